Source: an optimization exercise on an open RTL-to-GDS flow (aim: a short achievable clock period and few clock cycles). Production flows keep margins and buffers that such runs may drop. Only simulation tests tie the RTL to the original design; equivalence was not proved. Runs are listed by start time; runs that overlapped did not see each other's results, and the first one shown may already differ from the original design. The series may have gaps, and a smaller design here may also do less where the tests do not look. Power is estimated from default activity; no workload was simulated.

==> flow/design.v <==
`timescale 1ns / 1ps
module xmega_alu # (
		parameter  [10 - 1:0]CORE_TYPE = 10'b0111111111
		)(
	input [15:0]inst,
	input [4:0]rs1a,
	input [15:0]rs1,
	input [4:0]rs2a,
	input [15:0]rs2,
	input [4:0]rda,
	output reg [15:0]rd,
	input [7:0]sreg_in,
	output reg[7:0]sreg_out
);
reg [7:0]TMP;
(* use_dsp48 = "yes" *)
wire [15:0]mul_result_int = rs1 * rs2;
wire flag_h_adc_sub_cp = |{(~rs1[3] & rs2[3]), (rs2[3] & rd[3]), (rd[3] & ~rs1[3])};
wire flag_h_subi_sbci_cpi = |{(~rs1[3] & inst[3]), (inst[3] & rd[3]), (rd[3] & ~rs1[3])};
wire flag_v_add_adc = (&{rs1[7], rs2[7], ~rd[7]}) | (&{~rs1[7], ~rs2[7], rd[7]});
wire flag_v_sub_sbc = (&{rs1[7], ~rs2[7], ~rd[7]}) | (&{~rs1[7], rs2[7], rd[7]});
wire flag_v_subi_sbci_cpi = (&{rs1[7], ~inst[11], ~rd[7]}) | (&{~rs1[1], inst[11], rd[7]});
wire in_addr_1_and_2_equal = rs1a == rs2a;
wire RD_8_IS_ZERO = ~(|rd[7:0]);
wire RD_16_IS_ZERO = ~(|rd);
wire FLAG_S_NEG_INC_DEC_ADD_ADC = rd[7] ^ sreg_out[3];
wire FLAG_S_SUB_SBC_CP_CPC = rd[7] ^ flag_v_sub_sbc;
wire FLAG_S_SUBI_SBCI_CPI = rd[7] ^ flag_v_subi_sbci_cpi;
wire FLAG_S_ADIW_SBIW = rd[15] ^ sreg_out[0];
wire FLAG_S_ADD_ADC = rd[7] ^ flag_v_add_adc;
wire [8:0]RESULT_SUBI_SBCI_CPI = rs1[7:0] - {inst[11:8], inst[3:0]};
wire [8:0]RESULT_ADD_ADC = rs1[7:0] + rs2[7:0];
wire [8:0]RESULT_SUB_SBC = rs1[7:0] - rs2[7:0];
always @ *
begin
	sreg_out = sreg_in;
	rd = 16'h0000;
	casex({CORE_TYPE, inst})
	{10'bxxxx1xxxxx, 	16'b00000001xxxxxxxx},
	{10'bxxxxxxxxx1, 		16'b001011xxxxxxxxxx}: 
	begin
		rd = rs2;
	end
	{10'bxxxx1xxxxx, 	16'b100111xxxxxxxxxx}:
	begin
		rd = mul_result_int;
		sreg_out[0] = rd[15];
		sreg_out[1] = RD_16_IS_ZERO;
	end
	{10'bxxxx1xxxxx, 	16'b00000010xxxxxxxx}:
	begin
		case({rs1[7], rs2[7]})
		2'b00: rd = {mul_result_int[15:8], mul_result_int[7:0]}; 
		2'b10, 2'b01: rd = {~mul_result_int[15:8], mul_result_int[7:0]}; 
		default: rd = {1'b0, 7'h00 - mul_result_int[14:8], mul_result_int[7:0]}; 
		endcase
		sreg_out[0] = rd[15];
		sreg_out[1] = RD_16_IS_ZERO;
	end
	{10'bxxxx1xxxxx, 	16'b000000110xxx0xxx}:
	begin
		rd = {(rs1[7] ? ~mul_result_int[15:8] : mul_result_int[15:8]), mul_result_int[7:0]};
		sreg_out[0] = rd[15];
		sreg_out[1] = RD_16_IS_ZERO;
	end
	{10'bxxxx1xxxxx, 	16'b000000110xxx1xxx}:
	begin
		rd = {mul_result_int[14:0], 1'b0};
		sreg_out[0] = rd[15];
		sreg_out[1] = RD_16_IS_ZERO;
	end
	{10'bxxxx1xxxxx, 	16'b000000111xxx0xxx}:
	begin
		case({rs1[7], rs2[7]})
		2'b00: rd = {mul_result_int[14:8], mul_result_int[7:0], 1'b0}; 
		2'b10, 2'b01: rd = {~mul_result_int[14:8], mul_result_int[7:0], 1'b0}; 
		default: rd = {7'h00 - mul_result_int[14:8], mul_result_int[7:0], 1'b0}; 
		endcase
		sreg_out[0] = rd[15];
		sreg_out[1] = RD_16_IS_ZERO;
	end
	{10'bxxxx1xxxxx, 	16'b000000111xxx1xxx}:
	begin
		rd = {(rs1[7] ? ~mul_result_int[14:8] : mul_result_int[14:8]), mul_result_int[7:0], 1'b0};
		sreg_out[0] = rd[15];
		sreg_out[1] = RD_16_IS_ZERO;
	end
	{10'bxxxxxxxxx1, 		16'b000110xxxxxxxxxx}: 
	begin
		{sreg_out[0], rd[7:0]} = RESULT_SUB_SBC;
		sreg_out[5] = flag_h_adc_sub_cp;
		sreg_out[3] = flag_v_sub_sbc;
		sreg_out[2] = rd[7];
		sreg_out[4] = FLAG_S_SUB_SBC_CP_CPC;
		sreg_out[1] = RD_8_IS_ZERO;
	end
	{10'bxxxxxxxxx1, 		16'b000010xxxxxxxxxx}: 
	begin
		{sreg_out[0], rd[7:0]} = RESULT_SUB_SBC - sreg_in[0];
		sreg_out[5] = flag_h_adc_sub_cp;
		sreg_out[3] = flag_v_sub_sbc;
		sreg_out[2] = rd[7];
		sreg_out[4] = FLAG_S_SUB_SBC_CP_CPC;
		sreg_out[1] = &{~rd[7:0], sreg_in[1]};
	end
	{10'bxxxxxxxxx1, 		16'b000011xxxxxxxxxx}:
	begin
		{sreg_out[0], rd[7:0]} = RESULT_ADD_ADC;
		sreg_out[2] = rd[7];
		sreg_out[1] = RD_8_IS_ZERO;
		if(in_addr_1_and_2_equal)
		begin  
			sreg_out[5] = rs1[3];
			sreg_out[3] = rd[7] ^ sreg_out[0];
			sreg_out[4] = FLAG_S_NEG_INC_DEC_ADD_ADC;
		end
		else
		begin  
			sreg_out[5] = |{(rs1[3] & rs2[3]), (rs2[3] & ~rd[3]), (~rd[3] & rs1[3])};
			sreg_out[3] = flag_v_add_adc;
			sreg_out[4] = FLAG_S_ADD_ADC;
		end
	end
	{10'bxxxxxxxxx1, 		16'b000111xxxxxxxxxx}: 
	begin
		{sreg_out[0], rd[7:0]} = RESULT_ADD_ADC + sreg_in[0];
		sreg_out[2] = rd[7];
		sreg_out[1] = RD_8_IS_ZERO;
		if(in_addr_1_and_2_equal)
		begin  
			sreg_out[5] = rs1[3];
			sreg_out[3] = rd[7] ^ sreg_out[0];
			sreg_out[4] = FLAG_S_NEG_INC_DEC_ADD_ADC;
		end
		else
		begin  
			sreg_out[5] = |{(rs1[3] & rs2[3]), (rs2[3] & rd[3]), (~rd[3] & ~rs1[3])};
			sreg_out[3] = flag_v_add_adc;
			sreg_out[4] = FLAG_S_ADD_ADC;
		end
	end
	{10'bxxxxxxxxx1, 		16'b001000xxxxxxxxxx}:
	begin
		rd[7:0] = rs1[7:0] & rs2[7:0];
		sreg_out[3] = 1'b0;
		sreg_out[2] = rd[7];
		sreg_out[4] = rd[7];
		sreg_out[1] = RD_8_IS_ZERO;
	end
	{10'bxxxxxxxxx1, 		16'b001001xxxxxxxxxx}:
	begin
		rd[7:0] = rs1[7:0] ^ rs2[7:0];
		sreg_out[3] = 1'b0;
		sreg_out[2] = rd[7];
		sreg_out[4] = rd[7];
		sreg_out[1] = RD_8_IS_ZERO;
	end
	{10'bxxxxxxxxx1, 		16'b001010xxxxxxxxxx}:
	begin
		rd[7:0] = rs1[7:0] | rs2[7:0];
		sreg_out[3] = 1'b0;
		sreg_out[2] = rd[7];
		sreg_out[4] = rd[7];
		sreg_out[1] = RD_8_IS_ZERO;
	end
	{10'bxxxxxxxx1x, 		16'b0101xxxxxxxxxxxx}:
	begin
		{sreg_out[0], rd[7:0]} = RESULT_SUBI_SBCI_CPI;
		sreg_out[5] = flag_h_subi_sbci_cpi;
		sreg_out[3] = flag_v_subi_sbci_cpi;
		sreg_out[2] = rd[7];
		sreg_out[4] = FLAG_S_SUBI_SBCI_CPI;
		sreg_out[1] = RD_8_IS_ZERO;
	end
	{10'bxxxxxxxx1x, 		16'b0100xxxxxxxxxxxx}:
	begin
		{sreg_out[0], rd[7:0]} = RESULT_SUBI_SBCI_CPI - sreg_in[0];
		sreg_out[5] = flag_h_subi_sbci_cpi;
		sreg_out[3] = flag_v_subi_sbci_cpi;
		sreg_out[2] = rd[7];
		sreg_out[4] = FLAG_S_SUBI_SBCI_CPI;
		sreg_out[1] = &{~rd[7:0], sreg_in[1]};
	end
	{10'bxxxxxxxx1x, 		16'b0110xxxxxxxxxxxx}:
	begin
		rd[7:0] = rs1 | {inst[11:8], inst[3:0]};
		sreg_out[3] = 1'b0;
		sreg_out[2] = rd[7];
		sreg_out[4] = rd[7];
		sreg_out[1] = RD_8_IS_ZERO;
	end
	{10'bxxxxxxxx1x, 		16'b0111xxxxxxxxxxxx}:
	begin
		rd[7:0] = rs1 & {inst[11:8], inst[3:0]};
		sreg_out[3] = 1'b0;
		sreg_out[2] = rd[7];
		sreg_out[4] = rd[7];
		sreg_out[1] = RD_8_IS_ZERO;
	end
	{10'bxxxxxxxx1x, 		16'b1001010xxxxx0000}:
	begin
		{sreg_out[0], rd[7:0]} = {1'b1, 8'hFF - rs1[7:0]};
		sreg_out[3] = 1'b0;
		sreg_out[2] = rd[7];
		sreg_out[4] = rd[7];
		sreg_out[1] = RD_8_IS_ZERO;
	end
	{10'bxxxxxxxx1x, 		16'b1001010xxxxx0001}:
	begin
		{sreg_out[0], rd[7:0]} = {|rs1[7:0], (8'h00 - rs1[7:0])};
		sreg_out[5] = rd[3] + ~rs1[3];
		sreg_out[3] = &{rd[7], ~rd[6:0]};
		sreg_out[2] = rd[7];
		sreg_out[4] = FLAG_S_NEG_INC_DEC_ADD_ADC;
		sreg_out[1] = RD_8_IS_ZERO;
	end
	{10'bxxxxxxxx1x, 		16'b1001010xxxxx0010}:
	begin
		rd[7:0] = {rs1[3:0] , rs1[7:4]};
	end
	{10'bxxxxxxxx1x, 		16'b1001010xxxxx0011}:
	begin
		{sreg_out[0], rd[7:0]} = rs1[7:0] + 1;
		sreg_out[3] = &{~rd[7], rd[6:0]};
		sreg_out[2] = rd[7];
		sreg_out[4] = FLAG_S_NEG_INC_DEC_ADD_ADC;
		sreg_out[1] = RD_8_IS_ZERO;
	end
	{10'bxxxxxxxx1x, 		16'b1001010xxxxx1010}:
	begin
		{sreg_out[0], rd[7:0]} = rs1[7:0] - 1;
		sreg_out[3] = &{~rd[7], rd[6:0]};
		sreg_out[2] = rd[7];
		sreg_out[4] = FLAG_S_NEG_INC_DEC_ADD_ADC;
		sreg_out[1] = RD_8_IS_ZERO;
	end
	{10'bxxxxxxxx1x, 		16'b1001010xxxxx0101}:
	begin
		{sreg_out[0], rd[7:0]} = {rs1[0], rs1[7], rs1[7:1]};
		sreg_out[3] = 1'b0;
		sreg_out[2] = rd[7];
		sreg_out[4] = rd[7] ^ 1'b0;
		sreg_out[1] = RD_8_IS_ZERO;
	end
	{10'bxxxxxxxxx1, 		16'b1001010xxxxx0110}:
	begin
		{sreg_out[0], rd[7:0]} = {rs1[0], 1'b0, rs1[7:1]};
		sreg_out[5] = rs1[3];
		sreg_out[2] = 1'b0;
		sreg_out[3] = 1'b0 ^ sreg_out[0];
		sreg_out[4] = 1'b0 ^ sreg_out[3];
		sreg_out[1] = RD_8_IS_ZERO;
	end
	{10'bxxxxxxxxx1, 		16'b1001010xxxxx0111}:
	begin
		{sreg_out[0], rd[7:0]} = {rs1[0], sreg_in[0], rs1[7:1]};
		sreg_out[5] = rs1[3];
		sreg_out[2] = 1'b0;
		sreg_out[3] = 1'b0 ^ sreg_out[0];
		sreg_out[4] = 1'b0 ^ sreg_out[3];
		sreg_out[1] = RD_8_IS_ZERO;
	end
	{10'bxxxxxxxxx1, 		16'b000101xxxxxxxxxx}:
	begin
		{sreg_out[0], rd[7:0]} = RESULT_SUB_SBC;
		sreg_out[5] = flag_h_adc_sub_cp;
		sreg_out[3] = flag_v_sub_sbc;
		sreg_out[2] = rd[7];
		sreg_out[4] = FLAG_S_SUB_SBC_CP_CPC;
		sreg_out[1] = RD_8_IS_ZERO;
	end
	{10'bxxxxxxxxx1, 		16'b000001xxxxxxxxxx}:
	begin
		{sreg_out[0], rd[7:0]} = RESULT_SUB_SBC - sreg_in[0];
		sreg_out[5] = flag_h_adc_sub_cp;
		sreg_out[3] = flag_v_sub_sbc;
		sreg_out[2] = rd[7];
		sreg_out[4] = FLAG_S_SUB_SBC_CP_CPC;
		sreg_out[1] = &{~rd[7:0], sreg_in[1]};
	end
	{10'bxxxxxxxx1x, 		16'b0011xxxxxxxxxxxx}:
	begin
		{sreg_out[0], rd[7:0]} = RESULT_SUBI_SBCI_CPI;
		sreg_out[5] = flag_h_subi_sbci_cpi;
		sreg_out[3] = flag_v_subi_sbci_cpi;
		sreg_out[2] = rd[7];
		sreg_out[4] = FLAG_S_SUBI_SBCI_CPI;
		sreg_out[1] = RD_8_IS_ZERO;
	end
	{10'bxxxxxxxx1x, 		16'b10010100xxxx1000}:
	begin
		sreg_out[inst[6:4]] = ~inst[7];
	end
	{10'bxxxxxx1xxx, 		16'b10010110xxxxxxxx}:
	begin
		{sreg_out[0], rd} = rs1 + {inst[7:6], inst[3:0]};
		sreg_out[3] = sreg_out[0];
		sreg_out[2] = rd[15];
		sreg_out[4] = FLAG_S_ADIW_SBIW;
		sreg_out[1] = RD_16_IS_ZERO;
	end
	{10'bxxxxxx1xxx, 		16'b10010111xxxxxxxx}:
	begin
		{sreg_out[0], rd} = rs1 - {inst[7:6], inst[3:0]};
		sreg_out[3] = sreg_out[0];
		sreg_out[2] = rd[15];
		sreg_out[4] = FLAG_S_ADIW_SBIW;
		sreg_out[1] = RD_16_IS_ZERO;
	end
	{10'bxxxxxxxxx1, 		16'b1110xxxxxxxxxxxx}:
	begin
		rd[7:0] = {inst[11:8], inst[3:0]};
	end
	{10'bxxxxxxxx1x, 		16'b1111100xxxxx0xxx}:
	begin
		case(inst[2:0])
		3'h0: rd[7:0] = {rs1[7:1], sreg_in[6]};
		3'h1: rd[7:0] = {rs1[7:2], sreg_in[6], rs1[0]};
		3'h2: rd[7:0] = {rs1[7:3], sreg_in[6], rs1[1:0]};
		3'h3: rd[7:0] = {rs1[7:4], sreg_in[6], rs1[2:0]};
		3'h4: rd[7:0] = {rs1[7:5], sreg_in[6], rs1[3:0]};
		3'h5: rd[7:0] = {rs1[7:6], sreg_in[6], rs1[4:0]};
		3'h6: rd[7:0] = {rs1[7], sreg_in[6], rs1[5:0]};
		3'h7: rd[7:0] = {sreg_in[6], rs1[6:0]};
		endcase
	end
	{10'bxxxxxxxx1x, 		16'b1111101xxxxx0xxx}:
	begin
		sreg_out[6] = rs1[inst[2:0]];
	end
	endcase
end
endmodule
`timescale 1ns / 1ps
module xmega_regs #
	(
	parameter PLATFORM = "XILINX",
	parameter REGISTERED_OUTPUTS = "FALSE"
	)(
	input rst,
	input clk,
	input [4:0]rs1a,
	output reg[15:0]rs1,
	input rs1m,
	input [4:0]rs2a,
	output reg[15:0]rs2,
	input rs2m,
	input [4:0]rda,
	input [15:0]rd,
	input rdw,
	input rdm
	);
generate
if(PLATFORM == "XILINX")
begin
(* ram_style="block" *)
reg [7:0]REGL[0:15];
(* ram_style="block" *)
reg [7:0]REGH[0:15];
wire [3:0]rda_int = rdm ? rda[3:0] : rda[4:1];
wire [3:0]rs1a_int = rs1m ? rs1a[3:0] : rs1a[4:1];
wire [3:0]rs2a_int = rs2m ? rs2a[3:0] : rs2a[4:1];
wire rd_rw_l_int = rdw & ~rdm & ~rda[0];
wire rd_rw_h_int = rdw & ~rdm & rda[0];
always @ (posedge clk)
begin
	case({rdw, rdm, rda[0]})
	3'b100, 3'b110, 3'b111: REGL[rda_int] <= rd[7:0];
	endcase
	case({rdw, rdm, rda[0]})
	3'b101: REGH[rda_int] <= rd[7:0];
	3'b110, 3'b111: REGH[rda_int] <= rd[15:8];
	endcase
end
reg [15:0]REG_1_REG;
reg [15:0]REG_2_REG;
always @ (posedge clk)
begin
	if(REGISTERED_OUTPUTS == "TRUE")
	begin
		REG_1_REG = {REGH[rs1a_int], REGL[rs1a_int]};
		REG_2_REG = {REGH[rs2a_int], REGL[rs2a_int]};
	end
end
always @ *
begin
	if(REGISTERED_OUTPUTS == "TRUE")
	begin
		casex({rs1m, rs1a[0]})
		2'b00: rs1 <= {8'h00, REG_1_REG[7:0]};
		2'b01: rs1 <= {8'h00, REG_1_REG[15:8]};
		2'b1x: rs1 <= REG_1_REG;
		endcase
		casex({rs2m, rs2a[0]})
		2'b00: rs2 <= {8'h00, REG_2_REG[7:0]};
		2'b01: rs2 <= {8'h00, REG_2_REG[15:8]};
		2'b1x: rs2 <= REG_2_REG;
		endcase
	end
	else
	begin
		casex({rs1m, rs1a[0]})
		2'b00: rs1 <= {8'h00, REGL[rs1a_int]};
		2'b01: rs1 <= {8'h00, REGH[rs1a_int]};
		2'b1x: rs1 <= {REGH[rs1a_int], REGL[rs1a_int]};
		endcase
		casex({rs2m, rs2a[0]})
		2'b00: rs2 <= {8'h00, REGL[rs2a_int]};
		2'b01: rs2 <= {8'h00, REGH[rs2a_int]};
		2'b1x: rs2 <= {REGH[rs2a_int], REGL[rs2a_int]};
		endcase
	end
end
end  
else
if(PLATFORM == "LATTICE_ECP5" || PLATFORM == "LATTICE_ECP3" || PLATFORM == "LATTICE_LIFMD" || PLATFORM == "LATTICE_MARCHXO2" || PLATFORM == "LATTICE_MARCHXO3L")
begin 
wire [7:0]REGLD_out;
wire [7:0]REGHD_out;
wire [7:0]REGLR_out;
wire [7:0]REGHR_out;
wire write_to_L = rdw & ((!rdm & !rda[0]) || rdm);
wire write_to_H = rdw &((!rdm & rda[0]) || rdm);
wire write_to_HL = rdw &rdm;
DPR16X4C REG_L_D_4_7(
	.DI3(rd[7]),
	.DI2(rd[6]),
	.DI1(rd[5]),
	.DI0(rd[4]),
	.WAD3(write_to_HL ? rda[3]:rda[4]),
	.WAD2(write_to_HL ? rda[2]:rda[3]),
	.WAD1(write_to_HL ? rda[1]:rda[2]),
	.WAD0(write_to_HL ? rda[0]:rda[1]),
	.WCK(clk),
	.WRE(write_to_L | write_to_HL),
	.RAD3(rs1m ? rs2a[3]:rs1a[4]),
	.RAD2(rs1m ? rs2a[2]:rs1a[3]),
	.RAD1(rs1m ? rs2a[1]:rs1a[2]),
	.RAD0(rs1m ? rs2a[0]:rs1a[1]),
	.DO3(REGLD_out[7]),
	.DO2(REGLD_out[6]),
	.DO1(REGLD_out[5]),
	.DO0(REGLD_out[4])
);
DPR16X4C REG_L_D_0_3(
	.DI3(rd[3]),
	.DI2(rd[2]),
	.DI1(rd[1]),
	.DI0(rd[0]),
	.WAD3(write_to_HL ? rda[3]:rda[4]),
	.WAD2(write_to_HL ? rda[2]:rda[3]),
	.WAD1(write_to_HL ? rda[1]:rda[2]),
	.WAD0(write_to_HL ? rda[0]:rda[1]),
	.WCK(clk),
	.WRE(write_to_L | write_to_HL),
	.RAD3(rs1m ? rs2a[3]:rs1a[4]),
	.RAD2(rs1m ? rs2a[2]:rs1a[3]),
	.RAD1(rs1m ? rs2a[1]:rs1a[2]),
	.RAD0(rs1m ? rs2a[0]:rs1a[1]),
	.DO3(REGLD_out[3]),
	.DO2(REGLD_out[2]),
	.DO1(REGLD_out[1]),
	.DO0(REGLD_out[0])
);
DPR16X4C REG_H_D_4_7(
	.DI3(write_to_HL ? rd[15] : rd[7]),
	.DI2(write_to_HL ? rd[14] : rd[6]),
	.DI1(write_to_HL ? rd[13] : rd[5]),
	.DI0(write_to_HL ? rd[12] : rd[4]),
	.WAD3(write_to_HL ? rda[3]:rda[4]),
	.WAD2(write_to_HL ? rda[2]:rda[3]),
	.WAD1(write_to_HL ? rda[1]:rda[2]),
	.WAD0(write_to_HL ? rda[0]:rda[1]),
	.WCK(clk),
	.WRE(write_to_H | write_to_HL),
	.RAD3(rs1m ? rs2a[3]:rs1a[4]),
	.RAD2(rs1m ? rs2a[2]:rs1a[3]),
	.RAD1(rs1m ? rs2a[1]:rs1a[2]),
	.RAD0(rs1m ? rs2a[0]:rs1a[1]),
	.DO3(REGHD_out[7]),
	.DO2(REGHD_out[6]),
	.DO1(REGHD_out[5]),
	.DO0(REGHD_out[4])
);
DPR16X4C REG_H_D_0_3(
	.DI3(write_to_HL ? rd[11] : rd[3]),
	.DI2(write_to_HL ? rd[10] : rd[2]),
	.DI1(write_to_HL ? rd[9] : rd[1]),
	.DI0(write_to_HL ? rd[8] : rd[0]),
	.WAD3(write_to_HL ? rda[3]:rda[4]),
	.WAD2(write_to_HL ? rda[2]:rda[3]),
	.WAD1(write_to_HL ? rda[1]:rda[2]),
	.WAD0(write_to_HL ? rda[0]:rda[1]),
	.WCK(clk),
	.WRE(write_to_H | write_to_HL),
	.RAD3(rs1m ? rs2a[3]:rs1a[4]),
	.RAD2(rs1m ? rs2a[2]:rs1a[3]),
	.RAD1(rs1m ? rs2a[1]:rs1a[2]),
	.RAD0(rs1m ? rs2a[0]:rs1a[1]),
	.DO3(REGHD_out[3]),
	.DO2(REGHD_out[2]),
	.DO1(REGHD_out[1]),
	.DO0(REGHD_out[0])
);
DPR16X4C REG_L_R_4_7(
	.DI3(rd[7]),
	.DI2(rd[6]),
	.DI1(rd[5]),
	.DI0(rd[4]),
	.WAD3(write_to_HL ? rda[3]:rda[4]),
	.WAD2(write_to_HL ? rda[2]:rda[3]),
	.WAD1(write_to_HL ? rda[1]:rda[2]),
	.WAD0(write_to_HL ? rda[0]:rda[1]),
	.WCK(clk),
	.WRE(write_to_L | write_to_HL),
	.RAD3(rs2m ? rs2a[3]:rs2a[4]),
	.RAD2(rs2m ? rs2a[2]:rs2a[3]),
	.RAD1(rs2m ? rs2a[1]:rs2a[2]),
	.RAD0(rs2m ? rs2a[0]:rs2a[1]),
	.DO3(REGLR_out[7]),
	.DO2(REGLR_out[6]),
	.DO1(REGLR_out[5]),
	.DO0(REGLR_out[4])
);
DPR16X4C REG_L_R_0_3(
	.DI3(rd[3]),
	.DI2(rd[2]),
	.DI1(rd[1]),
	.DI0(rd[0]),
	.WAD3(write_to_HL ? rda[3]:rda[4]),
	.WAD2(write_to_HL ? rda[2]:rda[3]),
	.WAD1(write_to_HL ? rda[1]:rda[2]),
	.WAD0(write_to_HL ? rda[0]:rda[1]),
	.WCK(clk),
	.WRE(write_to_L | write_to_HL),
	.RAD3(rs2m ? rs2a[3]:rs2a[4]),
	.RAD2(rs2m ? rs2a[2]:rs2a[3]),
	.RAD1(rs2m ? rs2a[1]:rs2a[2]),
	.RAD0(rs2m ? rs2a[0]:rs2a[1]),
	.DO3(REGLR_out[3]),
	.DO2(REGLR_out[2]),
	.DO1(REGLR_out[1]),
	.DO0(REGLR_out[0])
);
DPR16X4C REG_H_R_4_7(
	.DI3(write_to_HL ? rd[15] : rd[7]),
	.DI2(write_to_HL ? rd[14] : rd[6]),
	.DI1(write_to_HL ? rd[13] : rd[5]),
	.DI0(write_to_HL ? rd[12] : rd[4]),
	.WAD3(write_to_HL ? rda[3]:rda[4]),
	.WAD2(write_to_HL ? rda[2]:rda[3]),
	.WAD1(write_to_HL ? rda[1]:rda[2]),
	.WAD0(write_to_HL ? rda[0]:rda[1]),
	.WCK(clk),
	.WRE(write_to_H | write_to_HL),
	.RAD3(rs2m ? rs2a[3]:rs2a[4]),
	.RAD2(rs2m ? rs2a[2]:rs2a[3]),
	.RAD1(rs2m ? rs2a[1]:rs2a[2]),
	.RAD0(rs2m ? rs2a[0]:rs2a[1]),
	.DO3(REGHR_out[7]),
	.DO2(REGHR_out[6]),
	.DO1(REGHR_out[5]),
	.DO0(REGHR_out[4])
);
DPR16X4C REG_H_R_0_3(
	.DI3(write_to_HL ? rd[11] : rd[3]),
	.DI2(write_to_HL ? rd[10] : rd[2]),
	.DI1(write_to_HL ? rd[9] : rd[1]),
	.DI0(write_to_HL ? rd[8] : rd[0]),
	.WAD3(write_to_HL ? rda[3]:rda[4]),
	.WAD2(write_to_HL ? rda[2]:rda[3]),
	.WAD1(write_to_HL ? rda[1]:rda[2]),
	.WAD0(write_to_HL ? rda[0]:rda[1]),
	.WCK(clk),
	.WRE(write_to_H | write_to_HL),
	.RAD3(rs2m ? rs2a[3]:rs2a[4]),
	.RAD2(rs2m ? rs2a[2]:rs2a[3]),
	.RAD1(rs2m ? rs2a[1]:rs2a[2]),
	.RAD0(rs2m ? rs2a[0]:rs2a[1]),
	.DO3(REGHR_out[3]),
	.DO2(REGHR_out[2]),
	.DO1(REGHR_out[1]),
	.DO0(REGHR_out[0])
);
always @ *
begin
	case({rs1m, rs1a[0]})
	2'b00: rs1 <= {8'h00, REGLD_out};
	2'b01: rs1 <= {8'h00, REGHD_out};
	default : rs1 <= {REGHD_out, REGLD_out};
	endcase
	case({rs2m, rs2a[0]})
	2'b00: rs2 <= {8'h00, REGLR_out};
	2'b01: rs2 <= {8'h00, REGHR_out};
	default : rs2 <= {REGHR_out, REGLR_out};
	endcase
end
end 
endgenerate
endmodule
`timescale 1ns / 1ps
module xmega #(
	parameter PLATFORM = "XILINX",
	parameter  [10 - 1:0]CORE_TYPE = 10'b0111111111,
	parameter ROM_ADDR_WIDTH = 10,
	parameter RAM_ADDR_WIDTH = 14,
	parameter WATCHDOG_CNT_WIDTH = 0,
	parameter VECTOR_INT_TABLE_SIZE = 0
	)(
	input rst,
	input clk,
	output reg[ROM_ADDR_WIDTH - 1:0]pgm_addr,
	input [15:0]pgm_data,
	output reg [RAM_ADDR_WIDTH - 1:0]data_addr,
	output reg [7:0]data_out,
	output reg data_write,
	input [7:0]data_in,
	output reg data_read,
	output reg [5:0]io_addr,
	output reg [7:0]io_out,
	output reg io_write,
	input [7:0]io_in,
	output reg io_read
    );
reg wdt_rst_out;
wire core_rst;
assign core_rst = rst;
reg [RAM_ADDR_WIDTH - 1:0]data_addr_int;
reg [7:0]data_out_int;
reg data_write_int;
reg [7:0]data_in_int;
reg data_read_int;
reg [5:0]io_addr_int;
reg [7:0]io_out_int;
reg io_write_int;
reg [7:0]io_in_int;
reg io_read_int;
reg [1:0]state_cnt;
reg [7:0]SREG;
reg [RAM_ADDR_WIDTH - 1:0]SP;
reg [7:0]EIND;
reg [7:0]RAMPZ;
reg [7:0]RAMPY;
reg [7:0]RAMPX;
reg [7:0]RAMPD;
reg [7:0]ramp_bits;
reg [ROM_ADDR_WIDTH - 1:0]PC;
wire [7:0]sreg_out;
reg [15:0]pgm_data_registered;
reg [15:0]pgm_data_int;
reg [15:0]pdr_n;  
reg [7:0]ioo_n;  
reg [4:0]rs1a;
reg [4:0]rs2a;
reg [4:0]rda;
reg [15:0]alu_rs1;
reg [15:0]alu_rs2;
wire [15:0]alu_rd;
wire [15:0]reg_rs1;
reg reg_rs1m;
wire [15:0]reg_rs2;
reg reg_rs2m;
reg [15:0]reg_rd;
reg reg_rdw;
reg reg_rdm;
reg skip_next_clock;
reg [7:0]PC_TMP_H;
wire [ROM_ADDR_WIDTH - 1:0]PC_PLUS_ONE = PC + 1;
wire [ROM_ADDR_WIDTH - 1:0]PC_MINUS_ONE = PC - 1;
wire [RAM_ADDR_WIDTH - 1:0]SP_PLUS_ONE = SP + 1;
reg [ROM_ADDR_WIDTH - 1:0]PC_PLUS_RJMP_RCALL;
reg [ROM_ADDR_WIDTH - 1:0]PC_PLUS_COND_BRANCH;
reg cnt_rst;
reg unlock_int_registered_step_2;
wire execute	= (~skip_next_clock & ~cnt_rst);
localparam int_bus_size = (VECTOR_INT_TABLE_SIZE > 127) ? 8 :
							(VECTOR_INT_TABLE_SIZE > 63) ? 7 :
							(VECTOR_INT_TABLE_SIZE > 31) ? 6 :
							(VECTOR_INT_TABLE_SIZE > 15) ? 5 :
							(VECTOR_INT_TABLE_SIZE > 7) ? 4 :
							(VECTOR_INT_TABLE_SIZE > 3) ? 3 :
							(VECTOR_INT_TABLE_SIZE > 1) ? 2 : 1;
wire [int_bus_size - 1 : 0]current_int_vect_request;
reg [int_bus_size - 1 : 0]current_int_vect_registered;
wire int_request;
reg int_registered;
assign int_request = 1'b0;
assign current_int_vect_request = {int_bus_size{1'b0}};
initial begin
end
always @ *
begin
	pgm_data_int <= pgm_data;
	int_registered <= 1'b0;
	if(VECTOR_INT_TABLE_SIZE != 0)
	begin
		case({unlock_int_registered_step_2, int_request, sreg_out[7], state_cnt})
		{3'b011, 2'h0}: 
		begin
			pgm_data_int <= 16'b1001010111111111;
			int_registered <= 1'b1;
		end
		{3'b111, 2'h1}: 
		begin
			pgm_data_int <= {current_int_vect_registered, 1'b0};
			int_registered <= 1'b1;
		end
		endcase
	end
end
always @ (posedge clk)
begin
	if(cnt_rst)
	begin
		if(ROM_ADDR_WIDTH > 16)
		begin
			EIND <= 8'h00;
			RAMPZ <= 8'h00;
			RAMPY <= 8'h00;
			RAMPX <= 8'h00;
			RAMPD <= 8'h00;
		end
	end
	else
	case({data_addr_int[5:0], data_write_int, |data_addr_int[RAM_ADDR_WIDTH - 1:6]})
	{6'h38, 1'b1, 1'b0}: if(ROM_ADDR_WIDTH > 16) RAMPD <= data_in_int;
	{6'h39, 1'b1, 1'b0}: if(ROM_ADDR_WIDTH > 16) RAMPX <= data_in_int;
	{6'h3A, 1'b1, 1'b0}: if(ROM_ADDR_WIDTH > 16) RAMPY <= data_in_int;
	{6'h3B, 1'b1, 1'b0}: if(ROM_ADDR_WIDTH > 16) RAMPZ <= data_in_int;
	{6'h3C, 1'b1, 1'b0}: if(ROM_ADDR_WIDTH > 16) EIND <= data_in_int;
	endcase
	begin
		case({io_addr_int, io_write_int})
		{6'h38, 1'b1}: if(ROM_ADDR_WIDTH > 16) RAMPD <= io_in_int;
		{6'h39, 1'b1}: if(ROM_ADDR_WIDTH > 16) RAMPX <= io_in_int;
		{6'h3A, 1'b1}: if(ROM_ADDR_WIDTH > 16) RAMPY <= io_in_int;
		{6'h3B, 1'b1}: if(ROM_ADDR_WIDTH > 16) RAMPZ <= io_in_int;
		{6'h3C, 1'b1}: if(ROM_ADDR_WIDTH > 16) EIND <= io_in_int;
		endcase
	end
end
always @ *
begin
	alu_rs1 <= reg_rs1;
	alu_rs2 <= reg_rs2;
	data_addr <= 'h000000;
	data_out <= 8'h00;
	data_write <= 1'b0;
	data_read <= 1'b0;
	data_in_int <= data_in;
	case({data_addr_int[5:0], |data_addr_int[RAM_ADDR_WIDTH - 1:6]})
	{6'h38, 1'b0}: if(ROM_ADDR_WIDTH > 16) data_in_int <= RAMPD[7:0];
	{6'h39, 1'b0}: if(ROM_ADDR_WIDTH > 16) data_in_int <= RAMPX[7:0];
	{6'h3A, 1'b0}: if(ROM_ADDR_WIDTH > 16) data_in_int <= RAMPY[7:0];
	{6'h3B, 1'b0}: if(ROM_ADDR_WIDTH > 16) data_in_int <= RAMPZ[7:0];
	{6'h3C, 1'b0}: if(ROM_ADDR_WIDTH > 16) data_in_int <= EIND[7:0];
	{6'h3D, 1'b0}: data_in_int <= SP[7:0];
	{6'h3E, 1'b0}: 
	begin
		if(RAM_ADDR_WIDTH > 8)
			data_in_int <= SP[RAM_ADDR_WIDTH - 1:8];
	end
	{6'h3F, 1'b0}: data_in_int <= SREG;
	default: 
	begin
		data_addr <= data_addr_int;
		data_out <= data_out_int;
		data_write <= data_write_int;
		data_read <= data_read_int;
	end
	endcase
	begin
		io_addr <= 6'h00;
		io_out <= 8'h00;
		io_write <= 1'b0;
		io_read <= 1'b0;
		io_in_int = io_in;
		case(io_addr_int)
		6'h38: if(ROM_ADDR_WIDTH > 16) io_in_int = RAMPD[7:0];
		6'h39: if(ROM_ADDR_WIDTH > 16) io_in_int = RAMPX[7:0];
		6'h3A: if(ROM_ADDR_WIDTH > 16) io_in_int = RAMPY[7:0];
		6'h3B: if(ROM_ADDR_WIDTH > 16) io_in_int = RAMPZ[7:0];
		6'h3C: if(ROM_ADDR_WIDTH > 16) io_in_int = EIND[7:0];
		6'h3D: io_in_int = SP[7:0];
		6'h3E: 
		begin
			if(RAM_ADDR_WIDTH > 8)
				io_in_int = SP[RAM_ADDR_WIDTH - 1:8];
		end
		'h3F: io_in_int = SREG;
		default: 
		begin
			io_addr <= io_addr_int;
			io_out <= io_out_int;
			io_write <= io_write_int;
			io_read <= io_read_int;
		end
		endcase
	end
	casex({execute, state_cnt, CORE_TYPE, pgm_data_registered})
	{1'b1, 2'h0, {10'bxxxxxx1xxx, 		16'b1001000xxxxx0000}},
	{1'b1, 2'h0, {10'bxxxxxxx0xx, 	16'b10100xxxxxxxxxxx}},
	{1'b1, 2'h0, {10'bxxxxxx1xxx, 		16'b1001000xxxxx1111}},
	{1'b1, 2'h0, {10'bxxxxxx1xxx, 		16'b10x0xx0xxxxxxxxx}},
	{1'b1, 2'h0, {10'bxxxxxx1xxx, 		16'b1001000xxxxx1100}},
	{1'b1, 2'h0, {10'bxxxxxx1xxx, 		16'b1001000xxxxx1101}},
	{1'b1, 2'h0, {10'bxxxxxx1xxx, 		16'b1001000xxxxxx001}},
	{1'b1, 2'h0, {10'bxxxxxx1xxx, 		16'b1001000xxxxx1110}},
	{1'b1, 2'h0, {10'bxxxxxx1xxx, 		16'b1001000xxxxxx010}}: reg_rd <= data_in_int;
	{1'b1, 2'h2, {10'bxxxxxx1xxx, 		16'b1001000xxxxx1101}},
	{1'b1, 2'h1, {10'bxxxxxx1xxx, 		16'b1001001xxxxx1101}}: 
	begin
		if(ROM_ADDR_WIDTH > 16)
			{ramp_bits, reg_rd} <= {RAMPX, reg_rs2} + 1;
		else
			reg_rd <= reg_rs2 + 1;
	end
	{1'b1, 2'h2, {10'bxxxxxx1xxx, 		16'b1001000xxxxxx001}},
	{1'b1, 2'h1, {10'bxxxxxx1xxx, 		16'b1001001xxxxxx001}}: 
	begin
		if(ROM_ADDR_WIDTH > 16)
			{ramp_bits, reg_rd} <= {pgm_data_registered[3] ? RAMPY : RAMPZ, reg_rs2} + 1;
		else
			reg_rd <= reg_rs2 + 1;
	end
	{1'b1, 2'h1, {10'bxxxx1xxxxx, 	16'b1001000xxxxx01x1}}: 
	begin
		if(ROM_ADDR_WIDTH > 16)
			{ramp_bits, reg_rd} <= {RAMPZ, reg_rs2} + 1;
		else
			reg_rd <= reg_rs2 + 1;
	end
	{1'b1, 2'h2, {10'bxxxxxx1xxx, 		16'b1001000xxxxx1110}},
	{1'b1, 2'h2, {10'bxxxxxx1xxx, 		16'b1001001xxxxx1110}}: 
	begin
		if(ROM_ADDR_WIDTH > 16)
			{ramp_bits, reg_rd} <= {RAMPX, reg_rs2} - 1;
		else
			reg_rd <= reg_rs2 - 1;
	end
	{1'b1, 2'h2, {10'bxxxxxx1xxx, 		16'b1001000xxxxxx010}},
	{1'b1, 2'h2, {10'bxxxxxx1xxx, 		16'b1001001xxxxxx010}}: 
	begin
		if(ROM_ADDR_WIDTH > 16)
			{ramp_bits, reg_rd} <= {pgm_data_registered[3] ? RAMPY : RAMPZ, reg_rs2} - 1;
		else
			reg_rd <= reg_rs2 - 1;
	end
	{1'b1, 2'h0, {10'bxxxxxxxx1x, 		16'b10110xxxxxxxxxxx}}: reg_rd <= io_in_int;
	{1'b1, 2'h2, {10'bxxxxxx1xxx, 		16'b1001000xxxxx01x0}},
	{1'b1, 2'h2, {10'bxxxxxxx1xx, 		16'b10010101110x1000}}: reg_rd <= reg_rs2[0] ? pgm_data_int[15:8] : pgm_data_int[7:0];
	{1'b1, 2'h2, {10'bxxxx1xxxxx, 	16'b1001000xxxxx01x1}}: reg_rd <= ~reg_rs2[0] ? pgm_data_int[15:8] : pgm_data_int[7:0];
	default: reg_rd <= alu_rd;
	endcase
	casex({execute,  state_cnt, CORE_TYPE, pgm_data_registered})
	{1'b1, 2'h1, {10'bxxxxxx1xxx, 		16'b1001000xxxxx01x0}},
	{1'b1, 2'h1, {10'bxxxx1xxxxx, 	16'b1001000xxxxx01x1}},
	{1'b1, 2'h1, {10'bxxxxxxx1xx, 		16'b10010101110x1000}}: 
	begin
		if(ROM_ADDR_WIDTH > 16)
			pgm_addr <= {RAMPZ, reg_rs2[15:1]};
		else
			pgm_addr <= reg_rs2[15:1];
	end
	default: pgm_addr <= PC;
	endcase
end
always @ (posedge clk or posedge core_rst)
begin
	if(core_rst)
	begin
		cnt_rst <= 1'b1;
		PC <= 'h000000;
		state_cnt <= 2'h0;
		data_write_int <= 1'b0;
		data_read_int <= 1'b0;
		io_write_int <= 1'b0;
		io_read_int <= 1'b0;
		unlock_int_registered_step_2 <= 1'b0;
		skip_next_clock <= 1'b0;
		pdr_n = 16'h0000;
		pgm_data_registered <= 16'h0000;
		current_int_vect_registered <= {int_bus_size{1'b0}};
		rs1a <= 5'h00;
		rs2a <= 5'h00;
		rda <= 5'h00;
		reg_rs1m <= 1'b0;
		reg_rs2m <= 1'b0;
		reg_rdm <= 1'b0;
		reg_rdw <= 1'b0;
		wdt_rst_out <= 1'b0;
		SREG <= 8'h00;
		SP <= {RAM_ADDR_WIDTH{1'b0}};
		io_addr_int <= 6'h00;
		ioo_n = 8'h00;
		io_out_int <= 8'h00;
		data_addr_int <= {RAM_ADDR_WIDTH{1'b0}};
		data_out_int <= 8'h00;
		PC_TMP_H <= 8'h00;
	end
	else
	begin
		pdr_n = pgm_data_registered;
		ioo_n = io_out_int;
		PC <= PC_PLUS_ONE;
		data_write_int <= 1'b0;
		data_read_int <= 1'b0;
		begin
			io_write_int <= 1'b0;
			io_read_int <= 1'b0;
			unlock_int_registered_step_2 <= 1'b0;
		end
		skip_next_clock <= 1'b0;
		if(state_cnt == 2'h0 && !skip_next_clock)
		begin
			pdr_n = pgm_data_int;
		end
		if(cnt_rst)
		begin
			cnt_rst <= 1'b0;
			pdr_n = 16'h0000;
			current_int_vect_registered <= {int_bus_size{1'b0}};
		end
		rs2a <= {pdr_n[9], pdr_n[3:0]};
		rs1a <= pdr_n[8:4];
		rda <= pdr_n[8:4];
		reg_rs1m <= 1'b0;
		reg_rs2m <= 1'b0;
		reg_rdm <= 1'b0;
		reg_rdw <= 1'b0;
		state_cnt <= 2'h0;
		wdt_rst_out <= 1'b0;
		begin
			SREG <= sreg_out;
			if(VECTOR_INT_TABLE_SIZE != 0)
			begin
				if(int_registered && state_cnt == 2'h0)
				begin
					current_int_vect_registered <= current_int_vect_request;
					unlock_int_registered_step_2 <= 1'b1;
				end
			end
			casex({execute, state_cnt, CORE_TYPE, pdr_n})
			{1'b1, 2'h0, {10'bxxxxxxxx1x, 		16'b1001010110101000}}: wdt_rst_out <= 1'b1;
			endcase
			casex({execute, state_cnt, CORE_TYPE, pdr_n})
			{1'b1, 2'h1, {10'bxxxxxxxx1x, 		16'b10111xxxxxxxxxxx}},
			{1'b1, 2'h0, {10'bxxxxxxxx1x, 		16'b10110xxxxxxxxxxx}}: io_addr_int <= {pdr_n[10:9],pdr_n[3:0]};
			{1'b1, 2'h0, {10'bxxxxxxxx1x, 		16'b100110x0xxxxxxxx}},
			{1'b1, 2'h1, {10'bxxxxxxxx1x, 		16'b100110x0xxxxxxxx}},
			{1'b1, 2'h0, {10'bxxxxxxxx1x, 		16'b100110x1xxxxxxxx}}: io_addr_int <= pdr_n[7:3];
			endcase
			casex({execute, state_cnt, CORE_TYPE, pdr_n})
			{1'b1, 2'h1, {10'bxxxxxxxx1x, 		16'b10111xxxxxxxxxxx}}: ioo_n = reg_rs1;
			{1'b1, 2'h1, {10'bxxxxxxxx1x, 		16'b100110x0xxxxxxxx}}:
			begin
				case(pdr_n[2:0])
				3'h0: ioo_n = {io_in[7:1], pdr_n[9]};
				3'h1: ioo_n = {io_in[7:2], pdr_n[9], io_in[0]};
				3'h2: ioo_n = {io_in[7:3], pdr_n[9], io_in[1:0]};
				3'h3: ioo_n = {io_in[7:4], pdr_n[9], io_in[2:0]};
				3'h4: ioo_n = {io_in[7:5], pdr_n[9], io_in[3:0]};
				3'h5: ioo_n = {io_in[7:6], pdr_n[9], io_in[4:0]};
				3'h6: ioo_n = {io_in[7], pdr_n[9], io_in[5:0]};
				3'h7: ioo_n = {pdr_n[9], io_in[6:0]};
				endcase
			end
			endcase
			casex({execute, state_cnt, CORE_TYPE, pdr_n})
			{1'b1, 2'h0, {10'bxxxxxxxx1x, 		16'b10110xxxxxxxxxxx}},
			{1'b1, 2'h1, {10'bxxxxxxxx1x, 		16'b10110xxxxxxxxxxx}},
			{1'b1, 2'h0, {10'bxxxxxxxx1x, 		16'b100110x0xxxxxxxx}},
			{1'b1, 2'h0, {10'bxxxxxxxx1x, 		16'b100110x1xxxxxxxx}}: io_read_int <= 1'b1;
			endcase
			casex({execute, state_cnt, CORE_TYPE, pdr_n})
			{1'b1, 2'h1, {10'bxxxxxxxx1x, 		16'b10111xxxxxxxxxxx}},
			{1'b1, 2'h1, {10'bxxxxxxxx1x, 		16'b100110x0xxxxxxxx}}: io_write_int <= 1'b1;
			endcase
			casex({execute, state_cnt, CORE_TYPE, pdr_n})
			{1'b1, 2'h1, {10'bxxxxx1xxxx, 	16'b1001010xxxxx111x}}:
			begin
				if(int_registered)
					SREG[7] <= 1'b0;
			end
			{1'b1, 2'h1, {10'bxxxxxx1xxx, 		16'b1001001xxxxx0000}}:
			begin
				case(data_addr_int)
				'h3F: SREG <= reg_rs1;  
				endcase
			end
			{1'b1, 2'h3, {10'bxxxxxxxxx1, 		16'b1001010100001000}},
			{1'b1, 2'h3, {10'bxxxxxxxx1x, 		16'b1001010100011000}}:
			begin
				if(pdr_n[4])
					SREG[7] <= 1'b1;
			end
			{1'b1, 2'h1, {10'bxxxxxxxx1x, 		16'b10111xxxxxxxxxxx}}:
			begin
				case({pdr_n[10:9],pdr_n[3:0]})
				6'h3F: SREG <= reg_rs1;  
				endcase
			end
			{1'b1, 2'h1, {10'bxxxxxxxx1x, 		16'b100110x0xxxxxxxx}}:
			begin
				case({pdr_n[10:9],pdr_n[3:0]})
				6'h3F: SREG <= ioo_n;  
				endcase
			end
			endcase
			casex({execute, state_cnt, CORE_TYPE, pdr_n})
			{1'b1, 2'h0, {10'bxxxxxxxxx1, 		16'b1101xxxxxxxxxxxx}},
			{1'b1, 2'h1, {10'bxxxxxxxxx1, 		16'b1101xxxxxxxxxxxx}},
			{1'b1, 2'h0, {10'bxxxxx1xxxx, 	16'b1001010xxxxx111x}},
			{1'b1, 2'h1, {10'bxxxxx1xxxx, 	16'b1001010xxxxx111x}},
			{1'b1, 2'h0, {10'bxxxxxx1xxx, 		16'b10010101000x1001}},
			{1'b1, 2'h1, {10'bxxxxxx1xxx, 		16'b10010101000x1001}},
			{1'b1, 2'h1, {10'bxxxxxx1xxx, 		16'b1001001xxxxx1111}}: SP <= SP - 1;
			{1'b1, 2'h0, {10'bxxxxxxxxx1, 		16'b1001010100001000}},
			{1'b1, 2'h0, {10'bxxxxxxxx1x, 		16'b1001010100011000}},
			{1'b1, 2'h1, {10'bxxxxxxxxx1, 		16'b1001010100001000}},
			{1'b1, 2'h1, {10'bxxxxxxxx1x, 		16'b1001010100011000}},
			{1'b1, 2'h0, {10'bxxxxxx1xxx, 		16'b1001000xxxxx1111}}: SP <= SP_PLUS_ONE;
			{1'b1, 2'h1, {10'bxxxxxx1xxx, 		16'b1001001xxxxx0000}}:
			begin
				case(pgm_data_int)
				16'h003D: SP[7:0] <= reg_rs1;
				16'h003E:
				begin
					if(RAM_ADDR_WIDTH > 8)
						SP[RAM_ADDR_WIDTH - 1:8] <= reg_rs1;  
				end
				endcase
			end
			{1'b1, 2'h1, {10'bxxxxxxxx1x, 		16'b10111xxxxxxxxxxx}}:
			begin
				case({pdr_n[10:9],pdr_n[3:0]})
				6'h3D: SP[7:0] <= reg_rs1;  
				6'h3E: 
				begin
					if(RAM_ADDR_WIDTH > 8)
						SP[RAM_ADDR_WIDTH - 1:8] <= reg_rs1;  
				end
				endcase
			end
			{1'b1, 2'h1, {10'bxxxxxxxx1x, 		16'b100110x0xxxxxxxx}}:
			begin
				case({pdr_n[10:9],pdr_n[3:0]})
				6'h3D: SP[7:0] <= ioo_n;  
				6'h3E: 
				begin
					if(RAM_ADDR_WIDTH > 8)
						SP[RAM_ADDR_WIDTH - 1:8] <= ioo_n;  
				end
				endcase
			end
			endcase
			casex({execute, state_cnt, CORE_TYPE, pdr_n})
			{1'b1, 2'h0, {10'bxxxx1xxxxx, 	16'b00000010xxxxxxxx}}: rs1a[4] <= 1'b1;
			{1'b1, 2'h0, {10'bxxxx1xxxxx, 	16'b000000110xxx1xxx}},
			{1'b1, 2'h0, {10'bxxxx1xxxxx, 	16'b000000111xxx0xxx}},
			{1'b1, 2'h0, {10'bxxxx1xxxxx, 	16'b000000110xxx0xxx}},
			{1'b1, 2'h0, {10'bxxxx1xxxxx, 	16'b000000111xxx1xxx}}: rs1a[4:3] <= 2'b10;
			{1'b1, 2'h0, {10'bxxxxxxxx1x, 		16'b0011xxxxxxxxxxxx}}: rs1a[4] <= 1'b1;
			{1'b1, 2'h0, {10'bxxxxxxxx1x, 		16'b0101xxxxxxxxxxxx}},
			{1'b1, 2'h0, {10'bxxxxxxxx1x, 		16'b0100xxxxxxxxxxxx}},
			{1'b1, 2'h0, {10'bxxxxxxxx1x, 		16'b0110xxxxxxxxxxxx}},
			{1'b1, 2'h0, {10'bxxxxxxxx1x, 		16'b0111xxxxxxxxxxxx}}: rs1a[4] <= 1'b1;
			{1'b1, 2'h0, {10'bxxxxxx1xxx, 		16'b10010110xxxxxxxx}},
			{1'b1, 2'h0, {10'bxxxxxx1xxx, 		16'b10010111xxxxxxxx}}: rs1a[4:2] <= 3'b111;
			{1'b1, 2'h0, {10'bxxxxxx1xxx, 		16'b10010100000x1001}},
			{1'b1, 2'h0, {10'bxxxxxx1xxx, 		16'b10010101000x1001}}: rs1a <= 5'b01111;
			endcase
			casex({execute, state_cnt, CORE_TYPE, pdr_n})
			{1'b1, 2'h0, {10'bxxxxxx1xxx, 		16'b10010110xxxxxxxx}},
			{1'b1, 2'h0, {10'bxxxxxx1xxx, 		16'b10010111xxxxxxxx}},
			{1'b1, 2'h0, {10'bxxxxxx1xxx, 		16'b10010100000x1001}},
			{1'b1, 2'h0, {10'bxxxxxx1xxx, 		16'b10010101000x1001}}: reg_rs1m <= 1'b1;
			endcase
			casex({execute, state_cnt, CORE_TYPE, pdr_n})
			{1'b1, 2'h0, {10'bxxxx1xxxxx, 	16'b00000010xxxxxxxx}}: rs2a[4] <= 1'b1;
			{1'b1, 2'h0, {10'bxxxx1xxxxx, 	16'b000000110xxx1xxx}},
			{1'b1, 2'h0, {10'bxxxx1xxxxx, 	16'b000000111xxx0xxx}},
			{1'b1, 2'h0, {10'bxxxx1xxxxx, 	16'b000000110xxx0xxx}},
			{1'b1, 2'h0, {10'bxxxx1xxxxx, 	16'b000000111xxx1xxx}}: rs2a[4:3] <= 2'b10;
			{1'b1, 2'h0, {10'bxxxxxx1xxx, 		16'b10x0xx0xxxxxxxxx}},
			{1'b1, 2'h0, {10'bxxxxxx1xxx, 		16'b10x0xx1xxxxxxxxx}},
			{1'b1, 2'h0, {10'bxxxxxx1xxx, 		16'b1001000xxxxxx001}},
			{1'b1, 2'h1, {10'bxxxxxx1xxx, 		16'b1001000xxxxxx001}},
			{1'b1, 2'h0, {10'bxxxxxx1xxx, 		16'b1001001xxxxxx001}},
			{1'b1, 2'h1, {10'bxxxxxx1xxx, 		16'b1001001xxxxxx001}},
			{1'b1, 2'h0, {10'bxxxxxx1xxx, 		16'b1001000xxxxxx010}},
			{1'b1, 2'h1, {10'bxxxxxx1xxx, 		16'b1001000xxxxxx010}},
			{1'b1, 2'h0, {10'bxxxxxx1xxx, 		16'b1001001xxxxxx010}},
			{1'b1, 2'h1, {10'bxxxxxx1xxx, 		16'b1001001xxxxxx010}}: rs2a <= {3'b111, ~pdr_n[3]};
			{1'b1, 2'h0, {10'bxxxxxx1xxx, 		16'b1001000xxxxx1100}},
			{1'b1, 2'h1, {10'bxxxxxx1xxx, 		16'b1001000xxxxx1100}},
			{1'b1, 2'h0, {10'bxxxxxx1xxx, 		16'b1001001xxxxx1100}},
			{1'b1, 2'h1, {10'bxxxxxx1xxx, 		16'b1001001xxxxx1100}},
			{1'b1, 2'h0, {10'bxxxxxx1xxx, 		16'b1001000xxxxx1101}},
			{1'b1, 2'h1, {10'bxxxxxx1xxx, 		16'b1001000xxxxx1101}},
			{1'b1, 2'h0, {10'bxxxxxx1xxx, 		16'b1001001xxxxx1101}},
			{1'b1, 2'h1, {10'bxxxxxx1xxx, 		16'b1001001xxxxx1101}},
			{1'b1, 2'h0, {10'bxxxxxx1xxx, 		16'b1001000xxxxx1110}},
			{1'b1, 2'h1, {10'bxxxxxx1xxx, 		16'b1001000xxxxx1110}},
			{1'b1, 2'h0, {10'bxxxxxx1xxx, 		16'b1001001xxxxx1110}},
			{1'b1, 2'h1, {10'bxxxxxx1xxx, 		16'b1001001xxxxx1110}}: rs2a <= 4'b1101;
			{1'b1, 2'h0, {10'bxxxxxx1xxx, 		16'b1001000xxxxx01x0}},
			{1'b1, 2'h1, {10'bxxxxxx1xxx, 		16'b1001000xxxxx01x0}},
			{1'b1, 2'h0, {10'bxxxx1xxxxx, 	16'b1001000xxxxx01x1}},
			{1'b1, 2'h1, {10'bxxxx1xxxxx, 	16'b1001000xxxxx01x1}},
			{1'b1, 2'h0, {10'bxxxxxxx1xx, 		16'b10010101110x1000}},
			{1'b1, 2'h1, {10'bxxxxxxx1xx, 		16'b10010101110x1000}}: rs2a <= 5'b01111;
			endcase
			casex({execute, state_cnt, CORE_TYPE, pdr_n})
			{1'b1, 2'h0, {10'bxxxx1xxxxx, 	16'b00000001xxxxxxxx}},
			{1'b1, 2'h0, {10'bxxxxxx1xxx, 		16'b10x0xx0xxxxxxxxx}},
			{1'b1, 2'h0, {10'bxxxxxx1xxx, 		16'b10x0xx1xxxxxxxxx}},
			{1'b1, 2'h0, {10'bxxxxxx1xxx, 		16'b1001000xxxxxx001}},
			{1'b1, 2'h1, {10'bxxxxxx1xxx, 		16'b1001000xxxxxx001}},
			{1'b1, 2'h0, {10'bxxxxxx1xxx, 		16'b1001001xxxxxx001}},
			{1'b1, 2'h1, {10'bxxxxxx1xxx, 		16'b1001001xxxxxx001}},
			{1'b1, 2'h0, {10'bxxxxxx1xxx, 		16'b1001000xxxxxx010}},
			{1'b1, 2'h1, {10'bxxxxxx1xxx, 		16'b1001000xxxxxx010}},
			{1'b1, 2'h0, {10'bxxxxxx1xxx, 		16'b1001001xxxxxx010}},
			{1'b1, 2'h1, {10'bxxxxxx1xxx, 		16'b1001001xxxxxx010}},
			{1'b1, 2'h0, {10'bxxxxxx1xxx, 		16'b1001000xxxxx1100}},
			{1'b1, 2'h1, {10'bxxxxxx1xxx, 		16'b1001000xxxxx1100}},
			{1'b1, 2'h0, {10'bxxxxxx1xxx, 		16'b1001001xxxxx1100}},
			{1'b1, 2'h1, {10'bxxxxxx1xxx, 		16'b1001001xxxxx1100}},
			{1'b1, 2'h0, {10'bxxxxxx1xxx, 		16'b1001000xxxxx1101}},
			{1'b1, 2'h1, {10'bxxxxxx1xxx, 		16'b1001000xxxxx1101}},
			{1'b1, 2'h0, {10'bxxxxxx1xxx, 		16'b1001001xxxxx1101}},
			{1'b1, 2'h1, {10'bxxxxxx1xxx, 		16'b1001001xxxxx1101}},
			{1'b1, 2'h0, {10'bxxxxxx1xxx, 		16'b1001000xxxxx1110}},
			{1'b1, 2'h1, {10'bxxxxxx1xxx, 		16'b1001000xxxxx1110}},
			{1'b1, 2'h0, {10'bxxxxxx1xxx, 		16'b1001001xxxxx1110}},
			{1'b1, 2'h1, {10'bxxxxxx1xxx, 		16'b1001001xxxxx1110}},
			{1'b1, 2'h0, {10'bxxxxxx1xxx, 		16'b1001000xxxxx01x0}},
			{1'b1, 2'h1, {10'bxxxxxx1xxx, 		16'b1001000xxxxx01x0}},
			{1'b1, 2'h0, {10'bxxxx1xxxxx, 	16'b1001000xxxxx01x1}},
			{1'b1, 2'h1, {10'bxxxx1xxxxx, 	16'b1001000xxxxx01x1}},
			{1'b1, 2'h0, {10'bxxxxxxx1xx, 		16'b10010101110x1000}},
			{1'b1, 2'h1, {10'bxxxxxxx1xx, 		16'b10010101110x1000}}: reg_rs2m <= 1'b1;
			endcase
			casex({execute, state_cnt, CORE_TYPE, pdr_n})
			{1'b1, 2'h0, {10'bxxxxxxxxx1, 		16'b11110xxxxxxxxxxx}}:  
			begin
				if(sreg_out[pdr_n[2:0]] == ~pdr_n[10])
				begin
					skip_next_clock <= 1'b1;
				end
			end
			{1'b1, 2'h1, {10'bxxxxxxxx1x, 		16'b000100xxxxxxxxxx}},
			{1'b1, 2'h2, {10'bxxxxxxxx1x, 		16'b000100xxxxxxxxxx}}:
			begin
				if(reg_rs1 == reg_rs2)
				begin
					casex({CORE_TYPE, pgm_data_int})
					{10'bxxxxxx1xxx, 		16'b1001000xxxxx0000},
					{10'bxxxxxx1xxx, 		16'b1001001xxxxx0000},
					{10'bxxxxx1xxxx, 	16'b1001010xxxxx110x},
					{10'bxxxxx1xxxx, 	16'b1001010xxxxx111x}: ;
					default: skip_next_clock <= 1'b1;
					endcase
				end
			end
			{1'b1, 2'h1, {10'bxxxxxxxx1x, 		16'b111111xxxxxx0xxx}},
			{1'b1, 2'h2, {10'bxxxxxxxx1x, 		16'b111111xxxxxx0xxx}}:
			begin
				if(reg_rs1[pdr_n[2:0]] == pdr_n[9])
				begin
					casex({CORE_TYPE, pgm_data_int})
					{10'bxxxxxx1xxx, 		16'b1001000xxxxx0000},
					{10'bxxxxxx1xxx, 		16'b1001001xxxxx0000},
					{10'bxxxxx1xxxx, 	16'b1001010xxxxx110x},
					{10'bxxxxx1xxxx, 	16'b1001010xxxxx111x}: ;
					default: skip_next_clock <= 1'b1;
					endcase
				end
			end
			{1'b1, 2'h0, {10'bxxxxxxxxx1, 		16'b1100xxxxxxxxxxxx}},
			{1'b1, 2'h1, {10'bxxxxx1xxxx, 	16'b1001010xxxxx110x}},
			{1'b1, 2'h1, {10'bxxxxxx1xxx, 		16'b10010100000x1001}},
			{1'b1, 2'h1, {10'bxxxxxxxxx1, 		16'b1101xxxxxxxxxxxx}},
			{1'b1, 2'h1, {10'bxxxxx1xxxx, 	16'b1001010xxxxx111x}},
			{1'b1, 2'h1, {10'bxxxxxx1xxx, 		16'b10010101000x1001}},
			{1'b1, 2'h3, {10'bxxxxxxxxx1, 		16'b1001010100001000}},
			{1'b1, 2'h3, {10'bxxxxxxxx1x, 		16'b1001010100011000}}:skip_next_clock <= 1'b1;
			endcase
			casex({execute, state_cnt, CORE_TYPE, pdr_n})
			{1'b1, 2'h0, {10'bxxxxxxxxx1, 		16'b1110xxxxxxxxxxxx}}: rda[4] <= 1'b1;
			{1'b1, 2'h0, {10'bxxxx1xxxxx, 	16'b100111xxxxxxxxxx}},
			{1'b1, 2'h0, {10'bxxxx1xxxxx, 	16'b00000010xxxxxxxx}},
			{1'b1, 2'h0, {10'bxxxx1xxxxx, 	16'b000000110xxx1xxx}},
			{1'b1, 2'h0, {10'bxxxx1xxxxx, 	16'b000000111xxx0xxx}},
			{1'b1, 2'h0, {10'bxxxx1xxxxx, 	16'b000000110xxx0xxx}},
			{1'b1, 2'h0, {10'bxxxx1xxxxx, 	16'b000000111xxx1xxx}},
			{1'b1, 2'h1, {10'bxxxxxxx1xx, 		16'b10010101110x1000}}: rda <= 5'h00;
			{1'b1, 2'h0, {10'bxxxxxxxx1x, 		16'b0101xxxxxxxxxxxx}},
			{1'b1, 2'h0, {10'bxxxxxxxx1x, 		16'b0100xxxxxxxxxxxx}},
			{1'b1, 2'h0, {10'bxxxxxxxx1x, 		16'b0110xxxxxxxxxxxx}},
			{1'b1, 2'h0, {10'bxxxxxxxx1x, 		16'b0111xxxxxxxxxxxx}}: rda[4] <= 1'b1;
			{1'b1, 2'h0, {10'bxxxxxx1xxx, 		16'b10010110xxxxxxxx}},
			{1'b1, 2'h0, {10'bxxxxxx1xxx, 		16'b10010111xxxxxxxx}}:rda[4:2] <= 3'b111;
			{1'b1, 2'h1, {10'bxxxxxx1xxx, 		16'b1001000xxxxxx001}},
			{1'b1, 2'h0, {10'bxxxxxx1xxx, 		16'b1001001xxxxxx001}},
			{1'b1, 2'h1, {10'bxxxxxx1xxx, 		16'b1001000xxxxxx010}},
			{1'b1, 2'h1, {10'bxxxxxx1xxx, 		16'b1001001xxxxxx010}}: rda <= {3'b111, ~pdr_n[3]};
			{1'b1, 2'h1, {10'bxxxxxx1xxx, 		16'b1001000xxxxx1101}},
			{1'b1, 2'h0, {10'bxxxxxx1xxx, 		16'b1001001xxxxx1101}},
			{1'b1, 2'h1, {10'bxxxxxx1xxx, 		16'b1001000xxxxx1110}},
			{1'b1, 2'h1, {10'bxxxxxx1xxx, 		16'b1001001xxxxx1110}}: rda <= 4'b1101;
			{1'b1, 2'h0, {10'bxxxx1xxxxx, 	16'b1001000xxxxx01x1}}: rda <= 5'b01111;
			endcase
			casex({execute, state_cnt, CORE_TYPE, pdr_n})
			{1'b1, 2'h0, {10'bxxxx1xxxxx, 	16'b00000001xxxxxxxx}},
			{1'b1, 2'h0, {10'bxxxx1xxxxx, 	16'b100111xxxxxxxxxx}},
			{1'b1, 2'h0, {10'bxxxx1xxxxx, 	16'b00000010xxxxxxxx}},
			{1'b1, 2'h0, {10'bxxxx1xxxxx, 	16'b000000110xxx1xxx}},
			{1'b1, 2'h0, {10'bxxxx1xxxxx, 	16'b000000111xxx0xxx}},
			{1'b1, 2'h0, {10'bxxxx1xxxxx, 	16'b000000110xxx0xxx}},
			{1'b1, 2'h0, {10'bxxxx1xxxxx, 	16'b000000111xxx1xxx}},
			{1'b1, 2'h0, {10'bxxxxxx1xxx, 		16'b10010110xxxxxxxx}},
			{1'b1, 2'h0, {10'bxxxxxx1xxx, 		16'b10010111xxxxxxxx}},
			{1'b1, 2'h1, {10'bxxxxxx1xxx, 		16'b1001000xxxxxx001}},
			{1'b1, 2'h0, {10'bxxxxxx1xxx, 		16'b1001001xxxxxx001}},
			{1'b1, 2'h1, {10'bxxxxxx1xxx, 		16'b1001000xxxxxx010}},
			{1'b1, 2'h1, {10'bxxxxxx1xxx, 		16'b1001001xxxxxx010}},
			{1'b1, 2'h1, {10'bxxxxxx1xxx, 		16'b1001000xxxxx1101}},
			{1'b1, 2'h0, {10'bxxxxxx1xxx, 		16'b1001001xxxxx1101}},
			{1'b1, 2'h1, {10'bxxxxxx1xxx, 		16'b1001000xxxxx1110}},
			{1'b1, 2'h1, {10'bxxxxxx1xxx, 		16'b1001001xxxxx1110}},
			{1'b1, 2'h0, {10'bxxxx1xxxxx, 	16'b1001000xxxxx01x1}}: reg_rdm <= 1'b1;
			endcase
			casex({execute, state_cnt, CORE_TYPE, pdr_n})
			{1'b1, 2'h0, {10'bxxxxxxxxx1, 		16'b1110xxxxxxxxxxxx}},
			{1'b1, 2'h0, {10'bxxxx1xxxxx, 	16'b00000001xxxxxxxx}},
			{1'b1, 2'h0, {10'bxxxx1xxxxx, 	16'b100111xxxxxxxxxx}},
			{1'b1, 2'h0, {10'bxxxx1xxxxx, 	16'b00000010xxxxxxxx}},
			{1'b1, 2'h0, {10'bxxxx1xxxxx, 	16'b000000110xxx1xxx}},
			{1'b1, 2'h0, {10'bxxxx1xxxxx, 	16'b000000111xxx0xxx}},
			{1'b1, 2'h0, {10'bxxxx1xxxxx, 	16'b000000110xxx0xxx}},
			{1'b1, 2'h0, {10'bxxxx1xxxxx, 	16'b000000111xxx1xxx}},
			{1'b1, 2'h0, {10'bxxxxxxxx1x, 		16'b1001010xxxxx0011}},
			{1'b1, 2'h0, {10'bxxxxxxxx1x, 		16'b1001010xxxxx1010}},
			{1'b1, 2'h0, {10'bxxxxxxxx1x, 		16'b1001010xxxxx0101}},
			{1'b1, 2'h0, {10'bxxxxxxxxx1, 		16'b1001010xxxxx0110}},
			{1'b1, 2'h0, {10'bxxxxxxxxx1, 		16'b1001010xxxxx0111}},
			{1'b1, 2'h0, {10'bxxxxxxxxx1, 		16'b000110xxxxxxxxxx}},
			{1'b1, 2'h0, {10'bxxxxxxxxx1, 		16'b000010xxxxxxxxxx}},
			{1'b1, 2'h0, {10'bxxxxxxxxx1, 		16'b000011xxxxxxxxxx}},
			{1'b1, 2'h0, {10'bxxxxxxxxx1, 		16'b000111xxxxxxxxxx}},
			{1'b1, 2'h0, {10'bxxxxxxxx1x, 		16'b1001010xxxxx0010}},
			{1'b1, 2'h0, {10'bxxxxxxxxx1, 		16'b001000xxxxxxxxxx}},
			{1'b1, 2'h0, {10'bxxxxxxxxx1, 		16'b001001xxxxxxxxxx}},
			{1'b1, 2'h0, {10'bxxxxxxxxx1, 		16'b001010xxxxxxxxxx}},
			{1'b1, 2'h0, {10'bxxxxxxxxx1, 		16'b001011xxxxxxxxxx}},
			{1'b1, 2'h0, {10'bxxxxxxxx1x, 		16'b1111100xxxxx0xxx}},
			{1'b1, 2'h0, {10'bxxxxxxxx1x, 		16'b0101xxxxxxxxxxxx}},
			{1'b1, 2'h0, {10'bxxxxxxxx1x, 		16'b0100xxxxxxxxxxxx}},
			{1'b1, 2'h0, {10'bxxxxxxxx1x, 		16'b0110xxxxxxxxxxxx}},
			{1'b1, 2'h0, {10'bxxxxxxxx1x, 		16'b0111xxxxxxxxxxxx}},
			{1'b1, 2'h0, {10'bxxxxxxxx1x, 		16'b1001010xxxxx0000}},
			{1'b1, 2'h0, {10'bxxxxxxxx1x, 		16'b1001010xxxxx0001}},
			{1'b1, 2'h0, {10'bxxxxxx1xxx, 		16'b10010110xxxxxxxx}},
			{1'b1, 2'h0, {10'bxxxxxx1xxx, 		16'b10010111xxxxxxxx}},
			{1'b1, 2'h1, {10'bxxxxxx1xxx, 		16'b1001000xxxxx1111}},
			{1'b1, 2'h2, {10'bxxxxxx1xxx, 		16'b1001000xxxxx0000}},
			{1'b1, 2'h1, {10'bxxxxxxx0xx, 	16'b10100xxxxxxxxxxx}},
			{1'b1, 2'h2, {10'bxxxxxx1xxx, 		16'b10x0xx0xxxxxxxxx}},
			{1'b1, 2'h1, {10'bxxxxxx1xxx, 		16'b1001000xxxxxx001}},
			{1'b1, 2'h2, {10'bxxxxxx1xxx, 		16'b1001000xxxxxx001}},
			{1'b1, 2'h0, {10'bxxxxxx1xxx, 		16'b1001001xxxxxx001}},
			{1'b1, 2'h1, {10'bxxxxxx1xxx, 		16'b1001000xxxxxx010}},
			{1'b1, 2'h2, {10'bxxxxxx1xxx, 		16'b1001000xxxxxx010}},
			{1'b1, 2'h1, {10'bxxxxxx1xxx, 		16'b1001001xxxxxx010}},
			{1'b1, 2'h2, {10'bxxxxxx1xxx, 		16'b1001000xxxxx1100}},
			{1'b1, 2'h1, {10'bxxxxxx1xxx, 		16'b1001000xxxxx1101}},
			{1'b1, 2'h2, {10'bxxxxxx1xxx, 		16'b1001000xxxxx1101}},
			{1'b1, 2'h0, {10'bxxxxxx1xxx, 		16'b1001001xxxxx1101}},
			{1'b1, 2'h1, {10'bxxxxxx1xxx, 		16'b1001000xxxxx1110}},
			{1'b1, 2'h2, {10'bxxxxxx1xxx, 		16'b1001000xxxxx1110}},
			{1'b1, 2'h1, {10'bxxxxxx1xxx, 		16'b1001001xxxxx1110}},
			{1'b1, 2'h1, {10'bxxxxxxxx1x, 		16'b10110xxxxxxxxxxx}},
			{1'b1, 2'h1, {10'bxxxxxx1xxx, 		16'b1001000xxxxx01x0}},
			{1'b1, 2'h0, {10'bxxxx1xxxxx, 	16'b1001000xxxxx01x1}},
			{1'b1, 2'h1, {10'bxxxx1xxxxx, 	16'b1001000xxxxx01x1}},
			{1'b1, 2'h1, {10'bxxxxxxx1xx, 		16'b10010101110x1000}}: reg_rdw <= 1'b1;
			endcase
			casex({execute, state_cnt, CORE_TYPE, pdr_n})
			{1'b1, 2'h0, {10'bxxxxxxxxx1, 		16'b1101xxxxxxxxxxxx}},
			{1'b1, 2'h1, {10'bxxxxxxxxx1, 		16'b1101xxxxxxxxxxxx}},
			{1'b1, 2'h0, {10'bxxxxx1xxxx, 	16'b1001010xxxxx111x}},
			{1'b1, 2'h1, {10'bxxxxx1xxxx, 	16'b1001010xxxxx111x}},
			{1'b1, 2'h0, {10'bxxxxxx1xxx, 		16'b10010101000x1001}},
			{1'b1, 2'h1, {10'bxxxxxx1xxx, 		16'b10010101000x1001}},
			{1'b1, 2'h1, {10'bxxxxxx1xxx, 		16'b1001001xxxxx1111}}: data_addr_int <= SP;
			{1'b1, 2'h0, {10'bxxxxxxxxx1, 		16'b1001010100001000}},
			{1'b1, 2'h0, {10'bxxxxxxxx1x, 		16'b1001010100011000}},
			{1'b1, 2'h1, {10'bxxxxxxxxx1, 		16'b1001010100001000}},
			{1'b1, 2'h1, {10'bxxxxxxxx1x, 		16'b1001010100011000}}: data_addr_int <= SP_PLUS_ONE;
			{1'b1, 2'h2, {10'bxxxxxxxxx1, 		16'b1001010100001000}},
			{1'b1, 2'h2, {10'bxxxxxxxx1x, 		16'b1001010100011000}}: data_addr_int <= SP;
			{1'b1, 2'h0, {10'bxxxxxx1xxx, 		16'b1001000xxxxx1111}}: data_addr_int <= SP_PLUS_ONE;
			{1'b1, 2'h1, {10'bxxxxxx1xxx, 		16'b1001000xxxxx1111}}: data_addr_int <= SP;
			{1'b1, 2'h1, {10'bxxxxxx1xxx, 		16'b1001000xxxxx0000}}: 
			begin
				if(ROM_ADDR_WIDTH > 16) 
					data_addr_int <= {RAMPD, pgm_data_int};
				else
					data_addr_int <= pgm_data_int;
			end
			{1'b1, 2'h2, {10'bxxxxxx1xxx, 		16'b1001000xxxxx0000}}: data_addr_int <= data_addr_int;
			{1'b1, 2'h0, {10'bxxxxxxx0xx, 	16'b10100xxxxxxxxxxx}}: data_addr_int <= {pdr_n[10:8], pdr_n[3:0]};
			{1'b1, 2'h1, {10'bxxxxxxx0xx, 	16'b10100xxxxxxxxxxx}}: data_addr_int <= data_addr_int;
			{1'b1, 2'h1, {10'bxxxxxx1xxx, 		16'b1001001xxxxx0000}}: 
			begin
				if(ROM_ADDR_WIDTH > 16) 
					data_addr_int <= {RAMPD, pgm_data_int};
				else
					data_addr_int <= pgm_data_int;
			end
			{1'b1, 2'h0, {10'bxxxxxxx0xx, 	16'b10101xxxxxxxxxxx}}: data_addr_int <= {pdr_n[10:8], pdr_n[3:0]};
			{1'b1, 2'h1, {10'bxxxxxx1xxx, 		16'b10x0xx0xxxxxxxxx}}:  
			begin
				if(ROM_ADDR_WIDTH > 16) 
					data_addr_int <= {pdr_n[3] ? RAMPY : RAMPZ, reg_rs2} + {pdr_n[13], pdr_n[11:10], pdr_n[2:0]};
				else
					data_addr_int <= reg_rs2 + {pdr_n[13], pdr_n[11:10], pdr_n[2:0]};
			end
			{1'b1, 2'h2, {10'bxxxxxx1xxx, 		16'b10x0xx0xxxxxxxxx}}: data_addr_int <= data_addr_int;
			{1'b1, 2'h1, {10'bxxxxxx1xxx, 		16'b10x0xx1xxxxxxxxx}}: 
			begin
				if(ROM_ADDR_WIDTH > 16) 
					data_addr_int <= {pdr_n[3] ? RAMPY : RAMPZ, reg_rs2} + {pdr_n[13], pdr_n[11:10], pdr_n[2:0]};
				else
					data_addr_int <= reg_rs2 + {pdr_n[13], pdr_n[11:10], pdr_n[2:0]};
			end
			{1'b1, 2'h1, {10'bxxxxxx1xxx, 		16'b1001000xxxxxx001}}: 
			begin
				if(ROM_ADDR_WIDTH > 16) 
					data_addr_int <= {pdr_n[3] ? RAMPY : RAMPZ, reg_rs2};
				else
					data_addr_int <= reg_rs2;
			end
			{1'b1, 2'h2, {10'bxxxxxx1xxx, 		16'b1001000xxxxxx001}}: data_addr_int <= data_addr_int;
			{1'b1, 2'h1, {10'bxxxxxx1xxx, 		16'b1001001xxxxxx001}}: 
			begin
				if(ROM_ADDR_WIDTH > 16) 
					data_addr_int <= {pdr_n[3] ? RAMPY : RAMPZ, reg_rs2};
				else
					data_addr_int <= reg_rs2;
			end
			{1'b1, 2'h1, {10'bxxxxxx1xxx, 		16'b1001000xxxxxx010}}: 
			begin
				if(ROM_ADDR_WIDTH > 16) 
					data_addr_int <= {pdr_n[3] ? RAMPY : RAMPZ, reg_rs2} - 1;
				else
					data_addr_int <= reg_rs2 - 1;
			end
			{1'b1, 2'h2, {10'bxxxxxx1xxx, 		16'b1001000xxxxxx010}}: data_addr_int <= data_addr_int;
			{1'b1, 2'h1, {10'bxxxxxx1xxx, 		16'b1001001xxxxxx010}}: 
			begin
				if(ROM_ADDR_WIDTH > 16) 
					data_addr_int <= {pdr_n[3] ? RAMPY : RAMPZ, reg_rs2} - 1;
				else
					data_addr_int <= reg_rs2 - 1;
			end
			{1'b1, 2'h2, {10'bxxxxxx1xxx, 		16'b1001001xxxxxx010}}: data_addr_int <= data_addr_int;
			{1'b1, 2'h1, {10'bxxxxxx1xxx, 		16'b1001000xxxxx1100}}: 
			begin
				if(ROM_ADDR_WIDTH > 16) 
					data_addr_int <= {RAMPX, reg_rs2};
				else
					data_addr_int <= reg_rs2;
			end
			{1'b1, 2'h2, {10'bxxxxxx1xxx, 		16'b1001000xxxxx1100}}: data_addr_int <= data_addr_int;
			{1'b1, 2'h1, {10'bxxxxxx1xxx, 		16'b1001001xxxxx1100}}: 
			begin
				if(ROM_ADDR_WIDTH > 16) 
					data_addr_int <= {RAMPX, reg_rs2};
				else
					data_addr_int <= reg_rs2;
			end
			{1'b1, 2'h1, {10'bxxxxxx1xxx, 		16'b1001000xxxxx1101}}: 
			begin
				if(ROM_ADDR_WIDTH > 16) 
					data_addr_int <= {RAMPX, reg_rs2};
				else
					data_addr_int <= reg_rs2;
			end
			{1'b1, 2'h2, {10'bxxxxxx1xxx, 		16'b1001000xxxxx1101}}: data_addr_int <= data_addr_int;
			{1'b1, 2'h1, {10'bxxxxxx1xxx, 		16'b1001001xxxxx1101}}: 
			begin
				if(ROM_ADDR_WIDTH > 16) 
					data_addr_int <= {RAMPX, reg_rs2};
				else
					data_addr_int <= reg_rs2;
			end
			{1'b1, 2'h1, {10'bxxxxxx1xxx, 		16'b1001000xxxxx1110}}: 
			begin
				if(ROM_ADDR_WIDTH > 16) 
					data_addr_int <= {RAMPX, reg_rs2} - 1;
				else
					data_addr_int <= reg_rs2 - 1;
			end
			{1'b1, 2'h2, {10'bxxxxxx1xxx, 		16'b1001000xxxxx1110}}: data_addr_int <= data_addr_int;
			{1'b1, 2'h1, {10'bxxxxxx1xxx, 		16'b1001001xxxxx1110}}: 
			begin
				if(ROM_ADDR_WIDTH > 16) 
					data_addr_int <= {RAMPX, reg_rs2} - 1;
				else
					data_addr_int <= reg_rs2 - 1;
			end
			{1'b1, 2'h2, {10'bxxxxxx1xxx, 		16'b1001001xxxxx1110}}: data_addr_int <= data_addr_int;
			endcase
			casex({execute, state_cnt, CORE_TYPE, pdr_n})
			{1'b1, 2'h0, {10'bxxxxxxxxx1, 		16'b1101xxxxxxxxxxxx}}: data_out_int <= PC;
			{1'b1, 2'h1, {10'bxxxxxxxxx1, 		16'b1101xxxxxxxxxxxx}}: data_out_int <= PC[ROM_ADDR_WIDTH - 1:8];
			{1'b1, 2'h0, {10'bxxxxx1xxxx, 	16'b1001010xxxxx111x}}: 
			begin
				data_out_int <= PC_PLUS_ONE;
				if(int_registered)
					data_out_int <= PC_MINUS_ONE;
			end
			{1'b1, 2'h1, {10'bxxxxx1xxxx, 	16'b1001010xxxxx111x}}:data_out_int <= PC_TMP_H;
			{1'b1, 2'h0, {10'bxxxxxx1xxx, 		16'b10010101000x1001}}: data_out_int <= PC;
			{1'b1, 2'h1, {10'bxxxxxx1xxx, 		16'b10010101000x1001}}: data_out_int <= PC_TMP_H;
			{1'b1, 2'h1, {10'bxxxxxx1xxx, 		16'b1001001xxxxx1111}},
			{1'b1, 2'h1, {10'bxxxxxx1xxx, 		16'b1001001xxxxx0000}},
			{1'b1, 2'h0, {10'bxxxxxxx0xx, 	16'b10101xxxxxxxxxxx}},
			{1'b1, 2'h1, {10'bxxxxxx1xxx, 		16'b10x0xx1xxxxxxxxx}},
			{1'b1, 2'h1, {10'bxxxxxx1xxx, 		16'b1001001xxxxxx001}},
			{1'b1, 2'h2, {10'bxxxxxx1xxx, 		16'b1001001xxxxxx010}},
			{1'b1, 2'h1, {10'bxxxxxx1xxx, 		16'b1001001xxxxx1100}},
			{1'b1, 2'h1, {10'bxxxxxx1xxx, 		16'b1001001xxxxx1101}},
			{1'b1, 2'h2, {10'bxxxxxx1xxx, 		16'b1001001xxxxx1110}}: data_out_int <= reg_rs1;
			endcase
			casex({execute, state_cnt, CORE_TYPE, pdr_n})
			{1'b1, 2'h0, {10'bxxxxxxxxx1, 		16'b1101xxxxxxxxxxxx}},
			{1'b1, 2'h1, {10'bxxxxxxxxx1, 		16'b1101xxxxxxxxxxxx}},
			{1'b1, 2'h0, {10'bxxxxx1xxxx, 	16'b1001010xxxxx111x}},
			{1'b1, 2'h1, {10'bxxxxx1xxxx, 	16'b1001010xxxxx111x}},
			{1'b1, 2'h0, {10'bxxxxxx1xxx, 		16'b10010101000x1001}},
			{1'b1, 2'h1, {10'bxxxxxx1xxx, 		16'b10010101000x1001}},
			{1'b1, 2'h1, {10'bxxxxxx1xxx, 		16'b1001001xxxxx1111}}: data_write_int <= 1'b1;
			{1'b1, 2'h0, {10'bxxxxxxx0xx, 	16'b10101xxxxxxxxxxx}},
			{1'b1, 2'h1, {10'bxxxxxx1xxx, 		16'b10x0xx1xxxxxxxxx}},
			{1'b1, 2'h1, {10'bxxxxxx1xxx, 		16'b1001001xxxxxx001}},
			{1'b1, 2'h2, {10'bxxxxxx1xxx, 		16'b1001001xxxxxx010}},
			{1'b1, 2'h1, {10'bxxxxxx1xxx, 		16'b1001001xxxxx1100}},
			{1'b1, 2'h1, {10'bxxxxxx1xxx, 		16'b1001001xxxxx1101}},
			{1'b1, 2'h2, {10'bxxxxxx1xxx, 		16'b1001001xxxxx1110}},
			{1'b1, 2'h1, {10'bxxxxxx1xxx, 		16'b1001001xxxxx0000}}: data_write_int <= 1'b1;
			endcase
			casex({execute, state_cnt, CORE_TYPE, pdr_n})
			{1'b1, 2'h1, {10'bxxxxxxxxx1, 		16'b1001010100001000}},
			{1'b1, 2'h1, {10'bxxxxxxxx1x, 		16'b1001010100011000}},
			{1'b1, 2'h2, {10'bxxxxxxxxx1, 		16'b1001010100001000}},
			{1'b1, 2'h2, {10'bxxxxxxxx1x, 		16'b1001010100011000}},
			{1'b1, 2'h1, {10'bxxxxxx1xxx, 		16'b1001000xxxxx1111}}: data_read_int <= 1'b1;
			{1'b1, 2'h1, {10'bxxxxxxx0xx, 	16'b10100xxxxxxxxxxx}},
			{1'b1, 2'h2, {10'bxxxxxx1xxx, 		16'b10x0xx0xxxxxxxxx}},
			{1'b1, 2'h2, {10'bxxxxxx1xxx, 		16'b1001000xxxxxx001}},
			{1'b1, 2'h2, {10'bxxxxxx1xxx, 		16'b1001000xxxxxx010}},
			{1'b1, 2'h2, {10'bxxxxxx1xxx, 		16'b1001000xxxxx1100}},
			{1'b1, 2'h2, {10'bxxxxxx1xxx, 		16'b1001000xxxxx1101}},
			{1'b1, 2'h2, {10'bxxxxxx1xxx, 		16'b1001000xxxxx1110}},
			{1'b1, 2'h2, {10'bxxxxxx1xxx, 		16'b1001000xxxxx0000}}: data_read_int <= 1'b1;
			endcase
			casex({execute, state_cnt, CORE_TYPE, pdr_n})
			{1'b1, 2'h0, {10'bxxxxx1xxxx, 	16'b1001010xxxxx110x}},
			{1'b1, 2'h0, {10'bxxxxxx1xxx, 		16'b10010100000x1001}},
			{1'b1, 2'h0, {10'bxxxxxxxxx1, 		16'b1101xxxxxxxxxxxx}},
			{1'b1, 2'h0, {10'bxxxxx1xxxx, 	16'b1001010xxxxx111x}},
			{1'b1, 2'h0, {10'bxxxxxx1xxx, 		16'b10010101000x1001}},
			{1'b1, 2'h0, {10'bxxxxxx1xxx, 		16'b1001001xxxxx1111}},
			{1'b1, 2'h0, {10'bxxxxxxxxx1, 		16'b1001010100001000}},
			{1'b1, 2'h0, {10'bxxxxxxxx1x, 		16'b1001010100011000}},
			{1'b1, 2'h0, {10'bxxxxxx1xxx, 		16'b1001000xxxxx1111}},
			{1'b1, 2'h0, {10'bxxxxxxxx1x, 		16'b000100xxxxxxxxxx}},
			{1'b1, 2'h0, {10'bxxxxxxxx1x, 		16'b111111xxxxxx0xxx}},
			{1'b1, 2'h0, {10'bxxxxxx1xxx, 		16'b1001000xxxxx0000}},
			{1'b1, 2'h0, {10'bxxxxxxx0xx, 	16'b10100xxxxxxxxxxx}},
			{1'b1, 2'h0, {10'bxxxxxx1xxx, 		16'b1001001xxxxx0000}},
			{1'b1, 2'h0, {10'bxxxxxx1xxx, 		16'b10x0xx0xxxxxxxxx}},
			{1'b1, 2'h0, {10'bxxxxxx1xxx, 		16'b10x0xx1xxxxxxxxx}},
			{1'b1, 2'h0, {10'bxxxxxx1xxx, 		16'b1001000xxxxxx001}},
			{1'b1, 2'h0, {10'bxxxxxx1xxx, 		16'b1001001xxxxxx001}},
			{1'b1, 2'h0, {10'bxxxxxx1xxx, 		16'b1001000xxxxxx010}},
			{1'b1, 2'h0, {10'bxxxxxx1xxx, 		16'b1001001xxxxxx010}},
			{1'b1, 2'h0, {10'bxxxxxx1xxx, 		16'b1001000xxxxx1100}},
			{1'b1, 2'h0, {10'bxxxxxx1xxx, 		16'b1001001xxxxx1100}},
			{1'b1, 2'h0, {10'bxxxxxx1xxx, 		16'b1001000xxxxx1101}},
			{1'b1, 2'h0, {10'bxxxxxx1xxx, 		16'b1001001xxxxx1101}},
			{1'b1, 2'h0, {10'bxxxxxx1xxx, 		16'b1001000xxxxx1110}},
			{1'b1, 2'h0, {10'bxxxxxx1xxx, 		16'b1001001xxxxx1110}},
			{1'b1, 2'h0, {10'bxxxxxxxx1x, 		16'b10111xxxxxxxxxxx}},
			{1'b1, 2'h0, {10'bxxxxxxxx1x, 		16'b10110xxxxxxxxxxx}},
			{1'b1, 2'h0, {10'bxxxxxxxx1x, 		16'b100110x0xxxxxxxx}},
			{1'b1, 2'h0, {10'bxxxxxxxx1x, 		16'b100110x1xxxxxxxx}},
			{1'b1, 2'h0, {10'bxxxxxx1xxx, 		16'b1001000xxxxx01x0}},
			{1'b1, 2'h0, {10'bxxxx1xxxxx, 	16'b1001000xxxxx01x1}},
			{1'b1, 2'h0, {10'bxxxxxxx1xx, 		16'b10010101110x1000}}: state_cnt <= 2'h1;
			{1'b1, 2'h1, {10'bxxxxxxxxx1, 		16'b1001010100001000}},
			{1'b1, 2'h1, {10'bxxxxxxxx1x, 		16'b1001010100011000}}:state_cnt <= 2'h2;
			{1'b1, 2'h1, {10'bxxxxxxxx1x, 		16'b000100xxxxxxxxxx}}:
			begin
				casex({reg_rs1 == reg_rs2, {CORE_TYPE, pgm_data_int}})
				{1'b1, {10'bxxxxxx1xxx, 		16'b1001000xxxxx0000}},
				{1'b1, {10'bxxxxxx1xxx, 		16'b1001001xxxxx0000}},
				{1'b1, {10'bxxxxx1xxxx, 	16'b1001010xxxxx110x}},
				{1'b1, {10'bxxxxx1xxxx, 	16'b1001010xxxxx111x}}: state_cnt <= 2'h2;
				endcase
			end
			{1'b1, 2'h1, {10'bxxxxxxxx1x, 		16'b111111xxxxxx0xxx}}:
			begin
				casex({reg_rs1[pdr_n[2:0]] == pdr_n[9], {CORE_TYPE, pgm_data_int}})
				{1'b1, {10'bxxxxxx1xxx, 		16'b1001000xxxxx0000}},
				{1'b1, {10'bxxxxxx1xxx, 		16'b1001001xxxxx0000}},
				{1'b1, {10'bxxxxx1xxxx, 	16'b1001010xxxxx110x}},
				{1'b1, {10'bxxxxx1xxxx, 	16'b1001010xxxxx111x}}: state_cnt <= 2'h2;
				endcase
			end
			{1'b1, 2'h1, {10'bxxxxxxxx1x, 		16'b100110x1xxxxxxxx}}:
			begin
				casex({io_in_int[pdr_n[2:0]] == pdr_n[9], {CORE_TYPE, pgm_data_int}})
				{1'b1, {10'bxxxxxx1xxx, 		16'b1001000xxxxx0000}},
				{1'b1, {10'bxxxxxx1xxx, 		16'b1001001xxxxx0000}},
				{1'b1, {10'bxxxxx1xxxx, 	16'b1001010xxxxx110x}},
				{1'b1, {10'bxxxxx1xxxx, 	16'b1001010xxxxx111x}}: state_cnt <= 2'h2;
				endcase
			end
			{1'b1, 2'h1, {10'bxxxxxx1xxx, 		16'b1001000xxxxx0000}},
			{1'b1, 2'h1, {10'bxxxxxx1xxx, 		16'b10x0xx0xxxxxxxxx}},
			{1'b1, 2'h1, {10'bxxxxxx1xxx, 		16'b1001000xxxxxx001}},
			{1'b1, 2'h1, {10'bxxxxxx1xxx, 		16'b1001000xxxxxx010}},
			{1'b1, 2'h1, {10'bxxxxxx1xxx, 		16'b1001001xxxxxx010}},
			{1'b1, 2'h1, {10'bxxxxxx1xxx, 		16'b1001000xxxxx1100}},
			{1'b1, 2'h1, {10'bxxxxxx1xxx, 		16'b1001000xxxxx1101}},
			{1'b1, 2'h1, {10'bxxxxxx1xxx, 		16'b1001000xxxxx1110}},
			{1'b1, 2'h1, {10'bxxxxxx1xxx, 		16'b1001001xxxxx1110}},
			{1'b1, 2'h1, {10'bxxxxxx1xxx, 		16'b1001000xxxxx01x0}},
			{1'b1, 2'h1, {10'bxxxx1xxxxx, 	16'b1001000xxxxx01x1}},
			{1'b1, 2'h1, {10'bxxxxxxx1xx, 		16'b10010101110x1000}}: state_cnt <= 2'h2;
			{1'b1, 2'h2, {10'bxxxxxxxxx1, 		16'b1001010100001000}},
			{1'b1, 2'h2, {10'bxxxxxxxx1x, 		16'b1001010100011000}}: state_cnt <= 2'h3;
			endcase
			casex({execute, state_cnt, CORE_TYPE, pdr_n})
			{1'b1, 2'h0, {10'bxxxxx1xxxx, 	16'b1001010xxxxx111x}}: 
			begin
				PC_TMP_H <= PC_PLUS_ONE[ROM_ADDR_WIDTH - 1:8];
				if(int_registered)
					PC_TMP_H <= PC_MINUS_ONE[ROM_ADDR_WIDTH - 1:8];
			end
			{1'b1, 2'h0, {10'bxxxxxx1xxx, 		16'b10010101000x1001}}: PC_TMP_H <= PC[ROM_ADDR_WIDTH - 1:8];
			{1'b1, 2'h2, {10'bxxxxxxxxx1, 		16'b1001010100001000}},
			{1'b1, 2'h2, {10'bxxxxxxxx1x, 		16'b1001010100011000}}: PC_TMP_H <= data_in_int;
			endcase
			casex({execute, state_cnt, CORE_TYPE, pdr_n})
			{1'b1, 2'h0, {10'bxxxxxxxxx1, 		16'b1100xxxxxxxxxxxx}}: PC <= PC + {{4{pdr_n[11]}}, pdr_n[11:0]};
			{1'b1, 2'h0, {10'bxxxxxxxxx1, 		16'b11110xxxxxxxxxxx}}:  
			begin
				if(sreg_out[pdr_n[2:0]] == ~pdr_n[10])
				begin
					PC <= PC + {{ROM_ADDR_WIDTH - 6{pdr_n[9]}}, pdr_n[8:3]};
				end
			end
			{1'b1, 2'h1, {10'bxxxxx1xxxx, 	16'b1001010xxxxx110x}}: PC <= {pdr_n[8:4], pdr_n[0], pgm_data_int};
			{1'b1, 2'h1, {10'bxxxxxx1xxx, 		16'b10010100000x1001}}: PC <= reg_rs1;
			{1'b1, 2'h0, {10'bxxxxxxxxx1, 		16'b1101xxxxxxxxxxxx}}:  PC <= PC;
			{1'b1, 2'h1, {10'bxxxxxxxxx1, 		16'b1101xxxxxxxxxxxx}}: PC <= PC + {{4{pdr_n[11]}}, pdr_n[11:0]};
			{1'b1, 2'h1, {10'bxxxxx1xxxx, 	16'b1001010xxxxx111x}}: PC <= {pdr_n[8:4], pdr_n[0], pgm_data_int};
			{1'b1, 2'h1, {10'bxxxxxx1xxx, 		16'b10010101000x1001}}: PC <= reg_rs1;
			{1'b1, 2'h0, {10'bxxxxxx1xxx, 		16'b1001001xxxxx1111}},
			{1'b1, 2'h0, {10'bxxxxxxxxx1, 		16'b1001010100001000}},
			{1'b1, 2'h0, {10'bxxxxxxxx1x, 		16'b1001010100011000}},
			{1'b1, 2'h1, {10'bxxxxxxxxx1, 		16'b1001010100001000}},
			{1'b1, 2'h1, {10'bxxxxxxxx1x, 		16'b1001010100011000}},
			{1'b1, 2'h2, {10'bxxxxxxxxx1, 		16'b1001010100001000}},
			{1'b1, 2'h2, {10'bxxxxxxxx1x, 		16'b1001010100011000}}: PC <= PC;
			{1'b1, 2'h3, {10'bxxxxxxxxx1, 		16'b1001010100001000}},
			{1'b1, 2'h3, {10'bxxxxxxxx1x, 		16'b1001010100011000}}: PC <= {PC_TMP_H, data_in_int};
			{1'b1, 2'h0, {10'bxxxxxxxx1x, 		16'b000100xxxxxxxxxx}},
			{1'b1, 2'h0, {10'bxxxxxxxx1x, 		16'b111111xxxxxx0xxx}},
			{1'b1, 2'h0, {10'bxxxxxx1xxx, 		16'b1001000xxxxx1111}},
			{1'b1, 2'h1, {10'bxxxxxx1xxx, 		16'b1001000xxxxx0000}},
			{1'b1, 2'h0, {10'bxxxxxxx0xx, 	16'b10100xxxxxxxxxxx}},
			{1'b1, 2'h0, {10'bxxxxxx1xxx, 		16'b10x0xx0xxxxxxxxx}},
			{1'b1, 2'h1, {10'bxxxxxx1xxx, 		16'b10x0xx0xxxxxxxxx}},
			{1'b1, 2'h0, {10'bxxxxxx1xxx, 		16'b10x0xx1xxxxxxxxx}},
			{1'b1, 2'h0, {10'bxxxxxx1xxx, 		16'b1001000xxxxxx001}},
			{1'b1, 2'h1, {10'bxxxxxx1xxx, 		16'b1001000xxxxxx001}},
			{1'b1, 2'h0, {10'bxxxxxx1xxx, 		16'b1001001xxxxxx001}},
			{1'b1, 2'h0, {10'bxxxxxx1xxx, 		16'b1001000xxxxxx010}},
			{1'b1, 2'h1, {10'bxxxxxx1xxx, 		16'b1001000xxxxxx010}},
			{1'b1, 2'h0, {10'bxxxxxx1xxx, 		16'b1001001xxxxxx010}},
			{1'b1, 2'h1, {10'bxxxxxx1xxx, 		16'b1001001xxxxxx010}},
			{1'b1, 2'h0, {10'bxxxxxx1xxx, 		16'b1001000xxxxx1100}},
			{1'b1, 2'h1, {10'bxxxxxx1xxx, 		16'b1001000xxxxx1100}},
			{1'b1, 2'h0, {10'bxxxxxx1xxx, 		16'b1001001xxxxx1100}},
			{1'b1, 2'h0, {10'bxxxxxx1xxx, 		16'b1001000xxxxx1101}},
			{1'b1, 2'h1, {10'bxxxxxx1xxx, 		16'b1001000xxxxx1101}},
			{1'b1, 2'h0, {10'bxxxxxx1xxx, 		16'b1001001xxxxx1101}},
			{1'b1, 2'h0, {10'bxxxxxx1xxx, 		16'b1001000xxxxx1110}},
			{1'b1, 2'h1, {10'bxxxxxx1xxx, 		16'b1001000xxxxx1110}},
			{1'b1, 2'h0, {10'bxxxxxx1xxx, 		16'b1001001xxxxx1110}},
			{1'b1, 2'h1, {10'bxxxxxx1xxx, 		16'b1001001xxxxx1110}},
			{1'b1, 2'h0, {10'bxxxxxxxx1x, 		16'b10111xxxxxxxxxxx}},
			{1'b1, 2'h0, {10'bxxxxxxxx1x, 		16'b10110xxxxxxxxxxx}},
			{1'b1, 2'h0, {10'bxxxxxxxx1x, 		16'b100110x0xxxxxxxx}},
			{1'b1, 2'h0, {10'bxxxxxx1xxx, 		16'b1001000xxxxx01x0}},
			{1'b1, 2'h1, {10'bxxxxxx1xxx, 		16'b1001000xxxxx01x0}},
			{1'b1, 2'h0, {10'bxxxx1xxxxx, 	16'b1001000xxxxx01x1}},
			{1'b1, 2'h1, {10'bxxxx1xxxxx, 	16'b1001000xxxxx01x1}},
			{1'b1, 2'h0, {10'bxxxxxxx1xx, 		16'b10010101110x1000}},
			{1'b1, 2'h1, {10'bxxxxxxx1xx, 		16'b10010101110x1000}}: PC <= PC;
			endcase
		end
		pgm_data_registered <= pdr_n;
		io_out_int <= ioo_n;
	end
end
xmega_alu #(
	.CORE_TYPE(CORE_TYPE)
)xmega_alu_inst(
	.inst(pgm_data_registered),
	.rs1a(rs1a),
	.rs1(alu_rs1),
	.rs2a(rs2a),
	.rs2(alu_rs2),
	.rda(rda),
	.rd(alu_rd),
	.sreg_in(SREG),
	.sreg_out(sreg_out)
);
xmega_regs #(
	.PLATFORM(PLATFORM)
)xmega_regs_inst(
	.rst(core_rst),
	.clk(clk),
	.rs1a(rs1a),
	.rs1(reg_rs1),
	.rs1m(reg_rs1m),
	.rs2a(rs2a),
	.rs2(reg_rs2),
	.rs2m(reg_rs2m),
	.rda(rda),
	.rd(reg_rd),
	.rdw(reg_rdw),
	.rdm(reg_rdm)
);
endmodule
==> flow/run.sh <==
#!/bin/bash
# synth_recipe.tcl (not shown) runs the flow's synth.tcl, then flattens the netlist and writes it again
# the make line also repeats each setting of config.mk as NAME=value (left out here)
make -C /OpenROAD-flow-scripts/flow DESIGN_CONFIG=/design/flow/config.mk WORK_HOME=/design/flow/orfs CLKGATE_MAP_FILE= SYNTH_SCRIPT=/design/flow/synth_recipe.tcl finish
==> flow/config.mk <==
export PLATFORM = sky130hd
export DESIGN_NAME = xmega
export DESIGN_NICKNAME = xmega
export VERILOG_FILES = /design/flow/design.v
export SDC_FILE = /design/flow/constraint.sdc
export NUM_CORES = 4
export LEC_CHECK = 0
export CAP_MARGIN = 20
export CORE_MARGIN = 2
export CORE_UTILIZATION = 30
export SLEW_MARGIN = 20
==> flow/constraint.sdc <==
create_clock -name core_clock -period 14.0 [get_ports {clk}]
set_input_delay 2.8000 -clock core_clock [delete_from_list [all_inputs] [get_ports {clk}]]
set_output_delay 2.8000 -clock core_clock [all_outputs]
set_load 0.01 [all_outputs]
==> results of run 1 <==
registers in the layout, indices dropped and copies added (netlist names), 2 cells and up:
signal	count
PC	10
io_out_int	8
data_out_int	8
SREG	8
PC_TMP_H	8
data_addr_int	14
rs2a	5
pgm_data_registered	16
xmega_regs_inst.genblk1.REGH	128
rda	5
SP	14
state_cnt	2
io_addr_int	6
rs1a	5
xmega_regs_inst.genblk1.REGL	128
synth_stat cells, drive strengths merged (33+ instances only):
cell       n  share of area [%]
a2111oi   33               0.76
a211oi    69                1.4
a21o      33               0.64
a21oi    262                3.4
a221oi    63                1.5
a22oi     48               0.93
a31oi     47               0.76
and2      64                1.0
and3      40               0.66
buf      131                2.2
clkbuf   216                2.1
dfrtp    118                7.6
edfxtp   256                 20
fa        88                4.5
ha       147                4.7
inv      233                2.3
mux2      54                1.6
mux2i    221                5.7
nand2    376                3.7
nand2b    44               0.71
nand3    130                1.7
nor2     455                4.4
nor2b     54               0.87
nor3     130                1.7
nor4      48               0.81
o211ai    58                1.1
o21ai    324                4.2
o221ai    76                1.7
o22ai    127                2.1
or2       37               0.60
xnor2    112                2.5
xor2      54                1.2
per-stage QoR:
| step | setup WS (ps) | cell area [sq um] |
|---|---|---|
| after floorplan | 3417 | 38850 |
| after global placement | 1639 | 41650 |
| after detailed placement | 1535 | 41660 |
| after CTS | 1515 | 43190 |
| after global routing | 739.0 | 43250 |
| final | 1141 | 43250 |
logic make-up (layout without fill, tap and decap cells):
family	after synthesis	count (layout)
and+or+nand+nor	1525	1525
AOI/OAI and AO/OA	1452	1452
buffers and inverters	591	581
DFF	375	375
muxes	289	289
adders and majority gates	235	235
xor gates and xnor gates	172	172
other	1	4
power by group through the flow:
stage                     Sequential, uW  Combinational (uW)  Clock, uW
after detailed placement            1590                5950          0
after CTS                           1560                5990       1260
after floorplan                     1480                4020          0
after global routing                1580                6670       1300
final                               1580                6250       1260
after global placement              1590                5940          0
cell type report:
class	count	area share [%]
clock inverter	31	0.8042
sequential	375	24.72
tap	1742	5.039
inverter	244	2.126
antenna	3	0.01736
timing repair buffer	252	4.938
multi-input combinational	3674	59.62
clock buffer	54	2.731
worst min-delay path, cell delays in order, from the launching register on:
cell and delay, ps:
sky130_fd_sc_hd__dfrtp_1 350, sky130_fd_sc_hd__nand2_1 50, sky130_fd_sc_hd__o21ai_0 60
cells in the final DEF, fill, tap and decap left out, types with 24 or more instances in the layout:
cell / count
sky130_fd_sc_hd__nor2_1: 448
sky130_fd_sc_hd__nand2_1: 373
sky130_fd_sc_hd__o21ai_0: 307
sky130_fd_sc_hd__a21oi_1: 258
sky130_fd_sc_hd__edfxtp_1: 256
sky130_fd_sc_hd__inv_1: 224
sky130_fd_sc_hd__mux2i_1: 218
sky130_fd_sc_hd__buf_4: 165
sky130_fd_sc_hd__ha_1: 147
sky130_fd_sc_hd__nand3_1: 129
sky130_fd_sc_hd__nor3_1: 126
sky130_fd_sc_hd__o22ai_1: 126
sky130_fd_sc_hd__xnor2_1: 112
sky130_fd_sc_hd__dfrtp_1: 110
sky130_fd_sc_hd__fa_1: 88
sky130_fd_sc_hd__clkdlybuf4s50_1: 83
sky130_fd_sc_hd__o221ai_1: 75
sky130_fd_sc_hd__a211oi_1: 66
sky130_fd_sc_hd__and2_1: 62
sky130_fd_sc_hd__a221oi_1: 61
sky130_fd_sc_hd__o211ai_1: 58
sky130_fd_sc_hd__nor2b_1: 54
sky130_fd_sc_hd__xor2_1: 53
sky130_fd_sc_hd__mux2_2: 51
sky130_fd_sc_hd__a22oi_1: 48
sky130_fd_sc_hd__nor4_1: 46
sky130_fd_sc_hd__clkbuf_16: 46
sky130_fd_sc_hd__a31oi_1: 45
sky130_fd_sc_hd__nand2b_1: 44
sky130_fd_sc_hd__and3_1: 39
sky130_fd_sc_hd__or2_2: 33
sky130_fd_sc_hd__a21o_1: 33
sky130_fd_sc_hd__nor3b_1: 31
sky130_fd_sc_hd__o21a_1: 31
sky130_fd_sc_hd__nand4_1: 31
sky130_fd_sc_hd__a2111oi_0: 30
sky130_fd_sc_hd__a221o_1: 24
how the worst max path moves through the flow:
stage	startpoint	end	slack [ps]
after CTS	rs2a[0]	PC[8]	1510
final	rs2a[1]	PC[8]	1140
after floorplan	rs2a[2]	PC[8]	3420
after global routing	rs2a[1]	PC[8]	740
after global placement	rs2a[0]	PC[8]	1640
after detailed placement	rs2a[0]	PC[8]	1540
metal layers:
metal / part of all wire, % / vias to the layer above / GRT usage, %
met5: 0.078 / - / 0.1089
met4: 8.1 / 12 / 19.37
met3: 13 / 914 / 8.791
met2: 41 / 3464 / 43.26
met1: 37 / 20333 / 37.42
li1: - / 17320 / -
==> metrics.yaml, run 1 <==
run_status:
  outcome: "no timing/DRC/antenna violations"
synthesis:
  netlist-cell-type-count: 117
  synth_compound_gate_area_share_pct: 25.52
  synth_enable_flop_cells: 256
  post_synth_fa_ha_maj_area_fraction_pct: 9.268
  synth_nets: 4909
  flip_flop_and_latch_count_after_synthesis: 375
  post_synth_instance_area_sq_um: 38850
  ys_warn_count: 3
  syn-mean-instance-area_sq_um: 8.374
  synthArstFlopShare_pct: 31.73
  synth_mux_area_share_pct: 8.089
  synthXorXnorAreaFrac_pct: 4.109
  post_synth_and_or_nand_nor_area_fraction_pct: 18.95
  syn-instance-count: 4640
  dominantRegCellSynth: "sky130_fd_sc_hd__edfxtp_1"
  synth_top_family_by_area: "compound AO/OA/AOI/OAI gates"
  seq_area_frac_synth_pct: 27.45
sta:
  setup_repair_after_global_routing_missed_its_margin: "no"
  worst_slew_margin_rel_pct: 11.17
  setup-violations-final: 0
  finalClockSkew_ps: 64.98
  fin_setup_tns_ps: 0
  maxSlewViolCount: 0
  tightestPinTransition_ps: 1332
  period_utilisation_layout_pct: 91.85
  timing.final.crit_period_ps: 12860
  final-hold-violation-count: 0
  clock.fmax_ghz: 0.07777
  fin_hold_ws_ps: 499.7
global_route:
  first_global_vias: 39145
  grt_max_degree: 71
  grt_pass1_wl_mm: 286.9
  antenna_violations_before_repair: 10
  track_usage_pct: 29.50
  grt-ovfl-total: 0
final_layout:
  sequential_cell_area_sq_um: 10690
  drive_above_1_share_pct: 9.222
  fillerInstances: 13394
  multiInputGateArea_sq_um: 25790
  flow.area_growth_from_synthesis_pct: 11.32
  layout.core_utilization_pct: 33.53
  finalNonFillerCells: 6375
  layout.nets: 4862
route:
  remaining_drc_errors: 0
  totalWireLength_mm: 203.0
  drt_pass_1_iters: 10
  drtAntennaViolNets: 0
  post_drt_wl_per_cell_um: 31.85
  vias: 42043
  post_dr_vias_cell: 6.595
  detail_route.iter0.violations: 7400
place:
  hpwlAfterDp_mm: 147.7
  port-buffer-count: 83
  dp_cell_count: 6284
  gp_congestion: 1.038
clock_network:
  cts.repair_timing.setup_buffer_count: 0
  postCtsHoldBufs: 0
  clock_tree_from_tritoncts: "done"
  numCtsBuffers: 46
  htree_num_levels: 2
  ctsResizeCount: 0
  worst_setup_hold_path_clk_slew_ps: 70
  cts_sinks: 375
  clk-insertion-delay-late_ps: 680
  cts_max_path_buffers: 3
  ctsRootBufferMaster: "sky130_fd_sc_hd__clkbuf_16"
power_and_ir_drop:
  leakage_uw: 0.01589
  power.share.switching_pct: 53.98
  sequentialPowerShare_pct: 17.4
  switchingPower_uw: 4903
  power_uw: 9083
  worst_ir_drop_vdd_mv: 0.3769
  p_per_area_nw_per_um2: 210.0
  power_frac_comb_pct: 68.8
  clockPowerShare_pct: 13.9
  p_int_uw: 4180
critical_path:
  timing.critical_path.depth: 39
  slowest_delay_ps: 660
  startpoint_type: "flip-flop"
  worst_r2r_endpoint: "PC[8]"
  worstPathBufferInverterCount: 8
  timing.setup.critical_path_class: "flip-flop to flip-flop"
  worstPathRequired_ps: 14520
  critical_path.top_delay_family: "compound AO/OA/AOI/OAI gates"
  timing.critical_path.to_type: "flip-flop"
  regToRegStartpoint: "rs2a[1]"
  r2r_cells: 39
  maximum_fanout_along_the_worst_path: 29
  timing.critical_path.slowest_stage_cell: "sky130_fd_sc_hd__dfrtp_4"
  cp_data_arrival_time_ps: 13380
  flop2flop_setup_slack_ps: 1140
floorplanning:
  rows: 132
  floorplan.die.width_um: 363.9
  core_sq_um: 129000
  floorplan.die_area_sq_um: 132400
  ioPinCount: 84
  dieHeight_um: 363.9
  initial_core_util_pct: 30.12
worst_hold_path:
  worst_hold_path.num_cells: 2
  hold_end: "PC_TMP_H[4]"
  timing.hold.worst.start: "PC_TMP_H[4]"
  worst_hold_path_type: "flip-flop to flip-flop"
flow_run:
  drv.max_cap_violation_count: 0
==> inputs of run 2 (changes only) <==
==> flow/design.v (replaced) <==
`timescale 1ns / 1ps
module xmega_alu # (
		parameter  [10 - 1:0]CORE_TYPE = 10'b0111111111
		)(
	input [15:0]inst,
	input [4:0]rs1a,
	input [15:0]rs1,
	input [4:0]rs2a,
	input [15:0]rs2,
	input [4:0]rda,
	output reg [15:0]rd,
	input [7:0]sreg_in,
	input [15:0]mul_in,
	output reg[7:0]sreg_out
);
reg [7:0]TMP;
wire [15:0]mul_result_int = mul_in;
wire flag_h_adc_sub_cp = |{(~rs1[3] & rs2[3]), (rs2[3] & rd[3]), (rd[3] & ~rs1[3])};
wire flag_h_subi_sbci_cpi = |{(~rs1[3] & inst[3]), (inst[3] & rd[3]), (rd[3] & ~rs1[3])};
wire flag_v_add_adc = (&{rs1[7], rs2[7], ~rd[7]}) | (&{~rs1[7], ~rs2[7], rd[7]});
wire flag_v_sub_sbc = (&{rs1[7], ~rs2[7], ~rd[7]}) | (&{~rs1[7], rs2[7], rd[7]});
wire flag_v_subi_sbci_cpi = (&{rs1[7], ~inst[11], ~rd[7]}) | (&{~rs1[1], inst[11], rd[7]});
wire in_addr_1_and_2_equal = rs1a == rs2a;
wire RD_8_IS_ZERO = ~(|rd[7:0]);
wire RD_16_IS_ZERO = ~(|rd);
wire FLAG_S_NEG_INC_DEC_ADD_ADC = rd[7] ^ sreg_out[3];
wire FLAG_S_SUB_SBC_CP_CPC = rd[7] ^ flag_v_sub_sbc;
wire FLAG_S_SUBI_SBCI_CPI = rd[7] ^ flag_v_subi_sbci_cpi;
wire FLAG_S_ADIW_SBIW = rd[15] ^ sreg_out[0];
wire FLAG_S_ADD_ADC = rd[7] ^ flag_v_add_adc;
wire [8:0]RESULT_SUBI_SBCI_CPI = rs1[7:0] - {inst[11:8], inst[3:0]};
wire [8:0]RESULT_ADD_ADC = rs1[7:0] + rs2[7:0];
wire [8:0]RESULT_SUB_SBC = rs1[7:0] - rs2[7:0];
always @ *
begin
	sreg_out = sreg_in;
	rd = 16'h0000;
	casex({CORE_TYPE, inst})
	{10'bxxxx1xxxxx, 	16'b00000001xxxxxxxx},
	{10'bxxxxxxxxx1, 		16'b001011xxxxxxxxxx}: 
	begin
		rd = rs2;
	end
	{10'bxxxx1xxxxx, 	16'b100111xxxxxxxxxx}:
	begin
		rd = mul_result_int;
		sreg_out[0] = rd[15];
		sreg_out[1] = RD_16_IS_ZERO;
	end
	{10'bxxxx1xxxxx, 	16'b00000010xxxxxxxx}:
	begin
		case({rs1[7], rs2[7]})
		2'b00: rd = {mul_result_int[15:8], mul_result_int[7:0]}; 
		2'b10, 2'b01: rd = {~mul_result_int[15:8], mul_result_int[7:0]}; 
		default: rd = {1'b0, 7'h00 - mul_result_int[14:8], mul_result_int[7:0]}; 
		endcase
		sreg_out[0] = rd[15];
		sreg_out[1] = RD_16_IS_ZERO;
	end
	{10'bxxxx1xxxxx, 	16'b000000110xxx0xxx}:
	begin
		rd = {(rs1[7] ? ~mul_result_int[15:8] : mul_result_int[15:8]), mul_result_int[7:0]};
		sreg_out[0] = rd[15];
		sreg_out[1] = RD_16_IS_ZERO;
	end
	{10'bxxxx1xxxxx, 	16'b000000110xxx1xxx}:
	begin
		rd = {mul_result_int[14:0], 1'b0};
		sreg_out[0] = rd[15];
		sreg_out[1] = RD_16_IS_ZERO;
	end
	{10'bxxxx1xxxxx, 	16'b000000111xxx0xxx}:
	begin
		case({rs1[7], rs2[7]})
		2'b00: rd = {mul_result_int[14:8], mul_result_int[7:0], 1'b0}; 
		2'b10, 2'b01: rd = {~mul_result_int[14:8], mul_result_int[7:0], 1'b0}; 
		default: rd = {7'h00 - mul_result_int[14:8], mul_result_int[7:0], 1'b0}; 
		endcase
		sreg_out[0] = rd[15];
		sreg_out[1] = RD_16_IS_ZERO;
	end
	{10'bxxxx1xxxxx, 	16'b000000111xxx1xxx}:
	begin
		rd = {(rs1[7] ? ~mul_result_int[14:8] : mul_result_int[14:8]), mul_result_int[7:0], 1'b0};
		sreg_out[0] = rd[15];
		sreg_out[1] = RD_16_IS_ZERO;
	end
	{10'bxxxxxxxxx1, 		16'b000110xxxxxxxxxx}: 
	begin
		{sreg_out[0], rd[7:0]} = RESULT_SUB_SBC;
		sreg_out[5] = flag_h_adc_sub_cp;
		sreg_out[3] = flag_v_sub_sbc;
		sreg_out[2] = rd[7];
		sreg_out[4] = FLAG_S_SUB_SBC_CP_CPC;
		sreg_out[1] = RD_8_IS_ZERO;
	end
	{10'bxxxxxxxxx1, 		16'b000010xxxxxxxxxx}: 
	begin
		{sreg_out[0], rd[7:0]} = RESULT_SUB_SBC - sreg_in[0];
		sreg_out[5] = flag_h_adc_sub_cp;
		sreg_out[3] = flag_v_sub_sbc;
		sreg_out[2] = rd[7];
		sreg_out[4] = FLAG_S_SUB_SBC_CP_CPC;
		sreg_out[1] = &{~rd[7:0], sreg_in[1]};
	end
	{10'bxxxxxxxxx1, 		16'b000011xxxxxxxxxx}:
	begin
		{sreg_out[0], rd[7:0]} = RESULT_ADD_ADC;
		sreg_out[2] = rd[7];
		sreg_out[1] = RD_8_IS_ZERO;
		if(in_addr_1_and_2_equal)
		begin  
			sreg_out[5] = rs1[3];
			sreg_out[3] = rd[7] ^ sreg_out[0];
			sreg_out[4] = FLAG_S_NEG_INC_DEC_ADD_ADC;
		end
		else
		begin  
			sreg_out[5] = |{(rs1[3] & rs2[3]), (rs2[3] & ~rd[3]), (~rd[3] & rs1[3])};
			sreg_out[3] = flag_v_add_adc;
			sreg_out[4] = FLAG_S_ADD_ADC;
		end
	end
	{10'bxxxxxxxxx1, 		16'b000111xxxxxxxxxx}: 
	begin
		{sreg_out[0], rd[7:0]} = RESULT_ADD_ADC + sreg_in[0];
		sreg_out[2] = rd[7];
		sreg_out[1] = RD_8_IS_ZERO;
		if(in_addr_1_and_2_equal)
		begin  
			sreg_out[5] = rs1[3];
			sreg_out[3] = rd[7] ^ sreg_out[0];
			sreg_out[4] = FLAG_S_NEG_INC_DEC_ADD_ADC;
		end
		else
		begin  
			sreg_out[5] = |{(rs1[3] & rs2[3]), (rs2[3] & rd[3]), (~rd[3] & ~rs1[3])};
			sreg_out[3] = flag_v_add_adc;
			sreg_out[4] = FLAG_S_ADD_ADC;
		end
	end
	{10'bxxxxxxxxx1, 		16'b001000xxxxxxxxxx}:
	begin
		rd[7:0] = rs1[7:0] & rs2[7:0];
		sreg_out[3] = 1'b0;
		sreg_out[2] = rd[7];
		sreg_out[4] = rd[7];
		sreg_out[1] = RD_8_IS_ZERO;
	end
	{10'bxxxxxxxxx1, 		16'b001001xxxxxxxxxx}:
	begin
		rd[7:0] = rs1[7:0] ^ rs2[7:0];
		sreg_out[3] = 1'b0;
		sreg_out[2] = rd[7];
		sreg_out[4] = rd[7];
		sreg_out[1] = RD_8_IS_ZERO;
	end
	{10'bxxxxxxxxx1, 		16'b001010xxxxxxxxxx}:
	begin
		rd[7:0] = rs1[7:0] | rs2[7:0];
		sreg_out[3] = 1'b0;
		sreg_out[2] = rd[7];
		sreg_out[4] = rd[7];
		sreg_out[1] = RD_8_IS_ZERO;
	end
	{10'bxxxxxxxx1x, 		16'b0101xxxxxxxxxxxx}:
	begin
		{sreg_out[0], rd[7:0]} = RESULT_SUBI_SBCI_CPI;
		sreg_out[5] = flag_h_subi_sbci_cpi;
		sreg_out[3] = flag_v_subi_sbci_cpi;
		sreg_out[2] = rd[7];
		sreg_out[4] = FLAG_S_SUBI_SBCI_CPI;
		sreg_out[1] = RD_8_IS_ZERO;
	end
	{10'bxxxxxxxx1x, 		16'b0100xxxxxxxxxxxx}:
	begin
		{sreg_out[0], rd[7:0]} = RESULT_SUBI_SBCI_CPI - sreg_in[0];
		sreg_out[5] = flag_h_subi_sbci_cpi;
		sreg_out[3] = flag_v_subi_sbci_cpi;
		sreg_out[2] = rd[7];
		sreg_out[4] = FLAG_S_SUBI_SBCI_CPI;
		sreg_out[1] = &{~rd[7:0], sreg_in[1]};
	end
	{10'bxxxxxxxx1x, 		16'b0110xxxxxxxxxxxx}:
	begin
		rd[7:0] = rs1 | {inst[11:8], inst[3:0]};
		sreg_out[3] = 1'b0;
		sreg_out[2] = rd[7];
		sreg_out[4] = rd[7];
		sreg_out[1] = RD_8_IS_ZERO;
	end
	{10'bxxxxxxxx1x, 		16'b0111xxxxxxxxxxxx}:
	begin
		rd[7:0] = rs1 & {inst[11:8], inst[3:0]};
		sreg_out[3] = 1'b0;
		sreg_out[2] = rd[7];
		sreg_out[4] = rd[7];
		sreg_out[1] = RD_8_IS_ZERO;
	end
	{10'bxxxxxxxx1x, 		16'b1001010xxxxx0000}:
	begin
		{sreg_out[0], rd[7:0]} = {1'b1, 8'hFF - rs1[7:0]};
		sreg_out[3] = 1'b0;
		sreg_out[2] = rd[7];
		sreg_out[4] = rd[7];
		sreg_out[1] = RD_8_IS_ZERO;
	end
	{10'bxxxxxxxx1x, 		16'b1001010xxxxx0001}:
	begin
		{sreg_out[0], rd[7:0]} = {|rs1[7:0], (8'h00 - rs1[7:0])};
		sreg_out[5] = rd[3] + ~rs1[3];
		sreg_out[3] = &{rd[7], ~rd[6:0]};
		sreg_out[2] = rd[7];
		sreg_out[4] = FLAG_S_NEG_INC_DEC_ADD_ADC;
		sreg_out[1] = RD_8_IS_ZERO;
	end
	{10'bxxxxxxxx1x, 		16'b1001010xxxxx0010}:
	begin
		rd[7:0] = {rs1[3:0] , rs1[7:4]};
	end
	{10'bxxxxxxxx1x, 		16'b1001010xxxxx0011}:
	begin
		{sreg_out[0], rd[7:0]} = rs1[7:0] + 1;
		sreg_out[3] = &{~rd[7], rd[6:0]};
		sreg_out[2] = rd[7];
		sreg_out[4] = FLAG_S_NEG_INC_DEC_ADD_ADC;
		sreg_out[1] = RD_8_IS_ZERO;
	end
	{10'bxxxxxxxx1x, 		16'b1001010xxxxx1010}:
	begin
		{sreg_out[0], rd[7:0]} = rs1[7:0] - 1;
		sreg_out[3] = &{~rd[7], rd[6:0]};
		sreg_out[2] = rd[7];
		sreg_out[4] = FLAG_S_NEG_INC_DEC_ADD_ADC;
		sreg_out[1] = RD_8_IS_ZERO;
	end
	{10'bxxxxxxxx1x, 		16'b1001010xxxxx0101}:
	begin
		{sreg_out[0], rd[7:0]} = {rs1[0], rs1[7], rs1[7:1]};
		sreg_out[3] = 1'b0;
		sreg_out[2] = rd[7];
		sreg_out[4] = rd[7] ^ 1'b0;
		sreg_out[1] = RD_8_IS_ZERO;
	end
	{10'bxxxxxxxxx1, 		16'b1001010xxxxx0110}:
	begin
		{sreg_out[0], rd[7:0]} = {rs1[0], 1'b0, rs1[7:1]};
		sreg_out[5] = rs1[3];
		sreg_out[2] = 1'b0;
		sreg_out[3] = 1'b0 ^ sreg_out[0];
		sreg_out[4] = 1'b0 ^ sreg_out[3];
		sreg_out[1] = RD_8_IS_ZERO;
	end
	{10'bxxxxxxxxx1, 		16'b1001010xxxxx0111}:
	begin
		{sreg_out[0], rd[7:0]} = {rs1[0], sreg_in[0], rs1[7:1]};
		sreg_out[5] = rs1[3];
		sreg_out[2] = 1'b0;
		sreg_out[3] = 1'b0 ^ sreg_out[0];
		sreg_out[4] = 1'b0 ^ sreg_out[3];
		sreg_out[1] = RD_8_IS_ZERO;
	end
	{10'bxxxxxxxxx1, 		16'b000101xxxxxxxxxx}:
	begin
		{sreg_out[0], rd[7:0]} = RESULT_SUB_SBC;
		sreg_out[5] = flag_h_adc_sub_cp;
		sreg_out[3] = flag_v_sub_sbc;
		sreg_out[2] = rd[7];
		sreg_out[4] = FLAG_S_SUB_SBC_CP_CPC;
		sreg_out[1] = RD_8_IS_ZERO;
	end
	{10'bxxxxxxxxx1, 		16'b000001xxxxxxxxxx}:
	begin
		{sreg_out[0], rd[7:0]} = RESULT_SUB_SBC - sreg_in[0];
		sreg_out[5] = flag_h_adc_sub_cp;
		sreg_out[3] = flag_v_sub_sbc;
		sreg_out[2] = rd[7];
		sreg_out[4] = FLAG_S_SUB_SBC_CP_CPC;
		sreg_out[1] = &{~rd[7:0], sreg_in[1]};
	end
	{10'bxxxxxxxx1x, 		16'b0011xxxxxxxxxxxx}:
	begin
		{sreg_out[0], rd[7:0]} = RESULT_SUBI_SBCI_CPI;
		sreg_out[5] = flag_h_subi_sbci_cpi;
		sreg_out[3] = flag_v_subi_sbci_cpi;
		sreg_out[2] = rd[7];
		sreg_out[4] = FLAG_S_SUBI_SBCI_CPI;
		sreg_out[1] = RD_8_IS_ZERO;
	end
	{10'bxxxxxxxx1x, 		16'b10010100xxxx1000}:
	begin
		sreg_out[inst[6:4]] = ~inst[7];
	end
	{10'bxxxxxx1xxx, 		16'b10010110xxxxxxxx}:
	begin
		{sreg_out[0], rd} = rs1 + {inst[7:6], inst[3:0]};
		sreg_out[3] = sreg_out[0];
		sreg_out[2] = rd[15];
		sreg_out[4] = FLAG_S_ADIW_SBIW;
		sreg_out[1] = RD_16_IS_ZERO;
	end
	{10'bxxxxxx1xxx, 		16'b10010111xxxxxxxx}:
	begin
		{sreg_out[0], rd} = rs1 - {inst[7:6], inst[3:0]};
		sreg_out[3] = sreg_out[0];
		sreg_out[2] = rd[15];
		sreg_out[4] = FLAG_S_ADIW_SBIW;
		sreg_out[1] = RD_16_IS_ZERO;
	end
	{10'bxxxxxxxxx1, 		16'b1110xxxxxxxxxxxx}:
	begin
		rd[7:0] = {inst[11:8], inst[3:0]};
	end
	{10'bxxxxxxxx1x, 		16'b1111100xxxxx0xxx}:
	begin
		case(inst[2:0])
		3'h0: rd[7:0] = {rs1[7:1], sreg_in[6]};
		3'h1: rd[7:0] = {rs1[7:2], sreg_in[6], rs1[0]};
		3'h2: rd[7:0] = {rs1[7:3], sreg_in[6], rs1[1:0]};
		3'h3: rd[7:0] = {rs1[7:4], sreg_in[6], rs1[2:0]};
		3'h4: rd[7:0] = {rs1[7:5], sreg_in[6], rs1[3:0]};
		3'h5: rd[7:0] = {rs1[7:6], sreg_in[6], rs1[4:0]};
		3'h6: rd[7:0] = {rs1[7], sreg_in[6], rs1[5:0]};
		3'h7: rd[7:0] = {sreg_in[6], rs1[6:0]};
		endcase
	end
	{10'bxxxxxxxx1x, 		16'b1111101xxxxx0xxx}:
	begin
		sreg_out[6] = rs1[inst[2:0]];
	end
	endcase
end
endmodule
`timescale 1ns / 1ps
module xmega_regs #
	(
	parameter PLATFORM = "XILINX",
	parameter REGISTERED_OUTPUTS = "FALSE"
	)(
	input rst,
	input clk,
	input [4:0]rs1a,
	output reg[15:0]rs1,
	input rs1m,
	input [4:0]rs2a,
	output reg[15:0]rs2,
	input rs2m,
	input [4:0]rda,
	input [15:0]rd,
	input rdw,
	input rdm
	);
generate
if(PLATFORM == "XILINX")
begin
(* ram_style="block" *)
reg [7:0]REGL[0:15];
(* ram_style="block" *)
reg [7:0]REGH[0:15];
wire [3:0]rda_int = rdm ? rda[3:0] : rda[4:1];
wire [3:0]rs1a_int = rs1m ? rs1a[3:0] : rs1a[4:1];
wire [3:0]rs2a_int = rs2m ? rs2a[3:0] : rs2a[4:1];
wire rd_rw_l_int = rdw & ~rdm & ~rda[0];
wire rd_rw_h_int = rdw & ~rdm & rda[0];
always @ (posedge clk)
begin
	case({rdw, rdm, rda[0]})
	3'b100, 3'b110, 3'b111: REGL[rda_int] <= rd[7:0];
	endcase
	case({rdw, rdm, rda[0]})
	3'b101: REGH[rda_int] <= rd[7:0];
	3'b110, 3'b111: REGH[rda_int] <= rd[15:8];
	endcase
end
reg [15:0]REG_1_REG;
reg [15:0]REG_2_REG;
always @ (posedge clk)
begin
	if(REGISTERED_OUTPUTS == "TRUE")
	begin
		REG_1_REG = {REGH[rs1a_int], REGL[rs1a_int]};
		REG_2_REG = {REGH[rs2a_int], REGL[rs2a_int]};
	end
end
always @ *
begin
	if(REGISTERED_OUTPUTS == "TRUE")
	begin
		casex({rs1m, rs1a[0]})
		2'b00: rs1 <= {8'h00, REG_1_REG[7:0]};
		2'b01: rs1 <= {8'h00, REG_1_REG[15:8]};
		2'b1x: rs1 <= REG_1_REG;
		endcase
		casex({rs2m, rs2a[0]})
		2'b00: rs2 <= {8'h00, REG_2_REG[7:0]};
		2'b01: rs2 <= {8'h00, REG_2_REG[15:8]};
		2'b1x: rs2 <= REG_2_REG;
		endcase
	end
	else
	begin
		casex({rs1m, rs1a[0]})
		2'b00: rs1 <= {8'h00, REGL[rs1a_int]};
		2'b01: rs1 <= {8'h00, REGH[rs1a_int]};
		2'b1x: rs1 <= {REGH[rs1a_int], REGL[rs1a_int]};
		endcase
		casex({rs2m, rs2a[0]})
		2'b00: rs2 <= {8'h00, REGL[rs2a_int]};
		2'b01: rs2 <= {8'h00, REGH[rs2a_int]};
		2'b1x: rs2 <= {REGH[rs2a_int], REGL[rs2a_int]};
		endcase
	end
end
end  
else
if(PLATFORM == "LATTICE_ECP5" || PLATFORM == "LATTICE_ECP3" || PLATFORM == "LATTICE_LIFMD" || PLATFORM == "LATTICE_MARCHXO2" || PLATFORM == "LATTICE_MARCHXO3L")
begin 
wire [7:0]REGLD_out;
wire [7:0]REGHD_out;
wire [7:0]REGLR_out;
wire [7:0]REGHR_out;
wire write_to_L = rdw & ((!rdm & !rda[0]) || rdm);
wire write_to_H = rdw &((!rdm & rda[0]) || rdm);
wire write_to_HL = rdw &rdm;
DPR16X4C REG_L_D_4_7(
	.DI3(rd[7]),
	.DI2(rd[6]),
	.DI1(rd[5]),
	.DI0(rd[4]),
	.WAD3(write_to_HL ? rda[3]:rda[4]),
	.WAD2(write_to_HL ? rda[2]:rda[3]),
	.WAD1(write_to_HL ? rda[1]:rda[2]),
	.WAD0(write_to_HL ? rda[0]:rda[1]),
	.WCK(clk),
	.WRE(write_to_L | write_to_HL),
	.RAD3(rs1m ? rs2a[3]:rs1a[4]),
	.RAD2(rs1m ? rs2a[2]:rs1a[3]),
	.RAD1(rs1m ? rs2a[1]:rs1a[2]),
	.RAD0(rs1m ? rs2a[0]:rs1a[1]),
	.DO3(REGLD_out[7]),
	.DO2(REGLD_out[6]),
	.DO1(REGLD_out[5]),
	.DO0(REGLD_out[4])
);
DPR16X4C REG_L_D_0_3(
	.DI3(rd[3]),
	.DI2(rd[2]),
	.DI1(rd[1]),
	.DI0(rd[0]),
	.WAD3(write_to_HL ? rda[3]:rda[4]),
	.WAD2(write_to_HL ? rda[2]:rda[3]),
	.WAD1(write_to_HL ? rda[1]:rda[2]),
	.WAD0(write_to_HL ? rda[0]:rda[1]),
	.WCK(clk),
	.WRE(write_to_L | write_to_HL),
	.RAD3(rs1m ? rs2a[3]:rs1a[4]),
	.RAD2(rs1m ? rs2a[2]:rs1a[3]),
	.RAD1(rs1m ? rs2a[1]:rs1a[2]),
	.RAD0(rs1m ? rs2a[0]:rs1a[1]),
	.DO3(REGLD_out[3]),
	.DO2(REGLD_out[2]),
	.DO1(REGLD_out[1]),
	.DO0(REGLD_out[0])
);
DPR16X4C REG_H_D_4_7(
	.DI3(write_to_HL ? rd[15] : rd[7]),
	.DI2(write_to_HL ? rd[14] : rd[6]),
	.DI1(write_to_HL ? rd[13] : rd[5]),
	.DI0(write_to_HL ? rd[12] : rd[4]),
	.WAD3(write_to_HL ? rda[3]:rda[4]),
	.WAD2(write_to_HL ? rda[2]:rda[3]),
	.WAD1(write_to_HL ? rda[1]:rda[2]),
	.WAD0(write_to_HL ? rda[0]:rda[1]),
	.WCK(clk),
	.WRE(write_to_H | write_to_HL),
	.RAD3(rs1m ? rs2a[3]:rs1a[4]),
	.RAD2(rs1m ? rs2a[2]:rs1a[3]),
	.RAD1(rs1m ? rs2a[1]:rs1a[2]),
	.RAD0(rs1m ? rs2a[0]:rs1a[1]),
	.DO3(REGHD_out[7]),
	.DO2(REGHD_out[6]),
	.DO1(REGHD_out[5]),
	.DO0(REGHD_out[4])
);
DPR16X4C REG_H_D_0_3(
	.DI3(write_to_HL ? rd[11] : rd[3]),
	.DI2(write_to_HL ? rd[10] : rd[2]),
	.DI1(write_to_HL ? rd[9] : rd[1]),
	.DI0(write_to_HL ? rd[8] : rd[0]),
	.WAD3(write_to_HL ? rda[3]:rda[4]),
	.WAD2(write_to_HL ? rda[2]:rda[3]),
	.WAD1(write_to_HL ? rda[1]:rda[2]),
	.WAD0(write_to_HL ? rda[0]:rda[1]),
	.WCK(clk),
	.WRE(write_to_H | write_to_HL),
	.RAD3(rs1m ? rs2a[3]:rs1a[4]),
	.RAD2(rs1m ? rs2a[2]:rs1a[3]),
	.RAD1(rs1m ? rs2a[1]:rs1a[2]),
	.RAD0(rs1m ? rs2a[0]:rs1a[1]),
	.DO3(REGHD_out[3]),
	.DO2(REGHD_out[2]),
	.DO1(REGHD_out[1]),
	.DO0(REGHD_out[0])
);
DPR16X4C REG_L_R_4_7(
	.DI3(rd[7]),
	.DI2(rd[6]),
	.DI1(rd[5]),
	.DI0(rd[4]),
	.WAD3(write_to_HL ? rda[3]:rda[4]),
	.WAD2(write_to_HL ? rda[2]:rda[3]),
	.WAD1(write_to_HL ? rda[1]:rda[2]),
	.WAD0(write_to_HL ? rda[0]:rda[1]),
	.WCK(clk),
	.WRE(write_to_L | write_to_HL),
	.RAD3(rs2m ? rs2a[3]:rs2a[4]),
	.RAD2(rs2m ? rs2a[2]:rs2a[3]),
	.RAD1(rs2m ? rs2a[1]:rs2a[2]),
	.RAD0(rs2m ? rs2a[0]:rs2a[1]),
	.DO3(REGLR_out[7]),
	.DO2(REGLR_out[6]),
	.DO1(REGLR_out[5]),
	.DO0(REGLR_out[4])
);
DPR16X4C REG_L_R_0_3(
	.DI3(rd[3]),
	.DI2(rd[2]),
	.DI1(rd[1]),
	.DI0(rd[0]),
	.WAD3(write_to_HL ? rda[3]:rda[4]),
	.WAD2(write_to_HL ? rda[2]:rda[3]),
	.WAD1(write_to_HL ? rda[1]:rda[2]),
	.WAD0(write_to_HL ? rda[0]:rda[1]),
	.WCK(clk),
	.WRE(write_to_L | write_to_HL),
	.RAD3(rs2m ? rs2a[3]:rs2a[4]),
	.RAD2(rs2m ? rs2a[2]:rs2a[3]),
	.RAD1(rs2m ? rs2a[1]:rs2a[2]),
	.RAD0(rs2m ? rs2a[0]:rs2a[1]),
	.DO3(REGLR_out[3]),
	.DO2(REGLR_out[2]),
	.DO1(REGLR_out[1]),
	.DO0(REGLR_out[0])
);
DPR16X4C REG_H_R_4_7(
	.DI3(write_to_HL ? rd[15] : rd[7]),
	.DI2(write_to_HL ? rd[14] : rd[6]),
	.DI1(write_to_HL ? rd[13] : rd[5]),
	.DI0(write_to_HL ? rd[12] : rd[4]),
	.WAD3(write_to_HL ? rda[3]:rda[4]),
	.WAD2(write_to_HL ? rda[2]:rda[3]),
	.WAD1(write_to_HL ? rda[1]:rda[2]),
	.WAD0(write_to_HL ? rda[0]:rda[1]),
	.WCK(clk),
	.WRE(write_to_H | write_to_HL),
	.RAD3(rs2m ? rs2a[3]:rs2a[4]),
	.RAD2(rs2m ? rs2a[2]:rs2a[3]),
	.RAD1(rs2m ? rs2a[1]:rs2a[2]),
	.RAD0(rs2m ? rs2a[0]:rs2a[1]),
	.DO3(REGHR_out[7]),
	.DO2(REGHR_out[6]),
	.DO1(REGHR_out[5]),
	.DO0(REGHR_out[4])
);
DPR16X4C REG_H_R_0_3(
	.DI3(write_to_HL ? rd[11] : rd[3]),
	.DI2(write_to_HL ? rd[10] : rd[2]),
	.DI1(write_to_HL ? rd[9] : rd[1]),
	.DI0(write_to_HL ? rd[8] : rd[0]),
	.WAD3(write_to_HL ? rda[3]:rda[4]),
	.WAD2(write_to_HL ? rda[2]:rda[3]),
	.WAD1(write_to_HL ? rda[1]:rda[2]),
	.WAD0(write_to_HL ? rda[0]:rda[1]),
	.WCK(clk),
	.WRE(write_to_H | write_to_HL),
	.RAD3(rs2m ? rs2a[3]:rs2a[4]),
	.RAD2(rs2m ? rs2a[2]:rs2a[3]),
	.RAD1(rs2m ? rs2a[1]:rs2a[2]),
	.RAD0(rs2m ? rs2a[0]:rs2a[1]),
	.DO3(REGHR_out[3]),
	.DO2(REGHR_out[2]),
	.DO1(REGHR_out[1]),
	.DO0(REGHR_out[0])
);
always @ *
begin
	case({rs1m, rs1a[0]})
	2'b00: rs1 <= {8'h00, REGLD_out};
	2'b01: rs1 <= {8'h00, REGHD_out};
	default : rs1 <= {REGHD_out, REGLD_out};
	endcase
	case({rs2m, rs2a[0]})
	2'b00: rs2 <= {8'h00, REGLR_out};
	2'b01: rs2 <= {8'h00, REGHR_out};
	default : rs2 <= {REGHR_out, REGLR_out};
	endcase
end
end 
endgenerate
endmodule
`timescale 1ns / 1ps
module xmega #(
	parameter PLATFORM = "XILINX",
	parameter  [10 - 1:0]CORE_TYPE = 10'b0111111111,
	parameter ROM_ADDR_WIDTH = 10,
	parameter RAM_ADDR_WIDTH = 14,
	parameter WATCHDOG_CNT_WIDTH = 0,
	parameter VECTOR_INT_TABLE_SIZE = 0
	)(
	input rst,
	input clk,
	output reg[ROM_ADDR_WIDTH - 1:0]pgm_addr,
	input [15:0]pgm_data,
	output reg [RAM_ADDR_WIDTH - 1:0]data_addr,
	output reg [7:0]data_out,
	output reg data_write,
	input [7:0]data_in,
	output reg data_read,
	output reg [5:0]io_addr,
	output reg [7:0]io_out,
	output reg io_write,
	input [7:0]io_in,
	output reg io_read
    );
localparam AW = ROM_ADDR_WIDTH;
localparam DW = RAM_ADDR_WIDTH;
reg [AW-1:0] pa;	 
reg [AW-1:0] pa1;	 
reg [AW-1:0] ea;	 
reg first;		 
reg rsync;		 
reg xv;			 
reg [15:0] xi;		 
reg [1:0] xs;		 
reg [AW-1:0] xpc1;	 
reg [AW-1:0] xtgt;	 
reg [AW-1:0] xret;	 
reg [4:0] ra, rb, wa;	 
reg [31:0] ra_oh, rb_oh;	 
reg [15:0] ra_ph, rb_ph;	 
reg xioset;		 
reg [7:0] SREG;
reg [DW-1:0] SP;
reg [7:0] mul_a, mul_b;
reg [7:0] ret_hi;
reg lpm_sel;		 
reg [4:0] lpm_rd;
reg m_rdreq;		 
reg m_v;		 
reg [4:0] m_r;
reg w_v;		 
reg [4:0] w_r;
reg w_pgm;		 
reg w_hi;		 
reg [7:0] R [0:31];
wire [15:0] w = pgm_data;
wire d_ldi   = (w[15:12] == 4'b1110);
wire d_imm   = (w[15:12] == 4'b0011) | (w[15:14] == 2'b01) | d_ldi;
wire d_muls  = (w[15:8] == 8'b00000010);
wire d_mulsu = (w[15:8] == 8'b00000011);
wire d_mul   = (w[15:10] == 6'b100111);
wire d_movw  = (w[15:8] == 8'b00000001);
wire d_adiw  = (w[15:9] == 7'b1001011);
wire d_rjmp  = (w[15:12] == 4'b1100);
wire d_rcall = (w[15:12] == 4'b1101);
wire d_br    = (w[15:11] == 5'b11110);
wire d_ldssts = (w[15:10] == 6'b100100) & (w[3:0] == 4'b0000);
wire d_jmpcall = (w[15:9] == 7'b1001010) & (w[3:2] == 2'b11);
wire d_2w    = d_ldssts | d_jmpcall;
wire d_in    = (w[15:11] == 5'b10110);
wire d_cbi   = (w[15:10] == 6'b100110) & ~w[8];
wire d_lpmz  = (w[15:9] == 7'b1001000) & (w[3:2] == 2'b01);
wire d_lpm0  = (w[15:5] == 11'b10010101110) & (w[3:0] == 4'b1000);
wire d_ret   = (w[15:5] == 11'b10010101000) & (w[3:0] == 4'b1000);
wire d_icall = (w[15:5] == 11'b10010101000) & (w[3:0] == 4'b1001);
wire d_redir = d_rjmp | d_rcall | (d_br & w[9]);
wire [AW-1:0] d_off = d_br ? {{(AW-6){w[9]}}, w[8:3]} : w[AW-1:0];
wire [AW-1:0] dtgt = pa1 + d_off;
wire [5:0] d_ioa = d_in ? {w[10:9], w[3:0]} : {1'b0, w[7:3]};
wire d_io_bus = d_cbi | (d_ioa[5:3] != 3'b111);
reg [4:0] d_ra, d_rb, d_wa;
always @*
begin
	d_ra = w[8:4];
	d_rb = {w[9], w[3:0]};
	d_wa = w[8:4];
	if(d_imm) begin d_ra = {1'b1, w[7:4]}; d_wa = {1'b1, w[7:4]}; end
	if(d_muls) begin d_ra = {1'b1, w[7:4]}; d_rb = {1'b1, w[3:0]}; end
	if(d_mulsu) begin d_ra = {2'b10, w[6:4]}; d_rb = {2'b10, w[2:0]}; end
	if(d_movw) begin d_rb = {w[3:0], 1'b0}; d_wa = {w[7:4], 1'b0}; end
	if(d_adiw) begin d_ra = {2'b11, w[5:4], 1'b0}; d_wa = {2'b11, w[5:4], 1'b0}; end
	if(d_muls | d_mulsu | d_mul | d_lpm0) d_wa = 5'd0;
end
wire x_2op_we = ((xi[15:13] == 3'b000) & xi[11]) | (xi[15:12] == 4'b0010);
wire x_2op    = ((xi[15:12] == 4'b0000) & (xi[11:10] != 2'b00)) | (xi[15:12] == 4'b0001) | (xi[15:12] == 4'b0010);
wire x_imm_we = (xi[15:14] == 2'b01) | (xi[15:12] == 4'b1110);
wire x_ldi    = (xi[15:12] == 4'b1110);
wire x_1op    = (xi[15:9] == 7'b1001010);
wire x_1op_we = x_1op & ((~xi[3] & (xi[2:0] != 3'b100)) | (xi[3:0] == 4'b1010));
wire x_bld    = (xi[15:9] == 7'b1111100) & ~xi[3];
wire x_we8    = x_2op_we | x_imm_we | x_1op_we | x_bld;
wire x_movw   = (xi[15:8] == 8'h01);
wire x_mulf   = (xi[15:9] == 7'b0000001) | (xi[15:10] == 6'b100111);
wire x_adiw   = (xi[15:9] == 7'b1001011);
wire x_ptrm   = (xi[3:2] == 2'b11 & xi[1:0] != 2'b11) | (xi[2:0] == 3'b001) | (xi[2:0] == 3'b010);
wire x_ldp    = (xi[15:9] == 7'b1001000) & x_ptrm;
wire x_stp    = (xi[15:9] == 7'b1001001) & x_ptrm;
wire x_ldd    = (xi[15:14] == 2'b10) & ~xi[12] & ~xi[9];
wire x_std    = (xi[15:14] == 2'b10) & ~xi[12] & xi[9];
wire x_push   = (xi[15:9] == 7'b1001001) & (xi[3:0] == 4'b1111);
wire x_pop    = (xi[15:9] == 7'b1001000) & (xi[3:0] == 4'b1111);
wire x_lds    = (xi[15:9] == 7'b1001000) & (xi[3:0] == 4'b0000);
wire x_sts    = (xi[15:9] == 7'b1001001) & (xi[3:0] == 4'b0000);
wire x_lpmz   = (xi[15:9] == 7'b1001000) & (xi[3:2] == 2'b01);
wire x_lpm0   = (xi[15:5] == 11'b10010101110) & (xi[3:0] == 4'b1000);
wire x_lpm    = x_lpmz | x_lpm0;
wire x_rjmp   = (xi[15:12] == 4'b1100);
wire x_rcall  = (xi[15:12] == 4'b1101);
wire x_br     = (xi[15:11] == 5'b11110);
wire x_jmp    = (xi[15:9] == 7'b1001010) & (xi[3:1] == 3'b110);
wire x_call   = (xi[15:9] == 7'b1001010) & (xi[3:1] == 3'b111);
wire x_ijmp   = (xi[15:5] == 11'b10010100000) & (xi[3:0] == 4'b1001);
wire x_icall  = (xi[15:5] == 11'b10010101000) & (xi[3:0] == 4'b1001);
wire x_ret    = (xi[15:5] == 11'b10010101000) & (xi[3:0] == 4'b1000);
wire x_cpse   = (xi[15:10] == 6'b000100);
wire x_sbrx   = (xi[15:10] == 6'b111111) & ~xi[3];
wire x_in     = (xi[15:11] == 5'b10110);
wire x_out    = (xi[15:11] == 5'b10111);
wire x_cbi    = (xi[15:10] == 6'b100110) & ~xi[8];
wire x_skipi  = x_cpse | x_sbrx;
wire x_w2     = x_lds | x_sts | x_jmp | x_call;
wire [5:0] x_ioa = {xi[10:9], xi[3:0]};
wire [3:0] x_pidx = (x_ldp | x_stp) ? ((xi[3:2] == 2'b11) ? 4'd13 : (xi[3] ? 4'd14 : 4'd15)) :
                    (x_ldd | x_std) ? (xi[3] ? 4'd14 : 4'd15) : 4'd15;
wire x_puse = x_ldp | x_stp | x_ldd | x_std | x_lpmz | x_lpm0 | x_ijmp | x_icall;
wire [1:0] x_lastst = x_ret ? 2'd3 :
                      (x_mulf | x_rcall | x_icall | x_call | x_lpm | ((x_in | x_cbi) & ~xioset)) ? 2'd1 : 2'd0;
wire x_last = (xs == x_lastst);
wire x_rause = ~(x_rjmp | x_rcall | x_br | x_jmp | x_call | x_ijmp | x_icall | x_ret |
                 x_lpm0 | x_movw | x_cbi | (xi == 16'h0000) | (x_1op & xi[3] & (xi[3:0] != 4'b1010)));
wire x_rapair = x_adiw;
wire x_rbuse = x_2op | x_mulf;
wire x_rbpair = x_movw;
wire x_wapair = x_movw | x_mulf;
wire [4:0] lpm_rd_x = x_lpm0 ? 5'd0 : xi[8:4];
wire hz_m = (x_rause & (m_r == ra)) | (x_rapair & (m_r[4:1] == ra[4:1])) |
            (x_rbuse & (m_r == rb)) | (x_rbpair & (m_r[4:1] == rb[4:1])) |
            (x_wapair & (m_r[4:1] == wa[4:1])) | (x_lpm & (m_r == lpm_rd_x)) |
            (x_puse & (m_r[4:1] == x_pidx));
wire hz_w = (x_rause & (w_r == ra)) | (x_rapair & (w_r[4:1] == ra[4:1])) |
            (x_rbuse & (w_r == rb)) | (x_rbpair & (w_r[4:1] == rb[4:1])) |
            (x_wapair & (w_r[4:1] == wa[4:1])) | (x_lpm & (w_r == lpm_rd_x)) |
            (x_puse & (w_r[4:1] == x_pidx));
wire haz = (m_v & hz_m) | (w_v & hz_w);
reg [7:0] A_lo, A_hi, B_lo, B_hi;
integer k;
always @*
begin
	A_lo = 8'h00; A_hi = 8'h00; B_lo = 8'h00; B_hi = 8'h00;
	for(k = 0; k < 32; k = k + 1)
	begin
		A_lo = A_lo | ({8{ra_oh[k]}} & R[k]);
		B_lo = B_lo | ({8{rb_oh[k]}} & R[k]);
	end
	for(k = 0; k < 16; k = k + 1)
	begin
		A_hi = A_hi | ({8{ra_ph[k]}} & R[2*k+1]);
		B_hi = B_hi | ({8{rb_ph[k]}} & R[2*k+1]);
	end
end
wire [15:0] Xp = {R[27], R[26]};
wire [15:0] Yp = {R[29], R[28]};
wire [15:0] Zp = {R[31], R[30]};
wire [15:0] ptr = (x_pidx == 4'd13) ? Xp : (x_pidx == 4'd14) ? Yp : Zp;
wire [15:0] ptr_inc = ptr + 16'd1;
wire [15:0] ptr_dec = ptr - 16'd1;
wire [15:0] ptr_q = ptr + {10'd0, xi[13], xi[11:10], xi[2:0]};
wire [DW-1:0] SP_inc = SP + 1'b1;
wire [DW-1:0] SP_dec = SP - 1'b1;
wire [15:0] alu_rd;
wire [7:0] sreg_out;
wire [15:0] mul_p = mul_a * mul_b;
xmega_alu #(
	.CORE_TYPE(CORE_TYPE)
)xmega_alu_inst(
	.inst(xi),
	.rs1a(ra),
	.rs1({A_hi, A_lo}),
	.rs2a(rb),
	.rs2({B_hi, B_lo}),
	.rda(wa),
	.rd(alu_rd),
	.sreg_in(SREG),
	.mul_in(mul_p),
	.sreg_out(sreg_out)
);
wire pvalid = rsync | ~first;
wire dv0 = pvalid & (pa == ea);
wire x_needw = xv & x_w2 & (xs == 2'd0);
wire xgo = xv & ~haz & (~(x_needw | x_skipi) | dv0);
wire xacc = ~xv | (xgo & x_last);
wire br_taken = (SREG[xi[2:0]] == ~xi[10]);
wire skip_cond = x_cpse ? (A_lo == B_lo) : (A_lo[xi[2:0]] == xi[9]);
wire skip = xgo & x_skipi & skip_cond;
wire xr_br = xgo & x_br & (xi[9] ? ~br_taken : br_taken);
wire xr_z  = xgo & (x_ijmp | (x_icall & (xs == 2'd0)));
wire xr_jc = xgo & (x_jmp | (x_call & (xs == 2'd0)));
wire xr_ret = xgo & x_ret & (xs == 2'd3);
wire xredir = xr_br | xr_z | xr_jc | xr_ret;
wire [AW-1:0] xtarget = xr_br ? (xi[9] ? xpc1 : xtgt) :
                        xr_z ? Zp[AW-1:0] :
                        xr_jc ? w[AW-1:0] : {ret_hi[AW-9:0], data_in};
wire dv = pvalid & (xredir ? (xr_br & (pa == xtarget)) : (pa == ea));
wire dcons = dv & xacc & ~x_needw & ~skip;
wire w2c = xgo & x_needw;
wire [AW-1:0] fa = pgm_addr;
wire [AW-1:0] fa_inc = fa + 1'b1;
wire lpm_fetch = xgo & x_lpm & (xs == 2'd0);
reg [AW-1:0] ea_n;
reg eq_n;
always @*
begin
	if(dcons) begin ea_n = d_redir ? dtgt : pa1; eq_n = (fa == pa1); end
	else if(skip) begin ea_n = pa1; eq_n = (fa == pa1); end
	else if(w2c & ~xredir) begin ea_n = pa1; eq_n = (fa == pa1); end
	else if(xredir) begin ea_n = xtarget; eq_n = 1'b0; end
	else begin ea_n = ea; eq_n = (fa == ea); end
end
wire d_ioset = ~(xv & (x_out | x_cbi));
wire d_n1 = ~(d_muls | d_mulsu | d_mul | d_rcall | d_icall | d_lpmz | d_lpm0 | d_ret | ((d_in | d_cbi) & ~d_ioset));
wire [1:0] xs_n = xs + {1'b0, xgo};
wire acc_pred = dcons ? d_n1 : (xacc | (xs_n == x_lastst));
always @(posedge clk)
	rsync <= rst;
wire [7:0] in_val = (x_ioa == 6'h3F) ? SREG :
                    (x_ioa == 6'h3D) ? SP[7:0] :
                    (x_ioa == 6'h3E) ? {{(16-DW){1'b0}}, SP[DW-1:8]} : io_in;
reg [7:0] cbi_val;
always @*
begin
	cbi_val = io_in;
	cbi_val[xi[2:0]] = xi[9];
end
reg x8_we, x16_we;
reg [4:0] x8_a;
reg [3:0] x16_p;
reg [7:0] x8_d;
reg [15:0] x16_d;
always @*
begin
	x8_we = 1'b0; x16_we = 1'b0;
	x8_a = wa; x16_p = wa[4:1];
	x8_d = alu_rd[7:0]; x16_d = alu_rd;
	if(xgo)
	begin
		if(x_we8) x8_we = 1'b1;
		if(x_in & x_last) begin x8_we = 1'b1; x8_d = in_val; end
		if(x_movw | x_adiw | (x_mulf & xs == 2'd1)) x16_we = 1'b1;
		if((x_ldp | x_stp) & (xi[1:0] == 2'b01 | xi[1:0] == 2'b10))
		begin
			x16_we = 1'b1; x16_p = x_pidx;
			x16_d = xi[0] ? ptr_inc : ptr_dec;
		end
		if(x_lpmz & xi[0] & xs == 2'd0)
		begin
			x16_we = 1'b1; x16_p = 4'd15; x16_d = ptr_inc;
		end
	end
end
wire [7:0] w_d = w_pgm ? (w_hi ? pgm_data[15:8] : pgm_data[7:0]) : data_in;
integer i;
always @(posedge clk)
begin
	for(i = 0; i < 32; i = i + 1)
	begin
		if(w_v && w_r == i) R[i] <= w_d;
		else if(x8_we && x8_a == i) R[i] <= x8_d;
		else if(x16_we && x16_p == i[4:1]) R[i] <= i[0] ? x16_d[15:8] : x16_d[7:0];
	end
end
always @(posedge clk or posedge rst)
begin
	if(rst)
	begin
		pgm_addr <= {AW{1'b0}};
		pa <= {AW{1'b0}};
		pa1 <= {{(AW-1){1'b0}}, 1'b1};
		ea <= {AW{1'b0}};
		first <= 1'b1;
		xv <= 1'b0;
		xi <= 16'h0000;
		xs <= 2'd0;
		xpc1 <= {AW{1'b0}};
		xtgt <= {AW{1'b0}};
		xret <= {AW{1'b0}};
		ra <= 5'd0; rb <= 5'd0; wa <= 5'd0;
		ra_oh <= 32'd1; rb_oh <= 32'd1; ra_ph <= 16'd1; rb_ph <= 16'd1;
		xioset <= 1'b0;
		SREG <= 8'h00;
		SP <= {DW{1'b0}};
		mul_a <= 8'h00; mul_b <= 8'h00;
		ret_hi <= 8'h00;
		lpm_sel <= 1'b0;
		lpm_rd <= 5'd0;
		m_rdreq <= 1'b0; m_v <= 1'b0; m_r <= 5'd0;
		w_v <= 1'b0; w_r <= 5'd0; w_pgm <= 1'b0; w_hi <= 1'b0;
		data_addr <= {DW{1'b0}};
		data_out <= 8'h00;
		data_write <= 1'b0;
		data_read <= 1'b0;
		io_addr <= 6'h00;
		io_out <= 8'h00;
		io_write <= 1'b0;
		io_read <= 1'b0;
	end
	else
	begin
		first <= 1'b0;
		ea <= ea_n;
		if(lpm_fetch) pgm_addr <= Zp[AW:1];
		else if(dcons & d_redir) pgm_addr <= dtgt;
		else if(eq_n & acc_pred) pgm_addr <= fa_inc;
		else pgm_addr <= ea_n;
		pa <= pgm_addr;
		pa1 <= fa_inc;
		data_write <= 1'b0;
		m_rdreq <= 1'b0;
		m_v <= 1'b0;
		data_read <= m_rdreq;
		w_v <= m_v;
		w_r <= m_r;
		w_pgm <= 1'b0;
		io_write <= 1'b0;
		io_read <= 1'b0;
		if(xv & (x_in | x_cbi) & xioset & ~xgo)
			io_read <= io_read;
		if(xgo)
		begin
			xs <= x_last ? 2'd0 : xs + 2'd1;
			if(x_last)
			begin
				SREG <= sreg_out;
				if(x_out && x_ioa == 6'h3F) SREG <= A_lo;
			end
			if(x_out)
			begin
				if(x_ioa == 6'h3D) SP[7:0] <= A_lo;
				if(x_ioa == 6'h3E) SP[DW-1:8] <= A_lo[DW-9:0];
				if(x_ioa[5:3] != 3'b111)
				begin
					io_addr <= x_ioa;
					io_out <= A_lo;
					io_write <= 1'b1;
				end
			end
			if((x_in | x_cbi) & ~xioset & (xs == 2'd0))
			begin
				io_addr <= x_in ? x_ioa : {1'b0, xi[7:3]};
				io_read <= x_cbi | (x_ioa[5:3] != 3'b111);
			end
			if(x_cbi & x_last)
			begin
				io_out <= cbi_val;
				io_write <= 1'b1;
			end
			if(x_mulf)
			begin
				mul_a <= A_lo;
				mul_b <= B_lo;
			end
			if(x_push)
			begin
				data_addr <= SP; data_out <= A_lo; data_write <= 1'b1; SP <= SP_dec;
			end
			if(x_pop)
			begin
				data_addr <= SP_inc; SP <= SP_inc;
				m_rdreq <= 1'b1; m_v <= 1'b1; m_r <= xi[8:4];
			end
			if(x_ldp | x_ldd | x_lds)
			begin
				data_addr <= x_lds ? w[DW-1:0] : x_ldd ? ptr_q[DW-1:0] : (xi[1:0] == 2'b10) ? ptr_dec[DW-1:0] : ptr[DW-1:0];
				m_rdreq <= 1'b1; m_v <= 1'b1; m_r <= xi[8:4];
			end
			if(x_stp | x_std | x_sts)
			begin
				data_addr <= x_sts ? w[DW-1:0] : x_std ? ptr_q[DW-1:0] : (xi[1:0] == 2'b10) ? ptr_dec[DW-1:0] : ptr[DW-1:0];
				data_out <= A_lo;
				data_write <= 1'b1;
			end
			if(x_rcall | x_icall | x_call)
			begin
				data_addr <= SP; SP <= SP_dec; data_write <= 1'b1;
				if(xs == 2'd0)
				begin
					data_out <= x_call ? pa1[7:0] : xret[7:0];
					if(x_call) xret <= pa1;
				end
				else
					data_out <= {{(16-AW){1'b0}}, xret[AW-1:8]};
			end
			if(x_ret)
			begin
				if(xs[1] == 1'b0)
				begin
					data_addr <= SP_inc; SP <= SP_inc; m_rdreq <= 1'b1;
				end
				if(xs == 2'd2) ret_hi <= data_in;
			end
			if(x_lpm)
			begin
				if(xs == 2'd0)
				begin
					lpm_sel <= Zp[0];
					lpm_rd <= lpm_rd_x;
				end
				else
				begin
					w_v <= 1'b1; w_r <= lpm_rd; w_pgm <= 1'b1; w_hi <= lpm_sel;
				end
			end
		end
		if(dcons)
		begin
			xv <= 1'b1;
			xi <= w;
			xs <= 2'd0;
			xpc1 <= pa1;
			xtgt <= dtgt;
			xret <= pa1;
			ra <= d_ra; rb <= d_rb; wa <= d_wa;
			ra_oh <= 32'd1 << d_ra; rb_oh <= 32'd1 << d_rb;
			ra_ph <= 16'd1 << d_ra[4:1]; rb_ph <= 16'd1 << d_rb[4:1];
			xioset <= 1'b0;
			if((d_in | d_cbi) & d_ioset)
			begin
				xioset <= 1'b1;
				io_addr <= d_ioa;
				io_read <= d_io_bus;
			end
		end
		else if(xacc)
			xv <= 1'b0;
	end
end
endmodule
--- a/flow/config.mk
+++ b/flow/config.mk
@@ -6,6 +6,6 @@
 export NUM_CORES = 4
 export LEC_CHECK = 0
-export CAP_MARGIN = 20
+export CAP_MARGIN = 30
 export CORE_MARGIN = 2
 export CORE_UTILIZATION = 30
-export SLEW_MARGIN = 20
+export SLEW_MARGIN = 30
==> run 2 against run 1 <==
Register-to-register slack improved by 5000 ps. Still clean on timing, DRC and antenna. Core utilization rose by 0.44 points. Worst setup slack improved by 5000 ps. Synthesized cell count rose by 26%. Non-clock buffer count rose by 24. Maximum frequency rose by 64%. First-iteration DRC count rose by 19%. Clock-buffer cell count rose by 41. Via count rose by 25%.
==> metrics.yaml, run 2 <==
clock_network:
  cts_sinks: 560
  htree_num_levels: 3
  worst_setup_hold_path_clk_slew_ps: 60
  clk-insertion-delay-late_ps: 710
  numCtsBuffers: 72
  postCtsHoldBufs: 0
  cts_max_path_buffers: 3
  cts.repair_timing.setup_buffer_count: 0
  ctsResizeCount: 0
  ctsRootBufferMaster: "sky130_fd_sc_hd__clkbuf_16"
  clock_tree_from_tritoncts: "done"
floorplanning:
  initial_core_util_pct: 30.22
  ioPinCount: 84
  floorplan.die.width_um: 400.7
  core_sq_um: 156200
  floorplan.die_area_sq_um: 160500
  rows: 145
  dieHeight_um: 400.7
place:
  gp_congestion: 1.084
  port-buffer-count: 83
  hpwlAfterDp_mm: 229.2
critical_path:
  timing.critical_path.depth: 23
  cp_common_cell: "sky130_fd_sc_hd__buf_4"
  startpoint_type: "flip-flop"
  worstPathRequired_ps: 14560
  timing.setup.critical_path_class: "flip-flop to flip-flop"
  regToRegStartpoint: "xi[0]"
  setup.worst_path.end: "pgm_addr[0]"
  cp_data_arrival_time_ps: 8390
  r2r_cells: 23
  critical_path.top_delay_family: "compound AO/OA/AOI/OAI gates"
  maximum_fanout_along_the_worst_path: 62
  flop2flop_setup_slack_ps: 6170
  worstPathCellList: "buf_4 > inv_1 > ha_1 > nor2_1 > o22ai_1 > a21o_1 > nor3_1 > o41ai_1 > a2111o_1 > or2_2 > buf_4 > inv_2 > buf_4 > ha_1 > xnor2_1 > o21a_1 > o31ai_1 > nor4bb_1 > a41oi_1 > a21oi_1 > a41oi_1 > nor2_2 > a221o_1"
  slowest_delay_ps: 610
  worst_r2r_endpoint: "pgm_addr[0]"
  timing.critical_path.from: "xi[0]"
  worstPathBufferInverterCount: 5
  timing.critical_path.to_type: "flip-flop"
  timing.critical_path.slowest_stage_cell: "sky130_fd_sc_hd__a41oi_1"
sta:
  finalClockSkew_ps: 31.28
  setup_repair_after_global_routing_missed_its_margin: "no"
  maxSlewViolCount: 0
  worst_slew_margin_rel_pct: 24.12
  setup-violations-final: 0
  timing.final.crit_period_ps: 7833
  clock.fmax_ghz: 0.1277
  period_utilisation_layout_pct: 55.95
  final-hold-violation-count: 0
  tightestPinTransition_ps: 1109
  fin_setup_tns_ps: 0
route:
  detail_route.iter0.violations: 8804
  remaining_drc_errors: 0
  vias: 52564
  totalWireLength_mm: 311.0
  drtAntennaViolNets: 0
  post_dr_vias_cell: 6.711
  post_drt_wl_per_cell_um: 39.70
  drt_pass_1_iters: 6
final_layout:
  drive_above_1_share_pct: 8.681
  largest_register: "R"
  layout.nets: 5931
  most-common-layout-cells: "sky130_fd_sc_hd__nand2_1 (693), sky130_fd_sc_hd__nor2_1 (561), sky130_fd_sc_hd__a21oi_1 (487), sky130_fd_sc_hd__o21ai_0 (389), sky130_fd_sc_hd__a22oi_1 (308)"
  mostFrequentLayoutCell: "sky130_fd_sc_hd__nand2_1"
  biggestRegsByFlops: "R: 256 flops, ra_oh: 32 flops, rb_oh: 32 flops"
  flow.area_growth_from_synthesis_pct: 12.42
  largest_reg_flops: 256
synthesis:
  synth_nets: 6073
  synthArstFlopShare_pct: 54.11
  ys_warn_count: 3
  synth_area_leader: "sky130_fd_sc_hd__edfxtp_1"
  netlist_top_cells_count: "sky130_fd_sc_hd__nand2_1 (695), sky130_fd_sc_hd__nor2_1 (571), sky130_fd_sc_hd__a21oi_1 (494), sky130_fd_sc_hd__clkbuf_1 (440), sky130_fd_sc_hd__o21ai_0 (394)"
  syn-instance-count: 5856
  synth.top_cells.by_area: "sky130_fd_sc_hd__edfxtp_1 (16%), sky130_fd_sc_hd__dfrtp_1 (16%), sky130_fd_sc_hd__nand2_1 (5.5%), sky130_fd_sc_hd__a21oi_1 (5.2%), sky130_fd_sc_hd__a22oi_1 (4.9%)"
  flip_flop_and_latch_count_after_synthesis: 560
  netlist-cell-type-count: 105
  syn-mean-instance-area_sq_um: 8.060
  post_synth_instance_area_sq_um: 47200
  synth.top_cell.area_share_pct: 16.29
  dominantRegCellSynth: "sky130_fd_sc_hd__dfrtp_1"
  synth_enable_flop_cells: 256
  synth_most_common_cell: "sky130_fd_sc_hd__nand2_1"
  seq_area_frac_synth_pct: 32.41
worst_hold_path:
  worst_hold_path_type: "flip-flop to flip-flop"
  timing.hold.worst.start: "m_rdreq"
global_route:
  grt_max_degree: 214
  grt_pass1_wl_mm: 419.6
  antenna_violations_before_repair: 17
  track_usage_pct: 37.35
  grt-ovfl-total: 0
  first_global_vias: 47589
run_status:
  outcome: "no timing/DRC/antenna violations"
flow_run:
  drv.max_cap_violation_count: 0
==> run 2: metal layers <==
metal,share of wire (%),wire length [um],up-vias,track usage [%]
li1,-,-,21460,-
met1,40,123000,26111,49.23
met2,41,128600,4034,53.98
met3,11,35340,945,10.02
met4,7.7,23940,14,23.30
met5,0.032,98,-,0
==> run 2: cell type report <==
cell class                 instances  area (sq um)
fill                           16359        103100
multi-input combinational       4643         29710
clock buffer                      95          1982
timing repair buffer             276          2306
clock inverter                    36         570.5
tap                             2058          2575
antenna                            4         10.01
inverter                         161         611.8
sequential                       560         15300
==> run 2: stage by stage <==
stage | instance area (sq um) | cells | setup slack [ps] | hold WS (ps) | util, %
after global routing | 53050 | 7829 | 5801 | 365.0 | 33.96
after floorplan | 47200 | 5856 | 2836 | 331.2 | -
final | 53060 | 7833 | 6167 | 353.8 | 33.97
after global placement | 50390 | 7692 | 6401 | 341.0 | 32.26
after detailed placement | 50450 | 7695 | 6268 | 345.8 | 32.30
after CTS | 53000 | 7826 | 6216 | 357.0 | 33.93
==> run 2: kinds of logic after synthesis <==
group                      count (synthesis)  share of synthesized area, %
adders and majority gates                183                         5.535
xor gates and xnor gates                 227                         4.212
DFF                                      560                         32.41
and+or+nand+nor                         2073                         20.45
AOI/OAI and AO/OA                       1913                         26.69
buffers and inverters                    653                         5.297
muxes                                    246                         5.403
other                                      1                      0.007945
==> run 2: worst min-delay path by stage <==
stage,endpoint,cells after the start,slack (ps)
final,data_read,0,350
after global routing,data_read,0,360
after CTS,data_read,0,360
after detailed placement,data_read,0,350
after global placement,data_read,0,340
after floorplan,data_read,0,330
==> run 2: worst reg2reg max path, stage by stage, from the launching register on <==
cell,delay [ps]
sky130_fd_sc_hd__dfrtp_1,330
sky130_fd_sc_hd__buf_4,360
sky130_fd_sc_hd__inv_1,390
sky130_fd_sc_hd__ha_1,330
sky130_fd_sc_hd__nor2_1,470
sky130_fd_sc_hd__o22ai_1,330
sky130_fd_sc_hd__a21o_1,360
sky130_fd_sc_hd__nor3_1,330
sky130_fd_sc_hd__o41ai_1,200
sky130_fd_sc_hd__a2111o_1,570
sky130_fd_sc_hd__or2_2,330
sky130_fd_sc_hd__buf_4,350
sky130_fd_sc_hd__inv_2,200
sky130_fd_sc_hd__buf_4,530
sky130_fd_sc_hd__ha_1,370
sky130_fd_sc_hd__xnor2_1,180
sky130_fd_sc_hd__o21a_1,140
sky130_fd_sc_hd__o31ai_1,90
sky130_fd_sc_hd__nor4bb_1,190
sky130_fd_sc_hd__a41oi_1,370
sky130_fd_sc_hd__a21oi_1,90
sky130_fd_sc_hd__a41oi_1,610
sky130_fd_sc_hd__nor2_2,200
sky130_fd_sc_hd__a221o_1,390
Testbench counts for the RTL of run 2, summed over its fixed seeds: cycles 111,572.
Power of run 2 is not shown: the default activity estimate is doubtful for this run.
==> inputs of run 3 (changes only) <==
==> flow/flow/run.sh (new file) <==
#!/bin/bash
# Standard layout (standard.sh: ORFS synthesis through finish) with a larger
# setup-slack margin for ORFS's timing repair, so that repair keeps improving paths
# that already meet the design's clock period. The SDC and every other setting are
# the standard ones. Each tool's output is in orfs/logs/; make's output in flow_make.log.
set -uo pipefail
MARGIN=$(cat flow/margin.txt 2>/dev/null || echo 8)
bash standard.sh SETUP_SLACK_MARGIN=$MARGIN finish > flow_make.log 2>&1
rc=$?
tail -50 flow_make.log
exit $rc
==> flow/flow/margin.txt (new file) <==
9
==> flow/standard.sh (new file) <==
#!/bin/bash
# synth_recipe.tcl (not shown) runs the flow's synth.tcl, then flattens the netlist and writes it again
# the make line also repeats each setting of config.mk as NAME=value (left out here)
make -C /OpenROAD-flow-scripts/flow DESIGN_CONFIG=/design/flow/config.mk WORK_HOME=/design/flow/orfs CLKGATE_MAP_FILE= SYNTH_SCRIPT=/design/flow/synth_recipe.tcl "${@:-finish}"
removed: flow/run.sh
==> run 3 against run 2 <==
Still clean on timing, DRC and antenna. Clock-buffer cell count is 5 lower. Hold slack better by 18 ps. Cell count is 8.6% higher. Sequential share of layout area shrank 5.8 points. Synthesized cell count is the same.
==> metrics.yaml, run 3 <==
global_route:
  antenna_violations_before_repair: 26
  track_usage_pct: 39.51
  first_global_vias: 52273
  grt-ovfl-total: 0
  grt_max_degree: 106
  grt_pass1_wl_mm: 446.2
clock_network:
  worst_setup_hold_path_clk_slew_ps: 60
  cts_sinks: 560
  htree_num_levels: 3
  clock_tree_from_tritoncts: "done"
  clk-insertion-delay-late_ps: 730
  ctsRootBufferMaster: "sky130_fd_sc_hd__clkbuf_16"
  postCtsHoldBufs: 0
  cts_max_path_buffers: 3
  numCtsBuffers: 71
synthesis:
  post_synth_instance_area_sq_um: 47200
  synthArstFlopShare_pct: 54.11
  syn-instance-count: 5856
  synth_area_leader: "sky130_fd_sc_hd__edfxtp_1"
  netlist_top_cells_count: "sky130_fd_sc_hd__nand2_1 (695), sky130_fd_sc_hd__nor2_1 (571), sky130_fd_sc_hd__a21oi_1 (494), sky130_fd_sc_hd__clkbuf_1 (440), sky130_fd_sc_hd__o21ai_0 (394)"
  seq_area_frac_synth_pct: 32.41
  synth_nets: 6073
  syn-mean-instance-area_sq_um: 8.060
  synth_most_common_cell: "sky130_fd_sc_hd__nand2_1"
  synth_enable_flop_cells: 256
  dominantRegCellSynth: "sky130_fd_sc_hd__dfrtp_1"
  flip_flop_and_latch_count_after_synthesis: 560
  synth.top_cell.area_share_pct: 16.29
  netlist-cell-type-count: 105
  ys_warn_count: 3
  synth.top_cells.by_area: "sky130_fd_sc_hd__edfxtp_1 (16%), sky130_fd_sc_hd__dfrtp_1 (16%), sky130_fd_sc_hd__nand2_1 (5.5%), sky130_fd_sc_hd__a21oi_1 (5.2%), sky130_fd_sc_hd__a22oi_1 (4.9%)"
sta:
  worst_slew_margin_rel_pct: 17.18
  fin_setup_tns_ps: 0
  tightestPinTransition_ps: 1242
  fin_hold_ws_ps: 372.1
  final-hold-violation-count: 0
  finalClockSkew_ps: 50.31
  maxSlewViolCount: 0
  clock.fmax_ghz: 0.1641
  timing.final.crit_period_ps: 6096
  setup_repair_after_global_routing_missed_its_margin: "yes"
  period_utilisation_layout_pct: 43.54
  setup-violations-final: 0
final_layout:
  largest_register: "R"
  fillerInstances: 14917
  drive_above_1_share_pct: 31.21
  layout.nets: 6574
  biggestRegsByFlops: "R: 256 flops, ra_oh: 32 flops, rb_oh: 32 flops"
  most-common-layout-cells: "sky130_fd_sc_hd__nor2_1 (535), sky130_fd_sc_hd__nand2_1 (535), sky130_fd_sc_hd__buf_4 (474), sky130_fd_sc_hd__a21oi_1 (391), sky130_fd_sc_hd__a22oi_1 (284)"
  final_design_area_no_fill_sq_um: 66930
  largest_reg_flops: 256
  flow.area_growth_from_synthesis_pct: 41.80
route:
  drtAntennaViolNets: 0
  totalWireLength_mm: 341.6
  drt_pass_1_iters: 10
  vias: 58873
  remaining_drc_errors: 0
  post_drt_wl_per_cell_um: 40.17
  detail_route.iter0.violations: 10318
  post_dr_vias_cell: 6.922
floorplanning:
  floorplan.die.width_um: 400.7
  ioPinCount: 84
  rows: 145
  dieHeight_um: 400.7
  floorplan.die_area_sq_um: 160500
  initial_core_util_pct: 30.22
  core_sq_um: 156200
place:
  hpwlAfterDp_mm: 217.7
  detailed_place.area_sq_um: 50970
  port-buffer-count: 83
  gp_congestion: 1.119
critical_path:
  timing.setup.critical_path_class: "flip-flop to flip-flop"
  worstPathRequired_ps: 14420
  timing.critical_path.slowest_stage_cell: "sky130_fd_sc_hd__fa_1"
  startpoint_type: "flip-flop"
  r2r_cells: 25
  cp_data_arrival_time_ps: 6510
  timing.critical_path.to_type: "flip-flop"
  maximum_fanout_along_the_worst_path: 7
  slowest_delay_ps: 560
run_status:
  outcome: "no timing/DRC/antenna violations"
worst_hold_path:
  worst_hold_path.num_cells: 0
  worst_hold_path_type: "flip-flop to flip-flop"
flow_run:
  drv.max_cap_violation_count: 0
-- run 3: cell counts after synthesis --
Identical to the previous run, type by type.
-- run 3: cell families (layout without fill, tap and decap cells) --
family,count (synthesis),after routing,share of synthesized area (%)
flip-flops,560,560,32.41
AND/OR/NAND/NOR,2073,2094,20.45
adder cells (fa/ha/maj),183,183,5.535
multiplexers,246,246,5.403
buffers and inverters,653,1183,5.297
AO/OA/AOI/OAI,1913,1917,26.69
other,1,37,0.007945
XOR/XNOR,227,227,4.212
-- run 3: timing repair --
item,in CTS,in global routing
setup buffers,387,189
hold endpoints to repair,0,0
endpoints found under the setup margin,782,722
pin swaps,180,280
gates cloned,50,26
gates resized for setup,926,691
-- run 3: per-layer routing --
metal | wire length, um | vias up | GRT usage, %
met3 | 51330 | 1703 | 16.75
met2 | 134000 | 5570 | 55.28
li1 | - | 22878 | -
met5 | 861 | - | 1.279
met1 | 121900 | 28690 | 48.58
met4 | 33610 | 32 | 27.43
-- run 3: worst paths after layout --
check | start | endpoint | slack, ps
setup reg to reg | mul_a[1] | R[29][2] | 7900
setup / recovery | mul_a[1] | R[29][2] | 7900
hold / removal | m_rdreq | data_read | 370
min in group asynchronous | rst | pa1[4] | 2340
hold reg to reg | m_rdreq | data_read | 370
max in group asynchronous | rst | rb_oh[17] | 9590
-- run 3: critical path: cells and delay by family (launching register included) --
| family | cells | cell delay (ps) |
|---|---|---|
| AND/OR/NAND/NOR | 4 | 400 |
| AO/OA/AOI/OAI | 8 | 1820 |
| flip-flops | 1 | 470 |
| XOR/XNOR | 1 | 160 |
| adder cells (fa/ha/maj) | 5 | 2030 |
| buffers and inverters | 7 | 900 |
-- run 3: metrics by stage --
| step | std cells | utilization (%) | setup WS, ps |
|---|---|---|---|
| after floorplan | 5856 | - | 7176 |
| after global placement | 7686 | 32.58 | 6564 |
| after detailed placement | 7689 | 32.63 | 6439 |
| after CTS | 8253 | 39.39 | 7973 |
| after global routing | 8472 | 42.79 | 7728 |
| final | 8505 | 42.85 | 7904 |
-- run 3: final cells by class --
class	count	area, sq um	share of cell area [%]
antenna	36	90.09	0.1346
clock buffer	90	2024	3.025
clock inverter	37	439.2	0.6562
inverter	161	678.2	1.013
multi-input combinational	4668	35660	53.28
sequential	560	15430	23.05
tap	2058	2575	3.847
timing repair buffer	895	10040	14.99
Power of run 3 is not shown: default switching activity piles up to over one toggle a cycle in this logic, so the estimate is an artifact.
==> inputs of run 4 (changes only) <==
==> flow/design.v (replaced) <==
`timescale 1ns / 1ps
module xmega_alu # (
		parameter  [10 - 1:0]CORE_TYPE = 10'b0111111111
		)(
	input [15:0]inst,
	input [4:0]rs1a,
	input [15:0]rs1,
	input [4:0]rs2a,
	input [15:0]rs2,
	input [4:0]rda,
	output reg [15:0]rd,
	input [7:0]sreg_in,
	input [15:0]mul_in,
	output reg[7:0]sreg_out
);
reg [7:0]TMP;
wire [15:0]mul_result_int = mul_in;
wire flag_h_adc_sub_cp = |{(~rs1[3] & rs2[3]), (rs2[3] & rd[3]), (rd[3] & ~rs1[3])};
wire flag_h_subi_sbci_cpi = |{(~rs1[3] & inst[3]), (inst[3] & rd[3]), (rd[3] & ~rs1[3])};
wire flag_v_add_adc = (&{rs1[7], rs2[7], ~rd[7]}) | (&{~rs1[7], ~rs2[7], rd[7]});
wire flag_v_sub_sbc = (&{rs1[7], ~rs2[7], ~rd[7]}) | (&{~rs1[7], rs2[7], rd[7]});
wire flag_v_subi_sbci_cpi = (&{rs1[7], ~inst[11], ~rd[7]}) | (&{~rs1[1], inst[11], rd[7]});
wire in_addr_1_and_2_equal = rs1a == rs2a;
wire RD_8_IS_ZERO = ~(|rd[7:0]);
wire RD_16_IS_ZERO = ~(|rd);
wire FLAG_S_NEG_INC_DEC_ADD_ADC = rd[7] ^ sreg_out[3];
wire FLAG_S_SUB_SBC_CP_CPC = rd[7] ^ flag_v_sub_sbc;
wire FLAG_S_SUBI_SBCI_CPI = rd[7] ^ flag_v_subi_sbci_cpi;
wire FLAG_S_ADIW_SBIW = rd[15] ^ sreg_out[0];
wire FLAG_S_ADD_ADC = rd[7] ^ flag_v_add_adc;
wire [8:0]RESULT_SUBI_SBCI_CPI = rs1[7:0] - {inst[11:8], inst[3:0]};
wire [8:0]RESULT_ADD_ADC = rs1[7:0] + rs2[7:0];
wire [8:0]RESULT_SUB_SBC = rs1[7:0] - rs2[7:0];
always @ *
begin
	sreg_out = sreg_in;
	rd = 16'h0000;
	casex({CORE_TYPE, inst})
	{10'bxxxx1xxxxx, 	16'b00000001xxxxxxxx},
	{10'bxxxxxxxxx1, 		16'b001011xxxxxxxxxx}: 
	begin
		rd = rs2;
	end
	{10'bxxxx1xxxxx, 	16'b100111xxxxxxxxxx}:
	begin
		rd = mul_result_int;
		sreg_out[0] = rd[15];
		sreg_out[1] = RD_16_IS_ZERO;
	end
	{10'bxxxx1xxxxx, 	16'b00000010xxxxxxxx}:
	begin
		case({rs1[7], rs2[7]})
		2'b00: rd = {mul_result_int[15:8], mul_result_int[7:0]}; 
		2'b10, 2'b01: rd = {~mul_result_int[15:8], mul_result_int[7:0]}; 
		default: rd = {1'b0, 7'h00 - mul_result_int[14:8], mul_result_int[7:0]}; 
		endcase
		sreg_out[0] = rd[15];
		sreg_out[1] = RD_16_IS_ZERO;
	end
	{10'bxxxx1xxxxx, 	16'b000000110xxx0xxx}:
	begin
		rd = {(rs1[7] ? ~mul_result_int[15:8] : mul_result_int[15:8]), mul_result_int[7:0]};
		sreg_out[0] = rd[15];
		sreg_out[1] = RD_16_IS_ZERO;
	end
	{10'bxxxx1xxxxx, 	16'b000000110xxx1xxx}:
	begin
		rd = {mul_result_int[14:0], 1'b0};
		sreg_out[0] = rd[15];
		sreg_out[1] = RD_16_IS_ZERO;
	end
	{10'bxxxx1xxxxx, 	16'b000000111xxx0xxx}:
	begin
		case({rs1[7], rs2[7]})
		2'b00: rd = {mul_result_int[14:8], mul_result_int[7:0], 1'b0}; 
		2'b10, 2'b01: rd = {~mul_result_int[14:8], mul_result_int[7:0], 1'b0}; 
		default: rd = {7'h00 - mul_result_int[14:8], mul_result_int[7:0], 1'b0}; 
		endcase
		sreg_out[0] = rd[15];
		sreg_out[1] = RD_16_IS_ZERO;
	end
	{10'bxxxx1xxxxx, 	16'b000000111xxx1xxx}:
	begin
		rd = {(rs1[7] ? ~mul_result_int[14:8] : mul_result_int[14:8]), mul_result_int[7:0], 1'b0};
		sreg_out[0] = rd[15];
		sreg_out[1] = RD_16_IS_ZERO;
	end
	{10'bxxxxxxxxx1, 		16'b000110xxxxxxxxxx}: 
	begin
		{sreg_out[0], rd[7:0]} = RESULT_SUB_SBC;
		sreg_out[5] = flag_h_adc_sub_cp;
		sreg_out[3] = flag_v_sub_sbc;
		sreg_out[2] = rd[7];
		sreg_out[4] = FLAG_S_SUB_SBC_CP_CPC;
		sreg_out[1] = RD_8_IS_ZERO;
	end
	{10'bxxxxxxxxx1, 		16'b000010xxxxxxxxxx}: 
	begin
		{sreg_out[0], rd[7:0]} = RESULT_SUB_SBC - sreg_in[0];
		sreg_out[5] = flag_h_adc_sub_cp;
		sreg_out[3] = flag_v_sub_sbc;
		sreg_out[2] = rd[7];
		sreg_out[4] = FLAG_S_SUB_SBC_CP_CPC;
		sreg_out[1] = &{~rd[7:0], sreg_in[1]};
	end
	{10'bxxxxxxxxx1, 		16'b000011xxxxxxxxxx}:
	begin
		{sreg_out[0], rd[7:0]} = RESULT_ADD_ADC;
		sreg_out[2] = rd[7];
		sreg_out[1] = RD_8_IS_ZERO;
		if(in_addr_1_and_2_equal)
		begin  
			sreg_out[5] = rs1[3];
			sreg_out[3] = rd[7] ^ sreg_out[0];
			sreg_out[4] = FLAG_S_NEG_INC_DEC_ADD_ADC;
		end
		else
		begin  
			sreg_out[5] = |{(rs1[3] & rs2[3]), (rs2[3] & ~rd[3]), (~rd[3] & rs1[3])};
			sreg_out[3] = flag_v_add_adc;
			sreg_out[4] = FLAG_S_ADD_ADC;
		end
	end
	{10'bxxxxxxxxx1, 		16'b000111xxxxxxxxxx}: 
	begin
		{sreg_out[0], rd[7:0]} = RESULT_ADD_ADC + sreg_in[0];
		sreg_out[2] = rd[7];
		sreg_out[1] = RD_8_IS_ZERO;
		if(in_addr_1_and_2_equal)
		begin  
			sreg_out[5] = rs1[3];
			sreg_out[3] = rd[7] ^ sreg_out[0];
			sreg_out[4] = FLAG_S_NEG_INC_DEC_ADD_ADC;
		end
		else
		begin  
			sreg_out[5] = |{(rs1[3] & rs2[3]), (rs2[3] & rd[3]), (~rd[3] & ~rs1[3])};
			sreg_out[3] = flag_v_add_adc;
			sreg_out[4] = FLAG_S_ADD_ADC;
		end
	end
	{10'bxxxxxxxxx1, 		16'b001000xxxxxxxxxx}:
	begin
		rd[7:0] = rs1[7:0] & rs2[7:0];
		sreg_out[3] = 1'b0;
		sreg_out[2] = rd[7];
		sreg_out[4] = rd[7];
		sreg_out[1] = RD_8_IS_ZERO;
	end
	{10'bxxxxxxxxx1, 		16'b001001xxxxxxxxxx}:
	begin
		rd[7:0] = rs1[7:0] ^ rs2[7:0];
		sreg_out[3] = 1'b0;
		sreg_out[2] = rd[7];
		sreg_out[4] = rd[7];
		sreg_out[1] = RD_8_IS_ZERO;
	end
	{10'bxxxxxxxxx1, 		16'b001010xxxxxxxxxx}:
	begin
		rd[7:0] = rs1[7:0] | rs2[7:0];
		sreg_out[3] = 1'b0;
		sreg_out[2] = rd[7];
		sreg_out[4] = rd[7];
		sreg_out[1] = RD_8_IS_ZERO;
	end
	{10'bxxxxxxxx1x, 		16'b0101xxxxxxxxxxxx}:
	begin
		{sreg_out[0], rd[7:0]} = RESULT_SUBI_SBCI_CPI;
		sreg_out[5] = flag_h_subi_sbci_cpi;
		sreg_out[3] = flag_v_subi_sbci_cpi;
		sreg_out[2] = rd[7];
		sreg_out[4] = FLAG_S_SUBI_SBCI_CPI;
		sreg_out[1] = RD_8_IS_ZERO;
	end
	{10'bxxxxxxxx1x, 		16'b0100xxxxxxxxxxxx}:
	begin
		{sreg_out[0], rd[7:0]} = RESULT_SUBI_SBCI_CPI - sreg_in[0];
		sreg_out[5] = flag_h_subi_sbci_cpi;
		sreg_out[3] = flag_v_subi_sbci_cpi;
		sreg_out[2] = rd[7];
		sreg_out[4] = FLAG_S_SUBI_SBCI_CPI;
		sreg_out[1] = &{~rd[7:0], sreg_in[1]};
	end
	{10'bxxxxxxxx1x, 		16'b0110xxxxxxxxxxxx}:
	begin
		rd[7:0] = rs1 | {inst[11:8], inst[3:0]};
		sreg_out[3] = 1'b0;
		sreg_out[2] = rd[7];
		sreg_out[4] = rd[7];
		sreg_out[1] = RD_8_IS_ZERO;
	end
	{10'bxxxxxxxx1x, 		16'b0111xxxxxxxxxxxx}:
	begin
		rd[7:0] = rs1 & {inst[11:8], inst[3:0]};
		sreg_out[3] = 1'b0;
		sreg_out[2] = rd[7];
		sreg_out[4] = rd[7];
		sreg_out[1] = RD_8_IS_ZERO;
	end
	{10'bxxxxxxxx1x, 		16'b1001010xxxxx0000}:
	begin
		{sreg_out[0], rd[7:0]} = {1'b1, 8'hFF - rs1[7:0]};
		sreg_out[3] = 1'b0;
		sreg_out[2] = rd[7];
		sreg_out[4] = rd[7];
		sreg_out[1] = RD_8_IS_ZERO;
	end
	{10'bxxxxxxxx1x, 		16'b1001010xxxxx0001}:
	begin
		{sreg_out[0], rd[7:0]} = {|rs1[7:0], (8'h00 - rs1[7:0])};
		sreg_out[5] = rd[3] + ~rs1[3];
		sreg_out[3] = &{rd[7], ~rd[6:0]};
		sreg_out[2] = rd[7];
		sreg_out[4] = FLAG_S_NEG_INC_DEC_ADD_ADC;
		sreg_out[1] = RD_8_IS_ZERO;
	end
	{10'bxxxxxxxx1x, 		16'b1001010xxxxx0010}:
	begin
		rd[7:0] = {rs1[3:0] , rs1[7:4]};
	end
	{10'bxxxxxxxx1x, 		16'b1001010xxxxx0011}:
	begin
		{sreg_out[0], rd[7:0]} = rs1[7:0] + 1;
		sreg_out[3] = &{~rd[7], rd[6:0]};
		sreg_out[2] = rd[7];
		sreg_out[4] = FLAG_S_NEG_INC_DEC_ADD_ADC;
		sreg_out[1] = RD_8_IS_ZERO;
	end
	{10'bxxxxxxxx1x, 		16'b1001010xxxxx1010}:
	begin
		{sreg_out[0], rd[7:0]} = rs1[7:0] - 1;
		sreg_out[3] = &{~rd[7], rd[6:0]};
		sreg_out[2] = rd[7];
		sreg_out[4] = FLAG_S_NEG_INC_DEC_ADD_ADC;
		sreg_out[1] = RD_8_IS_ZERO;
	end
	{10'bxxxxxxxx1x, 		16'b1001010xxxxx0101}:
	begin
		{sreg_out[0], rd[7:0]} = {rs1[0], rs1[7], rs1[7:1]};
		sreg_out[3] = 1'b0;
		sreg_out[2] = rd[7];
		sreg_out[4] = rd[7] ^ 1'b0;
		sreg_out[1] = RD_8_IS_ZERO;
	end
	{10'bxxxxxxxxx1, 		16'b1001010xxxxx0110}:
	begin
		{sreg_out[0], rd[7:0]} = {rs1[0], 1'b0, rs1[7:1]};
		sreg_out[5] = rs1[3];
		sreg_out[2] = 1'b0;
		sreg_out[3] = 1'b0 ^ sreg_out[0];
		sreg_out[4] = 1'b0 ^ sreg_out[3];
		sreg_out[1] = RD_8_IS_ZERO;
	end
	{10'bxxxxxxxxx1, 		16'b1001010xxxxx0111}:
	begin
		{sreg_out[0], rd[7:0]} = {rs1[0], sreg_in[0], rs1[7:1]};
		sreg_out[5] = rs1[3];
		sreg_out[2] = 1'b0;
		sreg_out[3] = 1'b0 ^ sreg_out[0];
		sreg_out[4] = 1'b0 ^ sreg_out[3];
		sreg_out[1] = RD_8_IS_ZERO;
	end
	{10'bxxxxxxxxx1, 		16'b000101xxxxxxxxxx}:
	begin
		{sreg_out[0], rd[7:0]} = RESULT_SUB_SBC;
		sreg_out[5] = flag_h_adc_sub_cp;
		sreg_out[3] = flag_v_sub_sbc;
		sreg_out[2] = rd[7];
		sreg_out[4] = FLAG_S_SUB_SBC_CP_CPC;
		sreg_out[1] = RD_8_IS_ZERO;
	end
	{10'bxxxxxxxxx1, 		16'b000001xxxxxxxxxx}:
	begin
		{sreg_out[0], rd[7:0]} = RESULT_SUB_SBC - sreg_in[0];
		sreg_out[5] = flag_h_adc_sub_cp;
		sreg_out[3] = flag_v_sub_sbc;
		sreg_out[2] = rd[7];
		sreg_out[4] = FLAG_S_SUB_SBC_CP_CPC;
		sreg_out[1] = &{~rd[7:0], sreg_in[1]};
	end
	{10'bxxxxxxxx1x, 		16'b0011xxxxxxxxxxxx}:
	begin
		{sreg_out[0], rd[7:0]} = RESULT_SUBI_SBCI_CPI;
		sreg_out[5] = flag_h_subi_sbci_cpi;
		sreg_out[3] = flag_v_subi_sbci_cpi;
		sreg_out[2] = rd[7];
		sreg_out[4] = FLAG_S_SUBI_SBCI_CPI;
		sreg_out[1] = RD_8_IS_ZERO;
	end
	{10'bxxxxxxxx1x, 		16'b10010100xxxx1000}:
	begin
		sreg_out[inst[6:4]] = ~inst[7];
	end
	{10'bxxxxxx1xxx, 		16'b10010110xxxxxxxx}:
	begin
		{sreg_out[0], rd} = rs1 + {inst[7:6], inst[3:0]};
		sreg_out[3] = sreg_out[0];
		sreg_out[2] = rd[15];
		sreg_out[4] = FLAG_S_ADIW_SBIW;
		sreg_out[1] = RD_16_IS_ZERO;
	end
	{10'bxxxxxx1xxx, 		16'b10010111xxxxxxxx}:
	begin
		{sreg_out[0], rd} = rs1 - {inst[7:6], inst[3:0]};
		sreg_out[3] = sreg_out[0];
		sreg_out[2] = rd[15];
		sreg_out[4] = FLAG_S_ADIW_SBIW;
		sreg_out[1] = RD_16_IS_ZERO;
	end
	{10'bxxxxxxxxx1, 		16'b1110xxxxxxxxxxxx}:
	begin
		rd[7:0] = {inst[11:8], inst[3:0]};
	end
	{10'bxxxxxxxx1x, 		16'b1111100xxxxx0xxx}:
	begin
		case(inst[2:0])
		3'h0: rd[7:0] = {rs1[7:1], sreg_in[6]};
		3'h1: rd[7:0] = {rs1[7:2], sreg_in[6], rs1[0]};
		3'h2: rd[7:0] = {rs1[7:3], sreg_in[6], rs1[1:0]};
		3'h3: rd[7:0] = {rs1[7:4], sreg_in[6], rs1[2:0]};
		3'h4: rd[7:0] = {rs1[7:5], sreg_in[6], rs1[3:0]};
		3'h5: rd[7:0] = {rs1[7:6], sreg_in[6], rs1[4:0]};
		3'h6: rd[7:0] = {rs1[7], sreg_in[6], rs1[5:0]};
		3'h7: rd[7:0] = {sreg_in[6], rs1[6:0]};
		endcase
	end
	{10'bxxxxxxxx1x, 		16'b1111101xxxxx0xxx}:
	begin
		sreg_out[6] = rs1[inst[2:0]];
	end
	endcase
end
endmodule
`timescale 1ns / 1ps
module xmega_dec (
	input [15:0] i,
	output c_2op_we,	 
	output c_2op,		 
	output c_imm_we,	 
	output c_1op,		 
	output c_1op_we,	 
	output c_bld,
	output c_we8,
	output c_movw,
	output c_mulf,		 
	output c_adiw,		 
	output c_ldp,		 
	output c_stp,
	output c_ldd,		 
	output c_std,
	output c_push,
	output c_pop,
	output c_lds,
	output c_sts,
	output c_lpmz,		 
	output c_lpm0,		 
	output c_rjmp,
	output c_rcall,
	output c_br,
	output c_jmp,
	output c_call,
	output c_ijmp,
	output c_icall,
	output c_ret,
	output c_cpse,
	output c_sbrx,		 
	output c_in,
	output c_out,
	output c_cbi,		 
	output c_2w,		 
	output [3:0] c_pidx	 
);
wire ptrm = ((i[3:2] == 2'b11) & (i[1:0] != 2'b11)) | (i[2:0] == 3'b001) | (i[2:0] == 3'b010);
assign c_2op_we = ((i[15:13] == 3'b000) & i[11]) | (i[15:12] == 4'b0010);
assign c_2op    = ((i[15:12] == 4'b0000) & (i[11:10] != 2'b00)) | (i[15:12] == 4'b0001) | (i[15:12] == 4'b0010);
assign c_imm_we = (i[15:14] == 2'b01) | (i[15:12] == 4'b1110);
assign c_1op    = (i[15:9] == 7'b1001010);
assign c_1op_we = c_1op & ((~i[3] & (i[2:0] != 3'b100)) | (i[3:0] == 4'b1010));
assign c_bld    = (i[15:9] == 7'b1111100) & ~i[3];
assign c_we8    = c_2op_we | c_imm_we | c_1op_we | c_bld;
assign c_movw   = (i[15:8] == 8'h01);
assign c_mulf   = (i[15:9] == 7'b0000001) | (i[15:10] == 6'b100111);
assign c_adiw   = (i[15:9] == 7'b1001011);
assign c_ldp    = (i[15:9] == 7'b1001000) & ptrm;
assign c_stp    = (i[15:9] == 7'b1001001) & ptrm;
assign c_ldd    = (i[15:14] == 2'b10) & ~i[12] & ~i[9];
assign c_std    = (i[15:14] == 2'b10) & ~i[12] & i[9];
assign c_push   = (i[15:9] == 7'b1001001) & (i[3:0] == 4'b1111);
assign c_pop    = (i[15:9] == 7'b1001000) & (i[3:0] == 4'b1111);
assign c_lds    = (i[15:9] == 7'b1001000) & (i[3:0] == 4'b0000);
assign c_sts    = (i[15:9] == 7'b1001001) & (i[3:0] == 4'b0000);
assign c_lpmz   = (i[15:9] == 7'b1001000) & (i[3:2] == 2'b01);
assign c_lpm0   = (i[15:5] == 11'b10010101110) & (i[3:0] == 4'b1000);
assign c_rjmp   = (i[15:12] == 4'b1100);
assign c_rcall  = (i[15:12] == 4'b1101);
assign c_br     = (i[15:11] == 5'b11110);
assign c_jmp    = (i[15:9] == 7'b1001010) & (i[3:1] == 3'b110);
assign c_call   = (i[15:9] == 7'b1001010) & (i[3:1] == 3'b111);
assign c_ijmp   = (i[15:5] == 11'b10010100000) & (i[3:0] == 4'b1001);
assign c_icall  = (i[15:5] == 11'b10010101000) & (i[3:0] == 4'b1001);
assign c_ret    = (i[15:5] == 11'b10010101000) & (i[3:0] == 4'b1000);
assign c_cpse   = (i[15:10] == 6'b000100);
assign c_sbrx   = (i[15:10] == 6'b111111) & ~i[3];
assign c_in     = (i[15:11] == 5'b10110);
assign c_out    = (i[15:11] == 5'b10111);
assign c_cbi    = (i[15:10] == 6'b100110) & ~i[8];
assign c_2w     = c_lds | c_sts | c_jmp | c_call;
assign c_pidx   = (c_ldp | c_stp) ? ((i[3:2] == 2'b11) ? 4'd13 : (i[3] ? 4'd14 : 4'd15)) :
                  (c_ldd | c_std) ? (i[3] ? 4'd14 : 4'd15) : 4'd15;
endmodule
`timescale 1ns / 1ps
module xmega #(
	parameter PLATFORM = "XILINX",
	parameter  [10 - 1:0]CORE_TYPE = 10'b0111111111,
	parameter ROM_ADDR_WIDTH = 10,
	parameter RAM_ADDR_WIDTH = 14,
	parameter WATCHDOG_CNT_WIDTH = 0,
	parameter VECTOR_INT_TABLE_SIZE = 0
	)(
	input rst,
	input clk,
	output reg[ROM_ADDR_WIDTH - 1:0]pgm_addr,
	input [15:0]pgm_data,
	output reg [RAM_ADDR_WIDTH - 1:0]data_addr,
	output reg [7:0]data_out,
	output reg data_write,
	input [7:0]data_in,
	output reg data_read,
	output reg [5:0]io_addr,
	output reg [7:0]io_out,
	output reg io_write,
	input [7:0]io_in,
	output reg io_read
    );
localparam AW = ROM_ADDR_WIDTH;
localparam DW = RAM_ADDR_WIDTH;
reg [AW-1:0] pa;	 
reg [AW-1:0] pa1;	 
reg [AW-1:0] ea;	 
reg first;		 
reg rsync;		 
reg rv;
reg [15:0] ri;
reg [AW-1:0] rpc1;	 
reg [AW-1:0] rtgt;	 
reg [4:0] ra, rb, wa;
reg [31:0] ra_oh, rb_oh;
reg [15:0] ra_ph, rb_ph;
reg r_dredir;		 
reg [15:0] rw2;		 
reg rw2v;
reg xv;
reg [15:0] xi;
reg [1:0] xs;
reg [AW-1:0] xpc1, xtgt, xret;
reg [4:0] xwa;
reg xeq;		 
reg [15:0] xw2;
reg [7:0] opA_lo, opA_hi, opB_lo, opB_hi;
reg xioset;		 
reg [7:0] SREG;
reg [DW-1:0] SP;
reg [15:0] mul_p;
reg [7:0] ret_hi;
reg lpm_sel;
reg [4:0] lpm_rd;
reg m_rdreq;		 
reg m_v;		 
reg [4:0] m_r;
reg w_v;		 
reg [4:0] w_r;
reg w_pgm;		 
reg w_hi;
reg [7:0] R [0:31];
wire [15:0] w = pgm_data;
wire d_2op_we, d_2op, d_imm_we, d_1op, d_1op_we, d_bld, d_we8, d_movw, d_mulf, d_adiw, d_ldp, d_stp, d_ldd, d_std,
     d_push, d_pop, d_lds, d_sts, d_lpmz, d_lpm0, d_rjmp, d_rcall, d_br, d_jmp, d_call, d_ijmp, d_icall, d_ret,
     d_cpse, d_sbrx, d_in, d_out, d_cbi, d_2w;
wire [3:0] d_pidx;
xmega_dec dec_d(.i(w), .c_2op_we(d_2op_we), .c_2op(d_2op), .c_imm_we(d_imm_we), .c_1op(d_1op), .c_1op_we(d_1op_we),
	.c_bld(d_bld), .c_we8(d_we8), .c_movw(d_movw), .c_mulf(d_mulf), .c_adiw(d_adiw), .c_ldp(d_ldp), .c_stp(d_stp),
	.c_ldd(d_ldd), .c_std(d_std), .c_push(d_push), .c_pop(d_pop), .c_lds(d_lds), .c_sts(d_sts), .c_lpmz(d_lpmz),
	.c_lpm0(d_lpm0), .c_rjmp(d_rjmp), .c_rcall(d_rcall), .c_br(d_br), .c_jmp(d_jmp), .c_call(d_call), .c_ijmp(d_ijmp),
	.c_icall(d_icall), .c_ret(d_ret), .c_cpse(d_cpse), .c_sbrx(d_sbrx), .c_in(d_in), .c_out(d_out), .c_cbi(d_cbi),
	.c_2w(d_2w), .c_pidx(d_pidx));
wire r_2op_we, r_2op, r_imm_we, r_1op, r_1op_we, r_bld, r_we8, r_movw, r_mulf, r_adiw, r_ldp, r_stp, r_ldd, r_std,
     r_push, r_pop, r_lds, r_sts, r_lpmz, r_lpm0, r_rjmp, r_rcall, r_br, r_jmp, r_call, r_ijmp, r_icall, r_ret,
     r_cpse, r_sbrx, r_in, r_out, r_cbi, r_2w;
wire [3:0] r_pidx;
xmega_dec dec_r(.i(ri), .c_2op_we(r_2op_we), .c_2op(r_2op), .c_imm_we(r_imm_we), .c_1op(r_1op), .c_1op_we(r_1op_we),
	.c_bld(r_bld), .c_we8(r_we8), .c_movw(r_movw), .c_mulf(r_mulf), .c_adiw(r_adiw), .c_ldp(r_ldp), .c_stp(r_stp),
	.c_ldd(r_ldd), .c_std(r_std), .c_push(r_push), .c_pop(r_pop), .c_lds(r_lds), .c_sts(r_sts), .c_lpmz(r_lpmz),
	.c_lpm0(r_lpm0), .c_rjmp(r_rjmp), .c_rcall(r_rcall), .c_br(r_br), .c_jmp(r_jmp), .c_call(r_call), .c_ijmp(r_ijmp),
	.c_icall(r_icall), .c_ret(r_ret), .c_cpse(r_cpse), .c_sbrx(r_sbrx), .c_in(r_in), .c_out(r_out), .c_cbi(r_cbi),
	.c_2w(r_2w), .c_pidx(r_pidx));
wire x_2op_we, x_2op, x_imm_we, x_1op, x_1op_we, x_bld, x_we8, x_movw, x_mulf, x_adiw, x_ldp, x_stp, x_ldd, x_std,
     x_push, x_pop, x_lds, x_sts, x_lpmz, x_lpm0, x_rjmp, x_rcall, x_br, x_jmp, x_call, x_ijmp, x_icall, x_ret,
     x_cpse, x_sbrx, x_in, x_out, x_cbi, x_2w;
wire [3:0] x_pidx;
xmega_dec dec_x(.i(xi), .c_2op_we(x_2op_we), .c_2op(x_2op), .c_imm_we(x_imm_we), .c_1op(x_1op), .c_1op_we(x_1op_we),
	.c_bld(x_bld), .c_we8(x_we8), .c_movw(x_movw), .c_mulf(x_mulf), .c_adiw(x_adiw), .c_ldp(x_ldp), .c_stp(x_stp),
	.c_ldd(x_ldd), .c_std(x_std), .c_push(x_push), .c_pop(x_pop), .c_lds(x_lds), .c_sts(x_sts), .c_lpmz(x_lpmz),
	.c_lpm0(x_lpm0), .c_rjmp(x_rjmp), .c_rcall(x_rcall), .c_br(x_br), .c_jmp(x_jmp), .c_call(x_call), .c_ijmp(x_ijmp),
	.c_icall(x_icall), .c_ret(x_ret), .c_cpse(x_cpse), .c_sbrx(x_sbrx), .c_in(x_in), .c_out(x_out), .c_cbi(x_cbi),
	.c_2w(x_2w), .c_pidx(x_pidx));
wire d_muls  = (w[15:8] == 8'b00000010);
wire d_mulsu = (w[15:8] == 8'b00000011);
wire d_imm   = (w[15:12] == 4'b0011) | d_imm_we;
wire d_redir = d_rjmp | d_rcall | (d_br & w[9]);
wire d_ptr   = d_ldp | d_stp | d_ldd | d_std | d_lpmz | d_lpm0 | d_ijmp | d_icall;
wire [AW-1:0] d_off = d_br ? {{(AW-6){w[9]}}, w[8:3]} : w[AW-1:0];
wire [AW-1:0] dtgt = pa1 + d_off;
reg [4:0] d_ra, d_rb, d_wa;
always @*
begin
	d_ra = w[8:4];
	d_rb = {w[9], w[3:0]};
	d_wa = w[8:4];
	if(d_imm) begin d_ra = {1'b1, w[7:4]}; d_wa = {1'b1, w[7:4]}; end
	if(d_muls) begin d_ra = {1'b1, w[7:4]}; d_rb = {1'b1, w[3:0]}; end
	if(d_mulsu) begin d_ra = {2'b10, w[6:4]}; d_rb = {2'b10, w[2:0]}; end
	if(d_movw) begin d_rb = {w[3:0], 1'b0}; d_wa = {w[7:4], 1'b0}; end
	if(d_adiw) begin d_ra = {2'b11, w[5:4], 1'b0}; d_wa = {2'b11, w[5:4], 1'b0}; end
	if(d_ptr) d_rb = {d_pidx, 1'b0};
	if(d_mulf | d_lpm0) d_wa = 5'd0;
end
wire [5:0] x_ioa = {xi[10:9], xi[3:0]};
wire [1:0] x_lastst = x_ret ? 2'd3 :
                      (x_mulf | x_rcall | x_icall | x_call | x_lpmz | x_lpm0 | ((x_in | x_cbi) & ~xioset)) ? 2'd1 : 2'd0;
wire x_last = (xs == x_lastst);
wire xacc = ~xv | x_last;
wire [15:0] ptr = {opB_hi, opB_lo};
wire [15:0] ptr_inc = ptr + 16'd1;
wire [15:0] ptr_dec = ptr - 16'd1;
wire [15:0] ptr_q = ptr + {10'd0, xi[13], xi[11:10], xi[2:0]};
wire [DW-1:0] SP_inc = SP + 1'b1;
wire [DW-1:0] SP_dec = SP - 1'b1;
wire [15:0] alu_rd;
wire [7:0] sreg_out;
xmega_alu #(
	.CORE_TYPE(CORE_TYPE)
)xmega_alu_inst(
	.inst(xi),
	.rs1a(5'd0),
	.rs1({opA_hi, opA_lo}),
	.rs2a({4'd0, ~xeq}),
	.rs2({opB_hi, opB_lo}),
	.rda(xwa),
	.rd(alu_rd),
	.sreg_in(SREG),
	.mul_in(mul_p),
	.sreg_out(sreg_out)
);
wire [7:0] in_val = (x_ioa == 6'h3F) ? SREG :
                    (x_ioa == 6'h3D) ? SP[7:0] :
                    (x_ioa == 6'h3E) ? {{(16-DW){1'b0}}, SP[DW-1:8]} : io_in;
reg [7:0] cbi_val;
always @*
begin
	cbi_val = io_in;
	cbi_val[xi[2:0]] = xi[9];
end
reg x8_we, x16_we;
reg [4:0] x8_a;
reg [3:0] x16_p;
reg [7:0] x8_d;
reg [15:0] x16_d;
always @*
begin
	x8_we = 1'b0; x16_we = 1'b0;
	x8_a = xwa; x16_p = xwa[4:1];
	x8_d = alu_rd[7:0]; x16_d = alu_rd;
	if(xv)
	begin
		if(x_we8) x8_we = 1'b1;
		if(x_in & x_last) begin x8_we = 1'b1; x8_d = in_val; end
		if(x_movw | x_adiw | (x_mulf & xs == 2'd1)) x16_we = 1'b1;
		if((x_ldp | x_stp) & (xi[1:0] == 2'b01 | xi[1:0] == 2'b10))
		begin
			x16_we = 1'b1; x16_p = x_pidx;
			x16_d = xi[0] ? ptr_inc : ptr_dec;
		end
		if(x_lpmz & xi[0] & xs == 2'd0)
		begin
			x16_we = 1'b1; x16_p = 4'd15; x16_d = ptr_inc;
		end
	end
end
wire [7:0] w_d = w_pgm ? (w_hi ? pgm_data[15:8] : pgm_data[7:0]) : data_in;
wire br_taken = (SREG[xi[2:0]] == ~xi[10]);
wire skip_cond = x_cpse ? (opA_lo == opB_lo) : (opA_lo[xi[2:0]] == xi[9]);
wire skip = xv & (x_cpse | x_sbrx) & skip_cond;
wire squash = skip & rv & ~r_2w & ~r_dredir;	 
wire xr_skip = skip & ~squash;			 
wire xr_br = xv & x_br & (xi[9] ? ~br_taken : br_taken);
wire xr_z  = xv & (x_ijmp | (x_icall & (xs == 2'd0)));
wire xr_ret = xv & x_ret & (xs == 2'd3);
wire xredir = xr_br | xr_z | xr_ret | xr_skip;
wire [AW-1:0] xpc2 = xpc1 + 1'b1;
wire [AW-1:0] xtarget = xr_skip ? xpc2 :
                        xr_br ? (xi[9] ? xpc1 : xtgt) :
                        xr_z ? ptr[AW-1:0] : {ret_hi[AW-9:0], data_in};
reg [7:0] fA_lo, fA_hi, fB_lo, fB_hi;
integer k;
always @*
begin
	fA_lo = 8'h00; fA_hi = 8'h00; fB_lo = 8'h00; fB_hi = 8'h00;
	for(k = 0; k < 32; k = k + 1)
	begin
		fA_lo = fA_lo | ({8{ra_oh[k]}} & R[k]);
		fB_lo = fB_lo | ({8{rb_oh[k]}} & R[k]);
	end
	for(k = 0; k < 16; k = k + 1)
	begin
		fA_hi = fA_hi | ({8{ra_ph[k]}} & R[2*k+1]);
		fB_hi = fB_hi | ({8{rb_ph[k]}} & R[2*k+1]);
	end
end
wire [4:0] ra_h = {ra[4:1], 1'b1};
wire [4:0] rb_h = {rb[4:1], 1'b1};
wire [7:0] rA_lo = (x8_we && x8_a == ra) ? x8_d : (x16_we && x16_p == ra[4:1]) ? (ra[0] ? x16_d[15:8] : x16_d[7:0]) :
                   (w_v && w_r == ra) ? w_d : fA_lo;
wire [7:0] rA_hi = (x8_we && x8_a == ra_h) ? x8_d : (x16_we && x16_p == ra[4:1]) ? x16_d[15:8] :
                   (w_v && w_r == ra_h) ? w_d : fA_hi;
wire [7:0] rB_lo = (x8_we && x8_a == rb) ? x8_d : (x16_we && x16_p == rb[4:1]) ? (rb[0] ? x16_d[15:8] : x16_d[7:0]) :
                   (w_v && w_r == rb) ? w_d : fB_lo;
wire [7:0] rB_hi = (x8_we && x8_a == rb_h) ? x8_d : (x16_we && x16_p == rb[4:1]) ? x16_d[15:8] :
                   (w_v && w_r == rb_h) ? w_d : fB_hi;
wire r_ptr = r_ldp | r_stp | r_ldd | r_std | r_lpmz | r_lpm0 | r_ijmp | r_icall;
wire r_rause = ~(r_rjmp | r_rcall | r_br | r_jmp | r_call | r_ijmp | r_icall | r_ret |
                 r_lpm0 | r_movw | r_cbi | (ri == 16'h0000) | (r_1op & ri[3] & (ri[3:0] != 4'b1010)));
wire r_rbuse = r_2op | r_mulf;
wire r_rbpair = r_movw | r_ptr;
wire r_wapair = r_movw | r_mulf;
wire x_ldnow = xv & (x_ldp | x_ldd | x_lds | x_pop);
wire x_lpm1 = xv & (x_lpmz | x_lpm0) & (xs == 2'd1);
wire [4:0] x_ldrd = xi[8:4];
wire rhaz = (x_ldnow & ((r_rause & ((x_ldrd) == ra)) | (r_adiw & ((x_ldrd) >> 1 == ra[4:1])) | (r_rbuse & ((x_ldrd) == rb)) | (r_rbpair & ((x_ldrd) >> 1 == rb[4:1])) | (r_wapair & ((x_ldrd) >> 1 == wa[4:1])) | (r_lpm0 & ((x_ldrd) == 5'd0)))) | (x_lpm1 & ((r_rause & ((lpm_rd) == ra)) | (r_adiw & ((lpm_rd) >> 1 == ra[4:1])) | (r_rbuse & ((lpm_rd) == rb)) | (r_rbpair & ((lpm_rd) >> 1 == rb[4:1])) | (r_wapair & ((lpm_rd) >> 1 == wa[4:1])) | (r_lpm0 & ((lpm_rd) == 5'd0)))) | (m_v & ((r_rause & ((m_r) == ra)) | (r_adiw & ((m_r) >> 1 == ra[4:1])) | (r_rbuse & ((m_r) == rb)) | (r_rbpair & ((m_r) >> 1 == rb[4:1])) | (r_wapair & ((m_r) >> 1 == wa[4:1])) | (r_lpm0 & ((m_r) == 5'd0))));
wire r_needw2 = rv & r_2w & ~rw2v;
wire rgo = rv & ~rhaz & ~r_needw2;
wire xcons = rgo & xacc & ~skip & ~xredir;
wire r_jc = r_jmp | r_call;
wire pvalid = rsync | ~first;
wire dv0 = pvalid & (pa == ea);
wire rfree = ~rv | xcons | squash;
wire dcons = dv0 & rfree & ~r_needw2 & ~xredir;
wire w2cap = dv0 & r_needw2 & ~xredir;
wire [AW-1:0] fa = pgm_addr;
wire [AW-1:0] fa_inc = fa + 1'b1;
wire lpm_fetch = xv & (x_lpmz | x_lpm0) & (xs == 2'd0);
reg [AW-1:0] ea_n;
reg eq_n;
always @*
begin
	if(xredir) begin ea_n = xtarget; eq_n = 1'b0; end
	else if(dcons) begin ea_n = d_redir ? dtgt : pa1; eq_n = (fa == pa1); end
	else if(w2cap) begin ea_n = r_jc ? w[AW-1:0] : pa1; eq_n = (fa == pa1); end
	else begin ea_n = ea; eq_n = (fa == ea); end
end
wire r_n1 = ~(r_mulf | r_rcall | r_icall | r_call | r_lpmz | r_lpm0 | r_ret);
wire [1:0] xs_n = xs + 2'd1;
wire x_free_n = xcons ? r_n1 : (~xv | x_last | (xs_n == x_lastst));
wire r_valid_n = dcons | (rv & ~xcons & ~squash & ~xredir);
wire r_w2_n = (dcons & d_2w) | (r_needw2 & ~w2cap & ~xredir);
wire acc_pred = r_w2_n | ~r_valid_n | x_free_n;
always @(posedge clk)
	rsync <= rst;
integer i;
always @(posedge clk)
begin
	for(i = 0; i < 32; i = i + 1)
	begin
		if(w_v && w_r == i) R[i] <= w_d;
		else if(x8_we && x8_a == i) R[i] <= x8_d;
		else if(x16_we && x16_p == i[4:1]) R[i] <= i[0] ? x16_d[15:8] : x16_d[7:0];
	end
end
wire io_conflict = xv & (x_out | x_cbi);
wire [5:0] r_ioa = r_in ? {ri[10:9], ri[3:0]} : {1'b0, ri[7:3]};
always @(posedge clk or posedge rst)
begin
	if(rst)
	begin
		pgm_addr <= {AW{1'b0}};
		pa <= {AW{1'b0}};
		pa1 <= {{(AW-1){1'b0}}, 1'b1};
		ea <= {AW{1'b0}};
		first <= 1'b1;
		rv <= 1'b0;
		ri <= 16'h0000;
		rpc1 <= {AW{1'b0}};
		rtgt <= {AW{1'b0}};
		ra <= 5'd0; rb <= 5'd0; wa <= 5'd0;
		ra_oh <= 32'd1; rb_oh <= 32'd1; ra_ph <= 16'd1; rb_ph <= 16'd1;
		r_dredir <= 1'b0;
		rw2 <= 16'h0000;
		rw2v <= 1'b0;
		xv <= 1'b0;
		xi <= 16'h0000;
		xs <= 2'd0;
		xpc1 <= {AW{1'b0}};
		xtgt <= {AW{1'b0}};
		xret <= {AW{1'b0}};
		xwa <= 5'd0;
		xeq <= 1'b0;
		xw2 <= 16'h0000;
		opA_lo <= 8'h00; opA_hi <= 8'h00; opB_lo <= 8'h00; opB_hi <= 8'h00;
		xioset <= 1'b0;
		SREG <= 8'h00;
		SP <= {DW{1'b0}};
		mul_p <= 16'h0000;
		ret_hi <= 8'h00;
		lpm_sel <= 1'b0;
		lpm_rd <= 5'd0;
		m_rdreq <= 1'b0; m_v <= 1'b0; m_r <= 5'd0;
		w_v <= 1'b0; w_r <= 5'd0; w_pgm <= 1'b0; w_hi <= 1'b0;
		data_addr <= {DW{1'b0}};
		data_out <= 8'h00;
		data_write <= 1'b0;
		data_read <= 1'b0;
		io_addr <= 6'h00;
		io_out <= 8'h00;
		io_write <= 1'b0;
		io_read <= 1'b0;
	end
	else
	begin
		first <= 1'b0;
		ea <= ea_n;
		if(lpm_fetch) pgm_addr <= ptr[AW:1];
		else if(xredir) pgm_addr <= xtarget;
		else if(dcons & d_redir) pgm_addr <= dtgt;
		else if(w2cap & r_jc) pgm_addr <= w[AW-1:0];
		else if(eq_n & acc_pred) pgm_addr <= fa_inc;
		else pgm_addr <= ea_n;
		pa <= pgm_addr;
		pa1 <= fa_inc;
		data_write <= 1'b0;
		m_rdreq <= 1'b0;
		m_v <= 1'b0;
		data_read <= m_rdreq;
		w_v <= m_v;
		w_r <= m_r;
		w_pgm <= 1'b0;
		io_write <= 1'b0;
		io_read <= 1'b0;
		if(xv)
		begin
			xs <= x_last ? 2'd0 : xs + 2'd1;
			if(x_last)
			begin
				SREG <= sreg_out;
				if(x_out && x_ioa == 6'h3F) SREG <= opA_lo;
			end
			if(x_out)
			begin
				if(x_ioa == 6'h3D) SP[7:0] <= opA_lo;
				if(x_ioa == 6'h3E) SP[DW-1:8] <= opA_lo[DW-9:0];
				if(x_ioa[5:3] != 3'b111)
				begin
					io_addr <= x_ioa;
					io_out <= opA_lo;
					io_write <= 1'b1;
				end
			end
			if((x_in | x_cbi) & ~xioset & (xs == 2'd0))
			begin
				io_addr <= x_in ? x_ioa : {1'b0, xi[7:3]};
				io_read <= x_cbi | (x_ioa[5:3] != 3'b111);
			end
			if(x_cbi & x_last)
			begin
				io_out <= cbi_val;
				io_write <= 1'b1;
			end
			if(x_mulf & (xs == 2'd0))
				mul_p <= opA_lo * opB_lo;
			if(x_push)
			begin
				data_addr <= SP; data_out <= opA_lo; data_write <= 1'b1; SP <= SP_dec;
			end
			if(x_pop)
			begin
				data_addr <= SP_inc; SP <= SP_inc;
				m_rdreq <= 1'b1; m_v <= 1'b1; m_r <= xi[8:4];
			end
			if(x_ldp | x_ldd | x_lds)
			begin
				data_addr <= x_lds ? xw2[DW-1:0] : x_ldd ? ptr_q[DW-1:0] : (xi[1:0] == 2'b10) ? ptr_dec[DW-1:0] : ptr[DW-1:0];
				m_rdreq <= 1'b1; m_v <= 1'b1; m_r <= xi[8:4];
			end
			if(x_stp | x_std | x_sts)
			begin
				data_addr <= x_sts ? xw2[DW-1:0] : x_std ? ptr_q[DW-1:0] : (xi[1:0] == 2'b10) ? ptr_dec[DW-1:0] : ptr[DW-1:0];
				data_out <= opA_lo;
				data_write <= 1'b1;
			end
			if(x_rcall | x_icall | x_call)
			begin
				data_addr <= SP; SP <= SP_dec; data_write <= 1'b1;
				if(xs == 2'd0)
					data_out <= xret[7:0];
				else
					data_out <= {{(16-AW){1'b0}}, xret[AW-1:8]};
			end
			if(x_ret)
			begin
				if(xs[1] == 1'b0)
				begin
					data_addr <= SP_inc; SP <= SP_inc; m_rdreq <= 1'b1;
				end
				if(xs == 2'd2) ret_hi <= data_in;
			end
			if(x_lpmz | x_lpm0)
			begin
				if(xs == 2'd0)
				begin
					lpm_sel <= ptr[0];
					lpm_rd <= x_lpm0 ? 5'd0 : xi[8:4];
				end
				else
				begin
					w_v <= 1'b1; w_r <= lpm_rd; w_pgm <= 1'b1; w_hi <= lpm_sel;
				end
			end
		end
		if(xcons)
		begin
			xv <= 1'b1;
			xi <= ri;
			xs <= 2'd0;
			xpc1 <= rpc1;
			xtgt <= rtgt;
			xret <= r_call ? rpc1 + 1'b1 : rpc1;
			xwa <= wa;
			xeq <= (ra == rb);
			xw2 <= rw2;
			opA_lo <= rA_lo; opA_hi <= rA_hi;
			opB_lo <= rB_lo; opB_hi <= rB_hi;
			xioset <= 1'b0;
			if((r_in | r_cbi) & ~io_conflict)
			begin
				xioset <= 1'b1;
				io_addr <= r_ioa;
				io_read <= r_cbi | (r_ioa[5:3] != 3'b111);
			end
		end
		else if(xacc)
			xv <= 1'b0;
		if(w2cap)
		begin
			rw2 <= w;
			rw2v <= 1'b1;
		end
		if(dcons)
		begin
			rv <= 1'b1;
			ri <= w;
			rpc1 <= pa1;
			rtgt <= dtgt;
			ra <= d_ra; rb <= d_rb; wa <= d_wa;
			ra_oh <= 32'd1 << d_ra; rb_oh <= 32'd1 << d_rb;
			ra_ph <= 16'd1 << d_ra[4:1]; rb_ph <= 16'd1 << d_rb[4:1];
			r_dredir <= d_redir;
			rw2v <= 1'b0;
		end
		else if(xcons | squash | xredir)
		begin
			rv <= 1'b0;
			rw2v <= 1'b0;
		end
	end
end
endmodule
==> flow/run.sh (new file) <==
#!/bin/bash
# synth_recipe.tcl (not shown) runs the flow's synth.tcl, then flattens the netlist and writes it again
# the make line also repeats each setting of config.mk as NAME=value (left out here)
make -C /OpenROAD-flow-scripts/flow DESIGN_CONFIG=/design/flow/config.mk WORK_HOME=/design/flow/orfs CLKGATE_MAP_FILE= SYNTH_SCRIPT=/design/flow/synth_recipe.tcl finish
removed: flow/flow/run.sh
removed: flow/flow/margin.txt
removed: flow/standard.sh
==> run 4 against run 3 <==
Still clean. Sequential cell count up 105. First-iteration DRC count decreased by 23%. Cell count is 0.88% lower. Global-route usage is 3.5 points lower. Core utilization down 8.7 points. Clock skew rose by 9.1 ps. Critical path depth decreased by 8. Routed wire length decreased by 2.4%. Sequential share of layout area rose by 6.9 points. Die area increased by 12%. Design area down 10%. Synthesized area up 12%. Critical path type is now input pin to flip-flop. Highest routed layer unchanged.
==> metrics.yaml, run 4 <==
critical_path:
  worstPathBufferInverterCount: 1
  cp_data_arrival_time_ps: 7760
  timing.setup.critical_path_class: "input pin to flip-flop"
  startpoint_type: "input pin"
  regToRegStartpoint: "opB_lo[4]"
  worstPathCellList: "clkdlybuf4s50_1 > nand2_1 > nor3_2 > mux2_2 > ha_1 > fa_1 > a21o_1 > a21oi_1 > o21bai_1 > a21oi_1 > o21bai_1 > a21oi_1 > xnor2_1 > a211o_1 > a31o_1 > nor3_1 > o31ai_2"
  worstPathRequired_ps: 14610
  timing.critical_path.from: "pgm_data[15]"
  maximum_fanout_along_the_worst_path: 10
  slowest_delay_ps: 1010
  timing.critical_path.slowest_stage_cell: "sky130_fd_sc_hd__clkdlybuf4s50_1"
  critical_path.top_delay_family: "compound AO/OA/AOI/OAI gates"
  cp_common_cell: "sky130_fd_sc_hd__a21oi_1"
  timing.critical_path.to_type: "flip-flop"
sta:
  finalClockSkew_ps: 59.44
  setup-violations-final: 0
  tightestPinTransition_ps: 1134
  maxSlewViolCount: 0
  fin_setup_tns_ps: 0
  timing.final.crit_period_ps: 7150
  clock.fmax_ghz: 0.1399
  setup_repair_after_global_routing_missed_its_margin: "no"
  period_utilisation_layout_pct: 51.07
  worst_slew_margin_rel_pct: 23.75
  final-hold-violation-count: 0
  fin_hold_ws_ps: 359.2
floorplanning:
  core_sq_um: 175700
  floorplan.die.width_um: 424.0
  dieHeight_um: 424.0
  rows: 154
  floorplan.die_area_sq_um: 179800
  initial_core_util_pct: 30.11
  ioPinCount: 84
route:
  drtAntennaViolNets: 0
  vias: 55202
  totalWireLength_mm: 333.5
  remaining_drc_errors: 0
  post_drt_wl_per_cell_um: 39.56
  detail_route.iter0.violations: 7924
  post_dr_vias_cell: 6.548
  drt_pass_1_iters: 9
synthesis:
  synth_area_leader: "sky130_fd_sc_hd__dfrtp_1"
  syn-instance-count: 6167
  synthXorXnorAreaFrac_pct: 4.171
  post_synth_fa_ha_maj_area_fraction_pct: 4.914
  synthArstFlopShare_pct: 61.35
  syn-mean-instance-area_sq_um: 8.580
  flip_flop_and_latch_count_after_synthesis: 665
  synth.top_cells.by_area: "sky130_fd_sc_hd__dfrtp_1 (19%), sky130_fd_sc_hd__edfxtp_1 (15%), sky130_fd_sc_hd__mux2i_1 (6.5%), sky130_fd_sc_hd__nand2_1 (4.6%), sky130_fd_sc_hd__o21ai_0 (3.7%)"
  synth_most_common_cell: "sky130_fd_sc_hd__nand2_1"
  synth_enable_flop_cells: 256
  synth_compound_gate_area_share_pct: 23.71
  synth_top_family_by_area: "compound AO/OA/AOI/OAI gates"
  synth.top_cell.area_share_pct: 19.01
  ys_warn_count: 3
  post_synth_instance_area_sq_um: 52910
  post_synth_and_or_nand_nor_area_fraction_pct: 18.40
  seq_area_frac_synth_pct: 33.88
  netlist-cell-type-count: 122
  synth_nets: 6383
  synth_mux_area_share_pct: 9.265
  netlist_top_cells_count: "sky130_fd_sc_hd__nand2_1 (646), sky130_fd_sc_hd__nor2_1 (496), sky130_fd_sc_hd__clkbuf_1 (413), sky130_fd_sc_hd__dfrtp_1 (402), sky130_fd_sc_hd__o21ai_0 (392)"
  dominantRegCellSynth: "sky130_fd_sc_hd__dfrtp_1"
final_layout:
  drive_above_1_share_pct: 11.25
  largest_reg_flops: 256
  biggestRegsByFlops: "R: 256 flops, ra_oh: 32 flops, rb_oh: 32 flops"
  sequential_cell_area_sq_um: 17930
  layout.core_utilization_pct: 34.10
  largest_register: "R"
  fillerInstances: 18156
  multiInputGateArea_sq_um: 32550
  flow.area_growth_from_synthesis_pct: 13.25
  most-common-layout-cells: "sky130_fd_sc_hd__nand2_1 (645), sky130_fd_sc_hd__nor2_1 (494), sky130_fd_sc_hd__dfrtp_1 (399), sky130_fd_sc_hd__o21ai_0 (388), sky130_fd_sc_hd__a21oi_1 (373)"
  mostFrequentLayoutCell: "sky130_fd_sc_hd__nand2_1"
  layout.nets: 6210
clock_network:
  ctsRootBufferMaster: "sky130_fd_sc_hd__clkbuf_16"
  cts.repair_timing.setup_buffer_count: 0
  cts_sinks: 665
  cts_max_path_buffers: 3
  numCtsBuffers: 87
  htree_num_levels: 3
  clock_tree_from_tritoncts: "done"
  postCtsHoldBufs: 0
  worst_setup_hold_path_clk_slew_ps: 60
  ctsResizeCount: 0
  clk-insertion-delay-late_ps: 770
global_route:
  grt-ovfl-total: 0
  antenna_violations_before_repair: 43
  grt_pass1_wl_mm: 449.1
  track_usage_pct: 36.00
  grt_max_degree: 161
  first_global_vias: 50794
flow_run:
  drv.max_cap_violation_count: 0
run_status:
  outcome: "no timing/DRC/antenna violations"
worst_hold_path:
  worst_hold_path_type: "flip-flop to flip-flop"
  timing.hold.worst.start: "m_rdreq"
place:
  gp_congestion: 1.071
  port-buffer-count: 83
  hpwlAfterDp_mm: 242.2
[run 4: cell count changes in the layout (fill, tap and decap cells not counted), sizes merged, moves of 33 or more]
| cell | before | now |
|---|---|---|
| dfrtp | 297 | 402 |
| a22o | 62 | 134 |
| nor4 | 56 | 92 |
| mux2 | 50 | 127 |
| mux2i | 194 | 342 |
| nand3 | 182 | 145 |
| buf | 802 | 242 |
| a221oi | 88 | 131 |
| nor2 | 585 | 508 |
| or3 | 27 | 60 |
| a21oi | 495 | 379 |
| a22oi | 308 | 182 |
| nand2 | 716 | 647 |
[run 4: layer usage]
| layer | global-route usage (%) | up-vias | routed length, um |
|---|---|---|---|
| li1 | - | 22676 | - |
| met1 | 47.74 | 27729 | 135200 |
| met2 | 52.35 | 3857 | 138500 |
| met3 | 9.849 | 914 | 36730 |
| met4 | 20.59 | 26 | 22990 |
| met5 | 0 | - | 166 |
[run 4: worst register-to-register path: cells and delay by family, from the launching register on]
| kind | cells | cell delay (ps) |
|---|---|---|
| adders and majority gates | 1 | 740 |
| and+or+nand+nor | 7 | 3060 |
| DFF | 1 | 330 |
| AOI/OAI and AO/OA | 2 | 330 |
| buffers and inverters | 4 | 2450 |
[run 4: logic make-up after synthesis]
| group | count (synthesis) |
|---|---|
| AND/OR/NAND/NOR | 2005 |
| AO/OA/AOI/OAI | 1847 |
| buffers and inverters | 744 |
| flip-flops | 665 |
| multiplexers | 471 |
| XOR/XNOR | 252 |
| adder cells (fa/ha/maj) | 182 |
| other | 1 |
[run 4: final cells by class]
type	count	share of cell area [%]
repair buffers	326	4.642
clock buffers	110	3.980
diodes	21	0.08769
clock inverters	54	1.176
well taps	2340	4.886
inverters	156	0.9834
flip-flops and latches	665	29.92
multi-input cells	4758	54.32
[run 4: worst paths after layout]
kind                            cells past startpoint          end  slack (ps)
worst max-delay path                               17  pgm_addr[8]        6850
worst min register to register                      0    data_read         360
worst max register to register                     14     rb_oh[5]        6920
max in group asynchronous                           6    io_out[5]        9550
min in group asynchronous                           2      xpc1[5]        2380
worst min-delay path                                0    data_read         360
[run 4: through the flow]
stage	area (sq um)	std cells	worst slack (ps)
final	59930	8430	6850
after global routing	59880	8411	6661
after CTS	59760	8404	6986
after detailed placement	56670	8240	6182
after global placement	56520	8235	5805
after floorplan	52920	6167	5707
Testbench counts for the RTL of run 4, summed over its fixed seeds: cycles 115,283.
Power of run 4 is not shown: the default activity estimate is doubtful for this run.
==> inputs of run 5 (changes only) <==
--- a/flow/design.v
+++ b/flow/design.v
@@ -452,5 +452,5 @@
 reg xv;
 reg [15:0] xi;
-reg [1:0] xs;
+reg [2:0] xs;
 reg [AW-1:0] xpc1, xtgt, xret;
 reg [4:0] xwa;
@@ -462,5 +462,6 @@
 reg [DW-1:0] SP;
 reg [15:0] mul_p;
-reg [7:0] ret_hi;
+reg [7:0] ret_hi, ret_lo;
+reg [AW-1:0] ras0, ras1;	 
 reg lpm_sel;
 reg [4:0] lpm_rd;
@@ -507,8 +508,8 @@
 wire d_mulsu = (w[15:8] == 8'b00000011);
 wire d_imm   = (w[15:12] == 4'b0011) | d_imm_we;
-wire d_redir = d_rjmp | d_rcall | (d_br & w[9]);
+wire d_redir = d_rjmp | d_rcall | (d_br & w[9]) | d_ret;
 wire d_ptr   = d_ldp | d_stp | d_ldd | d_std | d_lpmz | d_lpm0 | d_ijmp | d_icall;
 wire [AW-1:0] d_off = d_br ? {{(AW-6){w[9]}}, w[8:3]} : w[AW-1:0];
-wire [AW-1:0] dtgt = pa1 + d_off;
+wire [AW-1:0] dtgt = d_ret ? ras0 : pa1 + d_off;
 reg [4:0] d_ra, d_rb, d_wa;
 always @*
@@ -526,6 +527,6 @@
 end
 wire [5:0] x_ioa = {xi[10:9], xi[3:0]};
-wire [1:0] x_lastst = x_ret ? 2'd3 :
-                      (x_mulf | x_rcall | x_icall | x_call | x_lpmz | x_lpm0 | ((x_in | x_cbi) & ~xioset)) ? 2'd1 : 2'd0;
+wire [2:0] x_lastst = x_ret ? 3'd4 :
+                      (x_mulf | x_rcall | x_icall | x_call | x_lpmz | x_lpm0 | ((x_in | x_cbi) & ~xioset)) ? 3'd1 : 3'd0;
 wire x_last = (xs == x_lastst);
 wire xacc = ~xv | x_last;
@@ -575,5 +576,5 @@
 		if(x_we8) x8_we = 1'b1;
 		if(x_in & x_last) begin x8_we = 1'b1; x8_d = in_val; end
-		if(x_movw | x_adiw | (x_mulf & xs == 2'd1)) x16_we = 1'b1;
+		if(x_movw | x_adiw | (x_mulf & xs == 3'd1)) x16_we = 1'b1;
 		if((x_ldp | x_stp) & (xi[1:0] == 2'b01 | xi[1:0] == 2'b10))
 		begin
@@ -581,5 +582,5 @@
 			x16_d = xi[0] ? ptr_inc : ptr_dec;
 		end
-		if(x_lpmz & xi[0] & xs == 2'd0)
+		if(x_lpmz & xi[0] & xs == 3'd0)
 		begin
 			x16_we = 1'b1; x16_p = 4'd15; x16_d = ptr_inc;
@@ -594,11 +595,12 @@
 wire xr_skip = skip & ~squash;			 
 wire xr_br = xv & x_br & (xi[9] ? ~br_taken : br_taken);
-wire xr_z  = xv & (x_ijmp | (x_icall & (xs == 2'd0)));
-wire xr_ret = xv & x_ret & (xs == 2'd3);
+wire xr_z  = xv & (x_ijmp | (x_icall & (xs == 3'd0)));
+wire [AW-1:0] ret_pc = {ret_hi[AW-9:0], ret_lo};
+wire xr_ret = xv & x_ret & (xs == 3'd4) & (ret_pc != xtgt);
 wire xredir = xr_br | xr_z | xr_ret | xr_skip;
 wire [AW-1:0] xpc2 = xpc1 + 1'b1;
 wire [AW-1:0] xtarget = xr_skip ? xpc2 :
                         xr_br ? (xi[9] ? xpc1 : xtgt) :
-                        xr_z ? ptr[AW-1:0] : {ret_hi[AW-9:0], data_in};
+                        xr_z ? ptr[AW-1:0] : ret_pc;
 reg [7:0] fA_lo, fA_hi, fB_lo, fB_hi;
 integer k;
@@ -634,19 +636,20 @@
 wire r_wapair = r_movw | r_mulf;
 wire x_ldnow = xv & (x_ldp | x_ldd | x_lds | x_pop);
-wire x_lpm1 = xv & (x_lpmz | x_lpm0) & (xs == 2'd1);
+wire x_lpm1 = xv & (x_lpmz | x_lpm0) & (xs == 3'd1);
 wire [4:0] x_ldrd = xi[8:4];
 wire rhaz = (x_ldnow & ((r_rause & ((x_ldrd) == ra)) | (r_adiw & ((x_ldrd) >> 1 == ra[4:1])) | (r_rbuse & ((x_ldrd) == rb)) | (r_rbpair & ((x_ldrd) >> 1 == rb[4:1])) | (r_wapair & ((x_ldrd) >> 1 == wa[4:1])) | (r_lpm0 & ((x_ldrd) == 5'd0)))) | (x_lpm1 & ((r_rause & ((lpm_rd) == ra)) | (r_adiw & ((lpm_rd) >> 1 == ra[4:1])) | (r_rbuse & ((lpm_rd) == rb)) | (r_rbpair & ((lpm_rd) >> 1 == rb[4:1])) | (r_wapair & ((lpm_rd) >> 1 == wa[4:1])) | (r_lpm0 & ((lpm_rd) == 5'd0)))) | (m_v & ((r_rause & ((m_r) == ra)) | (r_adiw & ((m_r) >> 1 == ra[4:1])) | (r_rbuse & ((m_r) == rb)) | (r_rbpair & ((m_r) >> 1 == rb[4:1])) | (r_wapair & ((m_r) >> 1 == wa[4:1])) | (r_lpm0 & ((m_r) == 5'd0))));
 wire r_needw2 = rv & r_2w & ~rw2v;
 wire rgo = rv & ~rhaz & ~r_needw2;
-wire xcons = rgo & xacc & ~skip & ~xredir;
+wire xen = rgo & xacc;			 
+wire xcons = xen & ~skip & ~xredir;	 
 wire r_jc = r_jmp | r_call;
 wire pvalid = rsync | ~first;
 wire dv0 = pvalid & (pa == ea);
-wire rfree = ~rv | xcons | squash;
-wire dcons = dv0 & rfree & ~r_needw2 & ~xredir;
+wire ren = dv0 & ~r_needw2 & (~rv | (xacc & ~rhaz));	 
+wire dcons = ren & ~xredir;				 
 wire w2cap = dv0 & r_needw2 & ~xredir;
 wire [AW-1:0] fa = pgm_addr;
 wire [AW-1:0] fa_inc = fa + 1'b1;
-wire lpm_fetch = xv & (x_lpmz | x_lpm0) & (xs == 2'd0);
+wire lpm_fetch = xv & (x_lpmz | x_lpm0) & (xs == 3'd0);
 reg [AW-1:0] ea_n;
 reg eq_n;
@@ -659,5 +662,5 @@
 end
 wire r_n1 = ~(r_mulf | r_rcall | r_icall | r_call | r_lpmz | r_lpm0 | r_ret);
-wire [1:0] xs_n = xs + 2'd1;
+wire [2:0] xs_n = xs + 3'd1;
 wire x_free_n = xcons ? r_n1 : (~xv | x_last | (xs_n == x_lastst));
 wire r_valid_n = dcons | (rv & ~xcons & ~squash & ~xredir);
@@ -676,5 +679,6 @@
 	end
 end
-wire io_conflict = xv & (x_out | x_cbi);
+wire io_conflict = xv & ((x_out & (x_ioa[5:3] != 3'b111)) | x_cbi);
+wire r_iobus = r_cbi | (r_ioa[5:3] != 3'b111);
 wire [5:0] r_ioa = r_in ? {ri[10:9], ri[3:0]} : {1'b0, ri[7:3]};
 always @(posedge clk or posedge rst)
@@ -698,5 +702,7 @@
 		xv <= 1'b0;
 		xi <= 16'h0000;
-		xs <= 2'd0;
+		xs <= 3'd0;
+		ras0 <= {AW{1'b0}}; ras1 <= {AW{1'b0}};
+		ret_lo <= 8'h00;
 		xpc1 <= {AW{1'b0}};
 		xtgt <= {AW{1'b0}};
@@ -747,5 +753,5 @@
 		if(xv)
 		begin
-			xs <= x_last ? 2'd0 : xs + 2'd1;
+			xs <= x_last ? 3'd0 : xs + 3'd1;
 			if(x_last)
 			begin
@@ -764,5 +770,5 @@
 				end
 			end
-			if((x_in | x_cbi) & ~xioset & (xs == 2'd0))
+			if((x_in | x_cbi) & ~xioset & (xs == 3'd0))
 			begin
 				io_addr <= x_in ? x_ioa : {1'b0, xi[7:3]};
@@ -774,5 +780,5 @@
 				io_write <= 1'b1;
 			end
-			if(x_mulf & (xs == 2'd0))
+			if(x_mulf & (xs == 3'd0))
 				mul_p <= opA_lo * opB_lo;
 			if(x_push)
@@ -799,6 +805,9 @@
 			begin
 				data_addr <= SP; SP <= SP_dec; data_write <= 1'b1;
-				if(xs == 2'd0)
+				if(xs == 3'd0)
+				begin
 					data_out <= xret[7:0];
+					ras0 <= xret; ras1 <= ras0;
+				end
 				else
 					data_out <= {{(16-AW){1'b0}}, xret[AW-1:8]};
@@ -806,13 +815,15 @@
 			if(x_ret)
 			begin
-				if(xs[1] == 1'b0)
+				if(xs[2:1] == 2'b00)
 				begin
 					data_addr <= SP_inc; SP <= SP_inc; m_rdreq <= 1'b1;
 				end
-				if(xs == 2'd2) ret_hi <= data_in;
+				if(xs == 3'd0) ras0 <= ras1;
+				if(xs == 3'd2) ret_hi <= data_in;
+				if(xs == 3'd3) ret_lo <= data_in;
 			end
 			if(x_lpmz | x_lpm0)
 			begin
-				if(xs == 2'd0)
+				if(xs == 3'd0)
 				begin
 					lpm_sel <= ptr[0];
@@ -825,9 +836,9 @@
 			end
 		end
-		if(xcons)
+		if(xen)
 		begin
-			xv <= 1'b1;
+			xv <= xcons;
 			xi <= ri;
-			xs <= 2'd0;
+			xs <= 3'd0;
 			xpc1 <= rpc1;
 			xtgt <= rtgt;
@@ -839,9 +850,10 @@
 			opB_lo <= rB_lo; opB_hi <= rB_hi;
 			xioset <= 1'b0;
-			if((r_in | r_cbi) & ~io_conflict)
-			begin
+			if((r_in | r_cbi) & ~(io_conflict & r_iobus))
 				xioset <= 1'b1;
+			if((r_in | r_cbi) & r_iobus & ~io_conflict)
+			begin
 				io_addr <= r_ioa;
-				io_read <= r_cbi | (r_ioa[5:3] != 3'b111);
+				io_read <= 1'b1;
 			end
 		end
@@ -853,7 +865,7 @@
 			rw2v <= 1'b1;
 		end
-		if(dcons)
+		if(ren)
 		begin
-			rv <= 1'b1;
+			rv <= dcons;
 			ri <= w;
 			rpc1 <= pa1;
==> flow/flow/run.sh (new file) <==
#!/bin/bash
# Standard layout (standard.sh: ORFS synthesis through finish) with a larger
# setup-slack margin for ORFS's timing repair, so that repair keeps improving paths
# that already meet the design's clock period. The SDC and every other setting are
# the standard ones. Each tool's output is in orfs/logs/; make's output in flow_make.log.
set -uo pipefail
MARGIN=$(cat flow/margin.txt 2>/dev/null || echo 8)
bash standard.sh SETUP_SLACK_MARGIN=$MARGIN finish > flow_make.log 2>&1
rc=$?
tail -50 flow_make.log
exit $rc
==> flow/flow/margin.txt (new file) <==
9
==> flow/standard.sh (new file) <==
#!/bin/bash
# synth_recipe.tcl (not shown) runs the flow's synth.tcl, then flattens the netlist and writes it again
# the make line also repeats each setting of config.mk as NAME=value (left out here)
make -C /OpenROAD-flow-scripts/flow DESIGN_CONFIG=/design/flow/config.mk WORK_HOME=/design/flow/orfs CLKGATE_MAP_FILE= SYNTH_SCRIPT=/design/flow/synth_recipe.tcl "${@:-finish}"
removed: flow/run.sh
==> run 5 against run 4 <==
Sequential cell count increased by 29. Register-to-register slack improved by 2000 ps. Core utilization is 0.63 points higher. Synthesized area increased by 3.7%. First-iteration DRC count rose by 16%. Via count is 2.7% higher. Non-clock buffer count grew 34. Routed wire length is 7.9% lower. Maximum frequency grew 39%. Global-route usage down 4.5 points. Synthesized cell count is 2.9% higher. Sequential share of layout area fell by 0.28 points. Critical path type unchanged. Largest cell class unchanged. Highest routed layer unchanged.
==> metrics.yaml, run 5 <==
run_status:
  outcome: "no timing/DRC/antenna violations"
floorplanning:
  dieHeight_um: 431.7
  ioPinCount: 84
  core_sq_um: 181300
  floorplan.die.width_um: 431.7
  rows: 156
  floorplan.die_area_sq_um: 186400
  initial_core_util_pct: 30.27
synthesis:
  synth.top_cells.by_area: "sky130_fd_sc_hd__dfrtp_1 (20%), sky130_fd_sc_hd__edfxtp_1 (14%), sky130_fd_sc_hd__mux2i_1 (6.5%), sky130_fd_sc_hd__nand2_1 (4.7%), sky130_fd_sc_hd__nor2_1 (3.5%)"
  synth_nets: 6565
  syn-instance-count: 6347
  syn-mean-instance-area_sq_um: 8.648
  seq_area_frac_synth_pct: 33.98
  dominantRegCellSynth: "sky130_fd_sc_hd__dfrtp_1"
  synth_enable_flop_cells: 256
  synthArstFlopShare_pct: 62.97
  synth.top_cell.area_share_pct: 19.65
  ys_warn_count: 3
  netlist-cell-type-count: 132
  post_synth_instance_area_sq_um: 54890
  synth_area_leader: "sky130_fd_sc_hd__dfrtp_1"
  netlist_top_cells_count: "sky130_fd_sc_hd__nand2_1 (682), sky130_fd_sc_hd__nor2_1 (512), sky130_fd_sc_hd__dfrtp_1 (431), sky130_fd_sc_hd__clkbuf_1 (408), sky130_fd_sc_hd__a21oi_1 (383)"
  flip_flop_and_latch_count_after_synthesis: 694
  synth_most_common_cell: "sky130_fd_sc_hd__nand2_1"
final_layout:
  most-common-layout-cells: "sky130_fd_sc_hd__nand2_1 (676), sky130_fd_sc_hd__nor2_1 (499), sky130_fd_sc_hd__dfrtp_1 (421), sky130_fd_sc_hd__a21oi_1 (369), sky130_fd_sc_hd__mux2i_1 (355)"
  flow.area_growth_from_synthesis_pct: 14.73
  multiInputGateArea_sq_um: 34280
  drive_above_1_share_pct: 14.09
  sequential_cell_area_sq_um: 18670
  mostFrequentLayoutCell: "sky130_fd_sc_hd__nand2_1"
  largest_reg_flops: 256
  largest_register: "R"
  biggestRegsByFlops: "R: 256 flops, ra_oh: 32 flops, rb_oh: 32 flops"
  layout.nets: 6418
  fillerInstances: 18433
  final_design_area_no_fill_sq_um: 62970
route:
  remaining_drc_errors: 0
  drtAntennaViolNets: 0
  drt_pass_1_iters: 7
  detail_route.iter0.violations: 9221
  totalWireLength_mm: 307.2
  vias: 56715
  post_dr_vias_cell: 6.562
  post_drt_wl_per_cell_um: 35.54
critical_path:
  timing.setup.critical_path_class: "input pin to flip-flop"
  worstPathBufferInverterCount: 5
  startpoint_type: "input pin"
  flop2flop_setup_slack_ps: 8960
  maximum_fanout_along_the_worst_path: 5
  timing.critical_path.slowest_stage_cell: "sky130_fd_sc_hd__a2111oi_4"
  critical_path.top_delay_family: "compound AO/OA/AOI/OAI gates"
  worstPathCellList: "buf_12 > nor2b_1 > nand4_1 > buf_6 > buf_6 > buf_6 > mux2_4 > ha_4 > a21oi_4 > o21bai_4 > a2111oi_4 > nor3_2 > xor2_1 > buf_4 > a21oi_4 > o311ai_4 > nor3_2 > o41ai_2"
  cp_common_cell: "sky130_fd_sc_hd__buf_6"
  cp_data_arrival_time_ps: 5770
  timing.critical_path.to_type: "flip-flop"
  slowest_delay_ps: 360
  worstPathRequired_ps: 14620
clock_network:
  numCtsBuffers: 84
  postCtsHoldBufs: 0
  ctsRootBufferMaster: "sky130_fd_sc_hd__clkbuf_16"
  cts_sinks: 694
  clock_tree_from_tritoncts: "done"
  cts_max_path_buffers: 3
  htree_num_levels: 3
  worst_setup_hold_path_clk_slew_ps: 60
  clk-insertion-delay-late_ps: 740
worst_hold_path:
  worst_hold_path_type: "flip-flop to flip-flop"
sta:
  fin_hold_ws_ps: 372.0
  maxSlewViolCount: 0
  setup_repair_after_global_routing_missed_its_margin: "yes"
  fin_ws_ps: 8846
  tightestPinTransition_ps: 1265
  period_utilisation_layout_pct: 36.81
  finalClockSkew_ps: 45.13
  fin_setup_tns_ps: 0
  clock.fmax_ghz: 0.1940
  timing.final.crit_period_ps: 5154
  final-hold-violation-count: 0
  setup-violations-final: 0
  worst_slew_margin_rel_pct: 14.77
place:
  pre_cts_ws_ps: 6909
  hpwlAfterDp_mm: 218.7
  gp_congestion: 1.096
  port-buffer-count: 83
  detailed_place.area_sq_um: 57710
global_route:
  first_global_vias: 52099
  grt_pass1_wl_mm: 420.6
  track_usage_pct: 31.54
  grt-ovfl-total: 0
  antenna_violations_before_repair: 16
  grt_max_degree: 152
flow_run:
  drv.max_cap_violation_count: 0
==> run 5: changes by cell type after synthesis, sizes merged, moves of 9 or more <==
cell,delta
buf,+16
nand3,+51
nor4,-36
nand2,+39
mux2,+39
mux2i,+14
or3,-31
xnor2,-12
a22oi,+14
a221oi,+9
nor3,+13
a21o,+9
dfrtp,+29
==> run 5: worst paths after layout <==
kind	cells after the start	to	start
worst max-delay path	18	pgm_addr[7]	pgm_data[11]
worst min-delay path	0	data_read	m_rdreq
worst max register to register	13	opA_lo[4]	opB_lo[1]
worst min register to register	0	data_read	m_rdreq
max in group asynchronous	4	opB_lo[6]	rst
min in group asynchronous	2	pa[9]	rst
==> run 5: metrics by stage <==
stage	instances	util, %
finish	8643	34.73
global route	8639	34.72
CTS	8601	34.27
detailed placement	8359	31.82
global placement	8358	31.80
floorplan	6347	-
==> run 5: kinds of logic after synthesis <==
kind of cell               after synthesis  synth area share [%]
other                                    1              0.006832
and+or+nand+nor                       2055                 18.08
xor gates and xnor gates               247                 3.941
adders and majority gates              184                 4.783
muxes                                  526                 10.08
buffers and inverters                  761                 5.772
DFF                                    694                 33.98
AOI/OAI and AO/OA                     1879                 23.35
==> run 5: layer usage <==
metal  routed length [um]  share of wire, %  track usage [%]
met4                21850               7.1            17.39
met3                39100                13            10.16
met5                  196             0.064           0.4163
met2               124400                40            45.06
met1               121600                40            41.77
==> run 5: repair_timing <==
action | in CTS | in global routing
gates resized for setup | 236 | 115
gates cloned | 9 | 4
setup buffers | 79 | 32
setup endpoints to repair | 714 | 641
pin swaps | 47 | 53
==> run 5: cell type report <==
type | count | area share, %
Timing Repair Buffer | 360 | 5.547
Inverter | 163 | 1.134
Multi-Input combinational cell | 4897 | 54.44
Tap cell | 2370 | 4.709
Clock buffer | 110 | 3.702
Sequential cell | 694 | 29.64
Antenna cell | 5 | 0.01987
Clock inverter | 44 | 0.8086
==> run 5: worst reg2reg max path: stages (launching register included) <==
cell and delay [ps]:
sky130_fd_sc_hd__dfrtp_1 390, sky130_fd_sc_hd__buf_12 170, sky130_fd_sc_hd__clkinv_1 140, sky130_fd_sc_hd__buf_4 340, sky130_fd_sc_hd__ha_1 560, sky130_fd_sc_hd__and4_1 670
sky130_fd_sc_hd__nor3b_1 650, sky130_fd_sc_hd__buf_4 280, sky130_fd_sc_hd__o221ai_1 170, sky130_fd_sc_hd__a31oi_4 860, sky130_fd_sc_hd__mux2_2 320, sky130_fd_sc_hd__o21ai_1 70
sky130_fd_sc_hd__a21oi_1 210, sky130_fd_sc_hd__o21ai_1 80
Testbench counts for the RTL of run 5, summed over its fixed seeds: cycles 113,243.
Power of run 5 is not shown: the default activity estimate is doubtful for this run.
==> inputs of run 6 (changes only) <==
--- a/flow/design.v
+++ b/flow/design.v
@@ -1,333 +1,203 @@
 `timescale 1ns / 1ps
-module xmega_alu # (
-		parameter  [10 - 1:0]CORE_TYPE = 10'b0111111111
-		)(
-	input [15:0]inst,
-	input [4:0]rs1a,
-	input [15:0]rs1,
-	input [4:0]rs2a,
-	input [15:0]rs2,
-	input [4:0]rda,
-	output reg [15:0]rd,
-	input [7:0]sreg_in,
-	input [15:0]mul_in,
-	output reg[7:0]sreg_out
+module xmega_alu2 (
+	input [15:0] inst,
+	input eq,		 
+	input [15:0] rs1,
+	input [15:0] rs2,
+	input [7:0] sreg_in,
+	input [15:0] mul_in,	 
+	output reg [15:0] rd,
+	output reg [7:0] sreg_out
 );
-reg [7:0]TMP;
-wire [15:0]mul_result_int = mul_in;
-wire flag_h_adc_sub_cp = |{(~rs1[3] & rs2[3]), (rs2[3] & rd[3]), (rd[3] & ~rs1[3])};
-wire flag_h_subi_sbci_cpi = |{(~rs1[3] & inst[3]), (inst[3] & rd[3]), (rd[3] & ~rs1[3])};
-wire flag_v_add_adc = (&{rs1[7], rs2[7], ~rd[7]}) | (&{~rs1[7], ~rs2[7], rd[7]});
-wire flag_v_sub_sbc = (&{rs1[7], ~rs2[7], ~rd[7]}) | (&{~rs1[7], rs2[7], rd[7]});
-wire flag_v_subi_sbci_cpi = (&{rs1[7], ~inst[11], ~rd[7]}) | (&{~rs1[1], inst[11], rd[7]});
-wire in_addr_1_and_2_equal = rs1a == rs2a;
-wire RD_8_IS_ZERO = ~(|rd[7:0]);
-wire RD_16_IS_ZERO = ~(|rd);
-wire FLAG_S_NEG_INC_DEC_ADD_ADC = rd[7] ^ sreg_out[3];
-wire FLAG_S_SUB_SBC_CP_CPC = rd[7] ^ flag_v_sub_sbc;
-wire FLAG_S_SUBI_SBCI_CPI = rd[7] ^ flag_v_subi_sbci_cpi;
-wire FLAG_S_ADIW_SBIW = rd[15] ^ sreg_out[0];
-wire FLAG_S_ADD_ADC = rd[7] ^ flag_v_add_adc;
-wire [8:0]RESULT_SUBI_SBCI_CPI = rs1[7:0] - {inst[11:8], inst[3:0]};
-wire [8:0]RESULT_ADD_ADC = rs1[7:0] + rs2[7:0];
-wire [8:0]RESULT_SUB_SBC = rs1[7:0] - rs2[7:0];
-always @ *
+localparam FC = 0, FZ = 1, FN = 2, FV = 3, FS = 4, FH = 5, FT = 6;
+wire [7:0] a = rs1[7:0];
+wire [7:0] b = rs2[7:0];
+wire [7:0] k = {inst[11:8], inst[3:0]};
+wire cin = sreg_in[FC];
+wire i_2op  = (inst[15:14] == 2'b00);
+wire i_cpc  = i_2op & (inst[13:10] == 4'b0001);
+wire i_sbc  = i_2op & (inst[13:10] == 4'b0010);
+wire i_add  = i_2op & (inst[13:10] == 4'b0011);
+wire i_cp   = i_2op & (inst[13:10] == 4'b0101);
+wire i_sub  = i_2op & (inst[13:10] == 4'b0110);
+wire i_adc  = i_2op & (inst[13:10] == 4'b0111);
+wire i_and  = i_2op & (inst[13:10] == 4'b1000);
+wire i_eor  = i_2op & (inst[13:10] == 4'b1001);
+wire i_or   = i_2op & (inst[13:10] == 4'b1010);
+wire i_mov  = i_2op & (inst[13:10] == 4'b1011);
+wire i_cpi  = (inst[15:12] == 4'b0011);
+wire i_sbci = (inst[15:12] == 4'b0100);
+wire i_subi = (inst[15:12] == 4'b0101);
+wire i_ori  = (inst[15:12] == 4'b0110);
+wire i_andi = (inst[15:12] == 4'b0111);
+wire i_ldi  = (inst[15:12] == 4'b1110);
+wire i_1op  = (inst[15:9] == 7'b1001010);
+wire i_com  = i_1op & (inst[3:0] == 4'h0);
+wire i_neg  = i_1op & (inst[3:0] == 4'h1);
+wire i_swap = i_1op & (inst[3:0] == 4'h2);
+wire i_inc  = i_1op & (inst[3:0] == 4'h3);
+wire i_asr  = i_1op & (inst[3:0] == 4'h5);
+wire i_lsr  = i_1op & (inst[3:0] == 4'h6);
+wire i_ror  = i_1op & (inst[3:0] == 4'h7);
+wire i_dec  = i_1op & (inst[3:0] == 4'hA);
+wire i_sex  = (inst[15:8] == 8'b10010100) & (inst[3:0] == 4'b1000);
+wire i_adiw = (inst[15:8] == 8'b10010110);
+wire i_sbiw = (inst[15:8] == 8'b10010111);
+wire i_bld  = (inst[15:9] == 7'b1111100) & ~inst[3];
+wire i_bst  = (inst[15:9] == 7'b1111101) & ~inst[3];
+wire i_movw = (inst[15:8] == 8'b00000001);
+wire i_muls = (inst[15:8] == 8'b00000010);
+wire i_mulsu = (inst[15:7] == 9'b000000110) & ~inst[3];
+wire i_fmul  = (inst[15:7] == 9'b000000110) & inst[3];
+wire i_fmuls = (inst[15:7] == 9'b000000111) & ~inst[3];
+wire i_fmulsu = (inst[15:7] == 9'b000000111) & inst[3];
+wire i_mul  = (inst[15:10] == 6'b100111);
+wire s_rr  = i_sub | i_sbc | i_cp | i_cpc;		 
+wire s_ri  = i_subi | i_sbci | i_cpi;			 
+wire s_cin = i_sbc | i_cpc | i_sbci;			 
+wire a_add = i_add | i_adc;
+reg [7:0] ax, bx;
+reg cx;
+always @*
+begin
+	ax = a; bx = 8'h00; cx = 1'b0;
+	if(a_add) begin bx = b; cx = i_adc & cin; end
+	if(s_rr) begin bx = ~b; cx = s_cin ? ~cin : 1'b1; end
+	if(s_ri) begin bx = ~k; cx = s_cin ? ~cin : 1'b1; end
+	if(i_inc) begin bx = 8'h00; cx = 1'b1; end
+	if(i_dec) begin bx = 8'hFF; cx = 1'b0; end
+	if(i_neg) begin ax = 8'h00; bx = ~a; cx = 1'b1; end
+end
+wire [7:0] r;
+wire co;
+xmega_addc #(.N(8)) add8(.a(ax), .b(bx), .ci(cx), .s(r), .co(co));
+wire [5:0] kw = {inst[7:6], inst[3:0]};
+wire [16:0] w16 = i_sbiw ? ({1'b0, rs1} - {11'd0, kw}) : ({1'b0, rs1} + {11'd0, kw});
+wire r0 = (r == 8'h00);
+wire h_sub  = (~a[3] & b[3]) | (b[3] & r[3]) | (r[3] & ~a[3]);
+wire h_subi = (~a[3] & inst[3]) | (inst[3] & r[3]) | (r[3] & ~a[3]);
+wire v_add  = (a[7] & b[7] & ~r[7]) | (~a[7] & ~b[7] & r[7]);
+wire v_sub  = (a[7] & ~b[7] & ~r[7]) | (~a[7] & b[7] & r[7]);
+wire v_subi = (a[7] & ~inst[11] & ~r[7]) | (~a[1] & inst[11] & r[7]);
+reg [7:0] lg;
+always @*
+begin
+	lg = a & b;
+	if(i_eor) lg = a ^ b;
+	if(i_or) lg = a | b;
+	if(i_ori) lg = a | k;
+	if(i_andi) lg = a & k;
+	if(i_com) lg = ~a;
+end
+wire lg0 = (lg == 8'h00);
+reg [7:0] bl;
+always @*
+begin
+	bl = a;
+	bl[inst[2:0]] = sreg_in[FT];
+end
+wire [7:0] sh = {(i_asr ? a[7] : i_ror ? cin : 1'b0), a[7:1]};
+wire sh0 = (sh == 8'h00);
+always @*
 begin
 	sreg_out = sreg_in;
 	rd = 16'h0000;
-	casex({CORE_TYPE, inst})
-	{10'bxxxx1xxxxx, 	16'b00000001xxxxxxxx},
-	{10'bxxxxxxxxx1, 		16'b001011xxxxxxxxxx}: 
-	begin
-		rd = rs2;
-	end
-	{10'bxxxx1xxxxx, 	16'b100111xxxxxxxxxx}:
+	if(a_add | s_rr | s_ri | i_inc | i_dec | i_neg)
 	begin
-		rd = mul_result_int;
-		sreg_out[0] = rd[15];
-		sreg_out[1] = RD_16_IS_ZERO;
-	end
-	{10'bxxxx1xxxxx, 	16'b00000010xxxxxxxx}:
-	begin
-		case({rs1[7], rs2[7]})
-		2'b00: rd = {mul_result_int[15:8], mul_result_int[7:0]}; 
-		2'b10, 2'b01: rd = {~mul_result_int[15:8], mul_result_int[7:0]}; 
-		default: rd = {1'b0, 7'h00 - mul_result_int[14:8], mul_result_int[7:0]}; 
-		endcase
-		sreg_out[0] = rd[15];
-		sreg_out[1] = RD_16_IS_ZERO;
-	end
-	{10'bxxxx1xxxxx, 	16'b000000110xxx0xxx}:
-	begin
-		rd = {(rs1[7] ? ~mul_result_int[15:8] : mul_result_int[15:8]), mul_result_int[7:0]};
-		sreg_out[0] = rd[15];
-		sreg_out[1] = RD_16_IS_ZERO;
-	end
-	{10'bxxxx1xxxxx, 	16'b000000110xxx1xxx}:
-	begin
-		rd = {mul_result_int[14:0], 1'b0};
-		sreg_out[0] = rd[15];
-		sreg_out[1] = RD_16_IS_ZERO;
-	end
-	{10'bxxxx1xxxxx, 	16'b000000111xxx0xxx}:
-	begin
-		case({rs1[7], rs2[7]})
-		2'b00: rd = {mul_result_int[14:8], mul_result_int[7:0], 1'b0}; 
-		2'b10, 2'b01: rd = {~mul_result_int[14:8], mul_result_int[7:0], 1'b0}; 
-		default: rd = {7'h00 - mul_result_int[14:8], mul_result_int[7:0], 1'b0}; 
-		endcase
-		sreg_out[0] = rd[15];
-		sreg_out[1] = RD_16_IS_ZERO;
-	end
-	{10'bxxxx1xxxxx, 	16'b000000111xxx1xxx}:
-	begin
-		rd = {(rs1[7] ? ~mul_result_int[14:8] : mul_result_int[14:8]), mul_result_int[7:0], 1'b0};
-		sreg_out[0] = rd[15];
-		sreg_out[1] = RD_16_IS_ZERO;
-	end
-	{10'bxxxxxxxxx1, 		16'b000110xxxxxxxxxx}: 
-	begin
-		{sreg_out[0], rd[7:0]} = RESULT_SUB_SBC;
-		sreg_out[5] = flag_h_adc_sub_cp;
-		sreg_out[3] = flag_v_sub_sbc;
-		sreg_out[2] = rd[7];
-		sreg_out[4] = FLAG_S_SUB_SBC_CP_CPC;
-		sreg_out[1] = RD_8_IS_ZERO;
-	end
-	{10'bxxxxxxxxx1, 		16'b000010xxxxxxxxxx}: 
-	begin
-		{sreg_out[0], rd[7:0]} = RESULT_SUB_SBC - sreg_in[0];
-		sreg_out[5] = flag_h_adc_sub_cp;
-		sreg_out[3] = flag_v_sub_sbc;
-		sreg_out[2] = rd[7];
-		sreg_out[4] = FLAG_S_SUB_SBC_CP_CPC;
-		sreg_out[1] = &{~rd[7:0], sreg_in[1]};
-	end
-	{10'bxxxxxxxxx1, 		16'b000011xxxxxxxxxx}:
-	begin
-		{sreg_out[0], rd[7:0]} = RESULT_ADD_ADC;
-		sreg_out[2] = rd[7];
-		sreg_out[1] = RD_8_IS_ZERO;
-		if(in_addr_1_and_2_equal)
-		begin  
-			sreg_out[5] = rs1[3];
-			sreg_out[3] = rd[7] ^ sreg_out[0];
-			sreg_out[4] = FLAG_S_NEG_INC_DEC_ADD_ADC;
+		rd[7:0] = r;
+		sreg_out[FN] = r[7];
+		sreg_out[FZ] = ((i_sbc | i_cpc | i_sbci) ? sreg_in[FZ] : 1'b1) & r0;
+		if(~i_inc & ~i_dec) sreg_out[FC] = (s_rr | s_ri | i_neg) ? ~co : co;
+		if(i_inc) sreg_out[FC] = co;
+		if(i_dec) sreg_out[FC] = ~co;
+		if(s_rr)
+		begin
+			sreg_out[FH] = h_sub; sreg_out[FV] = v_sub; sreg_out[FS] = r[7] ^ v_sub;
 		end
-		else
-		begin  
-			sreg_out[5] = |{(rs1[3] & rs2[3]), (rs2[3] & ~rd[3]), (~rd[3] & rs1[3])};
-			sreg_out[3] = flag_v_add_adc;
-			sreg_out[4] = FLAG_S_ADD_ADC;
+		if(s_ri)
+		begin
+			sreg_out[FH] = h_subi; sreg_out[FV] = v_subi; sreg_out[FS] = r[7] ^ v_subi;
+		end
+		if(a_add)
+		begin
+			if(eq)
+			begin
+				sreg_out[FH] = a[3]; sreg_out[FV] = r[7] ^ co; sreg_out[FS] = co;
+			end
+			else
+			begin
+				sreg_out[FH] = i_adc ? ((a[3] & b[3]) | (b[3] & r[3]) | (~r[3] & ~a[3]))
+				                     : ((a[3] & b[3]) | (b[3] & ~r[3]) | (~r[3] & a[3]));
+				sreg_out[FV] = v_add; sreg_out[FS] = r[7] ^ v_add;
+			end
+		end
+		if(i_neg)
+		begin
+			sreg_out[FH] = r[3] ^ ~a[3];
+			sreg_out[FV] = (r == 8'h80); sreg_out[FS] = r[7] ^ (r == 8'h80);
+		end
+		if(i_inc | i_dec)
+		begin
+			sreg_out[FV] = (r == 8'h7F); sreg_out[FS] = r[7] ^ (r == 8'h7F);
 		end
 	end
-	{10'bxxxxxxxxx1, 		16'b000111xxxxxxxxxx}: 
+	if(i_and | i_eor | i_or | i_ori | i_andi | i_com)
 	begin
-		{sreg_out[0], rd[7:0]} = RESULT_ADD_ADC + sreg_in[0];
-		sreg_out[2] = rd[7];
-		sreg_out[1] = RD_8_IS_ZERO;
-		if(in_addr_1_and_2_equal)
-		begin  
-			sreg_out[5] = rs1[3];
-			sreg_out[3] = rd[7] ^ sreg_out[0];
-			sreg_out[4] = FLAG_S_NEG_INC_DEC_ADD_ADC;
+		rd[7:0] = lg;
+		if(i_com) sreg_out[FC] = 1'b1;
+		sreg_out[FV] = 1'b0; sreg_out[FN] = lg[7]; sreg_out[FS] = lg[7]; sreg_out[FZ] = lg0;
+	end
+	if(i_asr | i_lsr | i_ror)
+	begin
+		rd[7:0] = sh;
+		sreg_out[FC] = a[0];
+		sreg_out[FZ] = sh0;
+		if(i_asr)
+		begin
+			sreg_out[FV] = 1'b0; sreg_out[FN] = sh[7]; sreg_out[FS] = sh[7];
 		end
 		else
-		begin  
-			sreg_out[5] = |{(rs1[3] & rs2[3]), (rs2[3] & rd[3]), (~rd[3] & ~rs1[3])};
-			sreg_out[3] = flag_v_add_adc;
-			sreg_out[4] = FLAG_S_ADD_ADC;
+		begin
+			sreg_out[FH] = a[3]; sreg_out[FN] = 1'b0; sreg_out[FV] = a[0]; sreg_out[FS] = a[0];
 		end
 	end
-	{10'bxxxxxxxxx1, 		16'b001000xxxxxxxxxx}:
-	begin
-		rd[7:0] = rs1[7:0] & rs2[7:0];
-		sreg_out[3] = 1'b0;
-		sreg_out[2] = rd[7];
-		sreg_out[4] = rd[7];
-		sreg_out[1] = RD_8_IS_ZERO;
-	end
-	{10'bxxxxxxxxx1, 		16'b001001xxxxxxxxxx}:
-	begin
-		rd[7:0] = rs1[7:0] ^ rs2[7:0];
-		sreg_out[3] = 1'b0;
-		sreg_out[2] = rd[7];
-		sreg_out[4] = rd[7];
-		sreg_out[1] = RD_8_IS_ZERO;
-	end
-	{10'bxxxxxxxxx1, 		16'b001010xxxxxxxxxx}:
-	begin
-		rd[7:0] = rs1[7:0] | rs2[7:0];
-		sreg_out[3] = 1'b0;
-		sreg_out[2] = rd[7];
-		sreg_out[4] = rd[7];
-		sreg_out[1] = RD_8_IS_ZERO;
-	end
-	{10'bxxxxxxxx1x, 		16'b0101xxxxxxxxxxxx}:
-	begin
-		{sreg_out[0], rd[7:0]} = RESULT_SUBI_SBCI_CPI;
-		sreg_out[5] = flag_h_subi_sbci_cpi;
-		sreg_out[3] = flag_v_subi_sbci_cpi;
-		sreg_out[2] = rd[7];
-		sreg_out[4] = FLAG_S_SUBI_SBCI_CPI;
-		sreg_out[1] = RD_8_IS_ZERO;
-	end
-	{10'bxxxxxxxx1x, 		16'b0100xxxxxxxxxxxx}:
-	begin
-		{sreg_out[0], rd[7:0]} = RESULT_SUBI_SBCI_CPI - sreg_in[0];
-		sreg_out[5] = flag_h_subi_sbci_cpi;
-		sreg_out[3] = flag_v_subi_sbci_cpi;
-		sreg_out[2] = rd[7];
-		sreg_out[4] = FLAG_S_SUBI_SBCI_CPI;
-		sreg_out[1] = &{~rd[7:0], sreg_in[1]};
-	end
-	{10'bxxxxxxxx1x, 		16'b0110xxxxxxxxxxxx}:
-	begin
-		rd[7:0] = rs1 | {inst[11:8], inst[3:0]};
-		sreg_out[3] = 1'b0;
-		sreg_out[2] = rd[7];
-		sreg_out[4] = rd[7];
-		sreg_out[1] = RD_8_IS_ZERO;
-	end
-	{10'bxxxxxxxx1x, 		16'b0111xxxxxxxxxxxx}:
-	begin
-		rd[7:0] = rs1 & {inst[11:8], inst[3:0]};
-		sreg_out[3] = 1'b0;
-		sreg_out[2] = rd[7];
-		sreg_out[4] = rd[7];
-		sreg_out[1] = RD_8_IS_ZERO;
-	end
-	{10'bxxxxxxxx1x, 		16'b1001010xxxxx0000}:
-	begin
-		{sreg_out[0], rd[7:0]} = {1'b1, 8'hFF - rs1[7:0]};
-		sreg_out[3] = 1'b0;
-		sreg_out[2] = rd[7];
-		sreg_out[4] = rd[7];
-		sreg_out[1] = RD_8_IS_ZERO;
-	end
-	{10'bxxxxxxxx1x, 		16'b1001010xxxxx0001}:
-	begin
-		{sreg_out[0], rd[7:0]} = {|rs1[7:0], (8'h00 - rs1[7:0])};
-		sreg_out[5] = rd[3] + ~rs1[3];
-		sreg_out[3] = &{rd[7], ~rd[6:0]};
-		sreg_out[2] = rd[7];
-		sreg_out[4] = FLAG_S_NEG_INC_DEC_ADD_ADC;
-		sreg_out[1] = RD_8_IS_ZERO;
-	end
-	{10'bxxxxxxxx1x, 		16'b1001010xxxxx0010}:
-	begin
-		rd[7:0] = {rs1[3:0] , rs1[7:4]};
-	end
-	{10'bxxxxxxxx1x, 		16'b1001010xxxxx0011}:
-	begin
-		{sreg_out[0], rd[7:0]} = rs1[7:0] + 1;
-		sreg_out[3] = &{~rd[7], rd[6:0]};
-		sreg_out[2] = rd[7];
-		sreg_out[4] = FLAG_S_NEG_INC_DEC_ADD_ADC;
-		sreg_out[1] = RD_8_IS_ZERO;
-	end
-	{10'bxxxxxxxx1x, 		16'b1001010xxxxx1010}:
-	begin
-		{sreg_out[0], rd[7:0]} = rs1[7:0] - 1;
-		sreg_out[3] = &{~rd[7], rd[6:0]};
-		sreg_out[2] = rd[7];
-		sreg_out[4] = FLAG_S_NEG_INC_DEC_ADD_ADC;
-		sreg_out[1] = RD_8_IS_ZERO;
-	end
-	{10'bxxxxxxxx1x, 		16'b1001010xxxxx0101}:
-	begin
-		{sreg_out[0], rd[7:0]} = {rs1[0], rs1[7], rs1[7:1]};
-		sreg_out[3] = 1'b0;
-		sreg_out[2] = rd[7];
-		sreg_out[4] = rd[7] ^ 1'b0;
-		sreg_out[1] = RD_8_IS_ZERO;
-	end
-	{10'bxxxxxxxxx1, 		16'b1001010xxxxx0110}:
-	begin
-		{sreg_out[0], rd[7:0]} = {rs1[0], 1'b0, rs1[7:1]};
-		sreg_out[5] = rs1[3];
-		sreg_out[2] = 1'b0;
-		sreg_out[3] = 1'b0 ^ sreg_out[0];
-		sreg_out[4] = 1'b0 ^ sreg_out[3];
-		sreg_out[1] = RD_8_IS_ZERO;
-	end
-	{10'bxxxxxxxxx1, 		16'b1001010xxxxx0111}:
-	begin
-		{sreg_out[0], rd[7:0]} = {rs1[0], sreg_in[0], rs1[7:1]};
-		sreg_out[5] = rs1[3];
-		sreg_out[2] = 1'b0;
-		sreg_out[3] = 1'b0 ^ sreg_out[0];
-		sreg_out[4] = 1'b0 ^ sreg_out[3];
-		sreg_out[1] = RD_8_IS_ZERO;
-	end
-	{10'bxxxxxxxxx1, 		16'b000101xxxxxxxxxx}:
-	begin
-		{sreg_out[0], rd[7:0]} = RESULT_SUB_SBC;
-		sreg_out[5] = flag_h_adc_sub_cp;
-		sreg_out[3] = flag_v_sub_sbc;
-		sreg_out[2] = rd[7];
-		sreg_out[4] = FLAG_S_SUB_SBC_CP_CPC;
-		sreg_out[1] = RD_8_IS_ZERO;
-	end
-	{10'bxxxxxxxxx1, 		16'b000001xxxxxxxxxx}:
-	begin
-		{sreg_out[0], rd[7:0]} = RESULT_SUB_SBC - sreg_in[0];
-		sreg_out[5] = flag_h_adc_sub_cp;
-		sreg_out[3] = flag_v_sub_sbc;
-		sreg_out[2] = rd[7];
-		sreg_out[4] = FLAG_S_SUB_SBC_CP_CPC;
-		sreg_out[1] = &{~rd[7:0], sreg_in[1]};
-	end
-	{10'bxxxxxxxx1x, 		16'b0011xxxxxxxxxxxx}:
-	begin
-		{sreg_out[0], rd[7:0]} = RESULT_SUBI_SBCI_CPI;
-		sreg_out[5] = flag_h_subi_sbci_cpi;
-		sreg_out[3] = flag_v_subi_sbci_cpi;
-		sreg_out[2] = rd[7];
-		sreg_out[4] = FLAG_S_SUBI_SBCI_CPI;
-		sreg_out[1] = RD_8_IS_ZERO;
-	end
-	{10'bxxxxxxxx1x, 		16'b10010100xxxx1000}:
-	begin
-		sreg_out[inst[6:4]] = ~inst[7];
-	end
-	{10'bxxxxxx1xxx, 		16'b10010110xxxxxxxx}:
-	begin
-		{sreg_out[0], rd} = rs1 + {inst[7:6], inst[3:0]};
-		sreg_out[3] = sreg_out[0];
-		sreg_out[2] = rd[15];
-		sreg_out[4] = FLAG_S_ADIW_SBIW;
-		sreg_out[1] = RD_16_IS_ZERO;
-	end
-	{10'bxxxxxx1xxx, 		16'b10010111xxxxxxxx}:
-	begin
-		{sreg_out[0], rd} = rs1 - {inst[7:6], inst[3:0]};
-		sreg_out[3] = sreg_out[0];
-		sreg_out[2] = rd[15];
-		sreg_out[4] = FLAG_S_ADIW_SBIW;
-		sreg_out[1] = RD_16_IS_ZERO;
-	end
-	{10'bxxxxxxxxx1, 		16'b1110xxxxxxxxxxxx}:
-	begin
-		rd[7:0] = {inst[11:8], inst[3:0]};
-	end
-	{10'bxxxxxxxx1x, 		16'b1111100xxxxx0xxx}:
-	begin
-		case(inst[2:0])
-		3'h0: rd[7:0] = {rs1[7:1], sreg_in[6]};
-		3'h1: rd[7:0] = {rs1[7:2], sreg_in[6], rs1[0]};
-		3'h2: rd[7:0] = {rs1[7:3], sreg_in[6], rs1[1:0]};
-		3'h3: rd[7:0] = {rs1[7:4], sreg_in[6], rs1[2:0]};
-		3'h4: rd[7:0] = {rs1[7:5], sreg_in[6], rs1[3:0]};
-		3'h5: rd[7:0] = {rs1[7:6], sreg_in[6], rs1[4:0]};
-		3'h6: rd[7:0] = {rs1[7], sreg_in[6], rs1[5:0]};
-		3'h7: rd[7:0] = {sreg_in[6], rs1[6:0]};
+	if(i_swap) rd[7:0] = {a[3:0], a[7:4]};
+	if(i_ldi) rd[7:0] = k;
+	if(i_mov | i_movw) rd = rs2;
+	if(i_bld) rd[7:0] = bl;
+	if(i_bst) sreg_out[FT] = a[inst[2:0]];
+	if(i_sex) sreg_out[inst[6:4]] = ~inst[7];
+	if(i_adiw | i_sbiw)
+	begin
+		rd = w16[15:0];
+		sreg_out[FC] = w16[16]; sreg_out[FV] = w16[16];
+		sreg_out[FN] = w16[15]; sreg_out[FS] = w16[15] ^ w16[16];
+		sreg_out[FZ] = (w16[15:0] == 16'h0000);
+	end
+	if(i_mul)
+		rd = mul_in;
+	if(i_muls)
+		case({a[7], b[7]})
+		2'b00: rd = mul_in;
+		2'b10, 2'b01: rd = {~mul_in[15:8], mul_in[7:0]};
+		default: rd = {1'b0, 7'h00 - mul_in[14:8], mul_in[7:0]};
 		endcase
-	end
-	{10'bxxxxxxxx1x, 		16'b1111101xxxxx0xxx}:
+	if(i_mulsu)
+		rd = {(a[7] ? ~mul_in[15:8] : mul_in[15:8]), mul_in[7:0]};
+	if(i_fmul)
+		rd = {mul_in[14:0], 1'b0};
+	if(i_fmuls)
+		case({a[7], b[7]})
+		2'b00: rd = {mul_in[14:8], mul_in[7:0], 1'b0};
+		2'b10, 2'b01: rd = {~mul_in[14:8], mul_in[7:0], 1'b0};
+		default: rd = {7'h00 - mul_in[14:8], mul_in[7:0], 1'b0};
+		endcase
+	if(i_fmulsu)
+		rd = {(a[7] ? ~mul_in[14:8] : mul_in[14:8]), mul_in[7:0], 1'b0};
+	if(i_mul | i_muls | i_mulsu | i_fmul | i_fmuls | i_fmulsu)
 	begin
-		sreg_out[6] = rs1[inst[2:0]];
+		sreg_out[FC] = rd[15];
+		sreg_out[FZ] = (rd == 16'h0000);
 	end
-	endcase
 end
 endmodule
@@ -409,4 +279,49 @@
                   (c_ldd | c_std) ? (i[3] ? 4'd14 : 4'd15) : 4'd15;
 endmodule
+module xmega_add #(parameter N = 10) (
+	input [N-1:0] a,
+	input [N-1:0] b,
+	output [N-1:0] s
+);
+	wire [N-1:0] p0 = a ^ b;
+	reg [N-1:0] g, p;
+	integer d, k;
+	always @*
+	begin
+		g = a & b;
+		p = p0;
+		for(d = 1; d < N; d = d * 2)
+			for(k = N - 1; k >= d; k = k - 1)
+			begin
+				g[k] = g[k] | (p[k] & g[k-d]);
+				p[k] = p[k] & p[k-d];
+			end
+	end
+	assign s = p0 ^ {g[N-2:0], 1'b0};
+endmodule
+module xmega_addc #(parameter N = 8) (
+	input [N-1:0] a,
+	input [N-1:0] b,
+	input ci,
+	output [N-1:0] s,
+	output co
+);
+	wire [N-1:0] p0 = a ^ b;
+	reg [N:0] g, p;
+	integer d, k;
+	always @*
+	begin
+		g = {a & b, ci};
+		p = {p0, 1'b0};
+		for(d = 1; d <= N; d = d * 2)
+			for(k = N; k >= d; k = k - 1)
+			begin
+				g[k] = g[k] | (p[k] & g[k-d]);
+				p[k] = p[k] & p[k-d];
+			end
+	end
+	assign s = p0 ^ g[N-1:0];
+	assign co = g[N];
+endmodule
 `timescale 1ns / 1ps
 module xmega #(
@@ -510,6 +425,8 @@
 wire d_redir = d_rjmp | d_rcall | (d_br & w[9]) | d_ret;
 wire d_ptr   = d_ldp | d_stp | d_ldd | d_std | d_lpmz | d_lpm0 | d_ijmp | d_icall;
-wire [AW-1:0] d_off = d_br ? {{(AW-6){w[9]}}, w[8:3]} : w[AW-1:0];
-wire [AW-1:0] dtgt = d_ret ? ras0 : pa1 + d_off;
+wire [AW-1:0] tgt_br, tgt_rj;
+xmega_add #(.N(AW)) add_br(.a(pa1), .b({{(AW-6){w[9]}}, w[8:3]}), .s(tgt_br));
+xmega_add #(.N(AW)) add_rj(.a(pa1), .b(w[AW-1:0]), .s(tgt_rj));
+wire [AW-1:0] dtgt = d_ret ? ras0 : d_br ? tgt_br : tgt_rj;
 reg [4:0] d_ra, d_rb, d_wa;
 always @*
@@ -539,16 +456,12 @@
 wire [15:0] alu_rd;
 wire [7:0] sreg_out;
-xmega_alu #(
-	.CORE_TYPE(CORE_TYPE)
-)xmega_alu_inst(
+xmega_alu2 xmega_alu_inst(
 	.inst(xi),
-	.rs1a(5'd0),
+	.eq(xeq),
 	.rs1({opA_hi, opA_lo}),
-	.rs2a({4'd0, ~xeq}),
 	.rs2({opB_hi, opB_lo}),
-	.rda(xwa),
-	.rd(alu_rd),
 	.sreg_in(SREG),
 	.mul_in(mul_p),
+	.rd(alu_rd),
 	.sreg_out(sreg_out)
 );
==> run 6 against run 5 <==
Non-clock buffer count fell by 43. Worst setup slack better by 100 ps. Synthesized area decreased by 2.9%. Critical endpoint is now R[26][7]. Maximum frequency grew 2.0%. Via count grew 0.31%. Critical path type is now flip-flop to flip-flop. Register-to-register slack is essentially flat. Synthesized cell count up 1.5%. Highest routed layer unchanged.
==> metrics.yaml, run 6 <==
clock_network:
  ctsRootBufferMaster: "sky130_fd_sc_hd__clkbuf_16"
  clk-insertion-delay-late_ps: 750
  cts_sinks: 694
  postCtsHoldBufs: 0
  clock_tree_from_tritoncts: "done"
  htree_num_levels: 3
  numCtsBuffers: 82
  cts_max_path_buffers: 3
  worst_setup_hold_path_clk_slew_ps: 60
synthesis:
  synth_nets: 6649
  seq_area_frac_synth_pct: 35.01
  ys_warn_count: 5
  synth.top_cell.area_share_pct: 20.24
  synthArstFlopShare_pct: 62.97
  syn-instance-count: 6441
  flip_flop_and_latch_count_after_synthesis: 694
  synth_area_leader: "sky130_fd_sc_hd__dfrtp_1"
  netlist-cell-type-count: 120
  synth_most_common_cell: "sky130_fd_sc_hd__nand2_1"
  dominantRegCellSynth: "sky130_fd_sc_hd__dfrtp_1"
  post_synth_instance_area_sq_um: 53280
  synth.top_cells.by_area: "sky130_fd_sc_hd__dfrtp_1 (20%), sky130_fd_sc_hd__edfxtp_1 (14%), sky130_fd_sc_hd__nand2_1 (6.6%), sky130_fd_sc_hd__o21ai_0 (5.5%), sky130_fd_sc_hd__mux2i_1 (4.3%)"
  synth_enable_flop_cells: 256
  syn-mean-instance-area_sq_um: 8.271
  netlist_top_cells_count: "sky130_fd_sc_hd__nand2_1 (942), sky130_fd_sc_hd__o21ai_0 (583), sky130_fd_sc_hd__nor2_1 (493), sky130_fd_sc_hd__clkbuf_1 (436), sky130_fd_sc_hd__dfrtp_1 (431)"
sta:
  timing.final.crit_period_ps: 5053
  tightestPinTransition_ps: 1257
  setup_repair_after_global_routing_missed_its_margin: "yes"
  final-hold-violation-count: 0
  fin_setup_tns_ps: 0
  maxSlewViolCount: 0
  worst_slew_margin_rel_pct: 16.17
  clock.fmax_ghz: 0.1979
  finalClockSkew_ps: 56.63
  period_utilisation_layout_pct: 36.09
  setup-violations-final: 0
floorplanning:
  dieHeight_um: 425.4
  initial_core_util_pct: 30.22
  floorplan.die_area_sq_um: 181000
  core_sq_um: 176300
  rows: 154
  floorplan.die.width_um: 425.4
  ioPinCount: 84
critical_path:
  startpoint_type: "flip-flop"
  cp_data_arrival_time_ps: 5420
  timing.critical_path.to_type: "flip-flop"
  timing.setup.critical_path_class: "flip-flop to flip-flop"
  maximum_fanout_along_the_worst_path: 33
  worstPathRequired_ps: 14370
place:
  hpwlAfterDp_mm: 212.1
  gp_congestion: 1.117
  port-buffer-count: 83
global_route:
  grt_pass1_wl_mm: 406.6
  globalRoute.busiestLayer: "met2"
  track_usage_pct: 31.37
  first_global_vias: 51923
  global_route.usage.met3_pct: 11.04
  groute.layer.met2.usage_pct: 44.12
  grt_max_degree: 163
  antenna_violations_before_repair: 27
  grt-ovfl-total: 0
  grt_util_met1_pct: 40.43
final_layout:
  largest_reg_flops: 256
  biggestRegsByFlops: "R: 256 flops, ra_oh: 32 flops, rb_oh: 32 flops"
  mostFrequentLayoutCell: "sky130_fd_sc_hd__nand2_1"
  most-common-layout-cells: "sky130_fd_sc_hd__nand2_1 (930), sky130_fd_sc_hd__o21ai_0 (565), sky130_fd_sc_hd__nor2_1 (474), sky130_fd_sc_hd__dfrtp_1 (426), sky130_fd_sc_hd__a21oi_1 (366)"
  layout.nets: 6474
  fillerInstances: 18148
  drive_above_1_share_pct: 11.86
  flow.area_growth_from_synthesis_pct: 14.12
  largest_register: "R"
flow_run:
  drv.max_cap_violation_count: 0
route:
  post_drt_wl_per_cell_um: 34.20
  drtAntennaViolNets: 0
  vias: 56893
  remaining_drc_errors: 0
  detail_route.iter0.violations: 9169
  post_dr_vias_cell: 6.551
  totalWireLength_mm: 297.0
  drt_pass_1_iters: 10
run_status:
  outcome: "no timing/DRC/antenna violations"
worst_hold_path:
  worst_hold_path_type: "flip-flop to flip-flop"
[run 6: cell types whose count changed after synthesis, sizes merged, moves of 28 or more]
cell / delta
nand2: +256
o21ai: +206
mux2i: -126
mux2: -97
o31ai: -50
buf: -47
o211ai: +44
nand3: -42
or3: +40
xnor2: -33
a22oi: +30
a221oi: -28
[run 6: layer usage]
layer,vias up,wire length (um)
met3,1141,40740
met5,-,402
met4,25,24780
met2,4627,118400
met1,27683,112700
li1,23417,-
[run 6: critical path, stage by stage, from the launching register on]
cell	delay (ps)
sky130_fd_sc_hd__dfrtp_1	510
sky130_fd_sc_hd__buf_12	280
sky130_fd_sc_hd__nor2b_1	460
sky130_fd_sc_hd__nand3_1	460
sky130_fd_sc_hd__o21ai_2	430
sky130_fd_sc_hd__nand3_1	250
sky130_fd_sc_hd__a31oi_1	750
sky130_fd_sc_hd__a31oi_1	450
sky130_fd_sc_hd__nor2_1	570
sky130_fd_sc_hd__nor2_1	110
sky130_fd_sc_hd__nand2_2	390
[run 6: logic make-up after synthesis]
family | count (synthesis) | synth area share, %
simple gates | 2212 | 19.24
compound gates | 2091 | 25.70
buf+inv | 739 | 5.695
flops | 694 | 35.01
mux | 303 | 5.949
xor+xnor | 224 | 3.682
fa+ha+maj | 177 | 4.721
other cells | 1 | 0.007039
[run 6: worst paths after layout]
| kind | start | end | slack [ps] | depth (start not counted) |
|---|---|---|---|---|
| worst max-delay path | xi[9] | R[26][7] | 8950 | 10 |
| worst min-delay path | m_rdreq | data_read | 350 | 0 |
| worst max register to register | xi[9] | R[26][7] | 8950 | 10 |
| worst min register to register | m_rdreq | data_read | 350 | 0 |
| max in group asynchronous | rst | ra_oh[28] | 9440 | 4 |
| min in group asynchronous | rst | pgm_addr[5] | 2590 | 2 |
[run 6: final cells by class]
type / instances / area [sq um] / area share (%)
timing repair buffer: 317 / 2922 / 4.805
clock inverter: 37 / 381.6 / 0.6277
inverter: 161 / 675.6 / 1.111
multi-input combinational: 5010 / 32730 / 53.84
clock buffer: 115 / 2466 / 4.056
antenna: 11 / 27.53 / 0.04527
tap: 2340 / 2928 / 4.816
sequential: 694 / 18670 / 30.70
[run 6: stage by stage]
step	setup WS [ps]	utilization (%)	std cells	hold WS (ps)	instance area, sq um
finish	8947	34.49	8685	345.8	60800
floorplan	5302	-	6441	331.2	53360
global route	8780	34.47	8676	367.0	60780
global placement	7396	31.85	8450	333.4	56150
CTS	8951	34.01	8640	348.2	59970
detailed placement	7349	31.92	8454	336.5	56280
[run 6: repair_timing]
action | in CTS | in global routing
endpoints found under the hold margin | 0 | 0
pin swaps | 19 | 17
endpoints found under the setup margin | 590 | 576
gates cloned | 3 | 4
buffers inserted | 31 | 28
gates resized for setup | 188 | 129
Testbench counts for the RTL of run 6, summed over its fixed seeds: cycles 113,243.
Power of run 6 is not shown: the default activity estimate is doubtful for this run.
==> inputs of run 7 (changes only) <==
--- a/flow/design.v
+++ b/flow/design.v
@@ -355,4 +355,8 @@
 reg first;		 
 reg rsync;		 
+reg pa_pred;		 
+reg [3:0] bv;
+reg [AW-1:0] btag0, btag1, btag2, btag3, btgt0, btgt1, btgt2, btgt3;
+reg [1:0] bptr;
 reg rv;
 reg [15:0] ri;
@@ -565,4 +569,9 @@
 wire [AW-1:0] fa_inc = fa + 1'b1;
 wire lpm_fetch = xv & (x_lpmz | x_lpm0) & (xs == 3'd0);
+wire [3:0] bhit = bv & {btag3 == fa, btag2 == fa, btag1 == fa, btag0 == fa};
+wire btb_hit = |bhit;
+wire [AW-1:0] btb_t = ({AW{bhit[0]}} & btgt0) | ({AW{bhit[1]}} & btgt1) | ({AW{bhit[2]}} & btgt2) | ({AW{bhit[3]}} & btgt3);
+wire d_jump = dcons & d_redir & ~pa_pred;	 
+wire btb_ins = d_jump & ~d_ret;
 reg [AW-1:0] ea_n;
 reg eq_n;
@@ -570,5 +579,5 @@
 begin
 	if(xredir) begin ea_n = xtarget; eq_n = 1'b0; end
-	else if(dcons) begin ea_n = d_redir ? dtgt : pa1; eq_n = (fa == pa1); end
+	else if(dcons) begin ea_n = d_redir ? dtgt : pa1; eq_n = d_redir ? pa_pred : (fa == pa1); end
 	else if(w2cap) begin ea_n = r_jc ? w[AW-1:0] : pa1; eq_n = (fa == pa1); end
 	else begin ea_n = ea; eq_n = (fa == ea); end
@@ -600,4 +609,8 @@
 	begin
 		pgm_addr <= {AW{1'b0}};
+		pa_pred <= 1'b0;
+		bv <= 4'd0; bptr <= 2'd0;
+		btag0 <= {AW{1'b0}}; btag1 <= {AW{1'b0}}; btag2 <= {AW{1'b0}}; btag3 <= {AW{1'b0}};
+		btgt0 <= {AW{1'b0}}; btgt1 <= {AW{1'b0}}; btgt2 <= {AW{1'b0}}; btgt3 <= {AW{1'b0}};
 		pa <= {AW{1'b0}};
 		pa1 <= {{(AW-1){1'b0}}, 1'b1};
@@ -647,10 +660,26 @@
 		first <= 1'b0;
 		ea <= ea_n;
+		pa_pred <= 1'b0;
 		if(lpm_fetch) pgm_addr <= ptr[AW:1];
 		else if(xredir) pgm_addr <= xtarget;
-		else if(dcons & d_redir) pgm_addr <= dtgt;
+		else if(d_jump) pgm_addr <= dtgt;
 		else if(w2cap & r_jc) pgm_addr <= w[AW-1:0];
-		else if(eq_n & acc_pred) pgm_addr <= fa_inc;
+		else if(eq_n & acc_pred)
+		begin
+			pgm_addr <= btb_hit ? btb_t : fa_inc;
+			pa_pred <= btb_hit;
+		end
 		else pgm_addr <= ea_n;
+		if(btb_ins)
+		begin
+			bv[bptr] <= 1'b1;
+			bptr <= bptr + 2'd1;
+			case(bptr)
+			2'd0: begin btag0 <= pa; btgt0 <= dtgt; end
+			2'd1: begin btag1 <= pa; btgt1 <= dtgt; end
+			2'd2: begin btag2 <= pa; btgt2 <= dtgt; end
+			default: begin btag3 <= pa; btgt3 <= dtgt; end
+			endcase
+		end
 		pa <= pgm_addr;
 		pa1 <= fa_inc;
==> flow/flow/margin.txt (replaced) <==
10
==> run 7 against run 6 <==
Maximum frequency increased by 5.1%. Clock skew rose by 8.0 ps. Highest routed layer unchanged. Clock-buffer cell count up 7. First-iteration DRC count up 16%. Hold slack better by 19 ps. Worst setup slack better by 240 ps. Synthesized cell count is 3.4% higher. Global-route usage rose by 5.7 points. Non-clock buffer count up 813. Routed wire length increased by 29%. Die area is 6.7% higher. Synthesized area grew 6.8%.
==> metrics.yaml, run 7 <==
synthesis:
  netlist_top_cells_count: "sky130_fd_sc_hd__nand2_1 (892), sky130_fd_sc_hd__o21ai_0 (560), sky130_fd_sc_hd__clkbuf_1 (518), sky130_fd_sc_hd__dfrtp_1 (518), sky130_fd_sc_hd__nor2_1 (486)"
  post_synth_instance_area_sq_um: 56900
  ys_warn_count: 5
  synth_enable_flop_cells: 256
  synth_area_leader: "sky130_fd_sc_hd__dfrtp_1"
  synth_most_common_cell: "sky130_fd_sc_hd__nand2_1"
  synthArstFlopShare_pct: 67.09
  dominantRegCellSynth: "sky130_fd_sc_hd__dfrtp_1"
  synth.top_cell.area_share_pct: 22.78
  netlist-cell-type-count: 106
  syn-mean-instance-area_sq_um: 8.548
  syn-instance-count: 6657
  synth_nets: 6871
  seq_area_frac_synth_pct: 36.60
  flip_flop_and_latch_count_after_synthesis: 781
  synth.top_cells.by_area: "sky130_fd_sc_hd__dfrtp_1 (23%), sky130_fd_sc_hd__edfxtp_1 (14%), sky130_fd_sc_hd__nand2_1 (5.9%), sky130_fd_sc_hd__o21ai_0 (4.9%), sky130_fd_sc_hd__mux2i_1 (4.4%)"
global_route:
  first_global_vias: 59773
  grt-ovfl-total: 0
  track_usage_pct: 37.05
  antenna_violations_before_repair: 24
  grt_pass1_wl_mm: 501.3
  grt_max_degree: 118
route:
  drt_pass_1_iters: 9
  vias: 65880
  detail_route.iter0.violations: 10600
  post_drt_wl_per_cell_um: 38.75
  remaining_drc_errors: 0
  post_dr_vias_cell: 6.655
  drtAntennaViolNets: 0
  totalWireLength_mm: 383.6
critical_path:
  timing.setup.critical_path_class: "flip-flop to flip-flop"
  startpoint_type: "flip-flop"
  timing.critical_path.to_type: "flip-flop"
  worstPathRequired_ps: 14500
  flop2flop_setup_slack_ps: 9190
  maximum_fanout_along_the_worst_path: 31
  cp_data_arrival_time_ps: 5310
floorplanning:
  initial_core_util_pct: 30.24
  rows: 159
  floorplan.die.width_um: 439.5
  dieHeight_um: 439.5
  floorplan.die_area_sq_um: 193200
  core_sq_um: 188200
  ioPinCount: 84
final_layout:
  multiInputGateArea_sq_um: 39690
  mostFrequentLayoutCell: "sky130_fd_sc_hd__nand2_1"
  finalNonFillerCells: 9899
  largest_register: "R"
  flow.area_growth_from_synthesis_pct: 43.48
  drive_above_1_share_pct: 32.89
  sequential_cell_area_sq_um: 20880
  fillerInstances: 17817
  most-common-layout-cells: "sky130_fd_sc_hd__nand2_1 (726), sky130_fd_sc_hd__buf_4 (508), sky130_fd_sc_hd__dfrtp_1 (488), sky130_fd_sc_hd__nor2_1 (396), sky130_fd_sc_hd__a21oi_1 (371)"
  layout.nets: 7529
  largest_reg_flops: 256
  biggestRegsByFlops: "R: 256 flops, ra_oh: 32 flops, rb_oh: 32 flops"
clock_network:
  clock_tree_from_tritoncts: "done"
  clk-insertion-delay-late_ps: 810
  cts_max_path_buffers: 3
  htree_num_levels: 3
  numCtsBuffers: 92
  cts_sinks: 781
  ctsRootBufferMaster: "sky130_fd_sc_hd__clkbuf_16"
  worst_setup_hold_path_clk_slew_ps: 70
  postCtsHoldBufs: 0
sta:
  tightestPinTransition_ps: 1202
  worst_slew_margin_rel_pct: 19.40
  timing.final.crit_period_ps: 4809
  fin_setup_tns_ps: 0
  setup-violations-final: 0
  maxSlewViolCount: 0
  period_utilisation_layout_pct: 34.35
  setup_repair_after_global_routing_missed_its_margin: "yes"
  clock.fmax_ghz: 0.2079
  final-hold-violation-count: 0
  finalClockSkew_ps: 64.67
  fin_hold_ws_ps: 364.8
flow_run:
  drv.max_cap_violation_count: 0
place:
  port-buffer-count: 83
  gp_congestion: 1.088
  dp_cell_count: 8854
  hpwlAfterDp_mm: 235.3
run_status:
  outcome: "no timing/DRC/antenna violations"
worst_hold_path:
  worst_hold_path_type: "flip-flop to flip-flop"
-- run 7: cell count changes after synthesis, moves of 33 or more --
cell / before / now
sky130_fd_sc_hd__a21oi_1: 391 / 468
sky130_fd_sc_hd__a31oi_1: 63 / 30
sky130_fd_sc_hd__clkbuf_1: 436 / 518
sky130_fd_sc_hd__dfrtp_1: 431 / 518
sky130_fd_sc_hd__mux2_2: 68 / 160
sky130_fd_sc_hd__nand2_1: 942 / 892
sky130_fd_sc_hd__or3_1: 69 / 19
sky130_fd_sc_hd__xnor2_1: 112 / 183
-- run 7: path summary, 6_finish.rpt --
kind / start / to / depth (start not counted)
max in group asynchronous: rst / rb_ph[0] / 4
min in group asynchronous: rst / btgt0[8] / 2
max reg2reg: xi[2] / R[28][7] / 21
min reg2reg: m_rdreq / data_read / 0
max: xi[2] / R[28][7] / 21
min: m_rdreq / data_read / 0
-- run 7: cell type report --
type / instances / share of cell area [%]
sequential: 781 / 25.57
antenna: 13 / 0.03984
tap: 2495 / 3.824
inverter: 146 / 0.8168
clock inverter: 48 / 0.8704
multi-input combinational: 5163 / 48.62
timing repair inverter: 1 / 0.006130
timing repair buffer: 1130 / 17.08
clock buffer: 122 / 3.172
-- run 7: cell families after synthesis --
family                   synth area share (%)
AO/OA/AOI/OAI                           23.70
XOR/XNOR                                4.202
adder cells (fa/ha/maj)                 4.551
buffers and inverters                   5.099
flip-flops                              36.60
multiplexers                            8.215
other                                0.006590
AND/OR/NAND/NOR                         17.63
-- run 7: critical path, stage by stage, from the launching register on --
cell and delay (ps):
sky130_fd_sc_hd__dfrtp_1 370, sky130_fd_sc_hd__buf_6 220, sky130_fd_sc_hd__clkinv_4 180, sky130_fd_sc_hd__nand3_1 200, sky130_fd_sc_hd__nor3_2 330, sky130_fd_sc_hd__ha_1 300, sky130_fd_sc_hd__mux2i_1 160, sky130_fd_sc_hd__ha_1 310
sky130_fd_sc_hd__o21ai_1 120, sky130_fd_sc_hd__nand2b_1 90, sky130_fd_sc_hd__a21oi_2 170, sky130_fd_sc_hd__a21oi_2 60, sky130_fd_sc_hd__xor2_2 210, sky130_fd_sc_hd__a221o_1 390, sky130_fd_sc_hd__a211oi_4 290, sky130_fd_sc_hd__nor2_4 80
sky130_fd_sc_hd__a21o_4 270, sky130_fd_sc_hd__buf_12 150, sky130_fd_sc_hd__buf_16 130, sky130_fd_sc_hd__mux2_4 280, sky130_fd_sc_hd__nor2_4 110, sky130_fd_sc_hd__a21oi_2 40
-- run 7: metrics by stage --
step,setup slack [ps],util (%),instance area (sq um)
floorplan,4085,-,57450
global placement,6365,32.24,60680
detailed placement,6317,32.32,60820
CTS,9264,40.43,76090
global route,9069,43.37,81620
finish,9191,43.38,81650
-- run 7: what timing repair did --
| action | in CTS | in global routing |
|---|---|---|
| pin swaps | 351 | 314 |
| gates resized for setup | 1651 | 752 |
| buffers inserted | 527 | 183 |
| cloned | 107 | 44 |
| setup endpoints to repair | 1176 | 1096 |
-- run 7: per-layer routing --
layer / GRT usage (%) / vias up / part of all wire, %
met5: 0.8437 / - / 0.21
met2: 50.99 / 5643 / 40
met3: 15.79 / 1527 / 15
li1: - / 26020 / -
met1: 47.59 / 32657 / 38
met4: 22.12 / 33 / 7.9
Testbench counts for the RTL of run 7, summed over its fixed seeds: cycles 108,977.
Power of run 7 is not shown: the default activity estimate is doubtful for this run.
==> inputs of run 8 (changes only) <==
--- a/flow/design.v
+++ b/flow/design.v
@@ -378,4 +378,10 @@
 reg [7:0] opA_lo, opA_hi, opB_lo, opB_hi;
 reg xioset;		 
+reg xw8, xw8_in, xw16, xwstep;
+reg [31:0] xw8_oh;
+reg [3:0] xw16_p;
+reg [15:0] xw16_oh;
+reg [1:0] xw16_sel;	 
+reg [31:0] m_oh, w_oh;
 reg [7:0] SREG;
 reg [DW-1:0] SP;
@@ -479,30 +485,11 @@
 	cbi_val[xi[2:0]] = xi[9];
 end
-reg x8_we, x16_we;
-reg [4:0] x8_a;
-reg [3:0] x16_p;
-reg [7:0] x8_d;
-reg [15:0] x16_d;
-always @*
-begin
-	x8_we = 1'b0; x16_we = 1'b0;
-	x8_a = xwa; x16_p = xwa[4:1];
-	x8_d = alu_rd[7:0]; x16_d = alu_rd;
-	if(xv)
-	begin
-		if(x_we8) x8_we = 1'b1;
-		if(x_in & x_last) begin x8_we = 1'b1; x8_d = in_val; end
-		if(x_movw | x_adiw | (x_mulf & xs == 3'd1)) x16_we = 1'b1;
-		if((x_ldp | x_stp) & (xi[1:0] == 2'b01 | xi[1:0] == 2'b10))
-		begin
-			x16_we = 1'b1; x16_p = x_pidx;
-			x16_d = xi[0] ? ptr_inc : ptr_dec;
-		end
-		if(x_lpmz & xi[0] & xs == 3'd0)
-		begin
-			x16_we = 1'b1; x16_p = 4'd15; x16_d = ptr_inc;
-		end
-	end
-end
+wire wstep_ok = xv & (xs == {2'b00, xwstep});
+wire x8_we = wstep_ok & xw8;
+wire x16_we = wstep_ok & xw16;
+wire [4:0] x8_a = xwa;
+wire [3:0] x16_p = xw16_p;
+wire [7:0] x8_d = xw8_in ? in_val : alu_rd[7:0];
+wire [15:0] x16_d = xw16_sel[0] ? ptr_inc : xw16_sel[1] ? ptr_dec : alu_rd;
 wire [7:0] w_d = w_pgm ? (w_hi ? pgm_data[15:8] : pgm_data[7:0]) : data_in;
 wire br_taken = (SREG[xi[2:0]] == ~xi[10]);
@@ -596,11 +583,15 @@
 	for(i = 0; i < 32; i = i + 1)
 	begin
-		if(w_v && w_r == i) R[i] <= w_d;
-		else if(x8_we && x8_a == i) R[i] <= x8_d;
-		else if(x16_we && x16_p == i[4:1]) R[i] <= i[0] ? x16_d[15:8] : x16_d[7:0];
+		if(w_v && w_oh[i]) R[i] <= w_d;
+		else if(x8_we && xw8_oh[i]) R[i] <= x8_d;
+		else if(x16_we && xw16_oh[i/2]) R[i] <= i[0] ? x16_d[15:8] : x16_d[7:0];
 	end
 end
 wire io_conflict = xv & ((x_out & (x_ioa[5:3] != 3'b111)) | x_cbi);
 wire r_iobus = r_cbi | (r_ioa[5:3] != 3'b111);
+wire r_ioset = (r_in | r_cbi) & ~(io_conflict & r_iobus);
+wire r_ptrupd = (r_ldp | r_stp) & (ri[1:0] == 2'b01 | ri[1:0] == 2'b10);
+wire r_xw16 = r_movw | r_adiw | r_mulf | r_ptrupd | (r_lpmz & ri[0]);
+wire [3:0] r_xw16_p = (r_ldp | r_stp) ? r_pidx : r_lpmz ? 4'd15 : wa[4:1];
 wire [5:0] r_ioa = r_in ? {ri[10:9], ri[3:0]} : {1'b0, ri[7:3]};
 always @(posedge clk or posedge rst)
@@ -639,4 +630,7 @@
 		opA_lo <= 8'h00; opA_hi <= 8'h00; opB_lo <= 8'h00; opB_hi <= 8'h00;
 		xioset <= 1'b0;
+		xw8 <= 1'b0; xw8_in <= 1'b0; xw16 <= 1'b0; xwstep <= 1'b0;
+		xw8_oh <= 32'd0; xw16_p <= 4'd0; xw16_oh <= 16'd0; xw16_sel <= 2'd0;
+		m_oh <= 32'd0; w_oh <= 32'd0;
 		SREG <= 8'h00;
 		SP <= {DW{1'b0}};
@@ -690,4 +684,5 @@
 		w_v <= m_v;
 		w_r <= m_r;
+		w_oh <= m_oh;
 		w_pgm <= 1'b0;
 		io_write <= 1'b0;
@@ -731,10 +726,10 @@
 			begin
 				data_addr <= SP_inc; SP <= SP_inc;
-				m_rdreq <= 1'b1; m_v <= 1'b1; m_r <= xi[8:4];
+				m_rdreq <= 1'b1; m_v <= 1'b1; m_r <= xi[8:4]; m_oh <= 32'd1 << xi[8:4];
 			end
 			if(x_ldp | x_ldd | x_lds)
 			begin
 				data_addr <= x_lds ? xw2[DW-1:0] : x_ldd ? ptr_q[DW-1:0] : (xi[1:0] == 2'b10) ? ptr_dec[DW-1:0] : ptr[DW-1:0];
-				m_rdreq <= 1'b1; m_v <= 1'b1; m_r <= xi[8:4];
+				m_rdreq <= 1'b1; m_v <= 1'b1; m_r <= xi[8:4]; m_oh <= 32'd1 << xi[8:4];
 			end
 			if(x_stp | x_std | x_sts)
@@ -774,5 +769,5 @@
 				else
 				begin
-					w_v <= 1'b1; w_r <= lpm_rd; w_pgm <= 1'b1; w_hi <= lpm_sel;
+					w_v <= 1'b1; w_r <= lpm_rd; w_oh <= 32'd1 << lpm_rd; w_pgm <= 1'b1; w_hi <= lpm_sel;
 				end
 			end
@@ -791,7 +786,13 @@
 			opA_lo <= rA_lo; opA_hi <= rA_hi;
 			opB_lo <= rB_lo; opB_hi <= rB_hi;
-			xioset <= 1'b0;
-			if((r_in | r_cbi) & ~(io_conflict & r_iobus))
-				xioset <= 1'b1;
+			xioset <= r_ioset;
+			xw8 <= r_we8 | r_in;
+			xw8_in <= r_in;
+			xw8_oh <= (r_we8 | r_in) ? (32'd1 << wa) : 32'd0;
+			xw16 <= r_xw16;
+			xw16_p <= r_xw16_p;
+			xw16_oh <= r_xw16 ? (16'd1 << r_xw16_p) : 16'd0;
+			xw16_sel <= r_ptrupd ? (ri[0] ? 2'd1 : 2'd2) : (r_lpmz & ri[0]) ? 2'd1 : 2'd0;
+			xwstep <= r_mulf | (r_in & ~r_ioset);
 			if((r_in | r_cbi) & r_iobus & ~io_conflict)
 			begin
==> flow/flow/margin.txt (replaced) <==
11
==> run 8 against run 7 <==
Critical path type unchanged. Clock-buffer cell count grew 32. Sequential share of layout area grew 0.68 points. Still clean. Synthesized area rose by 9.1%. Hold slack worse by 3.9 ps.
==> metrics.yaml, run 8 <==
sta:
  setup-violations-final: 0
  clock.fmax_ghz: 0.2009
  finalClockSkew_ps: 84.58
  tightestPinTransition_ps: 1238
  period_utilisation_layout_pct: 35.56
  final-hold-violation-count: 0
  fin_setup_tns_ps: 0
  timing.final.crit_period_ps: 4979
  maxSlewViolCount: 0
  fin_hold_ws_ps: 360.9
  setup_repair_after_global_routing_missed_its_margin: "yes"
  worst_slew_margin_rel_pct: 16.61
route:
  remaining_drc_errors: 0
  drtAntennaViolNets: 0
  route.met2.wl_mm: 160.1
  dr_wl_met3_mm: 63.70
  post_drt_wl_per_cell_um: 38.27
  vias: 72876
  post_dr_vias_cell: 6.778
  wl_met1_mm: 145.7
  detail_route.iter0.violations: 12663
  top_layer_used: "met5"
  drt_pass_1_iters: 11
  totalWireLength_mm: 411.5
final_layout:
  mostFrequentLayoutCell: "sky130_fd_sc_hd__nand2_1"
  most-common-layout-cells: "sky130_fd_sc_hd__nand2_1 (837), sky130_fd_sc_hd__dfrtp_1 (596), sky130_fd_sc_hd__nor2_1 (508), sky130_fd_sc_hd__buf_4 (492), sky130_fd_sc_hd__a21oi_1 (346)"
  layout.nets: 8172
  largest_reg_flops: 256
  layout.core_utilization_pct: 44.50
  drive_above_1_share_pct: 35.59
  flow.area_growth_from_synthesis_pct: 47.11
  largest_register: "R"
floorplanning:
  core_sq_um: 205200
  initial_core_util_pct: 30.25
  ioPinCount: 84
  dieHeight_um: 458.9
  rows: 166
  floorplan.die_area_sq_um: 210600
  floorplan.die.width_um: 458.9
clock_network:
  clk-insertion-delay-late_ps: 850
  ctsRootBufferMaster: "sky130_fd_sc_hd__clkbuf_16"
  numCtsBuffers: 108
  htree_num_levels: 3
  cts_max_path_buffers: 3
  worst_setup_hold_path_clk_slew_ps: 70
  clock_tree_from_tritoncts: "done"
  postCtsHoldBufs: 0
  cts_sinks: 903
synthesis:
  ys_warn_count: 5
  synth_area_leader: "sky130_fd_sc_hd__dfrtp_1"
  netlist_top_cells_count: "sky130_fd_sc_hd__nand2_1 (1084), sky130_fd_sc_hd__dfrtp_1 (640), sky130_fd_sc_hd__nor2_1 (584), sky130_fd_sc_hd__clkbuf_1 (545), sky130_fd_sc_hd__o21ai_0 (545)"
  post_synth_instance_area_sq_um: 62070
  syn-instance-count: 7248
  synth.top_cells.by_area: "sky130_fd_sc_hd__dfrtp_1 (26%), sky130_fd_sc_hd__edfxtp_1 (12%), sky130_fd_sc_hd__nand2_1 (6.6%), sky130_fd_sc_hd__o21ai_0 (4.4%), sky130_fd_sc_hd__a21oi_1 (3.7%)"
  netlist-cell-type-count: 114
  synthArstFlopShare_pct: 71.54
  synth.top_cell.area_share_pct: 25.80
  dominantRegCellSynth: "sky130_fd_sc_hd__dfrtp_1"
  synth_enable_flop_cells: 256
  synth_nets: 7466
  syn-mean-instance-area_sq_um: 8.564
  flip_flop_and_latch_count_after_synthesis: 903
  synth_most_common_cell: "sky130_fd_sc_hd__nand2_1"
  seq_area_frac_synth_pct: 38.47
critical_path:
  timing.setup.critical_path_class: "flip-flop to flip-flop"
  worstPathCellList: "buf_12 > nand4bb_4 > nor3_4 > buf_12 > nand2_8 > nor2_4 > a21oi_4 > fa_2 > a21o_1 > a22o_1 > o31a_1 > buf_4 > buf_6 > o31a_1 > nor3_2 > o22ai_2 > o211ai_1 > buf_6 > o21ai_4 > a21oi_2 > o21ai_2 > a22oi_1"
  startpoint_type: "flip-flop"
  timing.critical_path.from: "xi[13]"
  slowest_delay_ps: 420
  timing.critical_path.slowest_stage_cell: "sky130_fd_sc_hd__dfrtp_2"
  maximum_fanout_along_the_worst_path: 6
  worstPathRequired_ps: 14730
  cp_data_arrival_time_ps: 5710
  regToRegStartpoint: "xi[13]"
  timing.critical_path.to_type: "flip-flop"
  flop2flop_setup_slack_ps: 9020
run_status:
  outcome: "no timing/DRC/antenna violations"
global_route:
  antenna_violations_before_repair: 30
  track_usage_pct: 36.06
  grt_max_degree: 75
  grt_pass1_wl_mm: 537.0
  first_global_vias: 65381
  grt-ovfl-total: 0
place:
  gp_congestion: 1.070
  port-buffer-count: 83
  hpwlAfterDp_mm: 242.9
flow_run:
  drv.max_cap_violation_count: 0
worst_hold_path:
  timing.hold.worst.start: "m_rdreq"
  worst_hold_path_type: "flip-flop to flip-flop"
-- run 8: worst paths after layout --
check / endpoint / cells after the start
setup / recovery: opB_lo[2] / 22
hold / removal: data_read / 0
setup reg to reg: opB_lo[2] / 22
hold reg to reg: data_read / 0
max in group asynchronous: data_addr[10] / 6
min in group asynchronous: btgt2[3] / 2
-- run 8: routing by layer --
metal / global-route usage, % / vias to the layer above
met5: 0.5741 / -
met4: 25.59 / 37
met3: 15.41 / 2128
met2: 49.80 / 6695
met1: 44.67 / 35738
li1: - / 28278
-- run 8: layout make-up --
class	count	area (sq um)
antenna	17	42.54
clock buffer	154	3085
clock inverter	49	779.5
fill	18523	113900
inverter	169	695.7
multi-input combinational	5562	43380
sequential	903	23980
tap	2688	3363
timing repair buffer	1208	15980
timing repair inverter	2	12.51
-- run 8: metrics by stage --
| stage | instances | setup WS [ps] | area [sq um] |
|---|---|---|---|
| 6_report | 10752 | 9021 | 91320 |
| 5_1_grt | 10739 | 9011 | 91280 |
| 4_1_cts | 10462 | 9225 | 84610 |
| 3_5_place_dp | 9534 | 7308 | 65680 |
| 3_3_place_gp | 9531 | 7479 | 65600 |
| 2_1_floorplan | 7248 | 2378 | 62700 |
-- run 8: logic make-up after synthesis --
family	count (synthesis)	synth area share, %
simple gates	2446	17.85
compound gates	2250	24.08
flops	903	38.47
buf+inv	817	5.086
mux	353	6.148
xor+xnor	292	4.120
fa+ha+maj	186	4.237
other cells	1	0.006041
-- run 8: what timing repair did --
action	4_1_cts	5_1_grt
setup buffers	569	229
gates resized for setup	2112	910
pin swaps	549	440
gates cloned	156	43
endpoints found under the setup margin	1829	1129
-- run 8: critical path: cells and delay by family, from the launching register on --
kind,cells,cell delay (ps)
adders and majority gates,1,380
and+or+nand+nor,5,1010
buffers and inverters,5,790
AOI/OAI and AO/OA,11,2240
DFF,1,420
Testbench counts for the RTL of run 8, summed over its fixed seeds: cycles 108,977.
Power of run 8 is not shown: the default activity estimate is doubtful for this run.
==> inputs of run 9 (changes only) <==
--- a/flow/design.v
+++ b/flow/design.v
@@ -1,4 +1,5 @@
 `timescale 1ns / 1ps
 module xmega_alu2 (
+	input [39:0] ctl,
 	input [15:0] inst,
 	input eq,		 
@@ -15,46 +16,44 @@
 wire [7:0] k = {inst[11:8], inst[3:0]};
 wire cin = sreg_in[FC];
-wire i_2op  = (inst[15:14] == 2'b00);
-wire i_cpc  = i_2op & (inst[13:10] == 4'b0001);
-wire i_sbc  = i_2op & (inst[13:10] == 4'b0010);
-wire i_add  = i_2op & (inst[13:10] == 4'b0011);
-wire i_cp   = i_2op & (inst[13:10] == 4'b0101);
-wire i_sub  = i_2op & (inst[13:10] == 4'b0110);
-wire i_adc  = i_2op & (inst[13:10] == 4'b0111);
-wire i_and  = i_2op & (inst[13:10] == 4'b1000);
-wire i_eor  = i_2op & (inst[13:10] == 4'b1001);
-wire i_or   = i_2op & (inst[13:10] == 4'b1010);
-wire i_mov  = i_2op & (inst[13:10] == 4'b1011);
-wire i_cpi  = (inst[15:12] == 4'b0011);
-wire i_sbci = (inst[15:12] == 4'b0100);
-wire i_subi = (inst[15:12] == 4'b0101);
-wire i_ori  = (inst[15:12] == 4'b0110);
-wire i_andi = (inst[15:12] == 4'b0111);
-wire i_ldi  = (inst[15:12] == 4'b1110);
-wire i_1op  = (inst[15:9] == 7'b1001010);
-wire i_com  = i_1op & (inst[3:0] == 4'h0);
-wire i_neg  = i_1op & (inst[3:0] == 4'h1);
-wire i_swap = i_1op & (inst[3:0] == 4'h2);
-wire i_inc  = i_1op & (inst[3:0] == 4'h3);
-wire i_asr  = i_1op & (inst[3:0] == 4'h5);
-wire i_lsr  = i_1op & (inst[3:0] == 4'h6);
-wire i_ror  = i_1op & (inst[3:0] == 4'h7);
-wire i_dec  = i_1op & (inst[3:0] == 4'hA);
-wire i_sex  = (inst[15:8] == 8'b10010100) & (inst[3:0] == 4'b1000);
-wire i_adiw = (inst[15:8] == 8'b10010110);
-wire i_sbiw = (inst[15:8] == 8'b10010111);
-wire i_bld  = (inst[15:9] == 7'b1111100) & ~inst[3];
-wire i_bst  = (inst[15:9] == 7'b1111101) & ~inst[3];
-wire i_movw = (inst[15:8] == 8'b00000001);
-wire i_muls = (inst[15:8] == 8'b00000010);
-wire i_mulsu = (inst[15:7] == 9'b000000110) & ~inst[3];
-wire i_fmul  = (inst[15:7] == 9'b000000110) & inst[3];
-wire i_fmuls = (inst[15:7] == 9'b000000111) & ~inst[3];
-wire i_fmulsu = (inst[15:7] == 9'b000000111) & inst[3];
-wire i_mul  = (inst[15:10] == 6'b100111);
-wire s_rr  = i_sub | i_sbc | i_cp | i_cpc;		 
-wire s_ri  = i_subi | i_sbci | i_cpi;			 
-wire s_cin = i_sbc | i_cpc | i_sbci;			 
-wire a_add = i_add | i_adc;
+wire i_cpc = ctl[39];
+wire i_sbc = ctl[38];
+wire i_add = ctl[37];
+wire i_cp = ctl[36];
+wire i_sub = ctl[35];
+wire i_adc = ctl[34];
+wire i_and = ctl[33];
+wire i_eor = ctl[32];
+wire i_or = ctl[31];
+wire i_mov = ctl[30];
+wire i_cpi = ctl[29];
+wire i_sbci = ctl[28];
+wire i_subi = ctl[27];
+wire i_ori = ctl[26];
+wire i_andi = ctl[25];
+wire i_ldi = ctl[24];
+wire i_com = ctl[23];
+wire i_neg = ctl[22];
+wire i_swap = ctl[21];
+wire i_inc = ctl[20];
+wire i_asr = ctl[19];
+wire i_lsr = ctl[18];
+wire i_ror = ctl[17];
+wire i_dec = ctl[16];
+wire i_sex = ctl[15];
+wire i_adiw = ctl[14];
+wire i_sbiw = ctl[13];
+wire i_bld = ctl[12];
+wire i_bst = ctl[11];
+wire i_movw = ctl[10];
+wire i_muls = ctl[9];
+wire i_mulsu = ctl[8];
+wire i_fmul = ctl[7];
+wire i_fmuls = ctl[6];
+wire i_fmulsu = ctl[5];
+wire i_mul = ctl[4];
+wire s_rr = ctl[3];
+wire s_ri = ctl[2];
+wire s_cin = ctl[1];
+wire a_add = ctl[0];
 reg [7:0] ax, bx;
 reg cx;
@@ -202,4 +201,52 @@
 end
 endmodule
+module xmega_alu_dec (
+	input [15:0] inst,
+	output [39:0] ctl
+);
+wire i_2op  = (inst[15:14] == 2'b00);
+wire i_cpc  = i_2op & (inst[13:10] == 4'b0001);
+wire i_sbc  = i_2op & (inst[13:10] == 4'b0010);
+wire i_add  = i_2op & (inst[13:10] == 4'b0011);
+wire i_cp   = i_2op & (inst[13:10] == 4'b0101);
+wire i_sub  = i_2op & (inst[13:10] == 4'b0110);
+wire i_adc  = i_2op & (inst[13:10] == 4'b0111);
+wire i_and  = i_2op & (inst[13:10] == 4'b1000);
+wire i_eor  = i_2op & (inst[13:10] == 4'b1001);
+wire i_or   = i_2op & (inst[13:10] == 4'b1010);
+wire i_mov  = i_2op & (inst[13:10] == 4'b1011);
+wire i_cpi  = (inst[15:12] == 4'b0011);
+wire i_sbci = (inst[15:12] == 4'b0100);
+wire i_subi = (inst[15:12] == 4'b0101);
+wire i_ori  = (inst[15:12] == 4'b0110);
+wire i_andi = (inst[15:12] == 4'b0111);
+wire i_ldi  = (inst[15:12] == 4'b1110);
+wire i_1op  = (inst[15:9] == 7'b1001010);
+wire i_com  = i_1op & (inst[3:0] == 4'h0);
+wire i_neg  = i_1op & (inst[3:0] == 4'h1);
+wire i_swap = i_1op & (inst[3:0] == 4'h2);
+wire i_inc  = i_1op & (inst[3:0] == 4'h3);
+wire i_asr  = i_1op & (inst[3:0] == 4'h5);
+wire i_lsr  = i_1op & (inst[3:0] == 4'h6);
+wire i_ror  = i_1op & (inst[3:0] == 4'h7);
+wire i_dec  = i_1op & (inst[3:0] == 4'hA);
+wire i_sex  = (inst[15:8] == 8'b10010100) & (inst[3:0] == 4'b1000);
+wire i_adiw = (inst[15:8] == 8'b10010110);
+wire i_sbiw = (inst[15:8] == 8'b10010111);
+wire i_bld  = (inst[15:9] == 7'b1111100) & ~inst[3];
+wire i_bst  = (inst[15:9] == 7'b1111101) & ~inst[3];
+wire i_movw = (inst[15:8] == 8'b00000001);
+wire i_muls = (inst[15:8] == 8'b00000010);
+wire i_mulsu = (inst[15:7] == 9'b000000110) & ~inst[3];
+wire i_fmul  = (inst[15:7] == 9'b000000110) & inst[3];
+wire i_fmuls = (inst[15:7] == 9'b000000111) & ~inst[3];
+wire i_fmulsu = (inst[15:7] == 9'b000000111) & inst[3];
+wire i_mul  = (inst[15:10] == 6'b100111);
+wire s_rr  = i_sub | i_sbc | i_cp | i_cpc;		 
+wire s_ri  = i_subi | i_sbci | i_cpi;			 
+wire s_cin = i_sbc | i_cpc | i_sbci;			 
+wire a_add = i_add | i_adc;
+assign ctl = {i_cpc, i_sbc, i_add, i_cp, i_sub, i_adc, i_and, i_eor, i_or, i_mov, i_cpi, i_sbci, i_subi, i_ori, i_andi, i_ldi, i_com, i_neg, i_swap, i_inc, i_asr, i_lsr, i_ror, i_dec, i_sex, i_adiw, i_sbiw, i_bld, i_bst, i_movw, i_muls, i_mulsu, i_fmul, i_fmuls, i_fmulsu, i_mul, s_rr, s_ri, s_cin, a_add};
+endmodule
 `timescale 1ns / 1ps
 module xmega_dec (
@@ -375,4 +422,6 @@
 reg [4:0] xwa;
 reg xeq;		 
+reg xbr_done;		 
+reg [39:0] xctl;		 
 reg [15:0] xw2;
 reg [7:0] opA_lo, opA_hi, opB_lo, opB_hi;
@@ -454,5 +503,5 @@
 end
 wire [5:0] x_ioa = {xi[10:9], xi[3:0]};
-wire [2:0] x_lastst = x_ret ? 3'd4 :
+wire [2:0] x_lastst = x_ret ? 3'd3 :
                       (x_mulf | x_rcall | x_icall | x_call | x_lpmz | x_lpm0 | ((x_in | x_cbi) & ~xioset)) ? 3'd1 : 3'd0;
 wire x_last = (xs == x_lastst);
@@ -467,4 +516,5 @@
 wire [7:0] sreg_out;
 xmega_alu2 xmega_alu_inst(
+	.ctl(xctl),
 	.inst(xi),
 	.eq(xeq),
@@ -498,8 +548,8 @@
 wire squash = skip & rv & ~r_2w & ~r_dredir;	 
 wire xr_skip = skip & ~squash;			 
-wire xr_br = xv & x_br & (xi[9] ? ~br_taken : br_taken);
+wire xr_br = xv & x_br & ~xbr_done & (xi[9] ? ~br_taken : br_taken);
 wire xr_z  = xv & (x_ijmp | (x_icall & (xs == 3'd0)));
-wire [AW-1:0] ret_pc = {ret_hi[AW-9:0], ret_lo};
-wire xr_ret = xv & x_ret & (xs == 3'd4) & (ret_pc != xtgt);
+wire [AW-1:0] ret_pc = {ret_hi[AW-9:0], data_in};
+wire xr_ret = xv & x_ret & (xs == 3'd3) & (ret_pc != xtgt);
 wire xredir = xr_br | xr_z | xr_ret | xr_skip;
 wire [AW-1:0] xpc2 = xpc1 + 1'b1;
@@ -548,9 +598,21 @@
 wire xcons = xen & ~skip & ~xredir;	 
 wire r_jc = r_jmp | r_call;
+wire [39:0] r_ctl;
+xmega_alu_dec alu_dec_r(.inst(ri), .ctl(r_ctl));
+wire x_nf = ~xv | (xi[15:10] == 6'b001011) | x_movw | (xi[15:12] == 4'b1110) | x_ldp | x_stp | x_ldd | x_std | x_push | x_pop | x_lds | x_sts |
+            x_in | (x_out & (x_ioa != 6'h3F)) | x_cbi | x_bld | x_lpmz | x_lpm0 | x_rjmp | x_rcall | x_br |
+            x_jmp | x_call | x_ijmp | x_icall | (xi == 16'h0000);
+wire x_dec = xv & x_1op & (xi[3:0] == 4'hA);
+wire r_zdec = x_dec & (ri[2:0] == 3'd1);
+wire r_flag = r_zdec ? (opA_lo == 8'h01) : SREG[ri[2:0]];
+wire r_known = x_nf | r_zdec;
+wire r_resolve = xen & r_br & r_known & ~xr_br & ~xr_z;
+wire rr_redir = r_resolve & (ri[9] ? (r_flag != ~ri[10]) : (r_flag == ~ri[10]));
+wire [AW-1:0] rr_target = ri[9] ? rpc1 : rtgt;
 wire pvalid = rsync | ~first;
 wire dv0 = pvalid & (pa == ea);
 wire ren = dv0 & ~r_needw2 & (~rv | (xacc & ~rhaz));	 
-wire dcons = ren & ~xredir;				 
-wire w2cap = dv0 & r_needw2 & ~xredir;
+wire dcons = ren & ~xredir & ~rr_redir;		 
+wire w2cap = dv0 & r_needw2 & ~xredir;	 
 wire [AW-1:0] fa = pgm_addr;
 wire [AW-1:0] fa_inc = fa + 1'b1;
@@ -566,4 +628,5 @@
 begin
 	if(xredir) begin ea_n = xtarget; eq_n = 1'b0; end
+	else if(rr_redir) begin ea_n = rr_target; eq_n = 1'b0; end
 	else if(dcons) begin ea_n = d_redir ? dtgt : pa1; eq_n = d_redir ? pa_pred : (fa == pa1); end
 	else if(w2cap) begin ea_n = r_jc ? w[AW-1:0] : pa1; eq_n = (fa == pa1); end
@@ -627,4 +690,6 @@
 		xwa <= 5'd0;
 		xeq <= 1'b0;
+		xctl <= 40'd0;
+		xbr_done <= 1'b0;
 		xw2 <= 16'h0000;
 		opA_lo <= 8'h00; opA_hi <= 8'h00; opB_lo <= 8'h00; opB_hi <= 8'h00;
@@ -657,4 +722,5 @@
 		if(lpm_fetch) pgm_addr <= ptr[AW:1];
 		else if(xredir) pgm_addr <= xtarget;
+		else if(rr_redir) pgm_addr <= rr_target;
 		else if(d_jump) pgm_addr <= dtgt;
 		else if(w2cap & r_jc) pgm_addr <= w[AW-1:0];
@@ -758,5 +824,4 @@
 				if(xs == 3'd0) ras0 <= ras1;
 				if(xs == 3'd2) ret_hi <= data_in;
-				if(xs == 3'd3) ret_lo <= data_in;
 			end
 			if(x_lpmz | x_lpm0)
@@ -783,4 +848,6 @@
 			xwa <= wa;
 			xeq <= (ra == rb);
+			xctl <= r_ctl;
+			xbr_done <= r_resolve;
 			xw2 <= rw2;
 			opA_lo <= rA_lo; opA_hi <= rA_hi;
==> flow/flow/margin.txt (replaced) <==
10
==> run 9 against run 8 <==
Still clean on timing, DRC and antenna. Clock-buffer cell count increased by 4. Critical path depth is 7 lower. Synthesized area increased by 1.6%. Synthesized cell count rose by 3.5%. Clock skew shrank 46 ps. Non-clock buffer count down 277. Global-route usage down 2.2 points. Critical endpoint is now pgm_addr[9]. Largest cell class unchanged. Highest routed layer unchanged.
==> metrics.yaml, run 9 <==
run_status:
  outcome: "no timing/DRC/antenna violations"
final_layout:
  finalNonFillerCells: 10836
  drive_above_1_share_pct: 29.37
  most-common-layout-cells: "sky130_fd_sc_hd__nand2_1 (1018), sky130_fd_sc_hd__dfrtp_1 (631), sky130_fd_sc_hd__nor2_1 (604), sky130_fd_sc_hd__buf_4 (467), sky130_fd_sc_hd__a21oi_1 (383)"
  fillerInstances: 19912
  largest_register: "R"
  mostFrequentLayoutCell: "sky130_fd_sc_hd__nand2_1"
  biggestRegsByFlops: "R: 256 flops, xctl: 35 flops"
  flow.area_growth_from_synthesis_pct: 36.39
  largest_reg_flops: 256
  layout.nets: 8131
floorplanning:
  rows: 168
  floorplan.die.width_um: 462.4
  dieHeight_um: 462.4
  floorplan.die_area_sq_um: 213900
  ioPinCount: 84
  core_sq_um: 209200
  initial_core_util_pct: 30.15
global_route:
  grt-ovfl-total: 0
  track_usage_pct: 33.82
  grt_pass1_wl_mm: 517.8
  grt_max_degree: 84
  first_global_vias: 64171
  antenna_violations_before_repair: 18
sta:
  clock.fmax_ghz: 0.1996
  setup-violations-final: 0
  setup_repair_after_global_routing_missed_its_margin: "yes"
  fin_setup_tns_ps: 0
  final-hold-violation-count: 0
  worst_slew_margin_rel_pct: 23.08
  finalClockSkew_ps: 38.57
  period_utilisation_layout_pct: 35.79
  maxSlewViolCount: 0
  timing.final.crit_period_ps: 5011
  tightestPinTransition_ps: 1145
place:
  hpwlAfterDp_mm: 248.8
  port-buffer-count: 83
  dp_cell_count: 9927
  gp_congestion: 1.028
synthesis:
  flip_flop_and_latch_count_after_synthesis: 931
  synth_area_leader: "sky130_fd_sc_hd__dfrtp_1"
  post_synth_instance_area_sq_um: 63050
  synth_enable_flop_cells: 256
  synth_most_common_cell: "sky130_fd_sc_hd__nand2_1"
  ys_warn_count: 5
  seq_area_frac_synth_pct: 38.99
  dominantRegCellSynth: "sky130_fd_sc_hd__dfrtp_1"
  netlist-cell-type-count: 100
  synth.top_cells.by_area: "sky130_fd_sc_hd__dfrtp_1 (27%), sky130_fd_sc_hd__edfxtp_1 (12%), sky130_fd_sc_hd__nand2_1 (6.5%), sky130_fd_sc_hd__a21oi_1 (5.0%), sky130_fd_sc_hd__o21ai_0 (4.4%)"
  synth.top_cell.area_share_pct: 26.51
  synth_nets: 7723
  netlist_top_cells_count: "sky130_fd_sc_hd__nand2_1 (1094), sky130_fd_sc_hd__nor2_1 (704), sky130_fd_sc_hd__dfrtp_1 (668), sky130_fd_sc_hd__a21oi_1 (626), sky130_fd_sc_hd__clkbuf_1 (600)"
  synthArstFlopShare_pct: 72.40
  syn-mean-instance-area_sq_um: 8.401
  syn-instance-count: 7505
critical_path:
  critical_path.top_delay_family: "compound AO/OA/AOI/OAI gates"
  regToRegStartpoint: "opB_lo[4]"
  r2r_cells: 23
  maximum_fanout_along_the_worst_path: 2
  flop2flop_setup_slack_ps: 9190
  startpoint_type: "input pin"
  worst_r2r_endpoint: "R[14][5]"
  timing.critical_path.to_type: "flip-flop"
  slowest_delay_ps: 370
  cp_common_cell: "sky130_fd_sc_hd__buf_6"
  cp_data_arrival_time_ps: 5690
  timing.critical_path.slowest_stage_cell: "sky130_fd_sc_hd__or3_1"
  worstPathBufferInverterCount: 2
  worstPathCellList: "buf_6 > buf_6 > ha_4 > nand3_2 > o211ai_1 > o41ai_2 > a31o_2 > a211oi_4 > xor2_2 > xnor2_1 > a21oi_2 > nor3_1 > or3_1 > a211o_1 > o21ai_2"
  worstPathRequired_ps: 14680
  timing.setup.critical_path_class: "input pin to flip-flop"
clock_network:
  htree_num_levels: 3
  cts_sinks: 931
  numCtsBuffers: 111
  clock_tree_from_tritoncts: "done"
  ctsRootBufferMaster: "sky130_fd_sc_hd__clkbuf_16"
  cts_max_path_buffers: 3
  clk-insertion-delay-late_ps: 790
  worst_setup_hold_path_clk_slew_ps: 60
route:
  route.met2.wl_mm: 160.5
  drtAntennaViolNets: 0
  totalWireLength_mm: 384.8
  drt_pass_1_iters: 8
  remaining_drc_errors: 0
  post_drt_wl_per_cell_um: 35.51
  post_dr_vias_cell: 6.450
  dr_wl_met3_mm: 48.98
  vias: 69895
  wl_met1_mm: 142.2
  detail_route.iter0.violations: 10313
  top_layer_used: "met5"
flow_run:
  drv.max_cap_violation_count: 0
worst_hold_path:
  timing.hold.worst.start: "m_rdreq"
  hold_end: "data_read"
  worst_hold_path_type: "flip-flop to flip-flop"
  worst_hold_path.num_cells: 0
==> run 9: cell families (layout without fill, tap and decap cells) <==
| logic type | count (synthesis) | in the layout | synth area share (%) |
|---|---|---|---|
| other | 1 | 21 | 0.005948 |
| xor gates and xnor gates | 305 | 305 | 4.237 |
| buffers and inverters | 817 | 1293 | 4.933 |
| and+or+nand+nor | 2579 | 2598 | 18.26 |
| adders and majority gates | 184 | 184 | 4.140 |
| muxes | 285 | 294 | 4.862 |
| AOI/OAI and AO/OA | 2403 | 2405 | 24.58 |
| DFF | 931 | 931 | 38.99 |
==> run 9: how the worst max path moves through the flow <==
stage | start | to | slack [ps] | cells past startpoint
after floorplan | rst | SP[0] | 1990 | 1
after global placement | pgm_data[3] | btag2[0] | 6880 | 10
after detailed placement | pgm_data[3] | btag2[9] | 6830 | 10
after CTS | pgm_data[2] | pgm_addr[9] | 9040 | 15
after global routing | pgm_data[7] | pgm_addr[9] | 8910 | 15
final | pgm_data[2] | pgm_addr[9] | 8990 | 15
==> run 9: final cells by class <==
cell class	instances	area [sq um]	area share [%]
clock inverters	53	752.0	0.8744
clock buffers	158	3228	3.754
flip-flops and latches	931	24640	28.66
multi-input cells	5787	42420	49.33
diodes	20	50.05	0.05820
well taps	2805	3510	4.081
inverters	151	685.7	0.7973
repair buffers	931	10710	12.45
==> run 9: per-layer routing <==
layer	up-vias	global-route usage, %
met5	-	0
met4	8	22.57
met3	1544	10.62
met2	5526	49.56
met1	34583	42.51
li1	28234	-
==> run 9: metrics by stage <==
stage	instance area (sq um)	utilization (%)	setup slack, ps	hold slack (ps)
floorplan	63630	-	1987	331.2
global placement	67000	32.04	6880	345.5
detailed placement	67100	32.08	6832	336.5
CTS	81310	38.88	9041	358.4
global route	85940	41.09	8907	363.2
finish	85990	41.12	8989	356.4
==> run 9: timing repair <==
action,CTS,global route
gates resized for setup,1704,726
endpoints found under the setup margin,1622,1104
hold buffers,0,0
setup buffers,463,132
cloned,68,14
pin swaps,462,343
==> run 9: worst register-to-register path, stage by stage (launching register included) <==
cell and delay, ps:
sky130_fd_sc_hd__dfrtp_1 390, sky130_fd_sc_hd__buf_12 130, sky130_fd_sc_hd__buf_12 130, sky130_fd_sc_hd__inv_6 40
sky130_fd_sc_hd__buf_12 140, sky130_fd_sc_hd__buf_6 120, sky130_fd_sc_hd__buf_8 130, sky130_fd_sc_hd__a211o_1 320
sky130_fd_sc_hd__a311oi_2 260, sky130_fd_sc_hd__a21oi_1 90, sky130_fd_sc_hd__ha_2 310, sky130_fd_sc_hd__nor3_1 260
sky130_fd_sc_hd__a211oi_2 110, sky130_fd_sc_hd__a21oi_1 190, sky130_fd_sc_hd__o31ai_1 100, sky130_fd_sc_hd__a31oi_2 380
sky130_fd_sc_hd__nor3_4 100, sky130_fd_sc_hd__a222oi_1 510, sky130_fd_sc_hd__buf_4 240, sky130_fd_sc_hd__buf_12 140
sky130_fd_sc_hd__buf_8 130, sky130_fd_sc_hd__a21oi_2 40, sky130_fd_sc_hd__o21ai_1 160, sky130_fd_sc_hd__o21ai_1 130
Testbench counts for the RTL of run 9, summed over its fixed seeds: cycles 106,822.
Power of run 9 is not shown: the default activity estimate is doubtful for this run.
==> inputs of run 10 (changes only) <==
--- a/flow/config.mk
+++ b/flow/config.mk
@@ -8,4 +8,4 @@
 export CAP_MARGIN = 30
 export CORE_MARGIN = 2
-export CORE_UTILIZATION = 30
+export CORE_UTILIZATION = 40
 export SLEW_MARGIN = 30
==> run 10 against run 9 <==
Die area shrank 25%. Highest routed layer unchanged. Maximum frequency is 3.4% higher. Critical path depth stayed put. Critical endpoint unchanged. Clock-buffer cell count down 3.
==> metrics.yaml, run 10 <==
run_status:
  outcome: "no timing/DRC/antenna violations"
final_layout:
  drive_above_1_share_pct: 29.38
  flow.area_growth_from_synthesis_pct: 34.58
  layout.nets: 8120
  fillerInstances: 13618
  largest_reg_flops: 256
  largest_register: "R"
  most-common-layout-cells: "sky130_fd_sc_hd__nand2_1 (1009), sky130_fd_sc_hd__dfrtp_1 (638), sky130_fd_sc_hd__nor2_1 (587), sky130_fd_sc_hd__buf_4 (448), sky130_fd_sc_hd__a21oi_1 (383)"
  mostFrequentLayoutCell: "sky130_fd_sc_hd__nand2_1"
  layout.core_utilization_pct: 54.26
  biggestRegsByFlops: "R: 256 flops, xctl: 35 flops"
clock_network:
  htree_num_levels: 3
  cts_max_path_buffers: 3
  postCtsHoldBufs: 0
  clock_tree_from_tritoncts: "done"
  clk-insertion-delay-late_ps: 790
  cts_sinks: 931
  ctsRootBufferMaster: "sky130_fd_sc_hd__clkbuf_16"
  worst_setup_hold_path_clk_slew_ps: 60
  numCtsBuffers: 106
critical_path:
  flop2flop_setup_slack_ps: 9180
  cp_data_arrival_time_ps: 5540
  worstPathRequired_ps: 14690
  maximum_fanout_along_the_worst_path: 3
  timing.critical_path.to_type: "flip-flop"
  startpoint_type: "input pin"
  regToRegStartpoint: "xctl[3]"
  timing.setup.critical_path_class: "input pin to flip-flop"
  worst_r2r_endpoint: "R[29][3]"
  r2r_cells: 22
floorplanning:
  initial_core_util_pct: 40.32
  floorplan.die_area_sq_um: 160800
  ioPinCount: 84
  rows: 145
  core_sq_um: 156400
  floorplan.die.width_um: 401.0
  dieHeight_um: 401.0
synthesis:
  netlist_top_cells_count: "sky130_fd_sc_hd__nand2_1 (1094), sky130_fd_sc_hd__nor2_1 (704), sky130_fd_sc_hd__dfrtp_1 (668), sky130_fd_sc_hd__a21oi_1 (626), sky130_fd_sc_hd__clkbuf_1 (600)"
  synthArstFlopShare_pct: 72.40
  netlist-cell-type-count: 100
  synth_enable_flop_cells: 256
  synth_nets: 7723
  ys_warn_count: 5
  seq_area_frac_synth_pct: 38.99
  synth.top_cell.area_share_pct: 26.51
  synth_area_leader: "sky130_fd_sc_hd__dfrtp_1"
  syn-instance-count: 7505
  dominantRegCellSynth: "sky130_fd_sc_hd__dfrtp_1"
  synth.top_cells.by_area: "sky130_fd_sc_hd__dfrtp_1 (27%), sky130_fd_sc_hd__edfxtp_1 (12%), sky130_fd_sc_hd__nand2_1 (6.5%), sky130_fd_sc_hd__a21oi_1 (5.0%), sky130_fd_sc_hd__o21ai_0 (4.4%)"
  flip_flop_and_latch_count_after_synthesis: 931
  syn-mean-instance-area_sq_um: 8.401
  post_synth_instance_area_sq_um: 63050
  synth_most_common_cell: "sky130_fd_sc_hd__nand2_1"
route:
  drt_pass_1_iters: 9
  detail_route.iter0.violations: 11548
  post_drt_wl_per_cell_um: 37.50
  drtAntennaViolNets: 0
  vias: 70675
  post_dr_vias_cell: 7.019
  totalWireLength_mm: 377.6
  remaining_drc_errors: 0
worst_hold_path:
  worst_hold_path.num_cells: 0
  hold_end: "data_read"
  worst_hold_path_type: "flip-flop to flip-flop"
  timing.hold.worst.start: "m_rdreq"
global_route:
  grt_max_degree: 114
  grt_pass1_wl_mm: 502.7
  antenna_violations_before_repair: 24
  grt-ovfl-total: 0
  track_usage_pct: 43.63
  first_global_vias: 63984
place:
  hpwlAfterDp_mm: 237.2
  gp_congestion: 1.090
  port-buffer-count: 83
sta:
  setup-violations-final: 0
  maxSlewViolCount: 0
  period_utilisation_layout_pct: 34.61
  worst_slew_margin_rel_pct: 9.200
  finalClockSkew_ps: 53.58
  final-hold-violation-count: 0
  setup_repair_after_global_routing_missed_its_margin: "yes"
  fin_setup_tns_ps: 0
  clock.fmax_ghz: 0.2064
  tightestPinTransition_ps: 1350
  timing.final.crit_period_ps: 4845
flow_run:
  drv.max_cap_violation_count: 0
-- run 10: kinds of logic after synthesis --
group / after synthesis / share of synthesized area [%]
XOR/XNOR: 305 / 4.237
AND/OR/NAND/NOR: 2579 / 18.26
flip-flops: 931 / 38.99
AO/OA/AOI/OAI: 2403 / 24.58
other: 1 / 0.005948
multiplexers: 285 / 4.862
buffers and inverters: 817 / 4.933
adder cells (fa/ha/maj): 184 / 4.140
-- run 10: timing repair --
item                                    in CTS  in global routing
cloned                                      79                 30
buffers inserted                           423                167
endpoints found under the hold margin        0                  0
pin swaps                                  456                387
endpoints found under the setup margin    1433               1095
gates resized for setup                   1700                735
-- run 10: layout make-up --
type / instances / area, sq um / area share (%)
diodes: 20 / 50.05 / 0.05898
clock buffers: 155 / 3080 / 3.630
clock inverters: 42 / 498.0 / 0.5869
inverters: 151 / 676.9 / 0.7977
multi-input cells: 5786 / 42380 / 49.95
flip-flops and latches: 931 / 24640 / 29.04
well taps: 2058 / 2575 / 3.035
repair buffers: 926 / 10950 / 12.90
-- run 10: worst max path at each step --
stage,from,to,slack [ps],cells after the start
after floorplan,rst,SP[0],1990,1
after global placement,pgm_data[13],btag2[1],6430,11
after detailed placement,pgm_data[13],btag1[6],6330,11
after CTS,pgm_data[2],pgm_addr[9],9080,15
after global routing,pgm_data[4],pgm_addr[9],9070,15
final,pgm_data[6],pgm_addr[9],9160,15
-- run 10: layer usage --
layer	track usage, %	vias to the layer above	share of wire, %
li1	-	28241	-
met2	62.31	6085	40
met1	54.60	34536	36
met5	1.249	-	0.16
met4	26.35	27	8.8
met3	18.09	1786	15
-- run 10: critical path, stage by stage --
cell and delay [ps]:
sky130_fd_sc_hd__buf_6 100, sky130_fd_sc_hd__buf_12 120, sky130_fd_sc_hd__ha_4 270, sky130_fd_sc_hd__nand3_2 60
sky130_fd_sc_hd__o211ai_1 280, sky130_fd_sc_hd__o41ai_2 130, sky130_fd_sc_hd__and3b_2 220, sky130_fd_sc_hd__a211oi_4 290
sky130_fd_sc_hd__xor2_2 210, sky130_fd_sc_hd__xnor2_1 100, sky130_fd_sc_hd__a21oi_2 220, sky130_fd_sc_hd__nor3_1 60
sky130_fd_sc_hd__or3_1 330, sky130_fd_sc_hd__a211o_1 230, sky130_fd_sc_hd__o21ai_1 100
-- run 10: metrics by stage --
| stage | hold WS [ps] | worst slack [ps] | instance area, sq um | std cells |
|---|---|---|---|---|
| 2_1_floorplan | 331.2 | 1987 | 63630 | 7505 |
| 3_3_place_gp | 346.5 | 6430 | 65840 | 9150 |
| 3_5_place_dp | 337.0 | 6335 | 65920 | 9152 |
| 4_1_cts | 363.8 | 9075 | 79680 | 9851 |
| 5_1_grt | 371.5 | 9066 | 84820 | 10054 |
| 6_report | 365.3 | 9155 | 84850 | 10069 |
Power of run 10 is not shown: the default activity estimate is doubtful for this run.
==> inputs of run 11 (changes only) <==
--- a/flow/design.v
+++ b/flow/design.v
@@ -623,14 +623,16 @@
 wire d_jump = dcons & d_redir & ~pa_pred;	 
 wire btb_ins = d_jump & ~d_ret;
-reg [AW-1:0] ea_n;
+reg [AW-1:0] ea_o;
 reg eq_n;
 always @*
 begin
-	if(xredir) begin ea_n = xtarget; eq_n = 1'b0; end
-	else if(rr_redir) begin ea_n = rr_target; eq_n = 1'b0; end
-	else if(dcons) begin ea_n = d_redir ? dtgt : pa1; eq_n = d_redir ? pa_pred : (fa == pa1); end
-	else if(w2cap) begin ea_n = r_jc ? w[AW-1:0] : pa1; eq_n = (fa == pa1); end
-	else begin ea_n = ea; eq_n = (fa == ea); end
+	if(xredir) begin ea_o = xtarget; eq_n = 1'b0; end
+	else if(rr_redir) begin ea_o = rr_target; eq_n = 1'b0; end
+	else if(dcons) begin ea_o = pa1; eq_n = d_redir ? pa_pred : (fa == pa1); end
+	else if(w2cap) begin ea_o = r_jc ? w[AW-1:0] : pa1; eq_n = (fa == pa1); end
+	else begin ea_o = ea; eq_n = (fa == ea); end
 end
+wire d_tgt_sel = dcons & d_redir;
+wire [AW-1:0] ea_n = d_tgt_sel ? dtgt : ea_o;
 wire r_n1 = ~(r_mulf | r_rcall | r_icall | r_call | r_lpmz | r_lpm0 | r_ret);
 wire [2:0] xs_n = xs + 3'd1;
@@ -720,8 +722,8 @@
 		ea <= ea_n;
 		pa_pred <= 1'b0;
-		if(lpm_fetch) pgm_addr <= ptr[AW:1];
+		if(d_tgt_sel & ~lpm_fetch & ~(pa_pred & acc_pred)) pgm_addr <= dtgt;
+		else if(lpm_fetch) pgm_addr <= ptr[AW:1];
 		else if(xredir) pgm_addr <= xtarget;
 		else if(rr_redir) pgm_addr <= rr_target;
-		else if(d_jump) pgm_addr <= dtgt;
 		else if(w2cap & r_jc) pgm_addr <= w[AW-1:0];
 		else if(eq_n & acc_pred)
@@ -730,5 +732,5 @@
 			pa_pred <= btb_hit;
 		end
-		else pgm_addr <= ea_n;
+		else pgm_addr <= ea_o;
 		if(btb_ins)
 		begin
--- a/flow/config.mk
+++ b/flow/config.mk
@@ -8,4 +8,4 @@
 export CAP_MARGIN = 30
 export CORE_MARGIN = 2
-export CORE_UTILIZATION = 40
+export CORE_UTILIZATION = 30
 export SLEW_MARGIN = 30
==> run 11 against run 10 <==
Design area decreased by 4.5%. Register-to-register slack got worse by 360 ps. Sequential cell count unchanged. Sequential share of layout area increased by 1.4 points. Clock-buffer cell count decreased by 17. Global-route usage decreased by 12 points. Maximum frequency decreased by 6.5%. First-iteration DRC count increased by 1.9%. Synthesized cell count decreased by 0.20%. Core utilization decreased by 16 points. Critical path type is now flip-flop to flip-flop. Largest cell class unchanged.
==> metrics.yaml, run 11 <==
synthesis:
  syn-mean-instance-area_sq_um: 8.457
  netlist-cell-type-count: 103
  synth.top_cells.by_area: "sky130_fd_sc_hd__dfrtp_1 (26%), sky130_fd_sc_hd__edfxtp_1 (12%), sky130_fd_sc_hd__nand2_1 (6.5%), sky130_fd_sc_hd__a21oi_1 (5.2%), sky130_fd_sc_hd__o21ai_0 (3.9%)"
  synth_enable_flop_cells: 256
  ys_warn_count: 5
  post_synth_instance_area_sq_um: 63340
  dominantRegCellSynth: "sky130_fd_sc_hd__dfrtp_1"
  netlist_top_cells_count: "sky130_fd_sc_hd__nand2_1 (1091), sky130_fd_sc_hd__dfrtp_1 (668), sky130_fd_sc_hd__a21oi_1 (654), sky130_fd_sc_hd__nor2_1 (646), sky130_fd_sc_hd__clkbuf_1 (611)"
  synth.top_cell.area_share_pct: 26.39
  seq_area_frac_synth_pct: 38.81
  synthArstFlopShare_pct: 72.40
  synth_nets: 7708
  synth_area_leader: "sky130_fd_sc_hd__dfrtp_1"
  synth_most_common_cell: "sky130_fd_sc_hd__nand2_1"
  syn-instance-count: 7490
  flip_flop_and_latch_count_after_synthesis: 931
route:
  drt_pass_1_iters: 8
  post_dr_vias_cell: 6.415
  totalWireLength_mm: 356.8
  vias: 67757
  post_drt_wl_per_cell_um: 33.78
  remaining_drc_errors: 0
  drtAntennaViolNets: 0
  detail_route.iter0.violations: 11771
sta:
  maxSlewViolCount: 0
  setup_repair_after_global_routing_missed_its_margin: "yes"
  period_utilisation_layout_pct: 37.00
  worst_slew_margin_rel_pct: 23.79
  final-hold-violation-count: 0
  fin_setup_tns_ps: 0
  tightestPinTransition_ps: 1134
  finalClockSkew_ps: 70.31
  setup-violations-final: 0
  clock.fmax_ghz: 0.1930
  timing.final.crit_period_ps: 5180
run_status:
  outcome: "no timing/DRC/antenna violations"
clock_network:
  htree_num_levels: 3
  numCtsBuffers: 106
  clock_tree_from_tritoncts: "done"
  clk-insertion-delay-late_ps: 810
  worst_setup_hold_path_clk_slew_ps: 60
  postCtsHoldBufs: 0
  cts_max_path_buffers: 3
  cts_sinks: 931
  ctsRootBufferMaster: "sky130_fd_sc_hd__clkbuf_16"
critical_path:
  worstPathRequired_ps: 14590
  worstPathBufferInverterCount: 4
  flop2flop_setup_slack_ps: 8820
  timing.setup.critical_path_class: "flip-flop to flip-flop"
  slowest_delay_ps: 470
  worst_r2r_endpoint: "R[22][7]"
  timing.critical_path.to_type: "flip-flop"
  cp_common_cell: "sky130_fd_sc_hd__buf_12"
  timing.critical_path.from: "xctl[2]"
  cp_data_arrival_time_ps: 5770
  critical_path.top_delay_family: "compound AO/OA/AOI/OAI gates"
  startpoint_type: "flip-flop"
  timing.critical_path.slowest_stage_cell: "sky130_fd_sc_hd__or4b_4"
  maximum_fanout_along_the_worst_path: 7
  r2r_cells: 20
  regToRegStartpoint: "xctl[2]"
  worstPathCellList: "buf_12 > a311o_1 > a21oi_4 > o21ba_4 > inv_2 > fa_2 > a21o_1 > a21oi_2 > o21bai_2 > a2111o_1 > nand3_1 > or4b_4 > a211o_1 > a311oi_4 > o22ai_2 > o21ai_4 > buf_8 > buf_12 > a31oi_1 > a21oi_1"
final_layout:
  most-common-layout-cells: "sky130_fd_sc_hd__nand2_1 (1006), sky130_fd_sc_hd__dfrtp_1 (637), sky130_fd_sc_hd__nor2_1 (599), sky130_fd_sc_hd__a21oi_1 (515), sky130_fd_sc_hd__buf_4 (396)"
  largest_reg_flops: 256
  biggestRegsByFlops: "R: 256 flops, xctl: 35 flops"
  largest_register: "R"
  flow.area_growth_from_synthesis_pct: 27.94
  drive_above_1_share_pct: 24.04
  layout.nets: 7875
  mostFrequentLayoutCell: "sky130_fd_sc_hd__nand2_1"
floorplanning:
  core_sq_um: 209800
  floorplan.die_area_sq_um: 214800
  initial_core_util_pct: 30.19
  rows: 168
  floorplan.die.width_um: 463.5
  ioPinCount: 84
  dieHeight_um: 463.5
global_route:
  grt-ovfl-total: 0
  antenna_violations_before_repair: 26
  first_global_vias: 61537
  grt_max_degree: 181
  track_usage_pct: 31.39
  grt_pass1_wl_mm: 487.6
place:
  gp_congestion: 1.099
  hpwlAfterDp_mm: 234.5
  port-buffer-count: 83
worst_hold_path:
  timing.hold.worst.start: "m_rdreq"
  hold_end: "data_read"
  worst_hold_path.num_cells: 0
  worst_hold_path_type: "flip-flop to flip-flop"
flow_run:
  drv.max_cap_violation_count: 0
[run 11: final cells by class]
| class | instances | area (sq um) |
|---|---|---|
| inverters | 178 | 774.5 |
| diodes | 10 | 25.02 |
| flip-flops and latches | 931 | 24650 |
| clock inverters | 61 | 775.7 |
| fillers | 20815 | 128700 |
| well taps | 2805 | 3510 |
| clock buffers | 138 | 2933 |
| repair buffers | 722 | 8055 |
| repair inverters | 1 | 7.507 |
| multi-input cells | 5717 | 40300 |
[run 11: routing by layer]
layer / vias up / GRT usage [%] / wire (um) / share of wire, %
li1: 27720 / - / - / -
met1: 33410 / 40.19 / 133600 / 37
met2: 5281 / 45.87 / 147100 / 41
met3: 1320 / 11.48 / 49680 / 14
met4: 26 / 16.60 / 26280 / 7.4
met5: - / 0 / 153 / 0.043
[run 11: repair_timing]
action	CTS	global route
gates resized for setup	1194	557
buffers inserted	304	129
pin swaps	277	225
gates cloned	56	14
setup endpoints to repair	1528	1244
endpoints found under the hold margin	0	0
[run 11: worst max-delay path by stage]
stage	endpoint	slack, ps	cells after the start
global placement	btag0[8]	6740	12
CTS	R[21][7]	8980	21
detailed placement	btag0[7]	6740	12
floorplan	SP[0]	1990	1
finish	R[22][7]	8820	20
global route	R[24][7]	8760	21
[run 11: worst register-to-register path, cell delays in order, from the launching register on]
cell	delay, ps
sky130_fd_sc_hd__dfrtp_2	430
sky130_fd_sc_hd__buf_12	150
sky130_fd_sc_hd__a311o_1	350
sky130_fd_sc_hd__a21oi_4	230
sky130_fd_sc_hd__o21ba_4	180
sky130_fd_sc_hd__inv_2	40
sky130_fd_sc_hd__fa_2	340
sky130_fd_sc_hd__a21o_1	180
sky130_fd_sc_hd__a21oi_2	180
sky130_fd_sc_hd__o21bai_2	110
sky130_fd_sc_hd__a2111o_1	420
sky130_fd_sc_hd__nand3_1	90
sky130_fd_sc_hd__or4b_4	470
sky130_fd_sc_hd__a211o_1	360
sky130_fd_sc_hd__a311oi_4	360
sky130_fd_sc_hd__o22ai_2	160
sky130_fd_sc_hd__o21ai_4	220
sky130_fd_sc_hd__buf_8	210
sky130_fd_sc_hd__buf_12	190
sky130_fd_sc_hd__a31oi_1	120
sky130_fd_sc_hd__a21oi_1	210
[run 11: metrics by stage]
stage               hold slack (ps)  cells  instance area, sq um  setup WS [ps]  util [%]
global placement              338.4   9847                 66810           6737     31.85
global route                  367.8  10555                 81020           8761     38.62
finish                        356.0  10563                 81040           8820     38.63
CTS                           357.9  10407                 77330           8979     36.86
detailed placement            342.7   9848                 66850           6743     31.87
floorplan                     331.2   7490                 63870           1987         -
[run 11: kinds of logic (layout without fill, tap and decap cells)]
kind of cell / count (synthesis) / in the layout / share of synthesized area, %
and+or+nand+nor: 2504 / 2523 / 17.72
xor gates and xnor gates: 302 / 302 / 4.176
other: 1 / 11 / 0.005920
AOI/OAI and AO/OA: 2392 / 2400 / 24.36
buffers and inverters: 869 / 1100 / 5.292
DFF: 931 / 931 / 38.81
adders and majority gates: 184 / 184 / 4.121
muxes: 307 / 307 / 5.519
Testbench counts for the RTL of run 11, summed over its fixed seeds: cycles 106,822.
Power of run 11 is not shown: the default activity estimate is doubtful for this run.
==> inputs of run 12 (changes only) <==
--- a/flow/config.mk
+++ b/flow/config.mk
@@ -8,4 +8,4 @@
 export CAP_MARGIN = 30
 export CORE_MARGIN = 2
-export CORE_UTILIZATION = 30
+export CORE_UTILIZATION = 45
 export SLEW_MARGIN = 30
==> run 12 against run 11 <==
Still clean. Worst setup slack gained 230 ps. Synthesized cell count is the same. Maximum frequency grew 4.7%.
==> metrics.yaml, run 12 <==
critical_path:
  maximum_fanout_along_the_worst_path: 7
  timing.setup.critical_path_class: "input pin to flip-flop"
  timing.critical_path.to_type: "flip-flop"
  cp_data_arrival_time_ps: 5630
  cp_common_cell: "sky130_fd_sc_hd__buf_6"
  timing.critical_path.slowest_stage_cell: "sky130_fd_sc_hd__or3_4"
  slowest_delay_ps: 430
  startpoint_type: "input pin"
  worstPathRequired_ps: 14690
  worstPathCellList: "buf_4 > xnor2_2 > nand4_1 > nor4_2 > o211ai_1 > buf_6 > nand2b_4 > a31o_4 > or3_4 > nor3b_4 > buf_6 > buf_12 > nand2_8 > mux2_4"
  flop2flop_setup_slack_ps: 9060
  worstPathBufferInverterCount: 4
  critical_path.top_delay_family: "simple AND/OR/NAND/NOR gates"
place:
  gp_congestion: 1.074
  port-buffer-count: 83
  hpwlAfterDp_mm: 251.3
  dp_cell_count: 8956
final_layout:
  largest_register: "R"
  biggestRegsByFlops: "R: 256 flops, xctl: 35 flops"
  sequential_cell_area_sq_um: 24650
  flow.area_growth_from_synthesis_pct: 31.18
  multiInputGateArea_sq_um: 41110
  drive_above_1_share_pct: 26.99
  finalNonFillerCells: 9822
  fillerInstances: 11459
  largest_reg_flops: 256
  most-common-layout-cells: "sky130_fd_sc_hd__nand2_1 (1008), sky130_fd_sc_hd__dfrtp_1 (627), sky130_fd_sc_hd__nor2_1 (579), sky130_fd_sc_hd__a21oi_1 (511), sky130_fd_sc_hd__buf_4 (459)"
  layout.core_utilization_pct: 59.55
  mostFrequentLayoutCell: "sky130_fd_sc_hd__nand2_1"
  layout.nets: 8034
route:
  post_drt_wl_per_cell_um: 40.32
  detail_route.iter0.violations: 12382
  vias: 71673
  remaining_drc_errors: 0
  drt_pass_1_iters: 17
  post_dr_vias_cell: 7.297
  drtAntennaViolNets: 0
  totalWireLength_mm: 396.1
synthesis:
  ys_warn_count: 5
  post_synth_instance_area_sq_um: 63340
  synthArstFlopShare_pct: 72.40
  seq_area_frac_synth_pct: 38.81
  syn-mean-instance-area_sq_um: 8.457
  dominantRegCellSynth: "sky130_fd_sc_hd__dfrtp_1"
  synth.top_cells.by_area: "sky130_fd_sc_hd__dfrtp_1 (26%), sky130_fd_sc_hd__edfxtp_1 (12%), sky130_fd_sc_hd__nand2_1 (6.5%), sky130_fd_sc_hd__a21oi_1 (5.2%), sky130_fd_sc_hd__o21ai_0 (3.9%)"
  synth.top_cell.area_share_pct: 26.39
  synth_most_common_cell: "sky130_fd_sc_hd__nand2_1"
  netlist-cell-type-count: 103
  synth_area_leader: "sky130_fd_sc_hd__dfrtp_1"
  flip_flop_and_latch_count_after_synthesis: 931
  netlist_top_cells_count: "sky130_fd_sc_hd__nand2_1 (1091), sky130_fd_sc_hd__dfrtp_1 (668), sky130_fd_sc_hd__a21oi_1 (654), sky130_fd_sc_hd__nor2_1 (646), sky130_fd_sc_hd__clkbuf_1 (611)"
  synth_enable_flop_cells: 256
  syn-instance-count: 7490
  synth_nets: 7708
floorplanning:
  ioPinCount: 84
  rows: 137
  floorplan.die_area_sq_um: 143800
  dieHeight_um: 379.2
  initial_core_util_pct: 45.39
  floorplan.die.width_um: 379.2
  core_sq_um: 139500
sta:
  fin_setup_tns_ps: 0
  maxSlewViolCount: 0
  timing.final.crit_period_ps: 4949
  setup-violations-final: 0
  period_utilisation_layout_pct: 35.35
  clock.fmax_ghz: 0.2021
  setup_repair_after_global_routing_missed_its_margin: "yes"
  final-hold-violation-count: 0
  finalClockSkew_ps: 96.60
  worst_slew_margin_rel_pct: 22.03
  tightestPinTransition_ps: 1169
clock_network:
  htree_num_levels: 3
  cts_sinks: 931
  clock_tree_from_tritoncts: "done"
  cts_max_path_buffers: 3
  clk-insertion-delay-late_ps: 810
  worst_setup_hold_path_clk_slew_ps: 60
  numCtsBuffers: 107
  ctsRootBufferMaster: "sky130_fd_sc_hd__clkbuf_16"
run_status:
  outcome: "no timing/DRC/antenna violations"
worst_hold_path:
  worst_hold_path_type: "flip-flop to flip-flop"
global_route:
  grt_max_degree: 109
  grt_pass1_wl_mm: 521.3
  antenna_violations_before_repair: 42
  first_global_vias: 63775
  grt-ovfl-total: 0
  track_usage_pct: 52.13
flow_run:
  drv.max_cap_violation_count: 0
[run 12: logic make-up after synthesis]
logic type / synth area share (%)
muxes: 5.519
other: 0.005920
AOI/OAI and AO/OA: 24.36
xor gates and xnor gates: 4.176
adders and majority gates: 4.121
and+or+nand+nor: 17.72
buffers and inverters: 5.292
DFF: 38.81
[run 12: cell type report]
type / count / area share (%)
Timing Repair Buffer: 876 / 12.27
Clock buffer: 134 / 3.453
Sequential cell: 931 / 29.67
Antenna cell: 36 / 0.1084
Inverter: 178 / 0.9321
Clock inverter: 69 / 1.251
Multi-Input combinational cell: 5720 / 49.47
Tap cell: 1876 / 2.825
Timing Repair inverter: 2 / 0.01506
[run 12: final timing paths]
kind | startpoint | endpoint | cells after the start
setup reg to reg | xctl[2] | opB_lo[7] | 20
hold reg to reg | m_rdreq | data_read | 0
setup / recovery | data_in[3] | btag1[0] | 14
hold / removal | m_rdreq | data_read | 0
min in group asynchronous | rst | btgt3[0] | 2
max in group asynchronous | rst | opA_lo[4] | 5
[run 12: metal layers]
metal  up-vias  part of all wire, %  track usage [%]
met1     34611                   34            61.76
li1      28101                    -                -
met3      2263                   15            21.63
met2      6672                   40            73.52
met5         -                 0.16            1.372
met4        26                   11            42.35
[run 12: timing repair]
| action | CTS | global route |
|---|---|---|
| pin swaps | 354 | 327 |
| resized for setup | 1284 | 707 |
| cloned | 73 | 28 |
| hold buffers | 0 | 0 |
| setup buffers | 370 | 152 |
| endpoints found under the setup margin | 1389 | 1159 |
[run 12: through the flow]
step | area [sq um] | hold WS, ps | setup slack, ps
after global routing | 83010 | 368.3 | 8968
final | 83090 | 357.3 | 9051
after global placement | 65920 | 338.1 | 6689
after floorplan | 63870 | 331.2 | 1987
after CTS | 78420 | 357.7 | 9150
after detailed placement | 66010 | 337.8 | 6622
Power of run 12 is not shown: the default activity estimate is doubtful for this run.
==> inputs of run 13 (changes only) <==
--- a/flow/design.v
+++ b/flow/design.v
@@ -98,11 +98,44 @@
 wire [7:0] sh = {(i_asr ? a[7] : i_ror ? cin : 1'b0), a[7:1]};
 wire sh0 = (sh == 8'h00);
+wire c_ar = a_add | s_rr | s_ri | i_inc | i_dec | i_neg;
+wire c_lg = i_and | i_eor | i_or | i_ori | i_andi | i_com;
+wire c_sh = i_asr | i_lsr | i_ror;
+wire c_w16 = i_adiw | i_sbiw;
+wire c_mul = i_mul | i_muls | i_mulsu | i_fmul | i_fmuls | i_fmulsu;
+reg [15:0] mul_rd;
+always @*
+begin
+	mul_rd = 16'h0000;
+	if(i_mul)
+		mul_rd = mul_in;
+	if(i_muls)
+		case({a[7], b[7]})
+		2'b00: mul_rd = mul_in;
+		2'b10, 2'b01: mul_rd = {~mul_in[15:8], mul_in[7:0]};
+		default: mul_rd = {1'b0, 7'h00 - mul_in[14:8], mul_in[7:0]};
+		endcase
+	if(i_mulsu)
+		mul_rd = {(a[7] ? ~mul_in[15:8] : mul_in[15:8]), mul_in[7:0]};
+	if(i_fmul)
+		mul_rd = {mul_in[14:0], 1'b0};
+	if(i_fmuls)
+		case({a[7], b[7]})
+		2'b00: mul_rd = {mul_in[14:8], mul_in[7:0], 1'b0};
+		2'b10, 2'b01: mul_rd = {~mul_in[14:8], mul_in[7:0], 1'b0};
+		default: mul_rd = {7'h00 - mul_in[14:8], mul_in[7:0], 1'b0};
+		endcase
+	if(i_fmulsu)
+		mul_rd = {(a[7] ? ~mul_in[14:8] : mul_in[14:8]), mul_in[7:0], 1'b0};
+end
+always @*
+	rd = ({16{c_ar}} & {8'h00, r}) | ({16{c_lg}} & {8'h00, lg}) | ({16{c_sh}} & {8'h00, sh}) |
+	     ({16{i_swap}} & {8'h00, a[3:0], a[7:4]}) | ({16{i_ldi}} & {8'h00, k}) |
+	     ({16{i_mov | i_movw}} & rs2) | ({16{i_bld}} & {8'h00, bl}) | ({16{c_w16}} & w16[15:0]) |
+	     ({16{c_mul}} & mul_rd);
 always @*
 begin
 	sreg_out = sreg_in;
-	rd = 16'h0000;
-	if(a_add | s_rr | s_ri | i_inc | i_dec | i_neg)
+	if(c_ar)
 	begin
-		rd[7:0] = r;
 		sreg_out[FN] = r[7];
 		sreg_out[FZ] = ((i_sbc | i_cpc | i_sbci) ? sreg_in[FZ] : 1'b1) & r0;
@@ -141,13 +174,11 @@
 		end
 	end
-	if(i_and | i_eor | i_or | i_ori | i_andi | i_com)
+	if(c_lg)
 	begin
-		rd[7:0] = lg;
 		if(i_com) sreg_out[FC] = 1'b1;
 		sreg_out[FV] = 1'b0; sreg_out[FN] = lg[7]; sreg_out[FS] = lg[7]; sreg_out[FZ] = lg0;
 	end
-	if(i_asr | i_lsr | i_ror)
+	if(c_sh)
 	begin
-		rd[7:0] = sh;
 		sreg_out[FC] = a[0];
 		sreg_out[FZ] = sh0;
@@ -161,41 +192,16 @@
 		end
 	end
-	if(i_swap) rd[7:0] = {a[3:0], a[7:4]};
-	if(i_ldi) rd[7:0] = k;
-	if(i_mov | i_movw) rd = rs2;
-	if(i_bld) rd[7:0] = bl;
 	if(i_bst) sreg_out[FT] = a[inst[2:0]];
 	if(i_sex) sreg_out[inst[6:4]] = ~inst[7];
-	if(i_adiw | i_sbiw)
+	if(c_w16)
 	begin
-		rd = w16[15:0];
 		sreg_out[FC] = w16[16]; sreg_out[FV] = w16[16];
 		sreg_out[FN] = w16[15]; sreg_out[FS] = w16[15] ^ w16[16];
 		sreg_out[FZ] = (w16[15:0] == 16'h0000);
 	end
-	if(i_mul)
-		rd = mul_in;
-	if(i_muls)
-		case({a[7], b[7]})
-		2'b00: rd = mul_in;
-		2'b10, 2'b01: rd = {~mul_in[15:8], mul_in[7:0]};
-		default: rd = {1'b0, 7'h00 - mul_in[14:8], mul_in[7:0]};
-		endcase
-	if(i_mulsu)
-		rd = {(a[7] ? ~mul_in[15:8] : mul_in[15:8]), mul_in[7:0]};
-	if(i_fmul)
-		rd = {mul_in[14:0], 1'b0};
-	if(i_fmuls)
-		case({a[7], b[7]})
-		2'b00: rd = {mul_in[14:8], mul_in[7:0], 1'b0};
-		2'b10, 2'b01: rd = {~mul_in[14:8], mul_in[7:0], 1'b0};
-		default: rd = {7'h00 - mul_in[14:8], mul_in[7:0], 1'b0};
-		endcase
-	if(i_fmulsu)
-		rd = {(a[7] ? ~mul_in[14:8] : mul_in[14:8]), mul_in[7:0], 1'b0};
-	if(i_mul | i_muls | i_mulsu | i_fmul | i_fmuls | i_fmulsu)
+	if(c_mul)
 	begin
-		sreg_out[FC] = rd[15];
-		sreg_out[FZ] = (rd == 16'h0000);
+		sreg_out[FC] = mul_rd[15];
+		sreg_out[FZ] = (mul_rd == 16'h0000);
 	end
 end
@@ -414,4 +420,7 @@
 reg [15:0] ra_ph, rb_ph;
 reg r_dredir;		 
+reg r_jdone;		 
+reg [AW-1:0] rpa;	 
+reg [AW-1:0] pred_t;	 
 reg [15:0] rw2;		 
 reg rw2v;
@@ -482,10 +491,8 @@
 wire d_mulsu = (w[15:8] == 8'b00000011);
 wire d_imm   = (w[15:12] == 4'b0011) | d_imm_we;
-wire d_redir = d_rjmp | d_rcall | (d_br & w[9]) | d_ret;
+wire d_redir = d_ret | (d_rjmp | d_rcall | (d_br & w[9])) & pa_pred;
 wire d_ptr   = d_ldp | d_stp | d_ldd | d_std | d_lpmz | d_lpm0 | d_ijmp | d_icall;
-wire [AW-1:0] tgt_br, tgt_rj;
-xmega_add #(.N(AW)) add_br(.a(pa1), .b({{(AW-6){w[9]}}, w[8:3]}), .s(tgt_br));
-xmega_add #(.N(AW)) add_rj(.a(pa1), .b(w[AW-1:0]), .s(tgt_rj));
-wire [AW-1:0] dtgt = d_ret ? ras0 : d_br ? tgt_br : tgt_rj;
+wire d_rel = d_rjmp | d_rcall | (d_br & w[9]);
+wire [AW-1:0] dtgt = d_ret ? ras0 : pred_t;
 reg [4:0] d_ra, d_rb, d_wa;
 always @*
@@ -598,4 +605,8 @@
 wire xcons = xen & ~skip & ~xredir;	 
 wire r_jc = r_jmp | r_call;
+wire r_rel = r_rjmp | r_rcall | (r_br & ri[9]);
+wire [AW-1:0] r_off = r_br ? {{(AW-6){ri[9]}}, ri[8:3]} : ri[AW-1:0];
+wire [AW-1:0] r_jtgt = rpc1 + r_off;
+wire r_fire = rv & r_rel & (~r_jdone | (rtgt != r_jtgt)) & ~xredir;
 wire [39:0] r_ctl;
 xmega_alu_dec alu_dec_r(.inst(ri), .ctl(r_ctl));
@@ -609,9 +620,9 @@
 wire r_resolve = xen & r_br & r_known & ~xr_br & ~xr_z;
 wire rr_redir = r_resolve & (ri[9] ? (r_flag != ~ri[10]) : (r_flag == ~ri[10]));
-wire [AW-1:0] rr_target = ri[9] ? rpc1 : rtgt;
+wire [AW-1:0] rr_target = ri[9] ? rpc1 : r_jtgt;
 wire pvalid = rsync | ~first;
 wire dv0 = pvalid & (pa == ea);
 wire ren = dv0 & ~r_needw2 & (~rv | (xacc & ~rhaz));	 
-wire dcons = ren & ~xredir & ~rr_redir;		 
+wire dcons = ren & ~xredir & ~rr_redir & ~r_fire;	 
 wire w2cap = dv0 & r_needw2 & ~xredir;	 
 wire [AW-1:0] fa = pgm_addr;
@@ -622,5 +633,5 @@
 wire [AW-1:0] btb_t = ({AW{bhit[0]}} & btgt0) | ({AW{bhit[1]}} & btgt1) | ({AW{bhit[2]}} & btgt2) | ({AW{bhit[3]}} & btgt3);
 wire d_jump = dcons & d_redir & ~pa_pred;	 
-wire btb_ins = d_jump & ~d_ret;
+wire btb_ins = r_fire & ~rr_redir;
 reg [AW-1:0] ea_o;
 reg eq_n;
@@ -629,4 +640,5 @@
 	if(xredir) begin ea_o = xtarget; eq_n = 1'b0; end
 	else if(rr_redir) begin ea_o = rr_target; eq_n = 1'b0; end
+	else if(r_fire) begin ea_o = r_jtgt; eq_n = 1'b0; end
 	else if(dcons) begin ea_o = pa1; eq_n = d_redir ? pa_pred : (fa == pa1); end
 	else if(w2cap) begin ea_o = r_jc ? w[AW-1:0] : pa1; eq_n = (fa == pa1); end
@@ -680,4 +692,7 @@
 		ra_oh <= 32'd1; rb_oh <= 32'd1; ra_ph <= 16'd1; rb_ph <= 16'd1;
 		r_dredir <= 1'b0;
+		r_jdone <= 1'b0;
+		rpa <= {AW{1'b0}};
+		pred_t <= {AW{1'b0}};
 		rw2 <= 16'h0000;
 		rw2v <= 1'b0;
@@ -726,4 +741,5 @@
 		else if(xredir) pgm_addr <= xtarget;
 		else if(rr_redir) pgm_addr <= rr_target;
+		else if(r_fire) pgm_addr <= r_jtgt;
 		else if(w2cap & r_jc) pgm_addr <= w[AW-1:0];
 		else if(eq_n & acc_pred)
@@ -731,4 +747,5 @@
 			pgm_addr <= btb_hit ? btb_t : fa_inc;
 			pa_pred <= btb_hit;
+			pred_t <= btb_t;
 		end
 		else pgm_addr <= ea_o;
@@ -738,8 +755,8 @@
 			bptr <= bptr + 2'd1;
 			case(bptr)
-			2'd0: begin btag0 <= pa; btgt0 <= dtgt; end
-			2'd1: begin btag1 <= pa; btgt1 <= dtgt; end
-			2'd2: begin btag2 <= pa; btgt2 <= dtgt; end
-			default: begin btag3 <= pa; btgt3 <= dtgt; end
+			2'd0: begin btag0 <= rpa; btgt0 <= r_jtgt; end
+			2'd1: begin btag1 <= rpa; btgt1 <= r_jtgt; end
+			2'd2: begin btag2 <= rpa; btgt2 <= r_jtgt; end
+			default: begin btag3 <= rpa; btgt3 <= r_jtgt; end
 			endcase
 		end
@@ -846,5 +863,5 @@
 			xs <= 3'd0;
 			xpc1 <= rpc1;
-			xtgt <= rtgt;
+			xtgt <= r_ret ? rtgt : r_jtgt;
 			xret <= r_call ? rpc1 + 1'b1 : rpc1;
 			xwa <= wa;
@@ -872,4 +889,9 @@
 		else if(xacc)
 			xv <= 1'b0;
+		if(r_fire)
+		begin
+			r_jdone <= 1'b1;
+			rtgt <= r_jtgt;
+		end
 		if(w2cap)
 		begin
@@ -883,8 +905,10 @@
 			rpc1 <= pa1;
 			rtgt <= dtgt;
+			rpa <= pa;
+			r_jdone <= pa_pred;
 			ra <= d_ra; rb <= d_rb; wa <= d_wa;
 			ra_oh <= 32'd1 << d_ra; rb_oh <= 32'd1 << d_rb;
 			ra_ph <= 16'd1 << d_ra[4:1]; rb_ph <= 16'd1 << d_rb[4:1];
-			r_dredir <= d_redir;
+			r_dredir <= d_ret | d_rel;
 			rw2v <= 1'b0;
 		end
--- a/flow/config.mk
+++ b/flow/config.mk
@@ -8,4 +8,4 @@
 export CAP_MARGIN = 30
 export CORE_MARGIN = 2
-export CORE_UTILIZATION = 45
+export CORE_UTILIZATION = 40
 export SLEW_MARGIN = 30
==> run 13 against run 12 <==
Still clean. Die area is 14% higher. Core utilization is 6.3 points lower. Hold slack better by 4.4 ps. Clock skew is 53 ps lower. Via count is 2.7% lower. Maximum frequency is 3.9% lower. Largest cell class unchanged. Highest routed layer unchanged.
==> metrics.yaml, run 13 <==
worst_hold_path:
  worst_hold_path_type: "flip-flop to flip-flop"
  worst_hold_path.num_cells: 0
place:
  gp_congestion: 1.088
  port-buffer-count: 83
  hpwlAfterDp_mm: 248.6
clock_network:
  clock_tree_from_tritoncts: "done"
  postCtsHoldBufs: 0
  clk-insertion-delay-late_ps: 790
  worst_setup_hold_path_clk_slew_ps: 60
  cts_max_path_buffers: 3
  numCtsBuffers: 112
  htree_num_levels: 3
  ctsRootBufferMaster: "sky130_fd_sc_hd__clkbuf_16"
  cts_sinks: 952
sta:
  setup-violations-final: 0
  worst_slew_margin_rel_pct: 22.22
  setup_repair_after_global_routing_missed_its_margin: "yes"
  finalClockSkew_ps: 44.07
  clock.fmax_ghz: 0.1942
  timing.final.crit_period_ps: 5148
  fin_setup_tns_ps: 0
  tightestPinTransition_ps: 1161
  period_utilisation_layout_pct: 36.77
  final-hold-violation-count: 0
  maxSlewViolCount: 0
floorplanning:
  floorplan.die_area_sq_um: 163600
  rows: 146
  initial_core_util_pct: 40.40
  dieHeight_um: 404.4
  ioPinCount: 84
  floorplan.die.width_um: 404.4
  core_sq_um: 158700
final_layout:
  most-common-layout-cells: "sky130_fd_sc_hd__nand2_1 (1083), sky130_fd_sc_hd__dfrtp_1 (653), sky130_fd_sc_hd__nor2_1 (562), sky130_fd_sc_hd__a21oi_1 (442), sky130_fd_sc_hd__buf_4 (417)"
  flow.area_growth_from_synthesis_pct: 31.75
  layout.core_utilization_pct: 53.23
  largest_reg_flops: 256
  drive_above_1_share_pct: 25.85
  fillerInstances: 14102
  layout.nets: 8068
  mostFrequentLayoutCell: "sky130_fd_sc_hd__nand2_1"
  largest_register: "R"
  biggestRegsByFlops: "R: 256 flops, xctl: 35 flops"
synthesis:
  syn-mean-instance-area_sq_um: 8.527
  synth_enable_flop_cells: 256
  flip_flop_and_latch_count_after_synthesis: 952
  seq_area_frac_synth_pct: 39.14
  synth_most_common_cell: "sky130_fd_sc_hd__nand2_1"
  synth.top_cell.area_share_pct: 26.88
  post_synth_instance_area_sq_um: 64140
  synth_area_leader: "sky130_fd_sc_hd__dfrtp_1"
  synth_nets: 7731
  netlist-cell-type-count: 113
  synthArstFlopShare_pct: 73.00
  syn-instance-count: 7522
  netlist_top_cells_count: "sky130_fd_sc_hd__nand2_1 (1155), sky130_fd_sc_hd__dfrtp_1 (689), sky130_fd_sc_hd__nor2_1 (657), sky130_fd_sc_hd__clkbuf_1 (600), sky130_fd_sc_hd__a21oi_1 (574)"
  ys_warn_count: 4
  synth.top_cells.by_area: "sky130_fd_sc_hd__dfrtp_1 (27%), sky130_fd_sc_hd__edfxtp_1 (12%), sky130_fd_sc_hd__nand2_1 (6.8%), sky130_fd_sc_hd__a21oi_1 (4.5%), sky130_fd_sc_hd__mux2i_1 (4.0%)"
  dominantRegCellSynth: "sky130_fd_sc_hd__dfrtp_1"
global_route:
  grt_max_degree: 83
  antenna_violations_before_repair: 25
  grt-ovfl-total: 0
  track_usage_pct: 45.53
  grt_pass1_wl_mm: 521.9
  first_global_vias: 62926
critical_path:
  slowest_delay_ps: 540
  cp_data_arrival_time_ps: 5860
  worstPathCellList: "buf_4 > mux4_2 > mux2_2 > mux2i_2 > buf_4 > nand2_1 > nor2_1 > nand4b_1 > or3_1 > buf_4 > o21ai_0 > inv_1 > o311a_1 > or4b_4 > a21oi_2"
  timing.critical_path.to_type: "flip-flop"
  worstPathRequired_ps: 14710
  timing.setup.critical_path_class: "flip-flop to flip-flop"
  maximum_fanout_along_the_worst_path: 26
  cp_common_cell: "sky130_fd_sc_hd__buf_4"
  r2r_cells: 15
  timing.critical_path.slowest_stage_cell: "sky130_fd_sc_hd__or4b_4"
  startpoint_type: "flip-flop"
route:
  drtAntennaViolNets: 0
  drt_pass_1_iters: 12
  post_drt_wl_per_cell_um: 39.02
  post_dr_vias_cell: 6.941
  detail_route.iter0.violations: 11210
  totalWireLength_mm: 391.9
  vias: 69710
  remaining_drc_errors: 0
run_status:
  outcome: "no timing/DRC/antenna violations"
flow_run:
  drv.max_cap_violation_count: 0
[run 13: critical path: cells and delay by family (launching register included)]
kind	cells	cell delay, ps
flops	1	440
buf+inv	4	870
mux	3	1120
simple gates	5	2080
compound gates	3	560
[run 13: cell families (layout without fill, tap and decap cells)]
kind of cell / Yosys count / after routing / synth area share [%]
AND/OR/NAND/NOR: 2626 / 2641 / 18.31
AO/OA/AOI/OAI: 2200 / 2209 / 22.61
flip-flops: 952 / 952 / 39.14
buffers and inverters: 859 / 1262 / 5.126
multiplexers: 407 / 414 / 6.761
XOR/XNOR: 302 / 302 / 4.157
adder cells (fa/ha/maj): 175 / 175 / 3.882
other: 1 / 16 / 0.005847
[run 13: final timing paths]
| path | startpoint | endpoint | slack (ps) |
|---|---|---|---|
| min in group asynchronous | rst | btag0[6] | 2520 |
| max | xi[1] | pgm_addr[7] | 8850 |
| min | m_rdreq | data_read | 360 |
| min reg2reg | m_rdreq | data_read | 360 |
| max reg2reg | xi[1] | pgm_addr[7] | 8850 |
| max in group asynchronous | rst | ri[0] | 10210 |
[run 13: final cells by class]
type                            instances  area [sq um]  share of cell area, %
Inverter                              176         817.0                 0.9669
Clock inverter                         72         875.8                  1.036
Clock buffer                          139          3015                  3.568
Multi-Input combinational cell       5742         41280                  48.85
Sequential cell                       952         25180                  29.80
Tap cell                             2072          2592                  3.068
Timing Repair Buffer                  873         10690                  12.64
Timing Repair inverter                  2         13.76                0.01629
Antenna cell                           15         37.54                0.04442
[run 13: per-layer routing]
metal	vias to the layer above	track usage [%]	part of all wire (%)
met1	34329	57.58	37
met3	1574	16.01	14
met2	5619	65.36	41
met4	18	30.14	8.8
met5	-	0	0.041
li1	28170	-	-
[run 13: repair_timing]
| item | CTS | global route |
|---|---|---|
| pin swaps | 317 | 377 |
| cloned | 94 | 25 |
| resized for setup | 1329 | 654 |
| endpoints found under the setup margin | 1343 | 1090 |
| buffers inserted | 386 | 139 |
[run 13: per-stage QoR]
stage	area (sq um)	worst slack, ps	hold slack, ps	instances
2_1_floorplan	64830	1693	331.2	7522
3_3_place_gp	66940	6852	346.4	9169
3_5_place_dp	67030	6790	341.8	9171
4_1_cts	80210	9005	364.3	9862
5_1_grt	84470	8844	373.6	10031
6_report	84500	8852	361.7	10043
Testbench counts for the RTL of run 13, summed over its fixed seeds: cycles 108,062.
Power of run 13 is not shown: the default activity estimate is doubtful for this run.
==> inputs of run 14 (changes only) <==
--- a/flow/design.v
+++ b/flow/design.v
@@ -420,7 +420,4 @@
 reg [15:0] ra_ph, rb_ph;
 reg r_dredir;		 
-reg r_jdone;		 
-reg [AW-1:0] rpa;	 
-reg [AW-1:0] pred_t;	 
 reg [15:0] rw2;		 
 reg rw2v;
@@ -491,8 +488,10 @@
 wire d_mulsu = (w[15:8] == 8'b00000011);
 wire d_imm   = (w[15:12] == 4'b0011) | d_imm_we;
-wire d_redir = d_ret | (d_rjmp | d_rcall | (d_br & w[9])) & pa_pred;
+wire d_redir = d_rjmp | d_rcall | (d_br & w[9]) | d_ret;
 wire d_ptr   = d_ldp | d_stp | d_ldd | d_std | d_lpmz | d_lpm0 | d_ijmp | d_icall;
-wire d_rel = d_rjmp | d_rcall | (d_br & w[9]);
-wire [AW-1:0] dtgt = d_ret ? ras0 : pred_t;
+wire [AW-1:0] tgt_br, tgt_rj;
+xmega_add #(.N(AW)) add_br(.a(pa1), .b({{(AW-6){w[9]}}, w[8:3]}), .s(tgt_br));
+xmega_add #(.N(AW)) add_rj(.a(pa1), .b(w[AW-1:0]), .s(tgt_rj));
+wire [AW-1:0] dtgt = d_ret ? ras0 : d_br ? tgt_br : tgt_rj;
 reg [4:0] d_ra, d_rb, d_wa;
 always @*
@@ -605,8 +604,4 @@
 wire xcons = xen & ~skip & ~xredir;	 
 wire r_jc = r_jmp | r_call;
-wire r_rel = r_rjmp | r_rcall | (r_br & ri[9]);
-wire [AW-1:0] r_off = r_br ? {{(AW-6){ri[9]}}, ri[8:3]} : ri[AW-1:0];
-wire [AW-1:0] r_jtgt = rpc1 + r_off;
-wire r_fire = rv & r_rel & (~r_jdone | (rtgt != r_jtgt)) & ~xredir;
 wire [39:0] r_ctl;
 xmega_alu_dec alu_dec_r(.inst(ri), .ctl(r_ctl));
@@ -620,9 +615,9 @@
 wire r_resolve = xen & r_br & r_known & ~xr_br & ~xr_z;
 wire rr_redir = r_resolve & (ri[9] ? (r_flag != ~ri[10]) : (r_flag == ~ri[10]));
-wire [AW-1:0] rr_target = ri[9] ? rpc1 : r_jtgt;
+wire [AW-1:0] rr_target = ri[9] ? rpc1 : rtgt;
 wire pvalid = rsync | ~first;
 wire dv0 = pvalid & (pa == ea);
 wire ren = dv0 & ~r_needw2 & (~rv | (xacc & ~rhaz));	 
-wire dcons = ren & ~xredir & ~rr_redir & ~r_fire;	 
+wire dcons = ren & ~xredir & ~rr_redir;		 
 wire w2cap = dv0 & r_needw2 & ~xredir;	 
 wire [AW-1:0] fa = pgm_addr;
@@ -633,5 +628,5 @@
 wire [AW-1:0] btb_t = ({AW{bhit[0]}} & btgt0) | ({AW{bhit[1]}} & btgt1) | ({AW{bhit[2]}} & btgt2) | ({AW{bhit[3]}} & btgt3);
 wire d_jump = dcons & d_redir & ~pa_pred;	 
-wire btb_ins = r_fire & ~rr_redir;
+wire btb_ins = d_jump & ~d_ret;
 reg [AW-1:0] ea_o;
 reg eq_n;
@@ -640,5 +635,4 @@
 	if(xredir) begin ea_o = xtarget; eq_n = 1'b0; end
 	else if(rr_redir) begin ea_o = rr_target; eq_n = 1'b0; end
-	else if(r_fire) begin ea_o = r_jtgt; eq_n = 1'b0; end
 	else if(dcons) begin ea_o = pa1; eq_n = d_redir ? pa_pred : (fa == pa1); end
 	else if(w2cap) begin ea_o = r_jc ? w[AW-1:0] : pa1; eq_n = (fa == pa1); end
@@ -692,7 +686,4 @@
 		ra_oh <= 32'd1; rb_oh <= 32'd1; ra_ph <= 16'd1; rb_ph <= 16'd1;
 		r_dredir <= 1'b0;
-		r_jdone <= 1'b0;
-		rpa <= {AW{1'b0}};
-		pred_t <= {AW{1'b0}};
 		rw2 <= 16'h0000;
 		rw2v <= 1'b0;
@@ -741,5 +732,4 @@
 		else if(xredir) pgm_addr <= xtarget;
 		else if(rr_redir) pgm_addr <= rr_target;
-		else if(r_fire) pgm_addr <= r_jtgt;
 		else if(w2cap & r_jc) pgm_addr <= w[AW-1:0];
 		else if(eq_n & acc_pred)
@@ -747,5 +737,4 @@
 			pgm_addr <= btb_hit ? btb_t : fa_inc;
 			pa_pred <= btb_hit;
-			pred_t <= btb_t;
 		end
 		else pgm_addr <= ea_o;
@@ -755,8 +744,8 @@
 			bptr <= bptr + 2'd1;
 			case(bptr)
-			2'd0: begin btag0 <= rpa; btgt0 <= r_jtgt; end
-			2'd1: begin btag1 <= rpa; btgt1 <= r_jtgt; end
-			2'd2: begin btag2 <= rpa; btgt2 <= r_jtgt; end
-			default: begin btag3 <= rpa; btgt3 <= r_jtgt; end
+			2'd0: begin btag0 <= pa; btgt0 <= dtgt; end
+			2'd1: begin btag1 <= pa; btgt1 <= dtgt; end
+			2'd2: begin btag2 <= pa; btgt2 <= dtgt; end
+			default: begin btag3 <= pa; btgt3 <= dtgt; end
 			endcase
 		end
@@ -863,5 +852,5 @@
 			xs <= 3'd0;
 			xpc1 <= rpc1;
-			xtgt <= r_ret ? rtgt : r_jtgt;
+			xtgt <= rtgt;
 			xret <= r_call ? rpc1 + 1'b1 : rpc1;
 			xwa <= wa;
@@ -889,9 +878,4 @@
 		else if(xacc)
 			xv <= 1'b0;
-		if(r_fire)
-		begin
-			r_jdone <= 1'b1;
-			rtgt <= r_jtgt;
-		end
 		if(w2cap)
 		begin
@@ -905,10 +889,8 @@
 			rpc1 <= pa1;
 			rtgt <= dtgt;
-			rpa <= pa;
-			r_jdone <= pa_pred;
 			ra <= d_ra; rb <= d_rb; wa <= d_wa;
 			ra_oh <= 32'd1 << d_ra; rb_oh <= 32'd1 << d_rb;
 			ra_ph <= 16'd1 << d_ra[4:1]; rb_ph <= 16'd1 << d_rb[4:1];
-			r_dredir <= d_ret | d_rel;
+			r_dredir <= d_redir;
 			rw2v <= 1'b0;
 		end
==> flow/flow/margin.txt (replaced) <==
9.5
==> run 14 against run 13 <==
Register-to-register slack gained 390 ps. Global-route usage decreased by 4.0 points. Still clean on timing, DRC and antenna. Sequential cell count decreased by 21. First-iteration DRC count is 9.8% lower. Synthesized area decreased by 2.4%. Synthesized cell count is 2.5% lower. Routed wire length shrank 12%. Design area down 12%.
==> metrics.yaml, run 14 <==
synthesis:
  synth_most_common_cell: "sky130_fd_sc_hd__nand2_1"
  synth_enable_flop_cells: 256
  seq_area_frac_synth_pct: 39.27
  post_synth_instance_area_sq_um: 62600
  synth.top_cell.area_share_pct: 26.70
  dominantRegCellSynth: "sky130_fd_sc_hd__dfrtp_1"
  synth_area_leader: "sky130_fd_sc_hd__dfrtp_1"
  synth_nets: 7551
  syn-mean-instance-area_sq_um: 8.538
  netlist_top_cells_count: "sky130_fd_sc_hd__nand2_1 (1001), sky130_fd_sc_hd__dfrtp_1 (668), sky130_fd_sc_hd__nor2_1 (649), sky130_fd_sc_hd__o21ai_0 (601), sky130_fd_sc_hd__clkbuf_1 (599)"
  synthArstFlopShare_pct: 72.40
  ys_warn_count: 5
  netlist-cell-type-count: 100
  flip_flop_and_latch_count_after_synthesis: 931
  synth.top_cells.by_area: "sky130_fd_sc_hd__dfrtp_1 (27%), sky130_fd_sc_hd__edfxtp_1 (12%), sky130_fd_sc_hd__nand2_1 (6.0%), sky130_fd_sc_hd__o21ai_0 (4.8%), sky130_fd_sc_hd__a21oi_1 (4.5%)"
  syn-instance-count: 7332
sta:
  tightestPinTransition_ps: 1206
  final-hold-violation-count: 0
  setup-violations-final: 0
  setup_repair_after_global_routing_missed_its_margin: "yes"
  timing.final.crit_period_ps: 4811
  period_utilisation_layout_pct: 34.37
  maxSlewViolCount: 0
  worst_slew_margin_rel_pct: 18.96
  clock.fmax_ghz: 0.2078
  finalClockSkew_ps: 76.87
  fin_setup_tns_ps: 0
clock_network:
  htree_num_levels: 3
  clk-insertion-delay-late_ps: 780
  numCtsBuffers: 107
  worst_setup_hold_path_clk_slew_ps: 60
  cts_sinks: 931
  cts_max_path_buffers: 3
  ctsRootBufferMaster: "sky130_fd_sc_hd__clkbuf_16"
  clock_tree_from_tritoncts: "done"
  postCtsHoldBufs: 0
critical_path:
  r2r_cells: 19
  timing.setup.critical_path_class: "input pin to flip-flop"
  cp_data_arrival_time_ps: 5510
  startpoint_type: "input pin"
  timing.critical_path.to_type: "flip-flop"
  worstPathRequired_ps: 14700
  maximum_fanout_along_the_worst_path: 7
place:
  port-buffer-count: 83
  hpwlAfterDp_mm: 236.2
  detailed_place.area_sq_um: 65610
  gp_congestion: 1.115
floorplanning:
  rows: 145
  floorplan.die.width_um: 399.6
  floorplan.die_area_sq_um: 159700
  core_sq_um: 155800
  initial_core_util_pct: 40.17
  ioPinCount: 84
  dieHeight_um: 399.6
final_layout:
  biggestRegsByFlops: "R: 256 flops, xctl: 35 flops"
  mostFrequentLayoutCell: "sky130_fd_sc_hd__nand2_1"
  drive_above_1_share_pct: 16.37
  layout.nets: 7553
  flow.area_growth_from_synthesis_pct: 18.84
  final_design_area_no_fill_sq_um: 74390
  largest_register: "R"
  fillerInstances: 14648
  largest_reg_flops: 256
  most-common-layout-cells: "sky130_fd_sc_hd__nand2_1 (977), sky130_fd_sc_hd__dfrtp_1 (642), sky130_fd_sc_hd__nor2_1 (629), sky130_fd_sc_hd__a21oi_1 (528), sky130_fd_sc_hd__o21ai_0 (516)"
route:
  drtAntennaViolNets: 0
  post_dr_vias_cell: 6.835
  vias: 64919
  post_drt_wl_per_cell_um: 36.21
  detail_route.iter0.violations: 10115
  drt_pass_1_iters: 9
  totalWireLength_mm: 344.0
  remaining_drc_errors: 0
flow_run:
  drv.max_cap_violation_count: 0
global_route:
  grt-ovfl-total: 0
  antenna_violations_before_repair: 30
  track_usage_pct: 41.55
  grt_max_degree: 148
  first_global_vias: 58393
  grt_pass1_wl_mm: 470.6
worst_hold_path:
  worst_hold_path_type: "flip-flop to flip-flop"
  worst_hold_path.num_cells: 0
run_status:
  outcome: "no timing/DRC/antenna violations"
## run 14: changes by cell type in the layout (fill, tap and decap cells not counted), sizes merged, moves of 26 or more
cell / previous run / this run
o21ai: 460 / 612
nand2: 1167 / 1001
clkdlybuf4s50: 4 / 30
mux2i: 257 / 188
clkinv: 65 / 29
buf: 823 / 459
## run 14: worst paths after layout
check                                    to  slack (ps)        from
worst max register to register  pgm_addr[8]        9240   opB_lo[7]
worst min register to register    data_read         390     m_rdreq
min in group asynchronous             pa[4]        2500         rst
worst min-delay path              data_read         390     m_rdreq
worst max-delay path            pgm_addr[8]        9190  data_in[1]
max in group asynchronous             xi[0]        9780         rst
## run 14: cells by family (layout without fill, tap and decap cells)
logic type	count (synthesis)	after routing	synth area share, %
flip-flops	931	931	39.27
other	1	19	0.005991
XOR/XNOR	303	303	4.239
multiplexers	329	331	5.771
AND/OR/NAND/NOR	2412	2423	17.29
AO/OA/AOI/OAI	2343	2345	24.18
adder cells (fa/ha/maj)	185	185	4.189
buffers and inverters	828	903	5.057
## run 14: cell type report
class	count	area [sq um]	area share [%]
diodes	18	45.04	0.06055
multi-input cells	5588	37280	50.12
well taps	2058	2575	3.461
inverters	164	704.4	0.9469
repair buffers	542	5524	7.425
flip-flops and latches	931	24640	33.12
clock buffers	164	3193	4.292
clock inverters	33	431.7	0.5802
## run 14: layer usage
layer  GRT usage, %  wire length (um)  up-vias
met5              0               229        -
met4          31.20             34330       30
met3          11.85             41720     1452
met2          61.03            143000     5105
met1          51.69            124700    31535
li1               -                 -    26797
## run 14: critical path: stages
cell and delay [ps]:
sky130_fd_sc_hd__buf_8 120, sky130_fd_sc_hd__xnor2_2 120, sky130_fd_sc_hd__nand4_1 140, sky130_fd_sc_hd__nor4_4 380, sky130_fd_sc_hd__buf_4 180, sky130_fd_sc_hd__o211ai_1 90
sky130_fd_sc_hd__buf_6 180, sky130_fd_sc_hd__nor3_4 200, sky130_fd_sc_hd__buf_6 180, sky130_fd_sc_hd__a21oi_2 60, sky130_fd_sc_hd__mux2i_2 240, sky130_fd_sc_hd__o211ai_4 170
sky130_fd_sc_hd__buf_12 170, sky130_fd_sc_hd__mux2i_1 110, sky130_fd_sc_hd__o21a_1 180, sky130_fd_sc_hd__a211oi_2 160
## run 14: through the flow
step,hold WS [ps],setup slack (ps),cells,utilization (%)
2_1_floorplan,331.2,1987,7332,-
3_3_place_gp,337.6,6676,9000,42.06
3_5_place_dp,343.4,6565,9001,42.10
4_1_cts,382.2,9139,9379,46.45
5_1_grt,389.2,9121,9480,47.71
6_report,388.3,9189,9498,47.74
## run 14: timing repair
action | 4_1_cts | 5_1_grt
endpoints found under the setup margin | 1113 | 551
setup buffers | 160 | 89
pin swaps | 100 | 94
endpoints found under the hold margin | 0 | 0
cloned | 21 | 12
gates resized for setup | 480 | 256
Testbench counts for the RTL of run 14, summed over its fixed seeds: cycles 106,822.
Power of run 14 is not shown: the default activity estimate is doubtful for this run.
==> inputs of run 15 (changes only) <==
==> flow/design.v: back to that of run 9 <==
==> flow/flow/margin.txt (replaced) <==
10
--- a/flow/config.mk
+++ b/flow/config.mk
@@ -8,4 +8,4 @@
 export CAP_MARGIN = 30
 export CORE_MARGIN = 2
-export CORE_UTILIZATION = 40
+export CORE_UTILIZATION = 35
 export SLEW_MARGIN = 30
==> run 15 against run 14 <==
Register-to-register slack worse by 100 ps. Critical path depth unchanged. Synthesized area up 0.72%. Hold slack worse by 34 ps. Worst setup slack worse by 84 ps. Highest routed layer unchanged.
==> metrics.yaml, run 15 <==
route:
  drtAntennaViolNets: 0
  drt_pass_1_iters: 9
  detail_route.iter0.violations: 11739
  post_dr_vias_cell: 6.753
  vias: 69742
  totalWireLength_mm: 379.5
  post_drt_wl_per_cell_um: 36.75
  remaining_drc_errors: 0
synthesis:
  seq_area_frac_synth_pct: 38.99
  netlist_top_cells_count: "sky130_fd_sc_hd__nand2_1 (1094), sky130_fd_sc_hd__nor2_1 (704), sky130_fd_sc_hd__dfrtp_1 (668), sky130_fd_sc_hd__a21oi_1 (626), sky130_fd_sc_hd__clkbuf_1 (600)"
  synth.top_cell.area_share_pct: 26.51
  post_synth_instance_area_sq_um: 63050
  synthArstFlopShare_pct: 72.40
  synth_nets: 7723
  synth_most_common_cell: "sky130_fd_sc_hd__nand2_1"
  flip_flop_and_latch_count_after_synthesis: 931
  dominantRegCellSynth: "sky130_fd_sc_hd__dfrtp_1"
  syn-mean-instance-area_sq_um: 8.401
  syn-instance-count: 7505
  synth_enable_flop_cells: 256
  synth_area_leader: "sky130_fd_sc_hd__dfrtp_1"
  netlist-cell-type-count: 100
  synth.top_cells.by_area: "sky130_fd_sc_hd__dfrtp_1 (27%), sky130_fd_sc_hd__edfxtp_1 (12%), sky130_fd_sc_hd__nand2_1 (6.5%), sky130_fd_sc_hd__a21oi_1 (5.0%), sky130_fd_sc_hd__o21ai_0 (4.4%)"
  ys_warn_count: 5
sta:
  period_utilisation_layout_pct: 34.96
  worst_slew_margin_rel_pct: 18.20
  maxSlewViolCount: 0
  setup-violations-final: 0
  setup_repair_after_global_routing_missed_its_margin: "yes"
  timing.final.crit_period_ps: 4895
  finalClockSkew_ps: 75.81
  clock.fmax_ghz: 0.2043
  fin_setup_tns_ps: 0
  final-hold-violation-count: 0
  tightestPinTransition_ps: 1218
final_layout:
  drive_above_1_share_pct: 28.30
  flow.area_growth_from_synthesis_pct: 33.55
  largest_reg_flops: 256
  most-common-layout-cells: "sky130_fd_sc_hd__nand2_1 (1018), sky130_fd_sc_hd__dfrtp_1 (636), sky130_fd_sc_hd__nor2_1 (590), sky130_fd_sc_hd__buf_4 (431), sky130_fd_sc_hd__a21oi_1 (414)"
  largest_register: "R"
  layout.nets: 8083
  biggestRegsByFlops: "R: 256 flops, xctl: 35 flops"
  mostFrequentLayoutCell: "sky130_fd_sc_hd__nand2_1"
critical_path:
  worstPathBufferInverterCount: 3
  maximum_fanout_along_the_worst_path: 4
  timing.setup.critical_path_class: "input pin to flip-flop"
  worstPathRequired_ps: 14670
  cp_common_cell: "sky130_fd_sc_hd__buf_6"
  startpoint_type: "input pin"
  critical_path.top_delay_family: "compound AO/OA/AOI/OAI gates"
  timing.critical_path.to_type: "flip-flop"
  cp_data_arrival_time_ps: 5570
  worstPathCellList: "buf_6 > buf_12 > ha_4 > nand3_2 > o211ai_1 > o41ai_2 > and3b_1 > a211oi_2 > xor2_2 > buf_6 > xnor2_4 > a21oi_4 > nor3_2 > or3_1 > a211o_1 > o21ai_1"
  slowest_delay_ps: 320
  timing.critical_path.slowest_stage_cell: "sky130_fd_sc_hd__or3_1"
clock_network:
  postCtsHoldBufs: 0
  ctsRootBufferMaster: "sky130_fd_sc_hd__clkbuf_16"
  numCtsBuffers: 106
  clock_tree_from_tritoncts: "done"
  htree_num_levels: 3
  cts_sinks: 931
  worst_setup_hold_path_clk_slew_ps: 60
  clk-insertion-delay-late_ps: 800
  cts_max_path_buffers: 3
floorplanning:
  ioPinCount: 84
  rows: 155
  initial_core_util_pct: 35.26
  floorplan.die.width_um: 428.4
  core_sq_um: 178800
  dieHeight_um: 428.4
  floorplan.die_area_sq_um: 183600
worst_hold_path:
  worst_hold_path_type: "flip-flop to flip-flop"
global_route:
  first_global_vias: 63079
  grt-ovfl-total: 0
  antenna_violations_before_repair: 24
  grt_max_degree: 107
  track_usage_pct: 38.58
  grt_pass1_wl_mm: 506.5
place:
  port-buffer-count: 83
  hpwlAfterDp_mm: 243.8
  gp_congestion: 1.078
flow_run:
  drv.max_cap_violation_count: 0
run_status:
  outcome: "no timing/DRC/antenna violations"
==> run 15: cell count changes after synthesis, sizes merged, moves of 19 or more <==
cell / delta
a211oi: +35
a21oi: +59
mux2: -25
mux2i: -19
nand2: +97
nor2: +56
o21ai: -48
==> run 15: per-stage QoR <==
step	setup WS (ps)	hold WS [ps]	area (sq um)	instances	utilization, %
4_1_cts	9128	354.7	79150	10123	44.26
6_report	9105	354.4	84200	10327	47.09
3_5_place_dp	6202	341.6	66260	9441	37.06
5_1_grt	8979	376.9	84170	10313	47.07
3_3_place_gp	6302	337.5	66160	9439	37.00
2_1_floorplan	1987	331.2	63630	7505	-
==> run 15: final cells by class <==
class                      count  area [sq um]
timing repair buffer         886         10270
clock buffer                 164          3236
clock inverter                33         475.5
multi-input combinational   5789         41880
fill                       16480         94610
antenna                       18         45.04
tap                         2355          2947
inverter                     151         700.7
sequential                   931         24650
==> run 15: logic make-up (layout without fill, tap and decap cells) <==
family,Yosys count,in the layout,synth area share [%]
AO/OA/AOI/OAI,2403,2408,24.58
multiplexers,285,295,4.862
other,1,19,0.005948
adder cells (fa/ha/maj),184,184,4.140
buffers and inverters,817,1234,4.933
AND/OR/NAND/NOR,2579,2596,18.26
flip-flops,931,931,38.99
XOR/XNOR,305,305,4.237
==> run 15: worst register-to-register path, cell delays in order (launching register included) <==
cell and delay [ps]:
sky130_fd_sc_hd__dfrtp_2 490, sky130_fd_sc_hd__nor2b_1 160, sky130_fd_sc_hd__a211o_1 270, sky130_fd_sc_hd__a311oi_2 380, sky130_fd_sc_hd__a21oi_2 100, sky130_fd_sc_hd__fa_2 420, sky130_fd_sc_hd__a21o_1 220, sky130_fd_sc_hd__a21oi_4 180
sky130_fd_sc_hd__buf_6 120, sky130_fd_sc_hd__buf_6 90, sky130_fd_sc_hd__o21a_1 170, sky130_fd_sc_hd__a211oi_4 60, sky130_fd_sc_hd__a21oi_2 170, sky130_fd_sc_hd__o31ai_2 80, sky130_fd_sc_hd__a31oi_2 390, sky130_fd_sc_hd__nor3_4 70
sky130_fd_sc_hd__a222oi_1 350, sky130_fd_sc_hd__buf_4 210, sky130_fd_sc_hd__buf_12 160, sky130_fd_sc_hd__buf_4 150, sky130_fd_sc_hd__a21oi_2 30, sky130_fd_sc_hd__o21ai_2 180, sky130_fd_sc_hd__o21ai_1 90
==> run 15: worst paths after layout <==
check	depth (start not counted)	startpoint	to	slack, ps
max in group asynchronous	5	rst	xwa[4]	10180
min reg2reg	0	m_rdreq	data_read	350
max reg2reg	22	xctl[3]	R[4][5]	9140
min in group asynchronous	3	rst	btag3[3]	2530
max	16	pgm_data[5]	pgm_addr[9]	9100
min	0	m_rdreq	data_read	350
==> run 15: layer usage <==
metal	track usage (%)	share of wire, %
met2	56.11	41
met5	0	0.076
met1	49.68	37
met4	22.26	8.2
met3	13.11	14
==> run 15: repair_timing <==
item                       4_1_cts  5_1_grt
gates resized for setup       1501      781
setup buffers                  415      166
pin swaps                      448      395
setup endpoints to repair     1567     1199
cloned                          70       20
Testbench counts for the RTL of run 15, summed over its fixed seeds: cycles 106,822.
Power of run 15 is not shown: the default activity estimate is doubtful for this run.

## static timing again, ports no longer ideal
Ports are ideal in the flow. The routed layouts listed here were re-timed in OpenROAD. Step 1, drivers: a clkbuf_16 drives clk and a buf_2 each remaining input, both assumed. Step 2 adds t to the input delays and takes it off the output delays; t is the mean of the earliest and latest rising clock arrival at the registers after step 1. Input paths then give back, and output paths get back, about the clock's delay inside the block. a / b / c = ideal ports / drivers / drivers and shift; a / b = the first two.
run	shift t [ns]	setup WS [ns]	worst register clock-pin slew, ns	worst data-port slew with drivers (ns)
run 1	0.715	1.141 / 1.141 / 1.141	0.07 / 0.07	0.04
run 2	0.780	6.167 / 6.167 / 6.167	0.07 / 0.07	0.04
run 3	0.799	7.904 / 7.904 / 7.770	0.07 / 0.07	0.07
run 4	0.817	6.850 / 6.894 / 6.078	0.07 / 0.07	0.08
run 5	0.810	8.846 / 8.874 / 8.064	0.07 / 0.07	0.08
run 6	0.816	8.947 / 8.947 / 8.311	0.07 / 0.07	0.08
run 7	0.857	9.191 / 9.191 / 8.524	0.07 / 0.07	0.16
run 8	0.895	9.021 / 9.021 / 8.367	0.08 / 0.08	0.12
run 9	0.853	8.989 / 9.038 / 8.185	0.07 / 0.07	0.07
run 10	0.843	9.155 / 9.124 / 8.331	0.07 / 0.07	0.17
run 11	0.859	8.820 / 8.820 / 8.263	0.08 / 0.08	0.11
run 12	0.852	9.051 / 9.056 / 8.259	0.08 / 0.08	0.13
run 13	0.857	8.852 / 8.852 / 8.135	0.08 / 0.08	0.17
run 14	0.827	9.189 / 9.191 / 8.365	0.07 / 0.07	0.12
run 15	0.846	9.105 / 9.121 / 8.315	0.07 / 0.07	0.18
After both steps setup and hold are still met in every run listed.
